Context: an optimization exercise on an open-source flow, tuned for small area, a short achievable clock period and few clock cycles. The choices shown serve that exercise and are no tape-out recipe.
RTL that was checked went through simulation tests only; none was proved equivalent to the original.
Order is by start time. A run may have started before the one above it ended, and the first run may already hold edits.
Some runs may be left out. An edit can pass the tests and still lose a function that they never use.
No functional check of the RTL was part of runs 2 to 15, 24 to 29, 34, 35, 41, 47, 48, 51, 52, 54, 57, 59, 61, 65 and 66.
No driver is modelled on the clock port, so clocking that relies on it looks cheaper here than on a real chip.
Power and IR drop assume default switching activity.

==> flow/design.v <==
module fsm(
    input [15:0] dataIn,
    input R_I,
    input reset,
    input clk,
    output reg REG_ERROR,
    output [15:0] dataOut,
    output reg R_O
);
parameter S0 = 0,
          S1 = 1,
          S2 = 2,
          S3 = 3,
          S4 = 4,
          S5 = 5,
          S6 = 6;
reg [3:0] state;
reg [15:0] REG_IN, REG_RES;
reg [16:0] REG_TMP;
reg REG_SIGN;
integer i, j, point;
always@(posedge clk) begin
    if (reset) begin
        state     <= S0;
        R_O       <= 0;
        REG_ERROR <= 0;
    end
    else begin
        case(state)
            S0: begin
                R_O       <= 0;
                REG_IN    <= 0;
                REG_RES   <= 0;
                REG_TMP   <= 0;
                REG_SIGN  <= 0;
                REG_ERROR <= 0;
                state <= S1;
            end
            S1: begin
                if (R_I) begin
                    REG_IN <= dataIn;
                    state <= S2;
                end
            end
            S2: begin
                REG_SIGN = REG_IN[15];
                REG_TMP  <= REG_IN;
                if (REG_SIGN)
                    state <= S3;
                else
                    state <= S4;
            end
            S3: begin
                REG_TMP     = ~REG_TMP;
                REG_TMP[16] = 0;
                REG_TMP     = REG_TMP + 1;
                state <= S4;
            end
            S4: begin
                if (REG_TMP > 2048)
                    state <= S5;
                else
                    state <= S6;
            end
            S5: begin
                REG_ERROR <= 1;
                state <= S0;
            end
            S6: begin
                if (REG_IN == 0) begin
                    REG_RES <= 0;
                end
                else begin
                    point = 0;
                    for (i = 0; i < 12; i = i + 1) begin
                        if (REG_TMP[i] == 1)
                            point = i;
                        else
                            point = point;
                    end
                    REG_RES[15] <= REG_SIGN;
                    REG_RES[14:10] <= 15 + point;
                    case(point)
                        0:  for (j = 0; j < 0; j = j + 1)  REG_RES[9-j] <= REG_TMP[point-j-1];
                        1:  for (j = 0; j < 1; j = j + 1)  REG_RES[9-j] <= REG_TMP[point-j-1];
                        2:  for (j = 0; j < 2; j = j + 1)  REG_RES[9-j] <= REG_TMP[point-j-1];
                        3:  for (j = 0; j < 3; j = j + 1)  REG_RES[9-j] <= REG_TMP[point-j-1];
                        4:  for (j = 0; j < 4; j = j + 1)  REG_RES[9-j] <= REG_TMP[point-j-1];
                        5:  for (j = 0; j < 5; j = j + 1)  REG_RES[9-j] <= REG_TMP[point-j-1];
                        6:  for (j = 0; j < 6; j = j + 1)  REG_RES[9-j] <= REG_TMP[point-j-1];
                        7:  for (j = 0; j < 7; j = j + 1)  REG_RES[9-j] <= REG_TMP[point-j-1];
                        8:  for (j = 0; j < 8; j = j + 1)  REG_RES[9-j] <= REG_TMP[point-j-1];
                        9:  for (j = 0; j < 9; j = j + 1)  REG_RES[9-j] <= REG_TMP[point-j-1];
                        10: for (j = 0; j < 10; j = j + 1) REG_RES[9-j] <= REG_TMP[point-j-1];
                    endcase
                end
                R_O <= 1;
                state <= S0;
            end
        endcase
    end
end
assign dataOut = REG_RES;
endmodule
==> flow/run.sh <==
#!/bin/bash
# synth_recipe.tcl (not shown) runs the flow's synth.tcl, then flattens the netlist and writes it again
# the make line also repeats each setting of config.mk as NAME=value (left out here)
make -C /OpenROAD-flow-scripts/flow DESIGN_CONFIG=/design/flow/config.mk WORK_HOME=/design/flow/orfs CLKGATE_MAP_FILE= SYNTH_SCRIPT=/design/flow/synth_recipe.tcl finish
==> flow/config.mk <==
export PLATFORM = sky130hd
export DESIGN_NAME = fsm
export DESIGN_NICKNAME = fsm
export VERILOG_FILES = /design/flow/design.v
export SDC_FILE = /design/flow/constraint.sdc
export NUM_CORES = 4
export LEC_CHECK = 0
export CAP_MARGIN = 20
export CORE_MARGIN = 2
export CORE_UTILIZATION = 40
export SLEW_MARGIN = 20
==> flow/constraint.sdc <==
create_clock -name core_clock -period 5.0 [get_ports {clk}]
set_input_delay 1.0000 -clock core_clock [delete_from_list [all_inputs] [get_ports {clk}]]
set_output_delay 1.0000 -clock core_clock [all_outputs]
set_load 0.01 [all_outputs]
==> results.toml, run 1 <==
[status]
status = "complete, no violations"

[job]
cap_violations = 0

[worst_setup_path]
cp_data_required_time_ns = 5.10
regToRegSetupSlack_ns = 1.00
critPathLaunch = "REG_TMP[2]"
crit_type = "flip-flop to flip-flop"
cp.arrival_ns = 4.10
reg2reg_depth = 10
slowest_delay_ns = 0.72
r2r_end = "REG_RES[9]"
critical_path.cell_chain = "nand2b_1, a221o_1, a21oi_2, inv_2, ha_1, or3_1, a21oi_1, a21oi_1, a31o_2, a31o_2"
critPathMaxFanout = 16
worstReg2RegStart = "REG_TMP[2]"
start_kind = "flip-flop"
critPathSlowestCell = "a21oi_2"
endpoint_kind = "flip-flop"

[pwr]
pwr-share-comb = 0.321
power_frac_seq = 0.463
p_leak_nw = 1.57
max-vdd-ir-drop_uv = 137
cell_internal_pwr_w = 0.000848
power.density_nw_per_um2 = 292
switching_share = 0.344
switchingPower_w = 0.000444
power.share.clock = 0.217

[logic_synthesis]
ys_seq_elements = 55
postSynth.asyncResetShare = 0
synth.distinct_cells = 62
syn_inst = 371
syn_area_um2 = 3880
yosysWarnings = 1
synth_area_per_cell_um2 = 10.5
synth_edf_count = 50
ys_seq_area_frac = 0.412
synth_flop_cell = "edfxtp_1"

[route]
wl_mm = 8.61
antenna_left = 0
drc_errors = 0
wl_per_cell_um = 16.6
firstDrtPassIters = 6
num_vias = 2931
drtIter0Drc = 212
via_per_inst = 5.64

[cells_and_area]
layout.nets = 428
final_util = 0.474
diodes = 0
multi_input_area_um2 = 2090
fillers = 863
syn_to_final_growth_pct = 13.8
drive_gt1_frac = 0.110
regArea_um2 = 1600

[clocking]
tritoncts = "done"
hold_buffers = 0
cts_max_path_buffers = 2
numCtsBuffers = 5
clock-root-buffer = "clkbuf_8"
path_clk_slew_ns = 0.11
cts_sinks = 55
cts_setup_buffers = 0
cts_resized = 0
clk-insertion-delay-late_ns = 0.32
htree_levels = 2

[grt]
grt_use_met3 = 0.0285
grt_use_met2 = 0.299
grt.busiest_layer = "met2"
grt_usage = 0.174
grt_pass1_vias = 2763
grt_use_met1 = 0.223
grt_max_degree = 21
grt_pass1_wl_mm = 14.2
antenna_found_initial = 0
grt_overflow = 0

[placement]
portBuffers = 36
dp_hpwl_mm = 6.47
place.gp.congestion = 0.944

[floorplanning]
pin_count = 37
rows = 35
coreArea_um2 = 9330
initial_utilization = 0.416
die_area_um2 = 10500
die_x_um = 103
die_height_um = 103

[min_path]
min-delay-start = "R_O"
hold_class = "flip-flop to flip-flop"
hold_path_end = "R_O"
hold-path-cell-count = 2

[timing]
setup_tns_ns = 0
hold_viol_final = 0
finClkSkew_ns = 0.00939
setup_viol = 0
maxSlewViolCount = 0
rsz0062_at_grt = "false"
tightest_slew_ns = 0.890
final.period_utilization = 0.800
slew_headroom = 0.407
fmax_ghz = 0.250
min_period_ns = 4.00
critical path, delay by kind of cell, from the launching register on:
family / cells / cell delay (ns)
buffers and inverters: 1 / 0.31
DFF: 1 / 0.51
AOI/OAI and AO/OA: 6 / 1.92
and+or+nand+nor: 2 / 0.63
adders and majority gates: 1 / 0.41
how the worst max path moves through the flow:
stage | to | cells after the start
after floorplan | REG_IN[0] | 2
after global placement | REG_RES[9] | 10
after detailed placement | REG_RES[8] | 10
after CTS | REG_RES[8] | 10
after global routing | REG_RES[1] | 9
final | REG_RES[9] | 10
cells in the final DEF, fill, tap and decap left out, types with 4 or more instances in the layout:
| cell | synthesis | layout |
|---|---|---|
| xnor2_1 | 9 | 9 |
| inv_1 | 13 | 13 |
| edfxtp_1 | 50 | 50 |
| mux2i_1 | 11 | 11 |
| nand2b_1 | 4 | 4 |
| a31o_2 | 5 | 5 |
| and2_1 | 17 | 17 |
| nor3_1 | 7 | 6 |
| or3_1 | 5 | 5 |
| nand2_1 | 20 | 20 |
| a21oi_1 | 23 | 23 |
| a211oi_1 | 8 | 8 |
| clkbuf_8 | 0 | 5 |
| a22o_1 | 11 | 11 |
| nand3_1 | 8 | 8 |
| a32o_1 | 4 | 4 |
| mux4_2 | 9 | 9 |
| nor4_1 | 6 | 6 |
| nor2b_1 | 6 | 5 |
| and3_1 | 4 | 4 |
| nor2_1 | 27 | 26 |
| o21ai_0 | 13 | 13 |
| dfxtp_1 | 5 | 5 |
| or2_2 | 4 | 4 |
| xor2_1 | 7 | 7 |
| clkdlybuf4s50_1 | 0 | 36 |
| ha_1 | 19 | 19 |
stage by stage:
| step | power, W | instance area, um^2 | setup slack (ns) | hold slack (ns) | std cells |
|---|---|---|---|---|---|
| floorplan | 0.000907 | 3880 | 0.757 | 0.508 | 371 |
| global placement | 0.00102 | 4310 | 1.15 | 0.480 | 512 |
| detailed placement | 0.00102 | 4310 | 1.04 | 0.477 | 512 |
| CTS | 0.00130 | 4410 | 1.02 | 0.499 | 520 |
| global route | 0.00136 | 4420 | 0.654 | 0.530 | 520 |
| finish | 0.00129 | 4420 | 1.00 | 0.500 | 520 |
power groups by stage:
stage	Combinational, W	Sequential [W]	Clock (W)
detailed placement	0.000411	0.000609	0
floorplan	0.000320	0.000586	0
CTS	0.000413	0.000598	0.000287
global route	0.000455	0.000606	0.000302
global placement	0.000409	0.000607	0
finish	0.000414	0.000598	0.000280
cells in the mapped netlist, types with 3 or more instances:
cell type	count	area [um^2]
nand3_1	8	40.0
dfxtp_1	5	100
and2_1	17	106
xnor2_1	9	78.8
buf_2	4	20.0
o31ai_1	3	22.5
a211oi_1	8	60.1
or3_1	5	31.3
or4_1	3	22.5
nor3_1	7	35.0
nor4_1	6	37.5
and3_1	4	25.0
edfxtp_1	50	1500
a2111oi_0	4	35.0
ha_1	19	238
o211ai_1	3	22.5
mux4_2	9	203
nor2_1	27	101
a21oi_1	23	115
xor2_1	7	61.3
o21ai_0	13	65.1
or2_2	4	25.0
a31o_2	5	43.8
inv_1	13	48.8
clkbuf_1	19	71.3
nand2b_1	4	25.0
a32o_1	4	40.0
nand2_1	20	75.1
nor2b_1	6	37.5
a22o_1	11	96.3
mux2i_1	11	110
logic make-up after synthesis:
family,after synthesis,synth area share
AND/OR/NAND/NOR,121,0.169
AO/OA/AOI/OAI,93,0.171
flip-flops,55,0.412
buffers and inverters,43,0.0541
multiplexers,23,0.0892
adder cells (fa/ha/maj),19,0.0612
XOR/XNOR,17,0.0432
registers in the layout, summed over array words and instances (netlist names):
| signal | cells |
|---|---|
| REG_ERROR | 1 |
| REG_IN | 16 |
| REG_RES | 16 |
| REG_SIGN | 1 |
| REG_TMP | 17 |
| R_O | 1 |
| state | 3 |
routing by layer:
metal | routed length, um | part of all wire
met5 | 0 | 0
met1 | 3900 | 0.45
met2 | 4170 | 0.48
met4 | 183 | 0.021
met3 | 351 | 0.041
area by class of cell:
| class | count | share of cell area |
|---|---|---|
| well taps | 129 | 0.0365 |
| inverters | 17 | 0.0201 |
| multi-input cells | 273 | 0.473 |
| clock inverters | 3 | 0.00764 |
| flip-flops and latches | 55 | 0.362 |
| repair buffers | 38 | 0.0849 |
| clock buffers | 5 | 0.0156 |
Testbench counts, summed over its fixed seeds: cycles 65,941.
==> inputs of run 2 (changes only) <==
==> flow/design.v (replaced) <==
module fsm(
    input [15:0] dataIn,
    input R_I,
    input reset,
    input clk,
    output reg REG_ERROR,
    output [15:0] dataOut,
    output reg R_O
);
reg        sgn;
reg [11:0] mag;
wire busy = R_O | REG_ERROR;
wire s    = dataIn[15];
wire [11:0] x = dataIn[11:0];
wire err  = s ? ~&dataIn[14:11]
              : (|dataIn[14:12] | (x[11] & |x[10:0]));
wire [11:0] lo;
assign lo[0] = 1'b0;
genvar g;
generate
    for (g = 1; g < 12; g = g + 1) begin : pre
        assign lo[g] = lo[g-1] | x[g-1];
    end
endgenerate
wire [11:0] m = x ^ ({12{s}} & lo);
always @(posedge clk) begin
    sgn <= s;
    mag <= m;
    if (reset) begin
        R_O       <= 1'b0;
        REG_ERROR <= 1'b0;
    end else begin
        R_O       <= R_I & ~busy & ~err;
        REG_ERROR <= R_I & ~busy & err;
    end
end
wire        z8 = ~|mag[11:4];
wire [11:0] t8 = z8 ? {mag[3:0], 8'd0} : mag;
wire        z4 = ~|t8[11:8];
wire [11:0] t4 = z4 ? {t8[7:0], 4'd0} : t8;
wire        z2 = ~|t4[11:10];
wire [11:0] t2 = z2 ? {t4[9:0], 2'd0} : t4;
wire        z1 = ~t2[11];
wire [11:0] t1 = z1 ? {t2[10:0], 1'b0} : t2;
wire [3:0]  lz = {z8, z4, z2, z1};    
wire [4:0] e = 5'd26 - {1'b0, lz};
assign dataOut[15]    = sgn;
assign dataOut[14:10] = (&lz) ? 5'd0 : e;
assign dataOut[9:0]   = t1[10:1];
endmodule
==> flow/flow/run.sh (new file) <==
#!/bin/bash
# Standard ORFS layout, with plain buf_1 cells as the port buffers.
set -euo pipefail
export BUFFER_PORTS_ARGS="-buffer_cell sky130_fd_sc_hd__buf_1"
bash standard.sh finish > standard_flow.log 2>&1
==> flow/standard.sh (new file) <==
#!/bin/bash
# synth_recipe.tcl (not shown) runs the flow's synth.tcl, then flattens the netlist and writes it again
# the make line also repeats each setting of config.mk as NAME=value (left out here)
make -C /OpenROAD-flow-scripts/flow DESIGN_CONFIG=/design/flow/config.mk WORK_HOME=/design/flow/orfs CLKGATE_MAP_FILE= SYNTH_SCRIPT=/design/flow/synth_recipe.tcl "${@:-finish}"
--- a/flow/config.mk
+++ b/flow/config.mk
@@ -7,2 +7,3 @@
 export LEC_CHECK = 0
+export ABC_AREA = 1
 export CAP_MARGIN = 20
removed: flow/run.sh
==> run 2 against run 1 <==
  * Global-route usage is 2.3 points lower
  * Critical path type is now flip-flop to primary output
  * Worst setup slack better by 0.69 ns
  * Flip-flop and latch count is 40 lower
  * Maximum frequency is 21% higher
  * Cell area is 71% lower
==> results.toml, run 2 <==
[worst_setup_path]
start_kind = "flip-flop"
critPathSlowestCell = "dfxtp_1"
cp_top_family = "simple AND/OR/NAND/NOR gates"
cp.arrival_ns = 2.31
endpoint_kind = "primary output"
worstReg2RegStart = "REG_ERROR"
slowest_delay_ns = 0.35
critPathLaunch = "mag[6]"
critical_path.cell_chain = "nor2_1, nand2_2, nor2_4, nand2_1, nand2_1, nor2_2, nand3_1, nand2_2, nor2_4, nand2_1, nand2_1, nand2_1, a21oi_2, buf_1"
cp_data_required_time_ns = 4.00
crit_type = "flip-flop to primary output"

[placement]
dp.cells = 240
place.gp.congestion = 0.924
dp_hpwl_mm = 2.04
portBuffers = 36
pre_cts_ws_ns = 1.98

[logic_synthesis]
ys_top_cells_by_count = "nand2_1, inv_1, nor2_1, dfxtp_1, o21ai_1"
ys_seq_area_frac = 0.265
synth_top_area_share = 0.265
synth_area_per_cell_um2 = 6.40
synth_largest_area_cell = "dfxtp_1"
yosysWarnings = 1
synth_area_leaders = "dfxtp_1, nand2_1, inv_1"
yosysMostFrequentCell = "nand2_1"
syn_inst = 177
postSynth.asyncResetShare = 0
synth.distinct_cells = 30
syn_area_um2 = 1130
synth_edf_count = 0

[cells_and_area]
drive_gt1_frac = 0.103
fillers = 305
n_all_buffers = 36
final_util = 0.476
top_register = "mag"
layout_commonest_cell = "nand2_1"
multi_input_area_share = 0.555
final_cells = 244
design_area_um2 = 1300
largest_reg_flops = 12
final_cell_mix = "nand2_1, buf_1, nor2_1, inv_1, dfxtp_1"
buffer_area_frac = 0.104
layout.nets = 233
syn_to_final_growth_pct = 14.8
nFlopsAndLatches = 15
n_clock_buffer = 3
diodes = 0
inv_count = 20
multi_input_gates = 138
dominant_cells = "multi-input combinational cells"
multi_input_area_um2 = 722

[min_path]
hold_class = "flip-flop to flip-flop"
min-delay-start = "R_O"

[floorplanning]
tap_cells = 31
rows = 19
pin_count = 37
initial_utilization = 0.415
coreArea_um2 = 2730
die_area_um2 = 3280
die_x_um = 57.2
die_height_um = 57.2

[route]
drc_errors = 0
wl_per_cell_um = 9.33
via_per_inst = 4.80
drtIter0Drc = 15
antenna_left = 0
firstDrtPassIters = 4
num_vias = 1172
wl_mm = 2.28

[grt]
grt_pass1_vias = 1048
grt_overflow = 0
grt_max_degree = 14
grt_pass1_wl_mm = 4.04
grt_usage = 0.151
antenna_found_initial = 0

[timing]
hold_ws_ns = 0.552
tightest_slew_ns = 0.402
setup_viol = 0
fmax_ghz = 0.302
setup_tns_ns = 0
final.period_utilization = 0.661
finClkSkew_ns = 0.0000230
maxSlewViolCount = 0
hold_viol_final = 0
min_period_ns = 3.31
layout_setup_ws_ns = 1.69
slew_headroom = 0.732
rsz0062_at_grt = "false"

[pwr]
power_w = 0.000347
max-vdd-ir-drop_uv = 165

[clocking]
cts_sinks = 15
htree_levels = 1
cts_setup_buffers = 0
numCtsBuffers = 3
clock-root-buffer = "clkbuf_4"
tritoncts = "done"
hold_buffers = 0
cts_max_path_buffers = 2
cts_resized = 0
clk-insertion-delay-late_ns = 0.27
path_clk_slew_ns = 0.08

[job]
cap_violations = 0

[status]
status = "complete, no violations"
-- run 2: changes by cell type in the layout (fill, tap and decap cells not counted), moves of 8 or more --
cell,change
edfxtp_1,-50
clkdlybuf4s50_1,-36
a211oi_1,-8
mux4_2,-9
ha_1,-19
nand2_1,+36
and2_1,-17
dfxtp_1,+10
buf_1,+36
mux2i_1,-11
o21ai_1,+11
a21oi_1,-19
nor2_1,-9
a22o_1,-11
-- run 2: worst min-delay path: stages, from the launching register on --
cell,delay (ns)
dfxtp_1,0.33
nor2_1,0.04
nand3b_1,0.09
nor2_1,0.05
-- run 2: report_power, final --
group          internal [W]  switching, W
logic             0.0000519     0.0000936
registers          0.000131    0.00000776
clock network     0.0000296     0.0000334
total              0.000212      0.000135
-- run 2: final timing paths --
kind                               endpoint  slack, ns  depth (start not counted)
worst min-delay path              REG_ERROR       0.55                          3
worst max-delay path            dataOut[13]       1.69                         14
worst max register to register          R_O       4.32                          3
worst min register to register    REG_ERROR       0.55                          3
-- run 2: routing by layer --
metal / vias to the layer above / wire [um] / track usage / share of wire
met5: - / 0 / 0 / 0
met4: 0 / 69 / 0.0764 / 0.030
met3: 10 / 107 / 0.0227 / 0.047
met2: 30 / 1180 / 0.284 / 0.52
met1: 503 / 914 / 0.162 / 0.40
li1: 629 / - / - / -
-- run 2: cells by family (layout without fill, tap and decap cells) --
| kind of cell | after synthesis | in the layout | share of synthesized area |
|---|---|---|---|
| buffers and inverters | 24 | 60 | 0.0982 |
| AND/OR/NAND/NOR | 98 | 98 | 0.391 |
| XOR/XNOR | 11 | 11 | 0.0850 |
| AO/OA/AOI/OAI | 29 | 29 | 0.161 |
| flip-flops | 15 | 15 | 0.265 |
==> inputs of run 3 (changes only) <==
--- a/flow/config.mk
+++ b/flow/config.mk
@@ -7,3 +7,2 @@
 export LEC_CHECK = 0
-export ABC_AREA = 1
 export CAP_MARGIN = 20
==> run 3 against run 2 <==
  * Still clean on timing, DRC and antenna
  * Synthesized cell count is 25% lower
  * Clock power is 2% lower
  * Global-route usage is 2.1 points higher
==> results.toml, run 3 <==
[status]
status = "complete, no violations"

[worst_setup_path]
cp.arrival_ns = 2.61
endpoint_kind = "primary output"
critPathSlowestCell = "or4_1"
r2r_end = "R_O"
crit_type = "flip-flop to primary output"
reg2reg_depth = 2
start_kind = "flip-flop"
cp.depth = 5
regToRegSetupSlack_ns = 4.17
critPathMaxFanout = 11
path_buf_inv = 1
cp_data_required_time_ns = 4.00
cp_top_family = "compound AO/OA/AOI/OAI gates"
worstReg2RegStart = "REG_ERROR"
critical_path.cell_chain = "or4_1, o21bai_1, a21bo_2, mux2i_1, buf_1"
slowest_delay_ns = 0.76

[clocking]
clock-root-buffer = "clkbuf_4"
cts_max_path_buffers = 2
tritoncts = "done"
numCtsBuffers = 3
htree_levels = 1
path_clk_slew_ns = 0.07
cts_sinks = 15
cts_resized = 0
cts_setup_buffers = 0
hold_buffers = 0
clk-insertion-delay-late_ns = 0.26

[logic_synthesis]
postSynth.asyncResetShare = 0
ys_seq_elements = 15
synth_edf_count = 0
synth_top_area_share = 0.273
synth.distinct_cells = 39
yosysMostFrequentCell = "dfxtp_1"
synth_area_leaders = "dfxtp_1, mux2i_1, xnor2_1"
syn_inst = 132
synth_area_per_cell_um2 = 8.32
synth_flop_cell = "dfxtp_1"
yosysWarnings = 1
synth_largest_area_cell = "dfxtp_1"
ys_seq_area_frac = 0.273
ys_top_cells_by_count = "dfxtp_1, mux2i_1, xnor2_1, nor2_1, o21ai_0"
syn_area_um2 = 1100

[grt]
grt_overflow = 0
grt_pass1_vias = 1067
grt_usage = 0.173
grt_max_degree = 15
antenna_found_initial = 0
grt_pass1_wl_mm = 4.49

[pwr]
switching_share = 0.361
pwr-share-comb = 0.378
max-vdd-ir-drop_uv = 160
maxPowerGroup = "sequential cells"
p_leak_nw = 0.431
power.density_nw_per_um2 = 270
powerClk_w = 0.0000614
cell_internal_pwr_w = 0.000218
switchingPower_w = 0.000124
power.share.clock = 0.179
pg_seq_w = 0.000151
power_frac_seq = 0.442
powerComb_w = 0.000129

[placement]
dp_hpwl_mm = 2.09
portBuffers = 36
place.gp.congestion = 0.879

[cells_and_area]
layout.nets = 185
fillers = 294
layout_commonest_cell = "buf_1"
diodes = 0
final_cell_mix = "buf_1, dfxtp_1, mux2i_1, xnor2_1"
final_util = 0.471
drive_gt1_frac = 0.0667
top_register = "mag"
largest_reg_flops = 12
syn_to_final_growth_pct = 15.1

[floorplanning]
die_area_um2 = 3180
pin_count = 37
rows = 19
initial_utilization = 0.409
die_height_um = 56.4
die_x_um = 56.4
coreArea_um2 = 2690

[route]
drtIter0Drc = 31
antenna_left = 0
wl_per_cell_um = 13.1
drc_errors = 0
wl_mm = 2.57
firstDrtPassIters = 4
via_per_inst = 5.67
num_vias = 1112

[timing]
rsz0062_at_grt = "false"
setup_tns_ns = 0
setup_viol = 0
hold_viol_final = 0
fmax_ghz = 0.277
tightest_slew_ns = 0.632
min_period_ns = 3.61
slew_headroom = 0.575
final.period_utilization = 0.721
maxSlewViolCount = 0
finClkSkew_ns = 0.0000277

[min_path]
hold_path_end = "R_O"
hold-path-cell-count = 2
hold_class = "flip-flop to flip-flop"
min-delay-start = "R_O"

[job]
cap_violations = 0
run 3: cell count changes in the layout (fill, tap and decap cells not counted), sizes merged, moves of 5 or more:
cell   change
nand3      -7
xor2       -5
nor2      -11
mux2i     +12
inv       -19
xnor2      +6
nand2     -57
o21ai      -8
run 3: worst max-delay path by stage:
stage                start           to  slack (ns)
floorplan           mag[7]  dataOut[13]        2.03
global placement    mag[8]   dataOut[6]        1.72
detailed placement  mag[8]   dataOut[7]        1.72
CTS                 mag[8]   dataOut[7]        1.40
global route        mag[8]   dataOut[7]        1.22
finish              mag[8]   dataOut[1]        1.39
run 3: stage by stage:
stage	worst slack (ns)	power, W	hold WS, ns	std cells	cell area, um^2
2_1_floorplan	2.03	0.000243	0.586	132	1100
3_3_place_gp	1.72	0.000283	0.530	192	1240
3_5_place_dp	1.72	0.000283	0.554	192	1240
4_1_cts	1.40	0.000346	0.566	196	1260
5_1_grt	1.22	0.000368	0.589	196	1260
6_report	1.39	0.000342	0.560	196	1260
run 3: layout make-up:
class / instances / area, um^2 / area share
multi-input cells: 110 / 764 / 0.604
flip-flops and latches: 15 / 300 / 0.237
repair buffers: 36 / 135 / 0.107
well taps: 31 / 38.8 / 0.0307
clock buffers: 4 / 26.3 / 0.0208
run 3: cells by family after synthesis:
family / synth area share
compound gates: 0.261
xor+xnor: 0.0957
buf+inv: 0.0307
flops: 0.273
mux: 0.109
simple gates: 0.230
run 3: routing by layer:
layer  global-route usage  routed length (um)  vias to the layer above
met3               0.0300                 143                        0
met4               0.0476                   0                        0
met2                0.303                1340                       40
li1                     -                   -                      560
met5                    0                   0                        -
met1                0.216                1090                      512
==> inputs of run 4 (changes only) <==
--- a/flow/design.v
+++ b/flow/design.v
@@ -9,4 +9,4 @@
 );
-reg        sgn;
-reg [11:0] mag;
+reg        sgn, q8, q4;
+reg [11:0] r4;
 wire busy = R_O | REG_ERROR;
@@ -25,5 +25,11 @@
 wire [11:0] m = x ^ ({12{s}} & lo);
+wire        z8 = ~|m[11:4];
+wire [11:0] t8 = z8 ? {m[3:0], 8'd0} : m;
+wire        z4 = ~|t8[11:8];
+wire [11:0] t4 = z4 ? {t8[7:0], 4'd0} : t8;
 always @(posedge clk) begin
     sgn <= s;
-    mag <= m;
+    q8  <= z8;
+    q4  <= z4;
+    r4  <= t4;
     if (reset) begin
@@ -36,15 +42,9 @@
 end
-wire        z8 = ~|mag[11:4];
-wire [11:0] t8 = z8 ? {mag[3:0], 8'd0} : mag;
-wire        z4 = ~|t8[11:8];
-wire [11:0] t4 = z4 ? {t8[7:0], 4'd0} : t8;
-wire        z2 = ~|t4[11:10];
-wire [11:0] t2 = z2 ? {t4[9:0], 2'd0} : t4;
+wire        z2 = ~|r4[11:10];
+wire [11:0] t2 = z2 ? {r4[9:0], 2'd0} : r4;
 wire        z1 = ~t2[11];
 wire [11:0] t1 = z1 ? {t2[10:0], 1'b0} : t2;
-wire [3:0]  lz = {z8, z4, z2, z1};    
-wire [4:0] e = 5'd26 - {1'b0, lz};
-assign dataOut[15]    = sgn;
-assign dataOut[14:10] = (&lz) ? 5'd0 : e;
-assign dataOut[9:0]   = t1[10:1];
+wire [3:0]  lz = {q8, q4, z2, z1};
+wire [4:0]  e  = 5'd26 - {1'b0, lz};
+assign dataOut = {sgn, (&lz) ? 5'd0 : e, t1[10:1]};
 endmodule
==> run 4 against run 3 <==
  * Critical path depth up 1
  * Highest routed layer is now met4
  * Cell area grew 6.9%
  * Still clean on timing, DRC and antenna
  * Clock power up 14%
  * Clock-buffer cell count is 1 lower
  * Total power rose by 4.1%
  * First-iteration DRC count rose to 3.6 times the previous value
  * Non-clock buffer count did not move
==> results.toml, run 4 <==
[logic_synthesis]
syn_area_um2 = 1200
ys_seq_elements = 17
synth_area_leaders = "dfxtp_1, mux2i_1, xor2_1"
synth_largest_area_cell = "dfxtp_1"
synth_top_area_share = 0.283
yosysMostFrequentCell = "dfxtp_1"
syn_inst = 143
synth_area_per_cell_um2 = 8.40
yosysWarnings = 1
synth_edf_count = 0
synth_flop_cell = "dfxtp_1"
synth.distinct_cells = 41
ys_top_cells_by_count = "dfxtp_1, nand2_1, o21ai_0, nor2_1, mux2i_1"
postSynth.asyncResetShare = 0
ys_seq_area_frac = 0.283

[pwr]
powerComb_w = 0.000123
power.share.clock = 0.196
powerClk_w = 0.0000697
power_frac_seq = 0.459
p_leak_nw = 0.519
power.density_nw_per_um2 = 263
pwr-share-comb = 0.346
pg_seq_w = 0.000163
switchingPower_w = 0.000125
cell_internal_pwr_w = 0.000231
maxPowerGroup = "sequential cells"
switching_share = 0.352

[timing]
min_period_ns = 3.30
hold_viol_final = 0
fmax_ghz = 0.303
final.period_utilization = 0.660
setup_viol = 0
rsz0062_at_grt = "false"
slew_headroom = 0.555
layout_setup_ws_ns = 1.70
maxSlewViolCount = 0
finClkSkew_ns = 0.0000624
tightest_slew_ns = 0.667
setup_tns_ns = 0

[cells_and_area]
top_register = "r4"
drive_gt1_frac = 0.0914
largest_reg_flops = 12
fillers = 302
final_cells = 206
diodes = 0
final_cell_mix = "buf_1, dfxtp_1, nand2_1, o21ai_0, nor2_1"
layout.nets = 195

[floorplanning]
die_x_um = 58.8
pin_count = 37
initial_utilization = 0.428
die_height_um = 58.8
die_area_um2 = 3460
coreArea_um2 = 2810

[worst_setup_path]
reg2reg_depth = 2
endpoint_kind = "primary output"
cp_data_required_time_ns = 4.00
worstReg2RegStart = "REG_ERROR"
critPathSlowestCell = "a21oi_1"
critPathLaunch = "r4[10]"
critPathMaxFanout = 10
slowest_delay_ns = 0.55
critical_path.cell_chain = "inv_1, a21oi_1, mux2_2, mux2i_1, o21ai_0, buf_1"
regToRegSetupSlack_ns = 3.83
path_buf_inv = 2
cp.arrival_ns = 2.30
crit_type = "flip-flop to primary output"
start_kind = "flip-flop"
cp_top_family = "compound AO/OA/AOI/OAI gates"

[min_path]
hold_path_end = "R_O"
hold_class = "flip-flop to flip-flop"
hold-path-cell-count = 2

[clocking]
path_clk_slew_ns = 0.09
clock-root-buffer = "clkbuf_4"
hold_buffers = 0
htree_levels = 1
cts_sinks = 17
clk-insertion-delay-late_ns = 0.29
numCtsBuffers = 3
cts_max_path_buffers = 2
cts_setup_buffers = 0
cts_resized = 0
tritoncts = "done"

[route]
via_per_inst = 5.61
antenna_left = 0
firstDrtPassIters = 21
drc_errors = 0
num_vias = 1155
drtIter0Drc = 111
wl_mm = 2.67
wl_per_cell_um = 12.9

[placement]
pre_cts_ws_ns = 1.98
dp.cells = 202
dp_hpwl_mm = 2.20
place.gp.congestion = 0.816
portBuffers = 36

[grt]
antenna_found_initial = 0
grt_usage = 0.171
grt_pass1_wl_mm = 4.51
grt_max_degree = 18
grt_pass1_vias = 1040

[job]
cap_violations = 0

[status]
status = "complete, no violations"
-- run 4: stage by stage --
| step | area (um^2) | hold WS (ns) | utilization | total power (W) |
|---|---|---|---|---|
| floorplan | 1200 | 0.572 | - | 0.000251 |
| global placement | 1330 | 0.504 | 0.472 | 0.000286 |
| detailed placement | 1330 | 0.513 | 0.472 | 0.000290 |
| CTS | 1350 | 0.528 | 0.482 | 0.000360 |
| global route | 1350 | 0.556 | 0.482 | 0.000385 |
| finish | 1350 | 0.522 | 0.482 | 0.000356 |
-- run 4: per-layer routing --
layer	track usage	vias to the layer above	wire (um)
met5	0	-	0
met4	0.0909	0	42
met3	0.0176	4	101
met2	0.295	38	1360
met1	0.206	526	1160
li1	-	587	-
-- run 4: cell families after synthesis --
kind of cell    after synthesis  synth area share
simple gates                 48             0.210
compound gates               39             0.228
flops                        17             0.283
mux                          14             0.127
xor+xnor                     13            0.0948
buf+inv                      12            0.0562
-- run 4: final cells by class --
cell class	instances	area (um^2)	area share
Multi-Input combinational cell	114	793	0.586
Sequential cell	17	340	0.252
Timing Repair Buffer	36	135	0.0999
Tap cell	31	38.8	0.0287
Clock buffer	3	22.5	0.0167
Inverter	4	17.5	0.0130
Clock inverter	1	5.00	0.00370
-- run 4: how the worst max path moves through the flow --
| stage | to | slack (ns) | cells after the start |
|---|---|---|---|
| after floorplan | r4[6] | 2.09 | 8 |
| after global placement | r4[6] | 2.01 | 7 |
| after detailed placement | r4[6] | 1.98 | 7 |
| after CTS | dataOut[7] | 1.69 | 6 |
| after global routing | dataOut[6] | 1.44 | 6 |
| final | dataOut[7] | 1.70 | 6 |
==> inputs of run 5 (changes only) <==
--- a/flow/design.v
+++ b/flow/design.v
@@ -9,4 +9,4 @@
 );
-reg        sgn, q8, q4;
-reg [11:0] r4;
+reg        sgn;
+reg [11:0] mag;
 wire busy = R_O | REG_ERROR;
@@ -25,11 +25,5 @@
 wire [11:0] m = x ^ ({12{s}} & lo);
-wire        z8 = ~|m[11:4];
-wire [11:0] t8 = z8 ? {m[3:0], 8'd0} : m;
-wire        z4 = ~|t8[11:8];
-wire [11:0] t4 = z4 ? {t8[7:0], 4'd0} : t8;
 always @(posedge clk) begin
     sgn <= s;
-    q8  <= z8;
-    q4  <= z4;
-    r4  <= t4;
+    mag <= m;
     if (reset) begin
@@ -42,9 +36,15 @@
 end
-wire        z2 = ~|r4[11:10];
-wire [11:0] t2 = z2 ? {r4[9:0], 2'd0} : r4;
+wire        z8 = ~|mag[11:4];
+wire [11:0] t8 = z8 ? {mag[3:0], 8'd0} : mag;
+wire        z4 = ~|t8[11:8];
+wire [11:0] t4 = z4 ? {t8[7:0], 4'd0} : t8;
+wire        z2 = ~|t4[11:10];
+wire [11:0] t2 = z2 ? {t4[9:0], 2'd0} : t4;
 wire        z1 = ~t2[11];
 wire [11:0] t1 = z1 ? {t2[10:0], 1'b0} : t2;
-wire [3:0]  lz = {q8, q4, z2, z1};
-wire [4:0]  e  = 5'd26 - {1'b0, lz};
-assign dataOut = {sgn, (&lz) ? 5'd0 : e, t1[10:1]};
+wire [3:0]  lz = {z8, z4, z2, z1};    
+wire [4:0] e = 5'd26 - {1'b0, lz};
+assign dataOut[15]    = sgn;
+assign dataOut[14:10] = (&lz) ? 5'd0 : e;
+assign dataOut[9:0]   = t1[10:1];
 endmodule
--- a/flow/config.mk
+++ b/flow/config.mk
@@ -10,2 +10,3 @@
 export CORE_UTILIZATION = 40
+export SETUP_SLACK_MARGIN = 1
 export SLEW_MARGIN = 20
==> run 5 against run 4 <==
  * Synthesized cell count shrank 7.7%
  * Sequential power fell by 7%
  * Worst hold slack better by 0.037 ns
  * Maximum frequency shrank 8.5%
  * First-iteration DRC count decreased by 72%
  * Final cell count shrank 4.9%
  * Utilization fell by 1.1 points
  * Combinational power rose by 5%
  * Clock power fell by 12%
  * Via count down 3.7%
==> results.toml, run 5 <==
[cells_and_area]
layout_commonest_cell = "buf_1"
top_register = "mag"
layout.nets = 185
diodes = 0
largest_reg_flops = 12
final_cell_mix = "buf_1, dfxtp_1, mux2i_1, xnor2_1"
design_area_um2 = 1260
syn_to_final_growth_pct = 15.1
drive_gt1_frac = 0.0667
final_util = 0.471

[timing]
finClkSkew_ns = 0.0000277
setup_viol = 0
tightest_slew_ns = 0.632
hold_viol_final = 0
final.period_utilization = 0.721
slew_headroom = 0.575
min_period_ns = 3.61
setup_tns_ns = 0
maxSlewViolCount = 0
layout_setup_ws_ns = 1.39
rsz0062_at_grt = "false"
fmax_ghz = 0.277

[route]
via_per_inst = 5.67
drtIter0Drc = 31
wl_per_cell_um = 13.1
wl_mm = 2.57
drc_errors = 0
firstDrtPassIters = 4
antenna_left = 0
num_vias = 1112

[worst_setup_path]
critPathMaxFanout = 11
regToRegSetupSlack_ns = 4.17
endpoint = "dataOut[1]"
worstReg2RegStart = "REG_ERROR"
endpoint_kind = "primary output"
crit_type = "flip-flop to primary output"
start_kind = "flip-flop"
cp_data_required_time_ns = 4.00
critPathLaunch = "mag[8]"
reg2reg_depth = 2
cp.arrival_ns = 2.61
r2r_end = "R_O"

[logic_synthesis]
ys_seq_elements = 15
synth_flop_cell = "dfxtp_1"
yosysWarnings = 1
synth_area_per_cell_um2 = 8.32
synth_area_leaders = "dfxtp_1, mux2i_1, xnor2_1"
synth_edf_count = 0
postSynth.asyncResetShare = 0
synth_top_area_share = 0.273
synth_largest_area_cell = "dfxtp_1"
synth.distinct_cells = 39
syn_area_um2 = 1100
ys_seq_area_frac = 0.273
yosysMostFrequentCell = "dfxtp_1"
syn_inst = 132
ys_top_cells_by_count = "dfxtp_1, mux2i_1, xnor2_1, nor2_1, o21ai_0"

[pwr]
switchingPower_w = 0.000124
power.share.clock = 0.179
cell_internal_pwr_w = 0.000218
p_leak_nw = 0.431
power.density_nw_per_um2 = 270
power_w = 0.000342
switching_share = 0.361
power_frac_seq = 0.442
pwr-share-comb = 0.378
max-vdd-ir-drop_uv = 160

[placement]
pre_cts_ws_ns = 1.72
placed_area_um2 = 1240
portBuffers = 36
dp_hpwl_mm = 2.09
place.gp.congestion = 0.879

[grt]
grt_pass1_wl_mm = 4.49
grt_usage = 0.173
grt_max_degree = 15
antenna_found_initial = 0
grt_pass1_vias = 1067
grt_overflow = 0

[clocking]
numCtsBuffers = 3
cts_sinks = 15
clk-insertion-delay-late_ns = 0.26
cts_resized = 0
cts_setup_buffers = 0
cts_max_path_buffers = 2
hold_buffers = 0
tritoncts = "done"
clock-root-buffer = "clkbuf_4"
htree_levels = 1
path_clk_slew_ns = 0.07

[job]
cap_violations = 0

[floorplanning]
coreArea_um2 = 2690
die_area_um2 = 3180
pin_count = 37
die_height_um = 56.4
rows = 19
initial_utilization = 0.409
die_x_um = 56.4

[status]
status = "complete, no violations"

[min_path]
min-delay-start = "R_O"
hold_class = "flip-flop to flip-flop"
hold_path_end = "R_O"
hold-path-cell-count = 2
[run 5: metrics by stage]
step	std cells	hold WS, ns
after floorplan	132	0.586
after global placement	192	0.530
after detailed placement	192	0.554
after CTS	196	0.566
after global routing	196	0.589
final	196	0.560
[run 5: power groups by stage]
stage | Combinational (W) | Sequential [W] | Clock, W
4_1_cts | 0.000131 | 0.000150 | 0.0000652
3_3_place_gp | 0.000129 | 0.000154 | 0
5_1_grt | 0.000145 | 0.000153 | 0.0000698
2_1_floorplan | 0.0000986 | 0.000144 | 0
3_5_place_dp | 0.000130 | 0.000153 | 0
6_report | 0.000129 | 0.000151 | 0.0000614
[run 5: logic make-up (layout without fill, tap and decap cells)]
logic type,count (synthesis),count (layout),synth area share
AOI/OAI and AO/OA,42,42,0.261
xor gates and xnor gates,12,12,0.0957
and+or+nand+nor,44,44,0.230
buffers and inverters,7,40,0.0307
DFF,15,15,0.273
muxes,12,12,0.109
[run 5: final cells by class]
| cell class | count | area [um^2] |
|---|---|---|
| Fill cell | 294 | 1420 |
| Multi-Input combinational cell | 110 | 764 |
| Sequential cell | 15 | 300 |
| Timing Repair Buffer | 36 | 135 |
| Tap cell | 31 | 38.8 |
| Clock buffer | 4 | 26.3 |
[run 5: metal layers]
| metal | track usage | wire (um) |
|---|---|---|
| met2 | 0.303 | 1340 |
| met4 | 0.0476 | 0 |
| met3 | 0.0300 | 143 |
| met5 | 0 | 0 |
| met1 | 0.216 | 1090 |
[run 5: critical path, stage by stage (launching register included)]
cell and delay (ns):
dfxtp_1 0.40, or4_1 0.76, o21bai_1 0.41, a21bo_2 0.37
mux2i_1 0.24, buf_1 0.17
==> inputs of run 6 (changes only) <==
--- a/flow/config.mk
+++ b/flow/config.mk
@@ -10,3 +10,3 @@
 export CORE_UTILIZATION = 40
-export SETUP_SLACK_MARGIN = 1
+export SETUP_SLACK_MARGIN = 2
 export SLEW_MARGIN = 20
==> run 6 against run 5 <==
  * Still clean on timing, DRC and antenna
  * Critical path depth stayed put
  * Combinational power increased by 23%
  * Via count increased by 5.8%
  * Die area unchanged
  * Cell area up 15%
  * Synthesized cell count unchanged
  * Worst hold slack is essentially flat
  * Flip-flop and latch count unchanged
  * Total power rose by 10%
  * Critical endpoint is now dataOut[7]
==> results.toml, run 6 <==
[cells_and_area]
dominant_cells = "multi-input combinational cells"
regArea_um2 = 322
diodes = 0
multi_input_area_um2 = 878
top_register = "mag"
largest_reg_flops = 12
layout_commonest_cell = "buf_1"
nFlopsAndLatches = 15
final_cell_mix = "buf_1, mux2i_1, xnor2_1, o21ai_0, buf_2"
layout.nets = 192
syn_to_final_growth_pct = 32.2
drive_gt1_frac = 0.291
multi_input_area_share = 0.605
fillers = 274
seq_share = 0.221
buffer_area_frac = 0.129
n_clock_buffer = 4
final_util = 0.541
multi_input_gates = 112
n_all_buffers = 41

[worst_setup_path]
reg2reg_depth = 2
critPathLaunch = "mag[11]"
critical_path.cell_chain = "or4_4, o21bai_4, a21bo_4, mux2i_1, buf_2"
critPathSlowestCell = "or4_4"
slowest_delay_ns = 0.60
path_buf_inv = 1
cp_top_family = "simple AND/OR/NAND/NOR gates"
critPathMaxFanout = 5
endpoint_kind = "primary output"
cp.depth = 5
r2r_end = "R_O"
start_kind = "flip-flop"
endpoint = "dataOut[7]"
cp.arrival_ns = 2.05
crit_type = "flip-flop to primary output"

[grt]
grt_overflow = 0
grt_usage = 0.191
grt_pass1_vias = 1133
antenna_found_initial = 0
grt_pass1_wl_mm = 4.91

[logic_synthesis]
ys_seq_elements = 15
synth_edf_count = 0
synthXorXnorAreaFrac = 0.0957
synth_simple_gate_area_frac = 0.230
yosysMostFrequentCell = "dfxtp_1"
postSynth.asyncResetShare = 0
synth_top_family_by_area = "compound AO/OA/AOI/OAI gates"
muxShareOfSynthArea = 0.109
yosysWarnings = 1
synth_flop_cell = "dfxtp_1"
synth_area_leaders = "dfxtp_1, mux2i_1, xnor2_1"
synth.distinct_cells = 39
ys_seq_area_frac = 0.273
synth-adder-area-share = 0
syn_inst = 132
synth_largest_area_cell = "dfxtp_1"

[floorplanning]
die_height_um = 56.4
initial_utilization = 0.409
pin_count = 37
coreArea_um2 = 2690
rows = 19
die_x_um = 56.4

[pwr]
switching_share = 0.366
power.density_nw_per_um2 = 259
cell_internal_pwr_w = 0.000239
p_leak_nw = 0.507
power.share.clock = 0.163
switchingPower_w = 0.000138
max-vdd-ir-drop_uv = 159
power_frac_seq = 0.415

[min_path]
hold_class = "flip-flop to flip-flop"

[timing]
fmax_ghz = 0.328
min_period_ns = 3.05
hold_viol_final = 0
slew_headroom = 0.645
setup_viol = 0
rsz0062_at_grt = "true"
setup_tns_ns = 0
maxSlewViolCount = 0
tightest_slew_ns = 0.533
final.period_utilization = 0.610

[clocking]
path_clk_slew_ns = 0.07
numCtsBuffers = 3
cts_setup_buffers = 2
htree_levels = 1
cts_resized = 29
clk-insertion-delay-late_ns = 0.26
cts_max_path_buffers = 2
cts_sinks = 15
hold_buffers = 0
clock-root-buffer = "clkbuf_4"

[status]
status = "complete, no violations"

[placement]
dp.cells = 192
dp_hpwl_mm = 2.09
portBuffers = 36

[route]
firstDrtPassIters = 4
antenna_left = 0
drtIter0Drc = 38
wl_mm = 2.94
wl_per_cell_um = 14.5
via_per_inst = 5.79

[job]
cap_violations = 0
==> run 6: cell counts after synthesis <==
No cell type changed its count.
==> run 6: worst min-delay path by stage <==
stage	from	to	slack, ns	cells past startpoint
5_1_grt	R_O	R_O	0.59	2
3_5_place_dp	R_O	R_O	0.55	2
3_3_place_gp	R_O	R_O	0.53	2
4_1_cts	R_O	R_O	0.57	2
6_report	R_O	R_O	0.56	2
2_1_floorplan	R_O	R_O	0.59	2
==> run 6: metal layers <==
layer,wire length [um],share of wire,GRT usage,vias up
met1,1160,0.40,0.232,543
met3,191,0.065,0.0323,7
met2,1540,0.53,0.336,46
li1,-,-,-,580
met4,38,0.013,0.0680,0
met5,0,0,0,-
==> run 6: power by group through the flow <==
stage / Sequential, W / Clock [W] / Combinational [W]
finish: 0.000156 / 0.0000613 / 0.000159
global route: 0.000158 / 0.0000698 / 0.000174
CTS: 0.000154 / 0.0000651 / 0.000147
detailed placement: 0.000153 / 0 / 0.000130
global placement: 0.000154 / 0 / 0.000129
floorplan: 0.000144 / 0 / 0.0000986
==> run 6: metrics by stage <==
step	total power (W)	worst slack, ns	area, um^2
5_1_grt	0.000402	1.88	1450
2_1_floorplan	0.000243	2.03	1100
4_1_cts	0.000366	1.96	1380
6_report	0.000376	1.95	1450
3_5_place_dp	0.000283	1.72	1240
3_3_place_gp	0.000283	1.72	1240
==> run 6: kinds of logic (layout without fill, tap and decap cells) <==
kind of cell,Yosys count,count (layout)
DFF,15,15
AOI/OAI and AO/OA,42,43
buffers and inverters,7,45
xor gates and xnor gates,12,12
and+or+nand+nor,44,45
muxes,12,12
==> inputs of run 7 (changes only) <==
==> flow/flow/run.sh (replaced) <==
#!/bin/bash
# ORFS layout as in standard.sh, with two changes:
#  - ABC maps with Yosys's own delay-driven script and target MY_ABC_D (ps)
#    instead of ORFS's abc_speed script (everything else in synthesis as in
#    synth_recipe.tcl, so the registers keep their names and cells);
#  - plain buf_1 cells as the port buffers.
set -euo pipefail
W=$PWD
source "$W/flow/params.sh"
export MY_ABC_D MY_ABC_SCRIPT
export BUFFER_PORTS_ARGS="-buffer_cell sky130_fd_sc_hd__buf_1"
sed "s#SYNTH_SCRIPT=[^ ]*#SYNTH_SCRIPT=$W/flow/my_synth.tcl#" standard.sh > my_standard.sh
bash my_standard.sh finish > standard_flow.log 2>&1
==> flow/flow/my_synth.tcl (new file) <==
# synth_recipe.tcl with the abc call's script and delay target replaced.
proc abc {args} {
  set out {}
  for {set i 0} {$i < [llength $args]} {incr i} {
    set a [lindex $args $i]
    if {$a eq "-script"} {
      incr i
      if {$::env(MY_ABC_SCRIPT) ne ""} { lappend out -script $::env(MY_ABC_SCRIPT) }
      continue
    }
    if {$a eq "-D"} { incr i; continue }
    lappend out $a
  }
  if {$::env(MY_ABC_D) ne ""} { lappend out -D $::env(MY_ABC_D) }
  puts "my abc: $out"
  yosys abc {*}$out
}
source [file join [file dirname [file normalize [info script]]] .. synth_recipe.tcl]
==> flow/flow/params.sh (new file) <==
MY_ABC_D=800; MY_ABC_SCRIPT=""
--- a/flow/config.mk
+++ b/flow/config.mk
@@ -10,3 +10,2 @@
 export CORE_UTILIZATION = 40
-export SETUP_SLACK_MARGIN = 2
 export SLEW_MARGIN = 20
==> run 7 against run 6 <==
  * Clock skew is essentially flat
  * Global-route usage down 2.7 points
  * Cell area down 11%
  * Critical path depth is 2 higher
  * Clock power is 8.8% higher
  * Die area increased by 1.7%
  * Sequential power down 8%
  * Critical path type unchanged
  * Critical endpoint is now dataOut[4]
  * Largest power group unchanged
==> results.toml, run 7 <==
[job]
cap_violations = 0

[min_path]
hold_class = "flip-flop to flip-flop"

[clocking]
cts_sinks = 15
hold_buffers = 0
path_clk_slew_ns = 0.09
numCtsBuffers = 3
clk-insertion-delay-late_ns = 0.27
cts_setup_buffers = 0
cts_max_path_buffers = 2
clock-root-buffer = "clkbuf_4"

[floorplanning]
rows = 19
initial_utilization = 0.413
pin_count = 37
coreArea_um2 = 2710
die_x_um = 56.9

[grt]
grt_pass1_wl_mm = 4.34
grt_use_met1 = 0.206
grt_usage = 0.164
grt_overflow = 0
grt_use_met3 = 0.0300
antenna_found_initial = 0
grt_pass1_vias = 1003

[logic_synthesis]
synth_area_leaders = "dfxtp_1, mux2i_1, xnor2_1"
synth_largest_area_cell = "dfxtp_1"
synth.distinct_cells = 33
syn_inst = 120
postSynth.asyncResetShare = 0
synth_flop_cell = "dfxtp_1"
synth_edf_count = 0
yosysWarnings = 1
yosysMostFrequentCell = "dfxtp_1"

[pwr]
power.density_nw_per_um2 = 278
max-vdd-ir-drop_uv = 192

[worst_setup_path]
slowest_delay_ns = 0.54
cp_top_family = "simple AND/OR/NAND/NOR gates"
critical_path.cell_chain = "nor4_4, a31oi_1, a41oi_2, and2_1, mux2_1, mux2i_1, buf_1"
critPathSlowestCell = "nor4_4"
critPathMaxFanout = 10
start_kind = "flip-flop"
cp.arrival_ns = 3.13
endpoint_kind = "primary output"
path_buf_inv = 1

[route]
top_layer_used = "met4"
wl_met2_mm = 1.19
drtIter0Drc = 42
firstDrtPassIters = 4
antenna_left = 0
via_per_inst = 5.65

[status]
status = "complete, no violations"

[timing]
tightest_slew_ns = 0.546
fmax_ghz = 0.242
maxSlewViolCount = 0
setup_viol = 0
slew_headroom = 0.634
layout_setup_ws_ns = 0.870
setup_tns_ns = 0
rsz0062_at_grt = "false"
hold_viol_final = 0
final.period_utilization = 0.826

[placement]
portBuffers = 36
dp_hpwl_mm = 2.02
pre_cts_ws_ns = 1.19

[cells_and_area]
fillers = 281
multi_input_area_um2 = 792
top_register = "mag"
final_cell_mix = "buf_1, dfxtp_1, mux2i_1, xnor2_1, nand2_1"
layout_commonest_cell = "buf_1"
syn_to_final_growth_pct = 15.9
layout.nets = 177
diodes = 0
regArea_um2 = 300
## run 7: changes by cell type in the layout (fill, tap and decap cells not counted), moves of 5 or more
cell	before	now
and2_1	0	7
dfxtp_2	5	0
dfxtp_1	6	15
a21oi_1	6	1
buf_1	27	36
buf_2	8	0
## run 7: logic make-up after synthesis
logic type	count (synthesis)	synth area share
xor+xnor	11	0.0861
flops	15	0.268
buf+inv	4	0.0235
compound gates	31	0.209
mux	19	0.180
simple gates	40	0.233
## run 7: final cells by class
cell class | count | area share
clock buffers | 4 | 0.0203
repair buffers | 36 | 0.104
inverters | 1 | 0.00290
well taps | 31 | 0.0299
multi-input cells | 101 | 0.611
flip-flops and latches | 15 | 0.232
## run 7: final timing paths
| kind | startpoint | endpoint | slack [ns] | depth (start not counted) |
|---|---|---|---|---|
| worst max-delay path | mag[6] | dataOut[4] | 0.87 | 7 |
| worst min register to register | R_O | REG_ERROR | 0.46 | 1 |
| worst min-delay path | R_O | REG_ERROR | 0.46 | 1 |
| worst max register to register | REG_ERROR | REG_ERROR | 4.18 | 2 |
## run 7: metrics by stage
step	utilization	hold slack, ns	std cells	total power [W]
detailed placement	0.469	0.459	184	0.000297
finish	0.478	0.465	188	0.000361
floorplan	-	0.485	120	0.000255
global route	0.478	0.497	188	0.000390
global placement	0.469	0.450	184	0.000294
CTS	0.478	0.472	188	0.000364
## run 7: where the power goes
group,internal (W),switching (W),total [W],leakage (nW)
logic,0.0000642,0.0000862,0.000150,0.277
clock network,0.0000309,0.0000358,0.0000667,0.0150
registers,0.000131,0.0000127,0.000144,0.126
## run 7: worst reg2reg max path: cells and delay by family, from the launching register on
family,cells,cell delay (ns)
flops,1,0.31
simple gates,2,0.41
==> inputs of run 8 (changes only) <==
==> flow/flow/params.sh (replaced) <==
MY_ABC_D=1500; MY_ABC_SCRIPT=""
==> run 8 against run 7 <==
  * Clock skew unchanged
  * Utilization unchanged
  * Still clean
  * Maximum frequency unchanged
  * Critical endpoint unchanged
  * Synthesized cell count unchanged
  * Total power unchanged
==> results.toml, run 8 <==
[status]
status = "complete, no violations"

[logic_synthesis]
syn_area_um2 = 1120
synth_edf_count = 0
synth_area_per_cell_um2 = 9.32
synth_largest_area_cell = "dfxtp_1"
ys_seq_elements = 15
ys_top_cells_by_count = "dfxtp_1, mux2i_1, xnor2_1, nand2_1, and2_1"
synth.distinct_cells = 33
yosysMostFrequentCell = "dfxtp_1"
synth_flop_cell = "dfxtp_1"
yosysWarnings = 1
postSynth.asyncResetShare = 0
synth_area_leaders = "dfxtp_1, mux2i_1, xnor2_1"
syn_inst = 120
ys_seq_area_frac = 0.268
synth_top_area_share = 0.268

[timing]
setup_viol = 0
rsz0062_at_grt = "false"
fmax_ghz = 0.242
finClkSkew_ns = 0.00000838
hold_ws_ns = 0.465
setup_tns_ns = 0
slew_headroom = 0.634
hold_viol_final = 0
min_period_ns = 4.13
layout_setup_ws_ns = 0.870
final.period_utilization = 0.826
tightest_slew_ns = 0.546
maxSlewViolCount = 0

[pwr]
p_leak_nw = 0.418
power.density_nw_per_um2 = 278
switchingPower_w = 0.000135
powerClk_w = 0.0000667
switching_share = 0.373
pg_seq_w = 0.000144
power.share.clock = 0.185
power_frac_seq = 0.398
cell_internal_pwr_w = 0.000226
maxPowerGroup = "combinational logic"
max-vdd-ir-drop_uv = 192
pwr-share-comb = 0.417
powerComb_w = 0.000150
power_w = 0.000361

[grt]
grt_use_met1 = 0.206
grt_usage = 0.164
grt_max_degree = 15
grt_overflow = 0
grt_use_met2 = 0.281
antenna_found_initial = 0
grt_pass1_wl_mm = 4.34
grt_pass1_vias = 1003
grt.busiest_layer = "met2"
grt_use_met3 = 0.0300

[placement]
dp_hpwl_mm = 2.02
place.gp.congestion = 0.804
portBuffers = 36
pre_cts_ws_ns = 1.19

[floorplanning]
coreArea_um2 = 2710
rows = 19
die_height_um = 56.9
die_x_um = 56.9
initial_utilization = 0.413
pin_count = 37
die_area_um2 = 3240

[worst_setup_path]
endpoint_kind = "primary output"
regToRegSetupSlack_ns = 4.18
r2r_end = "REG_ERROR"
worstReg2RegStart = "REG_ERROR"
crit_type = "flip-flop to primary output"
reg2reg_depth = 2
start_kind = "flip-flop"
cp_data_required_time_ns = 4.00
critPathMaxFanout = 10
cp.arrival_ns = 3.13

[clocking]
clock-root-buffer = "clkbuf_4"
cts_sinks = 15
numCtsBuffers = 3
cts_max_path_buffers = 2
path_clk_slew_ns = 0.09
hold_buffers = 0
cts_resized = 0
tritoncts = "done"
htree_levels = 1
cts_setup_buffers = 0
clk-insertion-delay-late_ns = 0.27

[route]
wl_mm = 2.48
num_vias = 1062
drc_errors = 0
top_layer_used = "met4"
via_per_inst = 5.65
antenna_left = 0
drt-met1-wl_mm = 1.12
drtIter0Drc = 42
wl_met3_um = 167
firstDrtPassIters = 4
wl_met2_mm = 1.19
wl_per_cell_um = 13.2

[cells_and_area]
final_cell_mix = "buf_1, dfxtp_1, mux2i_1, xnor2_1, nand2_1"
layout_commonest_cell = "buf_1"
layout.nets = 177
final_util = 0.478
largest_reg_flops = 12
top_register = "mag"
drive_gt1_frac = 0.115
syn_to_final_growth_pct = 15.9
diodes = 0

[job]
cap_violations = 0

[min_path]
hold_path_end = "REG_ERROR"
min-delay-start = "R_O"
hold-path-cell-count = 1
hold_class = "flip-flop to flip-flop"
## run 8: cell counts in the layout (fill, tap and decap cells not counted)
Identical to the previous run, type by type.
## run 8: kinds of logic (layout without fill, tap and decap cells)
group	count (synthesis)	count (layout)	synth area share
xor gates and xnor gates	11	11	0.0861
buffers and inverters	4	41	0.0235
AOI/OAI and AO/OA	31	31	0.209
DFF	15	15	0.268
muxes	19	19	0.180
and+or+nand+nor	40	40	0.233
## run 8: worst max path at each step
stage | start | end | slack [ns] | depth (start not counted)
4_1_cts | mag[6] | dataOut[5] | 0.87 | 7
2_1_floorplan | mag[6] | dataOut[3] | 1.73 | 7
3_3_place_gp | mag[6] | dataOut[6] | 1.33 | 7
6_report | mag[6] | dataOut[4] | 0.87 | 7
3_5_place_dp | mag[6] | dataOut[5] | 1.19 | 7
5_1_grt | mag[6] | dataOut[5] | 0.64 | 7
## run 8: final cells by class
class,instances,area [um^2]
Fill cell,281,1410
Multi-Input combinational cell,101,792
Sequential cell,15,300
Timing Repair Buffer,36,135
Tap cell,31,38.8
Clock buffer,4,26.3
Inverter,1,3.75
## run 8: worst max-delay path, stage by stage (launching register included)
cell and delay, ns:
dfxtp_1 0.37, nor4_4 0.54, a31oi_1 0.33, a41oi_2 0.43, and2_1 0.48, mux2_1 0.39, mux2i_1 0.14, buf_1 0.17
## run 8: metrics by stage
step           std cells  cell area, um^2
2_1_floorplan        120             1120
3_3_place_gp         184             1270
3_5_place_dp         184             1270
4_1_cts              188             1300
5_1_grt              188             1300
6_report             188             1300
==> inputs of run 9 (changes only) <==
--- a/flow/design.v
+++ b/flow/design.v
@@ -9,4 +9,4 @@
 );
-reg        sgn;
-reg [11:0] mag;
+reg        sgn, q8, q4;
+reg [11:0] r4;
 wire busy = R_O | REG_ERROR;
@@ -25,5 +25,11 @@
 wire [11:0] m = x ^ ({12{s}} & lo);
+wire        z8 = ~|m[11:4];
+wire [11:0] t8 = z8 ? {m[3:0], 8'd0} : m;
+wire        z4 = ~|t8[11:8];
+wire [11:0] t4 = z4 ? {t8[7:0], 4'd0} : t8;
 always @(posedge clk) begin
     sgn <= s;
-    mag <= m;
+    q8  <= z8;
+    q4  <= z4;
+    r4  <= t4;
     if (reset) begin
@@ -36,15 +42,9 @@
 end
-wire        z8 = ~|mag[11:4];
-wire [11:0] t8 = z8 ? {mag[3:0], 8'd0} : mag;
-wire        z4 = ~|t8[11:8];
-wire [11:0] t4 = z4 ? {t8[7:0], 4'd0} : t8;
-wire        z2 = ~|t4[11:10];
-wire [11:0] t2 = z2 ? {t4[9:0], 2'd0} : t4;
+wire        z2 = ~|r4[11:10];
+wire [11:0] t2 = z2 ? {r4[9:0], 2'd0} : r4;
 wire        z1 = ~t2[11];
 wire [11:0] t1 = z1 ? {t2[10:0], 1'b0} : t2;
-wire [3:0]  lz = {z8, z4, z2, z1};    
-wire [4:0] e = 5'd26 - {1'b0, lz};
-assign dataOut[15]    = sgn;
-assign dataOut[14:10] = (&lz) ? 5'd0 : e;
-assign dataOut[9:0]   = t1[10:1];
+wire [3:0]  lz = {q8, q4, z2, z1};
+wire [4:0]  e  = 5'd26 - {1'b0, lz};
+assign dataOut = {sgn, (&lz) ? 5'd0 : e, t1[10:1]};
 endmodule
==> flow/flow/run.sh (replaced) <==
#!/bin/bash
# Standard ORFS layout, with plain buf_1 cells as the port buffers.
set -euo pipefail
export BUFFER_PORTS_ARGS="-buffer_cell sky130_fd_sc_hd__buf_1"
bash standard.sh finish > standard_flow.log 2>&1
--- a/flow/config.mk
+++ b/flow/config.mk
@@ -7,2 +7,3 @@
 export LEC_CHECK = 0
+export ABC_AREA = 1
 export CAP_MARGIN = 20
removed: flow/flow/my_synth.tcl
removed: flow/flow/params.sh
==> run 9 against run 8 <==
  * Clock-buffer cell count did not move
  * Global-route usage fell by 1.8 points
  * Synthesized cell count rose by 72%
  * Maximum frequency rose by 34%
  * Wire length fell by 2.5%
  * Flip-flop and latch count rose by 2
  * Clock power rose by 2%
  * Worst hold slack improved by 0.085 ns
  * Sequential share of layout area rose by 0.74 points
  * Largest cell class unchanged
==> results.toml, run 9 <==
[floorplanning]
initial_utilization = 0.416
die_x_um = 60.1
pin_count = 37
rows = 20
coreArea_um2 = 3030
die_area_um2 = 3620
die_height_um = 60.1

[grt]
grt_usage = 0.146
grt_max_degree = 21
grt_pass1_vias = 999
antenna_found_initial = 0
grt_overflow = 0
grt_pass1_wl_mm = 4.06

[cells_and_area]
syn_to_final_growth_pct = 13.0
largest_reg_flops = 12
design_area_um2 = 1420
final_util = 0.470
final_cells = 282
layout.nets = 258
fillers = 348
drive_gt1_frac = 0.0588
layout_commonest_cell = "nand2_1"
final_cell_mix = "nand2_1, buf_1, inv_1, nand3_1, dfxtp_1"
top_register = "r4"
diodes = 0

[placement]
pre_cts_ws_ns = 1.86
placed_area_um2 = 1400
place.gp.congestion = 0.786
dp_hpwl_mm = 2.06
portBuffers = 36
dp.cells = 278

[pwr]
power.density_nw_per_um2 = 231
max-vdd-ir-drop_uv = 74.1
p_leak_nw = 0.699
power_w = 0.000329

[route]
num_vias = 1251
wl_mm = 2.42
via_per_inst = 4.44
antenna_left = 0
wl_per_cell_um = 8.58
drc_errors = 0
drtIter0Drc = 29
firstDrtPassIters = 4

[clocking]
cts_setup_buffers = 0
path_clk_slew_ns = 0.08
htree_levels = 1
cts_max_path_buffers = 2
tritoncts = "done"
clk-insertion-delay-late_ns = 0.28
hold_buffers = 0
cts_resized = 0
cts_sinks = 17
clock-root-buffer = "clkbuf_4"
numCtsBuffers = 3

[job]
cap_violations = 0

[worst_setup_path]
slowest_delay_ns = 0.69
endpoint_kind = "primary output"
start_kind = "flip-flop"
cp_top_family = "simple AND/OR/NAND/NOR gates"
cp_common_cell = "a21oi_1"
critical_path.cell_chain = "nor2_1, nand2_1, a21oi_1, inv_1, a21oi_1, buf_1"
cp.arrival_ns = 2.08
critPathMaxFanout = 12
reg2reg_depth = 3
cp_data_required_time_ns = 4.00
cp.depth = 6
path_buf_inv = 2
critPathSlowestCell = "nor2_1"
crit_type = "flip-flop to primary output"

[logic_synthesis]
ys_top_cells_by_count = "nand2_1, inv_1, nand3_1, dfxtp_1, nor2_1"
postSynth.asyncResetShare = 0
syn_inst = 206
syn_area_um2 = 1260
ys_seq_area_frac = 0.270
synth_top_area_share = 0.270
synth_area_leaders = "dfxtp_1, nand2_1, inv_1"
synth_area_per_cell_um2 = 6.12
yosysWarnings = 1
ys_seq_elements = 17
synth_flop_cell = "dfxtp_1"
synth_edf_count = 0
synth_largest_area_cell = "dfxtp_1"
yosysMostFrequentCell = "nand2_1"
synth.distinct_cells = 30

[timing]
rsz0062_at_grt = "false"
hold_ws_ns = 0.550
tightest_slew_ns = 0.881
layout_setup_ws_ns = 1.92
setup_tns_ns = 0
min_period_ns = 3.08
maxSlewViolCount = 0
finClkSkew_ns = 0.0000581
final.period_utilization = 0.616
hold_viol_final = 0
setup_viol = 0
slew_headroom = 0.411
fmax_ghz = 0.325

[status]
status = "complete, no violations"

[min_path]
hold-path-cell-count = 3
hold_class = "flip-flop to flip-flop"
## run 9: changes by cell type after synthesis, sizes merged, moves of 6 or more
| cell | previous run | this run |
|---|---|---|
| nand2 | 10 | 63 |
| inv | 1 | 33 |
| nand3 | 4 | 22 |
| nor2 | 4 | 21 |
| xnor2 | 11 | 1 |
| and2 | 7 | 1 |
| mux2 | 6 | 0 |
| mux2i | 13 | 7 |
| nor4 | 7 | 1 |
| o21ai | 7 | 13 |
## run 9: path summary, 6_finish.rpt
kind,startpoint,to,slack [ns]
worst max-delay path,r4[11],dataOut[13],1.92
worst min-delay path,R_O,REG_ERROR,0.55
worst max register to register,REG_ERROR,REG_ERROR,4.33
worst min register to register,R_O,REG_ERROR,0.55
## run 9: final cells by class
type,count,area [um^2],area share
Inverter,33,124,0.0870
Sequential cell,17,340,0.239
Timing Repair Buffer,36,135,0.0949
Tap cell,44,55.1,0.0387
Multi-Input combinational cell,148,743,0.522
Clock buffer,4,26.3,0.0185
## run 9: cells by family (layout without fill, tap and decap cells)
logic type | count (synthesis) | after routing | synth area share
and+or+nand+nor | 113 | 113 | 0.389
xor gates and xnor gates | 4 | 4 | 0.0278
muxes | 7 | 7 | 0.0556
buffers and inverters | 41 | 73 | 0.140
DFF | 17 | 17 | 0.270
AOI/OAI and AO/OA | 24 | 24 | 0.117
## run 9: where the power goes
part	internal, W	total [W]	switching, W
combinational	0.0000389	0.000108	0.0000693
sequential	0.000147	0.000153	0.00000615
clock	0.0000310	0.0000681	0.0000370
## run 9: metal layers
layer,wire length [um],track usage,part of all wire
met2,1120,0.247,0.46
met5,0,0,0
met1,1170,0.186,0.49
met4,57,0.0762,0.024
met3,65,0.00649,0.027
==> inputs of run 10 (changes only) <==
--- a/flow/config.mk
+++ b/flow/config.mk
@@ -11,2 +11,3 @@
 export CORE_UTILIZATION = 40
+export SETUP_SLACK_MARGIN = 1.5
 export SLEW_MARGIN = 20
==> run 10 against run 9 <==
  * Area after synthesis is the same
  * Final cell count unchanged
  * First-iteration DRC count did not move
  * Highest routed layer unchanged
==> results.toml, run 10 <==
[worst_setup_path]
path_buf_inv = 2
worstReg2RegStart = "REG_ERROR"
cp_common_cell = "a21oi_1"
cp_top_family = "simple AND/OR/NAND/NOR gates"
cp_data_required_time_ns = 4.00
endpoint_kind = "primary output"
cp.arrival_ns = 2.08
critPathMaxFanout = 12
start_kind = "flip-flop"
critPathLaunch = "r4[11]"
critical_path.cell_chain = "nor2_1, nand2_1, a21oi_1, inv_1, a21oi_1, buf_1"
critPathSlowestCell = "nor2_1"
crit_type = "flip-flop to primary output"
slowest_delay_ns = 0.69

[logic_synthesis]
synth_top_area_share = 0.270
ys_seq_elements = 17
syn_inst = 206
ys_top_cells_by_count = "nand2_1, inv_1, nand3_1, dfxtp_1, nor2_1"
synth_area_leaders = "dfxtp_1, nand2_1, inv_1"
synth_flop_cell = "dfxtp_1"
yosysWarnings = 1
postSynth.asyncResetShare = 0
synth.distinct_cells = 30
syn_area_um2 = 1260
ys_seq_area_frac = 0.270
synth_edf_count = 0
yosysMostFrequentCell = "nand2_1"
synth_largest_area_cell = "dfxtp_1"
synth_area_per_cell_um2 = 6.12

[route]
drc_errors = 0
firstDrtPassIters = 4
wl_per_cell_um = 8.58
antenna_left = 0
wl_mm = 2.42
via_per_inst = 4.44
num_vias = 1251
drtIter0Drc = 29

[cells_and_area]
fillers = 348
regArea_um2 = 340
drive_gt1_frac = 0.0588
layout.nets = 258
layout_commonest_cell = "nand2_1"
top_register = "r4"
largest_reg_flops = 12
final_cell_mix = "nand2_1, buf_1, inv_1, nand3_1, dfxtp_1"
syn_to_final_growth_pct = 13.0
final_util = 0.470
design_area_um2 = 1420
diodes = 0
final_cells = 282
multi_input_area_um2 = 743

[placement]
portBuffers = 36
dp.cells = 278
pre_cts_ws_ns = 1.86
placed_area_um2 = 1400
place.gp.congestion = 0.786
dp_hpwl_mm = 2.06

[timing]
rsz0062_at_grt = "false"
maxSlewViolCount = 0
tightest_slew_ns = 0.881
final.period_utilization = 0.616
min_period_ns = 3.08
hold_viol_final = 0
slew_headroom = 0.411
fmax_ghz = 0.325
setup_tns_ns = 0
finClkSkew_ns = 0.0000581
layout_setup_ws_ns = 1.92
setup_viol = 0
hold_ws_ns = 0.550

[grt]
grt_max_degree = 21
grt_pass1_vias = 999
grt_overflow = 0
grt_pass1_wl_mm = 4.06
grt_usage = 0.146
antenna_found_initial = 0

[pwr]
pwr-share-comb = 0.329
max-vdd-ir-drop_uv = 74.1
switchingPower_w = 0.000112
power_w = 0.000329
switching_share = 0.342
power.density_nw_per_um2 = 231
power.share.clock = 0.207
cell_internal_pwr_w = 0.000217
p_leak_nw = 0.699
power_frac_seq = 0.464

[clocking]
htree_levels = 1
numCtsBuffers = 3
path_clk_slew_ns = 0.08
cts_setup_buffers = 0
cts_resized = 0
hold_buffers = 0
clk-insertion-delay-late_ns = 0.28
tritoncts = "done"
cts_max_path_buffers = 2
cts_sinks = 17
clock-root-buffer = "clkbuf_4"

[min_path]
hold_class = "flip-flop to flip-flop"
min-delay-start = "R_O"

[status]
status = "complete, no violations"

[floorplanning]
pin_count = 37
initial_utilization = 0.416
die_area_um2 = 3620
rows = 20
die_height_um = 60.1
die_x_um = 60.1
coreArea_um2 = 3030

[job]
cap_violations = 0
-- run 10: cell families (layout without fill, tap and decap cells) --
family | count (synthesis) | after routing | synth area share
mux | 7 | 7 | 0.0556
simple gates | 113 | 113 | 0.389
flops | 17 | 17 | 0.270
buf+inv | 41 | 73 | 0.140
compound gates | 24 | 24 | 0.117
xor+xnor | 4 | 4 | 0.0278
-- run 10: layout make-up --
| class | instances | area share |
|---|---|---|
| timing repair buffer | 36 | 0.0949 |
| sequential | 17 | 0.239 |
| multi-input combinational | 148 | 0.522 |
| tap | 44 | 0.0387 |
| inverter | 33 | 0.0870 |
| clock buffer | 4 | 0.0185 |
-- run 10: path summary, 6_finish.rpt --
check	endpoint	slack, ns	cells past startpoint
hold reg to reg	REG_ERROR	0.55	3
hold / removal	REG_ERROR	0.55	3
setup / recovery	dataOut[13]	1.92	6
setup reg to reg	REG_ERROR	4.33	3
-- run 10: power groups by stage --
stage	clock (W)	sequential, W	combinational [W]
floorplan	0	0.000155	0.0000810
global placement	0	0.000156	0.000108
detailed placement	0	0.000156	0.000109
finish	0.0000681	0.000153	0.000108
CTS	0.0000709	0.000153	0.000109
global route	0.0000767	0.000154	0.000126
-- run 10: metal layers --
metal / track usage / share of wire / up-vias
met5: 0 / 0 / -
met4: 0.0762 / 0.024 / 0
met3: 0.00649 / 0.027 / 5
met2: 0.247 / 0.46 / 27
met1: 0.186 / 0.49 / 507
li1: - / - / 712
-- run 10: worst register-to-register path, cell delays in order (launching register included) --
cell and delay [ns]:
dfxtp_1 0.31, nor2_1 0.10, nand3b_1 0.10, nor2_1 0.10
==> inputs of run 11 (changes only) <==
--- a/flow/config.mk
+++ b/flow/config.mk
@@ -11,3 +11,3 @@
 export CORE_UTILIZATION = 40
-export SETUP_SLACK_MARGIN = 1.5
+export SETUP_SLACK_MARGIN = 2.5
 export SLEW_MARGIN = 20
==> run 11 against run 10 <==
  * Sequential power rose by 3%
  * Wire length increased by 17%
  * Still clean
  * Worst hold slack about the same
  * Total power rose by 11%
  * Via count is 7.9% higher
  * Critical path type unchanged
==> results.toml, run 11 <==
[cells_and_area]
nFlopsAndLatches = 17
multi_input_gates = 149
n_all_buffers = 49
seq_share = 0.206
layout_commonest_cell = "nand2_1"
layout.nets = 272
n_clock_buffer = 4
regArea_um2 = 348
dominant_cells = "multi-input combinational cells"
diodes = 0
final-clk-cell-share = 0.0156
top_register = "r4"
multi_input_area_um2 = 883
inv_count = 33
syn_to_final_growth_pct = 34.1
fillers = 325
final_cell_mix = "nand2_1, inv_1, buf_1, nand3_1, dfxtp_1"
buffer_area_frac = 0.150
largest_reg_flops = 12

[floorplanning]
coreArea_um2 = 3030
rows = 20
die_x_um = 60.1
pin_count = 37
tap_cells = 44
die_height_um = 60.1

[timing]
final.period_utilization = 0.489
maxSlewViolCount = 0
rsz0062_at_grt = "true"
hold_viol_final = 0
setup_tns_ns = 0
layout_setup_ws_ns = 2.55
tightest_slew_ns = 0.330
hold_ws_ns = 0.550
fmax_ghz = 0.409
setup_viol = 0
min_period_ns = 2.45

[min_path]
hold_path_end = "REG_ERROR"
hold-path-cell-count = 3

[logic_synthesis]
yosysMostFrequentCell = "nand2_1"
muxShareOfSynthArea = 0.0556
synth_flop_cell = "dfxtp_1"
synth_largest_area_cell = "dfxtp_1"
synth_top_area_share = 0.270
syn_area_um2 = 1260
ys_top_cells_by_count = "nand2_1, inv_1, nand3_1, dfxtp_1, nor2_1"
synth_area_leaders = "dfxtp_1, nand2_1, inv_1"
synth_compound_area_frac = 0.117
synth-adder-area-share = 0
synth_top_family_by_area = "simple AND/OR/NAND/NOR gates"
yosysWarnings = 1
ys_seq_area_frac = 0.270
synth.distinct_cells = 30
synthXorXnorAreaFrac = 0.0278
postSynth.asyncResetShare = 0
synth_area_per_cell_um2 = 6.12
synth_edf_count = 0

[pwr]
switchingPower_w = 0.000129
pwr-share-comb = 0.381
max-vdd-ir-drop_uv = 76.4
cell_internal_pwr_w = 0.000236
power.density_nw_per_um2 = 216
p_leak_nw = 0.830
power_w = 0.000365

[grt]
grt_pass1_vias = 1066
antenna_found_initial = 0
grt_max_degree = 21
grt.busiest_layer = "met2"
grt_use_met3 = 0.00649
grt_usage = 0.155
grt_use_met1 = 0.193
grt_use_met2 = 0.261

[worst_setup_path]
crit_type = "flip-flop to primary output"
start_kind = "flip-flop"
critical_path.cell_chain = "nor2_4, buf_6, mux2i_2, o21ai_0, clkbuf_2"
regToRegSetupSlack_ns = 4.33
cp_data_required_time_ns = 4.00
worstReg2RegStart = "REG_ERROR"
critPathMaxFanout = 5
r2r_end = "REG_ERROR"
reg2reg_depth = 3
slowest_delay_ns = 0.39

[route]
via_per_inst = 4.56
antenna_left = 0
wl_met2_mm = 1.44
drt-met1-wl_mm = 1.20
num_vias = 1350
drtIter0Drc = 39
wl_met3_um = 89
top_layer_used = "met4"
wl_per_cell_um = 9.55
drc_errors = 0
firstDrtPassIters = 4

[placement]
place.gp.congestion = 0.786
dp_hpwl_mm = 2.06

[clocking]
htree_levels = 1
path_clk_slew_ns = 0.08
tritoncts = "done"
clock-root-buffer = "clkbuf_4"
clk-insertion-delay-late_ns = 0.29
cts_sinks = 17
numCtsBuffers = 3

[status]
status = "complete, no violations"
-- run 11: cell counts after synthesis --
No cell type changed its count.
-- run 11: cells by family after synthesis --
group           count (synthesis)
simple gates                  113
buf+inv                        41
flops                          17
mux                             7
compound gates                 24
xor+xnor                        4
-- run 11: worst max-delay path by stage --
stage / end / startpoint / depth (start not counted) / slack (ns)
2_1_floorplan: dataOut[9] / r4[11] / 4 / 2.60
3_3_place_gp: r4[4] / dataIn[15] / 12 / 1.93
3_5_place_dp: r4[6] / dataIn[15] / 12 / 1.86
4_1_cts: dataOut[9] / r4[10] / 5 / 2.50
5_1_grt: dataOut[2] / r4[11] / 5 / 2.46
6_report: dataOut[3] / r4[11] / 5 / 2.55
-- run 11: what timing repair did --
action / CTS / global route
pin swaps: 2 / 11
resized for setup: 9 / 46
setup buffers: 4 / 9
setup endpoints to repair: 27 / 23
gates cloned: 1 / 0
-- run 11: critical path: cells and delay by family (launching register included) --
kind            cells  cell delay, ns
flops               1            0.39
buf+inv             2            0.26
mux                 1            0.21
simple gates        1            0.19
compound gates      1            0.10
-- run 11: power by group through the flow --
stage,Combinational (W),Sequential [W],Clock [W]
6_report,0.000139,0.000157,0.0000691
3_5_place_dp,0.000109,0.000156,0
3_3_place_gp,0.000108,0.000156,0
4_1_cts,0.000117,0.000155,0.0000709
2_1_floorplan,0.0000810,0.000155,0
5_1_grt,0.000157,0.000158,0.0000766
-- run 11: metrics by stage --
step	cell area [um^2]	utilization	std cells
2_1_floorplan	1260	-	206
3_3_place_gp	1400	0.462	278
3_5_place_dp	1400	0.462	278
4_1_cts	1490	0.493	287
5_1_grt	1690	0.558	296
6_report	1690	0.558	296
==> inputs of run 12 (changes only) <==
==> flow/design.v (replaced) <==
module fsm(
    input [15:0] dataIn,
    input R_I,
    input reset,
    input clk,
    output reg REG_ERROR,
    output [15:0] dataOut,
    output reg R_O
);
wire        s = dataIn[15];
wire [11:0] x = dataIn[11:0];
wire        busy = R_O | REG_ERROR;
wire        err;
cv_err u_err (.x(dataIn[14:0]), .s(s), .err(err));
wire [11:0] nm;
cv_abs u_abs (.x(x), .s(s), .nm(nm));
wire k8, k4, nk8, nk4, nk0;
cv_class u_cls (.x(x), .s(s), .k8(k8), .k4(k4), .nk8(nk8), .nk4(nk4), .nk0(nk0));
wire [11:0] t4;
genvar g;
generate
    for (g = 8; g < 12; g = g + 1) begin : c_hi
        cv_o221ai u (.a1(nk4), .a2(nm[g-4]), .b1(nk8), .b2(nm[g-8]), .c1(nm[g]), .y(t4[g]));
    end
    for (g = 4; g < 8; g = g + 1) begin : c_mid
        cv_mux2i u (.s(k4), .a0(nm[g]), .a1(nm[g-4]), .y(t4[g]));
    end
    for (g = 0; g < 4; g = g + 1) begin : c_lo
        cv_nor2 u (.a(nk0), .b(nm[g]), .y(t4[g]));
    end
endgenerate
wire z2, nz2;
cv_nor2 u_z2 (.a(t4[11]), .b(t4[10]), .y(z2));
cv_inv  u_nz2 (.a(z2), .y(nz2));
wire [11:0] nt2;
generate
    for (g = 2; g < 12; g = g + 1) begin : f_hi
        cv_mux2i u (.s(z2), .a0(t4[g]), .a1(t4[g-2]), .y(nt2[g]));
    end
    for (g = 0; g < 2; g = g + 1) begin : f_lo
        cv_nand2 u (.a(nz2), .b(t4[g]), .y(nt2[g]));
    end
endgenerate
reg        sgn, q8, q4, q2;
reg [11:0] n2;
always @(posedge clk) begin
    sgn <= s;
    q8  <= k8;
    q4  <= k4;
    q2  <= z2;
    n2  <= nt2;
    if (reset) begin
        R_O       <= 1'b0;
        REG_ERROR <= 1'b0;
    end else begin
        R_O       <= R_I & ~busy & ~err;
        REG_ERROR <= R_I & ~busy & err;
    end
end
generate
    for (g = 0; g < 10; g = g + 1) begin : o_m
        cv_mux2i u (.s(n2[11]), .a0(n2[g+1]), .a1(n2[g]), .y(dataOut[g]));
    end
endgenerate
cv_exp u_exp (.q8(q8), .q4(q4), .q2(q2), .n11(n2[11]), .n10(n2[10]), .e(dataOut[14:10]));
assign dataOut[15] = sgn;
endmodule
module cv_err (input [14:0] x, input s, output err);
    assign err = s ? ~&x[14:11] : (|x[14:12] | (x[11] & |x[10:0]));
endmodule
module cv_abs (input [11:0] x, input s, output [11:0] nm);
    wire [11:0] lo;
    assign lo[0] = 1'b0;
    genvar i;
    generate
        for (i = 1; i < 12; i = i + 1) begin : p
            assign lo[i] = |x[i-1:0];
        end
    endgenerate
    assign nm = ~(x ^ ({12{s}} & lo));
endmodule
module cv_class (input [11:0] x, input s, output k8, k4, nk8, nk4, nk0);
    wire lt16  = s ? (&x[10:4] & |x[3:0]) : ~|x[11:4];
    wire lt256 = s ? (&x[10:8] & |x[7:0]) : ~|x[11:8];
    assign k8  = lt16;
    assign nk8 = ~lt16;
    assign k4  = lt256 & ~lt16;
    assign nk4 = ~(lt256 & ~lt16);
    assign nk0 = lt256;
endmodule
module cv_exp (input q8, q4, q2, n11, n10, output [4:0] e);
    wire [3:0] lz = {q8, q4, q2, n11};
    wire nz = ~(n11 & n10);
    assign e = nz ? (5'd26 - {1'b0, lz}) : 5'd0;
endmodule
module cv_o221ai (input a1, a2, b1, b2, c1, output y);
    assign y = ~((a1 | a2) & (b1 | b2) & c1);
endmodule
module cv_mux2i (input s, a0, a1, output y);
    assign y = ~(s ? a1 : a0);
endmodule
module cv_nor2 (input a, b, output y);
    assign y = ~(a | b);
endmodule
module cv_nand2 (input a, b, output y);
    assign y = ~(a & b);
endmodule
module cv_inv (input a, output y);
    assign y = ~a;
endmodule
==> flow/flow/run.sh (replaced) <==
#!/bin/bash
# ORFS layout as in standard.sh, with two changes:
#  - ABC maps with Yosys's own delay-driven script and target MY_ABC_D (ps)
#    instead of ORFS's abc_speed script (everything else in synthesis as in
#    synth_recipe.tcl, so the registers keep their names and cells);
#  - plain buf_1 cells as the port buffers.
set -euo pipefail
W=$PWD
source "$W/flow/params.sh"
export MY_ABC_D MY_ABC_SCRIPT
# cells whose names match MY_ABC_AVOID (a regular expression) are kept out of ABC's library
MY_ABC_DONTUSE=""
if [[ -n "${MY_ABC_AVOID:-}" ]]; then
  MY_ABC_DONTUSE=$(grep -oE '^\s*cell *\( *"?sky130_fd_sc_hd__[a-z0-9_]+' "$FLOW_HOME/platforms/sky130hd/lib/sky130_fd_sc_hd__tt_025C_1v80.lib" \
    | grep -oE 'sky130_fd_sc_hd__[a-z0-9_]+' | grep -E "sky130_fd_sc_hd__($MY_ABC_AVOID)" | tr '\n' ' ')
fi
export MY_ABC_DONTUSE
export BUFFER_PORTS_ARGS="-buffer_cell sky130_fd_sc_hd__buf_1"
sed "s#SYNTH_SCRIPT=[^ ]*#SYNTH_SCRIPT=$W/flow/my_synth.tcl#" standard.sh > my_standard.sh
bash my_standard.sh finish > standard_flow.log 2>&1
==> flow/flow/map.abc (new file) <==
&get -n
&st
&dch
&nf
&put
topo
stime -c
==> flow/flow/my_synth.tcl (new file) <==
# synth_recipe.tcl with the abc call's script and delay target replaced.
proc abc {args} {
  set out {}
  for {set i 0} {$i < [llength $args]} {incr i} {
    set a [lindex $args $i]
    if {$a eq "-script"} {
      incr i
      if {$::env(MY_ABC_SCRIPT) ne ""} { lappend out -script $::env(MY_ABC_SCRIPT) }
      continue
    }
    if {$a eq "-D"} { incr i; continue }
    lappend out $a
  }
  if {$::env(MY_ABC_D) ne ""} { lappend out -D $::env(MY_ABC_D) }
  # extra cells ABC may not map to (slow many-input cells)
  if {[info exists ::env(MY_ABC_DONTUSE)]} {
    foreach pat $::env(MY_ABC_DONTUSE) {
      lappend out -dont_use $pat
    }
  }
  puts "my abc: $out"
  yosys abc {*}$out
}
source [file join [file dirname [file normalize [info script]]] .. synth_recipe.tcl]
==> flow/flow/params.sh (new file) <==
MY_ABC_D=""
MY_ABC_SCRIPT="$W/flow/map.abc"
MY_ABC_AVOID=""
--- a/flow/config.mk
+++ b/flow/config.mk
@@ -7,3 +7,2 @@
 export LEC_CHECK = 0
-export ABC_AREA = 1
 export CAP_MARGIN = 20
@@ -11,3 +10,4 @@
 export CORE_UTILIZATION = 40
-export SETUP_SLACK_MARGIN = 2.5
 export SLEW_MARGIN = 20
+export SYNTH_HIERARCHICAL = 1
+export SYNTH_MINIMUM_KEEP_SIZE = 0
==> run 12 against run 11 <==
  * Flip-flop and latch count up 1
  * Critical path depth increased by 3
  * Still clean on timing, DRC and antenna
  * Non-clock buffer count shrank 12
  * Worst setup slack worse by 0.48 ns
  * Sequential power increased by 15%
  * Clock skew about the same
==> results.toml, run 12 <==
[pwr]
power_frac_seq = 0.459
p_leak_nw = 0.470
max-vdd-ir-drop_uv = 185
power.density_nw_per_um2 = 299
cell_internal_pwr_w = 0.000262
powerComb_w = 0.000126
pg_seq_w = 0.000180
power.share.clock = 0.219
maxPowerGroup = "sequential cells"
powerClk_w = 0.0000860
switchingPower_w = 0.000130
pwr-share-comb = 0.322
switching_share = 0.332

[worst_setup_path]
critical_path.cell_chain = "buf_1, or4_1, o41ai_1, xor2_1, o221ai_1, nor2_1, buf_4, mux2i_1"
path_buf_inv = 2
crit_type = "input pin to flip-flop"
cp.depth = 8
worstReg2RegStart = "REG_ERROR"
start_kind = "input pin"
cp_top_family = "simple AND/OR/NAND/NOR gates"
reg2reg_depth = 2
endpoint_kind = "flip-flop"
endpoint = "n2[4]"
regToRegSetupSlack_ns = 4.05
critPathLaunch = "dataIn[1]"
critPathMaxFanout = 12
r2r_end = "REG_ERROR"
slowest_delay_ns = 0.67
cp_data_required_time_ns = 5.22

[cells_and_area]
syn_to_final_growth_pct = 19.1
drive_gt1_frac = 0.0318
final_cell_mix = "buf_1, mux2i_1, dfxtp_1, xor2_1"
largest_reg_flops = 12
layout_commonest_cell = "buf_1"
diodes = 0
final_util = 0.489
final_cells = 188
top_register = "n2"
layout.nets = 178
design_area_um2 = 1310

[timing]
setup_viol = 0
min_period_ns = 2.93
tightest_slew_ns = 0.681
rsz0062_at_grt = "false"
final.period_utilization = 0.585
setup_tns_ns = 0
hold_viol_final = 0
fmax_ghz = 0.342
maxSlewViolCount = 0

[job]
cap_violations = 0

[clocking]
cts_setup_buffers = 0
cts_resized = 0
htree_levels = 1
hold_buffers = 0
path_clk_slew_ns = 0.09
cts_max_path_buffers = 2
clock-root-buffer = "clkbuf_4"
numCtsBuffers = 3
clk-insertion-delay-late_ns = 0.29
cts_sinks = 18
tritoncts = "done"

[route]
via_per_inst = 5.37
drc_errors = 0
num_vias = 1009
firstDrtPassIters = 4
wl_per_cell_um = 11.7
antenna_left = 0
drtIter0Drc = 25
wl_mm = 2.21

[logic_synthesis]
ys_top_cells_by_count = "mux2i_1, dfxtp_1, xor2_1, nand2_1, o31ai_1"
synth_edf_count = 0
synth_area_leaders = "dfxtp_1, mux2i_1, xor2_1"
synth_flop_cell = "dfxtp_1"
ys_seq_area_frac = 0.327
yosysMostFrequentCell = "mux2i_1"
syn_inst = 117
synth_area_per_cell_um2 = 9.42
synth.distinct_cells = 30
syn_area_um2 = 1100
yosysWarnings = 7
postSynth.asyncResetShare = 0
synth_top_area_share = 0.327
synth_largest_area_cell = "dfxtp_1"
ys_seq_elements = 18

[grt]
grt_max_degree = 19
grt_pass1_vias = 897
antenna_found_initial = 0
grt_overflow = 0
grt_usage = 0.143

[floorplanning]
die_x_um = 56.5
initial_utilization = 0.410
rows = 19
coreArea_um2 = 2690
die_height_um = 56.5
die_area_um2 = 3190
pin_count = 37

[placement]
portBuffers = 36
dp.cells = 184
placed_area_um2 = 1280
dp_hpwl_mm = 1.82
place.gp.congestion = 0.782

[status]
status = "complete, no violations"
## run 12: worst min-delay path by stage
stage               slack [ns]       from  end  cells after the start
global placement          0.51  REG_ERROR  R_O                      2
global route              0.57  REG_ERROR  R_O                      2
CTS                       0.54  REG_ERROR  R_O                      2
floorplan                 0.57        R_O  R_O                      2
finish                    0.53  REG_ERROR  R_O                      2
detailed placement        0.52        R_O  R_O                      2
## run 12: metal layers
| layer | vias up | part of all wire | GRT usage |
|---|---|---|---|
| met5 | - | 0 | 0 |
| li1 | 534 | - | - |
| met2 | 34 | 0.46 | 0.249 |
| met1 | 438 | 0.47 | 0.177 |
| met4 | 0 | 0.014 | 0.0714 |
| met3 | 3 | 0.056 | 0.00922 |
## run 12: layout make-up
class,count,area (um^2)
multi-input combinational,96,727
tap,31,38.8
inverter,2,7.51
fill,292,1370
clock buffer,4,36.3
sequential,18,360
timing repair buffer,37,143
## run 12: through the flow
| stage | worst slack [ns] | hold slack (ns) | total power (W) |
|---|---|---|---|
| 6_report | 2.07 | 0.533 | 0.000392 |
| 5_1_grt | 1.89 | 0.575 | 0.000419 |
| 4_1_cts | 2.09 | 0.542 | 0.000398 |
| 3_5_place_dp | 1.77 | 0.521 | 0.000312 |
| 3_3_place_gp | 1.82 | 0.507 | 0.000308 |
| 2_1_floorplan | 1.61 | 0.570 | 0.000265 |
## run 12: cell families after synthesis
family,count (synthesis),share of synthesized area
xor+xnor,12,0.0953
mux,24,0.218
compound gates,26,0.165
fa+ha+maj,1,0.0113
flops,18,0.327
buf+inv,3,0.0136
simple gates,33,0.170
## run 12: tightest hold or removal path, cell delays in order (launching register included)
cell and delay, ns:
dfxtp_1 0.33, or3b_1 0.12, nor3_1 0.04
==> inputs of run 13 (changes only) <==
==> flow/flow/params.sh (replaced) <==
MY_ABC_D=""
MY_ABC_SCRIPT="$W/flow/map.abc"
MY_ABC_AVOID="or4|and4|or3|and3|nor4|nand4|o41|a41|o311|a311|o2111|a2111|mux4|xor3|xnor3|maj3|fa_|ha_"
==> run 13 against run 12 <==
  * Wire length rose by 10%
  * Sequential power barely moved
  * Synthesized cell count rose by 20%
  * Register-to-register slack improved by 0.14 ns
  * Maximum frequency fell by 9.5%
  * Via count rose by 8.2%
  * Total power rose by 0.67%
  * Final cell count rose by 12%
  * Critical path depth fell by 1
  * Die area rose by 4.2%
  * Worst hold slack improved by 0.022 ns
  * Largest cell class unchanged
  * Largest power group unchanged
  * Highest routed layer unchanged
==> results.toml, run 13 <==
[worst_setup_path]
critPathMaxFanout = 21
crit_type = "input pin to flip-flop"
critPathLaunch = "dataIn[15]"
worstReg2RegStart = "REG_ERROR"
critical_path.cell_chain = "buf_1, nor2_1, o221ai_1, o221ai_1, nor2_1, clkinv_1, nand2_1"
path_buf_inv = 2
endpoint = "n2[0]"
reg2reg_depth = 2
cp_data_required_time_ns = 5.24
cp.depth = 7
regToRegSetupSlack_ns = 4.19

[logic_synthesis]
syn_inst = 140
yosysMostFrequentCell = "mux2i_1"
synth_area_leaders = "dfxtp_1, mux2i_1, xor2_1"
synth_top_area_share = 0.313
ys_seq_area_frac = 0.313
syn_area_um2 = 1150
yosysWarnings = 7
synth_largest_area_cell = "dfxtp_1"
synth_flop_cell = "dfxtp_1"
synth_edf_count = 0
ys_top_cells_by_count = "mux2i_1, nor2_1, dfxtp_1, nand2_1, xor2_1"
postSynth.asyncResetShare = 0
synth_area_per_cell_um2 = 8.23

[clocking]
clk-insertion-delay-late_ns = 0.29
numCtsBuffers = 3
htree_levels = 1
cts_max_path_buffers = 2
clock-root-buffer = "clkbuf_4"
cts_setup_buffers = 0
path_clk_slew_ns = 0.10
cts_sinks = 18
hold_buffers = 0

[cells_and_area]
top_register = "n2"
drive_gt1_frac = 0.0223
fillers = 293
syn_to_final_growth_pct = 17.6
largest_reg_flops = 12
layout_commonest_cell = "buf_1"
layout.nets = 200
final_cell_mix = "buf_1, mux2i_1, nor2_1, dfxtp_1, nand2_1"
design_area_um2 = 1360

[route]
drc_errors = 0
wl_per_cell_um = 11.6
via_per_inst = 5.20
wl_mm = 2.44
firstDrtPassIters = 4
num_vias = 1092

[job]
cap_violations = 0

[floorplanning]
pin_count = 37
die_area_um2 = 3330
die_x_um = 57.7
coreArea_um2 = 2760
rows = 19
initial_utilization = 0.418

[pwr]
max-vdd-ir-drop_uv = 175
p_leak_nw = 0.511

[placement]
placed_area_um2 = 1320
dp_hpwl_mm = 1.98
place.gp.congestion = 0.903

[min_path]
hold_path_end = "REG_ERROR"
hold-path-cell-count = 2
min-delay-start = "REG_ERROR"

[grt]
grt_overflow = 0
grt_max_degree = 22

[timing]
setup_viol = 0
final.period_utilization = 0.647
min_period_ns = 3.23
hold_viol_final = 0
setup_tns_ns = 0

[status]
status = "complete, no violations"
-- run 13: cell count changes after synthesis, sizes merged, moves of 3 or more --
cell    previous run  this run
clkinv             2         5
nor2               5        23
or4                4         0
nand2              6        15
nor4               4         0
nand3              1         5
-- run 13: area by class of cell --
cell class	instances	area [um^2]	area share
Inverter	5	18.8	0.0139
Timing Repair Buffer	36	135	0.0997
Clock buffer	4	36.3	0.0268
Sequential cell	18	360	0.266
Multi-Input combinational cell	116	766	0.565
Tap cell	31	38.8	0.0286
-- run 13: power by group --
group          switching, W  internal, W  total (W)
registers         0.0000173     0.000163   0.000180
logic             0.0000738    0.0000546   0.000128
clock network     0.0000423    0.0000444  0.0000867
-- run 13: kinds of logic (layout without fill, tap and decap cells) --
family                   Yosys count  in the layout  share of synthesized area
XOR/XNOR                          12             12                     0.0912
multiplexers                      24             24                      0.208
AND/OR/NAND/NOR                   54             54                      0.205
flip-flops                        18             18                      0.313
AO/OA/AOI/OAI                     25             25                      0.149
buffers and inverters              6             45                     0.0228
adder cells (fa/ha/maj)            1              1                     0.0109
-- run 13: per-stage QoR --
stage	hold slack, ns	total power [W]	utilization	setup WS [ns]	std cells
after floorplan	0.589	0.000266	-	2.07	140
after global placement	0.526	0.000309	0.478	1.58	206
after detailed placement	0.544	0.000313	0.478	1.43	206
after CTS	0.558	0.000398	0.491	1.75	210
after global routing	0.569	0.000419	0.491	1.38	210
final	0.555	0.000395	0.491	1.77	210
-- run 13: per-layer routing --
metal / global-route usage / part of all wire / up-vias
met5: 0 / 0 / -
met4: 0.0698 / 0.014 / 0
met3: 0.0201 / 0.042 / 4
met2: 0.261 / 0.48 / 32
met1: 0.187 / 0.47 / 478
li1: - / - / 578
==> inputs of run 14 (changes only) <==
--- a/flow/config.mk
+++ b/flow/config.mk
@@ -10,2 +10,3 @@
 export CORE_UTILIZATION = 40
+export SETUP_SLACK_MARGIN = 2.5
 export SLEW_MARGIN = 20
==> run 14 against run 13 <==
  * Register-to-register slack is essentially flat
  * Combinational power increased by 6%
  * Clock-buffer cell count stayed put
  * Clock power rose by 0.5%
  * Worst hold slack got worse by 0.0033 ns
  * Total power is 2.0% higher
  * Non-clock buffer count rose by 1
  * Maximum frequency grew 34%
  * Sequential power about the same
  * Die area unchanged
==> results.toml, run 14 <==
[status]
status = "complete, no violations"

[pwr]
max-vdd-ir-drop_uv = 170
switchingPower_w = 0.000136
cell_internal_pwr_w = 0.000267
power.density_nw_per_um2 = 283
power_w = 0.000403
p_leak_nw = 0.531
power.share.clock = 0.216
switching_share = 0.338
power_frac_seq = 0.447
pwr-share-comb = 0.336

[worst_setup_path]
endpoint_kind = "flip-flop"
cp_data_required_time_ns = 5.22
cp.arrival_ns = 2.63
regToRegSetupSlack_ns = 4.20
reg2reg_depth = 2
crit_type = "input pin to flip-flop"
worstReg2RegStart = "REG_ERROR"
critPathMaxFanout = 12

[placement]
portBuffers = 36
placed_area_um2 = 1330
dp_hpwl_mm = 1.88
place.gp.congestion = 0.894
pre_cts_ws_ns = 1.94
dp.cells = 206

[route]
wl_met3_um = 133
antenna_left = 0
wl_mm = 2.40
wl_met2_mm = 1.14
drt-met1-wl_mm = 1.08
drc_errors = 0
drtIter0Drc = 22
num_vias = 1107
via_per_inst = 5.25
wl_per_cell_um = 11.4
top_layer_used = "met4"
firstDrtPassIters = 4

[grt]
grt_pass1_vias = 890
grt.busiest_layer = "met2"
grt_overflow = 0
grt_pass1_wl_mm = 3.67
grt_max_degree = 22
grt_usage = 0.139
antenna_found_initial = 0
grt_use_met2 = 0.239
grt_use_met1 = 0.175
grt_use_met3 = 0.0156

[cells_and_area]
final_util = 0.516
final_cells = 211
design_area_um2 = 1420
syn_to_final_growth_pct = 23.5
top_register = "n2"
final_cell_mix = "buf_1, mux2i_1, nor2_1, dfxtp_1, nand2_1"
fillers = 273
diodes = 0
largest_reg_flops = 12
layout_commonest_cell = "buf_1"
layout.nets = 201
drive_gt1_frac = 0.0889

[clocking]
clk-insertion-delay-late_ns = 0.29
path_clk_slew_ns = 0.10
hold_buffers = 0
cts_max_path_buffers = 2
clock-root-buffer = "clkbuf_4"
cts_setup_buffers = 1
htree_levels = 1
cts_sinks = 18
numCtsBuffers = 3

[logic_synthesis]
synth_edf_count = 0
postSynth.asyncResetShare = 0
ys_seq_area_frac = 0.313
synth_flop_cell = "dfxtp_1"
synth_largest_area_cell = "dfxtp_1"
syn_inst = 140
syn_area_um2 = 1150
synth_area_per_cell_um2 = 8.23
yosysMostFrequentCell = "mux2i_1"
yosysWarnings = 7
synth_area_leaders = "dfxtp_1, mux2i_1, xor2_1"
synth.distinct_cells = 23
synth_top_area_share = 0.313
ys_top_cells_by_count = "mux2i_1, nor2_1, dfxtp_1, nand2_1, xor2_1"

[timing]
setup_viol = 0
fmax_ghz = 0.414
final.period_utilization = 0.483
hold_viol_final = 0
setup_tns_ns = 0
hold_ws_ns = 0.552
min_period_ns = 2.42
layout_setup_ws_ns = 2.58

[floorplanning]
initial_utilization = 0.418
die_height_um = 57.7
die_area_um2 = 3330
rows = 19
die_x_um = 57.7
pin_count = 37
coreArea_um2 = 2760

[min_path]
min-delay-start = "REG_ERROR"
hold-path-cell-count = 2
hold_path_end = "R_O"
hold_class = "flip-flop to flip-flop"

[job]
cap_violations = 0
-- run 14: critical path: stages --
cell and delay, ns:
buf_1 0.14, nor2_1 0.21, nand2_2 0.14, o31ai_2 0.28, xor2_1 0.21, o221ai_2 0.16
nor2_4 0.13, buf_12 0.15, mux2i_1 0.21
-- run 14: power groups by stage --
stage          registers, W  clock network, W  logic [W]
2_1_floorplan      0.000180                 0  0.0000873
3_3_place_gp       0.000183                 0   0.000127
3_5_place_dp       0.000184                 0   0.000129
4_1_cts            0.000181         0.0000881   0.000134
5_1_grt            0.000184         0.0000948   0.000151
6_report           0.000180         0.0000871   0.000136
-- run 14: worst max-delay path by stage --
stage,end,cells after the start,from
6_report,n2[8],9,dataIn[2]
5_1_grt,n2[8],9,dataIn[2]
4_1_cts,dataOut[12],4,n2[11]
3_5_place_dp,n2[0],7,dataIn[15]
3_3_place_gp,n2[9],6,dataIn[15]
2_1_floorplan,n2[11],7,dataIn[1]
-- run 14: cells by family after synthesis --
kind of cell               Yosys count  synth area share
adders and majority gates            1            0.0109
muxes                               24             0.208
DFF                                 18             0.313
xor gates and xnor gates            12            0.0912
AOI/OAI and AO/OA                   25             0.149
and+or+nand+nor                     54             0.205
buffers and inverters                6            0.0228
-- run 14: layout make-up --
type / instances / area, um^2 / share of cell area
multi-input cells: 116 / 807 / 0.567
flip-flops and latches: 18 / 364 / 0.256
inverters: 5 / 18.8 / 0.0132
well taps: 31 / 38.8 / 0.0273
repair buffers: 37 / 158 / 0.111
clock buffers: 4 / 36.3 / 0.0255
==> inputs of run 15 (changes only) <==
--- a/flow/config.mk
+++ b/flow/config.mk
@@ -10,3 +10,3 @@
 export CORE_UTILIZATION = 40
-export SETUP_SLACK_MARGIN = 2.5
+export SETUP_SLACK_MARGIN = 3
 export SLEW_MARGIN = 20
==> run 15 against run 14 <==
  * Cell area up 36%
  * Maximum frequency up 4.5%
  * Clock power is essentially flat
  * Highest routed layer unchanged
  * Area after synthesis did not move
  * Register-to-register slack barely moved
==> results.toml, run 15 <==
[logic_synthesis]
synth_area_leaders = "dfxtp_1, mux2i_1, xor2_1"
synth_simple_gate_area_frac = 0.205
postSynth.asyncResetShare = 0
syn_inst = 140
synth_top_area_share = 0.313
synth-adder-area-share = 0.0109
synth.distinct_cells = 23
muxShareOfSynthArea = 0.208
ys_seq_area_frac = 0.313
syn_area_um2 = 1150
yosysWarnings = 7
synthXorXnorAreaFrac = 0.0912
synth_flop_cell = "dfxtp_1"
ys_top_cells_by_count = "mux2i_1, nor2_1, dfxtp_1, nand2_1, xor2_1"
synth_compound_area_frac = 0.149
synth_edf_count = 0
ys_seq_elements = 18
synth_largest_area_cell = "dfxtp_1"
synth_area_per_cell_um2 = 8.23
yosysMostFrequentCell = "mux2i_1"
synth_top_family_by_area = "multiplexers"

[timing]
rsz0062_at_grt = "true"
setup_tns_ns = 0
finClkSkew_ns = 0.0000570
final.period_utilization = 0.463
tightest_slew_ns = 0.329
hold_ws_ns = 0.553
maxSlewViolCount = 0
slew_headroom = 0.780
layout_setup_ws_ns = 2.69
setup_viol = 0
min_period_ns = 2.31
fmax_ghz = 0.432
hold_viol_final = 0

[grt]
grt_usage = 0.182
grt_max_degree = 22
grt_use_met3 = 0.0201
grt_overflow = 0
grt_use_met2 = 0.343
grt_pass1_wl_mm = 4.74
grt_use_met1 = 0.209
grt.busiest_layer = "met2"
antenna_found_initial = 0
grt_pass1_vias = 1125

[pwr]
power_w = 0.000489
p_leak_nw = 0.768
max-vdd-ir-drop_uv = 226
power.density_nw_per_um2 = 252

[floorplanning]
rows = 19
pin_count = 37
initial_utilization = 0.418
die_area_um2 = 3330
coreArea_um2 = 2760
die_height_um = 57.7
die_x_um = 57.7

[route]
num_vias = 1190
wl_mm = 3.06
firstDrtPassIters = 3
drc_errors = 0
via_per_inst = 5.31
drtIter0Drc = 22
antenna_left = 0
wl_per_cell_um = 13.7

[clocking]
tritoncts = "done"
numCtsBuffers = 3
hold_buffers = 0
cts_sinks = 18
path_clk_slew_ns = 0.09
clk-insertion-delay-late_ns = 0.29
clock-root-buffer = "clkbuf_4"
htree_levels = 1
cts_max_path_buffers = 2

[placement]
dp.cells = 206
dp_hpwl_mm = 2.07
place.gp.congestion = 0.857
portBuffers = 36
pre_cts_ws_ns = 1.94
placed_area_um2 = 1380

[cells_and_area]
drive_gt1_frac = 0.461
diodes = 0
final_util = 0.704
layout_commonest_cell = "mux2i_1"
top_register = "n2"
final_cells = 224
final_cell_mix = "mux2i_1, dfxtp_1, buf_2, nor2_1, buf_6"
layout.nets = 214
syn_to_final_growth_pct = 68.4
largest_reg_flops = 12
design_area_um2 = 1940

[worst_setup_path]
critPathMaxFanout = 6
cp.arrival_ns = 2.54
crit_type = "input pin to flip-flop"
cp_data_required_time_ns = 5.23
critPathLaunch = "dataIn[2]"
start_kind = "input pin"
worstReg2RegStart = "REG_ERROR"
endpoint_kind = "flip-flop"

[min_path]
min-delay-start = "R_O"
hold_class = "flip-flop to flip-flop"

[job]
cap_violations = 0

[status]
status = "complete, no violations"
-- run 15: cell types whose count changed in the layout (fill, tap and decap cells not counted), moves of 3 or more --
cell     before  now
buf_1        34    8
buf_12        1    4
buf_2         1   15
buf_4         0    7
buf_6         0   12
nand2_1      14    9
nand2_2       1    4
nor2_1       21   12
nor2_4        1   11
-- run 15: path summary, 6_finish.rpt --
kind               end  slack, ns  depth (start not counted)
min          REG_ERROR       0.55                          2
max reg2reg  REG_ERROR       4.19                          2
max              n2[6]       2.69                          9
min reg2reg  REG_ERROR       0.55                          2
-- run 15: routing by layer --
metal | wire [um] | part of all wire | vias up
li1 | - | - | 603
met1 | 1180 | 0.38 | 546
met2 | 1700 | 0.56 | 34
met3 | 121 | 0.040 | 7
met4 | 56 | 0.018 | 0
met5 | 0 | 0 | -
-- run 15: power by group --
group / total [W] / internal, W / switching [W]
logic: 0.000223 / 0.000119 / 0.000104
clock network: 0.0000868 / 0.0000444 / 0.0000424
registers: 0.000179 / 0.000163 / 0.0000160
-- run 15: worst max-delay path, stage by stage --
cell and delay [ns]:
buf_8 0.11, nor2_4 0.11, nand2_2 0.12, o31ai_4 0.27, xor2_1 0.22, o221ai_2 0.15, nor2_4 0.19, clkbuf_16 0.17
mux2i_1 0.19
-- run 15: timing repair --
action	CTS	global route
hold endpoints to repair	0	0
buffers inserted	9	3
gates cloned	1	1
resized for setup	44	80
setup endpoints to repair	30	28
pin swaps	11	26
-- run 15: cell type report --
type	count	area, um^2
multi-input combinational	116	1030
fill	221	817
timing repair buffer	50	448
sequential	18	367
tap	31	38.8
clock buffer	4	36.3
inverter	5	20.0
==> inputs of run 16 (changes only) <==
--- a/flow/design.v
+++ b/flow/design.v
@@ -31,16 +31,8 @@
 endgenerate
-wire z2, nz2;
-cv_nor2 u_z2 (.a(t4[11]), .b(t4[10]), .y(z2));
-cv_inv  u_nz2 (.a(z2), .y(nz2));
-wire [11:0] nt2;
-generate
-    for (g = 2; g < 12; g = g + 1) begin : f_hi
-        cv_mux2i u (.s(z2), .a0(t4[g]), .a1(t4[g-2]), .y(nt2[g]));
-    end
-    for (g = 0; g < 2; g = g + 1) begin : f_lo
-        cv_nand2 u (.a(nz2), .b(t4[g]), .y(nt2[g]));
-    end
-endgenerate
-reg        sgn, q8, q4, q2;
-reg [11:0] n2;
+wire f1, f2, f3;
+cv_nor2b u_f1 (.a(t4[11]), .bn(t4[10]), .y(f1));
+cv_nor3b u_f2 (.a(t4[11]), .b(t4[10]), .cn(t4[9]), .y(f2));
+cv_nor4b u_f3 (.a(t4[11]), .b(t4[10]), .c(t4[9]), .dn(t4[8]), .y(f3));
+reg        sgn, q8, q4, p1, p2, p3;
+reg [11:0] r4;
 always @(posedge clk) begin
@@ -49,4 +41,6 @@
     q4  <= k4;
-    q2  <= z2;
-    n2  <= nt2;
+    p1  <= f1;
+    p2  <= f2;
+    p3  <= f3;
+    r4  <= t4;
     if (reset) begin
@@ -59,9 +53,49 @@
 end
+wire p0 = r4[11];
+cv_ao22  u_m0 (.a1(p0), .a2(r4[1]), .b1(p1), .b2(r4[0]), .y(dataOut[0]));
+cv_ao222 u_m1 (.a1(p0), .a2(r4[2]), .b1(p1), .b2(r4[1]), .c1(p2), .c2(r4[0]), .y(dataOut[1]));
 generate
-    for (g = 0; g < 10; g = g + 1) begin : o_m
-        cv_mux2i u (.s(n2[11]), .a0(n2[g+1]), .a1(n2[g]), .y(dataOut[g]));
+    for (g = 2; g < 10; g = g + 1) begin : o_m
+        cv_ao2222 u (.a1(p0), .a2(r4[g+1]), .b1(p1), .b2(r4[g]), .c1(p2), .c2(r4[g-1]),
+                     .d1(p3), .d2(r4[g-2]), .y(dataOut[g]));
     end
 endgenerate
-cv_exp u_exp (.q8(q8), .q4(q4), .q2(q2), .n11(n2[11]), .n10(n2[10]), .e(dataOut[14:10]));
+cv_exp2 u_exp (.q8(q8), .q4(q4), .p0(p0), .p1(p1), .p2(p2), .p3(p3), .e(dataOut[14:10]));
 assign dataOut[15] = sgn;
+endmodule
+module cv_exp2 (input q8, q4, p0, p1, p2, p3, output [4:0] e);
+    wire k0 = ~q8 & ~q4;
+    wire p012 = p0 | p1 | p2;
+    assign e[0] = p1 | p3;
+    assign e[1] = p0 | p3;
+    assign e[2] = q4 ? p012 : p3;
+    assign e[3] = (k0 & p012) | (q8 & p3);
+    assign e[4] = p012 | (p3 & ~q8);
+endmodule
+module cv_ao22 (input a1, a2, b1, b2, output y);
+    assign y = (a1 & a2) | (b1 & b2);
+endmodule
+module cv_ao222 (input a1, a2, b1, b2, c1, c2, output y);
+    wire u, v;
+    cv_aoi22 ua (.a1(a1), .a2(a2), .b1(b1), .b2(b2), .y(u));
+    cv_nand2 ub (.a(c1), .b(c2), .y(v));
+    cv_nand2 uc (.a(u), .b(v), .y(y));
+endmodule
+module cv_ao2222 (input a1, a2, b1, b2, c1, c2, d1, d2, output y);
+    wire u, v;
+    cv_aoi22 ua (.a1(a1), .a2(a2), .b1(b1), .b2(b2), .y(u));
+    cv_aoi22 ub (.a1(c1), .a2(c2), .b1(d1), .b2(d2), .y(v));
+    cv_nand2 uc (.a(u), .b(v), .y(y));
+endmodule
+module cv_aoi22 (input a1, a2, b1, b2, output y);
+    assign y = ~((a1 & a2) | (b1 & b2));
+endmodule
+module cv_nor2b (input a, bn, output y);
+    assign y = ~a & bn;
+endmodule
+module cv_nor3b (input a, b, cn, output y);
+    assign y = ~a & ~b & cn;
+endmodule
+module cv_nor4b (input a, b, c, dn, output y);
+    assign y = ~a & ~b & ~c & dn;
 endmodule
==> flow/flow/params.sh (replaced) <==
MY_ABC_D=""
MY_ABC_SCRIPT="$W/flow/map.abc"
MY_ABC_AVOID=""
--- a/flow/config.mk
+++ b/flow/config.mk
@@ -10,3 +10,2 @@
 export CORE_UTILIZATION = 40
-export SETUP_SLACK_MARGIN = 3
 export SLEW_MARGIN = 20
==> run 16 against run 15 <==
  * Flip-flop and latch count rose by 2
  * Sequential share of layout area rose by 12 points
  * Maximum frequency fell by 15%
  * Critical path depth fell by 3
  * Clock-buffer cell count did not move
  * Global-route usage fell by 2.0 points
  * Total power fell by 21%
  * Critical endpoint is now p3
  * Worst setup slack got worse by 0.40 ns
  * Highest routed layer is now met3
  * Area after synthesis fell by 4.3%
  * Still clean
  * Utilization fell by 22 points
  * Register-to-register slack got worse by 0.14 ns
  * Largest power group is now sequential cells
==> results.toml, run 16 <==
[clocking]
cts_sinks = 20
htree_levels = 1
numCtsBuffers = 3
clock-root-buffer = "clkbuf_4"
hold_buffers = 0
cts_resized = 0
tritoncts = "done"
clk-insertion-delay-late_ns = 0.29

[worst_setup_path]
critPathMaxFanout = 8
critical_path.cell_chain = "buf_1, or4_1, o41ai_1, xor2_1, o221ai_1, nor4b_1"
critPathSlowestCell = "or4_1"
start_kind = "input pin"
cp_data_required_time_ns = 5.20

[timing]
rsz0062_at_grt = "false"
layout_setup_ws_ns = 2.28
hold_viol_final = 0
min_period_ns = 2.72
slew_headroom = 0.582
finClkSkew_ns = 0.0000418
final.period_utilization = 0.543

[logic_synthesis]
synth_compound_area_frac = 0.277
synth_simple_gate_area_frac = 0.222
synth-adder-area-share = 0
synth_area_leaders = "dfxtp_1, a22oi_1, xor2_1"
yosysMostFrequentCell = "dfxtp_1"
synth_area_per_cell_um2 = 8.89
synth_edf_count = 0
postSynth.asyncResetShare = 0
syn_inst = 124
ys_top_cells_by_count = "dfxtp_1, a22oi_1, nand2_1, xor2_1, o31ai_1"

[pwr]
p_leak_nw = 0.449
switching_share = 0.317
power.share.clock = 0.224
powerClk_w = 0.0000860
cell_internal_pwr_w = 0.000262
max-vdd-ir-drop_uv = 116
power_w = 0.000384
pwr-share-comb = 0.267
power.density_nw_per_um2 = 294
pg_seq_w = 0.000195

[route]
wl_mm = 2.50
top_layer_used = "met3"
drt-met1-wl_mm = 1.11
drc_errors = 0
wl_met2_mm = 1.26
wl_met3_um = 135
firstDrtPassIters = 5

[status]
status = "complete, no violations"

[placement]
placed_area_um2 = 1270
dp_hpwl_mm = 2.01
pre_cts_ws_ns = 1.97
dp.cells = 190
place.gp.congestion = 0.839

[cells_and_area]
layout.nets = 183
largest_reg_flops = 12
layout_commonest_cell = "buf_1"
drive_gt1_frac = 0.0245
diodes = 0
syn_to_final_growth_pct = 18.4
design_area_um2 = 1310

[floorplanning]
die_x_um = 56.5
initial_utilization = 0.410
die_area_um2 = 3190
coreArea_um2 = 2690
rows = 19

[min_path]
hold_class = "flip-flop to flip-flop"

[job]
cap_violations = 0

[grt]
grt_usage = 0.163
antenna_found_initial = 0
grt_pass1_vias = 974
grt_max_degree = 19
## run 16: changes by cell type after synthesis, sizes merged, moves of 3 or more
cell | previous run | this run
or4 | 0 | 4
clkinv | 5 | 2
nor2 | 23 | 5
nand3 | 5 | 1
a22oi | 0 | 18
nor4 | 0 | 4
o21ai | 7 | 4
o31ai | 4 | 7
mux2i | 24 | 4
## run 16: worst max-delay path: cells and delay by family
family	cells	cell delay, ns
AND/OR/NAND/NOR	2	1.00
AO/OA/AOI/OAI	2	0.61
buffers and inverters	1	0.13
XOR/XNOR	1	0.17
## run 16: path summary, 6_finish.rpt
check	slack, ns	end	startpoint
hold reg to reg	0.53	R_O	REG_ERROR
hold / removal	0.53	R_O	REG_ERROR
setup reg to reg	4.05	REG_ERROR	REG_ERROR
setup / recovery	2.28	p3	dataIn[1]
## run 16: layout make-up
| cell class | instances | area, um^2 |
|---|---|---|
| clock buffer | 4 | 36.3 |
| multi-input combinational | 101 | 687 |
| timing repair buffer | 36 | 135 |
| sequential | 20 | 400 |
| tap | 31 | 38.8 |
| inverter | 2 | 7.51 |
| fill | 297 | 1380 |
## run 16: per-layer routing
| metal | up-vias | GRT usage |
|---|---|---|
| met1 | 498 | 0.205 |
| met4 | 0 | 0.0646 |
| met5 | - | 0 |
| li1 | 569 | - |
| met3 | 0 | 0.0161 |
| met2 | 37 | 0.282 |
## run 16: metrics by stage
step	utilization	hold WS, ns
2_1_floorplan	-	0.570
3_3_place_gp	0.472	0.508
3_5_place_dp	0.472	0.519
4_1_cts	0.486	0.534
5_1_grt	0.486	0.552
6_report	0.486	0.529
Testbench counts for the RTL of run 16, summed over its fixed seeds: cycles 24,000.
==> inputs of run 17 (changes only) <==
==> flow/flow/params.sh (replaced) <==
MY_ABC_D=""
MY_ABC_SCRIPT="$W/flow/map.abc"
MY_ABC_AVOID="or4|and4|or3|and3|nor4|nand4|o41|a41|o311|a311|o2111|a2111|mux4|xor3|xnor3|maj3|fa_|ha_"
--- a/flow/config.mk
+++ b/flow/config.mk
@@ -10,2 +10,3 @@
 export CORE_UTILIZATION = 40
+export SETUP_SLACK_MARGIN = 2.5
 export SLEW_MARGIN = 20
==> run 17 against run 16 <==
  * Critical endpoint is now dataOut[13]
  * Utilization grew 1.4 points
  * Via count grew 5.4%
  * Cell area grew 5.6%
  * Wire length grew 1.8%
  * Combinational power is essentially flat
  * Worst hold slack gained 0.024 ns
  * Still clean
  * Total power grew 10%
==> results.toml, run 17 <==
[route]
drc_errors = 0
drtIter0Drc = 39
firstDrtPassIters = 5
num_vias = 1164
via_per_inst = 5.34
wl_per_cell_um = 11.7
antenna_left = 0
wl_mm = 2.55

[logic_synthesis]
synth_top_area_share = 0.347
postSynth.asyncResetShare = 0
synth-adder-area-share = 0
yosysWarnings = 7
ys_seq_elements = 20
synth_flop_cell = "dfxtp_1"
synth_top_family_by_area = "simple AND/OR/NAND/NOR gates"
synth_area_leaders = "dfxtp_1, a22oi_1, xor2_1"
synth_simple_gate_area_frac = 0.257
ys_top_cells_by_count = "nand2_1, nor2_1, dfxtp_1, a22oi_1, xor2_1"
synth_compound_area_frac = 0.256
syn_inst = 148
synth_area_per_cell_um2 = 7.80
synth_edf_count = 0

[clocking]
clk-insertion-delay-late_ns = 0.30
htree_levels = 1
cts_sinks = 20
clock-root-buffer = "clkbuf_4"
path_clk_slew_ns = 0.10
cts_setup_buffers = 0
numCtsBuffers = 3
cts_max_path_buffers = 2
hold_buffers = 0
tritoncts = "done"

[worst_setup_path]
start_kind = "flip-flop"
cp.arrival_ns = 1.33
cp.depth = 3
path_buf_inv = 1
crit_type = "flip-flop to primary output"
slowest_delay_ns = 0.53
cp_data_required_time_ns = 4.00
critPathMaxFanout = 10
cp_top_family = "flip-flops"
reg2reg_depth = 2
critPathSlowestCell = "dfxtp_1"
critical_path.cell_chain = "nor3_1, o31ai_1, buf_1"

[timing]
final.period_utilization = 0.467
rsz0062_at_grt = "false"
finClkSkew_ns = 0.00000205
layout_setup_ws_ns = 2.67
min_period_ns = 2.33
maxSlewViolCount = 0
hold_viol_final = 0
setup_viol = 0
setup_tns_ns = 0
slew_headroom = 0.729
tightest_slew_ns = 0.406
hold_ws_ns = 0.554
fmax_ghz = 0.429

[placement]
portBuffers = 36
pre_cts_ws_ns = 2.23
place.gp.congestion = 0.799
dp.cells = 214
dp_hpwl_mm = 2.12
placed_area_um2 = 1320

[pwr]
pwr-share-comb = 0.244
max-vdd-ir-drop_uv = 205
cell_internal_pwr_w = 0.000299
switching_share = 0.294
power.density_nw_per_um2 = 307
p_leak_nw = 0.501
power_w = 0.000423
power_frac_seq = 0.460
power.share.clock = 0.297
switchingPower_w = 0.000124

[floorplanning]
rows = 19
coreArea_um2 = 2760
pin_count = 37
die_height_um = 57.7
initial_utilization = 0.419
die_x_um = 57.7
die_area_um2 = 3330

[cells_and_area]
top_register = "r4"
largest_reg_flops = 12
diodes = 0
fillers = 306
regArea_um2 = 403
layout_commonest_cell = "buf_1"
final_util = 0.500
drive_gt1_frac = 0.0374
syn_to_final_growth_pct = 19.3
multi_input_area_um2 = 728
design_area_um2 = 1380
final_cells = 218
layout.nets = 207

[grt]
grt_max_degree = 22
grt_pass1_vias = 1022
grt_overflow = 0
antenna_found_initial = 0
grt_usage = 0.159
grt_pass1_wl_mm = 4.20

[job]
cap_violations = 0

[status]
status = "complete, no violations"

[min_path]
hold_class = "flip-flop to flip-flop"
-- run 17: cell types whose count changed after synthesis, moves of 3 or more --
cell	before	now
nor2_1	5	23
nand3_1	1	5
clkinv_1	2	5
nand2_1	14	23
nor4_1	4	0
or4_1	4	0
nor3_1	2	5
-- run 17: per-layer routing --
metal,up-vias,wire (um),GRT usage
met4,0,54,0.0897
met5,-,0,0
met1,516,1110,0.189
li1,616,-,-
met2,28,1280,0.284
met3,4,110,0.00670
-- run 17: layout make-up --
| class | instances | share of cell area |
|---|---|---|
| clock inverter | 1 | 0.0218 |
| inverter | 5 | 0.0136 |
| clock buffer | 3 | 0.0163 |
| tap | 31 | 0.0282 |
| sequential | 20 | 0.292 |
| timing repair buffer | 36 | 0.0990 |
| multi-input combinational | 122 | 0.529 |
-- run 17: power groups by stage --
| stage | registers [W] | clock network (W) | logic, W |
|---|---|---|---|
| floorplan | 0.000193 | 0 | 0.0000670 |
| global placement | 0.000196 | 0 | 0.000102 |
| detailed placement | 0.000198 | 0 | 0.000104 |
| CTS | 0.000194 | 0.000128 | 0.000104 |
| global route | 0.000198 | 0.000133 | 0.000117 |
| finish | 0.000195 | 0.000126 | 0.000103 |
-- run 17: what timing repair did --
item | CTS | global route
gates resized for setup | 0 | 3
endpoints found under the setup margin | 0 | 3
hold endpoints to repair | 0 | 0
-- run 17: final timing paths --
path | from | endpoint | slack (ns)
setup / recovery | p2 | dataOut[13] | 2.67
hold / removal | R_O | REG_ERROR | 0.55
setup reg to reg | REG_ERROR | R_O | 4.19
hold reg to reg | R_O | REG_ERROR | 0.55
==> inputs of run 18 (changes only) <==
--- a/flow/config.mk
+++ b/flow/config.mk
@@ -10,3 +10,3 @@
 export CORE_UTILIZATION = 40
-export SETUP_SLACK_MARGIN = 2.5
+export SETUP_SLACK_MARGIN = 3
 export SLEW_MARGIN = 20
==> run 18 against run 17 <==
  * Worst hold slack got worse by 0.0025 ns
  * First-iteration DRC count rose by 120%
  * Wire length rose by 26%
  * Flip-flop and latch count did not move
==> results.toml, run 18 <==
[route]
wl_mm = 3.20
num_vias = 1269
wl_per_cell_um = 13.9
via_per_inst = 5.52
antenna_left = 0
drtIter0Drc = 87
firstDrtPassIters = 4
drc_errors = 0

[timing]
setup_viol = 0
rsz0062_at_grt = "true"
finClkSkew_ns = 0.0000314
fmax_ghz = 0.458
setup_tns_ns = 0
tightest_slew_ns = 0.443
hold_viol_final = 0
slew_headroom = 0.704
final.period_utilization = 0.437
layout_setup_ws_ns = 2.82
maxSlewViolCount = 0
hold_ws_ns = 0.551
min_period_ns = 2.18

[cells_and_area]
multi_input_gates = 122
multi_input_area_um2 = 1010
final-clk-cell-share = 0.0192
nFlopsAndLatches = 20
multi_input_area_share = 0.537
syn_to_final_growth_pct = 63.4
n_all_buffers = 48
final_cells = 230
drive_gt1_frac = 0.442
largest_reg_flops = 12
dominant_cells = "multi-input combinational cells"
seq_share = 0.220
top_register = "r4"
inv_count = 5
n_clock_buffer = 4
layout_commonest_cell = "nand2_1"
final_util = 0.684
final_cell_mix = "nand2_1, dfxtp_1, nor2_1, buf_6"
regArea_um2 = 415
fillers = 220
buffer_area_frac = 0.193
diodes = 0
design_area_um2 = 1890
layout.nets = 219

[clocking]
path_clk_slew_ns = 0.10
tritoncts = "done"
numCtsBuffers = 3
clk-insertion-delay-late_ns = 0.29
clock-root-buffer = "clkbuf_4"
hold_buffers = 0
htree_levels = 1
cts_sinks = 20
cts_max_path_buffers = 2

[logic_synthesis]
ys_seq_elements = 20
postSynth.asyncResetShare = 0
ys_top_cells_by_count = "nand2_1, nor2_1, dfxtp_1, a22oi_1, xor2_1"
yosysWarnings = 7
synth_top_area_share = 0.347
synth_area_leaders = "dfxtp_1, a22oi_1, xor2_1"
synth_area_per_cell_um2 = 7.80
synth_edf_count = 0
syn_inst = 148
synth_flop_cell = "dfxtp_1"
synth_largest_area_cell = "dfxtp_1"
ys_seq_area_frac = 0.347
synth.distinct_cells = 24
syn_area_um2 = 1150

[placement]
portBuffers = 36
place.gp.congestion = 0.756
dp.cells = 214
placed_area_um2 = 1410
dp_hpwl_mm = 2.13
pre_cts_ws_ns = 2.16

[grt]
grt_pass1_wl_mm = 4.82
grt_overflow = 0
grt_pass1_vias = 1118
grt_usage = 0.181
antenna_found_initial = 0
grt_max_degree = 22

[pwr]
switchingPower_w = 0.000150
power_w = 0.000450
cell_internal_pwr_w = 0.000300
pwr-share-comb = 0.365
power.density_nw_per_um2 = 238
pg_seq_w = 0.000197
powerComb_w = 0.000164
powerClk_w = 0.0000881
power_frac_seq = 0.439
p_leak_nw = 0.706
maxPowerGroup = "sequential cells"
max-vdd-ir-drop_uv = 156
switching_share = 0.333
power.share.clock = 0.196

[job]
cap_violations = 0

[worst_setup_path]
endpoint_kind = "primary output"
crit_type = "flip-flop to primary output"
start_kind = "flip-flop"
cp.arrival_ns = 1.18
critPathMaxFanout = 6
cp_data_required_time_ns = 4.00

[status]
status = "complete, no violations"

[floorplanning]
tap_cells = 31
die_x_um = 57.7
coreArea_um2 = 2760
die_height_um = 57.7
rows = 19
pin_count = 37
die_area_um2 = 3330
initial_utilization = 0.419

[min_path]
hold_class = "flip-flop to flip-flop"
-- run 18: cell types whose count changed in the layout (fill, tap and decap cells not counted), moves of 4 or more --
cell / previous run / this run
dfxtp_4: 0 / 4
buf_8: 0 / 4
nand2_2: 0 / 4
buf_4: 0 / 9
nand2_1: 23 / 18
buf_6: 0 / 12
a22oi_2: 0 / 8
buf_1: 35 / 11
nor2_1: 23 / 13
a22oi_1: 17 / 9
nor3_1: 5 / 1
buf_2: 0 / 11
nor2_4: 0 / 7
o221ai_1: 5 / 1
-- run 18: critical path, cell delays in order, from the launching register on --
cell     delay, ns
dfxtp_4       0.39
buf_6         0.14
a22oi_2       0.15
nand2_1       0.07
buf_2         0.14
-- run 18: layer usage --
metal,track usage,routed length (um),vias up
met4,0.0897,68,0
met3,0.0134,117,5
met5,0,0,-
li1,-,-,637
met2,0.321,1710,38
met1,0.218,1300,589
-- run 18: cells by family after synthesis --
group / count (synthesis) / share of synthesized area
and+or+nand+nor: 67 / 0.257
AOI/OAI and AO/OA: 40 / 0.256
DFF: 20 / 0.347
xor gates and xnor gates: 11 / 0.0834
buffers and inverters: 6 / 0.0228
muxes: 4 / 0.0347
-- run 18: what timing repair did --
item,4_1_cts,5_1_grt
buffers inserted,7,5
pin swaps,30,18
setup endpoints to repair,33,22
gates resized for setup,83,35
-- run 18: worst paths after layout --
check	start	endpoint	slack [ns]	cells after the start
worst max-delay path	r4[11]	dataOut[9]	2.82	4
worst min register to register	R_O	REG_ERROR	0.55	2
worst min-delay path	R_O	REG_ERROR	0.55	2
worst max register to register	REG_ERROR	R_O	4.17	2
==> inputs of run 19 (changes only) <==
--- a/flow/config.mk
+++ b/flow/config.mk
@@ -10,3 +10,3 @@
 export CORE_UTILIZATION = 40
-export SETUP_SLACK_MARGIN = 3
+export SETUP_SLACK_MARGIN = 3.3
 export SLEW_MARGIN = 20
==> run 19 against run 18 <==
  * First-iteration DRC count decreased by 31%
  * Die area is the same
  * Via count up 5.4%
  * Wire length rose by 11%
  * Clock power increased by 41%
  * Register-to-register slack gained 0.02 ns
  * Cell area increased by 13%
  * Highest routed layer unchanged
==> results.toml, run 19 <==
[status]
status = "complete, no violations"

[cells_and_area]
final_cells = 238
top_register = "r4"
final_cell_mix = "buf_6, nand2_1, dfxtp_1, buf_4, buf_2"
layout_commonest_cell = "buf_6"
syn_to_final_growth_pct = 84.1
regArea_um2 = 418
layout.nets = 227
design_area_um2 = 2130
fillers = 179
drive_gt1_frac = 0.560
final_util = 0.771
diodes = 0
multi_input_area_um2 = 1110

[clocking]
cts_max_path_buffers = 2
clock-root-buffer = "clkbuf_4"
clk-insertion-delay-late_ns = 0.28
htree_levels = 1
path_clk_slew_ns = 0.11

[timing]
hold_ws_ns = 0.544
slew_headroom = 0.730
final.period_utilization = 0.437
setup_tns_ns = 0
layout_setup_ws_ns = 2.82
tightest_slew_ns = 0.404
min_period_ns = 2.18
setup_viol = 0
maxSlewViolCount = 0
fmax_ghz = 0.458
hold_viol_final = 0
rsz0062_at_grt = "true"
finClkSkew_ns = 0.00000969

[worst_setup_path]
critPathMaxFanout = 6
critPathLaunch = "r4[11]"
start_kind = "flip-flop"
critPathSlowestCell = "dfxtp_4"
cp.arrival_ns = 1.18
endpoint_kind = "primary output"
path_buf_inv = 2
cp_data_required_time_ns = 4.00
worstReg2RegStart = "REG_ERROR"
cp_top_family = "flip-flops"
slowest_delay_ns = 0.39
crit_type = "flip-flop to primary output"

[route]
drtIter0Drc = 60
via_per_inst = 5.62
firstDrtPassIters = 4
wl_mm = 3.57
antenna_left = 0
num_vias = 1338
wl_per_cell_um = 15.0
drc_errors = 0

[grt]
grt_pass1_vias = 1232
grt_max_degree = 22
antenna_found_initial = 0
grt_usage = 0.213
grt_pass1_wl_mm = 5.53
grt_overflow = 0

[logic_synthesis]
ys_seq_area_frac = 0.347
muxShareOfSynthArea = 0.0347
synth_area_leaders = "dfxtp_1, a22oi_1, xor2_1"
synthXorXnorAreaFrac = 0.0834
synth-adder-area-share = 0
synth_flop_cell = "dfxtp_1"
synth_simple_gate_area_frac = 0.257
synth_compound_area_frac = 0.256
yosysWarnings = 7
ys_seq_elements = 20
synth.distinct_cells = 24
synth_top_family_by_area = "simple AND/OR/NAND/NOR gates"
syn_inst = 148
synth_top_area_share = 0.347
synth_area_per_cell_um2 = 7.80
syn_area_um2 = 1150
synth_edf_count = 0
ys_top_cells_by_count = "nand2_1, nor2_1, dfxtp_1, a22oi_1, xor2_1"

[pwr]
pwr-share-comb = 0.363
max-vdd-ir-drop_uv = 226
power.density_nw_per_um2 = 238
power_frac_seq = 0.391
maxPowerGroup = "sequential cells"
switching_share = 0.310
power.share.clock = 0.246
powerClk_w = 0.000124
cell_internal_pwr_w = 0.000349
powerComb_w = 0.000184
pg_seq_w = 0.000198
power_w = 0.000506

[floorplanning]
die_height_um = 57.7
die_x_um = 57.7
coreArea_um2 = 2760
initial_utilization = 0.419
die_area_um2 = 3330
rows = 19
pin_count = 37

[placement]
dp_hpwl_mm = 2.19
placed_area_um2 = 1450
dp.cells = 214
portBuffers = 36
pre_cts_ws_ns = 2.15

[min_path]
hold_class = "flip-flop to flip-flop"

[job]
cap_violations = 0
-- run 19: cell types whose count changed in the layout (fill, tap and decap cells not counted), moves of 3 or more --
cell and delta:
nor2_1 -4, buf_8 -3, nor2_4 +3, buf_6 +7, buf_12 +4
-- run 19: routing by layer --
layer | track usage | share of wire | vias to the layer above
li1 | - | - | 666
met1 | 0.234 | 0.39 | 626
met2 | 0.409 | 0.55 | 41
met3 | 0.0156 | 0.036 | 5
met4 | 0.103 | 0.017 | 0
met5 | 0 | 0 | -
-- run 19: cell type report --
| class | count | share of cell area |
|---|---|---|
| Inverter | 5 | 0.00942 |
| Timing Repair Buffer | 56 | 0.228 |
| Multi-Input combinational cell | 122 | 0.523 |
| Sequential cell | 20 | 0.197 |
| Clock buffer | 3 | 0.0106 |
| Clock inverter | 1 | 0.0141 |
| Tap cell | 31 | 0.0182 |
-- run 19: what timing repair did --
action	CTS	global route
buffers inserted	16	4
pin swaps	41	14
setup endpoints to repair	37	36
gates resized for setup	110	31
-- run 19: per-module statistics from Yosys, one instance, submodules excluded, excerpt --
module	copies in the design	flops+latches	cell area [um^2]
cv_abs	1	0	206
cv_aoi22	17	0	7.51
cv_o221ai	4	0	8.76
cv_ao22	1	0	8.76
cv_nor4b	1	0	11.3
cv_nor2	4	0	3.75
cv_exp2	1	0	46.3
cv_nand2	10	0	3.75
cv_nor2b	1	0	6.26
cv_mux2i	4	0	10.0
fsm	1	20	434
-- run 19: final timing paths --
path / end / slack (ns) / cells after the start
worst max register to register: R_O / 4.19 / 2
worst min-delay path: REG_ERROR / 0.54 / 2
worst min register to register: REG_ERROR / 0.54 / 2
worst max-delay path: dataOut[2] / 2.82 / 4
==> inputs of run 20 (changes only) <==
--- a/flow/flow/run.sh
+++ b/flow/flow/run.sh
@@ -1,7 +1,11 @@
 #!/bin/bash
-# ORFS layout as in standard.sh, with two changes:
-#  - ABC maps with Yosys's own delay-driven script and target MY_ABC_D (ps)
-#    instead of ORFS's abc_speed script (everything else in synthesis as in
-#    synth_recipe.tcl, so the registers keep their names and cells);
-#  - plain buf_1 cells as the port buffers.
+# ORFS layout as in standard.sh (the standard flow's own layout), with two changes:
+#  - synthesis is synth_recipe.tcl, except that ABC maps with the script in
+#    flow/map.abc (plain mapping, no sizing: the resizer sizes the cells
+#    later) and, if MY_ABC_AVOID is set, without the slow many-input cells it
+#    names; registers are mapped as in synth_recipe.tcl and keep their names;
+#  - plain buf_1 cells as the port buffers (the resizer upsizes them where
+#    timing needs it).
+# Settings are in flow/params.sh; the ORFS output goes to standard_flow.log
+# and the per-step logs under orfs/logs.
 set -euo pipefail
--- a/flow/flow/my_synth.tcl
+++ b/flow/flow/my_synth.tcl
@@ -1,2 +1,3 @@
-# synth_recipe.tcl with the abc call's script and delay target replaced.
+# synth_recipe.tcl with the abc call's script replaced (MY_ABC_SCRIPT), its
+# delay target dropped or set (MY_ABC_D) and cells kept out (MY_ABC_DONTUSE).
 proc abc {args} {
--- a/flow/config.mk
+++ b/flow/config.mk
@@ -10,3 +10,3 @@
 export CORE_UTILIZATION = 40
-export SETUP_SLACK_MARGIN = 3.3
+export SETUP_SLACK_MARGIN = 2.85
 export SLEW_MARGIN = 20
==> run 20 against run 19 <==
  * Total power shrank 16%
  * Die area is the same
  * Sequential power is essentially flat
  * First-iteration DRC count grew 1.7%
  * Maximum frequency grew 0.80%
  * Global-route usage shrank 5.0 points
  * Largest power group unchanged
  * Worst setup slack gained 0.017 ns
  * Sequential share of layout area grew 5.3 points
  * Register-to-register slack is essentially flat
  * Clock skew is essentially flat
  * Still clean on timing, DRC and antenna
  * Cell area shrank 22%
  * Critical endpoint is now dataOut[6]
  * Flip-flop and latch count is the same
==> results.toml, run 20 <==
[cells_and_area]
n_clock_buffer = 4
regArea_um2 = 415
dominant_cells = "multi-input combinational cells"
multi_input_area_um2 = 923
nFlopsAndLatches = 20
seq_share = 0.250
layout_commonest_cell = "nand2_1"
n_all_buffers = 43
final_cell_mix = "nand2_1, nor2_1, buf_1, dfxtp_1, buf_2"
drive_gt1_frac = 0.325
top_register = "r4"

[worst_setup_path]
r2r_end = "REG_ERROR"
critPathLaunch = "r4[11]"
regToRegSetupSlack_ns = 4.19
cp.arrival_ns = 1.17
cp_data_required_time_ns = 4.00
endpoint = "dataOut[6]"
cp_top_family = "flip-flops"
worstReg2RegStart = "REG_ERROR"
path_buf_inv = 2
crit_type = "flip-flop to primary output"
reg2reg_depth = 2
slowest_delay_ns = 0.39
critPathMaxFanout = 6

[pwr]
cell_internal_pwr_w = 0.000286
max-vdd-ir-drop_uv = 197
switching_share = 0.327
power.share.clock = 0.202
pg_seq_w = 0.000196

[logic_synthesis]
muxShareOfSynthArea = 0.0347
synth_area_per_cell_um2 = 7.80
syn_inst = 148
synth_compound_area_frac = 0.256
synth_top_family_by_area = "simple AND/OR/NAND/NOR gates"
ys_top_cells_by_count = "nand2_1, nor2_1, dfxtp_1, a22oi_1, xor2_1"
synth-adder-area-share = 0
synth.distinct_cells = 24
ys_seq_elements = 20
ys_seq_area_frac = 0.347
synth_flop_cell = "dfxtp_1"

[timing]
min_period_ns = 2.17
hold_viol_final = 0
setup_tns_ns = 0
finClkSkew_ns = 0.00000183
layout_setup_ws_ns = 2.83
rsz0062_at_grt = "true"
slew_headroom = 0.706
setup_viol = 0

[grt]
grt_pass1_wl_mm = 4.31
grt_max_degree = 22
grt_pass1_vias = 992

[clocking]
htree_levels = 1
cts_setup_buffers = 3
clk-insertion-delay-late_ns = 0.28
path_clk_slew_ns = 0.10
cts_max_path_buffers = 2
cts_resized = 26

[placement]
portBuffers = 36
pre_cts_ws_ns = 2.13

[status]
status = "complete, no violations"

[floorplanning]
tap_cells = 31
rows = 19
initial_utilization = 0.419
die_area_um2 = 3330

[route]
antenna_left = 0
firstDrtPassIters = 4
drtIter0Drc = 61
drc_errors = 0
via_per_inst = 5.55

[min_path]
hold_class = "flip-flop to flip-flop"

[job]
cap_violations = 0
## run 20: modules after synthesis, one instance, submodules excluded, excerpt
module / flip-flops and latches / times used
fsm: 20 / 1
cv_abs: 0 / 1
cv_class: 0 / 1
cv_err: 0 / 1
cv_exp2: 0 / 1
cv_nor4b: 0 / 1
cv_mux2i: 0 / 4
cv_ao22: 0 / 1
cv_o221ai: 0 / 4
cv_aoi22: 0 / 17
cv_nor3b: 0 / 1
cv_nor2b: 0 / 1
cv_nand2: 0 / 10
cv_nor2: 0 / 4
## run 20: stage by stage
step / hold WS (ns) / util / cell area, um^2 / total power, W / cells
final: 0.555 / 0.603 / 1660 / 0.000425 / 225
after global routing: 0.574 / 0.603 / 1660 / 0.000453 / 225
after CTS: 0.560 / 0.542 / 1500 / 0.000401 / 221
after detailed placement: 0.544 / 0.502 / 1390 / 0.000306 / 214
after global placement: 0.524 / 0.502 / 1390 / 0.000304 / 214
after floorplan: 0.589 / - / 1220 / 0.000264 / 148
## run 20: worst min path at each step
| stage | slack [ns] | to | cells past startpoint | from |
|---|---|---|---|---|
| final | 0.56 | REG_ERROR | 2 | R_O |
| after global placement | 0.52 | REG_ERROR | 2 | R_O |
| after global routing | 0.57 | R_O | 2 | R_O |
| after detailed placement | 0.54 | R_O | 2 | REG_ERROR |
| after CTS | 0.56 | R_O | 2 | REG_ERROR |
| after floorplan | 0.59 | REG_ERROR | 2 | R_O |
## run 20: per-layer routing
layer	track usage	vias to the layer above	routed length, um
li1	-	628	-
met2	0.295	44	1590
met4	0.0698	0	87
met3	0.0134	8	140
met5	0	-	0
met1	0.197	568	1150
==> inputs of run 21 (changes only) <==
--- a/flow/config.mk
+++ b/flow/config.mk
@@ -10,3 +10,3 @@
 export CORE_UTILIZATION = 40
-export SETUP_SLACK_MARGIN = 2.85
+export SETUP_SLACK_MARGIN = 2.7
 export SLEW_MARGIN = 20
==> run 21 against run 20 <==
  * Wire length down 11%
  * Clock skew about the same
  * Utilization down 8.5 points
  * Worst hold slack better by 0.0023 ns
  * Largest cell class unchanged
==> results.toml, run 21 <==
[timing]
final.period_utilization = 0.445
layout_setup_ws_ns = 2.78
hold_viol_final = 0
rsz0062_at_grt = "true"
fmax_ghz = 0.450
slew_headroom = 0.749
hold_ws_ns = 0.558
setup_viol = 0
min_period_ns = 2.22
setup_tns_ns = 0
finClkSkew_ns = 0.00000547

[route]
num_vias = 1181
drtIter0Drc = 44
via_per_inst = 5.42
drc_errors = 0
antenna_left = 0
firstDrtPassIters = 5
wl_per_cell_um = 12.1

[floorplanning]
initial_utilization = 0.419
pin_count = 37
coreArea_um2 = 2760
die_height_um = 57.7
die_area_um2 = 3330
rows = 19
die_x_um = 57.7

[clocking]
path_clk_slew_ns = 0.11
htree_levels = 1
numCtsBuffers = 3
clk-insertion-delay-late_ns = 0.30
clock-root-buffer = "clkbuf_4"
cts_setup_buffers = 0
cts_sinks = 20
cts_max_path_buffers = 2

[placement]
portBuffers = 36
place.gp.congestion = 0.799
pre_cts_ws_ns = 2.23
dp.cells = 214
placed_area_um2 = 1320
dp_hpwl_mm = 2.12

[worst_setup_path]
start_kind = "input pin"
cp_data_required_time_ns = 5.25
crit_type = "input pin to flip-flop"
endpoint = "p3"
regToRegSetupSlack_ns = 4.17
critPathLaunch = "dataIn[1]"
endpoint_kind = "flip-flop"
cp.arrival_ns = 2.47
slowest_delay_ns = 0.32
critPathSlowestCell = "xnor2_1"
reg2reg_depth = 2
critPathMaxFanout = 6
critical_path.cell_chain = "buf_1, nor2_2, nand3_1, o21a_1, xnor2_1, o221ai_2, nor3_1, and2_0"
r2r_end = "R_O"
worstReg2RegStart = "REG_ERROR"

[grt]
grt_max_degree = 22
antenna_found_initial = 0
grt_usage = 0.159
grt_pass1_wl_mm = 4.20
grt_overflow = 0
grt_pass1_vias = 1022

[pwr]
switching_share = 0.299
max-vdd-ir-drop_uv = 206
switchingPower_w = 0.000129
p_leak_nw = 0.514
power.share.clock = 0.294
powerClk_w = 0.000126
power.density_nw_per_um2 = 301
pwr-share-comb = 0.252
pg_seq_w = 0.000195
maxPowerGroup = "sequential cells"
cell_internal_pwr_w = 0.000301
power_frac_seq = 0.454
power_w = 0.000430

[cells_and_area]
layout.nets = 207
top_register = "r4"
diodes = 0
largest_reg_flops = 12
syn_to_final_growth_pct = 23.7
final_cell_mix = "buf_1, nor2_1, nand2_1, a22oi_1, dfxtp_1"
drive_gt1_frac = 0.107
final_cells = 218
layout_commonest_cell = "buf_1"
final_util = 0.518
design_area_um2 = 1430

[job]
cap_violations = 0

[logic_synthesis]
synth_edf_count = 0
synth_flop_cell = "dfxtp_1"
syn_area_um2 = 1150
ys_seq_elements = 20
synth_largest_area_cell = "dfxtp_1"
ys_top_cells_by_count = "nand2_1, nor2_1, dfxtp_1, a22oi_1, xor2_1"
synth_area_leaders = "dfxtp_1, a22oi_1, xor2_1"
synth.distinct_cells = 24
synth_area_per_cell_um2 = 7.80
ys_seq_area_frac = 0.347
synth_top_area_share = 0.347
syn_inst = 148

[min_path]
hold-path-cell-count = 2
min-delay-start = "R_O"
hold_path_end = "REG_ERROR"
hold_class = "flip-flop to flip-flop"

[status]
status = "complete, no violations"
==> run 21: kinds of logic (layout without fill, tap and decap cells) <==
family                 Yosys count  after routing  share of synthesized area
buffers and inverters            6             45                     0.0228
AO/OA/AOI/OAI                   40             40                      0.256
AND/OR/NAND/NOR                 67             67                      0.257
flip-flops                      20             20                      0.347
XOR/XNOR                        11             11                     0.0834
multiplexers                     4              4                     0.0347
==> run 21: metal layers <==
layer,part of all wire,wire [um],GRT usage
met5,0,0,0
met3,0.049,129,0.00670
met2,0.51,1350,0.284
met1,0.42,1090,0.189
met4,0.025,66,0.0897
==> run 21: per-module statistics from Yosys (local to each module, per instance), excerpt <==
module	flip-flops and latches	area (um^2)	copies in the design	cells inside
cv_ao22	0	8.76	1	1
cv_aoi22	0	7.51	17	1
cv_err	0	60.1	1	14
cv_exp2	0	46.3	1	9
cv_mux2i	0	10.0	4	1
cv_nand2	0	3.75	10	1
cv_nor2	0	3.75	4	1
cv_nor2b	0	6.26	1	1
cv_nor3b	0	7.51	1	1
cv_nor4b	0	11.3	1	2
==> run 21: layout make-up <==
type                            count  area, um^2
Clock inverter                      1        30.0
Multi-Input combinational cell    122         769
Sequential cell                    20         410
Timing Repair Buffer               36         139
Clock buffer                        3        22.5
Inverter                            5        18.8
Fill cell                         300        1330
Tap cell                           31        38.8
==> run 21: worst max-delay path, delay by kind of cell <==
kind / cells / cell delay (ns)
buf+inv: 1 / 0.16
simple gates: 4 / 0.60
compound gates: 2 / 0.40
xor+xnor: 1 / 0.32
==> run 21: timing repair <==
action	CTS	global route
resized for setup	6	12
hold buffers	0	0
setup endpoints to repair	6	4
pin swaps	0	1
==> inputs of run 22 (changes only) <==
--- a/flow/flow/run.sh
+++ b/flow/flow/run.sh
@@ -21,2 +21,4 @@
 export MY_ABC_DONTUSE
+# clock tree options, if set, replace ORFS's defaults for clock_tree_synthesis
+if [[ -n "${MY_CTS_ARGS:-}" ]]; then export CTS_ARGS="$MY_CTS_ARGS"; fi
 export BUFFER_PORTS_ARGS="-buffer_cell sky130_fd_sc_hd__buf_1"
==> flow/flow/params.sh (replaced) <==
MY_ABC_D=""
MY_ABC_SCRIPT="$W/flow/map.abc"
MY_ABC_AVOID="or4|and4|or3|and3|nor4|nand4|o41|a41|o311|a311|o2111|a2111|mux4|xor3|xnor3|maj3|fa_|ha_"
MY_CTS_ARGS="-sink_clustering_enable -repair_clock_nets -dont_use_dummy_load"
--- a/flow/config.mk
+++ b/flow/config.mk
@@ -8,5 +8,5 @@
 export CAP_MARGIN = 20
-export CORE_MARGIN = 2
-export CORE_UTILIZATION = 40
-export SETUP_SLACK_MARGIN = 2.7
+export CORE_AREA = 2 2 62 62
+export DIE_AREA = 0 0 64 64
+export SETUP_SLACK_MARGIN = 2.6
 export SLEW_MARGIN = 20
==> run 22 against run 21 <==
  * First-iteration DRC count fell by 16%
  * Non-clock buffer count did not move
  * Register-to-register slack improved by 0.04 ns
  * Utilization fell by 10 points
  * Cell area fell by 1.9%
  * Clock-buffer cell count did not move
  * Area after synthesis did not move
  * Worst setup slack got worse by 0.10 ns
  * Critical path type is now flip-flop to primary output
  * Largest power group unchanged
==> results.toml, run 22 <==
[status]
status = "complete, no violations"

[pwr]
cell_internal_pwr_w = 0.000247
pwr-share-comb = 0.287
switching_share = 0.332
power.density_nw_per_um2 = 264
pg_seq_w = 0.000195
p_leak_nw = 0.498
power_frac_seq = 0.526
maxPowerGroup = "sequential cells"
max-vdd-ir-drop_uv = 64.8

[route]
firstDrtPassIters = 4
wl_per_cell_um = 11.1
num_vias = 1157
drc_errors = 0
drtIter0Drc = 37

[logic_synthesis]
syn_inst = 148
synth_largest_area_cell = "dfxtp_1"
synth_top_area_share = 0.347
synth_area_per_cell_um2 = 7.80
ys_seq_area_frac = 0.347
ys_top_cells_by_count = "nand2_1, nor2_1, dfxtp_1, a22oi_1, xor2_1"
syn_area_um2 = 1150
synth_area_leaders = "dfxtp_1, a22oi_1, xor2_1"
synth_edf_count = 0
ys_seq_elements = 20

[placement]
portBuffers = 36
place.gp.congestion = 0.768
dp_hpwl_mm = 2.03
pre_cts_ws_ns = 2.22

[timing]
setup_tns_ns = 0
layout_setup_ws_ns = 2.67
final.period_utilization = 0.465
hold_viol_final = 0
hold_ws_ns = 0.555
slew_headroom = 0.764
rsz0062_at_grt = "true"

[worst_setup_path]
critical_path.cell_chain = "nor3_1, o31ai_1, buf_1"
endpoint_kind = "primary output"
start_kind = "flip-flop"
path_buf_inv = 1
reg2reg_depth = 2
cp.depth = 3
regToRegSetupSlack_ns = 4.21
crit_type = "flip-flop to primary output"
r2r_end = "R_O"
cp.arrival_ns = 1.33
worstReg2RegStart = "REG_ERROR"
endpoint = "dataOut[13]"
slowest_delay_ns = 0.52

[clocking]
path_clk_slew_ns = 0.09
numCtsBuffers = 3
clk-insertion-delay-late_ns = 0.29
cts_sinks = 20
cts_setup_buffers = 0

[cells_and_area]
largest_reg_flops = 12
fillers = 352
final_cell_mix = "buf_1, nor2_1, nand2_1, dfxtp_1, a22oi_1"
top_register = "r4"
multi_input_area_um2 = 759
layout_commonest_cell = "buf_1"

[grt]
grt_pass1_wl_mm = 4.31
grt_overflow = 0
grt_max_degree = 22
grt_usage = 0.129
grt_pass1_vias = 1010

[min_path]
min-delay-start = "REG_ERROR"
hold_path_end = "REG_ERROR"

[floorplanning]
die_area_um2 = 4100
pin_count = 37
die_height_um = 64
die_x_um = 64
## run 22: cell families after synthesis
kind of cell | Yosys count | synth area share
flip-flops | 20 | 0.347
AND/OR/NAND/NOR | 67 | 0.257
XOR/XNOR | 11 | 0.0834
buffers and inverters | 6 | 0.0228
multiplexers | 4 | 0.0347
AO/OA/AOI/OAI | 40 | 0.256
## run 22: metal layers
layer,share of wire,up-vias,global-route usage
li1,-,613,-
met1,0.48,509,0.177
met2,0.46,32,0.201
met3,0.044,3,0.00704
met4,0.013,0,0.0734
met5,0,-,0
## run 22: stage by stage
step | cells | cell area [um^2] | util | total power (W)
finish | 232 | 1400 | 0.413 | 0.000370
global route | 232 | 1400 | 0.413 | 0.000395
CTS | 232 | 1370 | 0.403 | 0.000369
detailed placement | 229 | 1340 | 0.395 | 0.000301
global placement | 229 | 1340 | 0.395 | 0.000301
floorplan | 148 | 1150 | - | 0.000260
## run 22: layout make-up
type | instances | share of cell area
multi-input cells | 122 | 0.542
flip-flops and latches | 20 | 0.288
repair buffers | 36 | 0.0991
well taps | 46 | 0.0411
clock buffers | 3 | 0.0161
inverters | 5 | 0.0134
## run 22: Yosys stat by module, one instance, submodules excluded, excerpt
module,cell area (um^2),flops+latches
cv_abs,206,0
cv_ao22,8.76,0
fsm,434,20
cv_mux2i,10.0,0
cv_nand2,3.75,0
cv_aoi22,7.51,0
cv_nor2,3.75,0
cv_exp2,46.3,0
cv_nor3b,7.51,0
cv_nor2b,6.26,0
cv_err,60.1,0
cv_nor4b,11.3,0
cv_class,119,0
## run 22: repair_timing
item / CTS / global route
hold buffers: 0 / 0
setup endpoints to repair: 2 / 5
resized for setup: 2 / 11
pin swaps: 0 / 2
==> inputs of run 23 (changes only) <==
==> flow/flow/params.sh (replaced) <==
MY_ABC_D=""
MY_ABC_SCRIPT="$W/flow/map.abc"
MY_ABC_AVOID="or4|and4|or3|and3|nor4|nand4|o41|a41|o311|a311|o2111|a2111|mux4|xor3|xnor3|maj3|fa_|ha_"
MY_CTS_ARGS=""
==> run 23 against run 22 <==
  * Worst hold slack unchanged
  * Sequential share of layout area unchanged
  * Utilization unchanged
  * Clock skew unchanged
  * Flip-flop and latch count unchanged
  * Via count unchanged
  * Register-to-register slack about the same
  * Wire length unchanged
  * Sequential power about the same
  * Die area unchanged
==> results.toml, run 23 <==
[status]
status = "complete, no violations"

[timing]
setup_tns_ns = 0
rsz0062_at_grt = "true"
hold_ws_ns = 0.555
min_period_ns = 2.33
hold_viol_final = 0
tightest_slew_ns = 0.353
slew_headroom = 0.764
setup_viol = 0
finClkSkew_ns = 0.0000432
maxSlewViolCount = 0
final.period_utilization = 0.465

[logic_synthesis]
ys_seq_area_frac = 0.347
synth_largest_area_cell = "dfxtp_1"
synth_area_leaders = "dfxtp_1, a22oi_1, xor2_1"
synth_top_area_share = 0.347
syn_area_um2 = 1150
synth_edf_count = 0
ys_top_cells_by_count = "nand2_1, nor2_1, dfxtp_1, a22oi_1, xor2_1"
ys_seq_elements = 20
synth_area_per_cell_um2 = 7.80
synth.distinct_cells = 24
yosysWarnings = 7
syn_inst = 148

[clocking]
numCtsBuffers = 3
hold_buffers = 0
cts_sinks = 20
cts_setup_buffers = 0
cts_resized = 2
tritoncts = "done"
path_clk_slew_ns = 0.09
clk-insertion-delay-late_ns = 0.29

[pwr]
cell_internal_pwr_w = 0.000247
power.density_nw_per_um2 = 264
pg_seq_w = 0.000195
max-vdd-ir-drop_uv = 64.8
p_leak_nw = 0.498
power_frac_seq = 0.526
pwr-share-comb = 0.287
maxPowerGroup = "sequential cells"
switching_share = 0.332

[min_path]
hold_path_end = "REG_ERROR"
hold-path-cell-count = 2
min-delay-start = "REG_ERROR"
hold_class = "flip-flop to flip-flop"

[worst_setup_path]
endpoint = "dataOut[13]"
cp_data_required_time_ns = 4.00
regToRegSetupSlack_ns = 4.21
path_buf_inv = 1
slowest_delay_ns = 0.52
crit_type = "flip-flop to primary output"
endpoint_kind = "primary output"
start_kind = "flip-flop"
critPathLaunch = "p2"
r2r_end = "R_O"
critical_path.cell_chain = "nor3_1, o31ai_1, buf_1"
cp.depth = 3
critPathSlowestCell = "dfxtp_1"
reg2reg_depth = 2
worstReg2RegStart = "REG_ERROR"
cp.arrival_ns = 1.33

[cells_and_area]
diodes = 0
top_register = "r4"
syn_to_final_growth_pct = 21.3
largest_reg_flops = 12
fillers = 352
final_cell_mix = "buf_1, nor2_1, nand2_1, dfxtp_1, a22oi_1"
layout_commonest_cell = "buf_1"
drive_gt1_frac = 0.0806
design_area_um2 = 1400

[floorplanning]
rows = 21
pin_count = 37
die_x_um = 64
coreArea_um2 = 3390
initial_utilization = 0.341
die_height_um = 64
die_area_um2 = 4100

[job]
cap_violations = 0

[route]
firstDrtPassIters = 4
num_vias = 1157
drt-met1-wl_mm = 1.24
drtIter0Drc = 37
wl_met2_mm = 1.18
drc_errors = 0
antenna_left = 0
wl_per_cell_um = 11.1
top_layer_used = "met4"
wl_met3_um = 113

[grt]
grt_pass1_wl_mm = 4.31
grt_use_met3 = 0.00704
grt.busiest_layer = "met2"
antenna_found_initial = 0
grt_use_met2 = 0.201
grt_use_met1 = 0.177
grt_usage = 0.129
grt_overflow = 0
grt_max_degree = 22
grt_pass1_vias = 1010

[placement]
placed_area_um2 = 1340
dp_hpwl_mm = 2.03
place.gp.congestion = 0.768
portBuffers = 36
run 23: through the flow:
step	std cells	power, W	worst slack, ns	util
after floorplan	148	0.000260	2.76	-
after global placement	229	0.000301	2.26	0.395
after detailed placement	229	0.000301	2.22	0.395
after CTS	232	0.000369	2.60	0.403
after global routing	232	0.000395	2.57	0.413
final	232	0.000370	2.67	0.413
run 23: layout make-up:
class                   count  area (um^2)  share of cell area
clock buffers               3         22.5              0.0161
inverters                   5         18.8              0.0134
multi-input cells         122          759               0.542
flip-flops and latches     20          404               0.288
well taps                  46         57.6              0.0411
repair buffers             36          139              0.0991
run 23: cell families (layout without fill, tap and decap cells):
logic type	count (synthesis)	in the layout	synth area share
AOI/OAI and AO/OA	40	40	0.256
muxes	4	4	0.0347
DFF	20	20	0.347
xor gates and xnor gates	11	11	0.0834
and+or+nand+nor	67	67	0.257
buffers and inverters	6	44	0.0228
run 23: Yosys stat by module, one instance, submodules excluded, excerpt:
| module | cell area, um^2 | flip-flops and latches | times used | cells inside |
|---|---|---|---|---|
| cv_nor2b | 6.26 | 0 | 1 | 1 |
| cv_abs | 206 | 0 | 1 | 33 |
| cv_nor3b | 7.51 | 0 | 1 | 1 |
| cv_ao22 | 8.76 | 0 | 1 | 1 |
| cv_mux2i | 10.0 | 0 | 4 | 1 |
| fsm | 434 | 20 | 1 | 25 |
| cv_exp2 | 46.3 | 0 | 1 | 9 |
| cv_nand2 | 3.75 | 0 | 10 | 1 |
| cv_err | 60.1 | 0 | 1 | 14 |
| cv_aoi22 | 7.51 | 0 | 17 | 1 |
| cv_nor2 | 3.75 | 0 | 4 | 1 |
| cv_nor4b | 11.3 | 0 | 1 | 2 |
| cv_class | 119 | 0 | 1 | 23 |
==> inputs of run 24 (changes only) <==
--- a/flow/design.v
+++ b/flow/design.v
@@ -16,4 +16,6 @@
 cv_abs u_abs (.x(x), .s(s), .nm(nm));
-wire k8, k4, nk8, nk4, nk0;
-cv_class u_cls (.x(x), .s(s), .k8(k8), .k4(k4), .nk8(nk8), .nk4(nk4), .nk0(nk0));
+wire l4, l8, nl4, nl8, k4;
+cv_lt #(.J(4)) u_l4 (.x(x), .s(s), .lt(l4), .nlt(nl4));
+cv_lt #(.J(8)) u_l8 (.x(x), .s(s), .lt(l8), .nlt(nl8));
+cv_and2 u_k4 (.a(l8), .b(nl4), .y(k4));
 wire [11:0] t4;
@@ -22,3 +24,3 @@
     for (g = 8; g < 12; g = g + 1) begin : c_hi
-        cv_o221ai u (.a1(nk4), .a2(nm[g-4]), .b1(nk8), .b2(nm[g-8]), .c1(nm[g]), .y(t4[g]));
+        cv_o221ai u (.a1(nl8), .a2(nm[g-4]), .b1(nl4), .b2(nm[g-8]), .c1(nm[g]), .y(t4[g]));
     end
@@ -28,3 +30,3 @@
     for (g = 0; g < 4; g = g + 1) begin : c_lo
-        cv_nor2 u (.a(nk0), .b(nm[g]), .y(t4[g]));
+        cv_nor2 u (.a(l8), .b(nm[g]), .y(t4[g]));
     end
@@ -39,3 +41,3 @@
     sgn <= s;
-    q8  <= k8;
+    q8  <= l4;
     q4  <= k4;
@@ -62,13 +64,11 @@
 endgenerate
-cv_exp2 u_exp (.q8(q8), .q4(q4), .p0(p0), .p1(p1), .p2(p2), .p3(p3), .e(dataOut[14:10]));
+cv_exp3 u_exp (.q8(q8), .q4(q4), .p0(p0), .p1(p1), .p2(p2), .p3(p3), .e(dataOut[14:10]));
 assign dataOut[15] = sgn;
 endmodule
-module cv_exp2 (input q8, q4, p0, p1, p2, p3, output [4:0] e);
-    wire k0 = ~q8 & ~q4;
-    wire p012 = p0 | p1 | p2;
+module cv_exp3 (input q8, q4, p0, p1, p2, p3, output [4:0] e);
     assign e[0] = p1 | p3;
     assign e[1] = p0 | p3;
-    assign e[2] = q4 ? p012 : p3;
-    assign e[3] = (k0 & p012) | (q8 & p3);
-    assign e[4] = p012 | (p3 & ~q8);
+    assign e[2] = p3 ^ q4;
+    assign e[3] = p3 ? q8 : ~(q4 | q8);
+    assign e[4] = (p0 | p1 | p2 | p3) & ~(p3 & q8);
 endmodule
@@ -115,15 +115,9 @@
 endmodule
-module cv_class (input [11:0] x, input s, output k8, k4, nk8, nk4, nk0);
-    wire lt16  = s ? (&x[10:4] & |x[3:0]) : ~|x[11:4];
-    wire lt256 = s ? (&x[10:8] & |x[7:0]) : ~|x[11:8];
-    assign k8  = lt16;
-    assign nk8 = ~lt16;
-    assign k4  = lt256 & ~lt16;
-    assign nk4 = ~(lt256 & ~lt16);
-    assign nk0 = lt256;
+module cv_lt #(parameter J = 4) (input [11:0] x, input s, output lt, nlt);
+    wire l = s ? (&x[10:J] & |x[J-1:0]) : ~|x[11:J];
+    assign lt  = l;
+    assign nlt = ~l;
 endmodule
-module cv_exp (input q8, q4, q2, n11, n10, output [4:0] e);
-    wire [3:0] lz = {q8, q4, q2, n11};
-    wire nz = ~(n11 & n10);
-    assign e = nz ? (5'd26 - {1'b0, lz}) : 5'd0;
+module cv_and2 (input a, b, output y);
+    assign y = a & b;
 endmodule
@@ -141,4 +135 @@
 endmodule
-module cv_inv (input a, output y);
-    assign y = ~a;
-endmodule
--- a/flow/config.mk
+++ b/flow/config.mk
@@ -10,3 +10,3 @@
 export DIE_AREA = 0 0 64 64
-export SETUP_SLACK_MARGIN = 2.6
+export SETUP_SLACK_MARGIN = 2.8
 export SLEW_MARGIN = 20
==> run 24 against run 23 <==
  * Critical path type unchanged
  * Largest power group unchanged
  * First-iteration DRC count decreased by 27%
  * Critical path depth unchanged
  * Still clean
  * Register-to-register slack about the same
==> results.toml, run 24 <==
[placement]
portBuffers = 36
dp.cells = 228
pre_cts_ws_ns = 2.26
placed_area_um2 = 1360
dp_hpwl_mm = 2.27
place.gp.congestion = 0.861

[logic_synthesis]
yosysWarnings = 7
ys_top_cells_by_count = "nor2_1, dfxtp_1, nand2_1, a22oi_1, xor2_1"
synth_area_per_cell_um2 = 7.98
synth_flop_cell = "dfxtp_1"
synth_largest_area_cell = "dfxtp_1"
syn_area_um2 = 1170
syn_inst = 147
ys_seq_elements = 20
synth_top_area_share = 0.342
synth.distinct_cells = 24
synth_area_leaders = "dfxtp_1, a22oi_1, xor2_1"
ys_seq_area_frac = 0.342
synth_edf_count = 0

[worst_setup_path]
slowest_delay_ns = 0.37
critPathMaxFanout = 3
endpoint_kind = "primary output"
critical_path.cell_chain = "or2_4, o31a_1, buf_2"
reg2reg_depth = 2
r2r_end = "REG_ERROR"
cp_top_family = "flip-flops"
cp.arrival_ns = 1.29
regToRegSetupSlack_ns = 4.20
cp_data_required_time_ns = 4.00
critPathSlowestCell = "dfxtp_4"
crit_type = "flip-flop to primary output"
path_buf_inv = 1
start_kind = "flip-flop"
worstReg2RegStart = "REG_ERROR"

[cells_and_area]
top_register = "r4"
fillers = 338
final_util = 0.499
layout.nets = 214
final_cells = 240
diodes = 0
drive_gt1_frac = 0.345
final_cell_mix = "nor2_1, nand2_1, dfxtp_1, buf_1, clkbuf_2"
layout_commonest_cell = "nor2_1"
syn_to_final_growth_pct = 44.4
design_area_um2 = 1690
largest_reg_flops = 12

[clocking]
numCtsBuffers = 3
clk-insertion-delay-late_ns = 0.30
cts_sinks = 20
tritoncts = "done"
hold_buffers = 0
path_clk_slew_ns = 0.11

[job]
cap_violations = 0

[timing]
hold_viol_final = 0
layout_setup_ws_ns = 2.71
fmax_ghz = 0.436
tightest_slew_ns = 0.403
slew_headroom = 0.732
hold_ws_ns = 0.552
rsz0062_at_grt = "true"
finClkSkew_ns = 0.0000120
final.period_utilization = 0.459
maxSlewViolCount = 0
setup_viol = 0
setup_tns_ns = 0
min_period_ns = 2.29

[min_path]
hold-path-cell-count = 2
min-delay-start = "REG_ERROR"
hold_class = "flip-flop to flip-flop"
hold_path_end = "REG_ERROR"

[route]
antenna_left = 0
drc_errors = 0
num_vias = 1245
firstDrtPassIters = 4
drtIter0Drc = 27
wl_per_cell_um = 13.8

[pwr]
power.density_nw_per_um2 = 276
cell_internal_pwr_w = 0.000321
max-vdd-ir-drop_uv = 99.6
p_leak_nw = 0.646
pg_seq_w = 0.000196
maxPowerGroup = "sequential cells"
power.share.clock = 0.279
switching_share = 0.312
switchingPower_w = 0.000146
pwr-share-comb = 0.300
power_frac_seq = 0.421
power_w = 0.000467

[status]
status = "complete, no violations"

[floorplanning]
rows = 21
pin_count = 37
die_x_um = 64
coreArea_um2 = 3390
die_height_um = 64
die_area_um2 = 4100
initial_utilization = 0.346

[grt]
grt_overflow = 0
grt_pass1_vias = 1131
grt_max_degree = 20
antenna_found_initial = 0
grt_pass1_wl_mm = 5.12
grt_usage = 0.155
run 24: area by class of cell:
type | count | area (um^2) | area share
multi-input combinational | 123 | 916 | 0.541
sequential | 20 | 410 | 0.242
timing repair buffer | 44 | 245 | 0.145
tap | 46 | 57.6 | 0.0340
clock inverter | 1 | 30.0 | 0.0177
clock buffer | 3 | 22.5 | 0.0133
inverter | 3 | 11.3 | 0.00665
run 24: worst max-delay path by stage:
stage / startpoint / slack [ns] / end / cells past startpoint
2_1_floorplan: dataIn[5] / 2.80 / p3 / 7
3_3_place_gp: dataIn[4] / 2.36 / p3 / 8
3_5_place_dp: dataIn[4] / 2.26 / p3 / 8
4_1_cts: p1 / 2.71 / dataOut[14] / 3
5_1_grt: p1 / 2.65 / dataOut[14] / 3
6_report: p1 / 2.71 / dataOut[14] / 3
run 24: layer usage:
layer	global-route usage	vias to the layer above	wire length, um
li1	-	630	-
met1	0.185	566	1410
met2	0.276	45	1670
met3	0.0211	4	181
met4	0.0598	0	38
met5	0	-	0
run 24: per-module statistics from Yosys, one instance, submodules excluded, a selection:
module    cell area (um^2)  flops+latches
cv_abs                 206              0
cv_nor2b              6.26              0
cv_nand2              3.75              0
cv_nor3b              7.51              0
cv_mux2i              10.0              0
cv_nor2               3.75              0
fsm                    434             20
run 24: timing repair:
action	4_1_cts	5_1_grt
gates resized for setup	23	48
gates cloned	0	0
pin swaps	4	9
endpoints found under the setup margin	23	21
buffers inserted	4	4
run 24: kinds of logic after synthesis:
group                  count (synthesis)  share of synthesized area
AND/OR/NAND/NOR                       67                      0.263
buffers and inverters                  4                     0.0160
AO/OA/AOI/OAI                         38                      0.238
XOR/XNOR                              12                     0.0896
multiplexers                           6                     0.0523
flip-flops                            20                      0.342
==> inputs of run 25 (changes only) <==
--- a/flow/config.mk
+++ b/flow/config.mk
@@ -10,3 +10,3 @@
 export DIE_AREA = 0 0 64 64
-export SETUP_SLACK_MARGIN = 2.8
+export SETUP_SLACK_MARGIN = 2.6
 export SLEW_MARGIN = 20
==> run 25 against run 24 <==
  * Flip-flop and latch count did not move
  * Critical path type unchanged
  * Via count down 2.3%
  * Sequential power about the same
  * Final cell count fell by 2.9%
  * Maximum frequency shrank 1.5%
  * Critical path depth stayed put
  * Combinational power decreased by 19%
==> results.toml, run 25 <==
[cells_and_area]
largest_reg_flops = 12
fillers = 358
layout_commonest_cell = "buf_1"
layout.nets = 208
final_cell_mix = "buf_1, nor2_1, dfxtp_1, nand2_1, a22oi_1"
top_register = "r4"
drive_gt1_frac = 0.123
syn_to_final_growth_pct = 24.4
diodes = 0
design_area_um2 = 1460

[timing]
tightest_slew_ns = 0.367
hold_viol_final = 0
min_period_ns = 2.33
final.period_utilization = 0.466
maxSlewViolCount = 0
layout_setup_ws_ns = 2.67
setup_viol = 0
slew_headroom = 0.751
setup_tns_ns = 0
finClkSkew_ns = 0.0000134
hold_ws_ns = 0.548

[route]
antenna_left = 0
firstDrtPassIters = 5
wl_per_cell_um = 12.3
top_layer_used = "met4"
num_vias = 1216
wl_met3_um = 158
drtIter0Drc = 60
drc_errors = 0
drt-met1-wl_mm = 1.26

[worst_setup_path]
crit_type = "flip-flop to primary output"
endpoint = "dataOut[14]"
cp.arrival_ns = 1.33
r2r_end = "REG_ERROR"
start_kind = "flip-flop"
critPathLaunch = "p3"
cp_data_required_time_ns = 4.00
endpoint_kind = "primary output"
reg2reg_depth = 2
regToRegSetupSlack_ns = 4.22

[placement]
dp_hpwl_mm = 2.27
pre_cts_ws_ns = 2.15
placed_area_um2 = 1360
place.gp.congestion = 0.845
portBuffers = 36

[grt]
grt_pass1_wl_mm = 4.67
grt_overflow = 0
grt_use_met3 = 0.0106
grt_use_met2 = 0.254
grt_pass1_vias = 1066
grt.busiest_layer = "met2"
grt_usage = 0.139
antenna_found_initial = 0
grt_use_met1 = 0.174

[clocking]
cts_resized = 5
clk-insertion-delay-late_ns = 0.29
cts_setup_buffers = 0
numCtsBuffers = 3
tritoncts = "done"
hold_buffers = 0
path_clk_slew_ns = 0.10

[pwr]
switching_share = 0.338
maxPowerGroup = "sequential cells"
p_leak_nw = 0.520
pg_seq_w = 0.000194
cell_internal_pwr_w = 0.000250
power.share.clock = 0.187
max-vdd-ir-drop_uv = 84.8
power_frac_seq = 0.513
power.density_nw_per_um2 = 259

[logic_synthesis]
muxShareOfSynthArea = 0.0523
synth_largest_area_cell = "dfxtp_1"
yosysMostFrequentCell = "nor2_1"
synth_compound_area_frac = 0.238
syn_area_um2 = 1170
yosysWarnings = 7
synth.distinct_cells = 24
synth-adder-area-share = 0
synthXorXnorAreaFrac = 0.0896
synth_top_area_share = 0.342
synth_flop_cell = "dfxtp_1"
synth_area_leaders = "dfxtp_1, a22oi_1, xor2_1"
syn_inst = 147
ys_seq_area_frac = 0.342
ys_top_cells_by_count = "nor2_1, dfxtp_1, nand2_1, a22oi_1, xor2_1"
ys_seq_elements = 20
synth_area_per_cell_um2 = 7.98
synth_top_family_by_area = "simple AND/OR/NAND/NOR gates"
synth_edf_count = 0

[min_path]
hold_path_end = "REG_ERROR"
hold_class = "flip-flop to flip-flop"
hold-path-cell-count = 2
min-delay-start = "REG_ERROR"

[floorplanning]
die_height_um = 64
initial_utilization = 0.346
coreArea_um2 = 3390
pin_count = 37
die_x_um = 64
rows = 21
die_area_um2 = 4100

[job]
cap_violations = 0

[status]
status = "complete, no violations"
run 25: cell counts after synthesis:
No cell type changed its count.
run 25: per-module statistics from Yosys (local to each module, per instance), excerpt:
| module | cells | cell area, um^2 | copies in the design | flip-flops and latches |
|---|---|---|---|---|
| cv_nor4b | 2 | 11.3 | 1 | 0 |
| cv_ao22 | 1 | 8.76 | 1 | 0 |
| cv_abs | 33 | 206 | 1 | 0 |
| cv_and2 | 1 | 6.26 | 1 | 0 |
| fsm | 25 | 434 | 1 | 20 |
| cv_nand2 | 1 | 3.75 | 10 | 0 |
| cv_mux2i | 1 | 10.0 | 4 | 0 |
| cv_exp3 | 7 | 45.0 | 1 | 0 |
| cv_err | 14 | 60.1 | 1 | 0 |
| cv_o221ai | 1 | 8.76 | 4 | 0 |
| cv_nor2 | 1 | 3.75 | 4 | 0 |
| cv_nor2b | 1 | 6.26 | 1 | 0 |
| cv_nor3b | 1 | 7.51 | 1 | 0 |
run 25: cell type report:
| type | count | area, um^2 | share of cell area |
|---|---|---|---|
| clock buffer | 3 | 22.5 | 0.0154 |
| timing repair buffer | 38 | 156 | 0.107 |
| inverter | 3 | 11.3 | 0.00772 |
| multi-input combinational | 123 | 808 | 0.554 |
| tap | 46 | 57.6 | 0.0395 |
| sequential | 20 | 403 | 0.276 |
run 25: stage by stage:
stage | instances | utilization
2_1_floorplan | 147 | -
3_3_place_gp | 228 | 0.401
3_5_place_dp | 228 | 0.401
4_1_cts | 231 | 0.413
5_1_grt | 233 | 0.430
6_report | 233 | 0.430
run 25: critical path, cell delays in order (launching register included):
cell     delay (ns)
dfxtp_2        0.40
or2_0          0.26
o31a_1         0.25
buf_1          0.13
==> inputs of run 26 (changes only) <==
==> flow/flow/params.sh (replaced) <==
MY_ABC_D=""
MY_ABC_SCRIPT="$W/flow/map.abc"
MY_ABC_AVOID="or4|and4|or3|and3|nor4|nand4|o41|a41|o311|a311|o2111|a2111|o32a|a32o|o221a|a221o|o22a|a22o|or2|and2|mux2_|mux4|o31a|a31o|o21a|a21o|o21ba|a21bo|o211a|a211o|xor3|xnor3|maj3|fa_|ha_"
MY_CTS_ARGS=""
--- a/flow/config.mk
+++ b/flow/config.mk
@@ -10,3 +10,3 @@
 export DIE_AREA = 0 0 64 64
-export SETUP_SLACK_MARGIN = 2.6
+export SETUP_SLACK_MARGIN = 2.8
 export SLEW_MARGIN = 20
==> run 26 against run 25 <==
  * Still clean on timing, DRC and antenna
  * Final cell count increased by 33%
  * Sequential share of layout area is 6.1 points lower
  * Die area unchanged
  * Wire length is 23% higher
  * Clock skew about the same
  * Largest cell class unchanged
==> results.toml, run 26 <==
[timing]
hold_viol_final = 0
tightest_slew_ns = 0.419
finClkSkew_ns = 0.0000107
final.period_utilization = 0.443
min_period_ns = 2.22
layout_setup_ws_ns = 2.78
setup_viol = 0
hold_ws_ns = 0.556
slew_headroom = 0.721
fmax_ghz = 0.451
maxSlewViolCount = 0

[logic_synthesis]
synth_edf_count = 0
ys_seq_elements = 20
synth_area_per_cell_um2 = 6.64
yosysMostFrequentCell = "nand2_1"
syn_inst = 209
synth_flop_cell = "dfxtp_1"
synth_top_family_by_area = "simple AND/OR/NAND/NOR gates"
synth_top_area_share = 0.289
synth_largest_area_cell = "dfxtp_1"
yosysWarnings = 7
synth-adder-area-share = 0
muxShareOfSynthArea = 0.0361
synth_compound_area_frac = 0.126
synth_area_leaders = "dfxtp_1, a2bb2oi_1, nand2_1"
syn_area_um2 = 1390
synth.distinct_cells = 16
synthXorXnorAreaFrac = 0.0757
ys_seq_area_frac = 0.289
ys_top_cells_by_count = "nand2_1, clkinv_1, nor2_1, dfxtp_1, a2bb2oi_1"

[pwr]
power_frac_seq = 0.427
p_leak_nw = 0.853
max-vdd-ir-drop_uv = 83.6
power.share.clock = 0.195
maxPowerGroup = "sequential cells"
power.density_nw_per_um2 = 238
cell_internal_pwr_w = 0.000308
pg_seq_w = 0.000198
switching_share = 0.337

[grt]
grt_use_met3 = 0.0106
grt_pass1_wl_mm = 5.18
grt.busiest_layer = "met2"
grt_use_met2 = 0.259
grt_overflow = 0
grt_pass1_vias = 1183
antenna_found_initial = 0
grt_usage = 0.158
grt_use_met1 = 0.213

[worst_setup_path]
cp_data_required_time_ns = 4.00
crit_type = "flip-flop to primary output"
endpoint_kind = "primary output"
slowest_delay_ns = 0.36
critical_path.cell_chain = "buf_6, clkinv_1, a2bb2oi_1, nand2_1, buf_2"
regToRegSetupSlack_ns = 4.19
cp_top_family = "flip-flops"
start_kind = "flip-flop"
cp.arrival_ns = 1.22
critPathSlowestCell = "dfxtp_4"

[route]
firstDrtPassIters = 5
wl_per_cell_um = 11.3
drt-met1-wl_mm = 1.65
wl_mm = 3.52
num_vias = 1454
wl_met3_um = 139
top_layer_used = "met4"
antenna_left = 0
drc_errors = 0
drtIter0Drc = 89

[cells_and_area]
diodes = 0
layout.nets = 284
top_register = "r4"
layout_commonest_cell = "nand2_1"
final_util = 0.576
final_cell_mix = "nand2_1, clkinv_1, nor2_1"
multi_input_area_um2 = 972
design_area_um2 = 1950
regArea_um2 = 419
fillers = 342
final_cells = 310
drive_gt1_frac = 0.303
largest_reg_flops = 12
syn_to_final_growth_pct = 40.7

[placement]
placed_area_um2 = 1590
dp.cells = 290
place.gp.congestion = 0.851
pre_cts_ws_ns = 2.36
portBuffers = 36
dp_hpwl_mm = 2.25

[clocking]
tritoncts = "done"
path_clk_slew_ns = 0.11
clk-insertion-delay-late_ns = 0.30
numCtsBuffers = 3

[floorplanning]
pin_count = 37
initial_utilization = 0.409
die_height_um = 64
coreArea_um2 = 3390
die_area_um2 = 4100
rows = 21
die_x_um = 64

[job]
cap_violations = 0

[min_path]
hold_class = "flip-flop to flip-flop"

[status]
status = "complete, no violations"
[run 26: changes by cell type in the layout (fill, tap and decap cells not counted), sizes merged, moves of 5 or more]
cell,change
a22oi,-18
a2bb2oi,+19
buf,+5
clkbuf,+10
clkinv,+32
inv,+5
nand2,+22
nor2,+13
o21ai,-5
or2,-5
[run 26: final cells by class]
| class | instances | area share |
|---|---|---|
| Inverter | 40 | 0.0769 |
| Clock buffer | 4 | 0.0186 |
| Sequential cell | 20 | 0.215 |
| Multi-Input combinational cell | 148 | 0.498 |
| Tap cell | 46 | 0.0295 |
| Timing Repair Buffer | 52 | 0.162 |
[run 26: per-module statistics from Yosys, one instance, submodules excluded, a selection]
| module | flip-flops and latches | cell area, um^2 |
|---|---|---|
| cv_nor4b | 0 | 11.3 |
| cv_ao22 | 0 | 11.3 |
| cv_aoi22 | 0 | 16.3 |
| cv_nor3b | 0 | 7.51 |
| cv_and2 | 0 | 7.51 |
| cv_err | 0 | 65.1 |
| cv_exp3 | 0 | 55.1 |
| cv_o221ai | 0 | 15.0 |
| cv_nor2 | 0 | 3.75 |
| cv_nor2b | 0 | 6.26 |
| cv_mux2i | 0 | 10.0 |
| fsm | 20 | 434 |
[run 26: final timing paths]
| check | from | end | depth (start not counted) |
|---|---|---|---|
| hold / removal | REG_ERROR | REG_ERROR | 2 |
| setup / recovery | r4[11] | dataOut[7] | 5 |
| hold reg to reg | REG_ERROR | REG_ERROR | 2 |
| setup reg to reg | REG_ERROR | REG_ERROR | 2 |
[run 26: what timing repair did]
item | CTS | global route
hold buffers | 0 | 0
pin swaps | 0 | 6
endpoints found under the setup margin | 22 | 19
gates resized for setup | 9 | 75
buffers inserted | 4 | 12
==> inputs of run 27 (changes only) <==
--- a/flow/config.mk
+++ b/flow/config.mk
@@ -10,3 +10,3 @@
 export DIE_AREA = 0 0 64 64
-export SETUP_SLACK_MARGIN = 2.8
+export SETUP_SLACK_MARGIN = 2.6
 export SLEW_MARGIN = 20
==> run 27 against run 26 <==
  * Final cell count is 4.5% lower
  * Total power is 12% lower
  * Highest routed layer unchanged
  * Largest power group unchanged
  * Synthesized cell count stayed put
  * Critical path depth is 6 higher
  * Largest cell class unchanged
==> results.toml, run 27 <==
[logic_synthesis]
synth_top_family_by_area = "simple AND/OR/NAND/NOR gates"
synth.distinct_cells = 16
synth_edf_count = 0
synth_largest_area_cell = "dfxtp_1"
syn_inst = 209
synth_simple_gate_area_frac = 0.360
yosysMostFrequentCell = "nand2_1"
synth-adder-area-share = 0
syn_area_um2 = 1390
ys_seq_area_frac = 0.289
synth_flop_cell = "dfxtp_1"
postSynth.asyncResetShare = 0
ys_top_cells_by_count = "nand2_1, clkinv_1, nor2_1, dfxtp_1, a2bb2oi_1"
synth_area_leaders = "dfxtp_1, a2bb2oi_1, nand2_1"
synth_top_area_share = 0.289
ys_seq_elements = 20
synth_area_per_cell_um2 = 6.64
muxShareOfSynthArea = 0.0361
yosysWarnings = 7
synth_compound_area_frac = 0.126
synthXorXnorAreaFrac = 0.0757

[worst_setup_path]
endpoint_kind = "flip-flop"
critPathMaxFanout = 6
cp_data_required_time_ns = 5.21
slowest_delay_ns = 0.23
cp.arrival_ns = 2.48
start_kind = "input pin"
critPathSlowestCell = "nor3b_4"
critical_path.cell_chain = "clkbuf_2, nor2_2, nor3b_4, buf_4, nand3b_1, nand2_1, xor2_1, nor2_1, nor2_1, nand2_1, nor3b_1"
crit_type = "input pin to flip-flop"

[route]
drc_errors = 0
drtIter0Drc = 43
wl_per_cell_um = 9.13
antenna_left = 0
via_per_inst = 4.44
wl_mm = 2.70
firstDrtPassIters = 4
num_vias = 1314

[clocking]
tritoncts = "done"
numCtsBuffers = 3
hold_buffers = 0
cts_sinks = 20
clk-insertion-delay-late_ns = 0.28
path_clk_slew_ns = 0.10

[timing]
tightest_slew_ns = 0.412
fmax_ghz = 0.439
slew_headroom = 0.725
maxSlewViolCount = 0
setup_viol = 0
min_period_ns = 2.28
rsz0062_at_grt = "true"
hold_ws_ns = 0.549
layout_setup_ws_ns = 2.72
finClkSkew_ns = 0.0000345
hold_viol_final = 0
setup_tns_ns = 0
final.period_utilization = 0.455

[cells_and_area]
top_register = "r4"
final_cell_mix = "nand2_1, clkinv_1, nor2_1, buf_1, a2bb2oi_1"
largest_reg_flops = 12
diodes = 0
syn_to_final_growth_pct = 19.6
layout_commonest_cell = "nand2_1"
design_area_um2 = 1660
drive_gt1_frac = 0.0720
layout.nets = 270

[floorplanning]
initial_utilization = 0.409
die_height_um = 64
coreArea_um2 = 3390
die_area_um2 = 4100
rows = 21
die_x_um = 64
pin_count = 37

[min_path]
hold_class = "flip-flop to flip-flop"

[pwr]
power_w = 0.000410
p_leak_nw = 0.676
max-vdd-ir-drop_uv = 70.8
power.density_nw_per_um2 = 247

[status]
status = "complete, no violations"

[grt]
grt_pass1_wl_mm = 4.71
grt_pass1_vias = 1087
grt_max_degree = 20
antenna_found_initial = 0
grt_usage = 0.138
grt_overflow = 0

[placement]
portBuffers = 36
placed_area_um2 = 1580
dp_hpwl_mm = 2.18
place.gp.congestion = 0.803
pre_cts_ws_ns = 2.25

[job]
cap_violations = 0
[run 27: critical path, delay by kind of cell]
family / cells / cell delay (ns)
simple gates: 8 / 1.00
xor+xnor: 1 / 0.19
buf+inv: 2 / 0.29
[run 27: cells by family after synthesis]
family | Yosys count
compound gates | 20
xor+xnor | 12
buf+inv | 41
flops | 20
mux | 5
simple gates | 111
[run 27: power breakdown]
group          internal (W)  total (W)  switching [W]
sequential         0.000175   0.000197      0.0000214
clock             0.0000443  0.0000867      0.0000424
combinational     0.0000581   0.000127      0.0000685
total              0.000278   0.000410       0.000132
[run 27: path summary, 6_finish.rpt]
check             startpoint        end  slack [ns]  cells after the start
setup / recovery   dataIn[0]         p2        2.72                     11
hold / removal     REG_ERROR  REG_ERROR        0.55                      2
setup reg to reg   REG_ERROR  REG_ERROR        4.22                      2
hold reg to reg    REG_ERROR  REG_ERROR        0.55                      2
[run 27: cell type report]
class | count | area [um^2]
inverter | 40 | 150
tap | 46 | 57.6
timing repair buffer | 38 | 156
multi-input combinational | 148 | 855
fill | 382 | 1730
sequential | 20 | 404
clock buffer | 4 | 36.3
[run 27: timing repair]
| item | in CTS | in global routing |
|---|---|---|
| pin swaps | 0 | 1 |
| resized for setup | 2 | 10 |
| setup endpoints to repair | 11 | 19 |
| buffers inserted | 0 | 2 |
[run 27: metal layers]
layer | GRT usage | routed length [um] | vias up
met5 | 0 | 0 | -
met4 | 0.0408 | 6 | 0
met3 | 0.00528 | 91 | 2
met2 | 0.230 | 1220 | 28
met1 | 0.193 | 1390 | 542
li1 | - | - | 742
[run 27: metrics by stage]
step,std cells,utilization
floorplan,209,-
global placement,290,0.465
detailed placement,290,0.465
CTS,294,0.478
global route,296,0.489
finish,296,0.489
==> inputs of run 28 (changes only) <==
--- a/flow/design.v
+++ b/flow/design.v
@@ -16,6 +16,5 @@
 cv_abs u_abs (.x(x), .s(s), .nm(nm));
-wire l4, l8, nl4, nl8, k4;
+wire l4, l8, nl4, nl8;
 cv_lt #(.J(4)) u_l4 (.x(x), .s(s), .lt(l4), .nlt(nl4));
 cv_lt #(.J(8)) u_l8 (.x(x), .s(s), .lt(l8), .nlt(nl8));
-cv_and2 u_k4 (.a(l8), .b(nl4), .y(k4));
 wire [11:0] t4;
@@ -27,3 +26,3 @@
     for (g = 4; g < 8; g = g + 1) begin : c_mid
-        cv_mux2i u (.s(k4), .a0(nm[g]), .a1(nm[g-4]), .y(t4[g]));
+        cv_o32ai u (.a1(nl8), .a2(l4), .a3(nm[g-4]), .b1(l8), .b2(nm[g]), .y(t4[g]));
     end
@@ -42,3 +41,3 @@
     q8  <= l4;
-    q4  <= k4;
+    q4  <= l8 & nl4;
     p1  <= f1;
@@ -120,4 +119,4 @@
 endmodule
-module cv_and2 (input a, b, output y);
-    assign y = a & b;
+module cv_o32ai (input a1, a2, a3, b1, b2, output y);
+    assign y = ~((a1 | a2 | a3) & (b1 | b2));
 endmodule
@@ -125,5 +124,2 @@
     assign y = ~((a1 | a2) & (b1 | b2) & c1);
-endmodule
-module cv_mux2i (input s, a0, a1, output y);
-    assign y = ~(s ? a1 : a0);
 endmodule
==> flow/flow/params.sh (replaced) <==
MY_ABC_D=""
MY_ABC_SCRIPT="$W/flow/map.abc"
MY_ABC_AVOID="or4|and4|or3|and3|nor4_|nand4|o41|a41|o311|a311|o2111|a2111|mux4|xor3|xnor3|maj3|fa_|ha_"
MY_CTS_ARGS=""
==> run 28 against run 27 <==
  * Still clean
  * Cell area decreased by 9.0%
  * Synthesized cell count decreased by 31%
  * Clock power decreased by 19%
  * Maximum frequency decreased by 5.3%
  * Worst setup slack got worse by 0.13 ns
  * Global-route usage decreased by 0.26 points
  * Sequential power about the same
  * Area after synthesis decreased by 15%
  * Worst hold slack got worse by 0.094 ns
==> results.toml, run 28 <==
[timing]
final.period_utilization = 0.481
hold_viol_final = 0
tightest_slew_ns = 0.541
setup_tns_ns = 0
min_period_ns = 2.40
slew_headroom = 0.637
rsz0062_at_grt = "true"
hold_ws_ns = 0.455
finClkSkew_ns = 0.0000181
layout_setup_ws_ns = 2.60
maxSlewViolCount = 0
setup_viol = 0
fmax_ghz = 0.416

[cells_and_area]
drive_gt1_frac = 0.135
syn_to_final_growth_pct = 27.6
diodes = 0
final_cells = 231
final_cell_mix = "buf_1, dfxtp_1, nor2_1, a22oi_1, nand2_1"
layout_commonest_cell = "buf_1"
design_area_um2 = 1510
top_register = "r4"
largest_reg_flops = 12
layout.nets = 206
final_util = 0.445

[logic_synthesis]
synth_flop_cell = "dfxtp_1"
synth_edf_count = 0
synth_largest_area_cell = "dfxtp_1"
ys_seq_area_frac = 0.339
synth_area_leaders = "dfxtp_1, a22oi_1, nor2_1"
syn_area_um2 = 1180
synth.distinct_cells = 29
synthXorXnorAreaFrac = 0.0889
ys_top_cells_by_count = "dfxtp_1, nor2_1, a22oi_1, nand2_1, or2_0"
syn_inst = 145
synth-adder-area-share = 0
synth_compound_area_frac = 0.251
synth_simple_gate_area_frac = 0.291
yosysWarnings = 7
ys_seq_elements = 20
synth_top_area_share = 0.339
postSynth.asyncResetShare = 0
synth_top_family_by_area = "simple AND/OR/NAND/NOR gates"
synth_area_per_cell_um2 = 8.15
muxShareOfSynthArea = 0.0180

[clocking]
path_clk_slew_ns = 0.09
cts_resized = 11
hold_buffers = 0
cts_setup_buffers = 0
cts_sinks = 20
clk-insertion-delay-late_ns = 0.30
numCtsBuffers = 3
tritoncts = "done"

[worst_setup_path]
slowest_delay_ns = 0.44
start_kind = "flip-flop"
critPathMaxFanout = 13
endpoint_kind = "primary output"
critPathSlowestCell = "dfxtp_1"
cp.arrival_ns = 1.40
cp_data_required_time_ns = 4.00
crit_type = "flip-flop to primary output"
critical_path.cell_chain = "or2_0, o31a_1, buf_1"

[grt]
antenna_found_initial = 0
grt_use_met3 = 0.00704
grt_pass1_vias = 1053
grt_overflow = 0
grt_use_met2 = 0.230
grt_usage = 0.136
grt_max_degree = 19
grt_use_met1 = 0.179
grt_pass1_wl_mm = 4.62
grt.busiest_layer = "met2"

[pwr]
power_w = 0.000380
p_leak_nw = 0.523
max-vdd-ir-drop_uv = 64.5
power.density_nw_per_um2 = 252

[job]
cap_violations = 0

[min_path]
hold_class = "flip-flop to flip-flop"

[route]
wl_mm = 2.86
antenna_left = 0
drc_errors = 0
drtIter0Drc = 49
via_per_inst = 5.20
firstDrtPassIters = 5
wl_per_cell_um = 12.4
num_vias = 1201

[placement]
place.gp.congestion = 0.807
placed_area_um2 = 1400
dp_hpwl_mm = 2.25
pre_cts_ws_ns = 2.09
dp.cells = 226
portBuffers = 36

[floorplanning]
initial_utilization = 0.349
pin_count = 37
die_height_um = 64
rows = 21
die_x_um = 64
die_area_um2 = 4100
coreArea_um2 = 3390

[status]
status = "complete, no violations"
==> run 28: cell count changes after synthesis, moves of 5 or more <==
| cell | before | now |
|---|---|---|
| a22oi_1 | 0 | 17 |
| a2bb2oi_1 | 19 | 0 |
| clkinv_1 | 40 | 2 |
| nand2_1 | 41 | 17 |
| nor2_1 | 35 | 20 |
| nor3_1 | 8 | 3 |
| nor3b_1 | 9 | 1 |
| nor4b_1 | 0 | 5 |
| o21ai_0 | 0 | 6 |
| or2_0 | 0 | 9 |
==> run 28: report_power, final <==
group,internal (W),total (W),switching [W]
sequential,0.000175,0.000194,0.0000189
combinational,0.0000489,0.000116,0.0000667
clock,0.0000281,0.0000705,0.0000424
total,0.000252,0.000380,0.000128
==> run 28: worst max-delay path, delay by kind of cell, from the launching register on <==
family                 cells  cell delay, ns
AO/OA/AOI/OAI              1            0.25
buffers and inverters      1            0.13
flip-flops                 1            0.44
AND/OR/NAND/NOR            1            0.29
==> run 28: final timing paths <==
kind	from	endpoint	depth (start not counted)	slack, ns
hold / removal	R_O	R_O	1	0.45
hold reg to reg	R_O	R_O	1	0.45
setup / recovery	p3	dataOut[14]	3	2.60
setup reg to reg	REG_ERROR	REG_ERROR	1	4.29
==> run 28: layout make-up <==
type	instances	area, um^2
Fill cell	360	1880
Multi-Input combinational cell	122	867
Sequential cell	20	400
Timing Repair Buffer	38	154
Tap cell	46	57.6
Clock buffer	3	22.5
Inverter	2	7.51
==> run 28: layer usage <==
layer / part of all wire / vias up / wire, um
met5: 0 / - / 0
met4: 0.020 / 0 / 58
met2: 0.47 / 41 / 1350
li1: - / 620 / -
met3: 0.051 / 7 / 146
met1: 0.46 / 533 / 1310
==> inputs of run 29 (changes only) <==
==> flow/flow/params.sh (replaced) <==
MY_ABC_D=""
MY_ABC_SCRIPT="$W/flow/map.abc"
MY_ABC_AVOID="or4|and4|or3|and3|nor4|nand4|o41|a41|o311|a311|o2111|a2111|mux4|xor3|xnor3|maj3|fa_|ha_"
MY_CTS_ARGS=""
==> run 29 against run 28 <==
  * Final cell count increased by 1.7%
  * Sequential power about the same
  * Die area unchanged
  * Clock power is 0.6% lower
  * Critical endpoint is now p3
==> results.toml, run 29 <==
[timing]
maxSlewViolCount = 0
min_period_ns = 2.33
setup_tns_ns = 0
rsz0062_at_grt = "true"
tightest_slew_ns = 0.370
setup_viol = 0
finClkSkew_ns = 0.0000421
layout_setup_ws_ns = 2.67
fmax_ghz = 0.429
final.period_utilization = 0.467
hold_viol_final = 0
slew_headroom = 0.748

[floorplanning]
die_height_um = 64
rows = 21
pin_count = 37
die_area_um2 = 4100
die_x_um = 64
initial_utilization = 0.344
coreArea_um2 = 3390

[pwr]
power_w = 0.000381
powerComb_w = 0.000117
max-vdd-ir-drop_uv = 72.7
power.share.clock = 0.184
cell_internal_pwr_w = 0.000252
pg_seq_w = 0.000194
switching_share = 0.337
pwr-share-comb = 0.307
power_frac_seq = 0.509
switchingPower_w = 0.000128
p_leak_nw = 0.531
power.density_nw_per_um2 = 255
powerClk_w = 0.0000701
maxPowerGroup = "sequential cells"

[logic_synthesis]
synth_top_area_share = 0.343
synth_flop_cell = "dfxtp_1"
ys_seq_elements = 20
syn_area_um2 = 1170
synth-adder-area-share = 0
synth_area_per_cell_um2 = 7.94
synth_simple_gate_area_frac = 0.264
ys_top_cells_by_count = "nor2_1, dfxtp_1, nand2_1, a22oi_1, xor2_1"
synth_compound_area_frac = 0.269
synth.distinct_cells = 25
synth_top_family_by_area = "compound AO/OA/AOI/OAI gates"
synth_largest_area_cell = "dfxtp_1"
ys_seq_area_frac = 0.343
yosysMostFrequentCell = "nor2_1"
synth_area_leaders = "dfxtp_1, a22oi_1, xor2_1"
yosysWarnings = 7
muxShareOfSynthArea = 0.0182
postSynth.asyncResetShare = 0
synthXorXnorAreaFrac = 0.0900
syn_inst = 147
synth_edf_count = 0

[placement]
portBuffers = 36
placed_area_um2 = 1360
dp_hpwl_mm = 2.32
pre_cts_ws_ns = 2.23
place.gp.congestion = 0.854

[route]
via_per_inst = 5.34
firstDrtPassIters = 4
wl_per_cell_um = 12.6
num_vias = 1256
drc_errors = 0
drtIter0Drc = 39
wl_mm = 2.96
antenna_left = 0

[worst_setup_path]
regToRegSetupSlack_ns = 4.19
start_kind = "input pin"
endpoint_kind = "flip-flop"
cp.arrival_ns = 2.52
crit_type = "input pin to flip-flop"
slowest_delay_ns = 0.34
critPathSlowestCell = "a22oi_2"
cp_data_required_time_ns = 5.19
critPathMaxFanout = 7
critical_path.cell_chain = "buf_12, or2_1, nor3_2, a31oi_2, a22oi_2, buf_4, o221ai_1, and2_1"

[cells_and_area]
diodes = 0
final_cell_mix = "buf_1, nor2_1, dfxtp_1, nand2_1, a22oi_1"
largest_reg_flops = 12
drive_gt1_frac = 0.132
top_register = "r4"
layout.nets = 210
syn_to_final_growth_pct = 27.8
layout_commonest_cell = "buf_1"
design_area_um2 = 1490
final_util = 0.440

[min_path]
hold_class = "flip-flop to flip-flop"

[grt]
grt_pass1_wl_mm = 4.75
grt_max_degree = 20
antenna_found_initial = 0
grt_overflow = 0
grt_pass1_vias = 1094
grt_usage = 0.144

[clocking]
numCtsBuffers = 3
cts_setup_buffers = 1
cts_resized = 1
tritoncts = "done"
hold_buffers = 0
path_clk_slew_ns = 0.09
clk-insertion-delay-late_ns = 0.29
cts_sinks = 20

[job]
cap_violations = 0

[status]
status = "complete, no violations"
-- run 29: cell types whose count changed after synthesis, sizes merged, moves of 3 or more --
| cell | delta |
|---|---|
| xor2 | +3 |
| nor4b | -5 |
| nor3b | +4 |
| xnor2 | -3 |
| or2 | -4 |
| nor3 | +3 |
| o31ai | +3 |
| a21boi | -3 |
-- run 29: cell type report --
class                           count  area (um^2)
Timing Repair Buffer               40          193
Clock buffer                        3         22.5
Fill cell                         355         1900
Tap cell                           46         57.6
Multi-Input combinational cell    123          805
Inverter                            3         11.3
Sequential cell                    20          403
-- run 29: kinds of logic after synthesis --
family | after synthesis
buf+inv | 4
compound gates | 42
flops | 20
simple gates | 67
mux | 2
xor+xnor | 12
-- run 29: final timing paths --
path,start,cells past startpoint,endpoint
min,REG_ERROR,2,REG_ERROR
max reg2reg,REG_ERROR,2,R_O
max,dataIn[6],8,p3
min reg2reg,REG_ERROR,2,REG_ERROR
-- run 29: layer usage --
layer	share of wire	up-vias	track usage
li1	-	632	-
met5	0	-	0
met3	0.047	4	0.0158
met4	0.0098	0	0.0489
met2	0.49	40	0.254
met1	0.45	580	0.179
-- run 29: critical path, delay by kind of cell --
| family | cells | cell delay (ns) |
|---|---|---|
| compound gates | 3 | 0.63 |
| simple gates | 3 | 0.60 |
| buf+inv | 2 | 0.30 |
-- run 29: per-stage QoR --
step           hold WS [ns]  instances
3_3_place_gp          0.524        228
2_1_floorplan         0.589        147
5_1_grt               0.589        235
6_report              0.552        235
4_1_cts               0.553        232
3_5_place_dp          0.540        228
==> inputs of run 30 (changes only) <==
==> flow/design.v: back to that of run 16 <==
--- a/flow/flow/run.sh
+++ b/flow/flow/run.sh
@@ -23,2 +23,4 @@
 if [[ -n "${MY_CTS_ARGS:-}" ]]; then export CTS_ARGS="$MY_CTS_ARGS"; fi
+# extra ORFS variables (NAME=value words), e.g. repair options
+for kv in ${MY_ENV:-}; do export "$kv"; done
 export BUFFER_PORTS_ARGS="-buffer_cell sky130_fd_sc_hd__buf_1"
--- a/flow/flow/params.sh
+++ b/flow/flow/params.sh
@@ -4 +4,2 @@
 MY_CTS_ARGS=""
+MY_ENV="SETUP_MOVE_SEQUENCE=unbuffer,sizeup,swap SKIP_GATE_CLONING=1"
==> run 30 against run 29 <==
  * Clock skew is essentially flat
  * Non-clock buffer count fell by 4
  * Global-route usage fell by 1.4 points
  * Utilization decreased by 2.7 points
  * Via count decreased by 7.9%
  * Total power fell by 2.8%
  * Clock power down 2%
  * Maximum frequency is 0.34% higher
  * Sequential power barely moved
  * Sequential share of layout area grew 1.8 points
  * Worst setup slack improved by 0.0079 ns
  * Area after synthesis decreased by 1.1%
==> results.toml, run 30 <==
[job]
cap_violations = 0

[grt]
grt_pass1_vias = 1010
grt_overflow = 0
grt_use_met2 = 0.201
grt_max_degree = 22
grt_use_met1 = 0.177
grt.busiest_layer = "met2"
grt_use_met3 = 0.00704
grt_usage = 0.129
antenna_found_initial = 0
grt_pass1_wl_mm = 4.31

[timing]
setup_tns_ns = 0
maxSlewViolCount = 0
slew_headroom = 0.764
setup_viol = 0
fmax_ghz = 0.430
hold_viol_final = 0
layout_setup_ws_ns = 2.67
hold_ws_ns = 0.555
tightest_slew_ns = 0.353
final.period_utilization = 0.465
rsz0062_at_grt = "true"
finClkSkew_ns = 0.0000432
min_period_ns = 2.33

[placement]
place.gp.congestion = 0.768
dp_hpwl_mm = 2.03
pre_cts_ws_ns = 2.22
portBuffers = 36

[route]
wl_met2_mm = 1.18
wl_per_cell_um = 11.1
antenna_left = 0
firstDrtPassIters = 4
top_layer_used = "met4"
drtIter0Drc = 37
wl_met3_um = 113
drc_errors = 0
drt-met1-wl_mm = 1.24
wl_mm = 2.57
via_per_inst = 4.99
num_vias = 1157

[floorplanning]
rows = 21
pin_count = 37
die_height_um = 64
die_area_um2 = 4100
initial_utilization = 0.341
die_x_um = 64
coreArea_um2 = 3390

[logic_synthesis]
synth_flop_cell = "dfxtp_1"
synth_area_leaders = "dfxtp_1, a22oi_1, xor2_1"
ys_seq_area_frac = 0.347
synth_top_area_share = 0.347
synth_area_per_cell_um2 = 7.80
syn_inst = 148
postSynth.asyncResetShare = 0
yosysWarnings = 7
synth_largest_area_cell = "dfxtp_1"
synth_edf_count = 0
ys_seq_elements = 20
syn_area_um2 = 1150
ys_top_cells_by_count = "nand2_1, nor2_1, dfxtp_1, a22oi_1, xor2_1"
synth.distinct_cells = 24

[worst_setup_path]
r2r_end = "R_O"
critPathMaxFanout = 10
worstReg2RegStart = "REG_ERROR"
cp_data_required_time_ns = 4.00
start_kind = "flip-flop"
cp.arrival_ns = 1.33
endpoint_kind = "primary output"
reg2reg_depth = 2
regToRegSetupSlack_ns = 4.21
crit_type = "flip-flop to primary output"

[clocking]
hold_buffers = 0
path_clk_slew_ns = 0.09
tritoncts = "done"
cts_setup_buffers = 0
cts_resized = 2
cts_sinks = 20
numCtsBuffers = 3
clk-insertion-delay-late_ns = 0.29

[min_path]
hold_path_end = "REG_ERROR"
min-delay-start = "REG_ERROR"
hold_class = "flip-flop to flip-flop"
hold-path-cell-count = 2

[cells_and_area]
multi_input_area_um2 = 759
regArea_um2 = 404
syn_to_final_growth_pct = 21.3
drive_gt1_frac = 0.0806
layout.nets = 207
diodes = 0
fillers = 352
top_register = "r4"
layout_commonest_cell = "buf_1"
final_cell_mix = "buf_1, nor2_1, nand2_1, dfxtp_1, a22oi_1"
largest_reg_flops = 12

[pwr]
power.density_nw_per_um2 = 264
max-vdd-ir-drop_uv = 64.8
p_leak_nw = 0.498

[status]
status = "complete, no violations"
## run 30: cells by family (layout without fill, tap and decap cells)
logic type,count (synthesis),after routing,share of synthesized area
AO/OA/AOI/OAI,40,40,0.256
XOR/XNOR,11,11,0.0834
buffers and inverters,6,44,0.0228
flip-flops,20,20,0.347
multiplexers,4,4,0.0347
AND/OR/NAND/NOR,67,67,0.257
## run 30: worst max path at each step
stage / start / end / slack (ns) / cells after the start
after floorplan: dataIn[10] / p3 / 2.76 / 7
after global placement: dataIn[15] / p3 / 2.26 / 6
after detailed placement: dataIn[15] / p3 / 2.22 / 6
after CTS: p1 / dataOut[13] / 2.60 / 3
after global routing: dataIn[1] / p3 / 2.57 / 8
final: p2 / dataOut[13] / 2.67 / 3
## run 30: per-stage QoR
step                area (um^2)   util  total power [W]  cells
finish                     1400  0.413         0.000370    232
global route               1400  0.413         0.000395    232
CTS                        1370  0.403         0.000369    232
detailed placement         1340  0.395         0.000301    229
global placement           1340  0.395         0.000301    229
floorplan                  1150      -         0.000260    148
## run 30: cell type report
type	count	share of cell area
repair buffers	36	0.0991
clock buffers	3	0.0161
multi-input cells	122	0.542
inverters	5	0.0134
flip-flops and latches	20	0.288
well taps	46	0.0411
## run 30: where the power goes
part           internal [W]  switching, W  leakage (nW)
clock network     0.0000281     0.0000410        0.0138
registers          0.000175     0.0000195         0.168
logic             0.0000440     0.0000622         0.317
total              0.000247      0.000123         0.498
## run 30: critical path, stage by stage, from the launching register on
cell and delay (ns):
dfxtp_1 0.52, nor3_1 0.13, o31ai_1 0.21, buf_1 0.18
Testbench counts for the RTL of run 30, summed over its fixed seeds: cycles 24,000.
==> inputs of run 31 (changes only) <==
--- a/flow/flow/params.sh
+++ b/flow/flow/params.sh
@@ -4,2 +4,2 @@
 MY_CTS_ARGS=""
-MY_ENV="SETUP_MOVE_SEQUENCE=unbuffer,sizeup,swap SKIP_GATE_CLONING=1"
+MY_ENV="RECOVER_POWER=100"
==> run 31 against run 30 <==
  * Die area stayed put
  * Combinational power hardly changed
  * Final cell count stayed put
  * Critical path type is now input pin to flip-flop
  * Clock power is 0.6% lower
  * Total power is 0.65% lower
  * Via count hardly changed
  * Non-clock buffer count stayed put
  * Cell area is 1.2% lower
==> results.toml, run 31 <==
[placement]
place.gp.congestion = 0.768
pre_cts_ws_ns = 2.22
portBuffers = 36
dp_hpwl_mm = 2.03

[timing]
rsz0062_at_grt = "true"
setup_tns_ns = 0
hold_viol_final = 0
maxSlewViolCount = 0
min_period_ns = 2.51
final.period_utilization = 0.503
tightest_slew_ns = 0.842
hold_ws_ns = 0.555
setup_viol = 0
slew_headroom = 0.439
layout_setup_ws_ns = 2.49
fmax_ghz = 0.398
finClkSkew_ns = 0.0000423

[pwr]
maxPowerGroup = "sequential cells"
power.share.clock = 0.187
pg_seq_w = 0.000194
max-vdd-ir-drop_uv = 64.8
powerComb_w = 0.000105
p_leak_nw = 0.493
switchingPower_w = 0.000121
switching_share = 0.330
power_w = 0.000368
powerClk_w = 0.0000686
pwr-share-comb = 0.284
power.density_nw_per_um2 = 265
power_frac_seq = 0.529
cell_internal_pwr_w = 0.000246

[worst_setup_path]
r2r_end = "R_O"
critPathMaxFanout = 21
endpoint_kind = "flip-flop"
regToRegSetupSlack_ns = 4.21
worstReg2RegStart = "REG_ERROR"
start_kind = "input pin"
reg2reg_depth = 2
cp_data_required_time_ns = 5.24
crit_type = "input pin to flip-flop"
cp.arrival_ns = 2.75

[floorplanning]
pin_count = 37
die_area_um2 = 4100
initial_utilization = 0.341
die_height_um = 64
coreArea_um2 = 3390
die_x_um = 64
rows = 21

[route]
num_vias = 1156
firstDrtPassIters = 4
wl_per_cell_um = 11.1
wl_met3_um = 111
wl_met2_mm = 1.18
top_layer_used = "met4"
via_per_inst = 4.98
antenna_left = 0
wl_mm = 2.57
drc_errors = 0
drt-met1-wl_mm = 1.25
drtIter0Drc = 46

[cells_and_area]
syn_to_final_growth_pct = 19.9
largest_reg_flops = 12
layout.nets = 207
diodes = 0
drive_gt1_frac = 0.0538
layout_commonest_cell = "buf_1"
final_util = 0.409
top_register = "r4"
fillers = 357
final_cell_mix = "buf_1, nor2_1, nand2_1, dfxtp_1, a22oi_1"

[clocking]
cts_setup_buffers = 0
hold_buffers = 0
cts_resized = 2
clk-insertion-delay-late_ns = 0.29
path_clk_slew_ns = 0.09
tritoncts = "done"
numCtsBuffers = 3
cts_sinks = 20

[grt]
grt_use_met1 = 0.177
grt_use_met2 = 0.201
grt_overflow = 0
grt_pass1_vias = 1010
grt_use_met3 = 0.00704
grt_usage = 0.129
antenna_found_initial = 0
grt_max_degree = 22
grt_pass1_wl_mm = 4.31
grt.busiest_layer = "met2"

[logic_synthesis]
ys_seq_area_frac = 0.347
synth_largest_area_cell = "dfxtp_1"
synth_area_per_cell_um2 = 7.80
ys_seq_elements = 20
postSynth.asyncResetShare = 0
synth.distinct_cells = 24
synth_top_area_share = 0.347
ys_top_cells_by_count = "nand2_1, nor2_1, dfxtp_1, a22oi_1, xor2_1"
syn_area_um2 = 1150
yosysWarnings = 7
syn_inst = 148
synth_area_leaders = "dfxtp_1, a22oi_1, xor2_1"
synth_edf_count = 0
synth_flop_cell = "dfxtp_1"

[min_path]
min-delay-start = "REG_ERROR"
hold_path_end = "REG_ERROR"
hold-path-cell-count = 2
hold_class = "flip-flop to flip-flop"

[status]
status = "complete, no violations"

[job]
cap_violations = 0
==> run 31: cell counts after synthesis <==
Identical to the previous run, type by type.
==> run 31: through the flow <==
| step | area [um^2] | std cells |
|---|---|---|
| floorplan | 1150 | 148 |
| global placement | 1340 | 229 |
| detailed placement | 1340 | 229 |
| CTS | 1370 | 232 |
| global route | 1390 | 232 |
| finish | 1390 | 232 |
==> run 31: critical path: stages <==
cell      delay (ns)
clkbuf_1        0.61
o21ai_0         0.25
xor2_1          0.31
o221ai_1        0.23
nor3_1          0.21
and2_0          0.14
==> run 31: cell type report <==
type | instances | area [um^2] | share of cell area
well taps | 46 | 57.6 | 0.0416
clock buffers | 3 | 22.5 | 0.0163
flip-flops and latches | 20 | 402 | 0.290
repair buffers | 36 | 138 | 0.0994
multi-input cells | 122 | 747 | 0.539
inverters | 5 | 18.8 | 0.0136
==> run 31: worst max path at each step <==
stage	startpoint	end	slack [ns]	depth (start not counted)
3_5_place_dp	dataIn[15]	p3	2.22	6
4_1_cts	p1	dataOut[13]	2.60	3
6_report	dataIn[15]	p3	2.49	6
5_1_grt	dataIn[15]	p3	2.22	6
2_1_floorplan	dataIn[10]	p3	2.76	7
3_3_place_gp	dataIn[15]	p3	2.26	6
==> run 31: cells by family (layout without fill, tap and decap cells) <==
| logic type | count (synthesis) | after routing | synth area share |
|---|---|---|---|
| mux | 4 | 4 | 0.0347 |
| flops | 20 | 20 | 0.347 |
| buf+inv | 6 | 44 | 0.0228 |
| simple gates | 67 | 67 | 0.257 |
| compound gates | 40 | 40 | 0.256 |
| xor+xnor | 11 | 11 | 0.0834 |
==> inputs of run 32 (changes only) <==
==> flow/flow/map.abc (replaced) <==
strash
dch
map -a
topo
stime -c
--- a/flow/flow/params.sh
+++ b/flow/flow/params.sh
@@ -4,2 +4,2 @@
 MY_CTS_ARGS=""
-MY_ENV="RECOVER_POWER=100"
+MY_ENV=""
==> run 32 against run 31 <==
  * Synthesized cell count grew 2.0%
  * Wire length increased by 1.9%
  * Area after synthesis shrank 3.1%
  * Critical endpoint unchanged
  * Highest routed layer unchanged
  * Critical path type unchanged
  * Total power increased by 10%
  * Maximum frequency is 8.4% higher
  * Largest cell class unchanged
  * Still clean on timing, DRC and antenna
  * Non-clock buffer count did not move
==> results.toml, run 32 <==
[status]
status = "complete, no violations"

[grt]
antenna_found_initial = 0
grt_pass1_wl_mm = 4.06
grt_usage = 0.122
grt_max_degree = 14
grt_pass1_vias = 936

[cells_and_area]
final_cell_mix = "buf_1, nand2_1, nor2_1, dfxtp_1, a22oi_1"
top_register = "r4"
drive_gt1_frac = 0.132
design_area_um2 = 1420
diodes = 0
syn_to_final_growth_pct = 26.7
inv_count = 13
final_cells = 236
multi_input_gates = 117
multi_input_area_share = 0.515
seq_share = 0.285
n_all_buffers = 36
regArea_um2 = 404
final_util = 0.418
layout.nets = 210
largest_reg_flops = 12

[clocking]
tritoncts = "done"
numCtsBuffers = 3
clk-insertion-delay-late_ns = 0.30
hold_buffers = 0

[pwr]
powerClk_w = 0.0000917
power_w = 0.000405
max-vdd-ir-drop_uv = 75.5
maxPowerGroup = "sequential cells"
cell_internal_pwr_w = 0.000269
pwr-share-comb = 0.288
powerComb_w = 0.000117
power_frac_seq = 0.486
power.share.clock = 0.226
power.density_nw_per_um2 = 286
switching_share = 0.337
switchingPower_w = 0.000137

[logic_synthesis]
postSynth.asyncResetShare = 0
syn_inst = 151
ys_top_cells_by_count = "nand2_1, nor2_1, dfxtp_1, a22oi_1, clkinv_1"
synth_area_leaders = "dfxtp_1, a22oi_1, nand2_1"
synth.distinct_cells = 20
synth_area_per_cell_um2 = 7.41
synth_largest_area_cell = "dfxtp_1"
synth_top_area_share = 0.358
synth_edf_count = 0

[floorplanning]
coreArea_um2 = 3390
pin_count = 37
die_x_um = 64
die_area_um2 = 4100
tap_cells = 46

[worst_setup_path]
slowest_delay_ns = 0.22
cp_top_family = "simple AND/OR/NAND/NOR gates"
critPathMaxFanout = 5
cp_data_required_time_ns = 5.19
cp.arrival_ns = 2.51
critPathSlowestCell = "buf_1"

[timing]
slew_headroom = 0.746
tightest_slew_ns = 0.379
hold_ws_ns = 0.529
rsz0062_at_grt = "true"
hold_viol_final = 0
final.period_utilization = 0.464

[route]
via_per_inst = 4.84
firstDrtPassIters = 4
num_vias = 1142
antenna_left = 0
drtIter0Drc = 39
drc_errors = 0

[placement]
placed_area_um2 = 1310
[run 32: worst register-to-register path, cell delays in order (launching register included)]
cell and delay, ns:
dfxtp_1 0.33, nor2_1 0.09, nand2_1 0.07, nor3b_1 0.15
[run 32: path summary, 6_finish.rpt]
check                                start        end  slack, ns  cells after the start
worst min register to register         R_O        R_O       0.53                      3
worst max-delay path            dataIn[10]         p3       2.68                     10
worst max register to register   REG_ERROR  REG_ERROR       4.30                      3
worst min-delay path                   R_O        R_O       0.53                      3
[run 32: kinds of logic (layout without fill, tap and decap cells)]
kind of cell | count (synthesis) | after routing | synth area share
xor+xnor | 11 | 11 | 0.0861
mux | 4 | 4 | 0.0358
simple gates | 67 | 67 | 0.251
buf+inv | 14 | 53 | 0.0503
flops | 20 | 20 | 0.358
compound gates | 35 | 35 | 0.219
[run 32: what timing repair did]
action,CTS,global route
pin swaps,0,1
setup endpoints to repair,12,11
gates resized for setup,9,10
cloned,0,0
[run 32: modules after synthesis, one instance, submodules excluded, excerpt]
module     flip-flops and latches  times used  cell area, um^2
cv_nor2b                        0           1             7.51
cv_o221ai                       0           4             8.76
cv_aoi22                        0          17             7.51
cv_nor3b                        0           1             7.51
cv_nor2                         0           4             3.75
cv_class                        0           1             93.8
cv_mux2i                        0           4             10.0
cv_nor4b                        0           1             12.5
cv_ao22                         0           1             10.0
cv_err                          0           1             60.1
fsm                            20           1              428
cv_nand2                        0          10             3.75
cv_exp2                         0           1             46.3
cv_abs                          0           1              198
[run 32: routing by layer]
metal,up-vias,track usage,share of wire
li1,609,-,-
met1,488,0.172,0.50
met2,41,0.184,0.43
met3,4,0.0141,0.051
met4,0,0.0571,0.015
met5,-,0,0
==> inputs of run 33 (changes only) <==
==> flow/flow/map.abc (replaced) <==
&get -n
&st
&dch
&nf -a
&put
topo
stime -c
==> run 33 against run 32 <==
  * Still clean
  * Global-route usage up 0.73 points
  * Total power decreased by 8.7%
  * Critical path depth down 7
  * Via count is 1.3% higher
  * Die area did not move
  * Register-to-register slack lost 0.09 ns
  * Sequential power barely moved
  * Combinational power shrank 9%
==> results.toml, run 33 <==
[status]
status = "complete, no violations"

[clocking]
clk-insertion-delay-late_ns = 0.29
cts_sinks = 20
hold_buffers = 0
cts_setup_buffers = 0
numCtsBuffers = 3
path_clk_slew_ns = 0.09
tritoncts = "done"

[worst_setup_path]
endpoint_kind = "primary output"
start_kind = "flip-flop"
crit_type = "flip-flop to primary output"
cp_data_required_time_ns = 4.00
cp.arrival_ns = 1.33
critPathMaxFanout = 10

[cells_and_area]
multi_input_area_um2 = 759
regArea_um2 = 404
largest_reg_flops = 12
inv_count = 5
drive_gt1_frac = 0.0806
fillers = 352
final-clk-cell-share = 0.0161
nFlopsAndLatches = 20
multi_input_gates = 122
final_cells = 232
diodes = 0
n_all_buffers = 36
layout.nets = 207
top_register = "r4"
n_clock_buffer = 3
buffer_area_frac = 0.0991
syn_to_final_growth_pct = 21.3
multi_input_area_share = 0.542
dominant_cells = "multi-input combinational cells"
final_cell_mix = "buf_1, nor2_1, nand2_1, dfxtp_1, a22oi_1"
layout_commonest_cell = "buf_1"
seq_share = 0.288

[route]
drtIter0Drc = 37
wl_met3_um = 113
drt-met1-wl_mm = 1.24
wl_mm = 2.57
wl_per_cell_um = 11.1
wl_met2_mm = 1.18
num_vias = 1157
antenna_left = 0
top_layer_used = "met4"
firstDrtPassIters = 4
drc_errors = 0
via_per_inst = 4.99

[timing]
final.period_utilization = 0.465
layout_setup_ws_ns = 2.67
min_period_ns = 2.33
finClkSkew_ns = 0.0000432
slew_headroom = 0.764
rsz0062_at_grt = "true"
hold_viol_final = 0
maxSlewViolCount = 0
setup_viol = 0
fmax_ghz = 0.430
tightest_slew_ns = 0.353
setup_tns_ns = 0

[grt]
grt_pass1_vias = 1010
grt_use_met1 = 0.177
grt_pass1_wl_mm = 4.31
grt_use_met2 = 0.201
antenna_found_initial = 0
grt.busiest_layer = "met2"
grt_usage = 0.129
grt_use_met3 = 0.00704
grt_overflow = 0
grt_max_degree = 22

[min_path]
hold_class = "flip-flop to flip-flop"

[placement]
dp_hpwl_mm = 2.03
pre_cts_ws_ns = 2.22
portBuffers = 36
dp.cells = 229
place.gp.congestion = 0.768

[job]
cap_violations = 0

[logic_synthesis]
synth.distinct_cells = 24
synth_edf_count = 0
syn_area_um2 = 1150
synth_top_area_share = 0.347
ys_top_cells_by_count = "nand2_1, nor2_1, dfxtp_1, a22oi_1, xor2_1"
syn_inst = 148
synth_area_per_cell_um2 = 7.80
postSynth.asyncResetShare = 0
synth_largest_area_cell = "dfxtp_1"
synth_flop_cell = "dfxtp_1"
yosysWarnings = 7
ys_seq_elements = 20
synth_area_leaders = "dfxtp_1, a22oi_1, xor2_1"
ys_seq_area_frac = 0.347

[floorplanning]
tap_cells = 46
rows = 21
initial_utilization = 0.341
die_height_um = 64
die_area_um2 = 4100
coreArea_um2 = 3390
pin_count = 37
die_x_um = 64

[pwr]
max-vdd-ir-drop_uv = 64.8
power_w = 0.000370
power.density_nw_per_um2 = 264
p_leak_nw = 0.498
==> run 33: cell types whose count changed after synthesis, moves of 2 or more <==
cell	before	now
a21oi_1	3	1
clkinv_1	13	5
nand2_1	27	23
nor3_1	8	5
nor3b_1	2	4
o21a_1	0	2
o31ai_1	2	5
or2_0	0	5
or2_2	2	0
xnor2_1	4	1
xor2_1	7	10
==> run 33: final timing paths <==
kind / depth (start not counted) / to / start / slack, ns
worst max-delay path: 3 / dataOut[13] / p2 / 2.67
worst min-delay path: 2 / REG_ERROR / REG_ERROR / 0.56
worst max register to register: 2 / R_O / REG_ERROR / 4.21
worst min register to register: 2 / REG_ERROR / REG_ERROR / 0.56
==> run 33: cells by family after synthesis <==
| family | after synthesis | share of synthesized area |
|---|---|---|
| AOI/OAI and AO/OA | 40 | 0.256 |
| xor gates and xnor gates | 11 | 0.0834 |
| buffers and inverters | 6 | 0.0228 |
| DFF | 20 | 0.347 |
| muxes | 4 | 0.0347 |
| and+or+nand+nor | 67 | 0.257 |
==> run 33: stage by stage <==
stage	utilization	cell area, um^2	hold WS, ns
after floorplan	-	1150	0.589
after global placement	0.395	1340	0.535
after detailed placement	0.395	1340	0.547
after CTS	0.403	1370	0.559
after global routing	0.413	1400	0.589
final	0.413	1400	0.555
==> run 33: power by group <==
part	internal (W)	switching, W
registers	0.000175	0.0000195
clock network	0.0000281	0.0000410
logic	0.0000440	0.0000622
total	0.000247	0.000123
==> run 33: worst max-delay path, cell delays in order, from the launching register on <==
cell and delay, ns:
dfxtp_1 0.52, nor3_1 0.13, o31ai_1 0.21, buf_1 0.18
==> run 33: repair_timing <==
action                     CTS  global route
gates resized for setup      2            11
setup endpoints to repair    2             5
cloned                       0             0
pin swaps                    0             2
==> inputs of run 34 (changes only) <==
--- a/flow/design.v
+++ b/flow/design.v
@@ -13,7 +13,6 @@
 wire        err;
-cv_err u_err (.x(dataIn[14:0]), .s(s), .err(err));
 wire [11:0] nm;
-cv_abs u_abs (.x(x), .s(s), .nm(nm));
-wire k8, k4, nk8, nk4, nk0;
-cv_class u_cls (.x(x), .s(s), .k8(k8), .k4(k4), .nk8(nk8), .nk4(nk4), .nk0(nk0));
+wire l4, l8, nl4, nl8, k4;
+cv_front u_front (.x(dataIn[14:0]), .s(s), .nm(nm), .l4(l4), .nl4(nl4), .l8(l8), .nl8(nl8), .err(err));
+cv_and2 u_k4 (.a(l8), .b(nl4), .y(k4));
 wire [11:0] t4;
@@ -22,3 +21,3 @@
     for (g = 8; g < 12; g = g + 1) begin : c_hi
-        cv_o221ai u (.a1(nk4), .a2(nm[g-4]), .b1(nk8), .b2(nm[g-8]), .c1(nm[g]), .y(t4[g]));
+        cv_o221ai u (.a1(nl8), .a2(nm[g-4]), .b1(nl4), .b2(nm[g-8]), .c1(nm[g]), .y(t4[g]));
     end
@@ -28,3 +27,3 @@
     for (g = 0; g < 4; g = g + 1) begin : c_lo
-        cv_nor2 u (.a(nk0), .b(nm[g]), .y(t4[g]));
+        cv_nor2 u (.a(l8), .b(nm[g]), .y(t4[g]));
     end
@@ -39,3 +38,3 @@
     sgn <= s;
-    q8  <= k8;
+    q8  <= l4;
     q4  <= k4;
@@ -62,13 +61,11 @@
 endgenerate
-cv_exp2 u_exp (.q8(q8), .q4(q4), .p0(p0), .p1(p1), .p2(p2), .p3(p3), .e(dataOut[14:10]));
+cv_exp3 u_exp (.q8(q8), .q4(q4), .p0(p0), .p1(p1), .p2(p2), .p3(p3), .e(dataOut[14:10]));
 assign dataOut[15] = sgn;
 endmodule
-module cv_exp2 (input q8, q4, p0, p1, p2, p3, output [4:0] e);
-    wire k0 = ~q8 & ~q4;
-    wire p012 = p0 | p1 | p2;
+module cv_exp3 (input q8, q4, p0, p1, p2, p3, output [4:0] e);
     assign e[0] = p1 | p3;
     assign e[1] = p0 | p3;
-    assign e[2] = q4 ? p012 : p3;
-    assign e[3] = (k0 & p012) | (q8 & p3);
-    assign e[4] = p012 | (p3 & ~q8);
+    assign e[2] = p3 ^ q4;
+    assign e[3] = p3 ? q8 : ~(q4 | q8);
+    assign e[4] = (p0 | p1 | p2 | p3) & ~(p3 & q8);
 endmodule
@@ -101,6 +98,3 @@
 endmodule
-module cv_err (input [14:0] x, input s, output err);
-    assign err = s ? ~&x[14:11] : (|x[14:12] | (x[11] & |x[10:0]));
-endmodule
-module cv_abs (input [11:0] x, input s, output [11:0] nm);
+module cv_front (input [14:0] x, input s, output [11:0] nm, output l4, nl4, l8, nl8, err);
     wire [11:0] lo;
@@ -113,17 +107,13 @@
     endgenerate
-    assign nm = ~(x ^ ({12{s}} & lo));
+    assign nm = ~(x[11:0] ^ ({12{s}} & lo));
+    wire lt4 = s ? (&x[10:4] & lo[4]) : ~|x[11:4];
+    wire lt8 = s ? (&x[10:8] & lo[8]) : ~|x[11:8];
+    assign l4 = lt4;
+    assign nl4 = ~lt4;
+    assign l8 = lt8;
+    assign nl8 = ~lt8;
+    assign err = s ? ~&x[14:11] : (|x[14:12] | (x[11] & lo[11]));
 endmodule
-module cv_class (input [11:0] x, input s, output k8, k4, nk8, nk4, nk0);
-    wire lt16  = s ? (&x[10:4] & |x[3:0]) : ~|x[11:4];
-    wire lt256 = s ? (&x[10:8] & |x[7:0]) : ~|x[11:8];
-    assign k8  = lt16;
-    assign nk8 = ~lt16;
-    assign k4  = lt256 & ~lt16;
-    assign nk4 = ~(lt256 & ~lt16);
-    assign nk0 = lt256;
-endmodule
-module cv_exp (input q8, q4, q2, n11, n10, output [4:0] e);
-    wire [3:0] lz = {q8, q4, q2, n11};
-    wire nz = ~(n11 & n10);
-    assign e = nz ? (5'd26 - {1'b0, lz}) : 5'd0;
+module cv_and2 (input a, b, output y);
+    assign y = a & b;
 endmodule
@@ -141,4 +131 @@
 endmodule
-module cv_inv (input a, output y);
-    assign y = ~a;
-endmodule
==> flow/flow/map.abc (replaced) <==
&get -n
&st
&dch
&nf
&put
topo
stime -c
==> run 34 against run 33 <==
  * Combinational power hardly changed
  * Clock-buffer cell count increased by 1
  * Final cell count fell by 8.2%
  * Critical endpoint is now dataOut[14]
  * Largest cell class unchanged
  * Largest power group unchanged
  * Highest routed layer unchanged
==> results.toml, run 34 <==
[route]
drc_errors = 0
via_per_inst = 4.92
num_vias = 1049
antenna_left = 0
wl_met3_um = 160
top_layer_used = "met4"
wl_met2_mm = 1.18
drt-met1-wl_mm = 1.20
drtIter0Drc = 29
wl_mm = 2.56
wl_per_cell_um = 12.0
firstDrtPassIters = 5

[grt]
grt_pass1_wl_mm = 3.86
grt_pass1_vias = 893
grt_use_met1 = 0.150
grt_max_degree = 17
grt_overflow = 0
antenna_found_initial = 0
grt.busiest_layer = "met2"
grt_use_met2 = 0.194
grt_use_met3 = 0.00880
grt_usage = 0.117

[timing]
min_period_ns = 2.33
setup_tns_ns = 0
setup_viol = 0
rsz0062_at_grt = "true"
final.period_utilization = 0.465
hold_viol_final = 0
slew_headroom = 0.701
maxSlewViolCount = 0
finClkSkew_ns = 0.0000383
fmax_ghz = 0.430
tightest_slew_ns = 0.447

[logic_synthesis]
yosysWarnings = 7
yosysMostFrequentCell = "dfxtp_1"
synth_area_leaders = "dfxtp_1, a22oi_1, xor2_1"
ys_seq_area_frac = 0.374
synth.distinct_cells = 23
synth_edf_count = 0
ys_seq_elements = 20
syn_area_um2 = 1070
syn_inst = 127
postSynth.asyncResetShare = 0
synth_largest_area_cell = "dfxtp_1"
synth_area_per_cell_um2 = 8.42
ys_top_cells_by_count = "dfxtp_1, nand2_1, a22oi_1, nor2_1, xor2_1"
synth_top_area_share = 0.374
synth_flop_cell = "dfxtp_1"

[placement]
place.gp.congestion = 0.842
portBuffers = 36
dp_hpwl_mm = 2.04
placed_area_um2 = 1270

[cells_and_area]
buffer_area_frac = 0.106
regArea_um2 = 403
largest_reg_flops = 12
layout_commonest_cell = "buf_1"
layout.nets = 187
top_register = "r4"
seq_share = 0.296
n_clock_buffer = 4
final_cell_mix = "buf_1, nand2_1, dfxtp_1, a22oi_1, nor2_1"
n_all_buffers = 37
fillers = 378
nFlopsAndLatches = 20
final-clk-cell-share = 0.0266
syn_to_final_growth_pct = 27.4
diodes = 0
design_area_um2 = 1360
dominant_cells = "multi-input combinational cells"
multi_input_area_um2 = 714
inv_count = 2
multi_input_area_share = 0.524
drive_gt1_frac = 0.102
multi_input_gates = 104

[clocking]
numCtsBuffers = 3
tritoncts = "done"
cts_sinks = 20
path_clk_slew_ns = 0.10
clk-insertion-delay-late_ns = 0.29
hold_buffers = 0

[floorplanning]
rows = 21
die_area_um2 = 4100
pin_count = 37
tap_cells = 46
coreArea_um2 = 3390
die_x_um = 64
die_height_um = 64
initial_utilization = 0.316

[worst_setup_path]
cp_data_required_time_ns = 4.00
critPathSlowestCell = "dfxtp_2"
critical_path.cell_chain = "or2_0, o31a_1, buf_1"
endpoint_kind = "primary output"
crit_type = "flip-flop to primary output"
cp_top_family = "flip-flops"
start_kind = "flip-flop"
path_buf_inv = 1
slowest_delay_ns = 0.40
critPathMaxFanout = 13
cp.arrival_ns = 1.33

[pwr]
max-vdd-ir-drop_uv = 96.2
p_leak_nw = 0.479
power.density_nw_per_um2 = 288

[min_path]
hold_class = "flip-flop to flip-flop"

[job]
cap_violations = 0

[status]
status = "complete, no violations"
run 34: path summary, 6_finish.rpt:
check	endpoint	startpoint	cells after the start	slack, ns
setup / recovery	dataOut[14]	p3	3	2.67
hold / removal	R_O	REG_ERROR	2	0.56
setup reg to reg	REG_ERROR	REG_ERROR	2	4.16
hold reg to reg	R_O	REG_ERROR	2	0.56
run 34: power breakdown:
part,internal [W],leakage [nW],switching (W)
logic,0.0000453,0.290,0.0000618
clock network,0.0000444,0.0210,0.0000468
registers,0.000175,0.168,0.0000191
total,0.000265,0.479,0.000128
run 34: cell families after synthesis:
| kind of cell | count (synthesis) | share of synthesized area |
|---|---|---|
| mux | 4 | 0.0374 |
| buf+inv | 3 | 0.0140 |
| compound gates | 38 | 0.258 |
| xor+xnor | 12 | 0.0982 |
| simple gates | 50 | 0.218 |
| flops | 20 | 0.374 |
run 34: metrics by stage:
step	total power, W	util	hold slack [ns]	std cells	worst slack (ns)
3_5_place_dp	0.000297	0.374	0.543	208	2.15
3_3_place_gp	0.000293	0.374	0.527	208	2.29
4_1_cts	0.000386	0.385	0.559	212	2.61
5_1_grt	0.000414	0.402	0.573	213	2.55
6_report	0.000392	0.402	0.557	213	2.67
2_1_floorplan	0.000258	-	0.589	127	2.65
run 34: what timing repair did:
item / 4_1_cts / 5_1_grt
pin swaps: 0 / 2
resized for setup: 3 / 12
setup buffers: 0 / 1
endpoints found under the setup margin: 5 / 7
run 34: per-module statistics from Yosys (local to each module, per instance), a selection:
module | cells | flops+latches
fsm | 25 | 20
cv_exp3 | 7 | 0
cv_mux2i | 1 | 0
cv_o221ai | 1 | 0
cv_ao22 | 1 | 0
cv_aoi22 | 1 | 0
cv_nor2 | 1 | 0
==> inputs of run 35 (changes only) <==
==> flow/flow/map.abc (replaced) <==
strash
dch
map -a
topo
stime -c
==> run 35 against run 34 <==
  * Worst setup slack improved by 0.0065 ns
  * Synthesized cell count rose by 7.9%
  * Worst hold slack lost 0.027 ns
  * Combinational power increased by 8%
  * Cell area is 6.7% higher
  * Final cell count grew 5.2%
  * Area after synthesis is 0.47% lower
  * Clock skew about the same
  * Utilization is 2.7 points higher
  * Clock power decreased by 24%
==> results.toml, run 35 <==
[status]
status = "complete, no violations"

[floorplanning]
die_x_um = 64
initial_utilization = 0.314
pin_count = 37
die_height_um = 64
rows = 21

[logic_synthesis]
ys_top_cells_by_count = "nand2_1, dfxtp_1, a22oi_1, nor2_1, clkinv_1"
synth-adder-area-share = 0
synth_top_family_by_area = "simple AND/OR/NAND/NOR gates"
synth_compound_area_frac = 0.213
postSynth.asyncResetShare = 0
synth_top_area_share = 0.376
syn_area_um2 = 1060
synth_largest_area_cell = "dfxtp_1"
yosysWarnings = 7
muxShareOfSynthArea = 0.0376
synth_flop_cell = "dfxtp_1"
synth_area_leaders = "dfxtp_1, a22oi_1, xor2_1"
syn_inst = 137
synth_area_per_cell_um2 = 7.77
ys_seq_elements = 20
synth_simple_gate_area_frac = 0.219

[min_path]
hold_class = "flip-flop to flip-flop"
hold_path_end = "R_O"

[clocking]
numCtsBuffers = 3
tritoncts = "done"
path_clk_slew_ns = 0.09
cts_sinks = 20

[placement]
portBuffers = 36
dp_hpwl_mm = 1.96
place.gp.congestion = 0.802

[timing]
hold_viol_final = 0
min_period_ns = 2.32
final.period_utilization = 0.464
setup_tns_ns = 0
maxSlewViolCount = 0
slew_headroom = 0.720
layout_setup_ws_ns = 2.68
tightest_slew_ns = 0.417

[cells_and_area]
syn_to_final_growth_pct = 36.5
layout_commonest_cell = "buf_1"
drive_gt1_frac = 0.202
final_cells = 224
top_register = "r4"
largest_reg_flops = 12
diodes = 0

[grt]
grt_pass1_wl_mm = 4.04
grt_use_met1 = 0.169
antenna_found_initial = 0
grt.busiest_layer = "met2"
grt_overflow = 0
grt_use_met2 = 0.189
grt_usage = 0.122
grt_pass1_vias = 920

[worst_setup_path]
r2r_end = "REG_ERROR"
cp_data_required_time_ns = 5.19
reg2reg_depth = 3
cp.arrival_ns = 2.51
start_kind = "input pin"
cp_top_family = "buffers and inverters"
critical_path.cell_chain = "clkbuf_2, nor2_4, clkinv_2, nor3_4, clkinv_2, nor2_4, nor2_4, a21oi_4, buf_6, o221ai_4, buf_4"
crit_type = "input pin to flip-flop"

[route]
drtIter0Drc = 71
drt-met1-wl_mm = 1.16
drc_errors = 0
antenna_left = 0
num_vias = 1063
wl_met2_mm = 1.16
top_layer_used = "met4"

[pwr]
power.density_nw_per_um2 = 261
max-vdd-ir-drop_uv = 64.9
-- run 35: changes by cell type after synthesis, sizes merged, moves of 3 or more --
cell	change
clkinv	+12
a21oi	+6
nor3	+6
o31ai	-5
nand2	+4
o21ai	-4
nor2	+3
or2	-3
-- run 35: report_power, final --
| group | internal (W) | total (W) | switching [W] |
|---|---|---|---|
| combinational | 0.0000485 | 0.000116 | 0.0000676 |
| sequential | 0.000175 | 0.000194 | 0.0000191 |
| clock | 0.0000280 | 0.0000689 | 0.0000409 |
| total | 0.000252 | 0.000379 | 0.000128 |
-- run 35: metrics by stage --
step / hold slack, ns / area [um^2]
3_3_place_gp: 0.512 / 1310
2_1_floorplan: 0.554 / 1120
6_report: 0.530 / 1450
4_1_cts: 0.536 / 1350
5_1_grt: 0.573 / 1450
3_5_place_dp: 0.519 / 1310
-- run 35: area by class of cell --
type	instances	area, um^2
fill	360	1940
multi-input combinational	102	749
sequential	20	403
timing repair buffer	39	164
inverter	14	57.6
tap	46	57.6
clock buffer	3	22.5
-- run 35: repair_timing --
item                                    4_1_cts  5_1_grt
buffers inserted                              1        2
hold buffers                                  0        0
pin swaps                                     1        6
resized for setup                             4       19
endpoints found under the setup margin        9        9
-- run 35: how the worst max path moves through the flow --
stage / startpoint / to / slack (ns) / cells after the start
floorplan: dataIn[0] / r4[6] / 2.61 / 10
global placement: dataIn[9] / p1 / 2.25 / 9
detailed placement: dataIn[0] / p2 / 2.25 / 11
CTS: dataIn[9] / p3 / 2.60 / 10
global route: dataIn[9] / p3 / 2.51 / 11
finish: dataIn[1] / r4[11] / 2.68 / 11
==> inputs of run 36 (changes only) <==
==> flow/design.v (replaced) <==
module fsm(
    input [15:0] dataIn,
    input R_I,
    input reset,
    input clk,
    output reg REG_ERROR,
    output [15:0] dataOut,
    output reg R_O
);
wire        s = dataIn[15];
wire [14:0] x = dataIn[14:0];
wire        busy = R_O | REG_ERROR;
wire [11:0] lo;
assign lo[0] = 1'b0;
genvar g;
generate
    for (g = 1; g < 12; g = g + 1) begin : p
        assign lo[g] = |x[g-1:0];
    end
endgenerate
wire [11:0] m = x[11:0] ^ ({12{s}} & lo);
wire err = s ? ~&x[14:11] : (|x[14:12] | (x[11] & lo[11]));
wire l4 = s ? (&x[10:4] & lo[4]) : ~|x[11:4];
wire l8 = s ? (&x[10:8] & lo[8]) : ~|x[11:8];
wire [11:0] t4;
assign t4[11:8] = m[11:8] | ({4{l8}} & m[7:4]) | ({4{l4}} & m[3:0]);
assign t4[7:4]  = ({4{~l8}} & m[7:4]) | ({4{l8 & ~l4}} & m[3:0]);
assign t4[3:0]  = {4{~l8}} & m[3:0];
wire f1 = ~t4[11] & t4[10];
wire f2 = ~t4[11] & ~t4[10] & t4[9];
wire f3 = ~t4[11] & ~t4[10] & ~t4[9] & t4[8];
reg        sgn, q8, q4, p1, p2, p3;
reg [11:0] r4;
always @(posedge clk) begin
    sgn <= s;
    q8  <= l4;
    q4  <= l8 & ~l4;
    p1  <= f1;
    p2  <= f2;
    p3  <= f3;
    r4  <= t4;
    if (reset) begin
        R_O       <= 1'b0;
        REG_ERROR <= 1'b0;
    end else begin
        R_O       <= R_I & ~busy & ~err;
        REG_ERROR <= R_I & ~busy & err;
    end
end
wire p0 = r4[11];
wire [13:0] rz = {r4, 2'b00};
generate
    for (g = 0; g < 10; g = g + 1) begin : o_m
        assign dataOut[g] = (p0 & rz[g+3]) | (p1 & rz[g+2]) | (p2 & rz[g+1]) | (p3 & rz[g]);
    end
endgenerate
assign dataOut[10] = p1 | p3;
assign dataOut[11] = p0 | p3;
assign dataOut[12] = p3 ^ q4;
assign dataOut[13] = p3 ? q8 : ~(q4 | q8);
assign dataOut[14] = (p0 | p1 | p2 | p3) & ~(p3 & q8);
assign dataOut[15] = sgn;
endmodule
==> flow/flow/map.abc (replaced) <==
&get -n
&st
&dch
&nf
&put
topo
stime -c
==> flow/flow/params.sh (replaced) <==
MY_ABC_D=""
MY_ABC_SCRIPT="$W/flow/map.abc"
MY_ABC_AVOID=""
MY_CTS_ARGS=""
MY_ENV=""
--- a/flow/config.mk
+++ b/flow/config.mk
@@ -12,3 +12 @@
 export SLEW_MARGIN = 20
-export SYNTH_HIERARCHICAL = 1
-export SYNTH_MINIMUM_KEEP_SIZE = 0
==> run 36 against run 35 <==
  * Still clean on timing, DRC and antenna
  * Utilization is 2.3 points higher
  * Non-clock buffer count is 5 higher
  * Maximum frequency is 10% lower
  * Global-route usage is 0.26 points higher
  * Worst hold slack better by 0.0052 ns
  * Critical path depth is 3 lower
  * Clock-buffer cell count stayed put
  * Via count is 4.0% higher
  * Clock skew hardly changed
==> results.toml, run 36 <==
[worst_setup_path]
cp.depth = 8
cp.arrival_ns = 2.77
crit_type = "input pin to flip-flop"
start_kind = "input pin"
path_buf_inv = 3
critPathLaunch = "dataIn[9]"
slowest_delay_ns = 0.49
critical_path.cell_chain = "buf_1, or3_1, nor4_1, nor2_2, buf_4, nand2_1, clkinv_1, a22o_1"
endpoint_kind = "flip-flop"
cp_top_family = "simple AND/OR/NAND/NOR gates"
reg2reg_depth = 2
cp_data_required_time_ns = 5.19

[clocking]
numCtsBuffers = 3
cts_sinks = 20
path_clk_slew_ns = 0.11
clk-insertion-delay-late_ns = 0.28
tritoncts = "done"

[cells_and_area]
diodes = 0
final_cells = 210
seq_share = 0.263
nFlopsAndLatches = 20
top_register = "r4"
multi_input_area_um2 = 747
inv_count = 5
drive_gt1_frac = 0.232
largest_reg_flops = 12
syn_to_final_growth_pct = 49.3
n_clock_buffer = 3
design_area_um2 = 1530
fillers = 330
n_all_buffers = 44
regArea_um2 = 403
buffer_area_frac = 0.165
dominant_cells = "multi-input combinational cells"
final-clk-cell-share = 0.0343
layout_commonest_cell = "buf_1"
multi_input_gates = 91
multi_input_area_share = 0.488
layout.nets = 184

[timing]
fmax_ghz = 0.387
finClkSkew_ns = 0.0000577
min_period_ns = 2.58
slew_headroom = 0.646
final.period_utilization = 0.517
layout_setup_ws_ns = 2.42
hold_ws_ns = 0.535
tightest_slew_ns = 0.531
setup_tns_ns = 0
hold_viol_final = 0
maxSlewViolCount = 0
setup_viol = 0

[logic_synthesis]
ys_top_cells_by_count = "dfxtp_1, nand2_1, a222oi_1, xor2_1"
synth_flop_cell = "dfxtp_1"
synth_top_family_by_area = "compound AO/OA/AOI/OAI gates"
syn_area_um2 = 1030
synth_top_area_share = 0.390
synth_area_leaders = "dfxtp_1, a222oi_1, nand2_1"
synth-adder-area-share = 0
yosysWarnings = 1
muxShareOfSynthArea = 0
synth_largest_area_cell = "dfxtp_1"
synth_area_per_cell_um2 = 8.84
syn_inst = 116
postSynth.asyncResetShare = 0
synth_compound_area_frac = 0.262
synth_simple_gate_area_frac = 0.220
ys_seq_elements = 20

[floorplanning]
coreArea_um2 = 3390
die_x_um = 64
rows = 21
tap_cells = 46
initial_utilization = 0.303
die_height_um = 64
pin_count = 37

[placement]
place.gp.congestion = 0.794
portBuffers = 36
dp.cells = 197
placed_area_um2 = 1220
dp_hpwl_mm = 1.84

[pwr]
max-vdd-ir-drop_uv = 103
power_frac_seq = 0.442
power.density_nw_per_um2 = 287
power_w = 0.000440
switchingPower_w = 0.000129
cell_internal_pwr_w = 0.000311
pwr-share-comb = 0.274
power.share.clock = 0.284
switching_share = 0.293

[job]
cap_violations = 0

[grt]
grt_usage = 0.124
grt_overflow = 0
antenna_found_initial = 0
grt_pass1_vias = 906
grt_pass1_wl_mm = 4.11

[route]
antenna_left = 0
drc_errors = 0
num_vias = 1106
wl_per_cell_um = 12.7
drtIter0Drc = 102

[status]
status = "complete, no violations"

[min_path]
hold_class = "flip-flop to flip-flop"
min-delay-start = "R_O"
## run 36: cell count changes after synthesis, moves of 4 or more
cell	delta
a21oi_1	-5
a222oi_1	+9
a22oi_1	-17
clkinv_1	-9
mux2i_1	-4
nor2_1	-10
nor3_1	-5
o31ai_1	+5
## run 36: what timing repair did
action | CTS | global route
cloned | 1 | 0
endpoints found under the setup margin | 13 | 12
buffers inserted | 4 | 4
resized for setup | 26 | 23
hold buffers | 0 | 0
hold endpoints to repair | 0 | 0
pin swaps | 5 | 8
## run 36: routing by layer
| metal | part of all wire | vias up | GRT usage |
|---|---|---|---|
| met5 | 0 | - | 0 |
| met4 | 0.012 | 0 | 0.0571 |
| met3 | 0.065 | 2 | 0.0106 |
| met2 | 0.48 | 47 | 0.203 |
| met1 | 0.44 | 503 | 0.166 |
| li1 | - | 554 | - |
## run 36: power by group through the flow
stage	Combinational [W]	Sequential [W]	Clock, W
global placement	0.0000970	0.000196	0
finish	0.000120	0.000194	0.000125
floorplan	0.0000641	0.000192	0
CTS	0.000109	0.000193	0.000128
detailed placement	0.0000975	0.000197	0
global route	0.000132	0.000197	0.000136
## run 36: cells by family (layout without fill, tap and decap cells)
group	after synthesis	after routing
AO/OA/AOI/OAI	33	33
AND/OR/NAND/NOR	45	46
XOR/XNOR	12	12
buffers and inverters	6	53
flip-flops	20	20
## run 36: worst paths after layout
check               to  slack, ns
max              r4[4]       2.42
min          REG_ERROR       0.54
max reg2reg        R_O       3.96
min reg2reg  REG_ERROR       0.54
## run 36: worst register-to-register path, cell delays in order, from the launching register on
cell and delay, ns:
dfxtp_1 0.32, or4b_1 0.54, nor2b_1 0.12
Testbench counts for the RTL of run 36, summed over its fixed seeds: cycles 24,000.
==> inputs of run 37 (changes only) <==
==> flow/flow/params.sh (replaced) <==
MY_ABC_D=""
MY_ABC_SCRIPT="$W/flow/map.abc"
MY_ABC_AVOID="or4|and4|or3|and3|nor4|nand4|o41|a41|o311|a311|o2111|a2111|mux4|xor3|xnor3|maj3|fa_|ha_"
MY_CTS_ARGS=""
MY_ENV=""
==> run 37 against run 36 <==
  * Wire length fell by 8.4%
  * Worst setup slack better by 0.29 ns
  * Flip-flop and latch count is the same
  * Die area unchanged
  * Sequential share of layout area increased by 4.2 points
  * Worst hold slack better by 0.0026 ns
  * Critical path depth down 5
  * Register-to-register slack gained 0.35 ns
  * Highest routed layer unchanged
==> results.toml, run 37 <==
[status]
status = "complete, no violations"

[cells_and_area]
top_register = "r4"
layout.nets = 197
multi_input_area_um2 = 661
regArea_um2 = 407
diodes = 0
design_area_um2 = 1330
fillers = 381
final_cell_mix = "buf_1, nand2_1, dfxtp_1, nor2_1, clkinv_1"
drive_gt1_frac = 0.0966
layout_commonest_cell = "buf_1"
final_util = 0.393
syn_to_final_growth_pct = 24.9
largest_reg_flops = 12

[logic_synthesis]
yosysMostFrequentCell = "nand2_1"
syn_area_um2 = 1070
synth_area_leaders = "dfxtp_1, nand2_1, a222oi_1"
synth_flop_cell = "dfxtp_1"
postSynth.asyncResetShare = 0
synth.distinct_cells = 24
syn_inst = 137
synth_edf_count = 0
ys_top_cells_by_count = "nand2_1, dfxtp_1, nor2_1, clkinv_1, a222oi_1"
synth_top_area_share = 0.375
ys_seq_area_frac = 0.375
ys_seq_elements = 20
synth_largest_area_cell = "dfxtp_1"
synth_area_per_cell_um2 = 7.79
yosysWarnings = 1

[clocking]
numCtsBuffers = 3
path_clk_slew_ns = 0.09
hold_buffers = 0
tritoncts = "done"
cts_sinks = 20
clk-insertion-delay-late_ns = 0.28

[timing]
finClkSkew_ns = 0.00000225
fmax_ghz = 0.437
hold_viol_final = 0
hold_ws_ns = 0.538
setup_tns_ns = 0
min_period_ns = 2.29
final.period_utilization = 0.458
tightest_slew_ns = 0.450
slew_headroom = 0.698
rsz0062_at_grt = "true"
setup_viol = 0
maxSlewViolCount = 0
layout_setup_ws_ns = 2.71

[worst_setup_path]
worstReg2RegStart = "REG_ERROR"
critical_path.cell_chain = "a222oi_1, clkinv_1, buf_1"
start_kind = "flip-flop"
cp_top_family = "flip-flops"
critPathMaxFanout = 10
crit_type = "flip-flop to primary output"
cp.arrival_ns = 1.29
cp_data_required_time_ns = 4.00
slowest_delay_ns = 0.40
critPathLaunch = "p2"
endpoint_kind = "primary output"
path_buf_inv = 2
critPathSlowestCell = "dfxtp_1"

[grt]
grt_pass1_vias = 950
antenna_found_initial = 0
grt_overflow = 0
grt_max_degree = 15
grt_usage = 0.121
grt_pass1_wl_mm = 4.08

[min_path]
hold_class = "flip-flop to flip-flop"
min-delay-start = "R_O"

[route]
firstDrtPassIters = 4
wl_per_cell_um = 11.0
via_per_inst = 4.90
antenna_left = 0
num_vias = 1088
drtIter0Drc = 65
drc_errors = 0
wl_mm = 2.44

[placement]
pre_cts_ws_ns = 2.13
portBuffers = 36
dp_hpwl_mm = 1.92
place.gp.congestion = 0.781
placed_area_um2 = 1260

[floorplanning]
pin_count = 37
die_area_um2 = 4100
coreArea_um2 = 3390
initial_utilization = 0.315
die_x_um = 64
die_height_um = 64
rows = 21

[pwr]
power.density_nw_per_um2 = 278
p_leak_nw = 0.477
max-vdd-ir-drop_uv = 59.6

[job]
cap_violations = 0
-- run 37: final cells by class --
cell class	instances	area share
clock buffer	3	0.0169
inverter	11	0.0310
multi-input combinational	105	0.496
sequential	20	0.305
tap	46	0.0432
timing repair buffer	37	0.108
-- run 37: power breakdown --
part / switching (W) / internal [W] / leakage, nW / total [W]
clock network: 0.0000408 / 0.0000279 / 0.0138 / 0.0000688
registers: 0.0000190 / 0.000175 / 0.168 / 0.000194
logic: 0.0000616 / 0.0000463 / 0.295 / 0.000108
-- run 37: final timing paths --
check,to,slack (ns),depth (start not counted)
worst max-delay path,dataOut[1],2.71,3
worst min-delay path,R_O,0.54,3
worst max register to register,REG_ERROR,4.31,3
worst min register to register,R_O,0.54,3
-- run 37: stage by stage --
step | power [W] | std cells
floorplan | 0.000263 | 137
global route | 0.000398 | 222
CTS | 0.000371 | 221
detailed placement | 0.000301 | 218
finish | 0.000371 | 222
global placement | 0.000301 | 218
-- run 37: worst min-delay path, stage by stage (launching register included) --
cell,delay (ns)
dfxtp_1,0.34
nor2_1,0.06
nand3b_1,0.07
nor2_1,0.04
-- run 37: timing repair --
item | in CTS | in global routing
setup buffers | 0 | 1
gates resized for setup | 2 | 12
endpoints found under the setup margin | 5 | 13
pin swaps | 0 | 2
-- run 37: cells by family after synthesis --
family / after synthesis / share of synthesized area
AND/OR/NAND/NOR: 59 / 0.244
buffers and inverters: 12 / 0.0457
XOR/XNOR: 13 / 0.107
AO/OA/AOI/OAI: 33 / 0.229
flip-flops: 20 / 0.375
-- run 37: layer usage --
metal | wire [um] | global-route usage
met3 | 125 | 0.0106
met1 | 1250 | 0.176
met4 | 29 | 0.0571
met5 | 0 | 0
met2 | 1040 | 0.177
==> inputs of run 38 (changes only) <==
==> flow/flow/params.sh (replaced) <==
MY_ABC_D=""
MY_ABC_SCRIPT="$W/flow/map.abc"
MY_ABC_AVOID="or4|and4|or3|and3|nor4|nand4|o41|a41|o311|a311|o2111|a2111|mux4|xor3|xnor3|maj3|fa_|ha_|o21a|a21o|o22a|a22o|or2|and2|o31a|a31o|o211a|a211o|o221a|a221o|o32a|a32o|o21ba|a21bo|mux2_"
MY_CTS_ARGS=""
MY_ENV=""
==> run 38 against run 37 <==
  * Still clean
  * Combinational power grew 4%
  * Flip-flop and latch count unchanged
  * Via count up 4.9%
  * Largest power group unchanged
  * Highest routed layer unchanged
==> results.toml, run 38 <==
[cells_and_area]
n_clock_buffer = 3
final-clk-cell-share = 0.0153
drive_gt1_frac = 0.112
multi_input_area_um2 = 803
largest_reg_flops = 12
final_cells = 242
syn_to_final_growth_pct = 27.8
seq_share = 0.276
layout_commonest_cell = "nand2_1"
top_register = "r4"
inv_count = 9
dominant_cells = "multi-input combinational cells"
n_all_buffers = 37
fillers = 361
regArea_um2 = 407
nFlopsAndLatches = 20
final_cell_mix = "nand2_1, buf_1, dfxtp_1, nor2_1"
diodes = 0
final_util = 0.434
buffer_area_frac = 0.100

[floorplanning]
die_area_um2 = 4100
die_height_um = 64
initial_utilization = 0.340
pin_count = 37
rows = 21
die_x_um = 64

[route]
via_per_inst = 4.71
firstDrtPassIters = 4
num_vias = 1141
drt-met1-wl_mm = 1.26
drtIter0Drc = 34
antenna_left = 0
wl_per_cell_um = 10.4
drc_errors = 0
wl_met3_um = 109
wl_mm = 2.52

[worst_setup_path]
cp_top_family = "simple AND/OR/NAND/NOR gates"
crit_type = "input pin to flip-flop"
cp.arrival_ns = 2.52
start_kind = "input pin"
endpoint_kind = "flip-flop"
critPathMaxFanout = 4
cp_data_required_time_ns = 5.21
path_buf_inv = 1
critical_path.cell_chain = "buf_1, nor2_2, nor3b_4, nor2b_4, nor3_1, a2bb2oi_1, nor3b_4, nand3_2, nor3b_2"

[pwr]
powerComb_w = 0.000112
switchingPower_w = 0.000121
power_w = 0.000373
cell_internal_pwr_w = 0.000252
pwr-share-comb = 0.299
pg_seq_w = 0.000195
maxPowerGroup = "sequential cells"
max-vdd-ir-drop_uv = 74.1
p_leak_nw = 0.561
power.density_nw_per_um2 = 254
powerClk_w = 0.0000667
power.share.clock = 0.179

[logic_synthesis]
synth_area_per_cell_um2 = 7.33
synthXorXnorAreaFrac = 0.0837
ys_top_cells_by_count = "nand2_1, dfxtp_1, nor2_1"
ys_seq_area_frac = 0.348
synth_compound_area_frac = 0.148
syn_area_um2 = 1150
synth.distinct_cells = 18
synth_top_area_share = 0.348
yosysMostFrequentCell = "nand2_1"
synth_largest_area_cell = "dfxtp_1"
syn_inst = 157
synth_flop_cell = "dfxtp_1"
postSynth.asyncResetShare = 0
muxShareOfSynthArea = 0.00870
synth-adder-area-share = 0

[clocking]
cts_sinks = 20
tritoncts = "done"
numCtsBuffers = 3
path_clk_slew_ns = 0.10
hold_buffers = 0
clk-insertion-delay-late_ns = 0.28

[grt]
antenna_found_initial = 0
grt_usage = 0.125
grt_use_met3 = 0.0106
grt_use_met2 = 0.186
grt_use_met1 = 0.181
grt_max_degree = 19
grt_overflow = 0
grt_pass1_wl_mm = 4.15
grt_pass1_vias = 975

[timing]
setup_tns_ns = 0
hold_ws_ns = 0.560
finClkSkew_ns = 0.00000830
setup_viol = 0
tightest_slew_ns = 0.374
maxSlewViolCount = 0
hold_viol_final = 0
fmax_ghz = 0.434
rsz0062_at_grt = "false"
final.period_utilization = 0.461

[status]
status = "complete, no violations"

[placement]
dp.cells = 238
place.gp.congestion = 0.837
dp_hpwl_mm = 1.99

[job]
cap_violations = 0
==> run 38: cell count changes after synthesis, moves of 3 or more <==
| cell | previous run | this run |
|---|---|---|
| o2bb2ai_1 | 0 | 5 |
| a21oi_1 | 3 | 0 |
| o31ai_1 | 3 | 0 |
| nand2_1 | 25 | 48 |
| o22ai_1 | 4 | 0 |
| o21ai_0 | 7 | 0 |
| nor2_1 | 15 | 18 |
| a2bb2oi_1 | 0 | 3 |
| nand3_1 | 5 | 9 |
| nor3_1 | 4 | 7 |
| nor3b_1 | 1 | 5 |
| nand3b_1 | 1 | 4 |
| nor2b_1 | 1 | 4 |
| or2_0 | 4 | 0 |
==> run 38: path summary, 6_finish.rpt <==
check	start	endpoint	slack, ns	cells after the start
max	dataIn[4]	p3	2.70	9
min	R_O	REG_ERROR	0.56	3
max reg2reg	REG_ERROR	R_O	4.32	3
min reg2reg	R_O	REG_ERROR	0.56	3
==> run 38: per-stage QoR <==
stage	cell area, um^2	worst slack [ns]
3_3_place_gp	1350	2.18
5_1_grt	1470	2.56
6_report	1470	2.70
2_1_floorplan	1170	2.64
4_1_cts	1380	2.54
3_5_place_dp	1350	2.17
==> run 38: cells by family (layout without fill, tap and decap cells) <==
logic type | Yosys count | in the layout
and+or+nand+nor | 97 | 97
DFF | 20 | 20
muxes | 1 | 1
AOI/OAI and AO/OA | 18 | 18
xor gates and xnor gates | 11 | 11
buffers and inverters | 10 | 49
==> run 38: what timing repair did <==
action | CTS | global route
cloned | 0 | 0
pin swaps | 0 | 6
setup endpoints to repair | 5 | 16
resized for setup | 1 | 22
setup buffers | 0 | 1
==> inputs of run 39 (changes only) <==
==> flow/flow/params.sh (replaced) <==
MY_ABC_D=""
MY_ABC_SCRIPT="$W/flow/map.abc"
MY_ABC_AVOID="or4|and4|or3|and3|nor4|nand4|o41|a41|o311|a311|o2111|a2111|mux4|xor3|xnor3|maj3|fa_|ha_"
MY_CTS_ARGS=""
MY_ENV=""
--- a/flow/config.mk
+++ b/flow/config.mk
@@ -10,3 +10,3 @@
 export DIE_AREA = 0 0 64 64
-export SETUP_SLACK_MARGIN = 2.6
+export SETUP_SLACK_MARGIN = 2.75
 export SLEW_MARGIN = 20
==> run 39 against run 38 <==
  * Final cell count down 6.6%
  * Cell area down 5.5%
  * Area after synthesis down 7.3%
  * Global-route usage down 0.21 points
  * Non-clock buffer count up 4
  * Largest cell class unchanged
  * Still clean
  * Critical path type is now flip-flop to primary output
==> results.toml, run 39 <==
[timing]
final.period_utilization = 0.454
finClkSkew_ns = 0.0000111
min_period_ns = 2.27
slew_headroom = 0.724
tightest_slew_ns = 0.410
fmax_ghz = 0.441
setup_tns_ns = 0
rsz0062_at_grt = "true"
hold_viol_final = 0
hold_ws_ns = 0.530
maxSlewViolCount = 0
setup_viol = 0
layout_setup_ws_ns = 2.73

[grt]
grt_overflow = 0
grt_pass1_wl_mm = 4.06
grt_max_degree = 15
grt_pass1_vias = 944
antenna_found_initial = 0
grt_usage = 0.123

[logic_synthesis]
synth.distinct_cells = 24
yosysWarnings = 1
synth_edf_count = 0
ys_seq_area_frac = 0.375
yosysMostFrequentCell = "nand2_1"
synth_area_per_cell_um2 = 7.79
synth_top_area_share = 0.375
ys_seq_elements = 20
synth_largest_area_cell = "dfxtp_1"
synth_flop_cell = "dfxtp_1"
postSynth.asyncResetShare = 0
synth_area_leaders = "dfxtp_1, nand2_1, a222oi_1"
ys_top_cells_by_count = "nand2_1, dfxtp_1, nor2_1, clkinv_1, a222oi_1"
syn_inst = 137
syn_area_um2 = 1070

[route]
drtIter0Drc = 66
antenna_left = 0
wl_mm = 2.44
firstDrtPassIters = 5
drc_errors = 0
wl_per_cell_um = 10.8
num_vias = 1104
via_per_inst = 4.88

[cells_and_area]
largest_reg_flops = 12
top_register = "r4"
final_cells = 226
layout_commonest_cell = "buf_1"
final_util = 0.410
syn_to_final_growth_pct = 30.2
final_cell_mix = "buf_1, nand2_1, dfxtp_1, nor2_1, clkinv_1"
design_area_um2 = 1390
layout.nets = 201
drive_gt1_frac = 0.139
diodes = 0

[pwr]
power.density_nw_per_um2 = 270
power_w = 0.000375
max-vdd-ir-drop_uv = 64.7
switchingPower_w = 0.000121
pwr-share-comb = 0.303
power_frac_seq = 0.516
power.share.clock = 0.180
switching_share = 0.323
cell_internal_pwr_w = 0.000254
p_leak_nw = 0.517

[floorplanning]
coreArea_um2 = 3390
die_area_um2 = 4100
initial_utilization = 0.315
rows = 21
pin_count = 37
die_height_um = 64
die_x_um = 64

[worst_setup_path]
endpoint_kind = "primary output"
crit_type = "flip-flop to primary output"
cp_data_required_time_ns = 4.00
cp.arrival_ns = 1.27
critPathMaxFanout = 11
start_kind = "flip-flop"

[clocking]
clk-insertion-delay-late_ns = 0.28
tritoncts = "done"
numCtsBuffers = 3
cts_sinks = 20
path_clk_slew_ns = 0.09

[placement]
dp_hpwl_mm = 1.88
portBuffers = 36
pre_cts_ws_ns = 2.14
placed_area_um2 = 1270
place.gp.congestion = 0.842
dp.cells = 218

[min_path]
hold_class = "flip-flop to flip-flop"

[job]
cap_violations = 0

[status]
status = "complete, no violations"
run 39: power groups by stage:
stage	clock network, W	logic [W]	registers, W
2_1_floorplan	0	0.0000712	0.000193
3_3_place_gp	0	0.000105	0.000198
3_5_place_dp	0	0.000105	0.000198
4_1_cts	0.0000709	0.000107	0.000194
5_1_grt	0.0000786	0.000128	0.000197
6_report	0.0000676	0.000114	0.000194
run 39: metal layers:
metal  up-vias  GRT usage  share of wire
li1        581          -              -
met1       474      0.168           0.48
met2        47      0.191           0.45
met3         2     0.0141          0.064
met4         0     0.0571         0.0045
met5         -          0              0
run 39: layout make-up:
class,count,area [um^2]
Clock buffer,3,22.5
Fill cell,358,2000
Inverter,11,41.3
Multi-Input combinational cell,105,677
Sequential cell,20,413
Tap cell,46,57.6
Timing Repair Buffer,41,179
run 39: logic make-up after synthesis:
| logic type | count (synthesis) | share of synthesized area |
|---|---|---|
| buf+inv | 12 | 0.0457 |
| flops | 20 | 0.375 |
| simple gates | 59 | 0.244 |
| compound gates | 33 | 0.229 |
| xor+xnor | 13 | 0.107 |
run 39: critical path: stages (launching register included):
cell and delay [ns]:
dfxtp_4 0.39, a222oi_1 0.36, clkinv_1 0.10, buf_1 0.14
run 39: final timing paths:
kind                              endpoint      start  depth (start not counted)  slack [ns]
worst max-delay path            dataOut[1]         p1                          3        2.73
worst max register to register         R_O  REG_ERROR                          3        4.33
worst min register to register   REG_ERROR        R_O                          3        0.53
worst min-delay path             REG_ERROR        R_O                          3        0.53
run 39: what timing repair did:
item                       CTS  global route
setup buffers                1             4
setup endpoints to repair   24            20
gates resized for setup      7            13
pin swaps                    1             7
hold buffers                 0             0
==> inputs of run 40 (changes only) <==
==> flow/flow/params.sh (replaced) <==
MY_ABC_D=""
MY_ABC_SCRIPT="$W/flow/map.abc"
MY_ABC_AVOID="or4|and4|or3|and3|o41|a41|o311|a311|o2111|a2111|mux4|xor3|xnor3|maj3|fa_|ha_"
MY_CTS_ARGS=""
MY_ENV=""
--- a/flow/config.mk
+++ b/flow/config.mk
@@ -10,3 +10,3 @@
 export DIE_AREA = 0 0 64 64
-export SETUP_SLACK_MARGIN = 2.75
+export SETUP_SLACK_MARGIN = 2.6
 export SLEW_MARGIN = 20
==> run 40 against run 39 <==
  * Worst setup slack lost 0.025 ns
  * Critical path depth increased by 5
  * Area after synthesis down 2.7%
  * Sequential power about the same
  * Total power is 14% higher
  * Largest cell class unchanged
  * Register-to-register slack worse by 0.19 ns
  * Maximum frequency decreased by 1.1%
  * Clock power grew 86%
  * Die area stayed put
  * Worst hold slack improved by 0.014 ns
  * Cell area grew 0.54%
  * Global-route usage decreased by 0.32 points
==> results.toml, run 40 <==
[logic_synthesis]
synth_flop_cell = "dfxtp_1"
synth_largest_area_cell = "dfxtp_1"
synth_area_leaders = "dfxtp_1, a222oi_1, nand2_1"
syn_inst = 124
synth_top_area_share = 0.386
synth.distinct_cells = 28
syn_area_um2 = 1040
yosysWarnings = 1
ys_seq_elements = 20
synth_compound_area_frac = 0.237
synth_simple_gate_area_frac = 0.243
ys_seq_area_frac = 0.386
muxShareOfSynthArea = 0
synth_top_family_by_area = "simple AND/OR/NAND/NOR gates"
postSynth.asyncResetShare = 0
ys_top_cells_by_count = "nand2_1, dfxtp_1, a222oi_1, nor2_1, clkinv_1"

[worst_setup_path]
cp.depth = 8
endpoint_kind = "flip-flop"
slowest_delay_ns = 0.38
path_buf_inv = 3
critPathMaxFanout = 4
reg2reg_depth = 2
cp.arrival_ns = 2.47
cp_top_family = "simple AND/OR/NAND/NOR gates"

[route]
via_per_inst = 5.06
drc_errors = 0
drt-met1-wl_mm = 1.20
num_vias = 1077
drtIter0Drc = 128
top_layer_used = "met4"

[timing]
hold_viol_final = 0
fmax_ghz = 0.436
rsz0062_at_grt = "true"
min_period_ns = 2.29

[placement]
place.gp.congestion = 0.812
placed_area_um2 = 1250
dp_hpwl_mm = 1.95

[grt]
grt_use_met1 = 0.165
grt_pass1_wl_mm = 3.99
grt_max_degree = 15
grt_overflow = 0
grt.busiest_layer = "met2"
grt_pass1_vias = 900
grt_use_met2 = 0.193

[pwr]
switching_share = 0.294
power_frac_seq = 0.454
cell_internal_pwr_w = 0.000302
powerClk_w = 0.000126
pwr-share-comb = 0.252
power.density_nw_per_um2 = 306
maxPowerGroup = "sequential cells"
power.share.clock = 0.294
max-vdd-ir-drop_uv = 138
powerComb_w = 0.000108

[floorplanning]
die_height_um = 64
initial_utilization = 0.306
coreArea_um2 = 3390
die_area_um2 = 4100
pin_count = 37
die_x_um = 64

[cells_and_area]
largest_reg_flops = 12
drive_gt1_frac = 0.162
fillers = 361
top_register = "r4"
multi_input_area_um2 = 686

[clocking]
cts_sinks = 20
tritoncts = "done"
numCtsBuffers = 3
path_clk_slew_ns = 0.10

[status]
status = "complete, no violations"

[job]
cap_violations = 0
==> run 40: cell types whose count changed in the layout (fill, tap and decap cells not counted), sizes merged, moves of 3 or more <==
| cell | delta |
|---|---|
| o21ai | -4 |
| nor4 | +4 |
| nand2 | -4 |
| nand3 | -3 |
| nor2 | -6 |
| clkinv | -5 |
| nand2b | -3 |
==> run 40: stage by stage <==
| stage | hold WS [ns] | setup slack, ns | power, W | utilization | std cells |
|---|---|---|---|---|---|
| CTS | 0.550 | 2.62 | 0.000426 | 0.393 | 211 |
| detailed placement | 0.536 | 2.11 | 0.000299 | 0.369 | 205 |
| global route | 0.589 | 2.59 | 0.000451 | 0.412 | 213 |
| global placement | 0.521 | 2.19 | 0.000296 | 0.369 | 205 |
| finish | 0.544 | 2.71 | 0.000428 | 0.412 | 213 |
| floorplan | 0.586 | 2.53 | 0.000259 | - | 124 |
==> run 40: path summary, 6_finish.rpt <==
kind         slack [ns]       from   to
max reg2reg        4.14  REG_ERROR  R_O
min                0.54  REG_ERROR  R_O
min reg2reg        0.54  REG_ERROR  R_O
max                2.71  dataIn[2]   p3
==> run 40: area by class of cell <==
| class | count | area share |
|---|---|---|
| clock buffers | 3 | 0.0161 |
| clock inverters | 1 | 0.0215 |
| inverters | 7 | 0.0197 |
| multi-input cells | 96 | 0.491 |
| flip-flops and latches | 20 | 0.292 |
| well taps | 46 | 0.0412 |
| repair buffers | 40 | 0.119 |
==> run 40: repair_timing <==
item / CTS / global route
gates resized for setup: 4 / 14
cloned: 0 / 0
endpoints found under the setup margin: 9 / 6
hold buffers: 0 / 0
pin swaps: 1 / 5
hold endpoints to repair: 0 / 0
buffers inserted: 2 / 2
==> inputs of run 41 (changes only) <==
--- a/flow/design.v
+++ b/flow/design.v
@@ -28,7 +28,6 @@
 assign t4[3:0]  = {4{~l8}} & m[3:0];
-wire f1 = ~t4[11] & t4[10];
-wire f2 = ~t4[11] & ~t4[10] & t4[9];
-wire f3 = ~t4[11] & ~t4[10] & ~t4[9] & t4[8];
-reg        sgn, q8, q4, p1, p2, p3;
-reg [11:0] r4;
+wire z2 = ~(t4[11] | t4[10]);
+wire [11:0] t2 = z2 ? {t4[9:0], 2'b00} : t4;
+reg        sgn, q8, q4, q2;
+reg [11:0] r2;
 always @(posedge clk) begin
@@ -37,6 +36,4 @@
     q4  <= l8 & ~l4;
-    p1  <= f1;
-    p2  <= f2;
-    p3  <= f3;
-    r4  <= t4;
+    q2  <= z2;
+    r2  <= t2;
     if (reset) begin
@@ -49,14 +46,7 @@
 end
-wire p0 = r4[11];
-wire [13:0] rz = {r4, 2'b00};
-generate
-    for (g = 0; g < 10; g = g + 1) begin : o_m
-        assign dataOut[g] = (p0 & rz[g+3]) | (p1 & rz[g+2]) | (p2 & rz[g+1]) | (p3 & rz[g]);
-    end
-endgenerate
-assign dataOut[10] = p1 | p3;
-assign dataOut[11] = p0 | p3;
-assign dataOut[12] = p3 ^ q4;
-assign dataOut[13] = p3 ? q8 : ~(q4 | q8);
-assign dataOut[14] = (p0 | p1 | p2 | p3) & ~(p3 & q8);
+assign dataOut[9:0] = r2[11] ? r2[10:1] : r2[9:0];
+wire       z1 = ~r2[11];
+wire       nz = r2[11] | r2[10];
+wire [4:0] e  = 5'd26 - {1'b0, q8, q4, q2, z1};
+assign dataOut[14:10] = nz ? e : 5'd0;
 assign dataOut[15] = sgn;
==> flow/flow/params.sh (replaced) <==
MY_ABC_D=""
MY_ABC_SCRIPT="$W/flow/map.abc"
MY_ABC_AVOID="or4|and4|or3|and3|nor4|nand4|o41|a41|o311|a311|o2111|a2111|mux4|xor3|xnor3|maj3|fa_|ha_"
MY_CTS_ARGS=""
MY_ENV=""
==> run 41 against run 40 <==
  * Total power down 2.7%
  * Utilization up 5.9 points
  * Combinational power up 48%
  * Critical path depth down 1
  * Die area unchanged
  * Global-route usage up 2.5 points
  * Largest power group unchanged
  * Final cell count up 6.1%
  * Cell area up 14%
  * Register-to-register slack better by 0.12 ns
  * Sequential power down 12%
==> results.toml, run 41 <==
[floorplanning]
die_x_um = 64
coreArea_um2 = 3390
pin_count = 37
die_height_um = 64
initial_utilization = 0.316
rows = 21
tap_cells = 46
die_area_um2 = 4100

[route]
drt-met1-wl_mm = 1.16
num_vias = 1129
firstDrtPassIters = 4
drc_errors = 0
wl_mm = 2.89
antenna_left = 0
top_layer_used = "met4"
wl_met3_um = 162
wl_met2_mm = 1.54
via_per_inst = 5.00
wl_per_cell_um = 12.8
drtIter0Drc = 27

[grt]
grt_max_degree = 16
antenna_found_initial = 0
grt_use_met1 = 0.168
grt_use_met3 = 0.0194
grt_pass1_wl_mm = 4.72
grt_overflow = 0
grt_pass1_vias = 1069
grt_usage = 0.144
grt.busiest_layer = "met2"
grt_use_met2 = 0.270

[clocking]
numCtsBuffers = 3
tritoncts = "done"
clk-insertion-delay-late_ns = 0.28
cts_sinks = 18
path_clk_slew_ns = 0.09
hold_buffers = 0

[logic_synthesis]
synth.distinct_cells = 27
postSynth.asyncResetShare = 0
synth_edf_count = 0
synth_area_per_cell_um2 = 8.43
syn_inst = 127
yosysWarnings = 1
yosysMostFrequentCell = "dfxtp_1"
synth_top_area_share = 0.336
synth_area_leaders = "dfxtp_1, mux2_1, mux2i_1"
ys_seq_area_frac = 0.336
syn_area_um2 = 1070
synth_largest_area_cell = "dfxtp_1"
ys_top_cells_by_count = "dfxtp_1, nand2_1, nor2_1, mux2_1, a21oi_1"
synth_flop_cell = "dfxtp_1"
ys_seq_elements = 18

[cells_and_area]
diodes = 0
nFlopsAndLatches = 18
final-clk-cell-share = 0.0227
seq_share = 0.228
design_area_um2 = 1600
n_all_buffers = 49
multi_input_gates = 106
buffer_area_frac = 0.163
regArea_um2 = 364
largest_reg_flops = 12
inv_count = 3
layout.nets = 201
syn_to_final_growth_pct = 49.3
dominant_cells = "multi-input combinational cells"
multi_input_area_share = 0.541
layout_commonest_cell = "buf_1"
multi_input_area_um2 = 866
drive_gt1_frac = 0.272
n_clock_buffer = 4
top_register = "r2"
fillers = 342
final_cell_mix = "buf_1, dfxtp_1, nand2_1, buf_4, nor2_1"

[timing]
hold_ws_ns = 0.543
setup_tns_ns = 0
finClkSkew_ns = 0.0000636
min_period_ns = 2.42
rsz0062_at_grt = "true"
hold_viol_final = 0
slew_headroom = 0.645
fmax_ghz = 0.413
setup_viol = 0
layout_setup_ws_ns = 2.58
final.period_utilization = 0.484
maxSlewViolCount = 0
tightest_slew_ns = 0.528

[min_path]
hold_class = "flip-flop to flip-flop"

[worst_setup_path]
cp.arrival_ns = 2.59
crit_type = "input pin to flip-flop"
start_kind = "input pin"
cp_data_required_time_ns = 5.17
critPathMaxFanout = 5
endpoint_kind = "flip-flop"

[pwr]
p_leak_nw = 0.655
power.density_nw_per_um2 = 260
max-vdd-ir-drop_uv = 97.8

[placement]
pre_cts_ws_ns = 2.10
dp_hpwl_mm = 2.06
place.gp.congestion = 0.833
portBuffers = 36
placed_area_um2 = 1310

[status]
status = "complete, no violations"

[job]
cap_violations = 0
==> run 41: critical path: stages <==
cell and delay [ns]:
buf_6 0.10, or2_4 0.26, nand2b_4 0.18, a32o_2 0.32, a221oi_4 0.40, nand2_2 0.18, mux2i_1 0.15
==> run 41: timing repair <==
item                       CTS  global route
resized for setup           20            16
pin swaps                    9             5
gates cloned                 1             0
setup buffers               12             1
setup endpoints to repair   25            14
==> run 41: cells by family after synthesis <==
| logic type | count (synthesis) | share of synthesized area |
|---|---|---|
| xor gates and xnor gates | 11 | 0.0900 |
| adders and majority gates | 1 | 0.0117 |
| and+or+nand+nor | 44 | 0.181 |
| buffers and inverters | 4 | 0.0175 |
| AOI/OAI and AO/OA | 31 | 0.183 |
| muxes | 18 | 0.180 |
| DFF | 18 | 0.336 |
==> run 41: path summary, 6_finish.rpt <==
check | start | endpoint | slack, ns | cells after the start
worst min register to register | REG_ERROR | R_O | 0.54 | 3
worst max-delay path | dataIn[1] | r2[8] | 2.58 | 7
worst max register to register | REG_ERROR | REG_ERROR | 4.26 | 3
worst min-delay path | REG_ERROR | R_O | 0.54 | 3
==> run 41: report_power, final <==
part           switching (W)   total, W  internal (W)
clock              0.0000409  0.0000852     0.0000443
combinational      0.0000907   0.000160     0.0000691
sequential        0.00000895   0.000171      0.000162
total               0.000141   0.000416      0.000276
==> run 41: stage by stage <==
step	cells	power (W)	utilization
floorplan	127	0.000264	-
global placement	208	0.000304	0.388
detailed placement	208	0.000308	0.388
CTS	225	0.000409	0.451
global route	226	0.000441	0.472
finish	226	0.000416	0.472
==> inputs of run 42 (changes only) <==
--- a/flow/design.v
+++ b/flow/design.v
@@ -28,6 +28,7 @@
 assign t4[3:0]  = {4{~l8}} & m[3:0];
-wire z2 = ~(t4[11] | t4[10]);
-wire [11:0] t2 = z2 ? {t4[9:0], 2'b00} : t4;
-reg        sgn, q8, q4, q2;
-reg [11:0] r2;
+wire f1 = ~t4[11] & t4[10];
+wire f2 = ~t4[11] & ~t4[10] & t4[9];
+wire f3 = ~t4[11] & ~t4[10] & ~t4[9] & t4[8];
+reg        sgn, q8, q4, p1, p2, p3;
+reg [11:0] r4;
 always @(posedge clk) begin
@@ -36,4 +37,6 @@
     q4  <= l8 & ~l4;
-    q2  <= z2;
-    r2  <= t2;
+    p1  <= f1;
+    p2  <= f2;
+    p3  <= f3;
+    r4  <= t4;
     if (reset) begin
@@ -46,7 +49,14 @@
 end
-assign dataOut[9:0] = r2[11] ? r2[10:1] : r2[9:0];
-wire       z1 = ~r2[11];
-wire       nz = r2[11] | r2[10];
-wire [4:0] e  = 5'd26 - {1'b0, q8, q4, q2, z1};
-assign dataOut[14:10] = nz ? e : 5'd0;
+wire p0 = r4[11];
+wire [13:0] rz = {r4, 2'b00};
+generate
+    for (g = 0; g < 10; g = g + 1) begin : o_m
+        assign dataOut[g] = (p0 & rz[g+3]) | (p1 & rz[g+2]) | (p2 & rz[g+1]) | (p3 & rz[g]);
+    end
+endgenerate
+assign dataOut[10] = p1 | p3;
+assign dataOut[11] = p0 | p3;
+assign dataOut[12] = p3 ^ q4;
+assign dataOut[13] = p3 ? q8 : ~(q4 | q8);
+assign dataOut[14] = (p0 | p1 | p2 | p3) & ~(p3 & q8);
 assign dataOut[15] = sgn;
--- a/flow/config.mk
+++ b/flow/config.mk
@@ -8,4 +8,4 @@
 export CAP_MARGIN = 20
-export CORE_AREA = 2 2 62 62
-export DIE_AREA = 0 0 64 64
+export CORE_AREA = 2 2 59 59
+export DIE_AREA = 0 0 61 61
 export SETUP_SLACK_MARGIN = 2.6
==> run 42 against run 41 <==
  * Utilization fell by 4.3 points
  * Combinational power decreased by 33%
  * Sequential power rose by 13%
  * Cell area shrank 18%
  * Die area fell by 9.2%
  * Critical path type unchanged
  * Area after synthesis fell by 0.35%
  * Clock power decreased by 18%
  * Register-to-register slack better by 0.04 ns
  * Clock skew barely moved
  * Sequential share of layout area is 7.9 points higher
  * First-iteration DRC count rose to 4.5 times the previous value
  * Still clean on timing, DRC and antenna
  * Global-route usage decreased by 0.42 points
==> results.toml, run 42 <==
[logic_synthesis]
syn_inst = 137
synth_largest_area_cell = "dfxtp_1"
postSynth.asyncResetShare = 0
synth_area_per_cell_um2 = 7.79
synth_edf_count = 0
ys_seq_area_frac = 0.375
yosysWarnings = 1
syn_area_um2 = 1070
ys_top_cells_by_count = "nand2_1, dfxtp_1, nor2_1, clkinv_1, a222oi_1"
synth_top_area_share = 0.375

[pwr]
maxPowerGroup = "sequential cells"
power.density_nw_per_um2 = 282
cell_internal_pwr_w = 0.000249
pg_seq_w = 0.000194
power.share.clock = 0.189
switching_share = 0.329
switchingPower_w = 0.000122
powerComb_w = 0.000107
power_frac_seq = 0.523
powerClk_w = 0.0000701
max-vdd-ir-drop_uv = 84.2

[timing]
min_period_ns = 2.30
fmax_ghz = 0.434
hold_viol_final = 0
slew_headroom = 0.630
layout_setup_ws_ns = 2.70
final.period_utilization = 0.461

[cells_and_area]
top_register = "r4"
drive_gt1_frac = 0.0686
diodes = 0
layout_commonest_cell = "buf_1"
final_cells = 219
layout.nets = 196
final_util = 0.428
syn_to_final_growth_pct = 23.6

[grt]
grt_pass1_vias = 956
grt_usage = 0.140
grt_pass1_wl_mm = 3.84
antenna_found_initial = 0
grt_max_degree = 15

[route]
num_vias = 1083
wl_mm = 2.41
drc_errors = 0
antenna_left = 0
wl_per_cell_um = 11.0

[worst_setup_path]
endpoint_kind = "flip-flop"
regToRegSetupSlack_ns = 4.30
slowest_delay_ns = 0.34
critPathSlowestCell = "a221oi_4"
start_kind = "input pin"
r2r_end = "R_O"
cp_data_required_time_ns = 5.20
worstReg2RegStart = "REG_ERROR"
cp.arrival_ns = 2.50

[clocking]
path_clk_slew_ns = 0.10
hold_buffers = 0
clk-insertion-delay-late_ns = 0.29
cts_setup_buffers = 0
numCtsBuffers = 3
cts_resized = 2

[status]
status = "complete, no violations"

[min_path]
min-delay-start = "REG_ERROR"
hold-path-cell-count = 3

[placement]
place.gp.congestion = 0.781
dp_hpwl_mm = 1.96
dp.cells = 216
portBuffers = 36

[floorplanning]
initial_utilization = 0.347
die_height_um = 61
rows = 20
coreArea_um2 = 3080
[run 42: cell types whose count changed in the layout (fill, tap and decap cells not counted), moves of 4 or more]
| cell | change |
|---|---|
| clkbuf_2 | -4 |
| or2_0 | +4 |
| clkinv_1 | +9 |
| mux2_1 | -10 |
| mux2i_1 | -8 |
| a21oi_1 | -5 |
| a222oi_1 | +9 |
| nand2_1 | +9 |
| buf_4 | -14 |
| buf_1 | +7 |
[run 42: kinds of logic after synthesis]
| kind of cell | share of synthesized area |
|---|---|
| buffers and inverters | 0.0457 |
| flip-flops | 0.375 |
| XOR/XNOR | 0.107 |
| AND/OR/NAND/NOR | 0.244 |
| AO/OA/AOI/OAI | 0.229 |
[run 42: metrics by stage]
step,cell area (um^2),power (W)
detailed placement,1260,0.000300
global placement,1260,0.000299
CTS,1280,0.000370
finish,1320,0.000371
global route,1320,0.000398
floorplan,1080,0.000263
[run 42: layer usage]
metal	GRT usage	up-vias	wire length [um]
met4	0.0839	0	58
met1	0.177	471	1100
met5	0	-	0
met2	0.232	42	1120
met3	0.0128	4	138
li1	-	566	-
[run 42: area by class of cell]
cell class                 count  area [um^2]
fill                         333         1760
multi-input combinational    105          659
sequential                    20          404
timing repair buffer          36          136
tap                           44         55.1
inverter                      11         41.3
clock buffer                   3         22.5
[run 42: worst max-delay path by stage]
stage / startpoint / end / slack (ns) / cells past startpoint
6_report: dataIn[0] / p3 / 2.70 / 7
5_1_grt: dataIn[0] / p3 / 2.58 / 8
4_1_cts: dataIn[0] / p3 / 2.57 / 8
3_5_place_dp: dataIn[15] / p3 / 2.17 / 8
3_3_place_gp: dataIn[15] / p3 / 2.28 / 8
2_1_floorplan: dataIn[3] / p3 / 2.66 / 7
Testbench counts for the RTL of run 42, summed over its fixed seeds: cycles 24,000.
==> inputs of run 43 (changes only) <==
--- a/flow/config.mk
+++ b/flow/config.mk
@@ -8,4 +8,6 @@
 export CAP_MARGIN = 20
-export CORE_AREA = 2 2 59 59
-export DIE_AREA = 0 0 61 61
+export CORE_AREA = 2 2 62 62
+export CTS_CLUSTER_DIAMETER = 100
+export CTS_CLUSTER_SIZE = 30
+export DIE_AREA = 0 0 64 64
 export SETUP_SLACK_MARGIN = 2.6
==> run 43 against run 42 <==
  * Clock power is 2% lower
  * Largest cell class unchanged
  * Clock-buffer cell count stayed put
  * Cell area rose by 1.0%
  * Sequential share of layout area fell by 0.13 points
  * Utilization fell by 3.5 points
  * Flip-flop and latch count did not move
  * Still clean on timing, DRC and antenna
  * Via count is 0.46% higher
  * Global-route usage is 1.9 points lower
==> results.toml, run 43 <==
[worst_setup_path]
start_kind = "flip-flop"
endpoint_kind = "primary output"
cp.arrival_ns = 1.29
crit_type = "flip-flop to primary output"
critPathMaxFanout = 10
cp_data_required_time_ns = 4.00

[timing]
rsz0062_at_grt = "true"
min_period_ns = 2.29
final.period_utilization = 0.458
fmax_ghz = 0.437
maxSlewViolCount = 0
hold_ws_ns = 0.538
hold_viol_final = 0
finClkSkew_ns = 0.00000225
slew_headroom = 0.698
setup_tns_ns = 0
setup_viol = 0
layout_setup_ws_ns = 2.71
tightest_slew_ns = 0.450

[logic_synthesis]
ys_top_cells_by_count = "nand2_1, dfxtp_1, nor2_1, clkinv_1, a222oi_1"
synth_largest_area_cell = "dfxtp_1"
synth_area_per_cell_um2 = 7.79
synth_top_area_share = 0.375
synth_edf_count = 0
postSynth.asyncResetShare = 0
ys_seq_elements = 20
synth_area_leaders = "dfxtp_1, nand2_1, a222oi_1"
yosysMostFrequentCell = "nand2_1"
syn_inst = 137
syn_area_um2 = 1070
ys_seq_area_frac = 0.375
synth_flop_cell = "dfxtp_1"
yosysWarnings = 1
synth.distinct_cells = 24

[floorplanning]
pin_count = 37
initial_utilization = 0.315
coreArea_um2 = 3390
rows = 21
die_x_um = 64
die_area_um2 = 4100
die_height_um = 64

[placement]
dp.cells = 218
placed_area_um2 = 1260
place.gp.congestion = 0.781
portBuffers = 36
dp_hpwl_mm = 1.92
pre_cts_ws_ns = 2.13

[pwr]
p_leak_nw = 0.477
power_w = 0.000371
max-vdd-ir-drop_uv = 59.6
power.density_nw_per_um2 = 278

[cells_and_area]
diodes = 0
drive_gt1_frac = 0.0966
multi_input_area_um2 = 661
design_area_um2 = 1330
top_register = "r4"
fillers = 381
layout.nets = 197
layout_commonest_cell = "buf_1"
final_cell_mix = "buf_1, nand2_1, dfxtp_1, nor2_1, clkinv_1"
regArea_um2 = 407
final_util = 0.393
largest_reg_flops = 12
final_cells = 222
syn_to_final_growth_pct = 24.9

[route]
num_vias = 1088
wl_mm = 2.44
drtIter0Drc = 65
via_per_inst = 4.90
wl_per_cell_um = 11.0
antenna_left = 0
firstDrtPassIters = 4
drc_errors = 0

[min_path]
hold_class = "flip-flop to flip-flop"

[clocking]
cts_sinks = 20
numCtsBuffers = 3
tritoncts = "done"
path_clk_slew_ns = 0.09
clk-insertion-delay-late_ns = 0.28

[grt]
grt_overflow = 0
antenna_found_initial = 0
grt_usage = 0.121
grt_pass1_wl_mm = 4.08
grt_pass1_vias = 950
grt_max_degree = 15

[job]
cap_violations = 0

[status]
status = "complete, no violations"
[run 43: report_power, final]
group          leakage, nW  internal [W]  switching (W)
registers            0.168      0.000175      0.0000190
logic                0.295     0.0000463      0.0000616
clock network       0.0138     0.0000279      0.0000408
[run 43: path summary, 6_finish.rpt]
kind              from         end  slack (ns)  cells after the start
max                 p2  dataOut[1]        2.71                      3
min reg2reg        R_O         R_O        0.54                      3
max reg2reg  REG_ERROR   REG_ERROR        4.31                      3
min                R_O         R_O        0.54                      3
[run 43: area by class of cell]
type / instances / area share
Timing Repair Buffer: 37 / 0.108
Inverter: 11 / 0.0310
Multi-Input combinational cell: 105 / 0.496
Tap cell: 46 / 0.0432
Clock buffer: 3 / 0.0169
Sequential cell: 20 / 0.305
[run 43: worst max-delay path, stage by stage (launching register included)]
cell	delay, ns
dfxtp_1	0.40
a222oi_1	0.36
clkinv_1	0.10
buf_1	0.14
[run 43: timing repair]
action / in CTS / in global routing
pin swaps: 0 / 2
setup buffers: 0 / 1
hold buffers: 0 / 0
setup endpoints to repair: 5 / 13
resized for setup: 2 / 12
[run 43: cells by family after synthesis]
group / Yosys count / share of synthesized area
buffers and inverters: 12 / 0.0457
xor gates and xnor gates: 13 / 0.107
DFF: 20 / 0.375
and+or+nand+nor: 59 / 0.244
AOI/OAI and AO/OA: 33 / 0.229
[run 43: metal layers]
metal	wire (um)	part of all wire	global-route usage	vias to the layer above
li1	-	-	-	570
met1	1250	0.51	0.176	477
met2	1040	0.42	0.177	39
met3	125	0.051	0.0106	2
met4	29	0.012	0.0571	0
met5	0	0	0	-
==> inputs of run 44 (changes only) <==
==> flow/flow/map.abc (replaced) <==
&get -n
&st
&dch
&nf
&st
&syn2
&if -g -K 6
&synch2
&nf
&st
&syn2
&if -g -K 6
&synch2
&nf
&st
&syn2
&if -g -K 6
&synch2
&nf
&st
&syn2
&if -g -K 6
&synch2
&nf
&st
&syn2
&if -g -K 6
&synch2
&nf
&put
--- a/flow/config.mk
+++ b/flow/config.mk
@@ -9,4 +9,2 @@
 export CORE_AREA = 2 2 62 62
-export CTS_CLUSTER_DIAMETER = 100
-export CTS_CLUSTER_SIZE = 30
 export DIE_AREA = 0 0 64 64
==> run 44 against run 43 <==
  * First-iteration DRC count down 31%
  * Via count up 2.6%
  * Wire length up 5.7%
  * Worst setup slack worse by 0.095 ns
  * Clock-buffer cell count unchanged
  * Combinational power about the same
  * Sequential share of layout area down 1.6 points
  * Die area unchanged
  * Worst hold slack better by 0.0055 ns
  * Clock skew about the same
  * Synthesized cell count down 2.2%
  * Non-clock buffer count up 3
==> results.toml, run 44 <==
[status]
status = "complete, no violations"

[route]
drtIter0Drc = 45
drt-met1-wl_mm = 1.14
wl_per_cell_um = 11.6
wl_met3_um = 146
num_vias = 1116
via_per_inst = 5.03
firstDrtPassIters = 4
drc_errors = 0
wl_met2_mm = 1.25
wl_mm = 2.58
antenna_left = 0
top_layer_used = "met4"

[job]
cap_violations = 0

[clocking]
tritoncts = "done"
cts_sinks = 20
numCtsBuffers = 3
hold_buffers = 0
path_clk_slew_ns = 0.09
clk-insertion-delay-late_ns = 0.28
cts_resized = 4
cts_setup_buffers = 0

[timing]
final.period_utilization = 0.477
setup_viol = 0
rsz0062_at_grt = "true"
min_period_ns = 2.39
hold_ws_ns = 0.543
fmax_ghz = 0.419
slew_headroom = 0.656
hold_viol_final = 0
finClkSkew_ns = 0.0000394
maxSlewViolCount = 0
tightest_slew_ns = 0.513
layout_setup_ws_ns = 2.61
setup_tns_ns = 0

[min_path]
hold_class = "flip-flop to flip-flop"

[pwr]
p_leak_nw = 0.511
power_w = 0.000369
max-vdd-ir-drop_uv = 79.3
power.density_nw_per_um2 = 264

[grt]
grt_pass1_vias = 957
grt_use_met1 = 0.158
grt_use_met2 = 0.211
grt_pass1_wl_mm = 4.17
grt.busiest_layer = "met2"
grt_use_met3 = 0.0141
antenna_found_initial = 0
grt_usage = 0.124
grt_overflow = 0
grt_max_degree = 17

[logic_synthesis]
synth_top_area_share = 0.373
synth_flop_cell = "dfxtp_1"
synth_largest_area_cell = "dfxtp_1"
muxShareOfSynthArea = 0
synth_area_leaders = "dfxtp_1, a22oi_1, nand2_1"
synth.distinct_cells = 25
yosysMostFrequentCell = "nand2_1"
postSynth.asyncResetShare = 0
syn_inst = 134
synthXorXnorAreaFrac = 0.0978
synth_compound_area_frac = 0.269
synth_edf_count = 0
ys_top_cells_by_count = "nand2_1, dfxtp_1, a22oi_1, nor2_1, xor2_1"
ys_seq_elements = 20
synth_simple_gate_area_frac = 0.233
ys_seq_area_frac = 0.373
synth-adder-area-share = 0
synth_area_per_cell_um2 = 8.02
yosysWarnings = 1
syn_area_um2 = 1070
synth_top_family_by_area = "compound AO/OA/AOI/OAI gates"

[floorplanning]
rows = 21
die_x_um = 64
die_area_um2 = 4100
pin_count = 37
initial_utilization = 0.317
coreArea_um2 = 3390
die_height_um = 64

[cells_and_area]
final_util = 0.412
final_cell_mix = "buf_1, nand2_1, dfxtp_1, a22oi_1, nor2_1"
largest_reg_flops = 12
top_register = "r4"
layout_commonest_cell = "buf_1"
diodes = 0
drive_gt1_frac = 0.142
syn_to_final_growth_pct = 30.0
layout.nets = 197

[worst_setup_path]
cp_data_required_time_ns = 5.21
endpoint_kind = "flip-flop"
start_kind = "input pin"
critPathMaxFanout = 7
crit_type = "input pin to flip-flop"
cp.arrival_ns = 2.59

[placement]
dp_hpwl_mm = 2.06
pre_cts_ws_ns = 1.99
portBuffers = 36
place.gp.congestion = 0.819
run 44: changes by cell type after synthesis, sizes merged, moves of 3 or more:
cell	change
clkinv	-5
a222oi	-8
a21oi	-3
xor2	+4
nor2	-3
xnor2	-5
a22oi	+16
o221ai	+3
run 44: through the flow:
step                      std cells  area (um^2)
after global placement          215         1280
after detailed placement        215         1280
after global routing            222         1400
after floorplan                 134         1100
after CTS                       218         1320
final                           222         1400
run 44: worst max-delay path: stages:
cell and delay [ns]:
buf_1 0.12, nor3_4 0.28, nand2_4 0.12, o31ai_2 0.25, xor2_1 0.22, o221ai_2 0.16
or2_1 0.28, nor3b_2 0.17
run 44: power breakdown:
group / internal (W) / switching [W] / total [W]
sequential: 0.000175 / 0.0000190 / 0.000194
combinational: 0.0000444 / 0.0000624 / 0.000107
clock: 0.0000279 / 0.0000399 / 0.0000678
total: 0.000248 / 0.000121 / 0.000369
run 44: layout make-up:
cell class                      instances  area [um^2]
Timing Repair Buffer                   40          169
Multi-Input combinational cell        107          722
Inverter                                6         22.5
Clock buffer                            3         22.5
Tap cell                               46         57.6
Fill cell                             360         1990
Sequential cell                        20          404
run 44: kinds of logic after synthesis:
family / after synthesis
and+or+nand+nor: 55
AOI/OAI and AO/OA: 40
DFF: 20
xor gates and xnor gates: 12
buffers and inverters: 7
run 44: worst paths after layout:
check / start / end / slack [ns] / cells past startpoint
worst max-delay path: dataIn[2] / p3 / 2.61 / 8
worst min-delay path: REG_ERROR / REG_ERROR / 0.54 / 3
worst max register to register: REG_ERROR / R_O / 4.32 / 3
worst min register to register: REG_ERROR / REG_ERROR / 0.54 / 3
==> inputs of run 45 (changes only) <==
==> flow/flow/map.abc (replaced) <==
&get -n
&st
&dch
&nf
&put
topo
stime -c
dnsize -c
==> run 45 against run 44 <==
  * Clock-buffer cell count unchanged
  * First-iteration DRC count up 44%
  * Maximum frequency up 4.2%
  * Sequential share of layout area grew 1.6 points
  * Sequential power hardly changed
  * Combinational power barely moved
  * Via count is 2.5% lower
  * Flip-flop and latch count is the same
==> results.toml, run 45 <==
[status]
status = "complete, no violations"

[pwr]
power_frac_seq = 0.524
p_leak_nw = 0.477
max-vdd-ir-drop_uv = 59.6
pg_seq_w = 0.000194
switching_share = 0.327
powerClk_w = 0.0000688
power.density_nw_per_um2 = 278
pwr-share-comb = 0.291
switchingPower_w = 0.000121
powerComb_w = 0.000108
maxPowerGroup = "sequential cells"
power.share.clock = 0.185
cell_internal_pwr_w = 0.000249

[timing]
tightest_slew_ns = 0.450
setup_tns_ns = 0
fmax_ghz = 0.437
maxSlewViolCount = 0
hold_viol_final = 0
finClkSkew_ns = 0.00000225
rsz0062_at_grt = "true"
final.period_utilization = 0.458
min_period_ns = 2.29
setup_viol = 0
slew_headroom = 0.698

[placement]
dp_hpwl_mm = 1.92
portBuffers = 36
placed_area_um2 = 1260
place.gp.congestion = 0.781

[logic_synthesis]
muxShareOfSynthArea = 0
synth_top_family_by_area = "simple AND/OR/NAND/NOR gates"
synth_top_area_share = 0.375
syn_area_um2 = 1070
synth_edf_count = 0
ys_seq_elements = 20
synth_area_per_cell_um2 = 7.79
yosysWarnings = 1
synth_largest_area_cell = "dfxtp_1"
synth_compound_area_frac = 0.229
postSynth.asyncResetShare = 0
ys_seq_area_frac = 0.375
synth.distinct_cells = 24
synthXorXnorAreaFrac = 0.107
yosysMostFrequentCell = "nand2_1"
synth_area_leaders = "dfxtp_1, nand2_1, a222oi_1"
syn_inst = 137
ys_top_cells_by_count = "nand2_1, dfxtp_1, nor2_1, clkinv_1, a222oi_1"
synth_flop_cell = "dfxtp_1"
synth_simple_gate_area_frac = 0.244
synth-adder-area-share = 0

[cells_and_area]
syn_to_final_growth_pct = 24.9
final_cell_mix = "buf_1, nand2_1, dfxtp_1, nor2_1, clkinv_1"
layout_commonest_cell = "buf_1"
largest_reg_flops = 12
diodes = 0
drive_gt1_frac = 0.0966
layout.nets = 197
top_register = "r4"
final_util = 0.393
design_area_um2 = 1330

[floorplanning]
die_x_um = 64
coreArea_um2 = 3390
rows = 21
die_height_um = 64
initial_utilization = 0.315
die_area_um2 = 4100
pin_count = 37

[worst_setup_path]
cp_data_required_time_ns = 4.00
reg2reg_depth = 3
cp.arrival_ns = 1.29
endpoint_kind = "primary output"
path_buf_inv = 2
critPathMaxFanout = 10
cp_top_family = "flip-flops"
regToRegSetupSlack_ns = 4.31
crit_type = "flip-flop to primary output"
critical_path.cell_chain = "a222oi_1, clkinv_1, buf_1"
slowest_delay_ns = 0.40
start_kind = "flip-flop"
critPathSlowestCell = "dfxtp_1"
cp.depth = 3

[route]
wl_per_cell_um = 11.0
wl_met3_um = 125
drc_errors = 0
drt-met1-wl_mm = 1.25
top_layer_used = "met4"
drtIter0Drc = 65
num_vias = 1088
via_per_inst = 4.90
wl_mm = 2.44
antenna_left = 0
wl_met2_mm = 1.04
firstDrtPassIters = 4

[min_path]
hold_class = "flip-flop to flip-flop"
hold-path-cell-count = 3

[grt]
grt_pass1_vias = 950
grt_max_degree = 15
grt_overflow = 0
grt_pass1_wl_mm = 4.08
antenna_found_initial = 0
grt_usage = 0.121

[clocking]
tritoncts = "done"
numCtsBuffers = 3
path_clk_slew_ns = 0.09
cts_sinks = 20
clk-insertion-delay-late_ns = 0.28

[job]
cap_violations = 0
==> run 45: per-stage QoR <==
step	total power, W	setup slack [ns]	cells	hold slack [ns]
floorplan	0.000263	2.66	137	0.567
detailed placement	0.000301	2.13	218	0.520
CTS	0.000371	2.55	221	0.537
global placement	0.000301	2.22	218	0.514
global route	0.000398	2.60	222	0.592
finish	0.000371	2.71	222	0.538
==> run 45: worst reg2reg max path: cells and delay by family, from the launching register on <==
kind	cells	cell delay, ns
flops	1	0.32
simple gates	3	0.31
==> run 45: timing repair <==
item	in CTS	in global routing
setup buffers	0	1
resized for setup	2	12
setup endpoints to repair	5	13
pin swaps	0	2
hold buffers	0	0
==> run 45: path summary, 6_finish.rpt <==
path	from	endpoint
min	R_O	R_O
max	p2	dataOut[1]
min reg2reg	R_O	R_O
max reg2reg	REG_ERROR	REG_ERROR
==> run 45: logic make-up after synthesis <==
| group | count (synthesis) |
|---|---|
| xor gates and xnor gates | 13 |
| DFF | 20 |
| AOI/OAI and AO/OA | 33 |
| and+or+nand+nor | 59 |
| buffers and inverters | 12 |
==> run 45: cell type report <==
| type | instances | area (um^2) |
|---|---|---|
| repair buffers | 37 | 144 |
| well taps | 46 | 57.6 |
| clock buffers | 3 | 22.5 |
| multi-input cells | 105 | 661 |
| fillers | 381 | 2060 |
| inverters | 11 | 41.3 |
| flip-flops and latches | 20 | 407 |
==> run 45: layer usage <==
layer  GRT usage  up-vias
met1       0.176      477
met2       0.177       39
li1            -      570
met3      0.0106        2
met4      0.0571        0
met5           0        -
==> inputs of run 46 (changes only) <==
==> flow/flow/map.abc (replaced) <==
&get -n
&st
&dch
&nf
&put
topo
stime -c
--- a/flow/config.mk
+++ b/flow/config.mk
@@ -10,3 +10,3 @@
 export DIE_AREA = 0 0 64 64
-export SETUP_SLACK_MARGIN = 2.6
+export SETUP_SLACK_MARGIN = 2.5
 export SLEW_MARGIN = 20
==> run 46 against run 45 <==
  * Critical path type is now input pin to flip-flop
  * Worst hold slack got worse by 0.0097 ns
  * Die area unchanged
  * Flip-flop and latch count unchanged
  * Utilization decreased by 0.11 points
  * Largest cell class unchanged
  * Synthesized cell count unchanged
==> results.toml, run 46 <==
[grt]
grt_pass1_vias = 919
antenna_found_initial = 0
grt_use_met2 = 0.182
grt_use_met3 = 0.0158
grt_use_met1 = 0.162
grt_overflow = 0
grt.busiest_layer = "met2"

[logic_synthesis]
synth_area_per_cell_um2 = 7.79
synth_area_leaders = "dfxtp_1, nand2_1, a222oi_1"
postSynth.asyncResetShare = 0
ys_seq_area_frac = 0.375
syn_inst = 137
synth_flop_cell = "dfxtp_1"
synth_largest_area_cell = "dfxtp_1"
ys_top_cells_by_count = "nand2_1, dfxtp_1, nor2_1, clkinv_1, a222oi_1"
yosysWarnings = 1
ys_seq_elements = 20
yosysMostFrequentCell = "nand2_1"
synth_edf_count = 0

[worst_setup_path]
critPathLaunch = "dataIn[0]"
endpoint = "p3"
cp.arrival_ns = 2.58
slowest_delay_ns = 0.37
endpoint_kind = "flip-flop"
critical_path.cell_chain = "buf_1, nor2_1, nand2_2, o21ai_2, o21ai_2, a221oi_2, nand2_1, nor3b_1"
cp_data_required_time_ns = 5.20
critPathMaxFanout = 13
start_kind = "input pin"
cp_top_family = "compound AO/OA/AOI/OAI gates"
reg2reg_depth = 3
r2r_end = "R_O"
worstReg2RegStart = "REG_ERROR"
cp.depth = 8
critPathSlowestCell = "a221oi_2"
regToRegSetupSlack_ns = 4.33

[floorplanning]
coreArea_um2 = 3390
die_area_um2 = 4100
die_x_um = 64
tap_cells = 46
pin_count = 37
initial_utilization = 0.315
rows = 21
die_height_um = 64

[timing]
setup_tns_ns = 0
fmax_ghz = 0.421
final.period_utilization = 0.476
setup_viol = 0
maxSlewViolCount = 0
min_period_ns = 2.38
hold_viol_final = 0
finClkSkew_ns = 0.0000176
rsz0062_at_grt = "true"

[route]
top_layer_used = "met4"
wl_mm = 2.37
drc_errors = 0
num_vias = 1092
firstDrtPassIters = 5
drt-met1-wl_mm = 1.23
via_per_inst = 4.88
wl_met2_um = 991
wl_per_cell_um = 10.6
antenna_left = 0
drtIter0Drc = 52

[pwr]
power.density_nw_per_um2 = 294
pwr-share-comb = 0.277
p_leak_nw = 0.485
switchingPower_w = 0.000125
power_frac_seq = 0.496
switching_share = 0.319
max-vdd-ir-drop_uv = 82.6

[placement]
place.gp.congestion = 0.744
dp_hpwl_mm = 1.87
dp.cells = 218
portBuffers = 36

[cells_and_area]
dominant_cells = "multi-input combinational cells"
drive_gt1_frac = 0.0730
layout_commonest_cell = "buf_1"
buffer_area_frac = 0.114
top_register = "r4"
multi_input_gates = 105
syn_to_final_growth_pct = 24.5
final-clk-cell-share = 0.0273
diodes = 0
nFlopsAndLatches = 20
regArea_um2 = 402
fillers = 367
inv_count = 11
final_cells = 224
n_all_buffers = 38
multi_input_area_share = 0.482
final_cell_mix = "buf_1, nand2_1, dfxtp_1, nor2_1, clkinv_1"
multi_input_area_um2 = 641
largest_reg_flops = 12

[clocking]
clk-insertion-delay-late_ns = 0.29
numCtsBuffers = 3
path_clk_slew_ns = 0.10
hold_buffers = 0
tritoncts = "done"
cts_sinks = 20

[job]
cap_violations = 0

[min_path]
hold_class = "flip-flop to flip-flop"

[status]
status = "complete, no violations"
## run 46: cell counts after synthesis
Identical to the previous run, type by type.
## run 46: cell families after synthesis
logic type | Yosys count | share of synthesized area
xor+xnor | 13 | 0.107
flops | 20 | 0.375
compound gates | 33 | 0.229
simple gates | 59 | 0.244
buf+inv | 12 | 0.0457
## run 46: worst min path at each step
| stage | start | to | slack, ns | cells after the start |
|---|---|---|---|---|
| finish | R_O | REG_ERROR | 0.53 | 3 |
| global route | R_O | REG_ERROR | 0.57 | 3 |
| detailed placement | R_O | REG_ERROR | 0.52 | 3 |
| global placement | REG_ERROR | REG_ERROR | 0.51 | 3 |
| floorplan | R_O | R_O | 0.57 | 3 |
| CTS | R_O | REG_ERROR | 0.53 | 3 |
## run 46: stage by stage
stage	area, um^2	hold slack [ns]	setup WS [ns]	power, W	util
final	1330	0.528	2.62	0.000391	0.392
after global routing	1330	0.572	2.45	0.000417	0.392
after CTS	1300	0.533	2.52	0.000389	0.384
after detailed placement	1260	0.519	2.13	0.000301	0.372
after global placement	1260	0.513	2.12	0.000301	0.372
after floorplan	1080	0.567	2.56	0.000262	-
## run 46: what timing repair did
action / 4_1_cts / 5_1_grt
pin swaps: 0 / 1
cloned: 0 / 0
buffers inserted: 0 / 2
gates resized for setup: 2 / 5
endpoints found under the setup margin: 2 / 7
## run 46: power groups by stage
stage                     Combinational [W]  Sequential (W)   Clock, W
after floorplan                   0.0000699        0.000193          0
after global placement             0.000104        0.000198          0
after detailed placement           0.000104        0.000197          0
after CTS                          0.000105        0.000193  0.0000916
after global routing               0.000121        0.000196  0.0000996
final                              0.000108        0.000194  0.0000887
==> inputs of run 47 (changes only) <==
--- a/flow/design.v
+++ b/flow/design.v
@@ -30,3 +30,3 @@
 wire f2 = ~t4[11] & ~t4[10] & t4[9];
-wire f3 = ~t4[11] & ~t4[10] & ~t4[9] & t4[8];
+wire f3 = ~t4[11] & ~t4[10] & ~t4[9] & |x[11:0];    
 reg        sgn, q8, q4, p1, p2, p3;
--- a/flow/config.mk
+++ b/flow/config.mk
@@ -10,3 +10,3 @@
 export DIE_AREA = 0 0 64 64
-export SETUP_SLACK_MARGIN = 2.5
+export SETUP_SLACK_MARGIN = 2.6
 export SLEW_MARGIN = 20
==> run 47 against run 46 <==
  * Sequential power is essentially flat
  * Critical path depth is the same
  * Total power shrank 3.0%
  * Combinational power grew 7%
  * Worst setup slack lost 0.21 ns
  * Still clean
  * Flip-flop and latch count is the same
  * Register-to-register slack lost 0.02 ns
  * Utilization grew 2.9 points
  * Largest power group unchanged
  * Non-clock buffer count grew 6
  * Maximum frequency shrank 8.0%
  * Cell area grew 7.4%
  * Critical path type unchanged
==> results.toml, run 47 <==
[status]
status = "complete, no violations"

[timing]
tightest_slew_ns = 0.444
setup_tns_ns = 0
hold_viol_final = 0
finClkSkew_ns = 0.0000415
slew_headroom = 0.704
hold_ws_ns = 0.528
maxSlewViolCount = 0
min_period_ns = 2.59
setup_viol = 0
rsz0062_at_grt = "true"
fmax_ghz = 0.387
final.period_utilization = 0.517

[grt]
grt_use_met1 = 0.171
grt.busiest_layer = "met2"
grt_use_met3 = 0.0194
grt_usage = 0.124
grt_use_met2 = 0.193
antenna_found_initial = 0
grt_max_degree = 18
grt_overflow = 0
grt_pass1_vias = 971
grt_pass1_wl_mm = 4.18

[worst_setup_path]
critPathLaunch = "dataIn[8]"
worstReg2RegStart = "REG_ERROR"
critPathMaxFanout = 5
cp.arrival_ns = 2.77
endpoint_kind = "flip-flop"
cp_data_required_time_ns = 5.19
crit_type = "input pin to flip-flop"
start_kind = "input pin"

[logic_synthesis]
syn_inst = 128
synth_largest_area_cell = "dfxtp_1"
synth.distinct_cells = 23
synth_flop_cell = "dfxtp_1"
synth_area_per_cell_um2 = 8.12
ys_top_cells_by_count = "nand2_1, dfxtp_1, nor2_1, xor2_1, a222oi_1"
synth_top_area_share = 0.385
yosysMostFrequentCell = "nand2_1"
synth_area_leaders = "dfxtp_1, xor2_1, a222oi_1"
postSynth.asyncResetShare = 0
ys_seq_elements = 20
yosysWarnings = 1
synth_edf_count = 0
syn_area_um2 = 1040
ys_seq_area_frac = 0.385

[placement]
portBuffers = 36
placed_area_um2 = 1240
place.gp.congestion = 0.926
dp_hpwl_mm = 1.92

[pwr]
p_leak_nw = 0.527
power.density_nw_per_um2 = 265
max-vdd-ir-drop_uv = 70.2

[cells_and_area]
fillers = 371
drive_gt1_frac = 0.184
design_area_um2 = 1430
layout.nets = 195
layout_commonest_cell = "buf_1"
top_register = "r4"
diodes = 0
largest_reg_flops = 12
final_cell_mix = "buf_1, nand2_1, dfxtp_1, nor2_1, xor2_1"
syn_to_final_growth_pct = 37.3

[route]
num_vias = 1099
top_layer_used = "met4"
via_per_inst = 5.00
antenna_left = 0
wl_mm = 2.67
wl_per_cell_um = 12.1
drt-met1-wl_mm = 1.19
firstDrtPassIters = 5
wl_met2_mm = 1.29
wl_met3_um = 164
drc_errors = 0
drtIter0Drc = 131

[clocking]
cts_setup_buffers = 2
clk-insertion-delay-late_ns = 0.28
cts_sinks = 20
numCtsBuffers = 3
hold_buffers = 0
cts_resized = 9
path_clk_slew_ns = 0.10
tritoncts = "done"

[floorplanning]
die_area_um2 = 4100
coreArea_um2 = 3390
pin_count = 37
initial_utilization = 0.307
rows = 21
die_x_um = 64
die_height_um = 64

[min_path]
hold_class = "flip-flop to flip-flop"
min-delay-start = "R_O"

[job]
cap_violations = 0
-- run 47: worst paths after layout --
path	cells after the start	slack (ns)	endpoint
min reg2reg	3	0.53	REG_ERROR
max reg2reg	3	4.31	R_O
min	3	0.53	REG_ERROR
max	8	2.41	p2
-- run 47: cell families (layout without fill, tap and decap cells) --
family / after synthesis / in the layout / share of synthesized area
XOR/XNOR: 12 / 12 / 0.101
buffers and inverters: 6 / 52 / 0.0253
flip-flops: 20 / 20 / 0.385
AND/OR/NAND/NOR: 56 / 56 / 0.238
AO/OA/AOI/OAI: 34 / 34 / 0.250
-- run 47: report_power, final --
part | internal, W | leakage (nW) | switching, W | total [W]
sequential | 0.000175 | 0.168 | 0.0000192 | 0.000195
combinational | 0.0000510 | 0.346 | 0.0000653 | 0.000116
clock | 0.0000279 | 0.0138 | 0.0000398 | 0.0000677
-- run 47: layout make-up --
class	count	area, um^2	share of cell area
sequential	20	403	0.282
timing repair buffer	44	219	0.153
tap	46	57.6	0.0403
inverter	5	18.8	0.0131
clock buffer	3	22.5	0.0158
multi-input combinational	102	707	0.495
-- run 47: stage by stage --
stage	setup WS, ns	power [W]	std cells	utilization
2_1_floorplan	2.42	0.000261	128	-
5_1_grt	2.35	0.000405	220	0.421
6_report	2.41	0.000379	220	0.421
3_5_place_dp	2.10	0.000299	209	0.365
4_1_cts	2.58	0.000368	214	0.382
3_3_place_gp	2.13	0.000297	209	0.365
-- run 47: worst max-delay path, cell delays in order --
cell and delay [ns]:
buf_8 0.10, or2_4 0.24, or2_4 0.26, or2_4 0.27, o31a_1 0.39, o221ai_2 0.26
or2_1 0.19, nor2b_1 0.06
==> inputs of run 48 (changes only) <==
--- a/flow/config.mk
+++ b/flow/config.mk
@@ -10,3 +10,3 @@
 export DIE_AREA = 0 0 64 64
-export SETUP_SLACK_MARGIN = 2.6
+export SETUP_SLACK_MARGIN = 2.68
 export SLEW_MARGIN = 20
==> run 48 against run 47 <==
  * Largest power group unchanged
  * Combinational power hardly changed
  * Via count rose by 1.0%
  * Critical path depth stayed put
  * Total power grew 0.76%
  * Register-to-register slack is essentially flat
==> results.toml, run 48 <==
[worst_setup_path]
endpoint_kind = "flip-flop"
cp.arrival_ns = 2.68
regToRegSetupSlack_ns = 4.31
reg2reg_depth = 3
critPathMaxFanout = 4
r2r_end = "R_O"
cp_data_required_time_ns = 5.22
worstReg2RegStart = "REG_ERROR"
start_kind = "input pin"
crit_type = "input pin to flip-flop"

[grt]
grt_use_met1 = 0.170
grt_overflow = 0
antenna_found_initial = 0
grt_use_met2 = 0.198
grt_max_degree = 18
grt_pass1_wl_mm = 4.22
grt.busiest_layer = "met2"
grt_use_met3 = 0.0194
grt_pass1_vias = 989
grt_usage = 0.125

[pwr]
powerComb_w = 0.000119
switching_share = 0.325
power.density_nw_per_um2 = 266
power_frac_seq = 0.509
cell_internal_pwr_w = 0.000257
switchingPower_w = 0.000124
pwr-share-comb = 0.312
powerClk_w = 0.0000683
maxPowerGroup = "sequential cells"
max-vdd-ir-drop_uv = 72.3
power.share.clock = 0.179
p_leak_nw = 0.545
pg_seq_w = 0.000194

[clocking]
tritoncts = "done"
numCtsBuffers = 3
path_clk_slew_ns = 0.10
cts_sinks = 20
clk-insertion-delay-late_ns = 0.28

[placement]
dp.cells = 209
placed_area_um2 = 1240
portBuffers = 36
place.gp.congestion = 0.926
pre_cts_ws_ns = 2.10
dp_hpwl_mm = 1.92

[min_path]
hold-path-cell-count = 3
min-delay-start = "R_O"
hold_path_end = "REG_ERROR"
hold_class = "flip-flop to flip-flop"

[cells_and_area]
largest_reg_flops = 12
final_cells = 222
final_cell_mix = "buf_1, nand2_1, dfxtp_1, nor2_1, xor2_1"
syn_to_final_growth_pct = 37.9
drive_gt1_frac = 0.210
layout_commonest_cell = "buf_1"
final_util = 0.423
top_register = "r4"
layout.nets = 197
diodes = 0
design_area_um2 = 1430

[logic_synthesis]
ys_top_cells_by_count = "nand2_1, dfxtp_1, nor2_1, xor2_1, a222oi_1"
synth.distinct_cells = 23
synth_largest_area_cell = "dfxtp_1"
synth_area_per_cell_um2 = 8.12
syn_area_um2 = 1040
yosysMostFrequentCell = "nand2_1"
synth_top_area_share = 0.385
synth_area_leaders = "dfxtp_1, xor2_1, a222oi_1"
synth_flop_cell = "dfxtp_1"
ys_seq_area_frac = 0.385
yosysWarnings = 1
postSynth.asyncResetShare = 0
syn_inst = 128
synth_edf_count = 0
ys_seq_elements = 20

[floorplanning]
coreArea_um2 = 3390
rows = 21
pin_count = 37
initial_utilization = 0.307
die_area_um2 = 4100
die_height_um = 64
die_x_um = 64

[timing]
setup_tns_ns = 0
layout_setup_ws_ns = 2.54
rsz0062_at_grt = "true"
min_period_ns = 2.46
final.period_utilization = 0.493
maxSlewViolCount = 0
finClkSkew_ns = 0.0000182
hold_viol_final = 0
tightest_slew_ns = 0.470
setup_viol = 0
slew_headroom = 0.687
fmax_ghz = 0.406

[route]
drc_errors = 0
drt-met1-wl_mm = 1.12
antenna_left = 0
via_per_inst = 5.00
wl_met2_mm = 1.28
wl_per_cell_um = 11.8
wl_mm = 2.62
top_layer_used = "met4"
num_vias = 1110
firstDrtPassIters = 4
drtIter0Drc = 107
wl_met3_um = 200

[job]
cap_violations = 0

[status]
status = "complete, no violations"
run 48: cell counts after synthesis:
Identical to the previous run, type by type.
run 48: logic make-up (layout without fill, tap and decap cells):
| family | after synthesis | after routing | share of synthesized area |
|---|---|---|---|
| compound gates | 34 | 34 | 0.250 |
| simple gates | 56 | 56 | 0.238 |
| xor+xnor | 12 | 12 | 0.101 |
| buf+inv | 6 | 54 | 0.0253 |
| flops | 20 | 20 | 0.385 |
run 48: worst max path at each step:
stage | to | slack, ns | depth (start not counted) | start
after floorplan | p3 | 2.42 | 7 | dataIn[9]
after global placement | r4[7] | 2.13 | 7 | dataIn[8]
after global routing | p3 | 2.49 | 8 | dataIn[15]
after detailed placement | r4[7] | 2.10 | 7 | dataIn[8]
after CTS | p3 | 2.61 | 8 | dataIn[9]
final | p2 | 2.54 | 8 | dataIn[9]
run 48: metrics by stage:
| step | total power [W] | hold slack, ns |
|---|---|---|
| CTS | 0.000371 | 0.536 |
| floorplan | 0.000261 | 0.567 |
| detailed placement | 0.000299 | 0.521 |
| finish | 0.000382 | 0.528 |
| global placement | 0.000297 | 0.504 |
| global route | 0.000409 | 0.573 |
run 48: worst max-delay path: stages:
cell      delay (ns)
buf_6           0.09
or2_4           0.24
or2_4           0.24
or2_4           0.25
o31a_1          0.32
buf_6           0.15
o221ai_4        0.19
nor2b_1         0.19
run 48: cell type report:
class	count	area [um^2]
clock buffer	3	22.5
fill	368	1960
inverter	5	18.8
timing repair buffer	46	243
sequential	20	410
multi-input combinational	102	682
tap	46	57.6
run 48: timing repair:
action | in CTS | in global routing
buffers inserted | 4 | 6
hold buffers | 0 | 0
pin swaps | 2 | 9
resized for setup | 18 | 22
endpoints found under the setup margin | 12 | 18
==> inputs of run 49 (changes only) <==
--- a/flow/design.v
+++ b/flow/design.v
@@ -30,3 +30,3 @@
 wire f2 = ~t4[11] & ~t4[10] & t4[9];
-wire f3 = ~t4[11] & ~t4[10] & ~t4[9] & |x[11:0];    
+wire f3 = ~t4[11] & ~t4[10] & ~t4[9] & t4[8];
 reg        sgn, q8, q4, p1, p2, p3;
==> flow/flow/map.abc (replaced) <==
strash
dch
map -B 0.9
topo
stime -c
==> run 49 against run 48 <==
  * Critical path type is now flip-flop to primary output
  * Critical endpoint is now dataOut[9]
  * Clock power grew 82%
  * Area after synthesis rose by 16%
  * Final cell count grew 28%
  * Sequential share of layout area fell by 1.5 points
  * Die area unchanged
  * Cell area increased by 5.6%
  * Worst setup slack improved by 0.19 ns
  * Critical path depth down 4
  * Total power increased by 9.6%
  * Global-route usage increased by 1.1 points
  * Sequential power shrank 6%
  * Clock-buffer cell count is the same
==> results.toml, run 49 <==
[status]
status = "complete, no violations"

[floorplanning]
rows = 21
die_area_um2 = 4100
coreArea_um2 = 3390
initial_utilization = 0.357
die_height_um = 64

[pwr]
cell_internal_pwr_w = 0.000296
power_frac_seq = 0.437
switching_share = 0.291
pwr-share-comb = 0.266
power.density_nw_per_um2 = 276
p_leak_nw = 0.610
switchingPower_w = 0.000122
powerComb_w = 0.000111

[route]
num_vias = 1293
antenna_left = 0
wl_per_cell_um = 9.87
firstDrtPassIters = 4
via_per_inst = 4.55
drtIter0Drc = 63

[logic_synthesis]
synth_area_leaders = "dfxtp_1, nand2_1, clkinv_1"
ys_top_cells_by_count = "nand2_1, clkinv_1, nor2_1, nand3_1, dfxtp_1"
postSynth.asyncResetShare = 0
synth_edf_count = 0
yosysWarnings = 1
syn_area_um2 = 1210
synth_top_area_share = 0.331
ys_seq_elements = 20
synth_area_per_cell_um2 = 6.17
ys_seq_area_frac = 0.331
syn_inst = 196

[worst_setup_path]
start_kind = "flip-flop"
cp.arrival_ns = 1.27
critical_path.cell_chain = "inv_6, o22ai_1, a221o_2, buf_1"
critPathMaxFanout = 9
endpoint_kind = "primary output"
cp_top_family = "compound AO/OA/AOI/OAI gates"
regToRegSetupSlack_ns = 4.30
r2r_end = "R_O"

[timing]
tightest_slew_ns = 0.380
slew_headroom = 0.746
setup_viol = 0
hold_viol_final = 0
finClkSkew_ns = 0.000351
hold_ws_ns = 0.567
layout_setup_ws_ns = 2.73
min_period_ns = 2.27
fmax_ghz = 0.440
setup_tns_ns = 0
rsz0062_at_grt = "false"

[placement]
dp.cells = 277
pre_cts_ws_ns = 2.16
portBuffers = 36
place.gp.congestion = 0.842

[grt]
grt_pass1_wl_mm = 4.51
grt_overflow = 0
grt_max_degree = 24

[cells_and_area]
layout_commonest_cell = "nand2_1"
drive_gt1_frac = 0.113
design_area_um2 = 1510
final_cells = 284
diodes = 0
layout.nets = 258
final_cell_mix = "nand2_1, clkinv_1, buf_1, nor2_1, nand3_1"
syn_to_final_growth_pct = 25.1

[min_path]
hold_path_end = "REG_ERROR"
hold_class = "flip-flop to flip-flop"

[clocking]
tritoncts = "done"
numCtsBuffers = 3
cts_sinks = 20

[job]
cap_violations = 0
==> run 49: cell types whose count changed in the layout (fill, tap and decap cells not counted), moves of 9 or more <==
cell / before / now
nand3_1: 4 / 22
nor2_1: 13 / 23
a222oi_1: 9 / 0
clkinv_1: 4 / 35
nand2_1: 22 / 41
==> run 49: area by class of cell <==
type	instances	area [um^2]
fill	378	1880
multi-input combinational	136	669
sequential	20	410
timing repair buffer	39	165
inverter	39	159
tap	46	57.6
clock inverter	1	30.0
clock buffer	3	22.5
==> run 49: how the worst max path moves through the flow <==
stage               startpoint          to  slack, ns  depth (start not counted)
floorplan            dataIn[1]          p1       2.77                         11
global placement    dataIn[15]          p2       2.17                          8
detailed placement  dataIn[15]          p3       2.16                          8
CTS                         p3  dataOut[3]       2.68                          5
global route                p3  dataOut[9]       2.65                          4
finish                      p3  dataOut[9]       2.73                          4
==> run 49: cell families (layout without fill, tap and decap cells) <==
group,count (synthesis),after routing,share of synthesized area
xor+xnor,3,3,0.0217
buf+inv,40,82,0.127
flops,20,20,0.331
simple gates,95,95,0.332
compound gates,38,38,0.188
==> run 49: what timing repair did <==
action                                 CTS  global route
resized for setup                        8            18
setup endpoints to repair               21            21
cloned                                   0             0
endpoints found under the hold margin    0             0
buffers inserted                         0             3
==> run 49: routing by layer <==
| metal | track usage | vias to the layer above | share of wire |
|---|---|---|---|
| li1 | - | 722 | - |
| met1 | 0.181 | 542 | 0.48 |
| met2 | 0.223 | 29 | 0.49 |
| met3 | 0.0194 | 0 | 0.033 |
| met4 | 0.0489 | 0 | 0 |
| met5 | 0 | - | 0 |
Testbench counts for the RTL of run 49, summed over its fixed seeds: cycles 24,000.
==> inputs of run 50 (changes only) <==
==> flow/flow/map.abc (replaced) <==
strash
dch
map
topo
stime -c
==> run 50 against run 49 <==
  * Register-to-register slack about the same
  * Sequential power increased by 3%
  * Wire length increased by 3.8%
  * Utilization decreased by 1.1 points
  * Worst setup slack improved by 0.086 ns
  * Total power about the same
  * First-iteration DRC count increased by 62%
  * Area after synthesis decreased by 2.9%
  * Cell area decreased by 2.5%
  * Final cell count decreased by 8.5%
  * Critical path depth unchanged
  * Critical path type unchanged
  * Critical endpoint is now dataOut[4]
  * Largest cell class unchanged
  * Largest power group unchanged
  * Highest routed layer is now met4
==> results.toml, run 50 <==
[grt]
grt_overflow = 0
grt_pass1_wl_mm = 5.09
grt_usage = 0.153
grt_max_degree = 20
antenna_found_initial = 0
grt_pass1_vias = 1191

[logic_synthesis]
synth_largest_area_cell = "dfxtp_1"
yosysWarnings = 1
synth_top_family_by_area = "compound AO/OA/AOI/OAI gates"
synth_area_per_cell_um2 = 6.87
synth_area_leaders = "dfxtp_1, a22oi_1, nand2_1"
muxShareOfSynthArea = 0
postSynth.asyncResetShare = 0
synth_simple_gate_area_frac = 0.266
synth.distinct_cells = 22
synth_flop_cell = "dfxtp_1"
synthXorXnorAreaFrac = 0.0149
yosysMostFrequentCell = "nand2_1"
ys_top_cells_by_count = "nand2_1, clkinv_1, dfxtp_1, nor2_1, a22oi_1"
syn_inst = 171
syn_area_um2 = 1170
synth_compound_area_frac = 0.308
synth-adder-area-share = 0
ys_seq_elements = 20
synth_top_area_share = 0.341
synth_edf_count = 0
ys_seq_area_frac = 0.341

[worst_setup_path]
cp.arrival_ns = 1.19
path_buf_inv = 2
crit_type = "flip-flop to primary output"
cp_top_family = "flip-flops"
endpoint_kind = "primary output"
cp_data_required_time_ns = 4.00
critical_path.cell_chain = "buf_4, a22oi_1, nand2_1, buf_1"
critPathMaxFanout = 8
start_kind = "flip-flop"
slowest_delay_ns = 0.39
critPathSlowestCell = "dfxtp_4"

[floorplanning]
pin_count = 37
die_height_um = 64
rows = 21
initial_utilization = 0.347
die_area_um2 = 4100
die_x_um = 64
coreArea_um2 = 3390

[clocking]
hold_buffers = 0
cts_setup_buffers = 0
cts_resized = 5
cts_sinks = 20
clk-insertion-delay-late_ns = 0.30
path_clk_slew_ns = 0.11
tritoncts = "done"
numCtsBuffers = 3

[pwr]
max-vdd-ir-drop_uv = 112
p_leak_nw = 0.559
power.density_nw_per_um2 = 283

[placement]
placed_area_um2 = 1360
portBuffers = 36
place.gp.congestion = 0.866
dp_hpwl_mm = 2.33

[timing]
finClkSkew_ns = 0.0000978
rsz0062_at_grt = "true"
maxSlewViolCount = 0
fmax_ghz = 0.457
tightest_slew_ns = 0.455
slew_headroom = 0.694
setup_viol = 0
final.period_utilization = 0.437
setup_tns_ns = 0
hold_viol_final = 0
min_period_ns = 2.19

[cells_and_area]
largest_reg_flops = 12
fillers = 381
diodes = 0
drive_gt1_frac = 0.103
layout.nets = 234
syn_to_final_growth_pct = 25.7
final_cell_mix = "buf_1, nand2_1, clkinv_1, nor2_1, a22oi_1"
top_register = "r4"
layout_commonest_cell = "buf_1"
design_area_um2 = 1480

[route]
firstDrtPassIters = 4
wl_mm = 2.91
drc_errors = 0
antenna_left = 0
wl_per_cell_um = 11.2
drtIter0Drc = 102
via_per_inst = 5.09
num_vias = 1323

[status]
status = "complete, no violations"

[job]
cap_violations = 0

[min_path]
hold_class = "flip-flop to flip-flop"
[run 50: cell count changes after synthesis, sizes merged, moves of 10 or more]
cell,previous run,this run
a22oi,0,18
o22ai,12,0
nand3,22,12
clkinv,39,20
nand2,43,32
[run 50: power breakdown]
group | switching (W) | leakage (nW) | internal [W]
sequential | 0.0000157 | 0.169 | 0.000173
clock | 0.0000456 | 0.0279 | 0.0000810
combinational | 0.0000623 | 0.362 | 0.0000403
[run 50: cell type report]
cell class / instances / area, um^2 / share of cell area
Multi-Input combinational cell: 130 / 712 / 0.482
Sequential cell: 20 / 413 / 0.280
Timing Repair Buffer: 40 / 166 / 0.113
Inverter: 20 / 75.1 / 0.0508
Tap cell: 46 / 57.6 / 0.0390
Clock inverter: 1 / 30.0 / 0.0203
Clock buffer: 3 / 22.5 / 0.0153
[run 50: routing by layer]
metal	vias to the layer above	wire length, um	GRT usage
li1	694	-	-
met1	571	1410	0.197
met2	49	1290	0.260
met3	9	155	0.0194
met4	0	55	0.0571
met5	-	0	0
[run 50: metrics by stage]
stage	power, W	util	setup WS, ns	hold slack [ns]	std cells
global route	0.000447	0.436	2.68	0.584	260
finish	0.000418	0.436	2.81	0.532	260
floorplan	0.000251	-	2.70	0.568	171
global placement	0.000288	0.401	2.14	0.517	252
detailed placement	0.000288	0.401	2.12	0.528	252
CTS	0.000415	0.419	2.71	0.544	256
[run 50: path summary, 6_finish.rpt]
path / slack, ns / cells after the start / startpoint / to
worst max register to register: 4.31 / 3 / REG_ERROR / R_O
worst min register to register: 0.53 / 3 / R_O / REG_ERROR
worst max-delay path: 2.81 / 4 / p1 / dataOut[4]
worst min-delay path: 0.53 / 3 / R_O / REG_ERROR
==> inputs of run 51 (changes only) <==
--- a/flow/design.v
+++ b/flow/design.v
@@ -28,5 +28,7 @@
 assign t4[3:0]  = {4{~l8}} & m[3:0];
-wire f1 = ~t4[11] & t4[10];
-wire f2 = ~t4[11] & ~t4[10] & t4[9];
-wire f3 = ~t4[11] & ~t4[10] & ~t4[9] & t4[8];
+wire k0 = ~l8, k4 = l8 & ~l4;
+wire f1 = (k0 & ~m[11] & m[10]) | (k4 & ~m[7] & m[6]) | (l4 & ~m[3] & m[2]);
+wire f2 = (k0 & ~m[11] & ~m[10] & m[9]) | (k4 & ~m[7] & ~m[6] & m[5]) | (l4 & ~m[3] & ~m[2] & m[1]);
+wire f3 = (k0 & ~m[11] & ~m[10] & ~m[9] & m[8]) | (k4 & ~m[7] & ~m[6] & ~m[5] & m[4])
+        | (l4 & ~m[3] & ~m[2] & ~m[1] & m[0]);
 reg        sgn, q8, q4, p1, p2, p3;
@@ -36,3 +38,3 @@
     q8  <= l4;
-    q4  <= l8 & ~l4;
+    q4  <= k4;
     p1  <= f1;
==> flow/flow/map.abc (replaced) <==
&get -n
&st
&dch
&nf
&put
topo
stime -c
--- a/flow/config.mk
+++ b/flow/config.mk
@@ -10,3 +10,3 @@
 export DIE_AREA = 0 0 64 64
-export SETUP_SLACK_MARGIN = 2.68
+export SETUP_SLACK_MARGIN = 2.6
 export SLEW_MARGIN = 20
==> run 51 against run 50 <==
  * Still clean on timing, DRC and antenna
  * Wire length is 0.86% lower
  * Worst hold slack improved by 0.0054 ns
  * Via count shrank 8.8%
  * Clock power about the same
  * Sequential share of layout area is 0.29 points higher
  * Flip-flop and latch count unchanged
  * Largest cell class unchanged
==> results.toml, run 51 <==
[clocking]
hold_buffers = 0
clk-insertion-delay-late_ns = 0.29
path_clk_slew_ns = 0.10
tritoncts = "done"
cts_sinks = 20
numCtsBuffers = 3

[logic_synthesis]
synth_largest_area_cell = "dfxtp_1"
ys_seq_area_frac = 0.361
synth.distinct_cells = 27
yosysWarnings = 1
postSynth.asyncResetShare = 0
synth_top_area_share = 0.361
synth_edf_count = 0
synth_top_family_by_area = "compound AO/OA/AOI/OAI gates"
synth_flop_cell = "dfxtp_1"
synthXorXnorAreaFrac = 0.103
synth-adder-area-share = 0
synth_compound_area_frac = 0.271
synth_simple_gate_area_frac = 0.236
ys_seq_elements = 20
syn_area_um2 = 1110
synth_area_per_cell_um2 = 7.87
yosysMostFrequentCell = "nand2_1"
syn_inst = 141
synth_area_leaders = "dfxtp_1, a222oi_1, nand2_1"
ys_top_cells_by_count = "nand2_1, dfxtp_1, nor2_1, a222oi_1, nand3_1"
muxShareOfSynthArea = 0

[timing]
layout_setup_ws_ns = 2.69
setup_tns_ns = 0
tightest_slew_ns = 0.429
maxSlewViolCount = 0
fmax_ghz = 0.434
slew_headroom = 0.713
hold_ws_ns = 0.538
setup_viol = 0
finClkSkew_ns = 0.0000906
rsz0062_at_grt = "true"
final.period_utilization = 0.461
hold_viol_final = 0
min_period_ns = 2.31

[cells_and_area]
diodes = 0
design_area_um2 = 1430
final_cells = 230
drive_gt1_frac = 0.114
fillers = 361
top_register = "r4"
largest_reg_flops = 12
syn_to_final_growth_pct = 28.9
layout_commonest_cell = "buf_1"
multi_input_area_um2 = 711
final_util = 0.422
final_cell_mix = "buf_1, nand2_1, dfxtp_1, nor2_1"
regArea_um2 = 404
layout.nets = 204

[grt]
grt_max_degree = 16
grt_pass1_wl_mm = 4.69
grt_usage = 0.141
grt_overflow = 0
antenna_found_initial = 0
grt_pass1_vias = 1073

[worst_setup_path]
cp_data_required_time_ns = 5.18
critPathSlowestCell = "or2_1"
start_kind = "input pin"
endpoint_kind = "flip-flop"
cp.arrival_ns = 2.48
reg2reg_depth = 3
slowest_delay_ns = 0.25
critPathMaxFanout = 6
crit_type = "input pin to flip-flop"
critical_path.cell_chain = "buf_1, or2_1, or2_4, nor3_2, o21bai_4, buf_12, nor2_1, a32oi_1, o31ai_1"
regToRegSetupSlack_ns = 4.31

[floorplanning]
pin_count = 37
coreArea_um2 = 3390
die_area_um2 = 4100
die_x_um = 64
rows = 21
initial_utilization = 0.327
die_height_um = 64

[placement]
portBuffers = 36
dp_hpwl_mm = 2.26
place.gp.congestion = 0.905
pre_cts_ws_ns = 2.19
placed_area_um2 = 1300
dp.cells = 222

[route]
drtIter0Drc = 115
num_vias = 1206
drc_errors = 0
firstDrtPassIters = 4
via_per_inst = 5.24
wl_per_cell_um = 12.5
antenna_left = 0
wl_mm = 2.89

[min_path]
hold_class = "flip-flop to flip-flop"
hold-path-cell-count = 3

[pwr]
power_w = 0.000436
power.density_nw_per_um2 = 305
p_leak_nw = 0.513
max-vdd-ir-drop_uv = 102

[status]
status = "complete, no violations"

[job]
cap_violations = 0
run 51: cell count changes after synthesis, moves of 3 or more:
cell	delta
o22ai_1	+3
o211ai_1	-5
o21ai_0	-9
xor2_1	+6
a222oi_1	+9
nand3_1	-3
nand2_1	-10
clkinv_1	-13
or2_0	+4
a22oi_1	-17
xnor2_1	+5
nor2_1	-5
run 51: final cells by class:
type / count / area share
timing repair buffer: 40 / 0.125
clock buffer: 3 / 0.0157
inverter: 7 / 0.0184
sequential: 20 / 0.283
multi-input combinational: 113 / 0.497
clock inverter: 1 / 0.0210
tap: 46 / 0.0402
run 51: final timing paths:
kind | from | to
worst min-delay path | R_O | R_O
worst min register to register | R_O | R_O
worst max-delay path | dataIn[9] | p1
worst max register to register | REG_ERROR | REG_ERROR
run 51: repair_timing:
item | 4_1_cts | 5_1_grt
pin swaps | 0 | 4
resized for setup | 7 | 8
setup buffers | 0 | 4
setup endpoints to repair | 5 | 12
run 51: routing by layer:
layer,wire length [um],vias up,track usage
met4,21,0,0.0625
met3,150,3,0.0106
met5,0,-,0
met1,1320,544,0.177
met2,1400,50,0.245
li1,-,609,-
run 51: cell families after synthesis:
group	Yosys count
DFF	20
xor gates and xnor gates	13
buffers and inverters	8
and+or+nand+nor	59
AOI/OAI and AO/OA	41
run 51: critical path: cells and delay by family:
kind / cells / cell delay [ns]
buffers and inverters: 2 / 0.25
AOI/OAI and AO/OA: 3 / 0.48
and+or+nand+nor: 4 / 0.75
run 51: power by group:
group | switching [W] | internal [W] | leakage, nW
combinational | 0.0000665 | 0.0000469 | 0.317
sequential | 0.0000193 | 0.000175 | 0.168
clock | 0.0000468 | 0.0000810 | 0.0279
total | 0.000133 | 0.000303 | 0.513
==> inputs of run 52 (changes only) <==
--- a/flow/config.mk
+++ b/flow/config.mk
@@ -10,3 +10,3 @@
 export DIE_AREA = 0 0 64 64
-export SETUP_SLACK_MARGIN = 2.6
+export SETUP_SLACK_MARGIN = 2.68
 export SLEW_MARGIN = 20
==> run 52 against run 51 <==
  * Critical endpoint is now dataOut[14]
  * Die area unchanged
  * Worst hold slack lost 0.00081 ns
  * Largest cell class unchanged
  * Via count increased by 0.33%
  * Cell area up 0.35%
  * Global-route usage is 0.49 points higher
  * Worst setup slack better by 0.041 ns
==> results.toml, run 52 <==
[status]
status = "complete, no violations"

[timing]
slew_headroom = 0.700
tightest_slew_ns = 0.449
finClkSkew_ns = 0.0000215
setup_tns_ns = 0
fmax_ghz = 0.441
setup_viol = 0
rsz0062_at_grt = "true"
hold_viol_final = 0
min_period_ns = 2.27
final.period_utilization = 0.453

[logic_synthesis]
synth.distinct_cells = 27
syn_inst = 141
syn_area_um2 = 1110
synth_top_area_share = 0.361
synth_largest_area_cell = "dfxtp_1"
synth_area_leaders = "dfxtp_1, a222oi_1, nand2_1"
yosysMostFrequentCell = "nand2_1"
yosysWarnings = 1
synth_simple_gate_area_frac = 0.236
synth_top_family_by_area = "compound AO/OA/AOI/OAI gates"
ys_seq_area_frac = 0.361
synth_area_per_cell_um2 = 7.87
postSynth.asyncResetShare = 0
ys_top_cells_by_count = "nand2_1, dfxtp_1, nor2_1, a222oi_1, nand3_1"
synth_flop_cell = "dfxtp_1"
synth-adder-area-share = 0
synth_edf_count = 0
synthXorXnorAreaFrac = 0.103
synth_compound_area_frac = 0.271
ys_seq_elements = 20

[pwr]
maxPowerGroup = "sequential cells"
p_leak_nw = 0.519
switchingPower_w = 0.000134
power_frac_seq = 0.484
power.share.clock = 0.228
powerComb_w = 0.000116
pg_seq_w = 0.000194
switching_share = 0.334
cell_internal_pwr_w = 0.000267
powerClk_w = 0.0000913
power_w = 0.000401
power.density_nw_per_um2 = 280
max-vdd-ir-drop_uv = 93.6
pwr-share-comb = 0.288

[cells_and_area]
multi_input_area_um2 = 727
largest_reg_flops = 12
regArea_um2 = 413
final_cells = 231
layout_commonest_cell = "buf_1"
fillers = 360
top_register = "r4"
syn_to_final_growth_pct = 29.3
diodes = 0
drive_gt1_frac = 0.141
layout.nets = 205
final_cell_mix = "buf_1, nand2_1, dfxtp_1, nor2_1"

[placement]
portBuffers = 36
dp_hpwl_mm = 2.27
place.gp.congestion = 0.957
dp.cells = 222

[route]
wl_mm = 2.92
drtIter0Drc = 125
drc_errors = 0
antenna_left = 0
firstDrtPassIters = 6
via_per_inst = 5.24

[floorplanning]
coreArea_um2 = 3390
pin_count = 37
initial_utilization = 0.327
rows = 21
die_area_um2 = 4100
die_x_um = 64

[min_path]
hold-path-cell-count = 3
hold_class = "flip-flop to flip-flop"
hold_path_end = "R_O"
min-delay-start = "REG_ERROR"

[grt]
grt_use_met1 = 0.187
grt_max_degree = 16
grt_pass1_vias = 1105
antenna_found_initial = 0
grt.busiest_layer = "met2"
grt_usage = 0.146
grt_pass1_wl_mm = 4.84
grt_use_met3 = 0.0299
grt_overflow = 0
grt_use_met2 = 0.237

[worst_setup_path]
reg2reg_depth = 3
start_kind = "flip-flop"
endpoint_kind = "primary output"
critPathMaxFanout = 11
regToRegSetupSlack_ns = 4.32
cp.arrival_ns = 1.27
crit_type = "flip-flop to primary output"
r2r_end = "REG_ERROR"
cp_data_required_time_ns = 4.00

[clocking]
hold_buffers = 0
tritoncts = "done"
clk-insertion-delay-late_ns = 0.29
numCtsBuffers = 3
cts_sinks = 20

[job]
cap_violations = 0
==> run 52: cell counts after synthesis <==
Identical to the previous run, type by type.
==> run 52: per-stage QoR <==
stage,area [um^2],setup slack (ns),hold slack [ns]
final,1440,2.73,0.537
after global routing,1440,2.60,0.590
after CTS,1390,2.67,0.544
after detailed placement,1320,2.23,0.529
after global placement,1320,2.34,0.509
after floorplan,1130,2.69,0.567
==> run 52: metal layers <==
| layer | wire [um] | vias to the layer above |
|---|---|---|
| met2 | 1340 | 59 |
| met3 | 191 | 7 |
| met1 | 1320 | 532 |
| li1 | - | 612 |
| met5 | 0 | - |
| met4 | 60 | 0 |
==> run 52: worst max-delay path by stage <==
stage / end / from / slack [ns] / cells past startpoint
after detailed placement: p2 / dataIn[15] / 2.23 / 7
after floorplan: p1 / dataIn[9] / 2.69 / 8
after CTS: dataOut[14] / p1 / 2.67 / 4
after global routing: dataOut[4] / p1 / 2.60 / 3
after global placement: p1 / dataIn[0] / 2.34 / 9
final: dataOut[14] / p1 / 2.73 / 4
==> run 52: final cells by class <==
class	instances	area share
clock buffer	4	0.0253
inverter	7	0.0192
multi-input combinational	113	0.507
sequential	20	0.288
tap	46	0.0401
timing repair buffer	41	0.121
==> run 52: worst max-delay path, cell delays in order, from the launching register on <==
cell and delay [ns]:
dfxtp_4 0.40, or2_0 0.26, nor3_2 0.13, a21oi_1 0.06
buf_1 0.12
==> run 52: timing repair <==
item / CTS / global route
buffers inserted: 3 / 2
endpoints found under the hold margin: 0 / 0
pin swaps: 3 / 6
setup endpoints to repair: 7 / 17
resized for setup: 7 / 10
==> inputs of run 53 (changes only) <==
--- a/flow/design.v
+++ b/flow/design.v
@@ -28,7 +28,5 @@
 assign t4[3:0]  = {4{~l8}} & m[3:0];
-wire k0 = ~l8, k4 = l8 & ~l4;
-wire f1 = (k0 & ~m[11] & m[10]) | (k4 & ~m[7] & m[6]) | (l4 & ~m[3] & m[2]);
-wire f2 = (k0 & ~m[11] & ~m[10] & m[9]) | (k4 & ~m[7] & ~m[6] & m[5]) | (l4 & ~m[3] & ~m[2] & m[1]);
-wire f3 = (k0 & ~m[11] & ~m[10] & ~m[9] & m[8]) | (k4 & ~m[7] & ~m[6] & ~m[5] & m[4])
-        | (l4 & ~m[3] & ~m[2] & ~m[1] & m[0]);
+wire f1 = ~t4[11] & t4[10];
+wire f2 = ~t4[11] & ~t4[10] & t4[9];
+wire f3 = ~t4[11] & ~t4[10] & ~t4[9] & t4[8];
 reg        sgn, q8, q4, p1, p2, p3;
@@ -38,3 +36,3 @@
     q8  <= l4;
-    q4  <= k4;
+    q4  <= l8 & ~l4;
     p1  <= f1;
==> run 53 against run 52 <==
  * Clock skew hardly changed
  * Maximum frequency is 0.78% higher
  * Combinational power is 8% lower
  * Worst hold slack worse by 0.0086 ns
  * Total power is 7.0% lower
  * Clock power is 22% lower
  * First-iteration DRC count is 38% lower
  * Critical endpoint is now dataOut[1]
  * Largest cell class unchanged
  * Highest routed layer unchanged
==> results.toml, run 53 <==
[status]
status = "complete, no violations"

[grt]
grt_pass1_vias = 939
grt_max_degree = 15
grt_overflow = 0
grt_pass1_wl_mm = 3.97
antenna_found_initial = 0
grt_usage = 0.119

[logic_synthesis]
ys_top_cells_by_count = "nand2_1, dfxtp_1, nor2_1, clkinv_1, a222oi_1"
synth.distinct_cells = 24
synth_flop_cell = "dfxtp_1"
synth_edf_count = 0
synth_largest_area_cell = "dfxtp_1"
synth_top_area_share = 0.375
syn_inst = 137
ys_seq_area_frac = 0.375
yosysMostFrequentCell = "nand2_1"
synth_area_per_cell_um2 = 7.79
syn_area_um2 = 1070
postSynth.asyncResetShare = 0
ys_seq_elements = 20
synth_area_leaders = "dfxtp_1, nand2_1, a222oi_1"
yosysWarnings = 1

[cells_and_area]
final_cells = 222
layout_commonest_cell = "buf_1"
top_register = "r4"
diodes = 0
layout.nets = 197
largest_reg_flops = 12
final_cell_mix = "buf_1, nand2_1, dfxtp_1, nor2_1, clkinv_1"
design_area_um2 = 1340
final_util = 0.394
syn_to_final_growth_pct = 25.2
drive_gt1_frac = 0.102

[timing]
layout_setup_ws_ns = 2.75
slew_headroom = 0.713
setup_viol = 0
fmax_ghz = 0.445
finClkSkew_ns = 0.000127
hold_viol_final = 0
rsz0062_at_grt = "true"
maxSlewViolCount = 0
setup_tns_ns = 0
hold_ws_ns = 0.528
tightest_slew_ns = 0.428
min_period_ns = 2.25
final.period_utilization = 0.450

[placement]
portBuffers = 36
place.gp.congestion = 0.842
dp.cells = 218
placed_area_um2 = 1270
pre_cts_ws_ns = 2.18
dp_hpwl_mm = 1.91

[min_path]
hold_class = "flip-flop to flip-flop"

[pwr]
power.share.clock = 0.191
power_w = 0.000373
switchingPower_w = 0.000123
cell_internal_pwr_w = 0.000250
powerClk_w = 0.0000712
switching_share = 0.331
max-vdd-ir-drop_uv = 62.3
power.density_nw_per_um2 = 279
p_leak_nw = 0.482
power_frac_seq = 0.521
powerComb_w = 0.000107
pg_seq_w = 0.000195
pwr-share-comb = 0.288
maxPowerGroup = "sequential cells"

[clocking]
hold_buffers = 0
tritoncts = "done"
cts_sinks = 20
clk-insertion-delay-late_ns = 0.29
path_clk_slew_ns = 0.10
numCtsBuffers = 3

[route]
drc_errors = 0
wl_per_cell_um = 10.9
drtIter0Drc = 77
antenna_left = 0
num_vias = 1076
via_per_inst = 4.85
firstDrtPassIters = 5
wl_mm = 2.41

[floorplanning]
initial_utilization = 0.315
coreArea_um2 = 3390
die_height_um = 64
rows = 21
pin_count = 37
die_area_um2 = 4100
die_x_um = 64

[worst_setup_path]
cp_data_required_time_ns = 4.00
endpoint_kind = "primary output"
regToRegSetupSlack_ns = 4.32
critPathMaxFanout = 11
crit_type = "flip-flop to primary output"
start_kind = "flip-flop"
cp.arrival_ns = 1.25

[job]
cap_violations = 0
-- run 53: cell count changes after synthesis, moves of 2 or more --
| cell | before | now |
|---|---|---|
| clkinv_1 | 7 | 11 |
| nand3_1 | 9 | 5 |
| a21oi_1 | 6 | 3 |
| nand2_1 | 22 | 25 |
| a221oi_1 | 0 | 2 |
| and2_0 | 2 | 0 |
| nand2b_1 | 1 | 3 |
| nor3_1 | 6 | 4 |
| o221ai_1 | 2 | 0 |
| xnor2_1 | 5 | 7 |
| xor2_1 | 8 | 6 |
-- run 53: logic make-up after synthesis --
group                  synth area share
buffers and inverters            0.0457
AND/OR/NAND/NOR                   0.244
flip-flops                        0.375
XOR/XNOR                          0.107
AO/OA/AOI/OAI                     0.229
-- run 53: routing by layer --
metal / up-vias / global-route usage / share of wire
met1: 450 / 0.173 / 0.52
met5: - / 0 / 0
met4: 0 / 0.0489 / 0.0079
met2: 49 / 0.178 / 0.41
li1: 574 / - / -
met3: 3 / 0.0106 / 0.060
-- run 53: final timing paths --
check	depth (start not counted)	start	to
max	3	p1	dataOut[1]
min	3	R_O	REG_ERROR
max reg2reg	3	REG_ERROR	R_O
min reg2reg	3	R_O	REG_ERROR
-- run 53: critical path: stages (launching register included) --
cell	delay, ns
dfxtp_4	0.39
a222oi_1	0.32
clkinv_1	0.10
buf_1	0.14
-- run 53: area by class of cell --
type	instances	area (um^2)
clock buffers	3	22.5
fillers	374	2050
inverters	11	41.3
multi-input cells	105	659
flip-flops and latches	20	410
well taps	46	57.6
repair buffers	37	145
-- run 53: what timing repair did --
| action | CTS | global route |
|---|---|---|
| gates resized for setup | 5 | 11 |
| setup buffers | 1 | 0 |
| pin swaps | 1 | 3 |
| endpoints found under the setup margin | 10 | 21 |
Testbench counts for the RTL of run 53, summed over its fixed seeds: cycles 24,000.
==> inputs of run 54 (changes only) <==
--- a/flow/design.v
+++ b/flow/design.v
@@ -53,3 +53,4 @@
     for (g = 0; g < 10; g = g + 1) begin : o_m
-        assign dataOut[g] = (p0 & rz[g+3]) | (p1 & rz[g+2]) | (p2 & rz[g+1]) | (p3 & rz[g]);
+        cv_ao2222 u (.a1(p0), .a2(rz[g+3]), .b1(p1), .b2(rz[g+2]), .c1(p2), .c2(rz[g+1]),
+                     .d1(p3), .d2(rz[g]), .y(dataOut[g]));
     end
@@ -63 +64,6 @@
 endmodule
+module cv_ao2222 (input a1, a2, b1, b2, c1, c2, d1, d2, output y);
+    wire u = ~((a1 & a2) | (b1 & b2));
+    wire v = ~((c1 & c2) | (d1 & d2));
+    assign y = ~(u & v);
+endmodule
--- a/flow/config.mk
+++ b/flow/config.mk
@@ -12 +12,3 @@
 export SLEW_MARGIN = 20
+export SYNTH_HIERARCHICAL = 1
+export SYNTH_MINIMUM_KEEP_SIZE = 0
==> run 54 against run 53 <==
  * Still clean on timing, DRC and antenna
  * Total power rose by 2.0%
  * Register-to-register slack is essentially flat
  * First-iteration DRC count down 38%
  * Worst setup slack improved by 0.018 ns
  * Critical path depth grew 1
  * Clock skew about the same
  * Wire length up 9.5%
  * Critical endpoint is now dataOut[14]
  * Highest routed layer unchanged
==> results.toml, run 54 <==
[logic_synthesis]
syn_inst = 141
syn_area_um2 = 1100
ys_seq_elements = 20
synth_largest_area_cell = "dfxtp_1"
ys_seq_area_frac = 0.365
postSynth.asyncResetShare = 0
synth_area_per_cell_um2 = 7.77
synth_simple_gate_area_frac = 0.217
synth_edf_count = 0
synth.distinct_cells = 24
synthXorXnorAreaFrac = 0.104
synth_compound_area_frac = 0.269
synth_flop_cell = "dfxtp_1"
yosysWarnings = 7
synth_area_leaders = "dfxtp_1, a22oi_1, nand2_1"
synth_top_family_by_area = "compound AO/OA/AOI/OAI gates"
synth_top_area_share = 0.365
muxShareOfSynthArea = 0
ys_top_cells_by_count = "a22oi_1, dfxtp_1, nand2_1, nor2_1, clkinv_1"
synth-adder-area-share = 0

[floorplanning]
die_x_um = 64
initial_utilization = 0.323
pin_count = 37
rows = 21
coreArea_um2 = 3390
die_height_um = 64
die_area_um2 = 4100

[placement]
place.gp.congestion = 0.848
portBuffers = 36
dp.cells = 224
dp_hpwl_mm = 1.97
placed_area_um2 = 1310

[worst_setup_path]
crit_type = "flip-flop to primary output"
start_kind = "flip-flop"
cp.arrival_ns = 1.23
endpoint_kind = "primary output"
endpoint = "dataOut[14]"
critPathMaxFanout = 7
regToRegSetupSlack_ns = 4.33
cp_data_required_time_ns = 4.00
critPathLaunch = "r4[11]"
reg2reg_depth = 3
r2r_end = "R_O"
worstReg2RegStart = "REG_ERROR"

[timing]
min_period_ns = 2.23
hold_viol_final = 0
hold_ws_ns = 0.525
finClkSkew_ns = 0.0000513
rsz0062_at_grt = "false"
final.period_utilization = 0.446
setup_viol = 0
maxSlewViolCount = 0
fmax_ghz = 0.448
setup_tns_ns = 0

[pwr]
switchingPower_w = 0.000127
pwr-share-comb = 0.307
power_frac_seq = 0.509
max-vdd-ir-drop_uv = 69.6
p_leak_nw = 0.530
switching_share = 0.333
power.density_nw_per_um2 = 269
cell_internal_pwr_w = 0.000254
power.share.clock = 0.184

[grt]
grt_usage = 0.122
grt_overflow = 0
grt_pass1_vias = 938
grt_pass1_wl_mm = 4.01
grt_max_degree = 17
antenna_found_initial = 0

[cells_and_area]
syn_to_final_growth_pct = 29.2
drive_gt1_frac = 0.128
layout_commonest_cell = "buf_1"
final_cell_mix = "buf_1, a22oi_1, nand2_1, dfxtp_1, nor2_1"
final_cells = 234
layout.nets = 209
top_register = "r4"
design_area_um2 = 1420
largest_reg_flops = 12
diodes = 0

[route]
firstDrtPassIters = 4
num_vias = 1137
wl_per_cell_um = 11.3
drtIter0Drc = 48
via_per_inst = 4.86
wl_mm = 2.64
drc_errors = 0
antenna_left = 0

[status]
status = "complete, no violations"

[min_path]
hold_class = "flip-flop to flip-flop"
hold_path_end = "REG_ERROR"
hold-path-cell-count = 3
min-delay-start = "R_O"

[clocking]
tritoncts = "done"
clk-insertion-delay-late_ns = 0.29
path_clk_slew_ns = 0.09
cts_sinks = 20
numCtsBuffers = 3

[job]
cap_violations = 0
run 54: worst max-delay path, cell delays in order (launching register included):
cell	delay, ns
dfxtp_4	0.38
or2_0	0.24
nor3_1	0.15
a21oi_1	0.05
buf_1	0.12
run 54: area by class of cell:
class                      count  area, um^2
multi-input combinational    112         699
clock buffer                   3        22.5
inverter                      10        37.5
timing repair buffer          43         189
fill                         368        1970
sequential                    20         410
tap                           46        57.6
run 54: routing by layer:
| layer | vias to the layer above | share of wire | track usage |
|---|---|---|---|
| met3 | 2 | 0.055 | 0.00704 |
| met2 | 39 | 0.46 | 0.191 |
| met1 | 496 | 0.48 | 0.166 |
| li1 | 600 | - | - |
| met4 | 0 | 0.0080 | 0.0652 |
| met5 | - | 0 | 0 |
run 54: what timing repair did:
action                                  in CTS  in global routing
hold buffers                                 0                  0
pin swaps                                    1                  1
endpoints found under the setup margin      12                 17
gates resized for setup                      7                 10
setup buffers                                1                  6
run 54: power groups by stage:
stage / clock, W / combinational (W) / sequential [W]
floorplan: 0 / 0.0000720 / 0.000193
global placement: 0 / 0.000106 / 0.000199
detailed placement: 0 / 0.000106 / 0.000198
CTS: 0.0000720 / 0.000109 / 0.000195
global route: 0.0000763 / 0.000131 / 0.000196
finish: 0.0000701 / 0.000117 / 0.000194
run 54: stage by stage:
stage | total power (W) | worst slack, ns | utilization
CTS | 0.000375 | 2.68 | 0.398
floorplan | 0.000265 | 2.70 | -
global placement | 0.000305 | 2.25 | 0.385
global route | 0.000403 | 2.66 | 0.418
detailed placement | 0.000305 | 2.16 | 0.385
finish | 0.000380 | 2.77 | 0.418
==> inputs of run 55 (changes only) <==
--- a/flow/design.v
+++ b/flow/design.v
@@ -53,4 +53,3 @@
     for (g = 0; g < 10; g = g + 1) begin : o_m
-        cv_ao2222 u (.a1(p0), .a2(rz[g+3]), .b1(p1), .b2(rz[g+2]), .c1(p2), .c2(rz[g+1]),
-                     .d1(p3), .d2(rz[g]), .y(dataOut[g]));
+        assign dataOut[g] = (p0 & rz[g+3]) | (p1 & rz[g+2]) | (p2 & rz[g+1]) | (p3 & rz[g]);
     end
@@ -64,6 +63 @@
 endmodule
-module cv_ao2222 (input a1, a2, b1, b2, c1, c2, d1, d2, output y);
-    wire u = ~((a1 & a2) | (b1 & b2));
-    wire v = ~((c1 & c2) | (d1 & d2));
-    assign y = ~(u & v);
-endmodule
--- a/flow/config.mk
+++ b/flow/config.mk
@@ -10,5 +10,4 @@
 export DIE_AREA = 0 0 64 64
+export PLACE_DENSITY = 0.85
 export SETUP_SLACK_MARGIN = 2.68
 export SLEW_MARGIN = 20
-export SYNTH_HIERARCHICAL = 1
-export SYNTH_MINIMUM_KEEP_SIZE = 0
==> run 55 against run 54 <==
  * Final cell count is 3.8% lower
  * Synthesized cell count is 2.8% lower
  * Clock-buffer cell count is 1 higher
  * Cell area is 2.9% lower
  * Global-route usage is 0.32 points higher
  * Register-to-register slack worse by 0.03 ns
  * First-iteration DRC count grew to 3.0 times the previous value
  * Wire length is 0.11% lower
  * Non-clock buffer count is 4 lower
  * Critical path depth stayed put
  * Critical endpoint unchanged
==> results.toml, run 55 <==
[floorplanning]
coreArea_um2 = 3390
rows = 21
pin_count = 37
die_x_um = 64
die_area_um2 = 4100
initial_utilization = 0.315
die_height_um = 64

[status]
status = "complete, no violations"

[pwr]
p_leak_nw = 0.497
power.density_nw_per_um2 = 287
power_w = 0.000395
max-vdd-ir-drop_uv = 81.4

[cells_and_area]
top_register = "r4"
diodes = 0
syn_to_final_growth_pct = 28.8
layout_commonest_cell = "buf_1"
final_cell_mix = "buf_1, nand2_1, dfxtp_1, nor2_1, clkinv_1"
fillers = 361
largest_reg_flops = 12
design_area_um2 = 1380
layout.nets = 199
drive_gt1_frac = 0.128

[worst_setup_path]
slowest_delay_ns = 0.40
cp.depth = 4
critPathMaxFanout = 11
start_kind = "flip-flop"
endpoint_kind = "primary output"
cp.arrival_ns = 1.27
path_buf_inv = 1
cp_top_family = "flip-flops"
cp_data_required_time_ns = 4.00
reg2reg_depth = 3
crit_type = "flip-flop to primary output"
critical_path.cell_chain = "or2_0, nor3_1, a21oi_1, buf_1"
critPathSlowestCell = "dfxtp_4"

[logic_synthesis]
ys_seq_area_frac = 0.375
syn_area_um2 = 1070
postSynth.asyncResetShare = 0
synth.distinct_cells = 24
synth_flop_cell = "dfxtp_1"
synth_area_per_cell_um2 = 7.79
synth_area_leaders = "dfxtp_1, nand2_1, a222oi_1"
yosysWarnings = 1
syn_inst = 137
synth_largest_area_cell = "dfxtp_1"
yosysMostFrequentCell = "nand2_1"
ys_seq_elements = 20
synth_edf_count = 0
ys_top_cells_by_count = "nand2_1, dfxtp_1, nor2_1, clkinv_1, a222oi_1"
synth_top_area_share = 0.375

[timing]
slew_headroom = 0.718
maxSlewViolCount = 0
layout_setup_ws_ns = 2.73
hold_viol_final = 0
setup_viol = 0
rsz0062_at_grt = "true"
tightest_slew_ns = 0.419
finClkSkew_ns = 0.0000406
fmax_ghz = 0.440
final.period_utilization = 0.454
setup_tns_ns = 0
min_period_ns = 2.27

[route]
firstDrtPassIters = 5
wl_mm = 2.64
drtIter0Drc = 143
via_per_inst = 4.99
antenna_left = 0
drc_errors = 0
wl_per_cell_um = 11.7
num_vias = 1123

[clocking]
clk-insertion-delay-late_ns = 0.29
path_clk_slew_ns = 0.10
cts_sinks = 20
numCtsBuffers = 3
cts_setup_buffers = 1
tritoncts = "done"
cts_resized = 4
hold_buffers = 0

[job]
cap_violations = 0

[placement]
placed_area_um2 = 1270
pre_cts_ws_ns = 2.13
portBuffers = 36
place.gp.congestion = 0.880
dp_hpwl_mm = 2.00

[grt]
grt_max_degree = 15
grt_pass1_vias = 970
grt_pass1_wl_mm = 4.11
antenna_found_initial = 0
grt_usage = 0.125
grt_overflow = 0

[min_path]
hold_class = "flip-flop to flip-flop"
hold-path-cell-count = 3
-- run 55: changes by cell type after synthesis, sizes merged --
cell and delta:
conb -1, a22oi -20, a22o +1, a222oi +9
clkinv +1, nand2 +6
-- run 55: metal layers --
layer | share of wire | global-route usage
met1 | 0.44 | 0.149
met2 | 0.50 | 0.217
met5 | 0 | 0
met4 | 0.010 | 0.0652
met3 | 0.050 | 0.0141
-- run 55: cells by family (layout without fill, tap and decap cells) --
logic type | after synthesis | after routing | synth area share
xor gates and xnor gates | 13 | 13 | 0.107
and+or+nand+nor | 59 | 59 | 0.244
AOI/OAI and AO/OA | 33 | 33 | 0.229
buffers and inverters | 12 | 54 | 0.0457
DFF | 20 | 20 | 0.375
-- run 55: power by group --
group | total [W] | switching [W] | internal, W | leakage (nW)
clock network | 0.0000887 | 0.0000444 | 0.0000443 | 0.0210
registers | 0.000194 | 0.0000191 | 0.000175 | 0.169
logic | 0.000112 | 0.0000645 | 0.0000475 | 0.307
-- run 55: cell type report --
type                    count  area [um^2]  share of cell area
multi-input cells         105          668               0.486
flip-flops and latches     20          413               0.300
repair buffers             39          159               0.116
well taps                  46         57.6              0.0419
inverters                  11         41.3              0.0300
clock buffers               4         36.3              0.0264
-- run 55: per-stage QoR --
stage,cells,util,hold WS (ns)
floorplan,137,-,0.567
global placement,218,0.374,0.509
detailed placement,218,0.374,0.523
CTS,223,0.391,0.540
global route,225,0.406,0.577
finish,225,0.406,0.532
-- run 55: worst paths after layout --
kind / end / slack, ns / from
worst max-delay path: dataOut[14] / 2.73 / p1
worst min-delay path: R_O / 0.53 / R_O
worst max register to register: REG_ERROR / 4.30 / REG_ERROR
worst min register to register: R_O / 0.53 / R_O
Testbench counts for the RTL of run 55, summed over its fixed seeds: cycles 24,000.
==> inputs of run 56 (changes only) <==
--- a/flow/config.mk
+++ b/flow/config.mk
@@ -10,3 +10,3 @@
 export DIE_AREA = 0 0 64 64
-export PLACE_DENSITY = 0.85
+export PLACE_DENSITY = 0.4
 export SETUP_SLACK_MARGIN = 2.68
==> run 56 against run 55 <==
  * Sequential power hardly changed
  * Register-to-register slack about the same
  * Via count is 0.53% higher
  * Clock power is 44% higher
  * Final cell count up 0.44%
  * Worst hold slack improved by 0.0049 ns
  * Critical path type unchanged
  * Largest cell class unchanged
==> results.toml, run 56 <==
[logic_synthesis]
postSynth.asyncResetShare = 0
synth_edf_count = 0
syn_inst = 137
synth_top_area_share = 0.375
yosysMostFrequentCell = "nand2_1"
synth_area_leaders = "dfxtp_1, nand2_1, a222oi_1"
syn_area_um2 = 1070
yosysWarnings = 1
synth_largest_area_cell = "dfxtp_1"
ys_seq_area_frac = 0.375
synth_flop_cell = "dfxtp_1"
synth_area_per_cell_um2 = 7.79
synth.distinct_cells = 24
ys_top_cells_by_count = "nand2_1, dfxtp_1, nor2_1, clkinv_1, a222oi_1"
ys_seq_elements = 20

[clocking]
clk-insertion-delay-late_ns = 0.29
path_clk_slew_ns = 0.11
hold_buffers = 0
tritoncts = "done"
numCtsBuffers = 3
cts_sinks = 20

[job]
cap_violations = 0

[pwr]
power.share.clock = 0.295
power.density_nw_per_um2 = 310
switching_share = 0.299
cell_internal_pwr_w = 0.000305
switchingPower_w = 0.000130
pwr-share-comb = 0.256
p_leak_nw = 0.512
max-vdd-ir-drop_uv = 115
power_frac_seq = 0.448

[placement]
dp.cells = 218
placed_area_um2 = 1270
dp_hpwl_mm = 2.16
place.gp.congestion = 0.780
portBuffers = 36

[cells_and_area]
design_area_um2 = 1400
largest_reg_flops = 12
layout.nets = 200
syn_to_final_growth_pct = 31.3
final_cell_mix = "buf_1, nand2_1, dfxtp_1, nor2_1, clkinv_1"
top_register = "r4"
drive_gt1_frac = 0.133
diodes = 0
layout_commonest_cell = "buf_1"
final_cells = 226

[timing]
setup_tns_ns = 0
finClkSkew_ns = 0.0000619
rsz0062_at_grt = "true"
min_period_ns = 2.28
tightest_slew_ns = 0.457
maxSlewViolCount = 0
final.period_utilization = 0.456
setup_viol = 0
fmax_ghz = 0.439
hold_viol_final = 0
slew_headroom = 0.693

[route]
via_per_inst = 5.00
wl_met3_um = 122
firstDrtPassIters = 5
top_layer_used = "met4"
drtIter0Drc = 52
wl_per_cell_um = 11.9
antenna_left = 0
drt-met1-wl_mm = 1.15
wl_met2_mm = 1.38
num_vias = 1129
wl_mm = 2.69
drc_errors = 0

[worst_setup_path]
regToRegSetupSlack_ns = 4.30
start_kind = "flip-flop"
path_buf_inv = 2
cp_top_family = "flip-flops"
cp.arrival_ns = 1.28
crit_type = "flip-flop to primary output"
worstReg2RegStart = "REG_ERROR"
critPathSlowestCell = "dfxtp_4"
slowest_delay_ns = 0.40
critical_path.cell_chain = "a222oi_1, clkinv_1, buf_1"
cp_data_required_time_ns = 4.00
endpoint_kind = "primary output"
critPathLaunch = "p1"
critPathMaxFanout = 11

[grt]
grt.busiest_layer = "met2"
grt_use_met3 = 0.00528
grt_pass1_wl_mm = 4.15
grt_max_degree = 15
grt_use_met2 = 0.240
grt_pass1_vias = 984
antenna_found_initial = 0
grt_overflow = 0
grt_use_met1 = 0.147
grt_usage = 0.127

[floorplanning]
die_x_um = 64
die_area_um2 = 4100
pin_count = 37
initial_utilization = 0.315
die_height_um = 64
rows = 21
coreArea_um2 = 3390

[min_path]
min-delay-start = "R_O"
hold_class = "flip-flop to flip-flop"

[status]
status = "complete, no violations"
## run 56: cell counts after synthesis
No cell type changed its count.
## run 56: power groups by stage
stage               Sequential [W]  Clock, W  Combinational, W
floorplan                 0.000193         0         0.0000708
global placement          0.000198         0          0.000106
detailed placement        0.000198         0          0.000106
CTS                       0.000195  0.000133          0.000108
global route              0.000197  0.000139          0.000124
finish                    0.000195  0.000128          0.000111
## run 56: final cells by class
cell class / instances / area, um^2
multi-input combinational: 105 / 667
clock inverter: 1 / 30.0
inverter: 11 / 41.3
tap: 46 / 57.6
fill: 363 / 1990
clock buffer: 3 / 22.5
timing repair buffer: 40 / 170
sequential: 20 / 413
## run 56: through the flow
step	setup slack, ns	hold slack (ns)	util	power, W
after floorplan	2.70	0.567	-	0.000263
after global placement	2.25	0.510	0.374	0.000304
after detailed placement	2.11	0.521	0.374	0.000304
after CTS	2.70	0.542	0.396	0.000436
after global routing	2.63	0.570	0.413	0.000461
final	2.72	0.537	0.413	0.000435
## run 56: cell families after synthesis
family	count (synthesis)	synth area share
DFF	20	0.375
xor gates and xnor gates	13	0.107
and+or+nand+nor	59	0.244
AOI/OAI and AO/OA	33	0.229
buffers and inverters	12	0.0457
## run 56: worst reg2reg max path: stages (launching register included)
cell	delay, ns
dfxtp_1	0.33
nor2_1	0.14
nand3_1	0.09
nor2_1	0.09
## run 56: worst paths after layout
| check | end | cells after the start |
|---|---|---|
| setup reg to reg | REG_ERROR | 3 |
| hold / removal | R_O | 3 |
| hold reg to reg | R_O | 3 |
| setup / recovery | dataOut[1] | 3 |
## run 56: what timing repair did
item	CTS	global route
buffers inserted	1	3
gates resized for setup	9	11
hold endpoints to repair	0	0
pin swaps	1	1
setup endpoints to repair	14	10
==> inputs of run 57 (changes only) <==
--- a/flow/design.v
+++ b/flow/design.v
@@ -20,3 +20,3 @@
 endgenerate
-wire [11:0] m = x[11:0] ^ ({12{s}} & lo);
+wire [11:0] m = s ? (12'd0 - x[11:0]) : x[11:0];
 wire err = s ? ~&x[14:11] : (|x[14:12] | (x[11] & lo[11]));
--- a/flow/config.mk
+++ b/flow/config.mk
@@ -10,3 +10,2 @@
 export DIE_AREA = 0 0 64 64
-export PLACE_DENSITY = 0.4
 export SETUP_SLACK_MARGIN = 2.68
==> run 57 against run 56 <==
  * Flip-flop and latch count stayed put
  * Clock-buffer cell count increased by 1
  * Via count rose by 6.6%
  * First-iteration DRC count increased by 120%
  * Non-clock buffer count grew 5
  * Critical path depth is 8 higher
  * Synthesized cell count fell by 0.73%
  * Sequential power hardly changed
  * Final cell count is 1.8% higher
==> results.toml, run 57 <==
[status]
status = "complete, no violations"

[floorplanning]
die_x_um = 64
die_height_um = 64
initial_utilization = 0.320
die_area_um2 = 4100
pin_count = 37

[timing]
fmax_ghz = 0.430
layout_setup_ws_ns = 2.68
final.period_utilization = 0.465
maxSlewViolCount = 0
finClkSkew_ns = 0.0000364
rsz0062_at_grt = "true"
slew_headroom = 0.640
setup_viol = 0
hold_viol_final = 0
min_period_ns = 2.32
setup_tns_ns = 0

[placement]
place.gp.congestion = 0.921
dp_hpwl_mm = 2.02

[logic_synthesis]
synth_compound_area_frac = 0.257
postSynth.asyncResetShare = 0
syn_inst = 136
synth.distinct_cells = 29
synth_top_area_share = 0.369
synth_edf_count = 0
synthXorXnorAreaFrac = 0.0807
synth_flop_cell = "dfxtp_1"
ys_seq_elements = 20
ys_top_cells_by_count = "nand2_1, dfxtp_1, nor2_1, a222oi_1, nor3_1"
synth_area_per_cell_um2 = 7.98
yosysMostFrequentCell = "nand2_1"
synth_simple_gate_area_frac = 0.241
synth-adder-area-share = 0.0115

[clocking]
hold_buffers = 0
cts_sinks = 20
path_clk_slew_ns = 0.10
tritoncts = "done"
clk-insertion-delay-late_ns = 0.29
numCtsBuffers = 3

[pwr]
p_leak_nw = 0.582
power_w = 0.000408
power.density_nw_per_um2 = 263

[cells_and_area]
final_cell_mix = "buf_1, nand2_1, dfxtp_1, nor2_1, a222oi_1"
drive_gt1_frac = 0.217
layout_commonest_cell = "buf_1"
top_register = "r4"

[min_path]
hold_class = "flip-flop to flip-flop"

[route]
wl_met2_mm = 1.49
antenna_left = 0
drt-met1-wl_mm = 1.23
wl_per_cell_um = 13.1
wl_mm = 3.02
via_per_inst = 5.23
drc_errors = 0
drtIter0Drc = 115

[grt]
grt_use_met1 = 0.161
grt_max_degree = 15
grt_pass1_vias = 978
grt_usage = 0.125
grt_overflow = 0
grt_pass1_wl_mm = 4.17

[worst_setup_path]
crit_type = "input pin to flip-flop"
endpoint_kind = "flip-flop"
start_kind = "input pin"
slowest_delay_ns = 0.17
critPathSlowestCell = "ha_4"
cp.arrival_ns = 2.54
critPathMaxFanout = 3
critical_path.cell_chain = "clkbuf_2, clkinv_1, ha_4, nor3b_4, buf_6, a31oi_4, a21boi_2, buf_4, o221ai_4, o211ai_1, nor3_2"
path_buf_inv = 4

[job]
cap_violations = 0
-- run 57: cell types whose count changed in the layout (fill, tap and decap cells not counted), moves of 3 or more --
cell,before,now
nor3_2,0,3
clkinv_1,11,5
o31ai_1,3,0
buf_4,4,7
-- run 57: final cells by class --
class                   count  area, um^2
clock buffers               4        36.3
fillers                   358        1840
inverters                   7        27.5
multi-input cells         108         802
flip-flops and latches     20         413
well taps                  46        57.6
repair buffers             45         214
-- run 57: power by group --
group / switching, W / internal (W)
sequential: 0.0000176 / 0.000175
combinational: 0.0000732 / 0.0000552
clock: 0.0000426 / 0.0000443
total: 0.000133 / 0.000275
-- run 57: metrics by stage --
stage	hold WS, ns	cells	util	cell area (um^2)
global placement	0.510	217	0.378	1280
global route	0.575	230	0.457	1550
CTS	0.538	222	0.399	1350
detailed placement	0.522	217	0.378	1280
floorplan	0.561	136	-	1100
finish	0.528	230	0.457	1550
-- run 57: logic make-up after synthesis --
kind of cell	Yosys count
AND/OR/NAND/NOR	60
AO/OA/AOI/OAI	36
flip-flops	20
XOR/XNOR	10
buffers and inverters	8
multiplexers	1
adder cells (fa/ha/maj)	1
-- run 57: path summary, 6_finish.rpt --
path,start,slack (ns),cells past startpoint,to
worst max-delay path,dataIn[1],2.68,11,p3
worst min-delay path,R_O,0.53,3,R_O
worst min register to register,R_O,0.53,3,R_O
worst max register to register,REG_ERROR,4.27,3,REG_ERROR
-- run 57: timing repair --
| item | 4_1_cts | 5_1_grt |
|---|---|---|
| gates resized for setup | 8 | 31 |
| cloned | 0 | 0 |
| pin swaps | 1 | 8 |
| buffers inserted | 1 | 8 |
| endpoints found under the setup margin | 5 | 19 |
| hold endpoints to repair | 0 | 0 |
==> inputs of run 58 (changes only) <==
--- a/flow/design.v
+++ b/flow/design.v
@@ -20,3 +20,3 @@
 endgenerate
-wire [11:0] m = s ? (12'd0 - x[11:0]) : x[11:0];
+wire [11:0] m = x[11:0] ^ ({12{s}} & lo);
 wire err = s ? ~&x[14:11] : (|x[14:12] | (x[11] & lo[11]));
--- a/flow/config.mk
+++ b/flow/config.mk
@@ -10,2 +10,3 @@
 export DIE_AREA = 0 0 64 64
+export GPL_TIMING_DRIVEN = 1
 export SETUP_SLACK_MARGIN = 2.68
==> run 58 against run 57 <==
  * Critical path type is now flip-flop to primary output
  * Clock power is 18% lower
  * Final cell count is 3.5% lower
  * Largest cell class unchanged
  * Synthesized cell count is 0.74% higher
  * Worst setup slack better by 0.077 ns
  * Sequential power hardly changed
  * Worst hold slack hardly changed
  * Still clean on timing, DRC and antenna
  * Via count is 11% lower
==> results.toml, run 58 <==
[status]
status = "complete, no violations"

[route]
wl_per_cell_um = 10.9
wl_met2_um = 999
via_per_inst = 4.85
wl_mm = 2.41
firstDrtPassIters = 5
drtIter0Drc = 77
wl_met3_um = 145
drc_errors = 0
antenna_left = 0
top_layer_used = "met4"
num_vias = 1076
drt-met1-wl_mm = 1.25

[min_path]
hold_class = "flip-flop to flip-flop"

[logic_synthesis]
synth_largest_area_cell = "dfxtp_1"
yosysMostFrequentCell = "nand2_1"
synth_edf_count = 0
synth_area_per_cell_um2 = 7.79
syn_area_um2 = 1070
synth_area_leaders = "dfxtp_1, nand2_1, a222oi_1"
ys_seq_elements = 20
ys_top_cells_by_count = "nand2_1, dfxtp_1, nor2_1, clkinv_1, a222oi_1"
postSynth.asyncResetShare = 0
synth_flop_cell = "dfxtp_1"
synth.distinct_cells = 24
yosysWarnings = 1
syn_inst = 137
synth_top_area_share = 0.375
ys_seq_area_frac = 0.375

[grt]
grt_use_met3 = 0.0106
grt_max_degree = 15
grt.busiest_layer = "met2"
grt_pass1_wl_mm = 3.97
grt_usage = 0.119
grt_use_met1 = 0.173
grt_use_met2 = 0.178
grt_pass1_vias = 939
antenna_found_initial = 0
grt_overflow = 0

[pwr]
pg_seq_w = 0.000195
power.share.clock = 0.191
power.density_nw_per_um2 = 279
cell_internal_pwr_w = 0.000250
power_w = 0.000373
powerClk_w = 0.0000712
p_leak_nw = 0.482
powerComb_w = 0.000107
pwr-share-comb = 0.288
switchingPower_w = 0.000123
max-vdd-ir-drop_uv = 62.3
power_frac_seq = 0.521
maxPowerGroup = "sequential cells"
switching_share = 0.331

[timing]
min_period_ns = 2.25
slew_headroom = 0.713
finClkSkew_ns = 0.000127
hold_viol_final = 0
setup_viol = 0
maxSlewViolCount = 0
final.period_utilization = 0.450
setup_tns_ns = 0
fmax_ghz = 0.445
tightest_slew_ns = 0.428
rsz0062_at_grt = "true"

[cells_and_area]
final_cell_mix = "buf_1, nand2_1, dfxtp_1, nor2_1, clkinv_1"
diodes = 0
final_util = 0.394
final_cells = 222
top_register = "r4"
syn_to_final_growth_pct = 25.2
layout_commonest_cell = "buf_1"
design_area_um2 = 1340
drive_gt1_frac = 0.102
layout.nets = 197
largest_reg_flops = 12

[placement]
portBuffers = 36
place.gp.congestion = 0.842
placed_area_um2 = 1270
dp_hpwl_mm = 1.91
dp.cells = 218

[clocking]
tritoncts = "done"
numCtsBuffers = 3
cts_sinks = 20
clk-insertion-delay-late_ns = 0.29
path_clk_slew_ns = 0.10
hold_buffers = 0

[worst_setup_path]
cp.arrival_ns = 1.25
cp_data_required_time_ns = 4.00
critPathMaxFanout = 11
crit_type = "flip-flop to primary output"
start_kind = "flip-flop"
endpoint_kind = "primary output"

[job]
cap_violations = 0

[floorplanning]
initial_utilization = 0.315
die_height_um = 64
die_x_um = 64
die_area_um2 = 4100
pin_count = 37
coreArea_um2 = 3390
rows = 21
-- run 58: cell count changes after synthesis, sizes merged, moves of 2 or more --
cell,before,now
nor3,8,4
o221ai,2,0
o31ai,0,3
nor3b,3,1
xor2,4,6
nand2b,1,3
or2,2,4
a221oi,0,2
o21ai,4,7
clkinv,7,11
o211ai,2,0
o211a,2,0
-- run 58: cell type report --
cell class              instances  area, um^2
fillers                       374        2050
multi-input cells             105         659
flip-flops and latches         20         410
repair buffers                 37         145
well taps                      46        57.6
inverters                      11        41.3
clock buffers                   3        22.5
-- run 58: final timing paths --
kind,from,end,slack [ns],depth (start not counted)
min,R_O,REG_ERROR,0.53,3
max,p1,dataOut[1],2.75,3
max reg2reg,REG_ERROR,R_O,4.32,3
min reg2reg,R_O,REG_ERROR,0.53,3
-- run 58: repair_timing --
item,in CTS,in global routing
pin swaps,1,3
hold endpoints to repair,0,0
resized for setup,5,11
setup buffers,1,0
setup endpoints to repair,10,21
-- run 58: through the flow --
stage          setup WS (ns)  hold WS (ns)
6_report                2.75         0.528
5_1_grt                 2.65         0.569
4_1_cts                 2.66         0.536
3_5_place_dp            2.18         0.521
3_3_place_gp            2.25         0.516
2_1_floorplan           2.70         0.567
-- run 58: critical path, cell delays in order (launching register included) --
cell,delay [ns]
dfxtp_4,0.39
a222oi_1,0.32
clkinv_1,0.10
buf_1,0.14
-- run 58: logic make-up (layout without fill, tap and decap cells) --
| group | after synthesis | after routing | synth area share |
|---|---|---|---|
| compound gates | 33 | 33 | 0.229 |
| xor+xnor | 13 | 13 | 0.107 |
| buf+inv | 12 | 51 | 0.0457 |
| flops | 20 | 20 | 0.375 |
| simple gates | 59 | 59 | 0.244 |
Testbench counts for the RTL of run 58, summed over its fixed seeds: cycles 24,000.
==> inputs of run 59 (changes only) <==
--- a/flow/design.v
+++ b/flow/design.v
@@ -28,6 +28,3 @@
 assign t4[3:0]  = {4{~l8}} & m[3:0];
-wire f1 = ~t4[11] & t4[10];
-wire f2 = ~t4[11] & ~t4[10] & t4[9];
-wire f3 = ~t4[11] & ~t4[10] & ~t4[9] & t4[8];
-reg        sgn, q8, q4, p1, p2, p3;
+reg        sgn, q8, q4;
 reg [11:0] r4;
@@ -37,5 +34,2 @@
     q4  <= l8 & ~l4;
-    p1  <= f1;
-    p2  <= f2;
-    p3  <= f3;
     r4  <= t4;
@@ -50,2 +44,5 @@
 wire p0 = r4[11];
+wire p1 = ~r4[11] & r4[10];
+wire p2 = ~r4[11] & ~r4[10] & r4[9];
+wire p3 = ~r4[11] & ~r4[10] & ~r4[9] & r4[8];
 wire [13:0] rz = {r4, 2'b00};
--- a/flow/config.mk
+++ b/flow/config.mk
@@ -10,3 +10,2 @@
 export DIE_AREA = 0 0 64 64
-export GPL_TIMING_DRIVEN = 1
 export SETUP_SLACK_MARGIN = 2.68
==> run 59 against run 58 <==
  * Sequential share of layout area is 4.5 points lower
  * Clock power is 3.1% lower
  * Highest routed layer unchanged
  * Still clean on timing, DRC and antenna
  * Maximum frequency is 7.8% lower
  * Critical path depth is 3 higher
  * Largest cell class unchanged
==> results.toml, run 59 <==
[status]
status = "complete, no violations"

[floorplanning]
pin_count = 37
die_x_um = 64
die_height_um = 64
die_area_um2 = 4100
rows = 21
coreArea_um2 = 3390
initial_utilization = 0.293

[logic_synthesis]
ys_seq_elements = 17
yosysWarnings = 1
synth.distinct_cells = 26
syn_area_um2 = 992
synth_area_leaders = "dfxtp_1, nand2_1, a222oi_1"
synth_area_per_cell_um2 = 7.69
syn_inst = 129
synthXorXnorAreaFrac = 0.0971
muxShareOfSynthArea = 0
ys_top_cells_by_count = "nand2_1, dfxtp_1, nor2_1, a222oi_1"
synth_largest_area_cell = "dfxtp_1"
synth_flop_cell = "dfxtp_1"
postSynth.asyncResetShare = 0
synth_top_family_by_area = "compound AO/OA/AOI/OAI gates"
synth_compound_area_frac = 0.275
synth_edf_count = 0
synth-adder-area-share = 0
synth_top_area_share = 0.343
synth_simple_gate_area_frac = 0.251

[worst_setup_path]
reg2reg_depth = 3
worstReg2RegStart = "REG_ERROR"
endpoint_kind = "primary output"
cp.arrival_ns = 1.44
r2r_end = "REG_ERROR"
regToRegSetupSlack_ns = 4.28
critPathMaxFanout = 6
cp_data_required_time_ns = 4.00
crit_type = "flip-flop to primary output"
start_kind = "flip-flop"

[pwr]
switching_share = 0.336
powerClk_w = 0.0000690
switchingPower_w = 0.000118
maxPowerGroup = "sequential cells"
p_leak_nw = 0.493
pwr-share-comb = 0.339
power_w = 0.000353
cell_internal_pwr_w = 0.000234
power.share.clock = 0.196
power.density_nw_per_um2 = 265
pg_seq_w = 0.000164
power_frac_seq = 0.465
powerComb_w = 0.000120
max-vdd-ir-drop_uv = 69.2

[timing]
setup_viol = 0
tightest_slew_ns = 0.515
layout_setup_ws_ns = 2.56
finClkSkew_ns = 0.00000347
final.period_utilization = 0.488
rsz0062_at_grt = "true"
hold_viol_final = 0
fmax_ghz = 0.410
slew_headroom = 0.654
setup_tns_ns = 0
maxSlewViolCount = 0
hold_ws_ns = 0.526
min_period_ns = 2.44

[grt]
grt_max_degree = 13
grt_overflow = 0
grt_usage = 0.118
grt_pass1_wl_mm = 3.94
antenna_found_initial = 0
grt_pass1_vias = 892

[route]
drc_errors = 0
firstDrtPassIters = 5
wl_per_cell_um = 11.2
antenna_left = 0
via_per_inst = 4.97
drtIter0Drc = 119
num_vias = 1094
wl_mm = 2.46

[min_path]
hold_path_end = "R_O"
hold_class = "flip-flop to flip-flop"
min-delay-start = "R_O"
hold-path-cell-count = 3

[placement]
place.gp.congestion = 0.856
portBuffers = 36
pre_cts_ws_ns = 2.14

[cells_and_area]
top_register = "r4"
layout_commonest_cell = "buf_1"
final_util = 0.392
drive_gt1_frac = 0.155
diodes = 0
fillers = 376
largest_reg_flops = 12
final_cell_mix = "buf_1, nand2_1, dfxtp_1, nor2_1, a222oi_1"

[clocking]
cts_setup_buffers = 4
tritoncts = "done"
cts_sinks = 17
path_clk_slew_ns = 0.09
numCtsBuffers = 3
hold_buffers = 0
clk-insertion-delay-late_ns = 0.28
cts_resized = 21

[job]
cap_violations = 0
## run 59: cell types whose count changed after synthesis, moves of 2 or more
cell	change
xnor2_1	-3
clkinv_1	-4
nand2b_1	-2
nand2_1	-2
dfxtp_1	-3
a221oi_1	-2
and2_0	+2
o221ai_1	+4
nor2_1	-2
nor3_1	+2
## run 59: how the worst max path moves through the flow
stage	startpoint	end	slack, ns	depth (start not counted)
floorplan	dataIn[5]	r4[7]	2.69	5
global placement	dataIn[15]	r4[7]	2.22	6
detailed placement	dataIn[15]	r4[5]	2.14	6
CTS	r4[9]	dataOut[1]	2.54	5
global route	r4[9]	dataOut[8]	2.49	5
finish	r4[9]	dataOut[13]	2.56	6
## run 59: critical path, cell delays in order, from the launching register on
cell     delay, ns
dfxtp_4       0.35
buf_6         0.12
nor3_4        0.16
and2_4        0.22
nor3_1        0.05
a21o_1        0.15
buf_1         0.12
## run 59: final cells by class
class / instances / area (um^2) / area share
clock buffers: 4 / 26.3 / 0.0198
multi-input cells: 105 / 678 / 0.510
repair buffers: 41 / 193 / 0.145
well taps: 46 / 57.6 / 0.0433
flip-flops and latches: 17 / 349 / 0.262
inverters: 7 / 26.3 / 0.0198
## run 59: through the flow
stage	cells	instance area [um^2]
after floorplan	129	997
after global placement	210	1180
after detailed placement	210	1180
after CTS	220	1300
after global routing	220	1330
final	220	1330
## run 59: per-layer routing
| metal | wire length [um] | part of all wire | vias up | global-route usage |
|---|---|---|---|---|
| met5 | 0 | 0 | - | 0 |
| met4 | 51 | 0.021 | 0 | 0.0571 |
| met3 | 153 | 0.062 | 4 | 0.00704 |
| met2 | 1120 | 0.45 | 42 | 0.191 |
| met1 | 1140 | 0.46 | 479 | 0.159 |
| li1 | - | - | 569 | - |
==> inputs of run 60 (changes only) <==
--- a/flow/design.v
+++ b/flow/design.v
@@ -28,3 +28,6 @@
 assign t4[3:0]  = {4{~l8}} & m[3:0];
-reg        sgn, q8, q4;
+wire f1 = ~t4[11] & t4[10];
+wire f2 = ~t4[11] & ~t4[10] & t4[9];
+wire f3 = ~t4[11] & ~t4[10] & ~t4[9] & t4[8];
+reg        sgn, q8, q4, p1, p2, p3;
 reg [11:0] r4;
@@ -34,2 +37,5 @@
     q4  <= l8 & ~l4;
+    p1  <= f1;
+    p2  <= f2;
+    p3  <= f3;
     r4  <= t4;
@@ -44,5 +50,2 @@
 wire p0 = r4[11];
-wire p1 = ~r4[11] & r4[10];
-wire p2 = ~r4[11] & ~r4[10] & r4[9];
-wire p3 = ~r4[11] & ~r4[10] & ~r4[9] & r4[8];
 wire [13:0] rz = {r4, 2'b00};
--- a/flow/config.mk
+++ b/flow/config.mk
@@ -9,2 +9,5 @@
 export CORE_AREA = 2 2 62 62
+export CTS_BUF_LIST = sky130_fd_sc_hd__clkbuf_8
+export CTS_CLUSTER_DIAMETER = 200
+export CTS_CLUSTER_SIZE = 40
 export DIE_AREA = 0 0 64 64
==> run 60 against run 59 <==
  * Critical path type is now input pin to flip-flop
  * Still clean
  * Worst hold slack got worse by 0.0034 ns
  * Synthesized cell count up 6.2%
  * Clock skew barely moved
==> results.toml, run 60 <==
[status]
status = "complete, no violations"

[cells_and_area]
layout.nets = 199
drive_gt1_frac = 0.146
largest_reg_flops = 12
syn_to_final_growth_pct = 31.9
diodes = 0
layout_commonest_cell = "buf_1"
final_cell_mix = "buf_1, nand2_1, dfxtp_1, nor2_1, clkinv_1"
fillers = 370
final_util = 0.415
top_register = "r4"
final_cells = 224

[logic_synthesis]
synth.distinct_cells = 24
ys_seq_area_frac = 0.375
synth_flop_cell = "dfxtp_1"
synth_area_per_cell_um2 = 7.79
yosysWarnings = 1
synth_largest_area_cell = "dfxtp_1"
syn_inst = 137
ys_seq_elements = 20
synth_area_leaders = "dfxtp_1, nand2_1, a222oi_1"
ys_top_cells_by_count = "nand2_1, dfxtp_1, nor2_1, clkinv_1, a222oi_1"
postSynth.asyncResetShare = 0
synth_edf_count = 0
yosysMostFrequentCell = "nand2_1"
syn_area_um2 = 1070
synth_top_area_share = 0.375

[worst_setup_path]
critPathSlowestCell = "a221oi_2"
endpoint = "p3"
slowest_delay_ns = 0.29
worstReg2RegStart = "REG_ERROR"
regToRegSetupSlack_ns = 4.33
crit_type = "input pin to flip-flop"
critPathLaunch = "dataIn[3]"
cp_top_family = "compound AO/OA/AOI/OAI gates"
cp.arrival_ns = 2.45
reg2reg_depth = 3
critical_path.cell_chain = "buf_1, nor2_2, buf_4, a31oi_2, a21oi_1, xnor2_1, a221oi_2, nand2_1, nor3b_2"
critPathMaxFanout = 3
cp_data_required_time_ns = 5.16
cp.depth = 9
start_kind = "input pin"
r2r_end = "R_O"
path_buf_inv = 2
endpoint_kind = "flip-flop"

[clocking]
clk-insertion-delay-late_ns = 0.24
cts_sinks = 20
path_clk_slew_ns = 0.06
cts_resized = 6
numCtsBuffers = 3
cts_setup_buffers = 1
tritoncts = "done"
hold_buffers = 0

[placement]
portBuffers = 36
dp.cells = 218
dp_hpwl_mm = 1.91
place.gp.congestion = 0.842

[grt]
grt_usage = 0.123
antenna_found_initial = 0
grt_pass1_wl_mm = 4.10
grt_pass1_vias = 962
grt_overflow = 0
grt_max_degree = 15

[min_path]
hold_path_end = "REG_ERROR"
hold-path-cell-count = 3
min-delay-start = "R_O"
hold_class = "flip-flop to flip-flop"

[pwr]
p_leak_nw = 0.516
maxPowerGroup = "sequential cells"
power.share.clock = 0.238
power_w = 0.000404
max-vdd-ir-drop_uv = 75.0
switchingPower_w = 0.000126
switching_share = 0.311
pwr-share-comb = 0.280
pg_seq_w = 0.000195
power_frac_seq = 0.482
powerComb_w = 0.000113
cell_internal_pwr_w = 0.000278
power.density_nw_per_um2 = 287
powerClk_w = 0.0000962

[floorplanning]
die_x_um = 64
pin_count = 37
coreArea_um2 = 3390
die_area_um2 = 4100
rows = 21
initial_utilization = 0.315
die_height_um = 64

[timing]
min_period_ns = 2.29
tightest_slew_ns = 0.426
setup_tns_ns = 0
maxSlewViolCount = 0
fmax_ghz = 0.438
hold_ws_ns = 0.522
finClkSkew_ns = 0.0000401
hold_viol_final = 0
final.period_utilization = 0.457
slew_headroom = 0.714
setup_viol = 0
rsz0062_at_grt = "true"

[route]
firstDrtPassIters = 5
num_vias = 1079
drtIter0Drc = 94
antenna_left = 0
wl_per_cell_um = 11.2
wl_mm = 2.50
via_per_inst = 4.82
drc_errors = 0

[job]
cap_violations = 0
run 60: cell count changes after synthesis, sizes merged, moves of 2 or more:
| cell | before | now |
|---|---|---|
| and2 | 2 | 0 |
| nor3 | 6 | 4 |
| nor2 | 13 | 15 |
| nand2b | 1 | 3 |
| xnor2 | 4 | 7 |
| a221oi | 0 | 2 |
| dfxtp | 17 | 20 |
| nand2 | 23 | 25 |
| clkinv | 7 | 11 |
| o221ai | 4 | 0 |
run 60: cells by family (layout without fill, tap and decap cells):
family | Yosys count | after routing | share of synthesized area
XOR/XNOR | 13 | 13 | 0.107
AND/OR/NAND/NOR | 59 | 59 | 0.244
AO/OA/AOI/OAI | 33 | 33 | 0.229
flip-flops | 20 | 20 | 0.375
buffers and inverters | 12 | 53 | 0.0457
run 60: tightest hold or removal path: cells and delay by family, from the launching register on:
family	cells	cell delay, ns
flip-flops	1	0.33
AND/OR/NAND/NOR	3	0.15
run 60: per-stage QoR:
step	worst slack, ns	cell area, um^2
finish	2.71	1410
global route	2.64	1410
CTS	2.61	1330
detailed placement	2.18	1270
global placement	2.25	1270
floorplan	2.70	1080
run 60: routing by layer:
layer / global-route usage / vias up / share of wire
met3: 0.0158 / 0 / 0.060
met5: 0 / - / 0
met1: 0.174 / 460 / 0.49
met4: 0.0489 / 0 / 0
met2: 0.189 / 45 / 0.45
li1: - / 574 / -
run 60: area by class of cell:
cell class	instances	area [um^2]	area share
clock buffer	3	41.3	0.0293
multi-input combinational	105	696	0.494
tap	46	57.6	0.0409
sequential	20	408	0.290
inverter	11	41.3	0.0293
timing repair buffer	39	164	0.116
Testbench counts for the RTL of run 60, summed over its fixed seeds: cycles 24,000.
==> inputs of run 61 (changes only) <==
--- a/flow/design.v
+++ b/flow/design.v
@@ -28,6 +28,3 @@
 assign t4[3:0]  = {4{~l8}} & m[3:0];
-wire f1 = ~t4[11] & t4[10];
-wire f2 = ~t4[11] & ~t4[10] & t4[9];
-wire f3 = ~t4[11] & ~t4[10] & ~t4[9] & t4[8];
-reg        sgn, q8, q4, p1, p2, p3;
+reg        sgn, q8, q4;
 reg [11:0] r4;
@@ -37,5 +34,2 @@
     q4  <= l8 & ~l4;
-    p1  <= f1;
-    p2  <= f2;
-    p3  <= f3;
     r4  <= t4;
@@ -50,2 +44,5 @@
 wire p0 = r4[11];
+wire p1 = ~r4[11] & r4[10];
+wire p2 = ~r4[11] & ~r4[10] & r4[9];
+wire p3 = ~r4[11] & ~r4[10] & ~r4[9] & r4[8];
 wire [13:0] rz = {r4, 2'b00};
==> flow/flow/params.sh (replaced) <==
MY_ABC_D=""
MY_ABC_SCRIPT="$W/flow/map.abc"
MY_ABC_AVOID="or4|and4|or3|and3|nor4|nand4|o41|a41|o311|a311|o2111|a2111|mux4|xor3|xnor3|maj3|fa_|ha_"
MY_CTS_ARGS="-sink_clustering_enable -sink_clustering_size 50 -sink_clustering_max_diameter 300 -sink_clustering_levels 1 -repair_clock_nets -root_buf sky130_fd_sc_hd__clkbuf_8 -buf_list sky130_fd_sc_hd__clkbuf_8"
MY_ENV=""
--- a/flow/config.mk
+++ b/flow/config.mk
@@ -9,5 +9,2 @@
 export CORE_AREA = 2 2 62 62
-export CTS_BUF_LIST = sky130_fd_sc_hd__clkbuf_8
-export CTS_CLUSTER_DIAMETER = 200
-export CTS_CLUSTER_SIZE = 40
 export DIE_AREA = 0 0 64 64
==> run 61 against run 60 <==
  * Worst hold slack worse by 0.0019 ns
  * Largest power group unchanged
  * Via count is 1.1% higher
  * Synthesized cell count is 5.8% lower
  * Critical path depth is 4 lower
  * Flip-flop and latch count is 3 lower
  * Clock power is 2.5% lower
  * Utilization is 1.8 points lower
  * Total power is 6.5% lower
  * Die area stayed put
  * Clock skew hardly changed
==> results.toml, run 61 <==
[cells_and_area]
diodes = 0
fillers = 366
nFlopsAndLatches = 17
syn_to_final_growth_pct = 35.7
dominant_cells = "multi-input combinational cells"
n_all_buffers = 41
multi_input_gates = 105
multi_input_area_um2 = 671
design_area_um2 = 1350
drive_gt1_frac = 0.155
final-clk-cell-share = 0.0335
multi_input_area_share = 0.498
final_cells = 220
regArea_um2 = 349
buffer_area_frac = 0.147
top_register = "r4"
layout.nets = 194
seq_share = 0.259
inv_count = 7
layout_commonest_cell = "buf_1"

[route]
via_per_inst = 4.96
wl_met2_mm = 1.08
wl_mm = 2.42
num_vias = 1091
firstDrtPassIters = 5
drt-met1-wl_mm = 1.10
wl_met3_um = 176
antenna_left = 0
top_layer_used = "met4"
wl_per_cell_um = 11.0

[clocking]
path_clk_slew_ns = 0.06
numCtsBuffers = 3
clk-insertion-delay-late_ns = 0.24
hold_buffers = 0
tritoncts = "done"
cts_sinks = 17

[placement]
pre_cts_ws_ns = 2.14
dp_hpwl_mm = 1.87
placed_area_um2 = 1180
dp.cells = 210
place.gp.congestion = 0.856

[logic_synthesis]
synth_flop_cell = "dfxtp_1"
synth_edf_count = 0
yosysMostFrequentCell = "nand2_1"
muxShareOfSynthArea = 0
syn_area_um2 = 992
postSynth.asyncResetShare = 0
syn_inst = 129
synth_compound_area_frac = 0.275
ys_top_cells_by_count = "nand2_1, dfxtp_1, nor2_1, a222oi_1"
synth_top_area_share = 0.343
synth_simple_gate_area_frac = 0.251
synth_largest_area_cell = "dfxtp_1"
synth_area_per_cell_um2 = 7.69
ys_seq_elements = 17
synth_area_leaders = "dfxtp_1, nand2_1, a222oi_1"
synth.distinct_cells = 26
ys_seq_area_frac = 0.343
yosysWarnings = 1

[worst_setup_path]
endpoint_kind = "primary output"
reg2reg_depth = 3
cp_data_required_time_ns = 4.00
critPathMaxFanout = 5
start_kind = "flip-flop"
cp.arrival_ns = 1.42
crit_type = "flip-flop to primary output"

[grt]
grt_usage = 0.119
grt_overflow = 0
grt_pass1_vias = 895
grt_pass1_wl_mm = 3.95

[timing]
rsz0062_at_grt = "true"
final.period_utilization = 0.483
maxSlewViolCount = 0
fmax_ghz = 0.414
setup_viol = 0
tightest_slew_ns = 0.514
layout_setup_ws_ns = 2.58
hold_viol_final = 0
finClkSkew_ns = 0.00000838

[pwr]
switching_share = 0.316
switchingPower_w = 0.000119
powerClk_w = 0.0000938
power.density_nw_per_um2 = 280
maxPowerGroup = "sequential cells"
power_frac_seq = 0.435
p_leak_nw = 0.507
max-vdd-ir-drop_uv = 82.2
power.share.clock = 0.249
powerComb_w = 0.000119
cell_internal_pwr_w = 0.000258

[floorplanning]
die_x_um = 64
die_height_um = 64
rows = 21
pin_count = 37
initial_utilization = 0.293
tap_cells = 46
die_area_um2 = 4100
coreArea_um2 = 3390

[min_path]
hold-path-cell-count = 3
hold_class = "flip-flop to flip-flop"

[job]
cap_violations = 0

[status]
status = "complete, no violations"
## run 61: cell types whose count changed in the layout (fill, tap and decap cells not counted), sizes merged, moves of 3 or more
| cell | before | now |
|---|---|---|
| clkinv | 11 | 7 |
| o221ai | 0 | 4 |
| and2 | 0 | 3 |
| dfxtp | 20 | 17 |
| xnor2 | 7 | 4 |
## run 61: cells by family after synthesis
family / Yosys count
and+or+nand+nor: 56
xor gates and xnor gates: 11
buffers and inverters: 8
AOI/OAI and AO/OA: 37
DFF: 17
## run 61: metal layers
metal,up-vias,track usage
met5,-,0
met3,4,0.0141
li1,571,-
met4,0,0.0571
met2,45,0.191
met1,471,0.158
## run 61: worst paths after layout
path | start | endpoint | slack [ns]
setup / recovery | r4[9] | dataOut[1] | 2.58
hold / removal | R_O | R_O | 0.52
setup reg to reg | REG_ERROR | REG_ERROR | 4.28
hold reg to reg | R_O | R_O | 0.52
## run 61: repair_timing
action | 4_1_cts | 5_1_grt
setup buffers | 4 | 0
setup endpoints to repair | 20 | 27
gates cloned | 2 | 0
resized for setup | 21 | 8
pin swaps | 3 | 7
## run 61: per-stage QoR
step	utilization	total power [W]	hold slack, ns
after floorplan	-	0.000229	0.561
after global placement	0.349	0.000266	0.509
after detailed placement	0.349	0.000266	0.519
after CTS	0.394	0.000378	0.528
after global routing	0.397	0.000403	0.583
final	0.397	0.000378	0.521
## run 61: critical path: stages (launching register included)
cell and delay, ns:
dfxtp_4 0.35, nor3b_4 0.15, buf_6 0.12, a222oi_1 0.30, clkinv_1 0.10, buf_2 0.15
==> inputs of run 62 (changes only) <==
--- a/flow/design.v
+++ b/flow/design.v
@@ -28,3 +28,6 @@
 assign t4[3:0]  = {4{~l8}} & m[3:0];
-reg        sgn, q8, q4;
+wire f1 = ~t4[11] & t4[10];
+wire f2 = ~t4[11] & ~t4[10] & t4[9];
+wire f3 = ~t4[11] & ~t4[10] & ~t4[9] & t4[8];
+reg        sgn, q8, q4, p1, p2, p3;
 reg [11:0] r4;
@@ -34,2 +37,5 @@
     q4  <= l8 & ~l4;
+    p1  <= f1;
+    p2  <= f2;
+    p3  <= f3;
     r4  <= t4;
@@ -44,5 +50,2 @@
 wire p0 = r4[11];
-wire p1 = ~r4[11] & r4[10];
-wire p2 = ~r4[11] & ~r4[10] & r4[9];
-wire p3 = ~r4[11] & ~r4[10] & ~r4[9] & r4[8];
 wire [13:0] rz = {r4, 2'b00};
==> run 62 against run 61 <==
  * Combinational power down 5%
  * Global-route usage up 0.40 points
  * Die area unchanged
  * First-iteration DRC count down 6.0%
  * Sequential share of layout area up 3.0 points
  * Via count down 1.1%
  * Critical endpoint is now p3
  * Synthesized cell count up 6.2%
  * Sequential power up 19%
  * Flip-flop and latch count up 3
  * Maximum frequency up 5.7%
  * Total power up 7.0%
  * Final cell count up 1.8%
==> results.toml, run 62 <==
[status]
status = "complete, no violations"

[worst_setup_path]
crit_type = "input pin to flip-flop"
slowest_delay_ns = 0.29
critPathSlowestCell = "a221oi_2"
path_buf_inv = 2
endpoint_kind = "flip-flop"
critPathMaxFanout = 3
cp.arrival_ns = 2.45

[route]
num_vias = 1079
wl_mm = 2.50
top_layer_used = "met3"
antenna_left = 0
wl_met2_mm = 1.12
firstDrtPassIters = 5
drt-met1-wl_mm = 1.23
wl_met3_um = 151
via_per_inst = 4.82

[logic_synthesis]
synth_top_area_share = 0.375
synth_flop_cell = "dfxtp_1"
yosysMostFrequentCell = "nand2_1"
syn_area_um2 = 1070
ys_top_cells_by_count = "nand2_1, dfxtp_1, nor2_1, clkinv_1, a222oi_1"
synth_edf_count = 0
muxShareOfSynthArea = 0
postSynth.asyncResetShare = 0
yosysWarnings = 1
synth_simple_gate_area_frac = 0.244
synth_area_leaders = "dfxtp_1, nand2_1, a222oi_1"
syn_inst = 137
synth.distinct_cells = 24
synth_largest_area_cell = "dfxtp_1"
ys_seq_elements = 20

[cells_and_area]
multi_input_area_um2 = 696
drive_gt1_frac = 0.146
diodes = 0
final_cells = 224
layout_commonest_cell = "buf_1"
fillers = 370
top_register = "r4"

[grt]
grt_pass1_vias = 962
grt_usage = 0.123
grt_use_met3 = 0.0158
grt_pass1_wl_mm = 4.10
grt.busiest_layer = "met2"
grt_use_met2 = 0.189

[timing]
tightest_slew_ns = 0.426
maxSlewViolCount = 0
final.period_utilization = 0.457
fmax_ghz = 0.438
setup_viol = 0
hold_ws_ns = 0.522
finClkSkew_ns = 0.0000401

[placement]
dp_hpwl_mm = 1.91
pre_cts_ws_ns = 2.18
dp.cells = 218

[floorplanning]
pin_count = 37
rows = 21
die_height_um = 64
initial_utilization = 0.315
coreArea_um2 = 3390
die_x_um = 64

[min_path]
hold_class = "flip-flop to flip-flop"

[clocking]
cts_setup_buffers = 1
cts_resized = 6
path_clk_slew_ns = 0.06
cts_sinks = 20
tritoncts = "done"
numCtsBuffers = 3

[pwr]
p_leak_nw = 0.516
max-vdd-ir-drop_uv = 75.0
power.density_nw_per_um2 = 287
[run 62: changes by cell type after synthesis, sizes merged, moves of 2 or more]
| cell | change |
|---|---|
| nor3 | -2 |
| and2 | -2 |
| nand2 | +2 |
| o221ai | -4 |
| nor2 | +2 |
| a221oi | +2 |
| nand2b | +2 |
| clkinv | +4 |
| xnor2 | +3 |
| dfxtp | +3 |
[run 62: power breakdown]
part / internal [W] / total, W / switching (W)
registers: 0.000176 / 0.000195 / 0.0000190
clock network: 0.0000533 / 0.0000962 / 0.0000429
logic: 0.0000492 / 0.000113 / 0.0000639
total: 0.000278 / 0.000404 / 0.000126
[run 62: logic make-up after synthesis]
group / count (synthesis)
simple gates: 59
flops: 20
buf+inv: 12
xor+xnor: 13
compound gates: 33
[run 62: layout make-up]
type / instances / area share
Clock buffer: 3 / 0.0293
Inverter: 11 / 0.0293
Multi-Input combinational cell: 105 / 0.494
Sequential cell: 20 / 0.290
Tap cell: 46 / 0.0409
Timing Repair Buffer: 39 / 0.116
[run 62: path summary, 6_finish.rpt]
check        slack [ns]   endpoint  cells past startpoint      start
max                2.71         p3                      9  dataIn[3]
max reg2reg        4.33        R_O                      3  REG_ERROR
min reg2reg        0.52  REG_ERROR                      3        R_O
min                0.52  REG_ERROR                      3        R_O
[run 62: through the flow]
| step | area [um^2] | power [W] | utilization |
|---|---|---|---|
| finish | 1410 | 0.000404 | 0.415 |
| global route | 1410 | 0.000432 | 0.415 |
| detailed placement | 1270 | 0.000302 | 0.374 |
| CTS | 1330 | 0.000400 | 0.394 |
| global placement | 1270 | 0.000302 | 0.374 |
| floorplan | 1080 | 0.000263 | - |
Testbench counts for the RTL of run 62, summed over its fixed seeds: cycles 24,000.
==> inputs of run 63 (changes only) <==
==> flow/flow/params.sh (replaced) <==
MY_ABC_D=""
MY_ABC_SCRIPT="$W/flow/map.abc"
MY_ABC_AVOID="or4|and4|or3|and3|nor4|nand4|o41|a41|o311|a311|o2111|a2111|mux4|xor3|xnor3|maj3|fa_|ha_"
MY_CTS_ARGS=""
MY_ENV=""
--- a/flow/config.mk
+++ b/flow/config.mk
@@ -10,3 +10,3 @@
 export DIE_AREA = 0 0 64 64
-export SETUP_SLACK_MARGIN = 2.68
+export SETUP_SLACK_MARGIN = 2.64
 export SLEW_MARGIN = 20
==> run 63 against run 62 <==
  * Still clean on timing, DRC and antenna
  * Clock-buffer cell count unchanged
  * First-iteration DRC count up 6.4%
  * Clock skew about the same
  * Critical path type unchanged
==> results.toml, run 63 <==
[placement]
place.gp.congestion = 0.781
dp.cells = 218
portBuffers = 36
dp_hpwl_mm = 1.92
placed_area_um2 = 1260
pre_cts_ws_ns = 2.13

[grt]
grt_max_degree = 15
grt_usage = 0.122
antenna_found_initial = 0
grt_overflow = 0
grt_pass1_wl_mm = 4.11
grt_pass1_vias = 959

[logic_synthesis]
ys_top_cells_by_count = "nand2_1, dfxtp_1, nor2_1, clkinv_1, a222oi_1"
synthXorXnorAreaFrac = 0.107
muxShareOfSynthArea = 0
synth-adder-area-share = 0
synth_edf_count = 0
ys_seq_elements = 20
synth_top_area_share = 0.375
synth.distinct_cells = 24
synth_simple_gate_area_frac = 0.244
ys_seq_area_frac = 0.375
synth_area_leaders = "dfxtp_1, nand2_1, a222oi_1"
postSynth.asyncResetShare = 0
syn_inst = 137
yosysWarnings = 1
synth_compound_area_frac = 0.229
yosysMostFrequentCell = "nand2_1"
synth_top_family_by_area = "simple AND/OR/NAND/NOR gates"
synth_flop_cell = "dfxtp_1"
syn_area_um2 = 1070
synth_largest_area_cell = "dfxtp_1"
synth_area_per_cell_um2 = 7.79

[cells_and_area]
top_register = "r4"
final_util = 0.394
design_area_um2 = 1340
layout_commonest_cell = "buf_1"
fillers = 380
layout.nets = 197
largest_reg_flops = 12
syn_to_final_growth_pct = 25.2
final_cells = 222
final_cell_mix = "buf_1, nand2_1, dfxtp_1, nor2_1, clkinv_1"
drive_gt1_frac = 0.102
diodes = 0

[route]
num_vias = 1110
wl_mm = 2.46
drtIter0Drc = 100
via_per_inst = 5.00
wl_per_cell_um = 11.1
antenna_left = 0
firstDrtPassIters = 5
drc_errors = 0

[worst_setup_path]
r2r_end = "REG_ERROR"
critPathMaxFanout = 7
path_buf_inv = 1
regToRegSetupSlack_ns = 4.32
crit_type = "input pin to flip-flop"
cp.arrival_ns = 2.50
critical_path.cell_chain = "buf_1, nor2_2, nand2_2, or2_0, o21ai_0, xnor2_1, a221o_1, nor3b_2"
cp_top_family = "simple AND/OR/NAND/NOR gates"
cp_data_required_time_ns = 5.21
critPathSlowestCell = "a221o_1"
worstReg2RegStart = "REG_ERROR"
endpoint_kind = "flip-flop"
start_kind = "input pin"
critPathLaunch = "dataIn[0]"
reg2reg_depth = 3
slowest_delay_ns = 0.32

[timing]
setup_tns_ns = 0
hold_ws_ns = 0.537
setup_viol = 0
layout_setup_ws_ns = 2.71
tightest_slew_ns = 0.438
final.period_utilization = 0.459
min_period_ns = 2.29
maxSlewViolCount = 0
fmax_ghz = 0.436
hold_viol_final = 0
finClkSkew_ns = 0.0000284
slew_headroom = 0.706
rsz0062_at_grt = "true"

[pwr]
power.density_nw_per_um2 = 278
p_leak_nw = 0.478
max-vdd-ir-drop_uv = 62.8
power_w = 0.000372

[floorplanning]
rows = 21
die_height_um = 64
initial_utilization = 0.315
die_area_um2 = 4100
pin_count = 37
coreArea_um2 = 3390
die_x_um = 64

[min_path]
hold_class = "flip-flop to flip-flop"
min-delay-start = "R_O"
hold-path-cell-count = 3
hold_path_end = "R_O"

[job]
cap_violations = 0

[clocking]
tritoncts = "done"
cts_sinks = 20
numCtsBuffers = 3
clk-insertion-delay-late_ns = 0.28
path_clk_slew_ns = 0.09

[status]
status = "complete, no violations"
[run 63: cell counts after synthesis]
No cell type changed its count.
[run 63: worst min-delay path, delay by kind of cell (launching register included)]
family           cells  cell delay (ns)
DFF                  1             0.34
and+or+nand+nor      3             0.16
[run 63: kinds of logic after synthesis]
| kind of cell | Yosys count |
|---|---|
| simple gates | 59 |
| compound gates | 33 |
| flops | 20 |
| buf+inv | 12 |
| xor+xnor | 13 |
[run 63: timing repair]
item / in CTS / in global routing
gates resized for setup: 4 / 12
pin swaps: 1 / 1
hold buffers: 0 / 0
setup endpoints to repair: 6 / 20
buffers inserted: 1 / 0
[run 63: final cells by class]
type                       count  area [um^2]  share of cell area
inverter                      11         41.3              0.0309
multi-input combinational    105          661               0.494
clock buffer                   3         22.5              0.0169
timing repair buffer          37          144               0.108
sequential                    20          410               0.307
tap                           46         57.6              0.0431
[run 63: where the power goes]
part / internal (W) / total (W) / switching [W]
combinational: 0.0000463 / 0.000108 / 0.0000620
clock: 0.0000280 / 0.0000687 / 0.0000408
sequential: 0.000175 / 0.000195 / 0.0000194
[run 63: worst max path at each step]
stage | depth (start not counted) | endpoint
final | 8 | p3
after global routing | 4 | dataOut[14]
after CTS | 7 | p3
after detailed placement | 8 | p3
after global placement | 8 | p3
after floorplan | 7 | p3
[run 63: per-layer routing]
| layer | global-route usage | share of wire |
|---|---|---|
| met3 | 0.0106 | 0.061 |
| met5 | 0 | 0 |
| met2 | 0.180 | 0.42 |
| met1 | 0.177 | 0.51 |
| met4 | 0.0571 | 0.012 |
==> inputs of run 64 (changes only) <==
--- a/flow/config.mk
+++ b/flow/config.mk
@@ -10,3 +10,3 @@
 export DIE_AREA = 0 0 64 64
-export SETUP_SLACK_MARGIN = 2.64
+export SETUP_SLACK_MARGIN = 2.72
 export SLEW_MARGIN = 20
==> run 64 against run 63 <==
  * Still clean
  * Register-to-register slack barely moved
  * Clock power grew 1%
  * Clock skew hardly changed
  * Sequential power about the same
  * Global-route usage fell by 0.47 points
  * Worst hold slack got worse by 0.0071 ns
  * Final cell count up 0.90%
  * Worst setup slack gained 0.041 ns
  * Critical path type is now flip-flop to primary output
  * Critical endpoint is now dataOut[1]
  * Largest cell class unchanged
==> results.toml, run 64 <==
[timing]
setup_tns_ns = 0
rsz0062_at_grt = "true"
maxSlewViolCount = 0
finClkSkew_ns = 0.0000303
setup_viol = 0
min_period_ns = 2.25
fmax_ghz = 0.444

[cells_and_area]
final_cell_mix = "buf_1, nand2_1, dfxtp_1, nor2_1, clkinv_1"
largest_reg_flops = 12
regArea_um2 = 413
diodes = 0
top_register = "r4"
multi_input_area_um2 = 696
drive_gt1_frac = 0.140
design_area_um2 = 1390

[logic_synthesis]
synth_top_area_share = 0.375
yosysMostFrequentCell = "nand2_1"
synth_compound_area_frac = 0.229
synth_area_per_cell_um2 = 7.79
synth.distinct_cells = 24
yosysWarnings = 1
ys_top_cells_by_count = "nand2_1, dfxtp_1, nor2_1, clkinv_1, a222oi_1"
syn_area_um2 = 1070
synth-adder-area-share = 0
syn_inst = 137
ys_seq_area_frac = 0.375
synth_flop_cell = "dfxtp_1"
synth_area_leaders = "dfxtp_1, nand2_1, a222oi_1"
synth_largest_area_cell = "dfxtp_1"
synthXorXnorAreaFrac = 0.107

[clocking]
tritoncts = "done"
cts_setup_buffers = 1
numCtsBuffers = 3
hold_buffers = 0
clk-insertion-delay-late_ns = 0.29
path_clk_slew_ns = 0.10
cts_resized = 7

[route]
antenna_left = 0
drc_errors = 0
wl_mm = 2.43
via_per_inst = 4.80
wl_per_cell_um = 10.8

[worst_setup_path]
start_kind = "flip-flop"
endpoint = "dataOut[1]"
r2r_end = "R_O"
worstReg2RegStart = "REG_ERROR"
endpoint_kind = "primary output"
crit_type = "flip-flop to primary output"
critPathMaxFanout = 11
critPathLaunch = "p1"

[grt]
grt_pass1_wl_mm = 3.97
grt_pass1_vias = 952
antenna_found_initial = 0
grt_usage = 0.117
grt_max_degree = 15

[floorplanning]
initial_utilization = 0.315
die_x_um = 64
coreArea_um2 = 3390
die_area_um2 = 4100
die_height_um = 64

[pwr]
p_leak_nw = 0.506
switching_share = 0.329
power.density_nw_per_um2 = 270
max-vdd-ir-drop_uv = 73.9
cell_internal_pwr_w = 0.000252

[status]
status = "complete, no violations"

[job]
cap_violations = 0

[placement]
portBuffers = 36
dp_hpwl_mm = 1.86
placed_area_um2 = 1270

[min_path]
hold_class = "flip-flop to flip-flop"
==> run 64: metal layers <==
layer	global-route usage	routed length, um
met2	0.173	1050
met1	0.172	1170
met5	0	0
met4	0.0489	31
met3	0.0106	166
==> run 64: power groups by stage <==
stage | Combinational (W) | Sequential (W) | Clock (W)
CTS | 0.000107 | 0.000194 | 0.0000707
floorplan | 0.0000712 | 0.000193 | 0
global route | 0.000127 | 0.000196 | 0.0000803
detailed placement | 0.000105 | 0.000197 | 0
finish | 0.000113 | 0.000193 | 0.0000697
global placement | 0.000105 | 0.000198 | 0
==> run 64: worst min-delay path by stage <==
stage               startpoint  cells past startpoint  slack, ns        end
floorplan                  R_O                      3       0.57        R_O
global placement     REG_ERROR                      3       0.51  REG_ERROR
detailed placement   REG_ERROR                      3       0.52  REG_ERROR
CTS                  REG_ERROR                      3       0.54  REG_ERROR
global route               R_O                      3       0.59        R_O
finish               REG_ERROR                      3       0.53  REG_ERROR
==> run 64: worst max-delay path, cell delays in order, from the launching register on <==
cell and delay [ns]:
dfxtp_4 0.39, a222oi_1 0.34, clkinv_1 0.10, buf_1 0.13
==> run 64: final cells by class <==
type,instances,share of cell area
well taps,46,0.0413
clock buffers,3,0.0162
multi-input cells,105,0.500
inverters,11,0.0296
flip-flops and latches,20,0.296
repair buffers,39,0.117
==> run 64: through the flow <==
step	hold WS [ns]	total power, W	util	instances	worst slack, ns
2_1_floorplan	0.567	0.000264	-	137	2.74
3_3_place_gp	0.515	0.000303	0.376	218	2.18
3_5_place_dp	0.522	0.000302	0.376	218	2.13
4_1_cts	0.535	0.000371	0.388	222	2.71
5_1_grt	0.587	0.000403	0.411	224	2.62
6_report	0.530	0.000376	0.411	224	2.75
==> inputs of run 65 (changes only) <==
--- a/flow/design.v
+++ b/flow/design.v
@@ -10,2 +10,4 @@
 wire        s = dataIn[15];
+wire        sa = dataIn[14];
+wire        sc = dataIn[13];
 wire [14:0] x = dataIn[14:0];
@@ -20,6 +22,6 @@
 endgenerate
-wire [11:0] m = x[11:0] ^ ({12{s}} & lo);
+wire [11:0] m = x[11:0] ^ ({12{sa}} & lo);
 wire err = s ? ~&x[14:11] : (|x[14:12] | (x[11] & lo[11]));
-wire l4 = s ? (&x[10:4] & lo[4]) : ~|x[11:4];
-wire l8 = s ? (&x[10:8] & lo[8]) : ~|x[11:8];
+wire l4 = sc ? (&x[10:4] & lo[4]) : ~|x[11:4];
+wire l8 = sc ? (&x[10:8] & lo[8]) : ~|x[11:8];
 wire [11:0] t4;
--- a/flow/config.mk
+++ b/flow/config.mk
@@ -10,3 +10,3 @@
 export DIE_AREA = 0 0 64 64
-export SETUP_SLACK_MARGIN = 2.72
+export SETUP_SLACK_MARGIN = 2.6
 export SLEW_MARGIN = 20
==> run 65 against run 64 <==
  * Still clean on timing, DRC and antenna
  * Total power grew 3.8%
  * Sequential share of layout area shrank 0.70 points
  * First-iteration DRC count grew 9.4%
  * Critical path depth grew 6
  * Non-clock buffer count grew 2
  * Sequential power is essentially flat
  * Clock-buffer cell count grew 1
  * Worst setup slack lost 0.13 ns
  * Critical endpoint is now p3
==> results.toml, run 65 <==
[min_path]
hold_path_end = "REG_ERROR"
hold_class = "flip-flop to flip-flop"
hold-path-cell-count = 3
min-delay-start = "R_O"

[floorplanning]
die_height_um = 64
die_x_um = 64
coreArea_um2 = 3390
initial_utilization = 0.314
rows = 21
pin_count = 37
die_area_um2 = 4100

[timing]
slew_headroom = 0.691
setup_tns_ns = 0
tightest_slew_ns = 0.463
maxSlewViolCount = 0
finClkSkew_ns = 0.0000738
final.period_utilization = 0.477
setup_viol = 0
hold_ws_ns = 0.551
hold_viol_final = 0
fmax_ghz = 0.419
rsz0062_at_grt = "false"
min_period_ns = 2.39

[worst_setup_path]
cp_common_cell = "buf_6"
worstReg2RegStart = "REG_ERROR"
cp_data_required_time_ns = 5.22
path_buf_inv = 2
cp_top_family = "simple AND/OR/NAND/NOR gates"
reg2reg_depth = 3
critPathMaxFanout = 6
regToRegSetupSlack_ns = 4.31
endpoint_kind = "flip-flop"
slowest_delay_ns = 0.28
critical_path.cell_chain = "buf_6, or2_4, nor3_4, buf_6, a31oi_4, xnor2_1, o221a_1, nand3_2, nor3b_2"
cp.arrival_ns = 2.61
r2r_end = "R_O"
critPathSlowestCell = "nor3_4"
start_kind = "input pin"
crit_type = "input pin to flip-flop"

[clocking]
clk-insertion-delay-late_ns = 0.29
tritoncts = "done"
cts_sinks = 20
path_clk_slew_ns = 0.11
hold_buffers = 0
numCtsBuffers = 3

[logic_synthesis]
ys_seq_area_frac = 0.376
ys_top_cells_by_count = "nand2_1, dfxtp_1, nor2_1, a222oi_1, xor2_1"
postSynth.asyncResetShare = 0
synth_top_area_share = 0.376
synth_area_per_cell_um2 = 7.94
yosysWarnings = 1
yosysMostFrequentCell = "nand2_1"
synth.distinct_cells = 27
synth_flop_cell = "dfxtp_1"
syn_inst = 134
synth_edf_count = 0
synth_area_leaders = "dfxtp_1, nand2_1, a222oi_1"
syn_area_um2 = 1060
synth_largest_area_cell = "dfxtp_1"
ys_seq_elements = 20

[route]
drc_errors = 0
firstDrtPassIters = 4
wl_per_cell_um = 11.3
drtIter0Drc = 140
wl_mm = 2.53
antenna_left = 0
via_per_inst = 4.97
num_vias = 1114

[grt]
grt_max_degree = 15
grt_pass1_vias = 922
grt_pass1_wl_mm = 4.01
grt_overflow = 0
grt_usage = 0.119
antenna_found_initial = 0

[placement]
dp_hpwl_mm = 1.92
place.gp.congestion = 0.784
placed_area_um2 = 1250
portBuffers = 36

[pwr]
power.density_nw_per_um2 = 277
power_w = 0.000391
max-vdd-ir-drop_uv = 71.4
p_leak_nw = 0.521

[cells_and_area]
design_area_um2 = 1410
final_cell_mix = "buf_1, nand2_1, dfxtp_1, nor2_1"
syn_to_final_growth_pct = 32.5
top_register = "r4"
diodes = 0
largest_reg_flops = 12
final_util = 0.416
layout.nets = 198
drive_gt1_frac = 0.135
layout_commonest_cell = "buf_1"

[status]
status = "complete, no violations"

[job]
cap_violations = 0
## run 65: worst max-delay path by stage
stage | startpoint | end | slack (ns) | cells past startpoint
floorplan | dataIn[1] | p3 | 2.63 | 7
global placement | dataIn[5] | p3 | 2.29 | 8
detailed placement | dataIn[5] | p3 | 2.24 | 8
CTS | dataIn[1] | p3 | 2.58 | 8
global route | dataIn[14] | p3 | 2.52 | 7
finish | dataIn[0] | p3 | 2.61 | 9
## run 65: cells by family (layout without fill, tap and decap cells)
kind of cell    after synthesis  count (layout)  share of synthesized area
compound gates               31              31                      0.227
xor+xnor                     12              12                     0.0988
buf+inv                       7              51                     0.0282
flops                        20              20                      0.376
simple gates                 64              64                      0.269
## run 65: per-layer routing
layer  GRT usage  share of wire  up-vias
met5           0              0        -
met4      0.0489         0.0028        0
met3      0.0123          0.047        2
met2       0.178           0.46       34
met1       0.173           0.49      502
li1            -              -      576
## run 65: repair_timing
item / CTS / global route
setup endpoints to repair: 3 / 16
pin swaps: 0 / 9
buffers inserted: 0 / 5
resized for setup: 2 / 22
## run 65: cell type report
class,instances,area (um^2)
Sequential cell,20,408
Fill cell,361,1980
Clock buffer,4,36.3
Multi-Input combinational cell,107,701
Timing Repair Buffer,41,184
Tap cell,46,57.6
Inverter,6,22.5
## run 65: report_power, final
group	switching, W	internal (W)	leakage (nW)
clock	0.0000427	0.0000443	0.0210
combinational	0.0000610	0.0000480	0.331
sequential	0.0000191	0.000175	0.168
## run 65: stage by stage
stage	worst slack (ns)	cells
after floorplan	2.63	134
after global placement	2.29	215
after detailed placement	2.24	215
after CTS	2.58	219
after global routing	2.52	224
final	2.61	224
==> inputs of run 66 (changes only) <==
--- a/flow/config.mk
+++ b/flow/config.mk
@@ -10,3 +10,3 @@
 export DIE_AREA = 0 0 64 64
-export SETUP_SLACK_MARGIN = 2.6
+export SETUP_SLACK_MARGIN = 2.68
 export SLEW_MARGIN = 20
==> run 66 against run 65 <==
  * Still clean
  * Worst hold slack got worse by 0.0023 ns
  * Area after synthesis unchanged
  * Cell area decreased by 0.89%
  * Largest power group unchanged
==> results.toml, run 66 <==
[cells_and_area]
layout.nets = 197
final_cell_mix = "buf_1, nand2_1, dfxtp_1, nor2_1, a222oi_1"
regArea_um2 = 410
layout_commonest_cell = "buf_1"
diodes = 0
syn_to_final_growth_pct = 31.3
largest_reg_flops = 12
multi_input_area_um2 = 707
final_util = 0.412
top_register = "r4"
fillers = 363
drive_gt1_frac = 0.165

[logic_synthesis]
yosysMostFrequentCell = "nand2_1"
synth_largest_area_cell = "dfxtp_1"
synth_flop_cell = "dfxtp_1"
synth_area_per_cell_um2 = 7.94
ys_seq_elements = 20
ys_seq_area_frac = 0.376
synth_top_area_share = 0.376
synth.distinct_cells = 27
yosysWarnings = 1
synth_area_leaders = "dfxtp_1, nand2_1, a222oi_1"
ys_top_cells_by_count = "nand2_1, dfxtp_1, nor2_1, a222oi_1, xor2_1"
syn_inst = 134
syn_area_um2 = 1060
synth_edf_count = 0
postSynth.asyncResetShare = 0

[min_path]
hold_class = "flip-flop to flip-flop"
hold_path_end = "REG_ERROR"
min-delay-start = "R_O"
hold-path-cell-count = 3

[pwr]
power.density_nw_per_um2 = 269
pg_seq_w = 0.000194
switchingPower_w = 0.000121
powerComb_w = 0.000114
power_frac_seq = 0.516
power.share.clock = 0.180
max-vdd-ir-drop_uv = 68.5
powerClk_w = 0.0000677
pwr-share-comb = 0.304
cell_internal_pwr_w = 0.000255
maxPowerGroup = "sequential cells"
power_w = 0.000376
switching_share = 0.323
p_leak_nw = 0.521

[clocking]
tritoncts = "done"
path_clk_slew_ns = 0.09
clk-insertion-delay-late_ns = 0.28
hold_buffers = 0
cts_sinks = 20
numCtsBuffers = 3

[placement]
pre_cts_ws_ns = 2.36
portBuffers = 36
dp_hpwl_mm = 1.91
place.gp.congestion = 0.762

[grt]
grt.busiest_layer = "met2"
grt_use_met3 = 0.0211
grt_pass1_wl_mm = 4.00
grt_usage = 0.121
grt_overflow = 0
grt_max_degree = 15
grt_pass1_vias = 905
antenna_found_initial = 0
grt_use_met1 = 0.166
grt_use_met2 = 0.188

[worst_setup_path]
start_kind = "flip-flop"
cp_data_required_time_ns = 4.00
endpoint_kind = "primary output"
regToRegSetupSlack_ns = 4.32
r2r_end = "R_O"
critPathMaxFanout = 7
reg2reg_depth = 3
worstReg2RegStart = "REG_ERROR"
crit_type = "flip-flop to primary output"
critPathLaunch = "p1"
cp.arrival_ns = 1.34

[route]
wl_per_cell_um = 11.5
num_vias = 1091
drtIter0Drc = 123
antenna_left = 0
drc_errors = 0
wl_mm = 2.56
via_per_inst = 4.91
firstDrtPassIters = 4

[timing]
setup_tns_ns = 0
hold_viol_final = 0
min_period_ns = 2.34
hold_ws_ns = 0.549
layout_setup_ws_ns = 2.66
setup_viol = 0
tightest_slew_ns = 0.375
maxSlewViolCount = 0
final.period_utilization = 0.468
finClkSkew_ns = 0.0000115
fmax_ghz = 0.427
rsz0062_at_grt = "true"
slew_headroom = 0.750

[floorplanning]
die_area_um2 = 4100
die_height_um = 64
pin_count = 37
rows = 21
coreArea_um2 = 3390
initial_utilization = 0.314
die_x_um = 64

[job]
cap_violations = 0

[status]
status = "complete, no violations"
==> run 66: cell counts after synthesis <==
Identical to the previous run, type by type.
==> run 66: worst max-delay path: stages, from the launching register on <==
cell	delay, ns
dfxtp_4	0.38
buf_6	0.13
a222oi_1	0.32
nand2_1	0.09
clkbuf_2	0.14
==> run 66: timing repair <==
action	in CTS	in global routing
gates cloned	0	0
buffers inserted	2	2
pin swaps	2	18
hold endpoints to repair	0	0
setup endpoints to repair	3	17
gates resized for setup	3	26
==> run 66: cells by family after synthesis <==
kind of cell              count (synthesis)  share of synthesized area
and+or+nand+nor                          64                      0.269
DFF                                      20                      0.376
xor gates and xnor gates                 12                     0.0988
buffers and inverters                     7                     0.0282
AOI/OAI and AO/OA                        31                      0.227
==> run 66: metal layers <==
layer	vias up	wire length (um)	part of all wire
met4	0	21	0.0082
met5	-	0	0
met2	34	1200	0.47
met1	485	1210	0.47
met3	2	129	0.050
li1	570	-	-
==> run 66: layout make-up <==
cell class                 count  area share
timing repair buffer          40       0.126
sequential                    20       0.294
multi-input combinational    107       0.506
inverter                       6      0.0161
clock buffer                   3      0.0161
tap                           46      0.0412
==> run 66: how the worst max path moves through the flow <==
| stage | to | slack, ns | cells past startpoint |
|---|---|---|---|
| after floorplan | p3 | 2.65 | 7 |
| after global placement | p3 | 2.37 | 8 |
| after detailed placement | p3 | 2.36 | 8 |
| after CTS | dataOut[1] | 2.68 | 3 |
| after global routing | p3 | 2.59 | 8 |
| final | dataOut[5] | 2.66 | 4 |
==> run 66: per-stage QoR <==
stage          cells  cell area [um^2]
2_1_floorplan    134              1080
3_3_place_gp     215              1260
3_5_place_dp     215              1260
4_1_cts          220              1310
5_1_grt          222              1400
6_report         222              1400
==> inputs of run 67 (changes only) <==
--- a/flow/design.v
+++ b/flow/design.v
@@ -10,4 +10,2 @@
 wire        s = dataIn[15];
-wire        sa = dataIn[14];
-wire        sc = dataIn[13];
 wire [14:0] x = dataIn[14:0];
@@ -22,6 +20,6 @@
 endgenerate
-wire [11:0] m = x[11:0] ^ ({12{sa}} & lo);
+wire [11:0] m = x[11:0] ^ ({12{s}} & lo);
 wire err = s ? ~&x[14:11] : (|x[14:12] | (x[11] & lo[11]));
-wire l4 = sc ? (&x[10:4] & lo[4]) : ~|x[11:4];
-wire l8 = sc ? (&x[10:8] & lo[8]) : ~|x[11:8];
+wire l4 = s ? (&x[10:4] & lo[4]) : ~|x[11:4];
+wire l8 = s ? (&x[10:8] & lo[8]) : ~|x[11:8];
 wire [11:0] t4;
==> flow/flow/params.sh (replaced) <==
MY_ABC_D=""
MY_ABC_SCRIPT="$W/flow/map.abc"
MY_ABC_AVOID="or4|and4|or3|and3|nor4|nand4|o41|a41|o311|a311|o2111|a2111|mux4|xor3|xnor3|maj3|fa_|ha_|a222oi|a221o|or2_0"
MY_CTS_ARGS=""
MY_ENV=""
--- a/flow/config.mk
+++ b/flow/config.mk
@@ -10,3 +10,3 @@
 export DIE_AREA = 0 0 64 64
-export SETUP_SLACK_MARGIN = 2.68
+export SETUP_SLACK_MARGIN = 2.6
 export SLEW_MARGIN = 20
==> run 67 against run 66 <==
  * Largest cell class unchanged
  * Wire length fell by 5.3%
  * Flip-flop and latch count did not move
  * Highest routed layer unchanged
  * Maximum frequency rose by 1.4%
==> results.toml, run 67 <==
[worst_setup_path]
r2r_end = "R_O"
endpoint_kind = "flip-flop"
start_kind = "input pin"
reg2reg_depth = 3
cp.arrival_ns = 2.50
worstReg2RegStart = "REG_ERROR"
regToRegSetupSlack_ns = 4.31
cp_data_required_time_ns = 5.19
critPathLaunch = "dataIn[15]"
crit_type = "input pin to flip-flop"
critPathMaxFanout = 14

[placement]
dp_hpwl_mm = 1.91
portBuffers = 36
placed_area_um2 = 1250
dp.cells = 216
pre_cts_ws_ns = 1.91
place.gp.congestion = 0.826

[logic_synthesis]
synth_top_area_share = 0.374
postSynth.asyncResetShare = 0
synth_area_leaders = "dfxtp_1, a22oi_1, nand2_1"
synth_area_per_cell_um2 = 7.92
ys_seq_elements = 20
yosysMostFrequentCell = "dfxtp_1"
synth_largest_area_cell = "dfxtp_1"
synth_edf_count = 0
synth.distinct_cells = 27
synth_flop_cell = "dfxtp_1"
ys_top_cells_by_count = "dfxtp_1, nand2_1, a22oi_1, nor2_1"
ys_seq_area_frac = 0.374
yosysWarnings = 1
syn_inst = 135
syn_area_um2 = 1070

[pwr]
pg_seq_w = 0.000195
power.share.clock = 0.236
powerComb_w = 0.000102
powerClk_w = 0.0000917
p_leak_nw = 0.489
switching_share = 0.327
max-vdd-ir-drop_uv = 86.3
power.density_nw_per_um2 = 290
cell_internal_pwr_w = 0.000261
maxPowerGroup = "sequential cells"
switchingPower_w = 0.000127
pwr-share-comb = 0.262
power_frac_seq = 0.502

[floorplanning]
die_x_um = 64
pin_count = 37
rows = 21
die_area_um2 = 4100
coreArea_um2 = 3390
initial_utilization = 0.316
die_height_um = 64

[min_path]
hold_path_end = "REG_ERROR"
hold_class = "flip-flop to flip-flop"
hold-path-cell-count = 3
min-delay-start = "R_O"

[timing]
layout_setup_ws_ns = 2.69
setup_viol = 0
tightest_slew_ns = 0.398
slew_headroom = 0.734
setup_tns_ns = 0
final.period_utilization = 0.462
maxSlewViolCount = 0
rsz0062_at_grt = "true"
fmax_ghz = 0.433
finClkSkew_ns = 0.0000139
hold_viol_final = 0
min_period_ns = 2.31

[route]
wl_met2_mm = 1.01
antenna_left = 0
via_per_inst = 4.93
wl_met3_um = 133
drtIter0Drc = 57
drt-met1-wl_mm = 1.23
wl_per_cell_um = 11.0
top_layer_used = "met4"
drc_errors = 0
wl_mm = 2.43
num_vias = 1085
firstDrtPassIters = 4

[grt]
antenna_found_initial = 0
grt_pass1_vias = 938
grt_overflow = 0
grt_usage = 0.119
grt_max_degree = 15
grt_pass1_wl_mm = 3.98

[cells_and_area]
final_cell_mix = "buf_1, dfxtp_1, nand2_1, a22oi_1, nor2_1"
final_cells = 220
syn_to_final_growth_pct = 25.0
largest_reg_flops = 12
layout.nets = 194
drive_gt1_frac = 0.0862
design_area_um2 = 1340
diodes = 0
layout_commonest_cell = "buf_1"
final_util = 0.395
top_register = "r4"

[clocking]
tritoncts = "done"
hold_buffers = 0
numCtsBuffers = 3
path_clk_slew_ns = 0.10
clk-insertion-delay-late_ns = 0.29
cts_setup_buffers = 0
cts_sinks = 20

[status]
status = "complete, no violations"

[job]
cap_violations = 0
run 67: metal layers:
metal	track usage	vias up
met5	0	-
met4	0.0652	0
met3	0.00880	5
met2	0.171	38
met1	0.174	476
li1	-	566
run 67: cells by family after synthesis:
family / after synthesis / share of synthesized area
AOI/OAI and AO/OA: 44 / 0.287
xor gates and xnor gates: 12 / 0.0982
buffers and inverters: 7 / 0.0281
DFF: 20 / 0.374
and+or+nand+nor: 52 / 0.213
run 67: through the flow:
stage | hold slack, ns | total power, W
finish | 0.529 | 0.000388
global route | 0.569 | 0.000412
CTS | 0.536 | 0.000390
detailed placement | 0.521 | 0.000298
global placement | 0.516 | 0.000297
floorplan | 0.567 | 0.000258
run 67: what timing repair did:
| item | in CTS | in global routing |
|---|---|---|
| gates resized for setup | 5 | 10 |
| endpoints found under the setup margin | 13 | 11 |
| pin swaps | 0 | 0 |
run 67: critical path: stages:
cell	delay (ns)
buf_2	0.26
clkinv_1	0.18
nand3_1	0.17
nor2_1	0.11
a31oi_4	0.22
clkinv_1	0.14
a211oi_2	0.32
clkinv_1	0.10
run 67: how the worst max path moves through the flow:
stage	to	slack [ns]	depth (start not counted)
2_1_floorplan	p3	2.60	7
3_3_place_gp	r4[8]	1.86	8
3_5_place_dp	r4[8]	1.91	8
4_1_cts	dataOut[14]	2.61	4
5_1_grt	p3	2.56	8
6_report	r4[8]	2.69	8
run 67: cell type report:
cell class / instances / area, um^2
clock buffers: 4 / 36.3
fillers: 367 / 2050
inverters: 6 / 22.5
multi-input cells: 108 / 682
flip-flops and latches: 20 / 403
well taps: 46 / 57.6
repair buffers: 36 / 136
Testbench counts for the RTL of run 67, summed over its fixed seeds: cycles 24,000.
==> inputs of run 68 (changes only) <==
--- a/flow/config.mk
+++ b/flow/config.mk
@@ -10,3 +10,3 @@
 export DIE_AREA = 0 0 64 64
-export SETUP_SLACK_MARGIN = 2.6
+export SETUP_SLACK_MARGIN = 2.68
 export SLEW_MARGIN = 20
==> run 68 against run 67 <==
  * Total power is 0.61% lower
  * Still clean
  * Global-route usage down 0.84 points
  * Final cell count is 0.91% higher
  * Register-to-register slack is essentially flat
  * Sequential share of layout area is 0.34 points lower
==> results.toml, run 68 <==
[status]
status = "complete, no violations"

[logic_synthesis]
synth_area_per_cell_um2 = 7.92
synth-adder-area-share = 0
synth_compound_area_frac = 0.287
syn_inst = 135
synth_flop_cell = "dfxtp_1"
yosysWarnings = 1
syn_area_um2 = 1070
synth_top_family_by_area = "compound AO/OA/AOI/OAI gates"
synth_edf_count = 0
ys_seq_area_frac = 0.374
synthXorXnorAreaFrac = 0.0982
ys_top_cells_by_count = "dfxtp_1, nand2_1, a22oi_1, nor2_1"
muxShareOfSynthArea = 0
ys_seq_elements = 20
yosysMostFrequentCell = "dfxtp_1"
postSynth.asyncResetShare = 0
synth_largest_area_cell = "dfxtp_1"
synth_area_leaders = "dfxtp_1, a22oi_1, nand2_1"
synth.distinct_cells = 27
synth_simple_gate_area_frac = 0.213
synth_top_area_share = 0.374

[grt]
grt_max_degree = 15
grt_pass1_wl_mm = 3.84
grt_pass1_vias = 915
grt_overflow = 0
grt_usage = 0.111
antenna_found_initial = 0

[worst_setup_path]
critPathMaxFanout = 11
crit_type = "flip-flop to primary output"
worstReg2RegStart = "REG_ERROR"
cp.arrival_ns = 1.22
critPathSlowestCell = "dfxtp_4"
slowest_delay_ns = 0.39
endpoint_kind = "primary output"
cp_top_family = "flip-flops"
start_kind = "flip-flop"
critical_path.cell_chain = "or2_1, nor3_2, a21oi_1, buf_1"
cp_data_required_time_ns = 4.00
critPathLaunch = "p1"
path_buf_inv = 1

[timing]
hold_ws_ns = 0.527
layout_setup_ws_ns = 2.78
hold_viol_final = 0
tightest_slew_ns = 0.343
rsz0062_at_grt = "false"
finClkSkew_ns = 0.0000153
final.period_utilization = 0.443
setup_tns_ns = 0
maxSlewViolCount = 0
min_period_ns = 2.22
slew_headroom = 0.771
fmax_ghz = 0.451
setup_viol = 0

[placement]
dp_hpwl_mm = 1.93
placed_area_um2 = 1250
pre_cts_ws_ns = 2.07
dp.cells = 216
place.gp.congestion = 0.821
portBuffers = 36

[min_path]
min-delay-start = "R_O"
hold_class = "flip-flop to flip-flop"

[route]
firstDrtPassIters = 4
num_vias = 1076
wl_mm = 2.31
antenna_left = 0
drc_errors = 0
via_per_inst = 4.85
drtIter0Drc = 50
wl_per_cell_um = 10.4

[floorplanning]
rows = 21
die_x_um = 64
initial_utilization = 0.316
die_height_um = 64
coreArea_um2 = 3390
pin_count = 37
die_area_um2 = 4100

[cells_and_area]
drive_gt1_frac = 0.119
final_cells = 222
design_area_um2 = 1370
final_cell_mix = "buf_1, nand2_1, dfxtp_1, a22oi_1, nor2_1"
layout_commonest_cell = "buf_1"
largest_reg_flops = 12
layout.nets = 196
syn_to_final_growth_pct = 28.4
multi_input_area_um2 = 693
diodes = 0
regArea_um2 = 409
fillers = 367
top_register = "r4"

[clocking]
numCtsBuffers = 3
tritoncts = "done"
clk-insertion-delay-late_ns = 0.28
cts_sinks = 20
path_clk_slew_ns = 0.10

[pwr]
max-vdd-ir-drop_uv = 80.3
power.density_nw_per_um2 = 281
p_leak_nw = 0.513

[job]
cap_violations = 0
[run 68: final timing paths]
check	endpoint	slack, ns	depth (start not counted)
max	dataOut[14]	2.78	4
min	REG_ERROR	0.53	3
max reg2reg	R_O	4.32	3
min reg2reg	REG_ERROR	0.53	3
[run 68: layer usage]
metal | vias up | GRT usage | wire (um)
li1 | 569 | - | -
met1 | 471 | 0.159 | 1170
met2 | 34 | 0.177 | 1010
met3 | 2 | 0.00704 | 117
met4 | 0 | 0.0326 | 14
met5 | - | 0 | 0
[run 68: report_power, final]
part | internal, W | total (W) | switching, W
combinational | 0.0000449 | 0.000105 | 0.0000602
sequential | 0.000175 | 0.000195 | 0.0000201
clock | 0.0000442 | 0.0000857 | 0.0000415
total | 0.000264 | 0.000386 | 0.000122
[run 68: cell families after synthesis]
kind of cell,count (synthesis)
buf+inv,7
xor+xnor,12
compound gates,44
simple gates,52
flops,20
[run 68: through the flow]
stage	utilization	total power, W
floorplan	-	0.000258
global placement	0.370	0.000297
detailed placement	0.370	0.000297
CTS	0.387	0.000383
global route	0.405	0.000410
finish	0.405	0.000386
[run 68: layout make-up]
cell class              count  area share
clock buffers               4      0.0264
inverters                   6      0.0164
multi-input cells         108       0.505
flip-flops and latches     20       0.298
well taps                  46      0.0419
repair buffers             38       0.113
[run 68: worst min-delay path, stage by stage, from the launching register on]
cell and delay [ns]:
dfxtp_1 0.34, nor2_1 0.05, nand3_1 0.07, nor2_1 0.03
[run 68: repair_timing]
item                                    CTS  global route
pin swaps                                 0             1
endpoints found under the hold margin     0             0
setup buffers                             0             2
endpoints found under the setup margin   14            11
hold buffers                              0             0
gates resized for setup                   7            14
gates cloned                              0             0
==> inputs of run 69 (changes only) <==
==> flow/flow/params.sh (replaced) <==
MY_ABC_D=""
MY_ABC_SCRIPT="$W/flow/map.abc"
MY_ABC_AVOID="or4|and4|or3|and3|nor4|nand4|o41|a41|o311|a311|o2111|a2111|mux4|xor3|xnor3|maj3|fa_|ha_"
MY_CTS_ARGS=""
MY_ENV=""
--- a/flow/config.mk
+++ b/flow/config.mk
@@ -7,3 +7,3 @@
 export LEC_CHECK = 0
-export CAP_MARGIN = 20
+export CAP_MARGIN = 0
 export CORE_AREA = 2 2 62 62
@@ -11,2 +11,2 @@
 export SETUP_SLACK_MARGIN = 2.68
-export SLEW_MARGIN = 20
+export SLEW_MARGIN = 0
==> run 69 against run 68 <==
  * Largest power group unchanged
  * Area after synthesis shrank 0.23%
  * Flip-flop and latch count is the same
  * Largest cell class unchanged
  * Utilization shrank 1.1 points
==> results.toml, run 69 <==
[status]
status = "complete, no violations"

[logic_synthesis]
postSynth.asyncResetShare = 0
synth-adder-area-share = 0
synth_simple_gate_area_frac = 0.244
ys_top_cells_by_count = "nand2_1, dfxtp_1, nor2_1, clkinv_1, a222oi_1"
synthXorXnorAreaFrac = 0.107
synth_top_family_by_area = "simple AND/OR/NAND/NOR gates"
syn_inst = 137
yosysMostFrequentCell = "nand2_1"
muxShareOfSynthArea = 0
yosysWarnings = 1
ys_seq_area_frac = 0.375
synth_area_leaders = "dfxtp_1, nand2_1, a222oi_1"
synth_area_per_cell_um2 = 7.79
synth_top_area_share = 0.375
synth_edf_count = 0
synth_flop_cell = "dfxtp_1"
ys_seq_elements = 20
synth.distinct_cells = 24
synth_largest_area_cell = "dfxtp_1"
syn_area_um2 = 1070

[pwr]
max-vdd-ir-drop_uv = 62.3
power.density_nw_per_um2 = 279
p_leak_nw = 0.482
power_w = 0.000373

[grt]
grt_pass1_wl_mm = 3.97
antenna_found_initial = 0
grt_pass1_vias = 939
grt_max_degree = 15
grt_usage = 0.119
grt_overflow = 0

[timing]
finClkSkew_ns = 0.000127
hold_ws_ns = 0.528
tightest_slew_ns = 0.428
setup_viol = 0
setup_tns_ns = 0
min_period_ns = 2.25
rsz0062_at_grt = "true"
maxSlewViolCount = 0
slew_headroom = 0.713
fmax_ghz = 0.445
layout_setup_ws_ns = 2.75
final.period_utilization = 0.450
hold_viol_final = 0

[route]
via_per_inst = 4.85
drtIter0Drc = 77
num_vias = 1076
antenna_left = 0
firstDrtPassIters = 5
drc_errors = 0
wl_per_cell_um = 10.9
wl_mm = 2.41

[worst_setup_path]
slowest_delay_ns = 0.39
start_kind = "flip-flop"
cp_top_family = "flip-flops"
cp_data_required_time_ns = 4.00
critPathLaunch = "p1"
critical_path.cell_chain = "a222oi_1, clkinv_1, buf_1"
crit_type = "flip-flop to primary output"
cp.arrival_ns = 1.25
critPathMaxFanout = 11
reg2reg_depth = 3
worstReg2RegStart = "REG_ERROR"
r2r_end = "R_O"

[cells_and_area]
regArea_um2 = 410
final_cells = 222
multi_input_area_um2 = 659
final_util = 0.394
top_register = "r4"
largest_reg_flops = 12
layout.nets = 197
drive_gt1_frac = 0.102
diodes = 0
fillers = 374
design_area_um2 = 1340
syn_to_final_growth_pct = 25.2

[floorplanning]
die_x_um = 64
initial_utilization = 0.315
pin_count = 37
die_height_um = 64
coreArea_um2 = 3390
rows = 21
die_area_um2 = 4100

[min_path]
hold_class = "flip-flop to flip-flop"
hold_path_end = "REG_ERROR"
min-delay-start = "R_O"
hold-path-cell-count = 3

[clocking]
hold_buffers = 0
cts_sinks = 20
clk-insertion-delay-late_ns = 0.29
tritoncts = "done"
path_clk_slew_ns = 0.10
cts_resized = 5
cts_setup_buffers = 1
numCtsBuffers = 3

[placement]
dp.cells = 218
pre_cts_ws_ns = 2.18
place.gp.congestion = 0.842
placed_area_um2 = 1270
portBuffers = 36
dp_hpwl_mm = 1.91

[job]
cap_violations = 0
==> run 69: changes by cell type after synthesis, sizes merged, moves of 3 or more <==
cell and change:
a222oi +9, a22oi -17, clkinv +5, nand2 +6, xnor2 +3
==> run 69: report_power, final <==
| group | leakage, nW | internal (W) | switching [W] | total (W) |
|---|---|---|---|---|
| registers | 0.169 | 0.000175 | 0.0000193 | 0.000195 |
| clock network | 0.0138 | 0.0000280 | 0.0000431 | 0.0000712 |
| logic | 0.299 | 0.0000463 | 0.0000610 | 0.000107 |
| total | 0.482 | 0.000250 | 0.000123 | 0.000373 |
==> run 69: tightest hold or removal path, delay by kind of cell (launching register included) <==
family | cells | cell delay, ns
flip-flops | 1 | 0.34
AND/OR/NAND/NOR | 3 | 0.15
==> run 69: worst max path at each step <==
stage	end	slack, ns	depth (start not counted)
6_report	dataOut[1]	2.75	3
5_1_grt	p3	2.65	7
4_1_cts	p3	2.66	8
3_5_place_dp	p3	2.18	7
3_3_place_gp	p3	2.25	7
2_1_floorplan	p3	2.70	7
==> run 69: per-layer routing <==
metal	track usage	share of wire	wire (um)
met4	0.0489	0.0079	19
met3	0.0106	0.060	145
met2	0.178	0.41	999
met5	0	0	0
met1	0.173	0.52	1250
==> run 69: layout make-up <==
class / count / share of cell area
multi-input cells: 105 / 0.493
flip-flops and latches: 20 / 0.307
repair buffers: 37 / 0.109
well taps: 46 / 0.0431
inverters: 11 / 0.0309
clock buffers: 3 / 0.0169
==> run 69: logic make-up (layout without fill, tap and decap cells) <==
logic type | after synthesis | in the layout
flip-flops | 20 | 20
XOR/XNOR | 13 | 13
AO/OA/AOI/OAI | 33 | 33
buffers and inverters | 12 | 51
AND/OR/NAND/NOR | 59 | 59
==> inputs of run 70 (changes only) <==
--- a/flow/config.mk
+++ b/flow/config.mk
@@ -7,3 +7,3 @@
 export LEC_CHECK = 0
-export CAP_MARGIN = 0
+export CAP_MARGIN = 20
 export CORE_AREA = 2 2 62 62
@@ -11,2 +11,3 @@
 export SETUP_SLACK_MARGIN = 2.68
-export SLEW_MARGIN = 0
+export SLEW_MARGIN = 20
+export TNS_END_PERCENT = 5
==> run 70 against run 69 <==
  * Clock skew about the same
  * Global-route usage unchanged
  * Via count decreased by 0.65%
  * Critical path depth unchanged
  * Combinational power about the same
  * Sequential share of layout area decreased by 0.11 points
  * Critical path type unchanged
  * Worst setup slack got worse by 0.034 ns
  * Clock-buffer cell count unchanged
  * Total power decreased by 0.12%
  * Area after synthesis unchanged
==> results.toml, run 70 <==
[status]
status = "complete, no violations"

[logic_synthesis]
synth_area_per_cell_um2 = 7.79
postSynth.asyncResetShare = 0
syn_area_um2 = 1070
synth_edf_count = 0
syn_inst = 137
yosysMostFrequentCell = "nand2_1"
synth_largest_area_cell = "dfxtp_1"
synth_flop_cell = "dfxtp_1"
synth.distinct_cells = 24
ys_seq_area_frac = 0.375
synth_area_leaders = "dfxtp_1, nand2_1, a222oi_1"
ys_seq_elements = 20
ys_top_cells_by_count = "nand2_1, dfxtp_1, nor2_1, clkinv_1, a222oi_1"
yosysWarnings = 1
synth_top_area_share = 0.375

[worst_setup_path]
cp_data_required_time_ns = 4.00
endpoint_kind = "primary output"
crit_type = "flip-flop to primary output"
start_kind = "flip-flop"
critPathMaxFanout = 10
cp.arrival_ns = 1.28

[route]
drc_errors = 0
antenna_left = 0
wl_met2_um = 990
wl_met3_um = 149
firstDrtPassIters = 4
top_layer_used = "met4"
via_per_inst = 4.82
drtIter0Drc = 54
wl_mm = 2.41
num_vias = 1069
wl_per_cell_um = 10.9
drt-met1-wl_mm = 1.25

[pwr]
power_w = 0.000373
p_leak_nw = 0.479
max-vdd-ir-drop_uv = 62.2
power.density_nw_per_um2 = 280

[placement]
dp_hpwl_mm = 1.91
dp.cells = 218
pre_cts_ws_ns = 2.18
placed_area_um2 = 1270
portBuffers = 36
place.gp.congestion = 0.842

[timing]
tightest_slew_ns = 0.428
hold_ws_ns = 0.528
layout_setup_ws_ns = 2.72
finClkSkew_ns = 0.000127
final.period_utilization = 0.456
fmax_ghz = 0.438
setup_tns_ns = 0
min_period_ns = 2.28
hold_viol_final = 0
slew_headroom = 0.713
rsz0062_at_grt = "true"
maxSlewViolCount = 0
setup_viol = 0

[cells_and_area]
layout_commonest_cell = "buf_1"
design_area_um2 = 1330
final_cell_mix = "buf_1, nand2_1, dfxtp_1, nor2_1, clkinv_1"
final_util = 0.392
drive_gt1_frac = 0.0909
largest_reg_flops = 12
top_register = "r4"
fillers = 374
syn_to_final_growth_pct = 24.5
layout.nets = 197
final_cells = 222
diodes = 0

[floorplanning]
rows = 21
die_height_um = 64
initial_utilization = 0.315
coreArea_um2 = 3390
pin_count = 37
die_area_um2 = 4100
die_x_um = 64

[grt]
antenna_found_initial = 0
grt_max_degree = 15
grt_pass1_wl_mm = 3.97
grt_usage = 0.119
grt_overflow = 0
grt_pass1_vias = 939

[clocking]
tritoncts = "done"
numCtsBuffers = 3
cts_sinks = 20
clk-insertion-delay-late_ns = 0.29
path_clk_slew_ns = 0.10

[min_path]
hold_class = "flip-flop to flip-flop"

[job]
cap_violations = 0
## run 70: critical path: stages (launching register included)
cell and delay (ns):
dfxtp_1 0.41, a222oi_1 0.34, clkinv_1 0.10, buf_1 0.14
## run 70: final timing paths
check	from	endpoint	slack [ns]	cells after the start
worst max-delay path	p2	dataOut[1]	2.72	3
worst min-delay path	R_O	REG_ERROR	0.53	3
worst max register to register	REG_ERROR	R_O	4.32	3
worst min register to register	R_O	REG_ERROR	0.53	3
## run 70: cell families after synthesis
kind of cell / count (synthesis) / synth area share
AOI/OAI and AO/OA: 33 / 0.229
xor gates and xnor gates: 13 / 0.107
buffers and inverters: 12 / 0.0457
DFF: 20 / 0.375
and+or+nand+nor: 59 / 0.244
## run 70: what timing repair did
action                     CTS  global route
hold buffers                 0             0
pin swaps                    1             1
setup endpoints to repair   10            21
buffers inserted             1             0
resized for setup            4             9
## run 70: layout make-up
class / instances / area [um^2] / area share
multi-input cells: 105 / 656 / 0.493
flip-flops and latches: 20 / 407 / 0.306
repair buffers: 37 / 145 / 0.109
well taps: 46 / 57.6 / 0.0433
inverters: 11 / 41.3 / 0.0311
clock buffers: 3 / 22.5 / 0.0169
## run 70: per-layer routing
layer,GRT usage,vias to the layer above
met1,0.173,453
li1,-,570
met4,0.0489,0
met2,0.178,43
met3,0.0106,3
met5,0,-
## run 70: where the power goes
group | leakage [nW] | total (W) | switching (W) | internal (W)
Combinational | 0.297 | 0.000107 | 0.0000610 | 0.0000463
Clock | 0.0138 | 0.0000711 | 0.0000431 | 0.0000280
Sequential | 0.168 | 0.000194 | 0.0000191 | 0.000175

what the ideal ports hide:
How much do the figures lean on ideal ports? The routed layouts below were timed once more, with nothing changed but the port constraints. Step 1, drivers: a clkbuf_16 drives clk and a buf_2 each remaining input, both assumed. Step 2 times the ports against the registers' clock, not the clock port: input delays grow and output delays shrink by t, the midpoint of the rising clock arrivals with the driver on. Slacks: no drivers / after step 1 / after step 2; pairs: no drivers / after step 1.
run | t (ns) | setup slack, ns | worst register clock-pin slew, ns
run 1 | 0.344 | 1.001 / 1.001 / 1.001 | 0.12 / 0.12
run 2 | 0.285 | 1.693 / 1.674 / 1.959 | 0.08 / 0.08
run 3 | 0.280 | 1.393 / 1.375 / 1.654 | 0.07 / 0.07
run 4 | 0.305 | 1.699 / 1.677 / 1.963 | 0.09 / 0.09
run 5 | 0.280 | 1.393 / 1.375 / 1.654 | 0.07 / 0.07
run 6 | 0.279 | 1.951 / 1.933 / 2.183 | 0.07 / 0.07
run 7 | 0.288 | 0.870 / 0.854 / 1.142 | 0.09 / 0.09
run 8 | 0.288 | 0.870 / 0.854 / 1.142 | 0.09 / 0.09
run 9 | 0.303 | 1.920 / 1.900 / 1.817 | 0.08 / 0.08
run 10 | 0.303 | 1.920 / 1.900 / 1.817 | 0.08 / 0.08
run 11 | 0.307 | 2.554 / 2.534 / 2.312 | 0.08 / 0.08
run 12 | 0.308 | 2.074 / 2.071 / 1.763 | 0.09 / 0.09
run 13 | 0.309 | 1.765 / 1.763 / 1.454 | 0.10 / 0.10
run 14 | 0.310 | 2.583 / 2.583 / 2.273 | 0.10 / 0.10
run 15 | 0.312 | 2.686 / 2.662 / 2.350 | 0.09 / 0.09
run 16 | 0.304 | 2.285 / 2.284 / 1.980 | 0.10 / 0.10
run 17 | 0.316 | 2.667 / 2.643 / 2.394 | 0.10 / 0.10
run 18 | 0.310 | 2.815 / 2.793 / 2.567 | 0.10 / 0.10
run 19 | 0.302 | 2.815 / 2.793 / 2.491 | 0.11 / 0.11
run 20 | 0.303 | 2.833 / 2.810 / 2.542 | 0.10 / 0.10
run 21 | 0.316 | 2.776 / 2.780 / 2.464 | 0.11 / 0.11
run 22 | 0.311 | 2.674 / 2.655 / 2.478 | 0.09 / 0.09
run 23 | 0.311 | 2.674 / 2.655 / 2.478 | 0.09 / 0.09
run 24 | 0.325 | 2.706 / 2.682 / 2.451 | 0.11 / 0.11
run 25 | 0.307 | 2.670 / 2.652 / 2.444 | 0.10 / 0.10
run 26 | 0.320 | 2.783 / 2.761 / 2.507 | 0.11 / 0.11
run 27 | 0.302 | 2.724 / 2.724 / 2.422 | 0.10 / 0.10
run 28 | 0.312 | 2.597 / 2.577 / 2.306 | 0.09 / 0.09
run 29 | 0.308 | 2.667 / 2.632 / 2.324 | 0.09 / 0.09
run 30 | 0.311 | 2.674 / 2.655 / 2.478 | 0.09 / 0.09
run 31 | 0.309 | 2.487 / 2.481 / 2.171 | 0.09 / 0.09
run 32 | 0.315 | 2.681 / 2.665 / 2.362 | 0.11 / 0.11
run 33 | 0.311 | 2.674 / 2.655 / 2.478 | 0.09 / 0.09
run 34 | 0.316 | 2.673 / 2.653 / 2.372 | 0.10 / 0.10
run 35 | 0.301 | 2.680 / 2.677 / 2.378 | 0.09 / 0.09
run 36 | 0.304 | 2.416 / 2.415 / 2.110 | 0.11 / 0.11
run 37 | 0.302 | 2.709 / 2.688 / 2.426 | 0.09 / 0.09
run 38 | 0.296 | 2.697 / 2.698 / 2.401 | 0.10 / 0.10
run 39 | 0.299 | 2.731 / 2.712 / 2.487 | 0.09 / 0.09
run 40 | 0.305 | 2.706 / 2.691 / 2.401 | 0.11 / 0.11
run 41 | 0.303 | 2.580 / 2.572 / 2.268 | 0.09 / 0.09
run 42 | 0.307 | 2.697 / 2.676 / 2.388 | 0.10 / 0.10
run 43 | 0.302 | 2.709 / 2.688 / 2.426 | 0.09 / 0.09
run 44 | 0.299 | 2.614 / 2.606 / 2.316 | 0.09 / 0.09
run 45 | 0.302 | 2.709 / 2.688 / 2.426 | 0.09 / 0.09
run 46 | 0.308 | 2.622 / 2.621 / 2.312 | 0.10 / 0.10
run 47 | 0.302 | 2.414 / 2.399 / 2.097 | 0.10 / 0.10
run 48 | 0.303 | 2.536 / 2.527 / 2.223 | 0.10 / 0.10
run 49 | 0.303 | 2.726 / 2.705 / 2.565 | 0.11 / 0.11
run 50 | 0.314 | 2.813 / 2.791 / 2.540 | 0.11 / 0.11
run 51 | 0.312 | 2.693 / 2.678 / 2.381 | 0.11 / 0.11
run 52 | 0.318 | 2.734 / 2.715 / 2.423 | 0.11 / 0.11
run 53 | 0.309 | 2.752 / 2.732 / 2.470 | 0.10 / 0.10
run 54 | 0.310 | 2.770 / 2.749 / 2.488 | 0.09 / 0.09
run 55 | 0.308 | 2.729 / 2.707 / 2.425 | 0.10 / 0.10
run 56 | 0.312 | 2.722 / 2.699 / 2.473 | 0.11 / 0.11
run 57 | 0.308 | 2.675 / 2.677 / 2.369 | 0.10 / 0.10
run 58 | 0.309 | 2.752 / 2.732 / 2.470 | 0.10 / 0.10
run 59 | 0.301 | 2.560 / 2.539 / 2.570 | 0.09 / 0.09
run 60 | 0.266 | 2.715 / 2.713 / 2.448 | 0.06 / 0.06
run 61 | 0.267 | 2.585 / 2.560 / 2.566 | 0.06 / 0.06
run 62 | 0.266 | 2.715 / 2.713 / 2.448 | 0.06 / 0.06
run 63 | 0.302 | 2.706 / 2.705 / 2.403 | 0.09 / 0.09
run 64 | 0.307 | 2.748 / 2.727 / 2.444 | 0.10 / 0.10
run 65 | 0.303 | 2.615 / 2.602 / 2.299 | 0.11 / 0.11
run 66 | 0.301 | 2.659 / 2.638 / 2.401 | 0.09 / 0.09
run 67 | 0.315 | 2.692 / 2.689 / 2.374 | 0.11 / 0.11
run 68 | 0.296 | 2.783 / 2.764 / 2.507 | 0.10 / 0.10
run 69 | 0.309 | 2.752 / 2.732 / 2.470 | 0.10 / 0.10
run 70 | 0.309 | 2.718 / 2.698 / 2.467 | 0.10 / 0.10
After both steps setup and hold are still met in every run listed. The setup slack of run 29, which loses most, moves by -0.035 ns with the drivers and by -0.343 ns with both steps.
